Background: an optimization exercise with open tools, aiming at small area, a short achievable clock period and few clock cycles. Do not read the settings as production practice.
At most, simulation tests tie the RTL to the original design; equivalence was not proved.
The runs stand in the order in which they began. Some may have run side by side, so a run need not build on the results above it, and the first need not be the original design.
The series may have gaps, and a smaller design here may also do less where the tests do not look.
Only the layout flow was run in runs 3 to 8, 13, 14, 16, 17, 25, 29 and 32; the RTL was not checked for function there.
Power and IR drop assume default switching activity.

===== flow/design.v =====
module encode#(
	parameter DATAWIDTH_STATE		= 16,
	parameter DATAWIDTH_XMAX		= 18,
	parameter DATAWIDTH_RCPFREQ		= 32,
	parameter DATAWIDTH_BIAS		= 10,
	parameter DATAWIDTH_CMPLFREQ	= 9,
	parameter DATAWIDTH_RCPSHIFT	= 6,
	parameter RANS_BYTE_L_SHIFT		= 8,
	parameter DATANUM				= 130560
)(
	input wire								clk,
	input wire								rst,
	input wire								start,
	output reg								onebyte_end,
	output reg								finish,
	input wire	[	 DATAWIDTH_XMAX-1:0]	x_max,
	input wire								x_max_valid,
	input wire	[ DATAWIDTH_RCPFREQ-1:0]	rcp_freq,
	input wire								rcp_freq_valid,
	input wire	[	 DATAWIDTH_BIAS-1:0]	bias,
	input wire								bias_valid,
	input wire	[DATAWIDTH_CMPLFREQ-1:0]	cmpl_freq,
	input wire								cmpl_freq_valid,
	input wire	[DATAWIDTH_RCPSHIFT-1:0]	rcp_shift,
	input wire								rcp_shift_valid,
	input wire								tvalid,
	input wire	[			   	    7:0]	tdata,
	input wire								tlast,
	output reg	[			   	    7:0]	byte_enc,
	output reg								out_valid
);
	function [9:0] r4step;
		input [7:0] R;
		input [1:0] d;
		input [7:0] f;
		input [9:0] f3;
		reg   [9:0]  W;
		reg   [10:0] d1, d2, d3;
		begin
			W  = {R, d};
			d1 = {1'b0, W} - {3'b0, f};
			d2 = {1'b0, W} - {2'b0, f, 1'b0};
			d3 = {1'b0, W} - {1'b0, f3};
			if (!d3[10])      r4step = {2'd3, d3[7:0]};
			else if (!d2[10]) r4step = {2'd2, d2[7:0]};
			else if (!d1[10]) r4step = {2'd1, d1[7:0]};
			else              r4step = {2'd0, W[7:0]};
		end
	endfunction
	reg rst_r;
	always @(posedge clk) rst_r <= rst;
	reg			ld_v;
	reg	[7:0]	ld_f;
	always @(posedge clk) begin
		ld_v <= x_max_valid;
		ld_f <= x_max[15:8];
	end
	reg	[7:0]	ld_cnt;		 
	reg	[8:0]	ld_acc;		 
	always @(posedge clk) begin
		if (rst_r) begin
			ld_cnt <= 8'd0;
			ld_acc <= 9'd0;
		end else if (ld_v) begin
			ld_cnt <= ld_cnt + 8'd1;
			ld_acc <= ld_acc + {1'b0, ld_f};
		end
	end
	reg	[3*255-1:0]	lsr;	 
	always @(posedge clk)
		if (ld_v) lsr <= {lsr[3*254-1:0], ld_acc[2:0]};
	reg	[7:0]	thr [1:32];
	genvar gk;
	generate for (gk = 1; gk <= 32; gk = gk + 1) begin : g_thr
		always @(posedge clk)
			if (ld_v && ld_acc[8:3] < gk) thr[gk] <= ld_cnt;
	end endgenerate
	reg	[7:0]	idx;
	always @(posedge clk)
		idx <= tvalid ? tdata : idx + 8'd1;
	wire [2:0] lrow [0:255];
	genvar gp;
	generate for (gp = 0; gp < 255; gp = gp + 1) begin : g_row
		assign lrow[gp] = lsr[3*gp +: 3];
	end endgenerate
	assign lrow[255] = 3'd0;
	wire [2:0] rd_lo = lrow[~idx];
	wire [32:1] t;
	generate for (gk = 1; gk <= 32; gk = gk + 1) begin : g_cmp
		assign t[gk] = idx > thr[gk];
	end endgenerate
	wire [4:0] rd_hi;
	assign rd_hi[4] = t[16] ^ t[32];
	assign rd_hi[3] = t[8] ^ t[16] ^ t[24] ^ t[32];
	assign rd_hi[2] = t[4] ^ t[8] ^ t[12] ^ t[16] ^ t[20] ^ t[24] ^ t[28] ^ t[32];
	assign rd_hi[1] = ^{t[2], t[4], t[6], t[8], t[10], t[12], t[14], t[16],
	                    t[18], t[20], t[22], t[24], t[26], t[28], t[30], t[32]};
	assign rd_hi[0] = ^t;
	wire [7:0] rd_cdf = {rd_hi, rd_lo};
	reg			v1, v2, v3, v4, v5, fin1;
	reg			l1, l2, l3, l4, l5;
	always @(posedge clk) begin
		if (rst_r) begin
			v1 <= 1'b0; v2 <= 1'b0; v3 <= 1'b0; v4 <= 1'b0; v5 <= 1'b0; fin1 <= 1'b0;
		end else begin
			v1 <= tvalid; v2 <= v1; v3 <= v2; v4 <= v3; v5 <= v4;
			fin1 <= v5 & l5;
		end
		l1 <= tlast; l2 <= l1; l3 <= l2; l4 <= l3; l5 <= l4;
	end
	reg	[7:0]	c0, c1;
	always @(posedge clk) begin
		if (v1) c0 <= rd_cdf;
		c1 <= rd_cdf;
	end
	reg	[7:0]	pf, pc;
	reg	[9:0]	pf3;
	wire [7:0] f_new = c1 - c0;
	always @(posedge clk)
		if (v3) begin
			pf  <= f_new;
			pf3 <= {2'b0, f_new} + {1'b0, f_new, 1'b0};
			pc  <= c0;
		end
	reg	[15:0]	x;
	wire [7:0] hi = x[15:8];
	wire [7:0] lo = x[7:0];
	wire [9:0] a1 = r4step(8'd0,    hi[7:6], pf, pf3);
	wire [9:0] a2 = r4step(a1[7:0], hi[5:4], pf, pf3);
	wire [9:0] b1 = r4step(hi,      lo[7:6], pf, pf3);
	wire [9:0] b2 = r4step(b1[7:0], lo[5:4], pf, pf3);
	wire need = hi >= pf;
	reg			s_need;
	reg	[7:0]	s_ra, s_rb;
	reg	[3:0]	s_qa, s_qb, s_ha, s_lb;
	always @(posedge clk)
		if (v4) begin
			s_need <= need;
			s_ra <= a2[7:0]; s_qa <= {a1[9:8], a2[9:8]}; s_ha <= hi[3:0];
			s_rb <= b2[7:0]; s_qb <= {b1[9:8], b2[9:8]}; s_lb <= lo[3:0];
		end
	wire [9:0] a3 = r4step(s_ra,    s_ha[3:2], pf, pf3);
	wire [9:0] a4 = r4step(a3[7:0], s_ha[1:0], pf, pf3);
	wire [9:0] b3 = r4step(s_rb,    s_lb[3:2], pf, pf3);
	wire [9:0] b4 = r4step(b3[7:0], s_lb[1:0], pf, pf3);
	wire [7:0] q_new = s_need ? {s_qa, a3[9:8], a4[9:8]} : {s_qb, b3[9:8], b4[9:8]};
	wire [7:0] r_new = s_need ? a4[7:0] : b4[7:0];
	wire [15:0] x_new = {q_new, r_new + pc};
	always @(posedge clk)
		if (start)   x <= 16'd256;
		else if (v5) x <= x_new;
	always @(posedge clk) begin
		onebyte_end <= tvalid;
		if (rst_r) begin
			out_valid <= 1'b0;
			finish    <= 1'b0;
		end else begin
			out_valid <= (v4 & need) | (v5 & l5) | fin1;
			finish    <= fin1;
		end
		if (v4)
			byte_enc <= lo;
		else if (fin1)
			byte_enc <= x[15:8];
		else
			byte_enc <= x_new[7:0];
	end
endmodule

===== flow/run.sh =====
#!/bin/bash
# synth_recipe.tcl (not shown) runs the flow's synth.tcl, then flattens the netlist and writes it again
# the make line also repeats each setting of config.mk as NAME=value (left out here)
make -C /OpenROAD-flow-scripts/flow DESIGN_CONFIG=/design/flow/config.mk WORK_HOME=/design/flow/orfs CLKGATE_MAP_FILE= SYNTH_SCRIPT=/design/flow/synth_recipe.tcl finish

===== flow/config.mk =====
export PLATFORM = sky130hd
export DESIGN_NAME = encode
export DESIGN_NICKNAME = encode
export VERILOG_FILES = /design/flow/design.v
export SDC_FILE = /design/flow/constraint.sdc
export NUM_CORES = 8
export LEC_CHECK = 0
export CAP_MARGIN = 20
export CORE_MARGIN = 2
export CORE_UTILIZATION = 45
export SLEW_MARGIN = 20
export SYNTH_MEMORY_MAX_BITS = 16384

===== flow/constraint.sdc =====
create_clock -name core_clock -period 10.0 [get_ports {clk}]
set_input_delay 2.0000 -clock core_clock [delete_from_list [all_inputs] [get_ports {clk}]]
set_output_delay 2.0000 -clock core_clock [all_outputs]
set_load 0.01 [all_outputs]

==> results of run 1 <==
==> critical path, delay by kind of cell (launching register included) <==
family                     cells  cell delay (ns)
AOI/OAI and AO/OA             15             3.32
xor gates and xnor gates       1             0.21
adders and majority gates      3             1.09
buffers and inverters          1             0.65
DFF                            1             0.35
muxes                          2             0.80
and+or+nand+nor                7             1.88
==> routing by layer <==
layer / global-route usage [%] / vias up / share of wire, %
li1: - / 18290 / -
met2: 40.27 / 2516 / 42
met3: 8.969 / 596 / 13
met4: 10.82 / 2 / 4.7
met5: 0 / - / 0.0070
met1: 38.00 / 20140 / 40
==> logic make-up after synthesis <==
| kind of cell | count (synthesis) |
|---|---|
| AOI/OAI and AO/OA | 1302 |
| xor gates and xnor gates | 149 |
| adders and majority gates | 508 |
| buffers and inverters | 526 |
| DFF | 1168 |
| muxes | 75 |
| and+or+nand+nor | 967 |
==> cell usage after synthesis (13+ instances only) <==
library cell,n
o22ai_1,112
ha_1,481
nor3_1,64
a222oi_1,22
buf_1,16
dfxtp_1,81
edfxtp_1,1087
nand4_1,62
clkbuf_1,159
a32oi_1,75
nor2_1,278
nand2b_1,29
o211ai_1,20
or3_1,21
a211oi_1,26
nand3_1,135
a211o_1,15
and3_1,13
nor4_1,40
mux2_2,14
xor2_1,44
o21a_1,30
xnor2_1,103
a22o_1,25
fa_1,27
o21ai_0,197
o21bai_1,52
nor2b_1,88
mux2i_1,61
a221oi_1,30
a21oi_1,249
and2_1,23
a21o_1,87
a31oi_1,31
inv_1,343
a22oi_1,211
nand2_1,163
==> sequential cells by signal, summed over array words and instances, names as in the netlist, 4 cells and up <==
register and cells:
lsr 765, thr 256, x 16, pf3 10
ld_acc 9, byte_enc 8, c0 8, c1 8
idx 8, ld_cnt 8, ld_f 8, pc 8
s_ra 8, s_rb 8, pf 7, s_ha 4
s_lb 4, s_qa 4, s_qb 4
==> power by group <==
part | switching, W | leakage, nW | internal, W
clock | 0.00197 | 1.83 | 0.00240
sequential | 0.000273 | 11.3 | 0.00593
combinational | 0.00295 | 11.3 | 0.00199
==> layout make-up <==
| cell class | instances | area share [%] |
|---|---|---|
| well taps | 1742 | 3.344 |
| diodes | 1 | 0.003840 |
| clock inverters | 64 | 0.9465 |
| multi-input cells | 3001 | 34.38 |
| inverters | 343 | 1.976 |
| clock buffers | 162 | 4.894 |
| flip-flops and latches | 1168 | 52.64 |
| repair buffers | 146 | 1.824 |
==> worst paths after layout <==
path                            startpoint  depth (start not counted)  slack (ns)     endpoint
worst max register to register       pf[4]                         29        1.61  byte_enc[7]
worst min-delay path                    l3                          0        0.34           l4
worst min register to register          l3                          0        0.34           l4
worst max-delay path                 pf[4]                         29        1.61  byte_enc[7]
==> metrics by stage <==
stage / power (W) / util, % / setup slack (ns) / hold slack [ns] / area (µm²)
3_3_place_gp: 0.01108 / 47.44 / 1.807 / 0.3166 / 61350
5_1_grt: 0.01633 / 50.39 / 1.153 / 0.3360 / 65170
4_1_cts: 0.01554 / 50.38 / 1.708 / 0.3364 / 65150
3_5_place_dp: 0.01119 / 47.44 / 1.707 / 0.3216 / 61350
6_report: 0.01553 / 50.39 / 1.612 / 0.3364 / 65170
2_1_floorplan: 0.009724 / - / 2.445 / 0.3096 / 58570
==> results.txt, run 1 <==
- Largest net degree at the start of global routing: 172
- Fillers: 11130
- Die width: 364.8 µm
- Fin crit period: 8.388 ns
- Fmax: 119.2 MHz
- Final setup TNS: 0 ns
- Max rail drop VDD: 0.1868 mV
- Status: timing/DRC/antenna clean
- Antenna violations before repair: 3
- Largest family of logic cells by synthesized area: compound AO/OA/AOI/OAI gates
- Worst skew pair latency: 0.81 ns
- Initial Util: 45.29%
- Post-Syn Instances: 4695
- Tightest Hold Check Type: reg -> reg
- CP max-delay cell: inv_1
- Post-Synth Simple-Gate Area: 8.144%
- Final net count: 5380
- Resize count post-CTS: 0
- CTS Hold Buffers Added: 0
- CP endpoint kind: flop
- Asr flop ratio synth: 0%
- DRT iter0 DRCs: 6066
- Area leader, netlist: edfxtp_1
- Antenna Nets Post-Route: 0
- Worst slew pin tran: 1.268 ns
- Synth cell types: 80
- Final Hold Viols: 0
- Final Wtd Congestion: 0.9608
- Top cell type's share of synthesized area: 55.74%
- TritonCTS buffer count: 119
- Area contributors post-synth: edfxtp_1, ha_1, dfxtp_1, a22oi_1, inv_1
- Mapped cell area: 58560 µm²
- Commonest non-fill, non-tap cells in the layout: edfxtp_1, ha_1, inv_1
- Max-slew violations: 0
- Vias: 41550
- CP Max Fanout: 11
- Finished Layout Cells: 6627
- CP peak stage delay: 0.65 ns
- Layout area overhead: 11.28%
- Compound-Gate Fraction of Synth Area: 15.15%
- Seq/Total Area, Yosys: 58.51%
- DIE HEIGHT: 364.8 µm
- Drt total wl: 186200 µm
- Storage cell area: 34300 µm²
- Num Clock Sinks: 1168
- Gr usage total: 27.58%
- CTS tree: done
- CP Class: reg -> reg
- Post-Syn Nets: 5296
- First-pass GRT wire length: 266900 µm
- Clock Path Buffers: 3
- I/O pins: 104
- H-tree level count: 3
- Critical Path AT: 9.02 ns
- Crit path launch type: flop
- Vias in the first global route: 39370
- Cell mode on critical path: a21oi_1
- Leakage: 24.51 nW
- Max-Slew Margin vs Limit: 15.16%
- Number of synthesized register bits: 1168
- Unrepaired setup endpoints after global routing: false
- Drt via density: 6.269
- Reg clk slew, reported paths: 0.06 ns
- Yosys warns: 2
- Port buffer count: 32
- Worst Path Required: 10.63 ns
- Post-CTS setup buffer count: 0
- Max Clock Skew: 0.1033 ns
- CORE AREA: 129300 µm²
- Dpl cells: 6400
- GRT overflow: 0
- Adder-Cell Fraction of Synth Area: 11.20%
- Final Setup Violations: 0
- Final worst path period share: 83.88%
- DRC viols: 0
- Max Cap Violations: 0
- Xor-xnor portion of the synthesized cell area: 2.275%
- TritonRoute pass-1 iters: 8
- Mux contribution to synthesized area: 1.312%
- EDFF count, synth: 1087
- Layout cells sized above 1: 7.391%
- Area of the multi-input gates: 22400 µm²
- Synthesized area per cell: 12.47 µm²
- Commonest non-fill, non-tap cell in the layout: edfxtp_1
- Site Rows: 132
- HPWL Detailed: 120000 µm
- P per Cell Area: 238.3 nW/µm²
- Wire length per cell: 28.10 µm
- Synth Flop Type: edfxtp_1
- DIE AREA: 133000 µm²
- CTS root buffer: clkbuf_16
Testbench counts, summed over its fixed seeds: cycles 36,336.
==> run 2: changes to the inputs <==
--- a/flow/config.mk
+++ b/flow/config.mk
@@ -7,2 +7,3 @@
 export LEC_CHECK = 0
+export ABC_CLOCK_PERIOD_IN_PS = 3000
 export CAP_MARGIN = 20
@@ -10,2 +11,3 @@
 export CORE_UTILIZATION = 45
+export SETUP_SLACK_MARGIN = 5
 export SLEW_MARGIN = 20
==> run 2 against run 1 <==
  * Still clean on timing, DRC and antenna
  * Non-clock buffer count rose by 184
  * Final cell count rose by 2.7%
  * Count of clock-buffer cells in the layout fell by 22
  * Clock power rose by 3%
  * Clock skew fell by 0.026 ns
  * Worst setup slack improved by 2.1 ns
  * Critical endpoint unchanged
  * Highest routed layer unchanged
==> results.txt, run 2 <==
- Max-Slew Margin vs Limit: 18.91% (+3.7 points)
- Tightest Hold Check Type: reg -> reg
- Yosys warns: 2 (unchanged)
- Commonest non-fill, non-tap cell in the layout: edfxtp_1
- DRT iter0 DRCs: 6147 (+1.3%)
- GRT met1 Usage: 38.66% (+0.66 points)
- Status: timing/DRC/antenna clean
- Synthesized area per cell: 12.47 µm² (unchanged)
- Post-Syn Nets: 5296 (unchanged)
- Vias in the first global route: 40580 (+3.1%)
- CP peak stage delay: 0.43 ns (-0.22 ns)
- HPWL Detailed: 119300 µm (-0.58%)
- CP Max Fanout: 9 (-2)
- CTS Hold Buffers Added: 0 (unchanged)
- Finished Layout Cells: 6809 (+2.7%)
- Max-slew violations: 0 (unchanged)
- Worst slew pin tran: 1.213 ns (-0.05449 ns)
- Layout area overhead: 16.58%
- Worst Hold Path EP: l5
- Global routing usage on met2: 42.02% (+1.8 points)
- Post-Syn Instances: 4695 (unchanged)
- Registers with the most flip-flops: lsr: 765 flops, thr: 256 flops, x: 16 flops
- Number of flip-flops in the largest register: 765 (unchanged)
- Reg clk slew, reported paths: 0.07 ns (about the same)
- I/O pins: 104 (unchanged)
- Final worst path period share: 63.30% (-21 points)
- Pwr Total: 0.01670 W (+7.5%)
- Max Cap Violations: 0 (unchanged)
- Synth cell types: 80 (unchanged)
- Worst Path Required: 10.62 ns (about the same)
- Port buffer count: 32 (unchanged)
- Area of the multi-input gates: 23650 µm² (+5.6%)
- CP Class: reg -> reg
- Storage cell area: 34300 µm² (about the same)
- Area contributors post-synth: edfxtp_1, ha_1, dfxtp_1, a22oi_1, inv_1
- CP endpoint kind: flop
- Final setup TNS: 0 ns (unchanged)
- Reg2reg setup slack: 3.67 ns (+2.06 ns)
- Final net count: 5560 (+3.3%)
- Site Rows: 132 (unchanged)
- Crit path launch type: flop
- Max rail drop VDD: 0.1859 mV (-0.50%)
- Final Hold Viols: 0 (unchanged)
- Antenna Nets Post-Route: 0 (unchanged)
- Final Setup Violations: 0 (unchanged)
- Leakage: 25.66 nW (+4.7%)
- Drt total wl: 190700 µm (+2.4%)
- EDFF count, synth: 1087 (unchanged)
- Largest net degree at the start of global routing: 193 (+12%)
- Worst skew pair latency: 0.78 ns (-0.03 ns)
- Most common cell in the netlist: edfxtp_1
- CP max-delay cell: or4b_1
- DIE AREA: 133000 µm² (unchanged)
- Drt via density: 6.276 (+0.11%)
- First-pass GRT wire length: 273600 µm (+2.5%)
- DIE HEIGHT: 364.8 µm (unchanged)
- Cell mode on critical path: buf_4
- Top post-synthesis cells by count: edfxtp_1, ha_1, inv_1
- Die width: 364.8 µm (unchanged)
- Unrepaired setup endpoints after global routing: true
- Layout cells sized above 1: 14.86% (+7.5 points)
- RR Endpoint: byte_enc[7]
- Antenna violations before repair: 6 (+3)
- Commonest non-fill, non-tap cells in the layout: edfxtp_1, ha_1, inv_1
- Max Clock Skew: 0.07695 ns (-0.02640 ns)
- Mapped cell area: 58560 µm² (unchanged)
- Synth Flop Type: edfxtp_1
- Num Clock Sinks: 1168 (unchanged)
- TritonCTS buffer count: 115 (-3.4%)
- Worst r2r src: pf[5]
- Fmax: 158.0 MHz (+33%)
- P per Cell Area: 244.6 nW/µm² (+2.6%)
- Vias: 42730 (+2.9%)
- Fin crit period: 6.330 ns (-2.058 ns)
- Top cell type's share of synthesized area: 55.74% (unchanged)
- Largest Register: lsr
- Most used routing layer: met2
- GRT overflow: 0 (unchanged)
- Asr flop ratio synth: 0% (unchanged)
- Area leader, netlist: edfxtp_1
- H-tree level count: 3 (unchanged)
- Seq/Total Area, Yosys: 58.51% (unchanged)
- Clock Path Buffers: 3 (unchanged)
- CTS root buffer: clkbuf_16
- CTS tree: done
- Number of synthesized register bits: 1168 (unchanged)
- Dpl cells: 6395 (-0.078%)
- Initial Util: 45.29% (unchanged)
- Wire length per cell: 28.00 µm (-0.35%)
- Critical Path AT: 6.95 ns (-2.07 ns)
- DRC viols: 0 (unchanged)
- Fillers: 10860 (-2.3%)
- Worst Hold Path Cells: 0 (unchanged)
- Final Wtd Congestion: 0.9688 (+0.83%)
- CORE AREA: 129300 µm² (unchanged)
- Met3 usage: 8.099% (-0.87 points)
- Hold_sp: l4
- Gr usage total: 28.17% (+0.59 points)
- R2R cell count: 28 (-3.4%)
- Hold slack: 0.3267 ns (-0.009780 ns)
- TritonRoute pass-1 iters: 10 (+2)
## run 2: cell count changes in the layout (fill, tap and decap cells not counted), sizes merged
cell / previous run / this run
clkbuf: 162 / 140
bufbuf: 0 / 1
inv: 345 / 333
diode: 1 / 5
clkinv: 52 / 54
buf: 114 / 297
bufinv: 6 / 14
clkinvlp: 4 / 22
## run 2: layout make-up
type	count	area share, %
inverters	343	1.970
well taps	1742	3.192
multi-input cells	3001	34.64
diodes	5	0.01833
clock buffers	140	4.457
repair buffers	330	4.173
clock inverters	80	1.307
flip-flops and latches	1168	50.24
## run 2: routing by layer
layer	wire length (µm)	share of wire, %
met1	76960	40
met2	82230	43
met3	22910	12
met4	8521	4.5
met5	63	0.033
## run 2: worst max path at each step
| stage | cells after the start | slack [ns] | startpoint | end |
|---|---|---|---|---|
| after global routing | 29 | 3.42 | pf[5] | byte_enc[7] |
| after floorplan | 32 | 2.95 | pf[1] | byte_enc[7] |
| after detailed placement | 28 | 1.98 | pf[1] | byte_enc[7] |
| after CTS | 30 | 3.71 | pf[1] | byte_enc[7] |
| final | 28 | 3.67 | pf[5] | byte_enc[7] |
| after global placement | 26 | 2.14 | pf[7] | byte_enc[7] |
## run 2: worst max-delay path: cells and delay by family, from the launching register on
kind                     cells  cell delay, ns
buffers and inverters        5            0.91
XOR/XNOR                     1            0.14
flip-flops                   1            0.41
AND/OR/NAND/NOR              8            1.48
adder cells (fa/ha/maj)      3            0.96
AO/OA/AOI/OAI               11            2.35
## run 2: metrics by stage
step	utilization, %	setup WS (ns)	area, µm²
2_1_floorplan	-	2.951	58840
3_3_place_gp	47.60	2.143	61550
3_5_place_dp	47.60	1.984	61560
4_1_cts	52.22	3.712	67530
5_1_grt	52.78	3.423	68260
6_report	52.79	3.670	68270
## run 2: repair_timing
item,in CTS,in global routing
gates resized for setup,189,73
setup buffers,135,51
gates cloned,1,0
setup endpoints to repair,39,39
pin swaps,67,47
## run 2: kinds of logic after synthesis
logic type      after synthesis  synth area share (%)
mux                          75                 1.312
flops                      1168                 58.51
xor+xnor                    149                 2.275
simple gates                967                 8.144
buf+inv                     526                 3.410
compound gates             1302                 15.15
fa+ha+maj                   508                 11.20
## run 2: power breakdown
part	leakage (nW)	internal (W)	total [W]	switching, W
Sequential	11.3	0.00593	0.00620	0.000263
Clock	1.89	0.00254	0.00453	0.00199
Combinational	12.4	0.00265	0.00597	0.00332
Total	25.7	0.0111	0.0167	0.00557
==> run 3: changes to the inputs <==
--- a/flow/design.v
+++ b/flow/design.v
@@ -31,18 +31,36 @@
 );
-	function [9:0] r4step;
-		input [7:0] R;
-		input [1:0] d;
-		input [7:0] f;
-		input [9:0] f3;
-		reg   [9:0]  W;
-		reg   [10:0] d1, d2, d3;
+	function gt8;
+		input [7:0] a;
+		input [7:0] b;
+		integer i;
+		reg g;
 		begin
-			W  = {R, d};
-			d1 = {1'b0, W} - {3'b0, f};
-			d2 = {1'b0, W} - {2'b0, f, 1'b0};
-			d3 = {1'b0, W} - {1'b0, f3};
-			if (!d3[10])      r4step = {2'd3, d3[7:0]};
-			else if (!d2[10]) r4step = {2'd2, d2[7:0]};
-			else if (!d1[10]) r4step = {2'd1, d1[7:0]};
-			else              r4step = {2'd0, W[7:0]};
+			g = 1'b0;
+			for (i = 0; i < 8; i = i + 1)
+				g = (a[i] & ~b[i]) | (a[i] & g) | (~b[i] & g);
+			gt8 = g;
+		end
+	endfunction
+	function ge12;
+		input [11:0] a;
+		input [11:0] b;
+		reg [11:0] g, p;
+		reg [5:0] g1, p1;
+		reg [2:0] g2, p2;
+		reg g3, p3;
+		integer i;
+		begin
+			g = a & ~b;		 
+			p = a | ~b;		 
+			for (i = 0; i < 6; i = i + 1) begin
+				g1[i] = g[2*i+1] | (p[2*i+1] & g[2*i]);
+				p1[i] = g[2*i+1] | (p[2*i+1] & p[2*i]);
+			end
+			for (i = 0; i < 3; i = i + 1) begin
+				g2[i] = g1[2*i+1] | (p1[2*i+1] & g1[2*i]);
+				p2[i] = g1[2*i+1] | (p1[2*i+1] & p1[2*i]);
+			end
+			g3 = g2[1] | (p2[1] & g2[0]);
+			p3 = g2[1] | (p2[1] & p2[0]);
+			ge12 = g2[2] | (p2[2] & p3);
 		end
@@ -89,3 +107,3 @@
 	generate for (gk = 1; gk <= 32; gk = gk + 1) begin : g_cmp
-		assign t[gk] = idx > thr[gk];
+		assign t[gk] = gt8(idx, thr[gk]);
 	end endgenerate
@@ -99,12 +117,13 @@
 	wire [7:0] rd_cdf = {rd_hi, rd_lo};
-	reg			v1, v2, v3, v4, v5, fin1;
-	reg			l1, l2, l3, l4, l5;
+	reg			v1, v2, v3, v4, v5, v6, fin1;
+	reg			l1, l2, l3, l4, l5, l6;
 	always @(posedge clk) begin
 		if (rst_r) begin
-			v1 <= 1'b0; v2 <= 1'b0; v3 <= 1'b0; v4 <= 1'b0; v5 <= 1'b0; fin1 <= 1'b0;
+			v1 <= 1'b0; v2 <= 1'b0; v3 <= 1'b0; v4 <= 1'b0; v5 <= 1'b0; v6 <= 1'b0;
+			fin1 <= 1'b0;
 		end else begin
-			v1 <= tvalid; v2 <= v1; v3 <= v2; v4 <= v3; v5 <= v4;
-			fin1 <= v5 & l5;
-		end
-		l1 <= tlast; l2 <= l1; l3 <= l2; l4 <= l3; l5 <= l4;
+			v1 <= tvalid; v2 <= v1; v3 <= v2; v4 <= v3; v5 <= v4; v6 <= v5;
+			fin1 <= v6 & l6;
+		end
+		l1 <= tlast; l2 <= l1; l3 <= l2; l4 <= l3; l5 <= l4; l6 <= l5;
 	end
@@ -115,38 +134,95 @@
 	end
-	reg	[7:0]	pf, pc;
-	reg	[9:0]	pf3;
-	wire [7:0] f_new = c1 - c0;
+	reg	[7:0]	fa, ca;
 	always @(posedge clk)
 		if (v3) begin
-			pf  <= f_new;
-			pf3 <= {2'b0, f_new} + {1'b0, f_new, 1'b0};
-			pc  <= c0;
-		end
+			fa <= c1 - c0;
+			ca <= c0;
+		end
+	reg	[7:0]	pc;
+	reg	[7:0]	m1;
+	reg	[9:0]	m3;
+	reg	[10:0]	m5, m7;
+	reg	[11:0]	m9, m11, m13, m15;
+	always @(posedge clk)
+		if (v4) begin
+			pc  <= ca;
+			m1  <= fa;
+			m3  <= {2'b0, fa} + {1'b0, fa, 1'b0};
+			m5  <= {3'b0, fa} + {1'b0, fa, 2'b0};
+			m7  <= {fa, 3'b0} - {3'b0, fa};
+			m9  <= {1'b0, fa, 3'b0} + {4'b0, fa};
+			m11 <= {1'b0, fa, 3'b0} + {3'b0, fa, 1'b0} + {4'b0, fa};
+			m13 <= {fa, 4'b0} - {3'b0, fa, 1'b0} - {4'b0, fa};
+			m15 <= {fa, 4'b0} - {4'b0, fa};
+		end
+	wire [11:0] mul [0:15];
+	assign mul[0]  = 12'd0;
+	assign mul[1]  = {4'b0, m1};
+	assign mul[2]  = {3'b0, m1, 1'b0};
+	assign mul[3]  = {2'b0, m3};
+	assign mul[4]  = {2'b0, m1, 2'b0};
+	assign mul[5]  = {1'b0, m5};
+	assign mul[6]  = {1'b0, m3, 1'b0};
+	assign mul[7]  = {1'b0, m7};
+	assign mul[8]  = {1'b0, m1, 3'b0};
+	assign mul[9]  = m9;
+	assign mul[10] = {m5, 1'b0};
+	assign mul[11] = m11;
+	assign mul[12] = {m3, 2'b0};
+	assign mul[13] = m13;
+	assign mul[14] = {m7, 1'b0};
+	assign mul[15] = m15;
 	reg	[15:0]	x;
+	reg			need;		 
 	wire [7:0] hi = x[15:8];
 	wire [7:0] lo = x[7:0];
-	wire [9:0] a1 = r4step(8'd0,    hi[7:6], pf, pf3);
-	wire [9:0] a2 = r4step(a1[7:0], hi[5:4], pf, pf3);
-	wire [9:0] b1 = r4step(hi,      lo[7:6], pf, pf3);
-	wire [9:0] b2 = r4step(b1[7:0], lo[5:4], pf, pf3);
-	wire need = hi >= pf;
-	reg			s_need;
-	reg	[7:0]	s_ra, s_rb;
-	reg	[3:0]	s_qa, s_qb, s_ha, s_lb;
-	always @(posedge clk)
-		if (v4) begin
-			s_need <= need;
-			s_ra <= a2[7:0]; s_qa <= {a1[9:8], a2[9:8]}; s_ha <= hi[3:0];
-			s_rb <= b2[7:0]; s_qb <= {b1[9:8], b2[9:8]}; s_lb <= lo[3:0];
-		end
-	wire [9:0] a3 = r4step(s_ra,    s_ha[3:2], pf, pf3);
-	wire [9:0] a4 = r4step(a3[7:0], s_ha[1:0], pf, pf3);
-	wire [9:0] b3 = r4step(s_rb,    s_lb[3:2], pf, pf3);
-	wire [9:0] b4 = r4step(b3[7:0], s_lb[1:0], pf, pf3);
-	wire [7:0] q_new = s_need ? {s_qa, a3[9:8], a4[9:8]} : {s_qb, b3[9:8], b4[9:8]};
-	wire [7:0] r_new = s_need ? a4[7:0] : b4[7:0];
-	wire [15:0] x_new = {q_new, r_new + pc};
-	always @(posedge clk)
+	wire [7:0] r0 = need ? 8'd0 : hi;	 
+	wire [7:0] dv = need ? hi : lo;
+	reg	[7:0]	r1;			 
+	reg	[3:0]	qh;			 
+	wire [7:0]	u_r = v6 ? r1 : r0;
+	wire [3:0]	u_d = v6 ? dv[3:0] : dv[7:4];
+	wire [11:0]	u_w = {u_r, u_d};
+	wire [7:0]	u_v = u_w[7:0] + (v6 ? pc : 8'd0);	 
+	wire [15:0]	u_t;		 
+	wire [15:0]	u_e;		 
+	wire [7:0]	u_c [0:15];
+	assign u_t[0] = 1'b1;
+	genvar gm;
+	generate for (gm = 1; gm < 16; gm = gm + 1) begin : g_div
+		assign u_t[gm] = ge12(u_w, mul[gm]);
+	end endgenerate
+	generate for (gm = 0; gm < 16; gm = gm + 1) begin : g_cand
+		assign u_c[gm] = u_v - mul[gm][7:0];
+		if (gm < 15) begin : g_e
+			assign u_e[gm] = u_t[gm] & ~u_t[gm+1];
+		end else begin : g_e
+			assign u_e[gm] = u_t[gm];
+		end
+	end endgenerate
+	reg [7:0] u_rem;
+	reg [3:0] u_q;
+	integer mi;
+	always @(*) begin
+		u_rem = 8'd0;
+		u_q = 4'd0;
+		for (mi = 0; mi < 16; mi = mi + 1)
+			if (u_e[mi]) begin
+				u_rem = u_rem | u_c[mi];
+				u_q = u_q | mi[3:0];
+			end
+	end
+	wire [15:0] x_new = {qh, u_q, u_rem};
+	wire [3:0] fah = fa[7:4];
+	wire need_fast = (qh > fah) | ((qh == fah) & u_t[fa[3:0]]);
+	wire need_slow = hi >= fa;
+	always @(posedge clk) begin
+		if (v5) begin
+			r1 <= u_rem;
+			qh <= u_q;
+		end
+		if (v4) need <= v6 ? need_fast : need_slow;
 		if (start)   x <= 16'd256;
-		else if (v5) x <= x_new;
+		else if (v6) x <= x_new;
+	end
 	always @(posedge clk) begin
@@ -157,9 +233,9 @@
 		end else begin
-			out_valid <= (v4 & need) | (v5 & l5) | fin1;
+			out_valid <= (v5 & need) | (v6 & l6) | fin1;
 			finish    <= fin1;
 		end
-		if (v4)
+		if (v5)
 			byte_enc <= lo;
 		else if (fin1)
-			byte_enc <= x[15:8];
+			byte_enc <= hi;
 		else
==> flow/flow/run.sh (new file) <==
#!/bin/bash
# Standard layout flow, run through standard.sh.
set -e
bash standard.sh > standard.log 2>&1
==> flow/standard.sh (new file) <==
#!/bin/bash
# synth_recipe.tcl (not shown) runs the flow's synth.tcl, then flattens the netlist and writes it again
# the make line also repeats each setting of config.mk as NAME=value (left out here)
make -C /OpenROAD-flow-scripts/flow DESIGN_CONFIG=/design/flow/config.mk WORK_HOME=/design/flow/orfs CLKGATE_MAP_FILE= SYNTH_SCRIPT=/design/flow/synth_recipe.tcl "${@:-finish}"
--- a/flow/config.mk
+++ b/flow/config.mk
@@ -7,3 +7,2 @@
 export LEC_CHECK = 0
-export ABC_CLOCK_PERIOD_IN_PS = 3000
 export CAP_MARGIN = 20
removed: flow/run.sh
==> run 3 against run 2 <==
  * Combinational power is 65% lower
  * Final area is 4.4% lower
  * Sequential power is 3% higher
  * Global-route usage is 0.60 points higher
  * Sequential share of layout area is 4.8 points higher
  * Clock power is 11% higher
  * Register-to-register slack better by 1.4 ns
  * Via count is 3.2% lower
  * Maximum frequency is 27% higher
  * Worst hold slack worse by 0.0012 ns
==> results.txt, run 3 <==
- Vias in the first global route: 39160 (-3.5%)
- CP endpoint kind: flop
- Unrepaired setup endpoints after global routing: false
- Final Wtd Congestion: 0.9830 (+1.5%)
- DIE HEIGHT: 361.0 µm (-1.0%)
- Final setup TNS: 0 ns (unchanged)
- Int Pwr: 0.009740 W (-12%)
- Leakage: 22.81 nW (-11%)
- Vias: 41360 (-3.2%)
- Reg clk slew, reported paths: 0.06 ns (about the same)
- Tightest Hold Check Type: reg -> reg
- First-pass GRT wire length: 273100 µm (-0.17%)
- Clock Path Buffers: 3 (unchanged)
- Worst skew pair latency: 0.77 ns (about the same)
- GRT overflow: 0 (unchanged)
- Final worst path period share: 49.77% (-14 points)
- Area contributors post-synth: edfxtp_1, ha_1, a22oi_1, dfxtp_1, xnor2_1
- Critical Path AT: 5.58 ns (-1.37 ns)
- R2R cell count: 20 (-29%)
- Final Setup Violations: 0 (unchanged)
- TritonCTS buffer count: 135 (+17%)
- Worst slew pin tran: 1.243 ns (+0.02979 ns)
- Seq/Total Area, Yosys: 62.55% (+4.0 points)
- Hold slack: 0.3255 ns (-0.001165 ns)
- Commonest non-fill, non-tap cells in the layout: edfxtp_1, a22oi_1, nor2_1
- Max-Slew Margin vs Limit: 16.92% (-2.0 points)
- Mapped cell area: 57340 µm² (-2.1%)
- CP Max Fanout: 6 (-3)
- Synth cell types: 93 (+16%)
- Most common cell in the netlist: edfxtp_1
- H-tree level count: 4 (+1)
- Wire length per cell: 30.51 µm (+8.9%)
- Num Clock Sinks: 1222 (+4.6%)
- Layout cells sized above 1: 11.50% (-3.4 points)
- Pwr Total: 0.01347 W (-19%)
- Final net count: 4832 (-13%)
- Final Hold Viols: 0 (unchanged)
- DRC viols: 0 (unchanged)
- Layout area overhead: 13.80%
- Max Clock Skew: 0.03111 ns (-0.04584 ns)
- Top cell type's share of synthesized area: 59.65% (+3.9 points)
- Max Cap Violations: 0 (unchanged)
- Top post-synthesis cells by count: edfxtp_1, a22oi_1, nor2_1
- Final Core Density: 51.76% (-1.0 points)
- Hold_sp: l2
- DIE AREA: 130300 µm² (-2.1%)
- Number of flip-flops in the largest register: 765 (unchanged)
- Net Sw Frac: 27.71% (-5.7 points)
- Asr flop ratio synth: 0% (unchanged)
- Initial Util: 45.49% (+0.20 points)
- EDFF count, synth: 1139 (+4.8%)
- HPWL Detailed: 124200 µm (+4.1%)
- Port buffer count: 32 (unchanged)
- Fmax: 200.9 MHz (+27%)
- Largest net degree at the start of global routing: 86 (-55%)
- I/O pins: 104 (unchanged)
- Registers with the most flip-flops: lsr: 765 flops, thr: 256 flops, x: 16 flops
- Area leader, netlist: edfxtp_1
- Worst r2r src: need
- Largest Register: lsr
- Site Rows: 130 (-1.5%)
- Yosys warns: 2 (unchanged)
- Max-slew violations: 0 (unchanged)
- Antenna violations before repair: 8 (+2)
- Gr usage total: 28.77% (+0.60 points)
- Flop pwr share: 47.2% (+10 points)
- Antenna Nets Post-Route: 0 (unchanged)
- Status: timing/DRC/antenna clean
- Reg2reg setup slack: 5.02 ns (+1.35 ns)
- Placed Area: 60070 µm² (-2.4%)
- Die width: 361.0 µm (-1.0%)
- Post-Syn Nets: 4748 (-10%)
- TritonRoute pass-1 iters: 11 (+1)
- Worst Path Required: 10.60 ns (-0.02 ns)
- Final Instance Area: 65250 µm² (-4.4%)
- CORE AREA: 126100 µm² (-2.5%)
- Worst Hold Path Cells: 0 (unchanged)
- NetSw: 0.003734 W (-33%)
- Drt via density: 6.550 (+4.4%)
- CTS root buffer: clkbuf_16
- P per Cell Area: 206.5 nW/µm² (-16%)
- DRT iter0 DRCs: 6717 (+9.3%)
- Post-Syn Instances: 4467 (-4.9%)
- CP Class: reg -> reg
- CTS tree: done
- Gate power share: 15.7% (-20 points)
- Clock power frac: 37.2% (+10 points)
- RR Endpoint: byte_enc[6]
- Drt total wl: 192700 µm (+1.0%)
- Number of synthesized register bits: 1222 (+4.6%)
- Commonest non-fill, non-tap cell in the layout: edfxtp_1
- Fin crit period: 4.977 ns (-1.353 ns)
- Max rail drop VDD: 0.1974 mV (+6.2%)
- Synth Flop Type: edfxtp_1
- CTS Hold Buffers Added: 0 (unchanged)
- Synthesized area per cell: 12.84 µm² (+2.9%)
- Crit path launch type: flop
- Worst Hold Path EP: l3
run 3: changes by cell type after synthesis, sizes merged, moves of 49 or more:
cell / previous run / this run
ha: 481 / 164
inv: 343 / 212
maj3: 0 / 103
edfxtp: 1087 / 1139
nand2b: 29 / 79
nor2: 278 / 229
run 3: layer usage:
| layer | track usage, % | up-vias | share of wire (%) |
|---|---|---|---|
| met5 | 0 | - | 0.023 |
| met4 | 10.80 | 8 | 4.2 |
| met3 | 8.437 | 569 | 13 |
| met2 | 42.61 | 2875 | 43 |
| met1 | 40.04 | 20280 | 40 |
| li1 | - | 17630 | - |
run 3: repair_timing:
item                                    CTS  global route
pin swaps                                 3            20
cloned                                    0             4
resized for setup                        29            72
hold endpoints to repair                  0             0
endpoints found under the setup margin   29            22
setup buffers                             7            23
run 3: critical path: stages (launching register included):
cell	delay, ns
edfxtp_1	0.50
buf_4	0.19
buf_4	0.12
mux2_2	0.30
mux2i_4	0.23
inv_2	0.12
ha_4	0.33
a21oi_2	0.06
nor2_1	0.11
nor2_2	0.06
o31ai_1	0.26
a21oi_1	0.14
xnor2_2	0.28
clkbuf_4	0.29
ha_1	0.28
xnor2_1	0.16
a221o_1	0.34
nor4b_2	0.28
nand4_1	0.32
mux2i_1	0.26
o21ai_2	0.16
run 3: cell type report:
| class | count | area, µm² |
|---|---|---|
| Inverter | 215 | 823.3 |
| Clock inverter | 80 | 852.1 |
| Tap cell | 1650 | 2064 |
| Timing Repair Buffer | 189 | 1634 |
| Fill cell | 10650 | 60810 |
| Sequential cell | 1222 | 35890 |
| Antenna cell | 3 | 7.507 |
| Multi-Input combinational cell | 2788 | 20420 |
| Clock buffer | 168 | 3563 |
run 3: how the worst max path moves through the flow:
stage	start	endpoint	slack [ns]	depth (start not counted)
final	need	byte_enc[6]	5.02	20
after global routing	need	r1[7]	4.96	21
after CTS	need	byte_enc[6]	4.91	19
after detailed placement	need	byte_enc[6]	4.01	18
after global placement	need	byte_enc[6]	4.05	18
after floorplan	ld_v	thr[2][0]	2.96	8
run 3: cell families (layout without fill, tap and decap cells):
kind of cell,Yosys count,count (layout),share of synthesized area (%)
DFF,1222,1222,62.55
AOI/OAI and AO/OA,1267,1267,15.36
other,0,3,0
and+or+nand+nor,977,977,8.519
adders and majority gates,291,291,6.219
xor gates and xnor gates,210,210,3.509
buffers and inverters,458,652,3.044
muxes,42,43,0.8008
run 3: power groups by stage:
stage               Combinational, W  Sequential [W]  Clock (W)
CTS                          0.00207         0.00635    0.00506
detailed placement           0.00204         0.00645          0
global route                 0.00227         0.00639    0.00525
finish                       0.00211         0.00636    0.00501
global placement             0.00201         0.00644          0
floorplan                    0.00138         0.00641          0
run 3: metrics by stage:
step | instances | setup WS [ns]
floorplan | 4467 | 2.955
CTS | 6284 | 4.910
finish | 6315 | 5.023
global placement | 6029 | 4.050
global route | 6312 | 4.958
detailed placement | 6029 | 4.013
==> run 4: changes to the inputs <==
--- a/flow/design.v
+++ b/flow/design.v
@@ -34,9 +34,18 @@
 		input [7:0] b;
+		reg [7:0] g, p;
+		reg [3:0] g1, p1;
+		reg [1:0] g2, p2;
 		integer i;
-		reg g;
 		begin
-			g = 1'b0;
-			for (i = 0; i < 8; i = i + 1)
-				g = (a[i] & ~b[i]) | (a[i] & g) | (~b[i] & g);
-			gt8 = g;
+			g = a & ~b;		 
+			p = a | ~b;		 
+			for (i = 0; i < 4; i = i + 1) begin
+				g1[i] = g[2*i+1] | (p[2*i+1] & g[2*i]);
+				p1[i] = g[2*i+1] | (p[2*i+1] & p[2*i]);
+			end
+			for (i = 0; i < 2; i = i + 1) begin
+				g2[i] = g1[2*i+1] | (p1[2*i+1] & g1[2*i]);
+				p2[i] = g1[2*i+1] | (p1[2*i+1] & p1[2*i]);
+			end
+			gt8 = g2[1] | (p2[1] & g2[0]);
 		end
@@ -49,3 +58,3 @@
 		reg [2:0] g2, p2;
-		reg g3, p3;
+		reg p3;
 		integer i;
@@ -62,5 +71,10 @@
 			end
-			g3 = g2[1] | (p2[1] & g2[0]);
 			p3 = g2[1] | (p2[1] & p2[0]);
 			ge12 = g2[2] | (p2[2] & p3);
+		end
+	endfunction
+	function [15:0] dec4;
+		input [3:0] a;
+		begin
+			dec4 = 16'd1 << a;
 		end
@@ -96,11 +110,32 @@
 	reg	[7:0]	idx;
-	always @(posedge clk)
-		idx <= tvalid ? tdata : idx + 8'd1;
-	wire [2:0] lrow [0:255];
+	reg	[15:0]	oh_hi, oh_lo;
+	always @(posedge clk) begin
+		if (tvalid) begin
+			idx   <= tdata;
+			oh_hi <= dec4(tdata[7:4]);
+			oh_lo <= dec4(tdata[3:0]);
+		end else begin
+			idx   <= idx + 8'd1;
+			oh_lo <= {oh_lo[14:0], oh_lo[15]};
+			if (oh_lo[15]) oh_hi <= {oh_hi[14:0], oh_hi[15]};
+		end
+	end
+	wire [2:0] lent [0:255];
 	genvar gp;
 	generate for (gp = 0; gp < 255; gp = gp + 1) begin : g_row
-		assign lrow[gp] = lsr[3*gp +: 3];
-	end endgenerate
-	assign lrow[255] = 3'd0;
-	wire [2:0] rd_lo = lrow[~idx];
+		assign lent[gp] = lsr[3*gp +: 3];
+	end endgenerate
+	assign lent[255] = 3'd0;
+	reg [2:0] rd_lo;
+	reg [2:0] grp;
+	integer ia, ib;
+	always @(*) begin
+		rd_lo = 3'd0;
+		for (ia = 0; ia < 16; ia = ia + 1) begin
+			grp = 3'd0;
+			for (ib = 0; ib < 16; ib = ib + 1)
+				grp = grp | ({3{oh_lo[ib]}} & lent[16*(15-ia) + (15-ib)]);
+			rd_lo = rd_lo | ({3{oh_hi[ia]}} & grp);
+		end
+	end
 	wire [32:1] t;
@@ -109,9 +144,9 @@
 	end endgenerate
-	wire [4:0] rd_hi;
-	assign rd_hi[4] = t[16] ^ t[32];
-	assign rd_hi[3] = t[8] ^ t[16] ^ t[24] ^ t[32];
-	assign rd_hi[2] = t[4] ^ t[8] ^ t[12] ^ t[16] ^ t[20] ^ t[24] ^ t[28] ^ t[32];
-	assign rd_hi[1] = ^{t[2], t[4], t[6], t[8], t[10], t[12], t[14], t[16],
-	                    t[18], t[20], t[22], t[24], t[26], t[28], t[30], t[32]};
-	assign rd_hi[0] = ^t;
+	reg [4:0] rd_hi;
+	integer ik;
+	always @(*) begin
+		rd_hi = 5'd0;
+		for (ik = 1; ik < 32; ik = ik + 1)
+			if (t[ik] & ~t[ik+1]) rd_hi = rd_hi | ik[4:0];
+	end
 	wire [7:0] rd_cdf = {rd_hi, rd_lo};
@@ -176,12 +211,16 @@
 	reg			need;		 
+	reg			sel_n, sel_x;	 
 	wire [7:0] hi = x[15:8];
 	wire [7:0] lo = x[7:0];
-	wire [7:0] r0 = need ? 8'd0 : hi;	 
-	wire [7:0] dv = need ? hi : lo;
 	reg	[7:0]	r1;			 
 	reg	[3:0]	qh;			 
-	wire [7:0]	u_r = v6 ? r1 : r0;
-	wire [3:0]	u_d = v6 ? dv[3:0] : dv[7:4];
-	wire [11:0]	u_w = {u_r, u_d};
-	wire [7:0]	u_v = u_w[7:0] + (v6 ? pc : 8'd0);	 
+	reg	[3:0]	d2;			 
+	reg	[7:0]	e2;			 
+	wire [11:0]	u_w = ({12{sel_n}} & {8'd0, hi[7:4]})
+	                | ({12{sel_x}} & {hi, lo[7:4]})
+	                | ({12{v6}}    & {r1, d2});
+	wire [7:0]	v2h = r1[3:0] + e2[7:4];
+	wire [7:0]	u_v = ({8{sel_n}} & {4'd0, hi[7:4]})
+	                | ({8{sel_x}} & {hi[3:0], lo[7:4]})
+	                | ({8{v6}}    & {v2h[3:0], e2[3:0]});
 	wire [15:0]	u_t;		 
@@ -218,3 +257,8 @@
 	wire need_slow = hi >= fa;
-	always @(posedge clk) begin
+	wire need_nx = v6 ? need_fast : need_slow;
+	wire [3:0] d2_nx = need ? hi[3:0] : lo[3:0];
+	always @(posedge clk) begin
+		if (v4) need <= need_nx;
+		sel_n <= v4 & need_nx;
+		sel_x <= v4 & ~need_nx;
 		if (v5) begin
@@ -222,4 +266,5 @@
 			qh <= u_q;
-		end
-		if (v4) need <= v6 ? need_fast : need_slow;
+			d2 <= d2_nx;
+			e2 <= {4'd0, d2_nx} + pc;
+		end
 		if (start)   x <= 16'd256;
@@ -241,3 +286,3 @@
 		else
-			byte_enc <= x_new[7:0];
+			byte_enc <= u_rem;
 	end
==> flow/flow/run.sh (replaced) <==
#!/bin/bash
# Standard synthesis, then the standard ORFS layout steps with repair_timing
# aiming at a larger setup slack (a tighter internal target than the clock).
set -euo pipefail
MARGIN=${MARGIN:-6.5}
bash standard.sh synth > synth.log 2>&1
sed "s/SETUP_SLACK_MARGIN=[0-9.]*/SETUP_SLACK_MARGIN=$MARGIN/" standard.sh > layout.sh
grep -q "SETUP_SLACK_MARGIN=$MARGIN" layout.sh
bash layout.sh > layout.log 2>&1
==> run 4 against run 3 <==
  * Still clean
  * First-iteration DRC count fell by 34%
  * Power fell by 3.4%
  * Core utilization rose by 1.4 points
  * Count of clock-buffer cells in the layout rose by 12
  * Global-route usage fell by 5.5 points
  * Final cell count fell by 5.4%
  * Die area fell by 2.2%
  * Final area rose by 0.75%
  * Sequential cell count rose by 46
  * Clock skew fell by 0.0075 ns
==> results.txt, run 4 <==
- Status: timing/DRC/antenna clean
- Max rail drop VDD: 0.1853 mV (-6.1%)
- Final Setup Violations: 0 (unchanged)
- CTS root buffer: clkbuf_16
- Wire length per cell: 25.37 µm (-17%)
- Die width: 356.9 µm (-1.1%)
- TritonRoute pass-1 iters: 7 (-4)
- Commonest non-fill, non-tap cells in the layout: edfxtp_1, inv_1, a22oi_1
- Mux contribution to synthesized area: 0.4353% (-0.37 points)
- Final setup TNS: 0 ns (unchanged)
- Final Hold Viols: 0 (unchanged)
- Num Clock Sinks: 1268 (+3.8%)
- Worst slew pin tran: 1.028 ns (-0.2155 ns)
- DRT iter0 DRCs: 4427 (-34%)
- H-tree level count: 4 (unchanged)
- DRC viols: 0 (unchanged)
- CORE AREA: 123600 µm² (-1.9%)
- Drt total wl: 151600 µm (-21%)
- Xor-xnor portion of the synthesized cell area: 2.688% (-0.82 points)
- Tightest Hold Check Type: reg -> reg
- Vias in the first global route: 35300 (-9.9%)
- Worst skew pair latency: 0.76 ns (about the same)
- Area contributors post-synth: edfxtp_1, dfxtp_1, ha_1, a22oi_1, a221oi_1
- Layout area overhead: 17.29%
- CP Max Fanout: 9 (+3)
- Fmax: 269.3 MHz (+34%)
- Commonest non-fill, non-tap cell in the layout: edfxtp_1
- Leakage: 23.59 nW (+3.4%)
- Clock Path Buffers: 3 (unchanged)
- Final worst path period share: 37.13% (-13 points)
- Most common cell in the netlist: edfxtp_1
- HPWL Detailed: 89710 µm (-28%)
- Largest family of logic cells by synthesized area: compound AO/OA/AOI/OAI gates
- Port buffer count: 32 (unchanged)
- Post-Synth Simple-Gate Area: 6.045% (-2.5 points)
- Critical Path AT: 4.23 ns (-1.35 ns)
- Max Clock Skew: 0.02364 ns (-0.007475 ns)
- Final net count: 4503 (-6.8%)
- Final Instance Area: 65740 µm² (+0.75%)
- Antenna Nets Post-Route: 0 (unchanged)
- CP Class: reg -> reg
- Area leader, netlist: edfxtp_1
- Placed Area: 58520 µm² (-2.6%)
- Fillers: 10220 (-4.1%)
- EDFF count, synth: 1167 (+2.5%)
- CTS tree: done
- P per Cell Area: 197.9 nW/µm² (-4.1%)
- Adder-Cell Fraction of Synth Area: 6.694% (+0.48 points)
- Post-Syn Nets: 4329 (-8.8%)
- Seq/Total Area, Yosys: 66.12% (+3.6 points)
- Fin crit period: 3.713 ns (-1.263 ns)
- Compound-Gate Fraction of Synth Area: 15.11% (-0.25 points)
- Vias: 36620 (-11%)
- DP Worst Slack: 4.902 ns (+0.8886 ns)
- Reg clk slew, reported paths: 0.06 ns (about the same)
- Worst setup margin: 6.287 ns (+1.263 ns)
- CP endpoint kind: flop
- Post-Syn Instances: 4050 (-9.3%)
- DIE HEIGHT: 356.9 µm (-1.1%)
- Number of synthesized register bits: 1268 (+3.8%)
- I/O pins: 104 (unchanged)
- Max-Slew Margin vs Limit: 31.49% (+15 points)
- Yosys warns: 2 (unchanged)
- Largest Register: lsr
- GRT overflow: 0 (unchanged)
- Synth Flop Type: edfxtp_1
- First-pass GRT wire length: 224000 µm (-18%)
- Number of flip-flops in the largest register: 765 (unchanged)
- Initial Util: 45.34% (-0.15 points)
- Max Cap Violations: 0 (unchanged)
- Asr flop ratio synth: 0% (unchanged)
- TritonCTS buffer count: 137 (+1.5%)
- Top post-synthesis cells by count: edfxtp_1, inv_1, a22oi_1
- Final Wtd Congestion: 0.9128 (-7.1%)
- Worst Path Required: 10.51 ns (-0.09 ns)
- Unrepaired setup endpoints after global routing: true
- Crit path launch type: flop
- Antenna violations before repair: 2 (-6)
- Gr usage total: 23.25% (-5.5 points)
- Top cell type's share of synthesized area: 62.52% (+2.9 points)
- Synthesized area per cell: 13.84 µm² (+7.8%)
- Drt via density: 6.130 (-6.4%)
- DIE AREA: 127400 µm² (-2.2%)
- Registers with the most flip-flops: lsr: 765 flops, thr: 256 flops
- Layout cells sized above 1: 16.92% (+5.4 points)
- Mapped cell area: 56050 µm² (-2.2%)
- Largest net degree at the start of global routing: 205 (+140%)
- Max-slew violations: 0 (unchanged)
- Site Rows: 129 (-0.77%)
- Synth cell types: 83 (-11%)
- Ant. Diodes: 0 (-3)
==> run 4: changes by cell type after synthesis, sizes merged, moves of 65 or more <==
cell,before,now
nor2,229,151
o22ai,121,45
clkbuf,198,133
a22o,32,130
a221oi,32,141
nand3,159,88
==> run 4: cells by family after synthesis <==
family                     count (synthesis)
and+or+nand+nor                          667
muxes                                     23
xor gates and xnor gates                 172
buffers and inverters                    424
adders and majority gates                309
AOI/OAI and AO/OA                       1187
DFF                                     1268
==> run 4: area by class of cell <==
| class | instances | area [µm²] | share of cell area, % |
|---|---|---|---|
| multi-input combinational | 2358 | 18720 | 28.47 |
| timing repair buffer | 243 | 2382 | 3.624 |
| clock buffer | 180 | 3756 | 5.713 |
| inverter | 216 | 874.6 | 1.330 |
| clock inverter | 72 | 849.6 | 1.292 |
| sequential | 1268 | 37120 | 56.46 |
| tap | 1637 | 2048 | 3.115 |
==> run 4: what timing repair did <==
item / in CTS / in global routing
buffers inserted: 74 / 36
gates resized for setup: 283 / 122
pin swaps: 94 / 87
gates cloned: 7 / 4
endpoints found under the setup margin: 215 / 131
hold buffers: 0 / 0
==> run 4: per-stage QoR <==
stage	hold WS [ns]	std cells	total power (W)	util [%]
after floorplan	0.3096	4050	0.007285	-
after global placement	0.3113	5600	0.007646	47.33
after detailed placement	0.3121	5600	0.007672	47.33
after CTS	0.3252	5933	0.01303	52.44
after global routing	0.3384	5974	0.01346	53.17
final	0.3243	5974	0.01301	53.17
==> run 4: critical path: stages (launching register included) <==
cell and delay, ns:
dfxtp_4 0.37, buf_12 0.14, a222oi_1 0.29, buf_4 0.21, buf_4 0.12, buf_12 0.10
buf_4 0.11, a21oi_1 0.07, o2111a_1 0.23, o21ai_0 0.19, nand4_1 0.26, nand2_2 0.17
o22ai_1 0.12, a221o_1 0.32, a2111oi_4 0.39, o2111a_2 0.33, inv_1 0.05
==> run 4: report_power, final <==
part | internal (W) | switching, W
clock network | 0.00312 | 0.00210
logic | 0.000552 | 0.000807
registers | 0.00622 | 0.000214
total | 0.00989 | 0.00313
==> run 4: worst paths after layout <==
check | start | end | cells after the start | slack, ns
hold / removal | l4 | l5 | 0 | 0.32
hold reg to reg | l4 | l5 | 0 | 0.32
setup / recovery | v6 | r1[5] | 16 | 6.29
setup reg to reg | v6 | r1[5] | 16 | 6.29
==> run 4: routing by layer <==
metal | up-vias | part of all wire, % | GRT usage [%] | wire, µm
met1 | 18450 | 44 | 33.87 | 66470
met5 | - | 0.0073 | 0 | 11
li1 | 16270 | - | - | -
met4 | 2 | 2.5 | 6.387 | 3757
met2 | 1620 | 46 | 36.16 | 69420
met3 | 282 | 7.9 | 3.847 | 11920
==> run 5: changes to the inputs <==
--- a/flow/design.v
+++ b/flow/design.v
@@ -144,2 +144,8 @@
 	end endgenerate
+	reg	[32:1]	t_r;
+	reg	[2:0]	lo_r;
+	always @(posedge clk) begin
+		t_r  <= t;
+		lo_r <= rd_lo;
+	end
 	reg [4:0] rd_hi;
@@ -149,16 +155,16 @@
 		for (ik = 1; ik < 32; ik = ik + 1)
-			if (t[ik] & ~t[ik+1]) rd_hi = rd_hi | ik[4:0];
-	end
-	wire [7:0] rd_cdf = {rd_hi, rd_lo};
-	reg			v1, v2, v3, v4, v5, v6, fin1;
-	reg			l1, l2, l3, l4, l5, l6;
+			if (t_r[ik] & ~t_r[ik+1]) rd_hi = rd_hi | ik[4:0];
+	end
+	wire [7:0] rd_cdf = {rd_hi, lo_r};
+	reg			v1, v2, v3, v4, v5, v6, v7, fin1;
+	reg			l1, l2, l3, l4, l5, l6, l7;
 	always @(posedge clk) begin
 		if (rst_r) begin
-			v1 <= 1'b0; v2 <= 1'b0; v3 <= 1'b0; v4 <= 1'b0; v5 <= 1'b0; v6 <= 1'b0;
+			v1 <= 1'b0; v2 <= 1'b0; v3 <= 1'b0; v4 <= 1'b0; v5 <= 1'b0; v6 <= 1'b0; v7 <= 1'b0;
 			fin1 <= 1'b0;
 		end else begin
-			v1 <= tvalid; v2 <= v1; v3 <= v2; v4 <= v3; v5 <= v4; v6 <= v5;
-			fin1 <= v6 & l6;
-		end
-		l1 <= tlast; l2 <= l1; l3 <= l2; l4 <= l3; l5 <= l4; l6 <= l5;
+			v1 <= tvalid; v2 <= v1; v3 <= v2; v4 <= v3; v5 <= v4; v6 <= v5; v7 <= v6;
+			fin1 <= v7 & l7;
+		end
+		l1 <= tlast; l2 <= l1; l3 <= l2; l4 <= l3; l5 <= l4; l6 <= l5; l7 <= l6;
 	end
@@ -166,3 +172,3 @@
 	always @(posedge clk) begin
-		if (v1) c0 <= rd_cdf;
+		c0 <= c1;
 		c1 <= rd_cdf;
@@ -170,7 +176,6 @@
 	reg	[7:0]	fa, ca;
-	always @(posedge clk)
-		if (v3) begin
-			fa <= c1 - c0;
-			ca <= c0;
-		end
+	always @(posedge clk) begin
+		fa <= c1 - c0;
+		ca <= c0;
+	end
 	reg	[7:0]	pc;
@@ -181,3 +186,3 @@
 	always @(posedge clk)
-		if (v4) begin
+		if (v5) begin
 			pc  <= ca;
@@ -210,17 +215,9 @@
 	reg	[15:0]	x;
-	reg			need;		 
-	reg			sel_n, sel_x;	 
+	reg	[11:0]	w;
+	reg	[3:0]	qh;			 
+	reg	[7:0]	e2;			 
 	wire [7:0] hi = x[15:8];
 	wire [7:0] lo = x[7:0];
-	reg	[7:0]	r1;			 
-	reg	[3:0]	qh;			 
-	reg	[3:0]	d2;			 
-	reg	[7:0]	e2;			 
-	wire [11:0]	u_w = ({12{sel_n}} & {8'd0, hi[7:4]})
-	                | ({12{sel_x}} & {hi, lo[7:4]})
-	                | ({12{v6}}    & {r1, d2});
-	wire [7:0]	v2h = r1[3:0] + e2[7:4];
-	wire [7:0]	u_v = ({8{sel_n}} & {4'd0, hi[7:4]})
-	                | ({8{sel_x}} & {hi[3:0], lo[7:4]})
-	                | ({8{v6}}    & {v2h[3:0], e2[3:0]});
+	wire [3:0]	v2h = w[7:4] + e2[7:4];
+	wire [7:0]	u_v = v7 ? {v2h, e2[3:0]} : w[7:0];
 	wire [15:0]	u_t;		 
@@ -231,3 +228,3 @@
 	generate for (gm = 1; gm < 16; gm = gm + 1) begin : g_div
-		assign u_t[gm] = ge12(u_w, mul[gm]);
+		assign u_t[gm] = ge12(w, mul[gm]);
 	end endgenerate
@@ -253,20 +250,40 @@
 	end
+	wire [15:0]	s_t;
+	wire [15:0]	s_e;
+	assign s_t[0] = 1'b1;
+	generate for (gm = 1; gm < 16; gm = gm + 1) begin : g_sdiv
+		assign s_t[gm] = ge12({8'd0, w[11:8]}, mul[gm]);
+	end endgenerate
+	generate for (gm = 0; gm < 16; gm = gm + 1) begin : g_se
+		if (gm < 15) begin : g_e
+			assign s_e[gm] = s_t[gm] & ~s_t[gm+1];
+		end else begin : g_e
+			assign s_e[gm] = s_t[gm];
+		end
+	end endgenerate
+	reg [3:0] s_m;
+	reg [3:0] s_q;
+	always @(*) begin
+		s_m = 4'd0;
+		s_q = 4'd0;
+		for (mi = 0; mi < 16; mi = mi + 1)
+			if (s_e[mi]) begin
+				s_m = s_m | mul[mi][3:0];
+				s_q = s_q | mi[3:0];
+			end
+	end
+	wire [3:0] s_rem = w[11:8] - s_m;
+	wire need = w[11:4] >= m1;			 
+	wire [7:0] rem1 = need ? {4'd0, s_rem} : u_rem;
+	wire [3:0] dig1 = need ? s_q : u_q;
+	wire [3:0] d2   = need ? hi[3:0] : lo[3:0];
 	wire [15:0] x_new = {qh, u_q, u_rem};
-	wire [3:0] fah = fa[7:4];
-	wire need_fast = (qh > fah) | ((qh == fah) & u_t[fa[3:0]]);
-	wire need_slow = hi >= fa;
-	wire need_nx = v6 ? need_fast : need_slow;
-	wire [3:0] d2_nx = need ? hi[3:0] : lo[3:0];
-	always @(posedge clk) begin
-		if (v4) need <= need_nx;
-		sel_n <= v4 & need_nx;
-		sel_x <= v4 & ~need_nx;
-		if (v5) begin
-			r1 <= u_rem;
-			qh <= u_q;
-			d2 <= d2_nx;
-			e2 <= {4'd0, d2_nx} + pc;
-		end
+	always @(posedge clk) begin
+		qh <= dig1;
+		e2 <= {4'd0, d2} + pc;
+		if (v6)      w <= {rem1, d2};
+		else if (v7) w <= x_new[15:4];
+		else         w <= x[15:4];
 		if (start)   x <= 16'd256;
-		else if (v6) x <= x_new;
+		else if (v7) x <= x_new;
 	end
@@ -278,6 +295,6 @@
 		end else begin
-			out_valid <= (v5 & need) | (v6 & l6) | fin1;
+			out_valid <= (v6 & need) | (v7 & l7) | fin1;
 			finish    <= fin1;
 		end
-		if (v5)
+		if (v6)
 			byte_enc <= lo;
==> run 5 against run 4 <==
  * Non-clock buffer count is 5 higher
  * Sequential share of layout area fell by 1.7 points
  * Global-route usage increased by 0.35 points
  * Critical path depth down 4
  * Core utilization shrank 0.52 points
==> results.txt, run 5 <==
- Registers with the most flip-flops: lsr: 765 flops, thr: 256 flops, t_r: 32 flops
- First-pass GRT wire length: 236600 µm (+5.6%)
- CP Class: reg -> reg
- Worst skew pair latency: 0.76 ns (about the same)
- Fillers: 10970 (+7.3%)
- Die width: 365.2 µm (+2.3%)
- Layout cells sized above 1: 19.83% (+2.9 points)
- Fmax: 264.6 MHz (-1.7%)
- Final net count: 4849 (+7.7%)
- Synth Flop Type: edfxtp_1
- HPWL Detailed: 94780 µm (+5.7%)
- Mapped cell area: 58710 µm² (+4.7%)
- Max Clock Skew: 0.03209 ns (+0.008454 ns)
- DIE AREA: 133400 µm² (+4.7%)
- DIE HEIGHT: 365.2 µm (+2.3%)
- Max-Slew Margin vs Limit: 30.25% (-1.2 points)
- Post-Syn Instances: 4381 (+8.2%)
- Antenna Nets Post-Route: 0 (unchanged)
- Final worst path period share: 37.79% (+0.66 points)
- Worst slew pin tran: 1.046 ns (+0.01861 ns)
- Worst r2r src: w[9]
- Area leader, netlist: edfxtp_1
- Drt via density: 5.972 (-2.6%)
- Status: timing/DRC/antenna clean
- I/O pins: 104 (unchanged)
- Port buffer count: 32 (unchanged)
- Critical Path AT: 4.37 ns (+0.14 ns)
- Final Setup Violations: 0 (unchanged)
- P per Cell Area: 204.0 nW/µm² (+3.1%)
- Wire length per cell: 24.69 µm (-2.7%)
- Seq/Total Area, Yosys: 63.46% (-2.7 points)
- CTS tree: done
- Tightest Hold Check Type: reg -> reg
- CORE AREA: 129500 µm² (+4.7%)
- TritonCTS buffer count: 138 (+0.73%)
- Top cell type's share of synthesized area: 57.18% (-5.3 points)
- Dpl cells: 6027 (+7.6%)
- Crit path launch type: flop
- Number of synthesized register bits: 1302 (+2.7%)
- Largest net degree at the start of global routing: 166 (-19%)
- Gr usage total: 23.60% (+0.35 points)
- CP endpoint kind: flop
- Final Wtd Congestion: 0.9703 (+6.3%)
- Final setup TNS: 0 ns (unchanged)
- Site Rows: 132 (+2.3%)
- Max rail drop VDD: 0.1618 mV (-13%)
- Ant. Diodes: 0 (unchanged)
- H-tree level count: 4 (unchanged)
- DRT iter0 DRCs: 4183 (-5.5%)
- Post-Syn Nets: 4660 (+7.6%)
- Pwr Total: 0.01391 W (+6.9%)
- Commonest non-fill, non-tap cells in the layout: edfxtp_1, inv_1, maj3_2
- Clock Path Buffers: 3 (unchanged)
- Vias: 38300 (+4.6%)
- Antenna violations before repair: 1 (-1)
- Top post-synthesis cells by count: edfxtp_1, inv_1, maj3_2
- Most common cell in the netlist: edfxtp_1
- Worst Path Required: 10.59 ns (+0.08 ns)
- Max-slew violations: 0 (unchanged)
- Hold_sp: l6
- Synth cell types: 88 (+6.0%)
- Reg clk slew, reported paths: 0.06 ns (about the same)
- Drt total wl: 158300 µm (+4.4%)
- Max Cap Violations: 0 (unchanged)
- Finished Layout Cells: 6412 (+7.3%)
- CTS root buffer: clkbuf_16
- CTS Hold Buffers Added: 0 (unchanged)
- GRT overflow: 0 (unchanged)
- Layout area overhead: 16.12%
- Final Hold Viols: 0 (unchanged)
- Fin crit period: 3.779 ns (+0.06604 ns)
- Largest Register: lsr
- Worst Setup SP: w[9]
- Asr flop ratio synth: 0% (unchanged)
- Commonest non-fill, non-tap cell in the layout: edfxtp_1
- Initial Util: 45.34% (about the same)
- Unrepaired setup endpoints after global routing: true
- Number of flip-flops in the largest register: 765 (unchanged)
- EDFF count, synth: 1118 (-4.2%)
- DRC viols: 0 (unchanged)
- Vias in the first global route: 37340 (+5.8%)
- Num Clock Sinks: 1302 (+2.7%)
- Leakage: 24.64 nW (+4.5%)
- Area contributors post-synth: edfxtp_1, dfxtp_1, maj3_2, ha_1, inv_1
- Synthesized area per cell: 13.40 µm² (-3.2%)
- Yosys warns: 2 (unchanged)
- CP Max Fanout: 23 (+14)
- TritonRoute pass-1 iters: 7 (unchanged)
==> run 5: repair_timing <==
action,4_1_cts,5_1_grt
setup buffers,115,24
pin swaps,56,30
cloned,6,0
endpoints found under the setup margin,254,168
gates resized for setup,241,97
==> run 5: stage by stage <==
| stage | utilization (%) | setup WS (ns) | hold slack, ns | instance area, µm² |
|---|---|---|---|---|
| 6_report | 52.65 | 6.221 | 0.3049 | 68180 |
| 5_1_grt | 52.65 | 6.092 | 0.3131 | 68180 |
| 4_1_cts | 52.17 | 6.294 | 0.3101 | 67550 |
| 3_5_place_dp | 47.22 | 4.609 | 0.3128 | 61140 |
| 3_3_place_gp | 47.22 | 4.594 | 0.3138 | 61140 |
| 2_1_floorplan | - | 2.972 | 0.3096 | 58920 |
==> run 5: final timing paths <==
check        endpoint  slack [ns]  depth (start not counted)
max              x[5]        6.22                         12
min                l7        0.30                          0
max reg2reg      x[5]        6.22                         12
min reg2reg        l7        0.30                          0
==> run 5: layer usage <==
metal  global-route usage, %  vias up  wire (µm)
met3                   4.225      365      13030
met1                   33.45    19070      67990
li1                        -    17120          -
met5                       0        -         13
met2                   36.78     1744      72100
met4                   7.819        2       5144
==> run 5: power by group <==
group / internal, W / total [W] / switching (W) / leakage (nW)
clock network: 0.00287 / 0.00495 / 0.00208 / 2.10
logic: 0.000961 / 0.00221 / 0.00125 / 10.0
registers: 0.00647 / 0.00674 / 0.000276 / 12.5
==> run 5: logic make-up after synthesis <==
family / share of synthesized area, %
AO/OA/AOI/OAI: 13.13
XOR/XNOR: 2.088
adder cells (fa/ha/maj): 9.198
buffers and inverters: 4.117
flip-flops: 63.46
multiplexers: 0.3836
AND/OR/NAND/NOR: 7.631
==> run 5: worst max-delay path, stage by stage, from the launching register on <==
cell and delay (ns):
dfxtp_1 0.30, buf_4 0.36, clkinvlp_4 0.26, buf_4 0.25
a222oi_1 0.40, o211ai_1 0.21, o22ai_4 0.36, nor2_2 0.17
a22o_1 0.28, a221o_1 0.32, a2111oi_4 0.35, buf_4 0.23
a311oi_1 0.10
==> run 5: final cells by class <==
cell class	instances	area (µm²)	share of cell area, %
clock buffers	193	3815	5.596
clock inverters	47	488.0	0.7157
inverters	423	1654	2.426
multi-input cells	2455	20440	29.98
flip-flops and latches	1302	37310	54.73
well taps	1742	2180	3.197
repair buffers	248	2273	3.335
repair inverters	2	15.01	0.02202
==> run 6: changes to the inputs <==
--- a/flow/config.mk
+++ b/flow/config.mk
@@ -9,3 +9,4 @@
 export CORE_MARGIN = 2
-export CORE_UTILIZATION = 45
+export CORE_UTILIZATION = 60
+export CTS_BUF_LIST = sky130_fd_sc_hd__clkbuf_8
 export SETUP_SLACK_MARGIN = 5
==> run 6 against run 5 <==
  * Routed wire length fell by 0.31%
  * Die area down 25%
  * Highest routed layer is now met4
  * Global-route usage rose by 7.6 points
  * Via count increased by 1.4%
  * Sequential share of layout area grew 0.82 points
  * Final cell count decreased by 5.2%
  * Clock power fell by 15%
  * Worst hold slack better by 0.020 ns
  * Final area decreased by 1.4%
  * Sequential power about the same
  * Critical path depth is 6 higher
  * Power is 5.0% lower
==> results.txt, run 6 <==
- Top post-synthesis cells by count: edfxtp_1, inv_1, maj3_2
- Status: timing/DRC/antenna clean
- Clock power frac: 32.0% (-3.6 points)
- Pwr Total: 0.01321 W (-5.0%)
- Worst Path Required: 10.70 ns (+0.11 ns)
- Max rail drop VDD: 0.1561 mV (-3.5%)
- Final worst path period share: 38.40% (+0.60 points)
- Max Cap Violations: 0 (unchanged)
- Max-Slew Margin vs Limit: 25.85% (-4.4 points)
- Antenna Nets Post-Route: 0 (unchanged)
- DIE AREA: 100400 µm² (-25%)
- Site Rows: 114 (-14%)
- Wire length per cell: 25.95 µm (+5.1%)
- DIE HEIGHT: 316.8 µm (-13%)
- CTS tree: done
- Asr flop ratio synth: 0% (unchanged)
- Hold slack: 0.3254 ns (+0.02048 ns)
- Leakage: 24.88 nW (+0.97%)
- CP Max Fanout: 10 (-57%)
- Final Hold Viols: 0 (unchanged)
- DRC viols: 0 (unchanged)
- Area leader, netlist: edfxtp_1
- Number of synthesized register bits: 1302 (unchanged)
- Commonest non-fill, non-tap cells in the layout: edfxtp_1, inv_1, maj3_2
- Worst Setup SP: m11[2]
- Post-Syn Instances: 4381 (unchanged)
- Registers with the most flip-flops: lsr: 765 flops, thr: 256 flops, t_r: 32 flops
- Final setup TNS: 0 ns (unchanged)
- R2R cell count: 18 (+6)
- CORE AREA: 96850 µm² (-25%)
- Worst Hold Path Cells: 0 (unchanged)
- Synth cell types: 88 (unchanged)
- Worst skew pair latency: 0.87 ns (+0.11 ns)
- Vias in the first global route: 37450 (+0.30%)
- Num Clock Sinks: 1302 (unchanged)
- CP endpoint kind: flop
- Largest Register: lsr
- P per Cell Area: 196.6 nW/µm² (-3.6%)
- Area contributors post-synth: edfxtp_1, dfxtp_1, maj3_2, ha_1, inv_1
- DRT iter0 DRCs: 4763 (+14%)
- Reg clk slew, reported paths: 0.06 ns (about the same)
- Worst Hold Path EP: c1[2]
- Max Clock Skew: 0.04411 ns (+0.01202 ns)
- Drt total wl: 157800 µm (-0.31%)
- EDFF count, synth: 1118 (unchanged)
- Commonest non-fill, non-tap cell in the layout: edfxtp_1
- Critical Path AT: 4.54 ns (+0.17 ns)
- Drt via density: 6.388 (+7.0%)
- Final net count: 4912 (+1.3%)
- Mapped cell area: 58710 µm² (unchanged)
- RR Endpoint: qh[1]
- TritonCTS buffer count: 201 (+46%)
- Tightest Hold Check Type: reg -> reg
- CTS root buffer: clkbuf_8
- Vias: 38850 (+1.4%)
- Layout area overhead: 14.44%
- I/O pins: 104 (unchanged)
- Final Wtd Congestion: 1.000 (+3.1%)
- Crit path launch type: flop
- Post-Syn Nets: 4660 (unchanged)
- HPWL Detailed: 94220 µm (-0.60%)
- Number of flip-flops in the largest register: 765 (unchanged)
- CTS Hold Buffers Added: 0 (unchanged)
- Antenna violations before repair: 2 (+1)
- Layout cells sized above 1: 20.53% (+0.70 points)
- Worst r2r src: m11[2]
- GRT overflow: 0 (unchanged)
- Hold_sp: lo_r[2]
- Gate power share: 16.9% (+1.0 points)
- Worst slew pin tran: 1.112 ns (+0.06596 ns)
- Max-slew violations: 0 (unchanged)
- Reg2reg setup slack: 6.16 ns (-0.06 ns)
- Final Setup Violations: 0 (unchanged)
- Unrepaired setup endpoints after global routing: true
- Initial Util: 60.62% (+15 points)
- Int Pwr: 0.009607 W (-6.7%)
- Fmax: 260.4 MHz (-1.6%)
- Fillers: 6836 (-38%)
- Largest net degree at the start of global routing: 200 (+20%)
- CP Class: reg -> reg
- Synth Flop Type: edfxtp_1
- Most common cell in the netlist: edfxtp_1
- Net Sw Frac: 27.27% (+1.3 points)
- Flop pwr share: 51.1% (+2.6 points)
- TritonRoute pass-1 iters: 8 (+1)
- Die width: 316.8 µm (-13%)
- Yosys warns: 2 (unchanged)
- Synthesized area per cell: 13.40 µm² (unchanged)
- H-tree level count: 4 (unchanged)
- First-pass GRT wire length: 232600 µm (-1.7%)
- Clock Path Buffers: 3 (unchanged)
- NetSw: 0.003603 W (-0.19%)
- Fin crit period: 3.840 ns (+0.06030 ns)
- Port buffer count: 32 (unchanged)
- Gr usage total: 31.15% (+7.6 points)
- Seq/Total Area, Yosys: 63.46% (unchanged)
- Top cell type's share of synthesized area: 57.18% (unchanged)
==> run 6: cell counts after synthesis <==
No cell type changed its count.
==> run 6: metrics by stage <==
| step | setup slack, ns | cell area, µm² | utilization, % | instances |
|---|---|---|---|---|
| 2_1_floorplan | 2.972 | 58920 | - | 4381 |
| 3_3_place_gp | 5.029 | 60600 | 62.57 | 5564 |
| 3_5_place_dp | 5.039 | 60600 | 62.57 | 5564 |
| 4_1_cts | 6.252 | 66050 | 68.20 | 6032 |
| 5_1_grt | 6.105 | 67190 | 69.38 | 6081 |
| 6_report | 6.160 | 67190 | 69.38 | 6081 |
==> run 6: timing repair <==
| item | CTS | global route |
|---|---|---|
| resized for setup | 191 | 139 |
| pin swaps | 39 | 47 |
| endpoints found under the setup margin | 57 | 40 |
| buffers inserted | 89 | 41 |
| gates cloned | 6 | 5 |
==> run 6: final cells by class <==
cell class                 instances  area [µm²]  area share [%]
antenna                            2       5.005        0.007449
inverter                         423        1643           2.445
tap                             1276        1597           2.376
clock inverter                   154       835.8           1.244
timing repair buffer             248        2431           3.618
sequential                      1302       37320           55.54
clock buffer                     219        3014           4.486
timing repair inverter             2       12.51         0.01862
multi-input combinational       2455       20330           30.26
==> run 6: power by group through the flow <==
stage	Sequential, W	Combinational (W)	Clock [W]
after floorplan	0.00681	0.00163	0
after CTS	0.00675	0.00221	0.00432
after global placement	0.00685	0.00212	0
after detailed placement	0.00686	0.00218	0
after global routing	0.00679	0.00249	0.00456
final	0.00675	0.00224	0.00423
==> run 6: routing by layer <==
metal,share of wire [%],wire (µm),GRT usage (%),up-vias
li1,-,-,-,17280
met4,2.9,4643,10.01,0
met2,45,71090,47.40,2005
met5,0,0,0,-
met3,10,15840,5.987,342
met1,42,66220,45.54,19220
==> run 6: logic make-up (layout without fill, tap and decap cells) <==
kind of cell / Yosys count / count (layout) / share of synthesized area (%)
fa+ha+maj: 446 / 446 / 9.198
simple gates: 796 / 796 / 7.631
compound gates: 1051 / 1051 / 13.13
flops: 1302 / 1302 / 63.46
other cells: 0 / 2 / 0
buf+inv: 624 / 1046 / 4.117
mux: 22 / 22 / 0.3836
xor+xnor: 140 / 140 / 2.088
==> run 6: worst max path at each step <==
stage / end / slack [ns] / cells after the start
5_1_grt: w[7] / 6.10 / 17
3_3_place_gp: w[2] / 5.03 / 13
2_1_floorplan: thr[2][0] / 2.97 / 7
4_1_cts: w[7] / 6.25 / 15
6_report: qh[1] / 6.16 / 18
3_5_place_dp: byte_enc[7] / 5.04 / 13
==> run 6: worst max-delay path: stages (launching register included) <==
cell      delay (ns)
edfxtp_1        0.50
clkinv_2        0.35
maj3_2          0.43
maj3_2          0.34
nand2_2         0.10
nor2_2          0.04
nand3b_1        0.23
buf_4           0.17
buf_4           0.12
buf_4           0.13
buf_4           0.13
buf_4           0.12
buf_4           0.12
buf_4           0.12
buf_4           0.12
buf_4           0.12
buf_4           0.13
nor3_2          0.35
nor2_1          0.06
==> run 7: changes to the inputs <==
==> flow/design.v: back to that of run 4 <==
--- a/flow/flow/run.sh
+++ b/flow/flow/run.sh
@@ -4,3 +4,3 @@
 set -euo pipefail
-MARGIN=${MARGIN:-6.5}
+MARGIN=${MARGIN:-6.0}
 bash standard.sh synth > synth.log 2>&1
--- a/flow/config.mk
+++ b/flow/config.mk
@@ -9,4 +9,3 @@
 export CORE_MARGIN = 2
-export CORE_UTILIZATION = 60
-export CTS_BUF_LIST = sky130_fd_sc_hd__clkbuf_8
+export CORE_UTILIZATION = 45
 export SETUP_SLACK_MARGIN = 5
==> run 7 against run 6 <==
  * Final cell count fell by 3.3%
  * Worst hold slack got worse by 0.0011 ns
  * Global-route usage fell by 8.3 points
  * Sequential power fell by 4.9%
  * Non-clock buffer count fell by 96
  * Highest routed layer is now met5
  * Synthesized cell count fell by 7.6%
  * Clock skew fell by 0.021 ns
==> results.txt, run 7 <==
- Antenna Nets Post-Route: 0 (unchanged)
- Reg2reg setup slack: 6.10 ns (-0.06 ns)
- TritonCTS buffer count: 137 (-32%)
- Unrepaired setup endpoints after global routing: true
- Layout cells sized above 1: 10.83% (-9.7 points)
- Worst setup endpoint: r1[2]
- Max Clock Skew: 0.02349 ns (-0.02062 ns)
- Largest net degree at the start of global routing: 205 (+2.5%)
- DRC viols: 0 (unchanged)
- RR Endpoint: r1[2]
- Int Pwr: 0.009780 W (+1.8%)
- Final setup TNS: 0 ns (unchanged)
- Synth cell types: 83 (-5.7%)
- Die width: 356.9 µm (+13%)
- CP Class: reg -> reg
- Post-Syn Nets: 4329 (-7.1%)
- Leakage: 22.75 nW (-8.6%)
- Layout area overhead: 13.92%
- Final Wtd Congestion: 0.9128 (-8.7%)
- GRT overflow: 0 (unchanged)
- Max rail drop VDD: 0.1842 mV (+18%)
- Most common cell in the netlist: edfxtp_1
- Port buffer count: 32 (unchanged)
- Worst slew pin tran: 1.029 ns (-0.08276 ns)
- CP endpoint kind: flop
- Top cell type's share of synthesized area: 62.52% (+5.3 points)
- HPWL Detailed: 89710 µm (-4.8%)
- Reg clk slew, reported paths: 0.06 ns (about the same)
- Seq/Total Area, Yosys: 66.12% (+2.7 points)
- Area leader, netlist: edfxtp_1
- Max-slew violations: 0 (unchanged)
- Gate power share: 9.2% (-7.7 points)
- Crit path depth: 13 (-5)
- Vias in the first global route: 34810 (-7.0%)
- Synth Flop Type: edfxtp_1
- Registers with the most flip-flops: lsr: 765 flops, thr: 256 flops
- Worst skew pair latency: 0.76 ns (-0.11 ns)
- Net Sw Frac: 23.69% (-3.6 points)
- Gr usage total: 22.85% (-8.3 points)
- NetSw: 0.003036 W (-16%)
- DIE AREA: 127400 µm² (+27%)
- Site Rows: 129 (+13%)
- Worst Setup SP: sel_x
- Number of flip-flops in the largest register: 765 (unchanged)
- CP Max Fanout: 42 (+32)
- Final net count: 4412 (-10%)
- Mapped cell area: 56050 µm² (-4.5%)
- Worst r2r src: sel_x
- CTS root buffer: clkbuf_16
- I/O pins: 104 (unchanged)
- Status: timing/DRC/antenna clean
- Vias: 35830 (-7.8%)
- Worst setup margin: 6.104 ns (-0.05611 ns)
- Commonest non-fill, non-tap cell in the layout: edfxtp_1
- CP bufs+invs: 3 (-8)
- Clock Path Buffers: 3 (unchanged)
- Final Setup Violations: 0 (unchanged)
- CP max-delay cell: nor4_4
- Worst Path Required: 10.49 ns (-0.21 ns)
- DP Worst Slack: 4.902 ns (-0.1368 ns)
- Fin crit period: 3.896 ns (+0.05611 ns)
- Antenna violations before repair: 3 (+1)
- TritonRoute pass-1 iters: 6 (-2)
- EDFF count, synth: 1167 (+4.4%)
- Met2 WL: 66670 µm (-6.2%)
- Drt via density: 6.090 (-4.7%)
- Clock power frac: 40.7% (+8.7 points)
- CP peak stage delay: 0.53 ns (+0.03 ns)
- Number of synthesized register bits: 1268 (-2.6%)
- Critical Path AT: 4.38 ns (-0.16 ns)
- Max-Slew Margin vs Limit: 31.37% (+5.5 points)
- Commonest non-fill, non-tap cells in the layout: edfxtp_1, inv_1, a22oi_1
- Pwr Total: 0.01282 W (-3.0%)
- H-tree level count: 4 (unchanged)
- Ant. Diodes: 0 (-2)
- CP Cell Sequence: buf_4, a22oi_2, buf_6, a222oi_1, a22o_1, a221oi_1, o21ai_2, nor2b_2, or2_2, nand3b_1, nand3_1, nor4_4, inv_1
- Largest Register: lsr
- Tightest Hold Check Type: reg -> reg
- Area contributors post-synth: edfxtp_1, dfxtp_1, ha_1, a22oi_1, a221oi_1
- Final worst path period share: 38.96% (+0.56 points)
- Max Cap Violations: 0 (unchanged)
- Met3 wire length: 10520 µm (-34%)
- Metal-1 WL: 66040 µm (-0.28%)
- First-pass GRT wire length: 220400 µm (-5.2%)
- Crit path launch type: flop
- Num Clock Sinks: 1268 (-2.6%)
- Asr flop ratio synth: 0% (unchanged)
- Final Hold Viols: 0 (unchanged)
- Crit path max-delay family: simple AND/OR/NAND/NOR gates
- Synthesized area per cell: 13.84 µm² (+3.3%)
- DR top layer: met5
- DIE HEIGHT: 356.9 µm (+13%)
- Fillers: 10410 (+52%)
- Flop pwr share: 50.1% (-1.0 points)
- P per Cell Area: 200.7 nW/µm² (+2.1%)
- DRT iter0 DRCs: 4316 (-9.4%)
- Drt total wl: 147000 µm (-6.8%)
- Post-Syn Instances: 4050 (-7.6%)
- Fmax: 256.7 MHz (-1.4%)
- Yosys warns: 2 (unchanged)
- R2R cell count: 13 (-5)
- Wire length per cell: 24.99 µm (-3.7%)
- CORE AREA: 123600 µm² (+28%)
- Top post-synthesis cells by count: edfxtp_1, inv_1, a22oi_1
- Initial Util: 45.34% (-15 points)
- CTS tree: done
- Final Core Density: 51.65% (-18 points)
## run 7: cell count changes after synthesis, sizes merged, moves of 49 or more
cell,delta
edfxtp,+49
a22oi,+62
nor2b,-73
maj3,-137
dfxtp,-83
inv,-204
a21oi,+52
## run 7: area by class of cell
class / instances / area, µm² / area share (%)
multi-input cells: 2358 / 17860 / 27.97
repair buffers: 152 / 1386 / 2.171
flip-flops and latches: 1268 / 37110 / 58.12
clock buffers: 180 / 3756 / 5.882
inverters: 216 / 843.3 / 1.321
well taps: 1637 / 2048 / 3.208
clock inverters: 72 / 849.6 / 1.330
## run 7: metrics by stage
step	hold slack [ns]	cells	instance area, µm²
floorplan	0.3096	4050	56270
global placement	0.3113	5600	58520
detailed placement	0.3121	5600	58520
CTS	0.3252	5870	63540
global route	0.3384	5883	63850
finish	0.3243	5883	63850
## run 7: per-layer routing
layer | vias to the layer above | global-route usage [%]
li1 | 16080 | -
met1 | 18010 | 33.39
met2 | 1465 | 35.28
met3 | 263 | 3.939
met4 | 4 | 6.303
met5 | - | 0
## run 7: worst reg2reg max path, cell delays in order (launching register included)
cell and delay [ns]:
dfxtp_4 0.41, buf_4 0.21, a22oi_2 0.21, buf_6 0.34, a222oi_1 0.25, a22o_1 0.25, a221oi_1 0.33, o21ai_2 0.21
nor2b_2 0.27, or2_2 0.31, nand3b_1 0.09, nand3_1 0.14, nor4_4 0.54, inv_1 0.08
## run 7: cells by family (layout without fill, tap and decap cells)
kind of cell,Yosys count,count (layout),synth area share [%]
muxes,23,23,0.4353
and+or+nand+nor,667,667,6.045
DFF,1268,1268,66.13
AOI/OAI and AO/OA,1187,1187,15.11
adders and majority gates,309,309,6.694
xor gates and xnor gates,172,172,2.687
buffers and inverters,424,620,2.900
## run 7: worst min path at each step
stage | startpoint | endpoint | slack (ns) | depth (start not counted)
after CTS | l4 | l5 | 0.33 | 0
final | l4 | l5 | 0.32 | 0
after global routing | l1 | l2 | 0.34 | 0
after detailed placement | l2 | l3 | 0.31 | 0
after global placement | l5 | l6 | 0.31 | 0
after floorplan | l1 | l2 | 0.31 | 0
## run 7: power groups by stage
stage | registers (W) | logic, W | clock network [W]
after global placement | 0.00652 | 0.00113 | 0
final | 0.00642 | 0.00118 | 0.00522
after detailed placement | 0.00653 | 0.00114 | 0
after global routing | 0.00646 | 0.00129 | 0.00552
after floorplan | 0.00651 | 0.000779 | 0
after CTS | 0.00642 | 0.00117 | 0.00533
## run 7: timing repair
action | 4_1_cts | 5_1_grt
setup endpoints to repair | 40 | 189
pin swaps | 8 | 15
cloned | 1 | 1
setup buffers | 17 | 11
gates resized for setup | 62 | 49
hold buffers | 0 | 0
==> run 8: changes to the inputs <==
--- a/flow/flow/run.sh
+++ b/flow/flow/run.sh
@@ -4,3 +4,3 @@
 set -euo pipefail
-MARGIN=${MARGIN:-6.0}
+MARGIN=${MARGIN:-7.5}
 bash standard.sh synth > synth.log 2>&1
==> run 8 against run 7 <==
  * Critical path type unchanged
  * Largest power group unchanged
  * Worst setup slack better by 0.12 ns
  * Largest cell class unchanged
  * Final cell count up 5.5%
  * First-iteration DRC count rose by 15%
  * Area after synthesis unchanged
  * Power grew 2.7%
  * Core utilization up 4.9 points
==> results.txt, run 8 <==
- Layout cells sized above 1: 25.43% (+15 points)
- TritonRoute pass-1 iters: 9 (+3)
- Gr usage total: 24.78% (+1.9 points)
- Tightest Hold Check Type: reg -> reg
- Mapped cell area: 56050 µm² (unchanged)
- Top cell type's share of synthesized area: 62.52% (unchanged)
- Flop pwr share: 48.8% (-1.3 points)
- Synth Flop Type: edfxtp_1
- Asr flop ratio synth: 0% (unchanged)
- Fin crit period: 3.771 ns (-0.1244 ns)
- Max-Slew Margin vs Limit: 31.29% (-0.077 points)
- Worst Setup SP: v6
- Worst r2r src: v6
- Critical Path AT: 4.28 ns (-0.10 ns)
- Max Clock Skew: 0.03142 ns (+0.007934 ns)
- Final Setup Violations: 0 (unchanged)
- Site Rows: 129 (unchanged)
- Layout area overhead: 24.67%
- Clock power frac: 39.8% (-0.9 points)
- GRT overflow: 0 (unchanged)
- Seq/Total Area, Yosys: 66.12% (unchanged)
- CP Max Fanout: 5 (-88%)
- TritonCTS buffer count: 137 (unchanged)
- P per Cell Area: 188.4 nW/µm² (-6.1%)
- Yosys warns: 2 (unchanged)
- Pwr Total: 0.01317 W (+2.7%)
- Drt total wl: 163500 µm (+11%)
- HPWL Detailed: 89710 µm (unchanged)
- Net Sw Frac: 24.24% (+0.55 points)
- CTS tree: done
- DRT iter0 DRCs: 4958 (+15%)
- CP peak stage delay: 0.38 ns (-0.15 ns)
- Hold_sp: l4
- Post-Syn Instances: 4050 (unchanged)
- Number of flip-flops in the largest register: 765 (unchanged)
- DIE HEIGHT: 356.9 µm (unchanged)
- Initial Util: 45.34% (unchanged)
- Die width: 356.9 µm (unchanged)
- Worst slew pin tran: 1.031 ns (+0.001151 ns)
- Commonest non-fill, non-tap cells in the layout: edfxtp_1, buf_4, inv_1
- Gate power share: 11.4% (+2.2 points)
- Max-slew violations: 0 (unchanged)
- Vias in the first global route: 37080 (+6.5%)
- Post-Syn Nets: 4329 (unchanged)
- Registers with the most flip-flops: lsr: 765 flops, thr: 256 flops
- CORE AREA: 123600 µm² (unchanged)
- Reg clk slew, reported paths: 0.06 ns (about the same)
- Drt via density: 6.200 (+1.8%)
- Wire length per cell: 26.34 µm (+5.4%)
- CP endpoint kind: flop
- Worst Path Required: 10.51 ns (+0.02 ns)
- I/O pins: 104 (unchanged)
- Leakage: 25.36 nW (+11%)
- Largest net degree at the start of global routing: 205 (unchanged)
- Int Pwr: 0.009976 W (+2.0%)
- Unrepaired setup endpoints after global routing: true
- Status: timing/DRC/antenna clean
- Most common cell in the netlist: edfxtp_1
- Reg2reg setup slack: 6.23 ns (+0.12 ns)
- Final net count: 4732 (+7.3%)
- Antenna violations before repair: 7 (+4)
- EDFF count, synth: 1167 (unchanged)
- Synth cell types: 83 (unchanged)
- CP Cell Sequence: buf_12, a222oi_1, buf_4, buf_6, buf_12, buf_8, a21oi_4, o2111a_1, o21ai_2, nand4_1, nand2_2, buf_6, buf_12, a21oi_2, a2111oi_2, nand2_1, nor4_4, buf_6, inv_1
- DP Worst Slack: 4.902 ns (unchanged)
- CTS root buffer: clkbuf_16
- Area contributors post-synth: edfxtp_1, dfxtp_1, ha_1, a22oi_1, a221oi_1
- First-pass GRT wire length: 237100 µm (+7.6%)
- Final Hold Viols: 0 (unchanged)
- Largest Register: lsr
- Worst skew pair latency: 0.77 ns (about the same)
- Top post-synthesis cells by count: edfxtp_1, inv_1, a22oi_1
- Antenna Nets Post-Route: 0 (unchanged)
- H-tree level count: 4 (unchanged)
- Final worst path period share: 37.71% (-1.2 points)
- CP max-delay cell: dfxtp_4
- Fmax: 265.1 MHz (+3.3%)
- Final Wtd Congestion: 0.9128 (unchanged)
- Final setup TNS: 0 ns (unchanged)
- Hold slack: 0.3243 ns (+0.000001000 ns)
- Clock Path Buffers: 3 (unchanged)
- Vias: 38470 (+7.4%)
- CP Class: reg -> reg
- Port buffer count: 32 (unchanged)
- Max rail drop VDD: 0.1796 mV (-2.5%)
- Max Cap Violations: 0 (unchanged)
- Area leader, netlist: edfxtp_1
- Commonest non-fill, non-tap cell in the layout: edfxtp_1
- Crit path launch type: flop
- DIE AREA: 127400 µm² (unchanged)
- Num Clock Sinks: 1268 (unchanged)
- Final Core Density: 56.52% (+4.9 points)
- Number of synthesized register bits: 1268 (unchanged)
- Synthesized area per cell: 13.84 µm² (unchanged)
- NetSw: 0.003192 W (+5.1%)
- DRC viols: 0 (unchanged)
- Worst setup margin: 6.229 ns (+0.1244 ns)
[run 8: final timing paths]
kind	end	cells after the start
setup / recovery	r1[2]	19
hold / removal	l5	0
setup reg to reg	r1[2]	19
hold reg to reg	l5	0
[run 8: layout make-up]
type / instances / area, µm²
Tap cell: 1637 / 2048
Clock buffer: 180 / 3756
Inverter: 216 / 897.1
Timing Repair Buffer: 472 / 5311
Sequential cell: 1268 / 37150
Antenna cell: 2 / 5.005
Clock inverter: 72 / 849.6
Multi-Input combinational cell: 2358 / 19860
Fill cell: 9703 / 53760
[run 8: metal layers]
metal,vias up,global-route usage [%],wire (µm)
met3,474,5.423,15040
met4,2,7.824,5664
met5,-,0,11
met1,19290,35.30,68970
met2,1955,37.96,73780
li1,16750,-,-
[run 8: timing repair]
item                                    CTS  global route
cloned                                   25             4
hold buffers                              0             0
gates resized for setup                 685           230
pin swaps                               218           148
endpoints found under the setup margin  583           122
buffers inserted                        230            91
[run 8: cells by family (layout without fill, tap and decap cells)]
| group | count (synthesis) | after routing | synth area share, % |
|---|---|---|---|
| DFF | 1268 | 1268 | 66.13 |
| AOI/OAI and AO/OA | 1187 | 1187 | 15.11 |
| and+or+nand+nor | 667 | 667 | 6.045 |
| buffers and inverters | 424 | 940 | 2.900 |
| adders and majority gates | 309 | 309 | 6.694 |
| xor gates and xnor gates | 172 | 172 | 2.687 |
| muxes | 23 | 23 | 0.4353 |
| other | 0 | 2 | 0 |
[run 8: critical path: cells and delay by family (launching register included)]
kind	cells	cell delay, ns
buffers and inverters	9	1.13
DFF	1	0.38
and+or+nand+nor	4	0.81
AOI/OAI and AO/OA	6	1.19
[run 8: power groups by stage]
| stage | sequential (W) | combinational [W] | clock, W |
|---|---|---|---|
| after global routing | 0.00646 | 0.00162 | 0.00553 |
| after detailed placement | 0.00653 | 0.00114 | 0 |
| after floorplan | 0.00651 | 0.000779 | 0 |
| after global placement | 0.00652 | 0.00113 | 0 |
| final | 0.00643 | 0.00151 | 0.00523 |
| after CTS | 0.00642 | 0.00142 | 0.00533 |
[run 8: metrics by stage]
stage / instances / instance area (µm²)
global route: 6204 / 69880
CTS: 6107 / 68010
detailed placement: 5600 / 58520
finish: 6205 / 69880
floorplan: 4050 / 56270
global placement: 5600 / 58520
==> run 9: changes to the inputs <==
--- a/flow/design.v
+++ b/flow/design.v
@@ -166,12 +166,9 @@
 	always @(posedge clk) begin
-		if (v1) c0 <= rd_cdf;
+		c0 <= c1;
 		c1 <= rd_cdf;
 	end
-	reg	[7:0]	fa, ca;
+	reg	[7:0]	fa;
 	always @(posedge clk)
-		if (v3) begin
-			fa <= c1 - c0;
-			ca <= c0;
-		end
-	reg	[7:0]	pc;
+		if (v3) fa <= c1 - c0;
+	reg	[7:0]	ca, pc;
 	reg	[7:0]	m1;
@@ -180,14 +177,14 @@
 	reg	[11:0]	m9, m11, m13, m15;
-	always @(posedge clk)
-		if (v4) begin
-			pc  <= ca;
-			m1  <= fa;
-			m3  <= {2'b0, fa} + {1'b0, fa, 1'b0};
-			m5  <= {3'b0, fa} + {1'b0, fa, 2'b0};
-			m7  <= {fa, 3'b0} - {3'b0, fa};
-			m9  <= {1'b0, fa, 3'b0} + {4'b0, fa};
-			m11 <= {1'b0, fa, 3'b0} + {3'b0, fa, 1'b0} + {4'b0, fa};
-			m13 <= {fa, 4'b0} - {3'b0, fa, 1'b0} - {4'b0, fa};
-			m15 <= {fa, 4'b0} - {4'b0, fa};
-		end
+	always @(posedge clk) begin
+		ca  <= c0;
+		pc  <= ca;
+		m1  <= fa;
+		m3  <= {2'b0, fa} + {1'b0, fa, 1'b0};
+		m5  <= {3'b0, fa} + {1'b0, fa, 2'b0};
+		m7  <= {fa, 3'b0} - {3'b0, fa};
+		m9  <= {1'b0, fa, 3'b0} + {4'b0, fa};
+		m11 <= {1'b0, fa, 3'b0} + {3'b0, fa, 1'b0} + {4'b0, fa};
+		m13 <= {fa, 4'b0} - {3'b0, fa, 1'b0} - {4'b0, fa};
+		m15 <= {fa, 4'b0} - {4'b0, fa};
+	end
 	wire [11:0] mul [0:15];
@@ -260,11 +257,9 @@
 	always @(posedge clk) begin
-		if (v4) need <= need_nx;
+		need <= need_nx;
 		sel_n <= v4 & need_nx;
 		sel_x <= v4 & ~need_nx;
-		if (v5) begin
-			r1 <= u_rem;
-			qh <= u_q;
-			d2 <= d2_nx;
-			e2 <= {4'd0, d2_nx} + pc;
-		end
+		r1 <= u_rem;
+		qh <= u_q;
+		d2 <= d2_nx;
+		e2 <= {4'd0, d2_nx} + pc;
 		if (start)   x <= 16'd256;
--- a/flow/flow/run.sh
+++ b/flow/flow/run.sh
@@ -4,3 +4,3 @@
 set -euo pipefail
-MARGIN=${MARGIN:-7.5}
+MARGIN=${MARGIN:-6.5}
 bash standard.sh synth > synth.log 2>&1
==> run 9 against run 8 <==
  * Register-to-register slack gained 0.09 ns
  * Combinational power up 7%
  * Sequential share of layout area grew 3.3 points
  * Routed wire length is 9.3% lower
  * Sequential power rose by 2%
  * Clock skew is essentially flat
  * Critical path depth shrank 4
  * Critical endpoint is now byte_enc[2]
==> results.txt, run 9 <==
- TritonCTS buffer count: 137 (unchanged)
- Wire length per cell: 24.76 µm (-6.0%)
- TritonRoute pass-1 iters: 8 (-1)
- CORE AREA: 122000 µm² (-1.3%)
- DIE AREA: 126000 µm² (-1.1%)
- Die width: 354.9 µm (-0.57%)
- CTS root buffer: clkbuf_16
- Largest net degree at the start of global routing: 179 (-13%)
- Worst Hold Path Cells: 0 (unchanged)
- Commonest non-fill, non-tap cell in the layout: edfxtp_1
- Clock Path Buffers: 3 (unchanged)
- Largest Register: lsr
- Global routing usage on met2: 35.28% (-2.7 points)
- Final Wtd Congestion: 0.9300 (+1.9%)
- Final worst path period share: 36.77% (-0.94 points)
- Yosys warns: 2 (unchanged)
- Synthesized area per cell: 13.40 µm² (-3.2%)
- Max Clock Skew: 0.03146 ns (+0.00003710 ns)
- Status: timing/DRC/antenna clean
- Most common cell in the netlist: edfxtp_1
- H-tree level count: 4 (unchanged)
- DIE HEIGHT: 354.9 µm (-0.57%)
- Num Clock Sinks: 1268 (unchanged)
- EDFF count, synth: 1045 (-10%)
- Post-Syn Instances: 4136 (+2.1%)
- CTS Hold Buffers Added: 0 (unchanged)
- Antenna violations before repair: 5 (-2)
- Met3 usage: 3.862% (-1.6 points)
- Synth Flop Type: edfxtp_1
- Max Cap Violations: 0 (unchanged)
- Area leader, netlist: edfxtp_1
- Registers with the most flip-flops: lsr: 765 flops, thr: 256 flops
- Port buffer count: 32 (unchanged)
- Final Instance Area: 63580 µm² (-9.0%)
- CP Cell Sequence: buf_12, a222oi_1, buf_4, buf_12, buf_4, a22oi_1, o211ai_1, nand4_1, and2_1, and2_2, a221o_1, a211o_1, a2111oi_4, buf_4, a221oi_1
- Mapped cell area: 55410 µm² (-1.1%)
- Layout cells sized above 1: 12.84% (-13 points)
- Top post-synthesis cells by count: edfxtp_1, inv_1, dfxtp_1
- Initial Util: 45.41% (+0.070 points)
- Top cell type's share of synthesized area: 56.63% (-5.9 points)
- Cell mode on critical path: buf_4
- Crit path launch type: flop
- Hold slack: 0.3249 ns (+0.0006510 ns)
- DRC viols: 0 (unchanged)
- Worst slew pin tran: 1.044 ns (+0.01298 ns)
- Fin crit period: 3.677 ns (-0.09413 ns)
- Fillers: 10300 (+6.1%)
- P per Cell Area: 204.2 nW/µm² (+8.4%)
- Commonest non-fill, non-tap cells in the layout: edfxtp_1, inv_1, a22oi_1, dfxtp_1, nor2_1
- Worst skew pair latency: 0.76 ns (about the same)
- DRT iter0 DRCs: 4307 (-13%)
- I/O pins: 104 (unchanged)
- Max rail drop VDD: 0.1353 mV (-25%)
- Drt total wl: 148300 µm (-9.3%)
- Final setup TNS: 0 ns (unchanged)
- Unrepaired setup endpoints after global routing: true
- Critical Path AT: 4.27 ns (about the same)
- Drt via density: 6.089 (-1.8%)
- GRT met1 Usage: 33.79% (-1.5 points)
- Vias: 36470 (-5.2%)
- R2R cell count: 15 (-4)
- Seq/Total Area, Yosys: 64.68% (-1.4 points)
- GRT overflow: 0 (unchanged)
- Fmax: 271.9 MHz (+2.6%)
- Final Hold Viols: 0 (unchanged)
- Final net count: 4534 (-4.2%)
- Placed Area: 57690 µm² (-1.4%)
- Area contributors post-synth: edfxtp_1, dfxtp_1, ha_1, a22oi_1, a221oi_1
- Antenna Nets Post-Route: 0 (unchanged)
- Asr flop ratio synth: 0% (unchanged)
- Max-Slew Margin vs Limit: 30.43% (-0.87 points)
- Max-slew violations: 0 (unchanged)
- CP Max Fanout: 13 (+8)
- Final Setup Violations: 0 (unchanged)
- CP peak stage delay: 0.40 ns (+0.02 ns)
- Post-Syn Nets: 4415 (+2.0%)
- Number of flip-flops in the largest register: 765 (unchanged)
- Gr usage total: 23.08% (-1.7 points)
- CP endpoint kind: flop
- Tightest Hold Check Type: reg -> reg
- Synth cell types: 94 (+13%)
- Leakage: 22.94 nW (-9.6%)
- Reg clk slew, reported paths: 0.06 ns (about the same)
- CTS tree: done
- CP max-delay cell: a222oi_1
- Most used routing layer: met2
- Vias in the first global route: 35070 (-5.4%)
- Number of synthesized register bits: 1268 (unchanged)
- Worst Path Required: 10.59 ns (+0.08 ns)
- Layout area overhead: 14.74%
- Site Rows: 128 (-0.78%)
- First-pass GRT wire length: 221000 µm (-6.8%)
- HPWL Detailed: 90100 µm (+0.44%)
- CP Class: reg -> reg
run 9: cell types whose count changed after synthesis, sizes merged, moves of 16 or more:
cell    before   now
dfxtp      101   223
edfxtp    1167  1045
inv        214   230
maj3       123   107
nor2       151   168
o21ai      185   158
run 9: kinds of logic (layout without fill, tap and decap cells):
kind of cell | after synthesis | after routing | share of synthesized area, %
flops | 1268 | 1268 | 64.68
compound gates | 1199 | 1199 | 15.61
simple gates | 742 | 743 | 6.927
buf+inv | 440 | 665 | 3.161
fa+ha+maj | 293 | 293 | 6.473
xor+xnor | 170 | 170 | 2.687
mux | 24 | 24 | 0.4606
other cells | 0 | 3 | 0
run 9: area by class of cell:
type                            count  area, µm²  share of cell area, %
Antenna cell                        3      7.507                0.01181
Clock buffer                      182       3755                  5.905
Clock inverter                     64      526.8                 0.8284
Inverter                          232      923.4                  1.452
Multi-Input combinational cell   2429      18760                  29.51
Sequential cell                  1268      35890                  56.44
Tap cell                         1625       2033                  3.198
Timing Repair Buffer              187       1685                  2.651
run 9: stage by stage:
stage	utilization, %	instances	power (W)	worst slack, ns
finish	52.10	5990	0.01299	6.323
global route	52.10	5987	0.01348	6.284
CTS	51.63	5959	0.01305	6.399
detailed placement	47.27	5662	0.008168	5.296
floorplan	-	4136	0.007653	2.950
global placement	47.27	5662	0.008132	5.350
run 9: power by group:
part / total (W) / internal [W] / switching, W
sequential: 0.00653 / 0.00621 / 0.000321
combinational: 0.00161 / 0.000636 / 0.000978
clock: 0.00484 / 0.00274 / 0.00210
total: 0.0130 / 0.00959 / 0.00340
run 9: final timing paths:
check,start,end,slack (ns)
worst max-delay path,sel_x,byte_enc[2],6.32
worst min-delay path,l3,l4,0.32
worst max register to register,sel_x,byte_enc[2],6.32
worst min register to register,l3,l4,0.32
run 9: layer usage:
metal,share of wire (%),vias up
li1,-,16380
met1,44,18230
met2,45,1620
met3,8.6,246
met4,2.5,2
met5,0.0088,-
run 9: worst max-delay path: cells and delay by family, from the launching register on:
family / cells / cell delay, ns
buffers and inverters: 5 / 0.82
AND/OR/NAND/NOR: 3 / 0.76
AO/OA/AOI/OAI: 7 / 1.58
flip-flops: 1 / 0.34
run 9: timing repair:
item / in CTS / in global routing
gates cloned: 4 / 0
buffers inserted: 47 / 28
resized for setup: 148 / 77
endpoints found under the setup margin: 268 / 270
pin swaps: 30 / 36
Testbench counts for the RTL of run 9, summed over its fixed seeds: cycles 36,384.
==> run 10: changes to the inputs <==
--- a/flow/config.mk
+++ b/flow/config.mk
@@ -10,2 +10,4 @@
 export CORE_UTILIZATION = 45
+export CTS_CLUSTER_DIAMETER = 50
+export CTS_CLUSTER_SIZE = 40
 export SETUP_SLACK_MARGIN = 5
==> run 10 against run 9 <==
  * Still clean
  * Sequential cell count unchanged
  * Register-to-register slack improved by 0.06 ns
  * Die area is the same
  * Synthesized cell count stayed put
  * Routed wire length is 0.60% lower
  * Clock skew shrank 0.0026 ns
  * Sequential share of layout area barely moved
  * Critical endpoint is now byte_enc[5]
==> results.txt, run 10 <==
- CP Class: reg -> reg
- Final Instance Area: 63640 µm² (about the same)
- Reg clk slew, reported paths: 0.07 ns (about the same)
- Final Core Density: 52.15% (about the same)
- DRT iter0 DRCs: 4327 (+0.46%)
- Crit path launch type: flop
- Met3 usage: 3.544% (-0.32 points)
- Status: timing/DRC/antenna clean
- Area of the multi-input gates: 18830 µm² (+0.37%)
- Area leader, netlist: edfxtp_1
- DIE HEIGHT: 354.9 µm (unchanged)
- Yosys warns: 2 (unchanged)
- Top cell type's share of synthesized area: 56.63% (unchanged)
- Area contributors post-synth: edfxtp_1, dfxtp_1, ha_1, a22oi_1, a221oi_1
- Mapped cell area: 55410 µm² (unchanged)
- Max rail drop VDD: 0.1615 mV (+19%)
- Worst slew pin tran: 1.057 ns (+0.01310 ns)
- CP Max Fanout: 7 (-6)
- Max-Slew Margin vs Limit: 29.56% (-0.87 points)
- Largest net degree at the start of global routing: 179 (unchanged)
- Synth cell types: 94 (unchanged)
- Fmax: 276.4 MHz (+1.6%)
- Fin crit period: 3.618 ns (-0.05899 ns)
- Seq/Total Area, Yosys: 64.68% (unchanged)
- Top post-synthesis cells by count: edfxtp_1, inv_1, dfxtp_1
- Synthesized area per cell: 13.40 µm² (unchanged)
- Layout cells sized above 1: 13.83% (+0.99 points)
- DIE AREA: 126000 µm² (unchanged)
- Largest Register: lsr
- TritonRoute pass-1 iters: 6 (-2)
- CP Cell Sequence: buf_12, a222oi_1, buf_4, buf_6, nand2_4, a2111oi_4, a2111oi_4, a221oi_4, nand2b_4, buf_6, o32ai_1, nor4_1, and3_2, a31oi_1
- Leakage: 22.96 nW (about the same)
- Die width: 354.9 µm (unchanged)
- Max-slew violations: 0 (unchanged)
- Commonest non-fill, non-tap cell in the layout: edfxtp_1
- CTS tree: done
- Critical Path AT: 4.18 ns (-0.09 ns)
- DRC viols: 0 (unchanged)
- H-tree level count: 3 (-1)
- Antenna Nets Post-Route: 0 (unchanged)
- CTS root buffer: clkbuf_16
- Max Clock Skew: 0.02883 ns (-0.002630 ns)
- Number of flip-flops in the largest register: 765 (unchanged)
- Number of synthesized register bits: 1268 (unchanged)
- Tightest Hold Check Type: reg -> reg
- Dpl cells: 5662 (unchanged)
- Initial Util: 45.41% (unchanged)
- Num Clock Sinks: 1268 (unchanged)
- CTS Hold Buffers Added: 0 (unchanged)
- Vias in the first global route: 34770 (-0.85%)
- GRT overflow: 0 (unchanged)
- Site Rows: 128 (unchanged)
- EDFF count, synth: 1045 (unchanged)
- Clock Path Buffers: 3 (unchanged)
- I/O pins: 104 (unchanged)
- Pwr Total: 0.01284 W (-1.1%)
- CP max-delay cell: a221oi_4
- Wire length per cell: 24.68 µm (-0.35%)
- Worst Path Required: 10.56 ns (-0.03 ns)
- HPWL Detailed: 90100 µm (unchanged)
- Final Hold Viols: 0 (unchanged)
- Storage cell area: 35890 µm² (about the same)
- Final Setup Violations: 0 (unchanged)
- CP endpoint kind: flop
- Commonest non-fill, non-tap cells in the layout: edfxtp_1, inv_1, a22oi_1
- Asr flop ratio synth: 0% (unchanged)
- Fillers: 10280 (-0.17%)
- Global routing usage on met2: 35.19% (-0.086 points)
- Layout area overhead: 14.84% (about the same)
- Post-Syn Instances: 4136 (unchanged)
- TritonCTS buffer count: 118 (-14%)
- Drt via density: 6.078 (-0.17%)
- Worst skew pair latency: 0.73 ns (-0.03 ns)
- Placed Area: 57690 µm² (unchanged)
- Vias: 36320 (-0.42%)
- GRT met1 Usage: 33.60% (-0.18 points)
- Final net count: 4525 (-0.20%)
- Max Cap Violations: 0 (unchanged)
- Most common cell in the netlist: edfxtp_1
- Antenna violations before repair: 5 (unchanged)
- Post-Syn Nets: 4415 (unchanged)
- CP peak stage delay: 0.49 ns (+0.09 ns)
- P per Cell Area: 201.8 nW/µm² (-1.2%)
- Final setup TNS: 0 ns (unchanged)
- Port buffer count: 32 (unchanged)
- Final Wtd Congestion: 0.9300 (unchanged)
- Final worst path period share: 36.18% (-0.59 points)
- First-pass GRT wire length: 219500 µm (-0.71%)
- Drt total wl: 147400 µm (-0.60%)
- CORE AREA: 122000 µm² (unchanged)
- Finished Layout Cells: 5975 (-0.25%)
- Unrepaired setup endpoints after global routing: true
- Synth Flop Type: edfxtp_1
- Registers with the most flip-flops: lsr: 765 flops, thr: 256 flops
- Most used routing layer: met2
- Gr usage total: 22.81% (-0.27 points)
-- run 10: changes by cell type in the layout (fill, tap and decap cells not counted), moves of 7 or more --
cell	previous run	this run
clkinv_4	1	11
clkbuf_1	32	5
clkbuf_16	140	120
clkinv_2	21	10
clkbuf_8	9	2
clkinv_1	20	3
inv_6	5	27
inv_8	1	15
-- run 10: where the power goes --
group / internal (W) / switching [W]
clock: 0.00247 / 0.00224
combinational: 0.000639 / 0.000978
sequential: 0.00620 / 0.000321
-- run 10: final timing paths --
check,start,to,slack (ns),cells after the start
min reg2reg,l1,l2,0.33,0
max reg2reg,sel_x,byte_enc[5],6.38,14
max,sel_x,byte_enc[5],6.38,14
min,l1,l2,0.33,0
-- run 10: metal layers --
layer  up-vias  part of all wire [%]  wire [µm]
met5         -                0.0061          9
met4         2                   2.2       3246
met3       238                   8.2      12160
met2      1473                    45      66630
met1     18230                    44      65390
li1      16370                     -          -
-- run 10: timing repair --
item / in CTS / in global routing
buffers inserted: 36 / 47
endpoints found under the setup margin: 275 / 220
gates cloned: 3 / 3
resized for setup: 152 / 107
pin swaps: 27 / 49
-- run 10: area by class of cell --
class	instances	share of cell area (%)
Clock inverter	95	1.703
Clock buffer	126	4.752
Sequential cell	1268	56.40
Inverter	232	1.447
Multi-Input combinational cell	2428	29.59
Timing Repair Buffer	198	2.896
Antenna cell	3	0.01180
Tap cell	1625	3.195
-- run 10: logic make-up (layout without fill, tap and decap cells) --
group	Yosys count	in the layout	synth area share [%]
adders and majority gates	293	293	6.473
buffers and inverters	440	651	3.161
AOI/OAI and AO/OA	1199	1199	15.61
and+or+nand+nor	742	742	6.927
muxes	24	24	0.4606
xor gates and xnor gates	170	170	2.687
other	0	3	0
DFF	1268	1268	64.68
-- run 10: stage by stage --
step                hold WS, ns  setup WS [ns]
finish                   0.3258          6.382
detailed placement       0.3128          5.296
CTS                      0.3274          6.391
global route             0.3272          6.325
floorplan                0.3096          2.950
global placement         0.3118          5.350
-- run 10: critical path, delay by kind of cell, from the launching register on --
family | cells | cell delay, ns
buf+inv | 4 | 0.59
compound gates | 6 | 1.56
flops | 1 | 0.36
simple gates | 4 | 0.94
==> run 11: changes to the inputs <==
--- a/flow/config.mk
+++ b/flow/config.mk
@@ -10,4 +10,4 @@
 export CORE_UTILIZATION = 45
-export CTS_CLUSTER_DIAMETER = 50
-export CTS_CLUSTER_SIZE = 40
+export CTS_CLUSTER_DIAMETER = 100
+export CTS_CLUSTER_SIZE = 30
 export SETUP_SLACK_MARGIN = 5
==> run 11 against run 10 <==
  * Global-route usage fell by 0.27 points
  * Via count fell by 1.7%
  * Sequential cell count did not move
  * Final cell count fell by 2.3%
  * Synthesized cell count did not move
  * Sequential share of layout area rose by 2.5 points
  * Routed wire length fell by 0.85%
  * Sequential power barely moved
  * Maximum frequency rose by 0.15%
  * Area after synthesis did not move
  * Critical path depth rose by 1
  * Register-to-register slack barely moved
==> results.txt, run 11 <==
- Status: timing/DRC/antenna clean
- Area leader, netlist: edfxtp_1
- GRT overflow: 0 (unchanged)
- CTS tree: done
- Crit path launch type: flop
- Asr flop ratio synth: 0% (unchanged)
- Placed Area: 57690 µm² (unchanged)
- Most used routing layer: met2
- Final net count: 4457 (-1.5%)
- CORE AREA: 122000 µm² (unchanged)
- Final worst path period share: 36.13% (-0.053 points)
- Worst Path Required: 10.53 ns (-0.03 ns)
- HPWL Detailed: 90100 µm (unchanged)
- Gr usage total: 22.54% (-0.27 points)
- Global routing usage on met2: 35.25% (+0.059 points)
- Layout area overhead: 10.00%
- Worst setup margin: 6.387 ns (+0.005300 ns)
- CTS root buffer: clkbuf_16
- Fillers: 10510 (+2.2%)
- Die width: 354.9 µm (unchanged)
- Max Cap Violations: 0 (unchanged)
- Clock Path Buffers: 3 (unchanged)
- Leakage: 21.65 nW (-5.7%)
- Tightest Hold Check Type: reg -> reg
- Registers with the most flip-flops: lsr: 765 flops, thr: 256 flops
- Largest net degree at the start of global routing: 179 (unchanged)
- Fin crit period: 3.613 ns (-0.005300 ns)
- Number of flip-flops in the largest register: 765 (unchanged)
- Hold_sp: l2
- DIE HEIGHT: 354.9 µm (unchanged)
- Synthesized area per cell: 13.40 µm² (unchanged)
- Commonest non-fill, non-tap cell in the layout: edfxtp_1
- H-tree level count: 2 (-1)
- I/O pins: 104 (unchanged)
- Critical Path AT: 4.14 ns (-0.04 ns)
- Mapped cell area: 55410 µm² (unchanged)
- Drt via density: 6.117 (+0.64%)
- Initial Util: 45.41% (unchanged)
- Final Wtd Congestion: 0.9300 (unchanged)
- Site Rows: 128 (unchanged)
- Top post-synthesis cells by count: edfxtp_1, inv_1, dfxtp_1
- GRT met1 Usage: 33.52% (-0.082 points)
- Unrepaired setup endpoints after global routing: true
- P per Cell Area: 177.0 nW/µm² (-12%)
- Met3 usage: 3.354% (-0.19 points)
- CP endpoint kind: flop
- Worst skew pair latency: 0.69 ns (-0.04 ns)
- Antenna Nets Post-Route: 0 (unchanged)
- Post-Syn Nets: 4415 (unchanged)
- Top cell type's share of synthesized area: 56.63% (unchanged)
- Layout cells sized above 1: 10.55% (-3.3 points)
- Most common cell in the netlist: edfxtp_1
- Final Instance Area: 60960 µm² (-4.2%)
- Final Core Density: 49.95% (-2.2 points)
- Area contributors post-synth: edfxtp_1, dfxtp_1, ha_1, a22oi_1, a221oi_1
- CP Class: reg -> reg
- Max rail drop VDD: 0.1337 mV (-17%)
- DRT iter0 DRCs: 4370 (+0.99%)
- First-pass GRT wire length: 216600 µm (-1.3%)
- Max-Slew Margin vs Limit: 30.06% (+0.50 points)
- Reg clk slew, reported paths: 0.11 ns (+0.04 ns)
- Yosys warns: 2 (unchanged)
- Port buffer count: 32 (unchanged)
- DIE AREA: 126000 µm² (unchanged)
- Worst r2r src: sel_x
- Worst slew pin tran: 1.049 ns (-0.007513 ns)
- Num Clock Sinks: 1268 (unchanged)
- EDFF count, synth: 1045 (unchanged)
- Final Hold Viols: 0 (unchanged)
- Worst Setup SP: sel_x
- Drt total wl: 146200 µm (-0.85%)
- DRC viols: 0 (unchanged)
- Vias: 35720 (-1.7%)
- Final Setup Violations: 0 (unchanged)
- Antenna violations before repair: 4 (-1)
- Seq/Total Area, Yosys: 64.68% (unchanged)
- Largest Register: lsr
- Number of synthesized register bits: 1268 (unchanged)
- Vias in the first global route: 33980 (-2.3%)
- Final setup TNS: 0 ns (unchanged)
- Max Clock Skew: 0.02185 ns (-0.006977 ns)
- Commonest non-fill, non-tap cells in the layout: edfxtp_1, inv_1, dfxtp_1
- Fmax: 276.8 MHz (+0.15%)
- Synth cell types: 94 (unchanged)
- Max-slew violations: 0 (unchanged)
- TritonCTS buffer count: 50 (-58%)
- Wire length per cell: 25.04 µm (+1.5%)
- Post-Syn Instances: 4136 (unchanged)
- CTS Hold Buffers Added: 0 (unchanged)
- Synth Flop Type: edfxtp_1
- DP Worst Slack: 5.296 ns (unchanged)
- TritonRoute pass-1 iters: 8 (+2)
- CP Max Fanout: 26 (+19)
## run 11: changes by cell type in the layout (fill, tap and decap cells not counted), sizes merged, moves of 2 or more
| cell | delta |
|---|---|
| clkbuf | -53 |
| clkinvlp | -5 |
| bufbuf | -2 |
| clkinv | -33 |
| bufinv | -4 |
| inv | -43 |
## run 11: critical path: stages, from the launching register on
cell and delay, ns:
dfxtp_2 0.35, buf_12 0.16, a222oi_1 0.32, buf_4 0.20, clkdlybuf4s15_2 0.30, a31oi_1 0.18
a2111oi_2 0.27, nor4_1 0.11, or3_4 0.42, nand3_4 0.15, buf_4 0.15, o22ai_1 0.06
a211o_1 0.27, nor4_4 0.25, buf_4 0.20, a211oi_1 0.08
## run 11: routing by layer
metal	part of all wire (%)	wire [µm]
met4	2.1	3064
met1	44	63990
met3	8.8	12830
met5	0	0
met2	45	66300
## run 11: area by class of cell
class,count,area [µm²],share of cell area [%]
clock inverters,10,155.1,0.2545
well taps,1625,2033,3.335
repair buffers,196,1763,2.892
multi-input cells,2430,18820,30.87
diodes,4,10.01,0.01642
inverters,232,920.9,1.511
flip-flops and latches,1268,35890,58.88
clock buffers,74,1366,2.241
## run 11: timing repair
item                                   4_1_cts  5_1_grt
setup endpoints to repair                  274      228
endpoints found under the hold margin        0        0
pin swaps                                   44       44
gates resized for setup                    162       70
cloned                                       4        2
setup buffers                               45       38
## run 11: cells by family (layout without fill, tap and decap cells)
| family | after synthesis | after routing | share of synthesized area [%] |
|---|---|---|---|
| other | 0 | 4 | 0 |
| AOI/OAI and AO/OA | 1199 | 1199 | 15.61 |
| muxes | 24 | 24 | 0.4606 |
| buffers and inverters | 440 | 512 | 3.161 |
| and+or+nand+nor | 742 | 744 | 6.927 |
| DFF | 1268 | 1268 | 64.68 |
| adders and majority gates | 293 | 293 | 6.473 |
| xor gates and xnor gates | 170 | 170 | 2.687 |
## run 11: final timing paths
path                             end  depth (start not counted)  slack (ns)
worst max-delay path            x[7]                         15        6.39
worst min-delay path              l3                          0        0.34
worst max register to register  x[7]                         15        6.39
worst min register to register    l3                          0        0.34
## run 11: through the flow
stage	cells	total power (W)	hold WS, ns
6_report	5839	0.01079	0.3383
3_5_place_dp	5662	0.008168	0.3128
5_1_grt	5835	0.01122	0.3397
3_3_place_gp	5662	0.008132	0.3118
2_1_floorplan	4136	0.007653	0.3096
4_1_cts	5795	0.01081	0.3401
## run 11: where the power goes
| group | internal, W | total (W) | switching, W |
|---|---|---|---|
| sequential | 0.00620 | 0.00652 | 0.000319 |
| clock | 0.00104 | 0.00265 | 0.00162 |
| combinational | 0.000638 | 0.00162 | 0.000978 |
==> run 12: changes to the inputs <==
--- a/flow/config.mk
+++ b/flow/config.mk
@@ -9,3 +9,3 @@
 export CORE_MARGIN = 2
-export CORE_UTILIZATION = 45
+export CORE_UTILIZATION = 58
 export CTS_CLUSTER_DIAMETER = 100
==> run 12 against run 11 <==
  * Final area fell by 0.47%
  * Non-clock buffer count rose by 14
  * Clock power is 3% lower
  * Register-to-register slack worse by 0.03 ns
  * Still clean on timing, DRC and antenna
  * Routed wire length is 4.0% higher
  * Power fell by 0.38%
  * First-iteration DRC count rose by 7.2%
  * Global-route usage rose by 7.6 points
==> results.txt, run 12 <==
- Commonest non-fill, non-tap cell in the layout: edfxtp_1
- GRT met1 Usage: 43.87% (+10 points)
- Worst setup margin: 6.357 ns (-0.03026 ns)
- Die width: 313.1 µm (-12%)
- Number of flip-flops in the largest register: 765 (unchanged)
- Post-Syn Instances: 4136 (unchanged)
- Global routing usage on met2: 47.12% (+12 points)
- Final setup TNS: 0 ns (unchanged)
- DRC viols: 0 (unchanged)
- Synthesized area per cell: 13.40 µm² (unchanged)
- Top post-synthesis cells by count: edfxtp_1, inv_1, dfxtp_1
- Largest net degree at the start of global routing: 188 (+5.0%)
- Drt total wl: 152000 µm (+4.0%)
- Reg clk slew, reported paths: 0.11 ns (about the same)
- GRT overflow: 0 (unchanged)
- CP max-delay cell: dfxtp_2
- CP Cell Sequence: bufbuf_16, a22oi_1, nand2_1, buf_6, ha_1, nor2b_1, o21a_1, o21ai_2, mux2i_1, nand2_1, xnor2_2, o22ai_2, a211o_1, nor4_4, buf_6, a221oi_4
- Area contributors post-synth: edfxtp_1, dfxtp_1, ha_1, a22oi_1, a221oi_1
- CP Max Fanout: 18 (-31%)
- CORE AREA: 94870 µm² (-22%)
- Gate power share: 15.3% (+0.3 points)
- Initial Util: 58.41% (+13 points)
- Num Clock Sinks: 1268 (unchanged)
- NetSw: 0.002930 W (+0.52%)
- Final net count: 4470 (+0.29%)
- Met3 usage: 5.657% (+2.3 points)
- Max-slew violations: 0 (unchanged)
- Mapped cell area: 55410 µm² (unchanged)
- Registers with the most flip-flops: lsr: 765 flops, thr: 256 flops
- Vias in the first global route: 36040 (+6.0%)
- Fin crit period: 3.643 ns (+0.03026 ns)
- Final Instance Area: 60670 µm² (-0.47%)
- Antenna violations before repair: 7 (+3)
- CP endpoint kind: flop
- CP peak stage delay: 0.35 ns (-0.07 ns)
- Crit path launch type: flop
- DIE HEIGHT: 313.1 µm (-12%)
- Layout cells sized above 1: 10.78% (+0.24 points)
- TritonCTS buffer count: 49 (-2.0%)
- Layout area overhead: 9.485%
- Critical Path AT: 4.19 ns (+0.05 ns)
- First-pass GRT wire length: 224500 µm (+3.7%)
- Max Cap Violations: 0 (unchanged)
- Max rail drop VDD: 0.1621 mV (+21%)
- Asr flop ratio synth: 0% (unchanged)
- Final worst path period share: 36.43% (+0.30 points)
- Worst slew pin tran: 1.113 ns (+0.06409 ns)
- Commonest non-fill, non-tap cells in the layout: edfxtp_1, inv_1, a22oi_1, dfxtp_1, nor2_1
- Clock power frac: 23.9% (-0.7 points)
- Max Clock Skew: 0.03809 ns (+0.01624 ns)
- Reg2reg setup slack: 6.36 ns (-0.03 ns)
- DP Worst Slack: 5.322 ns (+0.02641 ns)
- Gr usage total: 30.15% (+7.6 points)
- P per Cell Area: 177.1 nW/µm² (about the same)
- Status: timing/DRC/antenna clean
- HPWL Detailed: 93440 µm (+3.7%)
- Antenna Nets Post-Route: 0 (unchanged)
- Fmax: 274.5 MHz (-0.83%)
- Flop pwr share: 60.8% (+0.4 points)
- Placed Area: 57270 µm² (-0.72%)
- Net Sw Frac: 27.26% (+0.24 points)
- TritonRoute pass-1 iters: 7 (-1)
- Yosys warns: 2 (unchanged)
- Synth cell types: 94 (unchanged)
- Area leader, netlist: edfxtp_1
- Most common cell in the netlist: edfxtp_1
- Most used routing layer: met2
- EDFF count, synth: 1045 (unchanged)
- Fillers: 7135 (-32%)
- Synth Flop Type: edfxtp_1
- Vias: 36890 (+3.3%)
- DRT iter0 DRCs: 4686 (+7.2%)
- Tightest Hold Check Type: reg -> reg
- Max-Slew Margin vs Limit: 25.78% (-4.3 points)
- Wire length per cell: 27.66 µm (+10%)
- Top cell type's share of synthesized area: 56.63% (unchanged)
- CTS tree: done
- Clock Path Buffers: 3 (unchanged)
- Unrepaired setup endpoints after global routing: true
- CTS root buffer: clkbuf_16
- Port buffer count: 32 (unchanged)
- Seq/Total Area, Yosys: 64.68% (unchanged)
- CTS Hold Buffers Added: 0 (unchanged)
- Final Hold Viols: 0 (unchanged)
- Number of synthesized register bits: 1268 (unchanged)
- Int Pwr: 0.007817 W (-0.71%)
- I/O pins: 104 (unchanged)
- H-tree level count: 2 (unchanged)
- Final Wtd Congestion: 0.9417 (+1.3%)
- DIE AREA: 98030 µm² (-22%)
- Largest Register: lsr
- CP bufs+invs: 3 (-2)
- Crit path max-delay family: compound AO/OA/AOI/OAI gates
- Post-Syn Nets: 4415 (unchanged)
- Drt via density: 6.711 (+9.7%)
- Site Rows: 113 (-12%)
- Final Setup Violations: 0 (unchanged)
- Worst skew pair latency: 0.70 ns (about the same)
- Leakage: 21.76 nW (+0.50%)
- Worst Path Required: 10.54 ns (about the same)
- CP Class: reg -> reg
## run 12: cell types whose count changed in the layout (fill, tap and decap cells not counted), moves of 4 or more
cell      change
clkbuf_1     +12
a221oi_1      -4
a221oi_2      +4
buf_4         +8
a21oi_2       -4
a21oi_1       +4
## run 12: path summary, 6_finish.rpt
| check | endpoint | startpoint | cells past startpoint |
|---|---|---|---|
| setup / recovery | byte_enc[7] | sel_x | 16 |
| hold / removal | l2 | l1 | 0 |
| setup reg to reg | byte_enc[7] | sel_x | 16 |
| hold reg to reg | l2 | l1 | 0 |
## run 12: stage by stage
step           power [W]  instances  utilization (%)  hold slack (ns)
2_1_floorplan   0.007653       4136                -           0.3096
3_3_place_gp    0.008117       5305            60.37           0.3135
3_5_place_dp    0.008191       5305            60.37           0.3138
4_1_cts          0.01074       5450            63.15           0.3307
5_1_grt          0.01116       5496            63.95           0.3422
6_report         0.01075       5497            63.95           0.3318
## run 12: layout make-up
cell class	instances	area (µm²)	area share, %
diodes	3	7.507	0.01237
well taps	1265	1583	2.609
inverters	232	912.1	1.503
multi-input cells	2429	18830	31.03
clock inverters	6	118.9	0.1959
flip-flops and latches	1268	35890	59.16
clock buffers	83	1354	2.231
repair inverters	1	5.005	0.008249
repair buffers	210	1974	3.254
## run 12: kinds of logic after synthesis
kind of cell	count (synthesis)	share of synthesized area, %
compound gates	1199	15.61
xor+xnor	170	2.687
fa+ha+maj	293	6.473
buf+inv	440	3.161
flops	1268	64.68
mux	24	0.4606
simple gates	742	6.927
## run 12: layer usage
layer / up-vias / wire, µm / part of all wire [%]
met5: - / 43 / 0.028
met4: 8 / 3675 / 2.4
met3: 268 / 14130 / 9.3
met2: 1865 / 70110 / 46
met1: 18580 / 64070 / 42
li1: 16170 / - / -
## run 12: timing repair
action	in CTS	in global routing
resized for setup	169	75
buffers inserted	50	39
pin swaps	47	46
setup endpoints to repair	145	136
cloned	6	5
## run 12: power by group through the flow
| stage | Combinational, W | Clock, W | Sequential, W |
|---|---|---|---|
| 5_1_grt | 0.00179 | 0.00279 | 0.00658 |
| 6_report | 0.00164 | 0.00257 | 0.00654 |
| 3_3_place_gp | 0.00150 | 0 | 0.00662 |
| 4_1_cts | 0.00159 | 0.00263 | 0.00653 |
| 2_1_floorplan | 0.00111 | 0 | 0.00655 |
| 3_5_place_dp | 0.00155 | 0 | 0.00664 |
==> run 13: changes to the inputs <==
--- a/flow/design.v
+++ b/flow/design.v
@@ -75,2 +75,15 @@
 	endfunction
+	function cmp7;
+		input [6:0] a;
+		input [6:0] b;
+		input ge;
+		integer i;
+		reg r;
+		begin
+			r = ge;
+			for (i = 0; i < 7; i = i + 1)
+				r = (a[i] & ~b[i]) | ((a[i] | ~b[i]) & r);
+			cmp7 = r;
+		end
+	endfunction
 	function [15:0] dec4;
@@ -100,10 +113,15 @@
 	end
-	reg	[3*255-1:0]	lsr;	 
+	reg	[2*255-1:0]	lsr;	 
 	always @(posedge clk)
-		if (ld_v) lsr <= {lsr[3*254-1:0], ld_acc[2:0]};
-	reg	[7:0]	thr [1:32];
+		if (ld_v) lsr <= {lsr[2*254-1:0], ld_acc[1:0]};
+	reg	[4:0]	thb [1:64];
 	genvar gk;
-	generate for (gk = 1; gk <= 32; gk = gk + 1) begin : g_thr
+	generate for (gk = 1; gk <= 64; gk = gk + 1) begin : g_thb
+		always @(posedge clk)
+			if (ld_v && !cmp7(ld_acc[8:2], gk, 1'b1)) thb[gk] <= ld_cnt[4:0];
+	end endgenerate
+	reg	[6:0]	thw [1:7];
+	generate for (gk = 1; gk <= 7; gk = gk + 1) begin : g_thw
 		always @(posedge clk)
-			if (ld_v && ld_acc[8:3] < gk) thr[gk] <= ld_cnt;
+			if (ld_v && ld_cnt == 32*gk) thw[gk] <= ld_acc[8:2];
 	end endgenerate
@@ -122,43 +140,60 @@
 	end
-	wire [2:0] lent [0:255];
+	wire [1:0] lent [0:255];
 	genvar gp;
 	generate for (gp = 0; gp < 255; gp = gp + 1) begin : g_row
-		assign lent[gp] = lsr[3*gp +: 3];
+		assign lent[gp] = lsr[2*gp +: 2];
 	end endgenerate
-	assign lent[255] = 3'd0;
-	reg [2:0] rd_lo;
-	reg [2:0] grp;
+	assign lent[255] = 2'd0;
+	reg [1:0] rd_lo;
+	reg [1:0] grp;
 	integer ia, ib;
 	always @(*) begin
-		rd_lo = 3'd0;
+		rd_lo = 2'd0;
 		for (ia = 0; ia < 16; ia = ia + 1) begin
-			grp = 3'd0;
+			grp = 2'd0;
 			for (ib = 0; ib < 16; ib = ib + 1)
-				grp = grp | ({3{oh_lo[ib]}} & lent[16*(15-ia) + (15-ib)]);
-			rd_lo = rd_lo | ({3{oh_hi[ia]}} & grp);
+				grp = grp | ({2{oh_lo[ib]}} & lent[16*(15-ia) + (15-ib)]);
+			rd_lo = rd_lo | ({2{oh_hi[ia]}} & grp);
 		end
 	end
-	wire [32:1] t;
-	generate for (gk = 1; gk <= 32; gk = gk + 1) begin : g_cmp
-		assign t[gk] = gt8(idx, thr[gk]);
+	reg [6:0] thw_a, thw_b;
+	reg [4:0] s_lo;
+	reg [1:0] lo_r;
+	always @(posedge clk) begin
+		case (idx[7:5])
+			3'd0: begin thw_a <= 7'd0;   thw_b <= thw[1]; end
+			3'd1: begin thw_a <= thw[1]; thw_b <= thw[2]; end
+			3'd2: begin thw_a <= thw[2]; thw_b <= thw[3]; end
+			3'd3: begin thw_a <= thw[3]; thw_b <= thw[4]; end
+			3'd4: begin thw_a <= thw[4]; thw_b <= thw[5]; end
+			3'd5: begin thw_a <= thw[5]; thw_b <= thw[6]; end
+			3'd6: begin thw_a <= thw[6]; thw_b <= thw[7]; end
+			default: begin thw_a <= thw[7]; thw_b <= 7'd64; end
+		endcase
+		s_lo <= idx[4:0];
+		lo_r <= rd_lo;
+	end
+	wire [64:1] t;
+	generate for (gk = 1; gk <= 64; gk = gk + 1) begin : g_cmp
+		assign t[gk] = cmp7(thw_a, gk, 1'b1) | (cmp7(thw_b, gk, 1'b1) & cmp7({2'b0, s_lo}, {2'b0, thb[gk]}, 1'b0));
 	end endgenerate
-	reg [4:0] rd_hi;
+	reg [5:0] rd_hi;
 	integer ik;
 	always @(*) begin
-		rd_hi = 5'd0;
-		for (ik = 1; ik < 32; ik = ik + 1)
-			if (t[ik] & ~t[ik+1]) rd_hi = rd_hi | ik[4:0];
-	end
-	wire [7:0] rd_cdf = {rd_hi, rd_lo};
-	reg			v1, v2, v3, v4, v5, v6, fin1;
-	reg			l1, l2, l3, l4, l5, l6;
+		rd_hi = 6'd0;
+		for (ik = 1; ik < 64; ik = ik + 1)
+			if (t[ik] & ~t[ik+1]) rd_hi = rd_hi | ik[5:0];
+	end
+	wire [7:0] rd_cdf = {rd_hi, lo_r};
+	reg			v1, v2, v3, v4, v5, v6, v7, fin1;
+	reg			l1, l2, l3, l4, l5, l6, l7;
 	always @(posedge clk) begin
 		if (rst_r) begin
-			v1 <= 1'b0; v2 <= 1'b0; v3 <= 1'b0; v4 <= 1'b0; v5 <= 1'b0; v6 <= 1'b0;
+			v1 <= 1'b0; v2 <= 1'b0; v3 <= 1'b0; v4 <= 1'b0; v5 <= 1'b0; v6 <= 1'b0; v7 <= 1'b0;
 			fin1 <= 1'b0;
 		end else begin
-			v1 <= tvalid; v2 <= v1; v3 <= v2; v4 <= v3; v5 <= v4; v6 <= v5;
-			fin1 <= v6 & l6;
+			v1 <= tvalid; v2 <= v1; v3 <= v2; v4 <= v3; v5 <= v4; v6 <= v5; v7 <= v6;
+			fin1 <= v7 & l7;
 		end
-		l1 <= tlast; l2 <= l1; l3 <= l2; l4 <= l3; l5 <= l4; l6 <= l5;
+		l1 <= tlast; l2 <= l1; l3 <= l2; l4 <= l3; l5 <= l4; l6 <= l5; l7 <= l6;
 	end
@@ -171,3 +206,3 @@
 	always @(posedge clk)
-		if (v3) fa <= c1 - c0;
+		if (v4) fa <= c1 - c0;
 	reg	[7:0]	ca, pc;
@@ -217,3 +252,3 @@
 	                | ({12{sel_x}} & {hi, lo[7:4]})
-	                | ({12{v6}}    & {r1, d2});
+	                | ({12{v7}}    & {r1, d2});
 	wire [7:0]	v2h = r1[3:0] + e2[7:4];
@@ -221,3 +256,3 @@
 	                | ({8{sel_x}} & {hi[3:0], lo[7:4]})
-	                | ({8{v6}}    & {v2h[3:0], e2[3:0]});
+	                | ({8{v7}}    & {v2h[3:0], e2[3:0]});
 	wire [15:0]	u_t;		 
@@ -254,3 +289,3 @@
 	wire need_slow = hi >= fa;
-	wire need_nx = v6 ? need_fast : need_slow;
+	wire need_nx = v7 ? need_fast : need_slow;
 	wire [3:0] d2_nx = need ? hi[3:0] : lo[3:0];
@@ -258,4 +293,4 @@
 		need <= need_nx;
-		sel_n <= v4 & need_nx;
-		sel_x <= v4 & ~need_nx;
+		sel_n <= v5 & need_nx;
+		sel_x <= v5 & ~need_nx;
 		r1 <= u_rem;
@@ -265,3 +300,3 @@
 		if (start)   x <= 16'd256;
-		else if (v6) x <= x_new;
+		else if (v7) x <= x_new;
 	end
@@ -273,6 +308,6 @@
 		end else begin
-			out_valid <= (v5 & need) | (v6 & l6) | fin1;
+			out_valid <= (v6 & need) | (v7 & l7) | fin1;
 			finish    <= fin1;
 		end
-		if (v5)
+		if (v6)
 			byte_enc <= lo;
--- a/flow/config.mk
+++ b/flow/config.mk
@@ -9,3 +9,3 @@
 export CORE_MARGIN = 2
-export CORE_UTILIZATION = 58
+export CORE_UTILIZATION = 45
 export CTS_CLUSTER_DIAMETER = 100
==> run 13 against run 12 <==
  * Final area down 1.1%
  * Sequential cell count down 120
  * Global-route usage down 6.3 points
  * Power down 4.3%
  * Clock skew down 0.0098 ns
  * Count of clock-buffer cells in the layout down 17
  * Critical endpoint is now byte_enc[6]
  * Largest cell class unchanged
  * Highest routed layer is now met4
==> results.txt, run 13 <==
- P per Cell Area: 171.4 nW/µm² (-3.2%)
- Synth Flop Type: edfxtp_1
- Layout area overhead: 13.60%
- Wire length per cell: 25.50 µm (-7.8%)
- Clock Path Buffers: 3 (unchanged)
- Crit path launch type: flop
- First-pass GRT wire length: 219800 µm (-2.1%)
- Port buffer count: 32 (unchanged)
- Area leader, netlist: edfxtp_1
- Status: timing/DRC/antenna clean
- Gr usage total: 23.90% (-6.3 points)
- TritonRoute pass-1 iters: 6 (-1)
- Final Instance Area: 60020 µm² (-1.1%)
- Worst Hold Path EP: l7
- TritonCTS buffer count: 47 (-4.1%)
- Max-Slew Margin vs Limit: 27.96% (+2.2 points)
- Post-Syn Nets: 4473 (+1.3%)
- Storage cell area: 32080 µm² (-11%)
- Worst Hold Path Cells: 0 (unchanged)
- Fmax: 261.1 MHz (-4.9%)
- Mapped cell area: 52830 µm² (-4.7%)
- Hold_sp: l6
- Final Setup Violations: 0 (unchanged)
- Final Wtd Congestion: 0.9774 (+3.8%)
- Max Cap Violations: 0 (unchanged)
- Worst slew pin tran: 1.081 ns (-0.03259 ns)
- Largest Register: lsr
- Site Rows: 125 (+11%)
- Antenna Nets Post-Route: 0 (unchanged)
- Worst r2r src: sel_x
- Unrepaired setup endpoints after global routing: true
- Placed Area: 55020 µm² (-3.9%)
- CP max-delay cell: fa_2
- Num Clock Sinks: 1148 (-9.5%)
- Initial Util: 45.40% (-13 points)
- Drt via density: 6.124 (-8.7%)
- Asr flop ratio synth: 0% (unchanged)
- Number of flip-flops in the largest register: 510 (-33%)
- Fillers: 10040 (+41%)
- DRC viols: 0 (unchanged)
- Post-Syn Instances: 4193 (+1.4%)
- Antenna violations before repair: 0 (-7)
- H-tree level count: 2 (unchanged)
- Max rail drop VDD: 0.1493 mV (-7.9%)
- Die width: 346.6 µm (+11%)
- Vias: 35950 (-2.5%)
- Number of synthesized register bits: 1148 (-9.5%)
- Seq/Total Area, Yosys: 60.61% (-4.1 points)
- Layout cells sized above 1: 16.64% (+5.9 points)
- Reg clk slew, reported paths: 0.10 ns (about the same)
- CTS Hold Buffers Added: 0 (unchanged)
- Reg2reg setup slack: 6.17 ns (-0.19 ns)
- Leakage: 21.73 nW (-0.12%)
- DRT iter0 DRCs: 3646 (-22%)
- Tightest Hold Check Type: reg -> reg
- RR Endpoint: byte_enc[6]
- CP endpoint kind: flop
- Worst skew pair latency: 0.70 ns (about the same)
- Finished Layout Cells: 5870 (+6.8%)
- Largest net degree at the start of global routing: 184 (-2.1%)
- Commonest non-fill, non-tap cell in the layout: edfxtp_1
- CP peak stage delay: 0.43 ns (+0.08 ns)
- Critical Path AT: 4.40 ns (+0.21 ns)
- Final Hold Viols: 0 (unchanged)
- Final setup TNS: 0 ns (unchanged)
- Registers with the most flip-flops: lsr: 510 flops, thb: 320 flops, thw: 49 flops
- GRT overflow: 0 (unchanged)
- Synth cell types: 94 (unchanged)
- Max Clock Skew: 0.02832 ns (-0.009768 ns)
- Final net count: 4598 (+2.9%)
- HPWL Detailed: 90230 µm (-3.4%)
- CTS root buffer: clkbuf_16
- CP Cell Sequence: a22oi_2, a21boi_4, ha_4, clkinvlp_4, fa_2, a21o_1, buf_6, a21oi_4, o21bai_1, a21oi_1, xor2_1, nor3_1, a2111o_1, nor4_4, buf_4, nand2b_1, a22o_1
- Most common cell in the netlist: edfxtp_1
- CORE AREA: 116400 µm² (+23%)
- Synthesized area per cell: 12.60 µm² (-6.0%)
- Ant. Diodes: 0 (-3)
- CP Max Fanout: 6 (-12)
- Top post-synthesis cells by count: edfxtp_1, dfxtp_1, nor2_1
- I/O pins: 104 (unchanged)
- Area contributors post-synth: edfxtp_1, dfxtp_1, ha_1, maj3_1, a21oi_1
- Dpl cells: 5599 (+5.5%)
- Commonest non-fill, non-tap cells in the layout: edfxtp_1, dfxtp_1, buf_4
- EDFF count, synth: 903 (-14%)
- Max-slew violations: 0 (unchanged)
- Vias in the first global route: 34520 (-4.2%)
- Fin crit period: 3.829 ns (+0.1860 ns)
- Area of the multi-input gates: 20740 µm² (+10%)
- DIE AREA: 120200 µm² (+23%)
- CTS tree: done
- Final worst path period share: 38.29% (+1.9 points)
- Drt total wl: 149700 µm (-1.5%)
- R2R cell count: 17 (+1)
- DIE HEIGHT: 346.6 µm (+11%)
- Final Core Density: 51.58% (-12 points)
- Top cell type's share of synthesized area: 51.32% (-5.3 points)
- CP Class: reg -> reg
- Worst Path Required: 10.57 ns (+0.03 ns)
- Yosys warns: 3 (+1)
[run 13: per-stage QoR]
| stage | hold WS (ns) | power [W] | setup WS (ns) |
|---|---|---|---|
| after CTS | 0.3394 | 0.01025 | 6.317 |
| after global routing | 0.3452 | 0.01068 | 6.063 |
| final | 0.3344 | 0.01029 | 6.171 |
| after floorplan | 0.3096 | 0.007098 | 4.491 |
| after detailed placement | 0.3132 | 0.007672 | 4.672 |
| after global placement | 0.3102 | 0.007648 | 4.761 |
[run 13: how the worst max path moves through the flow]
stage | start | end | slack [ns] | cells past startpoint
after global routing | sel_x | byte_enc[6] | 6.06 | 17
after global placement | sel_x | byte_enc[6] | 4.76 | 15
after detailed placement | sel_x | byte_enc[6] | 4.67 | 15
after floorplan | ld_v | thb[35][0] | 4.49 | 6
after CTS | v7 | byte_enc[7] | 6.32 | 16
final | sel_x | byte_enc[6] | 6.17 | 17
[run 13: layout make-up]
type                            instances  share of cell area, %
Clock buffer                           66                  2.114
Tap cell                             1524                  3.177
Multi-Input combinational cell       2616                  34.57
Clock inverter                         11                 0.3190
Timing Repair Buffer                  304                  5.018
Inverter                              199                  1.326
Sequential cell                      1148                  53.45
Timing Repair inverter                  2                0.02710
[run 13: kinds of logic (layout without fill, tap and decap cells)]
logic type                 after synthesis  count (layout)  synth area share [%]
xor gates and xnor gates               168             168                 2.837
and+or+nand+nor                        845             845                 8.239
buffers and inverters                  429             582                 3.192
DFF                                   1148            1148                 60.61
adders and majority gates              387             387                 8.592
muxes                                   55              55                 1.198
AOI/OAI and AO/OA                     1161            1161                 15.33
[run 13: worst max-delay path, delay by kind of cell (launching register included)]
kind / cells / cell delay, ns
compound gates: 8 / 1.62
buf+inv: 3 / 0.48
flops: 1 / 0.39
simple gates: 3 / 0.44
xor+xnor: 1 / 0.16
fa+ha+maj: 2 / 0.62
[run 13: per-layer routing]
| layer | vias to the layer above | track usage, % | share of wire [%] |
|---|---|---|---|
| met1 | 17960 | 33.02 | 43 |
| li1 | 16240 | - | - |
| met5 | - | 0 | 0 |
| met2 | 1494 | 39.65 | 48 |
| met4 | 0 | 6.699 | 2.8 |
| met3 | 250 | 3.086 | 6.9 |
[run 13: where the power goes]
group          internal [W]  switching (W)
combinational      0.000779        0.00117
clock              0.000935        0.00150
sequential          0.00565       0.000245
total               0.00737        0.00292
[run 13: what timing repair did]
item,in CTS,in global routing
gates resized for setup,241,199
pin swaps,80,133
endpoints found under the setup margin,129,122
setup buffers,96,81
cloned,11,6
==> run 14: changes to the inputs <==
--- a/flow/design.v
+++ b/flow/design.v
@@ -75,15 +75,2 @@
 	endfunction
-	function cmp7;
-		input [6:0] a;
-		input [6:0] b;
-		input ge;
-		integer i;
-		reg r;
-		begin
-			r = ge;
-			for (i = 0; i < 7; i = i + 1)
-				r = (a[i] & ~b[i]) | ((a[i] | ~b[i]) & r);
-			cmp7 = r;
-		end
-	endfunction
 	function [15:0] dec4;
@@ -113,15 +100,10 @@
 	end
-	reg	[2*255-1:0]	lsr;	 
+	reg	[3*255-1:0]	lsr;	 
 	always @(posedge clk)
-		if (ld_v) lsr <= {lsr[2*254-1:0], ld_acc[1:0]};
-	reg	[4:0]	thb [1:64];
+		if (ld_v) lsr <= {lsr[3*254-1:0], ld_acc[2:0]};
+	reg	[7:0]	thr [1:32];
 	genvar gk;
-	generate for (gk = 1; gk <= 64; gk = gk + 1) begin : g_thb
-		always @(posedge clk)
-			if (ld_v && !cmp7(ld_acc[8:2], gk, 1'b1)) thb[gk] <= ld_cnt[4:0];
-	end endgenerate
-	reg	[6:0]	thw [1:7];
-	generate for (gk = 1; gk <= 7; gk = gk + 1) begin : g_thw
+	generate for (gk = 1; gk <= 32; gk = gk + 1) begin : g_thr
 		always @(posedge clk)
-			if (ld_v && ld_cnt == 32*gk) thw[gk] <= ld_acc[8:2];
+			if (ld_v && ld_acc[8:3] < gk) thr[gk] <= ld_cnt;
 	end endgenerate
@@ -140,60 +122,45 @@
 	end
-	wire [1:0] lent [0:255];
+	wire [2:0] lent [0:255];
 	genvar gp;
 	generate for (gp = 0; gp < 255; gp = gp + 1) begin : g_row
-		assign lent[gp] = lsr[2*gp +: 2];
+		assign lent[gp] = lsr[3*gp +: 3];
 	end endgenerate
-	assign lent[255] = 2'd0;
-	reg [1:0] rd_lo;
-	reg [1:0] grp;
+	assign lent[255] = 3'd0;
+	reg [2:0] rd_lo;
+	reg [2:0] grp;
 	integer ia, ib;
 	always @(*) begin
-		rd_lo = 2'd0;
+		rd_lo = 3'd0;
 		for (ia = 0; ia < 16; ia = ia + 1) begin
-			grp = 2'd0;
+			grp = 3'd0;
 			for (ib = 0; ib < 16; ib = ib + 1)
-				grp = grp | ({2{oh_lo[ib]}} & lent[16*(15-ia) + (15-ib)]);
-			rd_lo = rd_lo | ({2{oh_hi[ia]}} & grp);
+				grp = grp | ({3{oh_lo[ib]}} & lent[16*(15-ia) + (15-ib)]);
+			rd_lo = rd_lo | ({3{oh_hi[ia]}} & grp);
 		end
 	end
-	reg [6:0] thw_a, thw_b;
-	reg [4:0] s_lo;
-	reg [1:0] lo_r;
-	always @(posedge clk) begin
-		case (idx[7:5])
-			3'd0: begin thw_a <= 7'd0;   thw_b <= thw[1]; end
-			3'd1: begin thw_a <= thw[1]; thw_b <= thw[2]; end
-			3'd2: begin thw_a <= thw[2]; thw_b <= thw[3]; end
-			3'd3: begin thw_a <= thw[3]; thw_b <= thw[4]; end
-			3'd4: begin thw_a <= thw[4]; thw_b <= thw[5]; end
-			3'd5: begin thw_a <= thw[5]; thw_b <= thw[6]; end
-			3'd6: begin thw_a <= thw[6]; thw_b <= thw[7]; end
-			default: begin thw_a <= thw[7]; thw_b <= 7'd64; end
-		endcase
-		s_lo <= idx[4:0];
-		lo_r <= rd_lo;
-	end
-	wire [64:1] t;
-	generate for (gk = 1; gk <= 64; gk = gk + 1) begin : g_cmp
-		assign t[gk] = cmp7(thw_a, gk, 1'b1) | (cmp7(thw_b, gk, 1'b1) & cmp7({2'b0, s_lo}, {2'b0, thb[gk]}, 1'b0));
+	wire [32:1] t;
+	generate for (gk = 1; gk <= 32; gk = gk + 1) begin : g_cmp
+		assign t[gk] = gt8(idx, thr[gk]);
 	end endgenerate
-	reg [5:0] rd_hi;
+	reg [4:0] rd_hi;
 	integer ik;
 	always @(*) begin
-		rd_hi = 6'd0;
-		for (ik = 1; ik < 64; ik = ik + 1)
-			if (t[ik] & ~t[ik+1]) rd_hi = rd_hi | ik[5:0];
-	end
-	wire [7:0] rd_cdf = {rd_hi, lo_r};
-	reg			v1, v2, v3, v4, v5, v6, v7, fin1;
-	reg			l1, l2, l3, l4, l5, l6, l7;
+		rd_hi = 5'd0;
+		for (ik = 1; ik < 32; ik = ik + 1)
+			if (t[ik] & ~t[ik+1]) rd_hi = rd_hi | ik[4:0];
+	end
+	wire [7:0] rd_cdf = {rd_hi, rd_lo};
+	reg			v1, v2, v3, v4, v5, v6, fin1, fin2;
+	reg			l1, l2, l3, l4, l5, l6;
 	always @(posedge clk) begin
 		if (rst_r) begin
-			v1 <= 1'b0; v2 <= 1'b0; v3 <= 1'b0; v4 <= 1'b0; v5 <= 1'b0; v6 <= 1'b0; v7 <= 1'b0;
+			v1 <= 1'b0; v2 <= 1'b0; v3 <= 1'b0; v4 <= 1'b0; v5 <= 1'b0; v6 <= 1'b0;
 			fin1 <= 1'b0;
+			fin2 <= 1'b0;
 		end else begin
-			v1 <= tvalid; v2 <= v1; v3 <= v2; v4 <= v3; v5 <= v4; v6 <= v5; v7 <= v6;
-			fin1 <= v7 & l7;
+			v1 <= tvalid; v2 <= v1; v3 <= v2; v4 <= v3; v5 <= v4; v6 <= v5;
+			fin1 <= v6 & l6;
+			fin2 <= fin1;
 		end
-		l1 <= tlast; l2 <= l1; l3 <= l2; l4 <= l3; l5 <= l4; l6 <= l5; l7 <= l6;
+		l1 <= tlast; l2 <= l1; l3 <= l2; l4 <= l3; l5 <= l4; l6 <= l5;
 	end
@@ -206,3 +173,3 @@
 	always @(posedge clk)
-		if (v4) fa <= c1 - c0;
+		if (v3) fa <= c1 - c0;
 	reg	[7:0]	ca, pc;
@@ -252,3 +219,3 @@
 	                | ({12{sel_x}} & {hi, lo[7:4]})
-	                | ({12{v7}}    & {r1, d2});
+	                | ({12{v6}}    & {r1, d2});
 	wire [7:0]	v2h = r1[3:0] + e2[7:4];
@@ -256,3 +223,3 @@
 	                | ({8{sel_x}} & {hi[3:0], lo[7:4]})
-	                | ({8{v7}}    & {v2h[3:0], e2[3:0]});
+	                | ({8{v6}}    & {v2h[3:0], e2[3:0]});
 	wire [15:0]	u_t;		 
@@ -289,3 +256,3 @@
 	wire need_slow = hi >= fa;
-	wire need_nx = v7 ? need_fast : need_slow;
+	wire need_nx = v6 ? need_fast : need_slow;
 	wire [3:0] d2_nx = need ? hi[3:0] : lo[3:0];
@@ -293,4 +260,4 @@
 		need <= need_nx;
-		sel_n <= v5 & need_nx;
-		sel_x <= v5 & ~need_nx;
+		sel_n <= v4 & need_nx;
+		sel_x <= v4 & ~need_nx;
 		r1 <= u_rem;
@@ -300,3 +267,3 @@
 		if (start)   x <= 16'd256;
-		else if (v7) x <= x_new;
+		else if (v6) x <= x_new;
 	end
@@ -308,11 +275,6 @@
 		end else begin
-			out_valid <= (v6 & need) | (v7 & l7) | fin1;
-			finish    <= fin1;
+			out_valid <= (v5 & need) | fin1 | fin2;
+			finish    <= fin2;
 		end
-		if (v6)
-			byte_enc <= lo;
-		else if (fin1)
-			byte_enc <= hi;
-		else
-			byte_enc <= u_rem;
+		byte_enc <= (v5 | fin1) ? lo : hi;
 	end
==> run 14 against run 13 <==
  * Still clean on timing, DRC and antenna
  * Count of clock-buffer cells in the layout rose by 9
  * Via count fell by 1.2%
  * Area after synthesis rose by 4.7%
  * Non-clock buffer count fell by 85
  * Core utilization fell by 1.3 points
  * Register-to-register slack improved by 0.19 ns
  * Final area rose by 2.2%
  * Combinational power fell by 16%
  * Final cell count fell by 0.94%
==> results.txt, run 14 <==
- Status: timing/DRC/antenna clean
- Synth Flop Type: edfxtp_1
- Largest Register: lsr
- CP endpoint kind: flop
- CP Class: reg -> reg
- Worst Path Required: 10.59 ns (+0.02 ns)
- Mapped cell area: 55330 µm² (+4.7%)
- Top cell type's share of synthesized area: 56.72% (+5.4 points)
- Yosys warns: 2 (-1)
- Antenna violations before repair: 6 (+6)
- DIE AREA: 125800 µm² (+4.7%)
- Largest net degree at the start of global routing: 183 (-0.54%)
- Seq/Total Area, Yosys: 64.79% (+4.2 points)
- Top post-synthesis cells by count: edfxtp_1, dfxtp_1, inv_1
- Synth cell types: 93 (-1.1%)
- Die width: 354.6 µm (+2.3%)
- Final Wtd Congestion: 0.8906 (-8.9%)
- CTS tree: done
- CTS root buffer: clkbuf_16
- Pwr Total: 0.01086 W (+5.5%)
- Port buffer count: 32 (unchanged)
- P per Cell Area: 177.0 nW/µm² (+3.3%)
- Worst setup margin: 6.364 ns (+0.1936 ns)
- Area leader, netlist: edfxtp_1
- Worst skew pair latency: 0.72 ns (+0.02 ns)
- DRC viols: 0 (unchanged)
- Final net count: 4434 (-3.6%)
- Most common cell in the netlist: edfxtp_1
- GRT overflow: 0 (unchanged)
- Vias in the first global route: 33860 (-1.9%)
- Hold slack: 0.3361 ns (+0.001713 ns)
- Asr flop ratio synth: 0% (unchanged)
- Placed Area: 57620 µm² (+4.7%)
- Layout area overhead: 10.84%
- DP Worst Slack: 4.865 ns (+0.1931 ns)
- CORE AREA: 121900 µm² (+4.7%)
- Antenna Nets Post-Route: 0 (unchanged)
- Wire length per cell: 25.19 µm (-1.2%)
- H-tree level count: 2 (unchanged)
- Final Hold Viols: 0 (unchanged)
- TritonRoute pass-1 iters: 6 (unchanged)
- DRT iter0 DRCs: 4385 (+20%)
- CP Max Fanout: 7 (+1)
- Crit path launch type: flop
- Drt via density: 6.106 (-0.30%)
- DIE HEIGHT: 354.6 µm (+2.3%)
- HPWL Detailed: 87550 µm (-3.0%)
- Max Cap Violations: 0 (unchanged)
- Number of synthesized register bits: 1268 (+10%)
- Site Rows: 128 (+2.4%)
- Registers with the most flip-flops: lsr: 765 flops, thr: 256 flops
- Fmax: 275.0 MHz (+5.3%)
- Unrepaired setup endpoints after global routing: true
- Max rail drop VDD: 0.1379 mV (-7.6%)
- First-pass GRT wire length: 216300 µm (-1.6%)
- Max Clock Skew: 0.03823 ns (+0.009905 ns)
- Layout cells sized above 1: 11.72% (-4.9 points)
- Final Setup Violations: 0 (unchanged)
- Clock Path Buffers: 3 (unchanged)
- Max-Slew Margin vs Limit: 27.56% (-0.40 points)
- Final worst path period share: 36.36% (-1.9 points)
- Post-Syn Instances: 4095 (-2.3%)
- TritonCTS buffer count: 52 (+11%)
- Number of flip-flops in the largest register: 765 (+50%)
- Drt total wl: 146500 µm (-2.2%)
- Synthesized area per cell: 13.51 µm² (+7.2%)
- I/O pins: 104 (unchanged)
- Leakage: 21.92 nW (+0.87%)
- Reg clk slew, reported paths: 0.12 ns (+0.02 ns)
- EDFF count, synth: 1045 (+16%)
- Worst slew pin tran: 1.087 ns (+0.006026 ns)
- Num Clock Sinks: 1268 (+10%)
- Initial Util: 45.40% (about the same)
- Tightest Hold Check Type: reg -> reg
- Fin crit period: 3.636 ns (-0.1936 ns)
- Final setup TNS: 0 ns (unchanged)
- Gr usage total: 22.49% (-1.4 points)
- Area contributors post-synth: edfxtp_1, dfxtp_1, ha_1, a221oi_1, a22o_1
- Commonest non-fill, non-tap cell in the layout: edfxtp_1
- Post-Syn Nets: 4374 (-2.2%)
- Final Instance Area: 61320 µm² (+2.2%)
- Critical Path AT: 4.22 ns (-0.18 ns)
- Vias: 35510 (-1.2%)
- Fillers: 10370 (+3.3%)
- Max-slew violations: 0 (unchanged)
- Commonest non-fill, non-tap cells in the layout: edfxtp_1, inv_1, dfxtp_1
run 14: layout make-up:
cell class,count,area [µm²],area share [%]
antenna,1,2.502,0.004081
multi-input combinational,2386,18700,30.50
clock inverter,13,192.7,0.3142
inverter,228,908.4,1.481
tap,1625,2033,3.316
sequential,1268,35890,58.52
timing repair buffer,219,2167,3.534
clock buffer,75,1430,2.332
run 14: timing repair:
action                                  in CTS  in global routing
buffers inserted                            59                 40
gates resized for setup                    166                103
hold buffers                                 0                  0
pin swaps                                   45                 70
cloned                                       7                  4
endpoints found under the setup margin     106                 31
run 14: through the flow:
stage               std cells  utilization [%]
floorplan                4095                -
global placement         5616            47.28
detailed placement       5616            47.28
CTS                      5770            49.64
global route             5814            50.31
finish                   5815            50.32
run 14: final timing paths:
kind              startpoint    end  slack, ns  cells after the start
setup / recovery       sel_x   x[5]       6.36                     15
hold / removal         ca[0]  pc[0]       0.34                      0
setup reg to reg       sel_x   x[5]       6.36                     15
hold reg to reg        ca[0]  pc[0]       0.34                      0
run 14: layer usage:
layer / global-route usage [%] / part of all wire [%]
met3: 3.018 / 7.5
met5: 0 / 0.027
met1: 33.26 / 45
met2: 35.37 / 46
met4: 5.051 / 2.1
run 14: kinds of logic (layout without fill, tap and decap cells):
kind of cell	after synthesis	count (layout)	share of synthesized area [%]
flip-flops	1268	1268	64.79
AO/OA/AOI/OAI	1163	1163	15.61
AND/OR/NAND/NOR	727	727	6.646
buffers and inverters	441	535	3.132
adder cells (fa/ha/maj)	293	293	6.483
XOR/XNOR	168	168	2.659
multiplexers	35	35	0.6829
other	0	1	0
run 14: power breakdown:
group | switching, W | leakage (nW) | total [W] | internal, W
Combinational | 0.000977 | 8.99 | 0.00163 | 0.000648
Clock | 0.00168 | 0.776 | 0.00272 | 0.00105
Sequential | 0.000310 | 12.2 | 0.00651 | 0.00620
Total | 0.00297 | 21.9 | 0.0109 | 0.00789
run 14: critical path: stages, from the launching register on:
cell,delay [ns]
dfxtp_4,0.39
buf_8,0.14
a222oi_1,0.33
buf_4,0.21
clkinvlp_4,0.18
buf_6,0.17
ha_4,0.22
o21ai_2,0.06
nand2b_1,0.19
a31oi_2,0.22
nand2b_1,0.09
xor2_1,0.14
a31oi_1,0.19
o221ai_1,0.17
or3_4,0.44
o41a_1,0.37
==> run 15: changes to the inputs <==
--- a/flow/design.v
+++ b/flow/design.v
@@ -75,2 +75,15 @@
 	endfunction
+	function cmp7;
+		input [6:0] a;
+		input [6:0] b;
+		input ge;
+		integer i;
+		reg r;
+		begin
+			r = ge;
+			for (i = 0; i < 7; i = i + 1)
+				r = (a[i] & ~b[i]) | ((a[i] | ~b[i]) & r);
+			cmp7 = r;
+		end
+	endfunction
 	function [15:0] dec4;
@@ -100,59 +113,73 @@
 	end
-	reg	[3*255-1:0]	lsr;	 
+	reg	[2*255-1:0]	lsr;	 
 	always @(posedge clk)
-		if (ld_v) lsr <= {lsr[3*254-1:0], ld_acc[2:0]};
-	reg	[7:0]	thr [1:32];
+		if (ld_v) lsr <= {lsr[2*254-1:0], ld_acc[1:0]};
+	reg	[4:0]	thb [1:64];
 	genvar gk;
-	generate for (gk = 1; gk <= 32; gk = gk + 1) begin : g_thr
+	generate for (gk = 1; gk <= 64; gk = gk + 1) begin : g_thb
 		always @(posedge clk)
-			if (ld_v && ld_acc[8:3] < gk) thr[gk] <= ld_cnt;
+			if (ld_v && !cmp7(ld_acc[8:2], gk, 1'b1)) thb[gk] <= ld_cnt[4:0];
+	end endgenerate
+	reg	[6:0]	thw [1:7];
+	generate for (gk = 1; gk <= 7; gk = gk + 1) begin : g_thw
+		always @(posedge clk)
+			if (ld_v && ld_cnt == 32*gk) thw[gk] <= ld_acc[8:2];
 	end endgenerate
 	reg	[7:0]	idx;
-	reg	[15:0]	oh_hi, oh_lo;
-	always @(posedge clk) begin
-		if (tvalid) begin
-			idx   <= tdata;
-			oh_hi <= dec4(tdata[7:4]);
-			oh_lo <= dec4(tdata[3:0]);
-		end else begin
-			idx   <= idx + 8'd1;
-			oh_lo <= {oh_lo[14:0], oh_lo[15]};
-			if (oh_lo[15]) oh_hi <= {oh_hi[14:0], oh_hi[15]};
-		end
-	end
-	wire [2:0] lent [0:255];
+	always @(posedge clk)
+		idx <= tvalid ? tdata : idx + 8'd1;
+	wire [15:0] oh_hi = dec4(idx[7:4]);
+	wire [15:0] oh_lo = dec4(idx[3:0]);
+	wire [1:0] lent [0:255];
 	genvar gp;
 	generate for (gp = 0; gp < 255; gp = gp + 1) begin : g_row
-		assign lent[gp] = lsr[3*gp +: 3];
-	end endgenerate
-	assign lent[255] = 3'd0;
-	reg [2:0] rd_lo;
-	reg [2:0] grp;
+		assign lent[gp] = lsr[2*gp +: 2];
+	end endgenerate
+	assign lent[255] = 2'd0;
+	reg [1:0] rd_lo;
+	reg [1:0] grp;
 	integer ia, ib;
 	always @(*) begin
-		rd_lo = 3'd0;
+		rd_lo = 2'd0;
 		for (ia = 0; ia < 16; ia = ia + 1) begin
-			grp = 3'd0;
+			grp = 2'd0;
 			for (ib = 0; ib < 16; ib = ib + 1)
-				grp = grp | ({3{oh_lo[ib]}} & lent[16*(15-ia) + (15-ib)]);
-			rd_lo = rd_lo | ({3{oh_hi[ia]}} & grp);
-		end
-	end
-	wire [32:1] t;
-	generate for (gk = 1; gk <= 32; gk = gk + 1) begin : g_cmp
-		assign t[gk] = gt8(idx, thr[gk]);
-	end endgenerate
-	reg [4:0] rd_hi;
+				grp = grp | ({2{oh_lo[ib]}} & lent[16*(15-ia) + (15-ib)]);
+			rd_lo = rd_lo | ({2{oh_hi[ia]}} & grp);
+		end
+	end
+	reg [6:0] thw_a, thw_b;
+	reg [4:0] s_lo;
+	reg [1:0] lo_r;
+	always @(posedge clk) begin
+		case (idx[7:5])
+			3'd0: begin thw_a <= 7'd0;   thw_b <= thw[1]; end
+			3'd1: begin thw_a <= thw[1]; thw_b <= thw[2]; end
+			3'd2: begin thw_a <= thw[2]; thw_b <= thw[3]; end
+			3'd3: begin thw_a <= thw[3]; thw_b <= thw[4]; end
+			3'd4: begin thw_a <= thw[4]; thw_b <= thw[5]; end
+			3'd5: begin thw_a <= thw[5]; thw_b <= thw[6]; end
+			3'd6: begin thw_a <= thw[6]; thw_b <= thw[7]; end
+			default: begin thw_a <= thw[7]; thw_b <= 7'd64; end
+		endcase
+		s_lo <= idx[4:0];
+		lo_r <= rd_lo;
+	end
+	wire [64:1] t;
+	generate for (gk = 1; gk <= 64; gk = gk + 1) begin : g_cmp
+		assign t[gk] = cmp7(thw_a, gk, 1'b1) | (cmp7(thw_b, gk, 1'b1) & cmp7({2'b0, s_lo}, {2'b0, thb[gk]}, 1'b0));
+	end endgenerate
+	reg [5:0] rd_hi;
 	integer ik;
 	always @(*) begin
-		rd_hi = 5'd0;
-		for (ik = 1; ik < 32; ik = ik + 1)
-			if (t[ik] & ~t[ik+1]) rd_hi = rd_hi | ik[4:0];
-	end
-	wire [7:0] rd_cdf = {rd_hi, rd_lo};
-	reg			v1, v2, v3, v4, v5, v6, fin1, fin2;
-	reg			l1, l2, l3, l4, l5, l6;
+		rd_hi = 6'd0;
+		for (ik = 1; ik < 64; ik = ik + 1)
+			if (t[ik] & ~t[ik+1]) rd_hi = rd_hi | ik[5:0];
+	end
+	wire [7:0] rd_cdf = {rd_hi, lo_r};
+	reg			v1, v2, v3, v4, v5, v6, v7, fin1, fin2;
+	reg			l1, l2, l3, l4, l5, l6, l7;
 	always @(posedge clk) begin
 		if (rst_r) begin
-			v1 <= 1'b0; v2 <= 1'b0; v3 <= 1'b0; v4 <= 1'b0; v5 <= 1'b0; v6 <= 1'b0;
+			v1 <= 1'b0; v2 <= 1'b0; v3 <= 1'b0; v4 <= 1'b0; v5 <= 1'b0; v6 <= 1'b0; v7 <= 1'b0;
 			fin1 <= 1'b0;
@@ -160,7 +187,7 @@
 		end else begin
-			v1 <= tvalid; v2 <= v1; v3 <= v2; v4 <= v3; v5 <= v4; v6 <= v5;
-			fin1 <= v6 & l6;
+			v1 <= tvalid; v2 <= v1; v3 <= v2; v4 <= v3; v5 <= v4; v6 <= v5; v7 <= v6;
+			fin1 <= v7 & l7;
 			fin2 <= fin1;
 		end
-		l1 <= tlast; l2 <= l1; l3 <= l2; l4 <= l3; l5 <= l4; l6 <= l5;
+		l1 <= tlast; l2 <= l1; l3 <= l2; l4 <= l3; l5 <= l4; l6 <= l5; l7 <= l6;
 	end
@@ -173,3 +200,3 @@
 	always @(posedge clk)
-		if (v3) fa <= c1 - c0;
+		if (v4) fa <= c1 - c0;
 	reg	[7:0]	ca, pc;
@@ -219,3 +246,3 @@
 	                | ({12{sel_x}} & {hi, lo[7:4]})
-	                | ({12{v6}}    & {r1, d2});
+	                | ({12{v7}}    & {r1, d2});
 	wire [7:0]	v2h = r1[3:0] + e2[7:4];
@@ -223,3 +250,3 @@
 	                | ({8{sel_x}} & {hi[3:0], lo[7:4]})
-	                | ({8{v6}}    & {v2h[3:0], e2[3:0]});
+	                | ({8{v7}}    & {v2h[3:0], e2[3:0]});
 	wire [15:0]	u_t;		 
@@ -256,3 +283,3 @@
 	wire need_slow = hi >= fa;
-	wire need_nx = v6 ? need_fast : need_slow;
+	wire need_nx = v7 ? need_fast : need_slow;
 	wire [3:0] d2_nx = need ? hi[3:0] : lo[3:0];
@@ -260,4 +287,4 @@
 		need <= need_nx;
-		sel_n <= v4 & need_nx;
-		sel_x <= v4 & ~need_nx;
+		sel_n <= v5 & need_nx;
+		sel_x <= v5 & ~need_nx;
 		r1 <= u_rem;
@@ -267,3 +294,3 @@
 		if (start)   x <= 16'd256;
-		else if (v6) x <= x_new;
+		else if (v7) x <= x_new;
 	end
@@ -275,6 +302,6 @@
 		end else begin
-			out_valid <= (v5 & need) | fin1 | fin2;
+			out_valid <= (v6 & need) | fin1 | fin2;
 			finish    <= fin2;
 		end
-		byte_enc <= (v5 | fin1) ? lo : hi;
+		byte_enc <= (v6 | fin1) ? lo : hi;
 	end
==> run 15 against run 14 <==
  * Power down 1.3%
  * Critical path depth fell by 2
  * Clock power shrank 7%
  * Core utilization decreased by 0.12 points
  * Final area decreased by 5.3%
  * Global-route usage increased by 2.0 points
  * Combinational power grew 44%
  * Critical path type unchanged
  * Non-clock buffer count did not move
==> results.txt, run 15 <==
- Status: timing/DRC/antenna clean
- Largest Register: lsr
- Layout cells sized above 1: 14.31% (+2.6 points)
- Wire length per cell: 25.90 µm (+2.8%)
- Reg clk slew, reported paths: 0.11 ns (about the same)
- Max Clock Skew: 0.05652 ns (+0.01830 ns)
- Final setup TNS: 0 ns (unchanged)
- Drt via density: 6.104 (about the same)
- Leakage: 21.06 nW (-3.9%)
- Post-Syn Instances: 4165 (+1.7%)
- CTS tree: done
- Area contributors post-synth: edfxtp_1, dfxtp_1, ha_1, maj3_1, a22oi_1
- Number of synthesized register bits: 1118 (-12%)
- Vias in the first global route: 33890 (+0.10%)
- EDFF count, synth: 887 (-15%)
- Area of the multi-input gates: 20380 µm² (+9.0%)
- CP Class: reg -> reg
- GRT met1 Usage: 34.52% (+1.3 points)
- Top cell type's share of synthesized area: 50.92% (-5.8 points)
- TritonCTS buffer count: 49 (-5.8%)
- Dpl cells: 5571 (-0.80%)
- Site Rows: 125 (-2.3%)
- Vias: 35270 (-0.66%)
- Synthesized area per cell: 12.56 µm² (-7.0%)
- Top post-synthesis cells by count: edfxtp_1, dfxtp_1, nor2_1
- Unrepaired setup endpoints after global routing: true
- Clock Path Buffers: 3 (unchanged)
- Asr flop ratio synth: 0% (unchanged)
- H-tree level count: 2 (unchanged)
- TritonRoute pass-1 iters: 7 (+1)
- Registers with the most flip-flops: lsr: 510 flops, thb: 320 flops, thw: 49 flops
- Fmax: 273.4 MHz (-0.60%)
- Largest net degree at the start of global routing: 196 (+7.1%)
- HPWL Detailed: 92560 µm (+5.7%)
- GRT overflow: 0 (unchanged)
- Die width: 345.0 µm (-2.7%)
- Port buffer count: 32 (unchanged)
- Final worst path period share: 36.58% (+0.22 points)
- Final net count: 4499 (+1.5%)
- Max Cap Violations: 0 (unchanged)
- Number of flip-flops in the largest register: 510 (-33%)
- Mapped cell area: 52310 µm² (-5.5%)
- I/O pins: 104 (unchanged)
- Post-Syn Nets: 4450 (+1.7%)
- Drt total wl: 149700 µm (+2.2%)
- CP Max Fanout: 8 (+1)
- Tightest Hold Check Type: reg -> reg
- Crit path launch type: flop
- Synth Flop Type: edfxtp_1
- Met3 usage: 3.056% (+0.038 points)
- Antenna Nets Post-Route: 0 (unchanged)
- Fin crit period: 3.658 ns (+0.02201 ns)
- Worst skew pair latency: 0.71 ns (about the same)
- DRT iter0 DRCs: 3928 (-10%)
- Fillers: 10040 (-3.1%)
- Initial Util: 45.20% (-0.20 points)
- CP endpoint kind: flop
- CORE AREA: 115700 µm² (-5.0%)
- Synth cell types: 101 (+8.6%)
- Finished Layout Cells: 5779 (-0.62%)
- Seq/Total Area, Yosys: 59.76% (-5.0 points)
- Max-Slew Margin vs Limit: 19.46% (-8.1 points)
- Storage cell area: 31310 µm² (-13%)
- R2R cell count: 13 (-2)
- Yosys warns: 3 (+1)
- Most used routing layer: met2
- Commonest non-fill, non-tap cells in the layout: edfxtp_1, nor2_1, dfxtp_1
- Final Hold Viols: 0 (unchanged)
- Max rail drop VDD: 0.1521 mV (+10%)
- Layout area overhead: 11.06%
- Final Wtd Congestion: 0.9738 (+9.3%)
- Worst Path Required: 10.59 ns (about the same)
- Final Setup Violations: 0 (unchanged)
- Worst Hold Path Cells: 0 (unchanged)
- Commonest non-fill, non-tap cell in the layout: edfxtp_1
- First-pass GRT wire length: 218600 µm (+1.1%)
- DIE AREA: 119000 µm² (-5.4%)
- Max-slew violations: 0 (unchanged)
- Ant. Diodes: 0 (-1)
- Most common cell in the netlist: edfxtp_1
- Critical Path AT: 4.24 ns (+0.02 ns)
- CTS Hold Buffers Added: 0 (unchanged)
- CTS root buffer: clkbuf_16
- Worst slew pin tran: 1.208 ns (+0.1214 ns)
- Antenna violations before repair: 1 (-5)
- Gr usage total: 24.51% (+2.0 points)
- DRC viols: 0 (unchanged)
- Global routing usage on met2: 39.38% (+4.0 points)
- P per Cell Area: 184.4 nW/µm² (+4.1%)
- Num Clock Sinks: 1118 (-12%)
- DIE HEIGHT: 345.0 µm (-2.7%)
- Area leader, netlist: edfxtp_1
-- run 15: changes by cell type after synthesis, moves of 37 or more --
cell | previous run | this run
o21ai_0 | 134 | 185
a22oi_1 | 103 | 167
nand2_1 | 123 | 192
inv_1 | 223 | 172
nand2b_1 | 70 | 107
maj3_1 | 106 | 187
a221oi_1 | 182 | 75
nor2_1 | 183 | 229
a21oi_1 | 167 | 228
mux2_2 | 12 | 82
a22o_1 | 174 | 47
edfxtp_1 | 1045 | 887
-- run 15: through the flow --
| step | setup WS, ns | total power (W) | util, % | hold WS, ns | instance area, µm² |
|---|---|---|---|---|---|
| finish | 6.342 | 0.01071 | 50.20 | 0.3305 | 58100 |
| CTS | 6.397 | 0.01068 | 49.43 | 0.3336 | 57210 |
| detailed placement | 5.414 | 0.008052 | 47.08 | 0.3121 | 54490 |
| global placement | 5.438 | 0.008032 | 47.08 | 0.3103 | 54490 |
| global route | 6.275 | 0.01114 | 50.20 | 0.3449 | 58100 |
| floorplan | 4.491 | 0.007315 | - | 0.3096 | 52620 |
-- run 15: cell families after synthesis --
group,Yosys count,share of synthesized area (%)
simple gates,846,8.072
flops,1118,59.76
xor+xnor,169,2.830
compound gates,1109,14.62
fa+ha+maj,401,9.003
mux,122,2.626
buf+inv,400,3.088
-- run 15: critical path, cell delays in order, from the launching register on --
cell and delay [ns]:
dfxtp_4 0.40, buf_12 0.14, a222oi_1 0.41, bufbuf_16 0.36, buf_12 0.14, nor2_1 0.06
nor4_2 0.27, nand3_1 0.13, and3_2 0.26, o21a_1 0.30, nand2_1 0.16, o221ai_1 0.13
or4_1 0.52, o31a_1 0.28
-- run 15: final timing paths --
check                           from   end  slack, ns
worst max register to register    v7  x[2]       6.34
worst min register to register    l3    l4       0.33
worst max-delay path              v7  x[2]       6.34
worst min-delay path              l3    l4       0.33
-- run 15: timing repair --
item                                    CTS  global route
pin swaps                                41            61
cloned                                   10             2
resized for setup                       136           122
setup buffers                            51            53
endpoints found under the setup margin   47            33
-- run 15: area by class of cell --
class	instances	area share, %
inverter	176	1.219
sequential	1118	53.88
timing repair inverter	1	0.01507
timing repair buffer	219	3.773
tap	1524	3.282
clock buffer	74	2.272
multi-input combinational	2649	35.08
clock inverter	18	0.4802
-- run 15: metal layers --
layer  routed length [µm]  share of wire, %
met4                 4950               3.3
met2                69600                46
met3                 9884               6.6
met1                65240                44
met5                    0                 0
-- run 15: power by group --
part | switching, W | internal, W
clock network | 0.00156 | 0.000988
logic | 0.00143 | 0.000908
registers | 0.000281 | 0.00554
Testbench counts for the RTL of run 15, summed over its fixed seeds: cycles 36,480.
==> run 16: changes to the inputs <==
--- a/flow/design.v
+++ b/flow/design.v
@@ -235,7 +235,8 @@
 	assign mul[15] = m15;
-	reg	[15:0]	x;
+	reg	[15:0]	xr;			 
+	reg			fresh;		 
 	reg			need;		 
 	reg			sel_n, sel_x;	 
-	wire [7:0] hi = x[15:8];
-	wire [7:0] lo = x[7:0];
+	wire [7:0] hi = fresh ? 8'd1 : xr[15:8];
+	wire [7:0] lo = fresh ? 8'd0 : xr[7:0];
 	reg	[7:0]	r1;			 
@@ -293,4 +294,5 @@
 		e2 <= {4'd0, d2_nx} + pc;
-		if (start)   x <= 16'd256;
-		else if (v7) x <= x_new;
+		if (start)   fresh <= 1'b1;
+		else if (v7) fresh <= 1'b0;
+		if (v7) xr <= x_new;
 	end
==> run 16 against run 15 <==
  * Largest cell class unchanged
  * Maximum frequency shrank 5.7%
  * Critical path depth grew 3
  * Sequential cell count is the same
  * Routed wire length grew 0.13%
  * Clock skew shrank 0.013 ns
  * Register-to-register slack lost 0.22 ns
  * Highest routed layer is now met5
==> results.txt, run 16 <==
- Status: timing/DRC/antenna clean
- Number of flip-flops in the largest register: 510 (unchanged)
- Top post-synthesis cells by count: edfxtp_1, a21oi_1, dfxtp_1
- HPWL Detailed: 94420 µm (+2.0%)
- P per Cell Area: 178.1 nW/µm² (-3.4%)
- CORE AREA: 116200 µm² (+0.41%)
- CTS root buffer: clkbuf_16
- Clock Path Buffers: 3 (unchanged)
- Final Wtd Congestion: 0.9597 (-1.4%)
- Tightest Hold Check Type: reg -> reg
- Final setup TNS: 0 ns (unchanged)
- Synth Flop Type: edfxtp_1
- Area contributors post-synth: edfxtp_1, dfxtp_1, ha_1, maj3_1, a22oi_1
- Initial Util: 45.33% (+0.13 points)
- Registers with the most flip-flops: lsr: 510 flops, thb: 320 flops, thw: 49 flops
- Synth cell types: 103 (+2.0%)
- Max rail drop VDD: 0.1875 mV (+23%)
- EDFF count, synth: 903 (+1.8%)
- DIE HEIGHT: 346.1 µm (+0.35%)
- Yosys warns: 3 (unchanged)
- Largest net degree at the start of global routing: 88 (-55%)
- Drt total wl: 149900 µm (+0.13%)
- First-pass GRT wire length: 220400 µm (+0.83%)
- Largest Register: lsr
- H-tree level count: 2 (unchanged)
- TritonRoute pass-1 iters: 5 (-2)
- Max-slew violations: 0 (unchanged)
- Max Clock Skew: 0.04336 ns (-0.01316 ns)
- Port buffer count: 32 (unchanged)
- GRT overflow: 0 (unchanged)
- Worst slew pin tran: 1.163 ns (-0.04532 ns)
- Placed Area: 54760 µm² (+0.50%)
- Most common cell in the netlist: edfxtp_1
- Critical Path AT: 4.30 ns (+0.06 ns)
- Final net count: 4490 (-0.20%)
- Number of synthesized register bits: 1118 (unchanged)
- Worst Hold Path Cells: 0 (unchanged)
- Top cell type's share of synthesized area: 51.47% (+0.56 points)
- Asr flop ratio synth: 0% (unchanged)
- Unrepaired setup endpoints after global routing: true
- Antenna violations before repair: 1 (unchanged)
- Fillers: 9940 (-1.0%)
- Final Hold Viols: 0 (unchanged)
- Commonest non-fill, non-tap cell in the layout: edfxtp_1
- R2R cell count: 16 (+3)
- Antenna Nets Post-Route: 0 (unchanged)
- Drt via density: 6.114 (+0.17%)
- Post-Syn Instances: 4133 (-0.77%)
- Worst Path Required: 10.42 ns (-0.17 ns)
- Layout area overhead: 12.27%
- Layout cells sized above 1: 18.29% (+4.0 points)
- Fmax: 257.8 MHz (-5.7%)
- Reg clk slew, reported paths: 0.11 ns (about the same)
- Worst setup margin: 6.121 ns (-0.2208 ns)
- Post-Syn Nets: 4418 (-0.72%)
- DRT iter0 DRCs: 3740 (-4.8%)
- Num Clock Sinks: 1118 (unchanged)
- Commonest non-fill, non-tap cells in the layout: edfxtp_1, a21oi_1, dfxtp_1
- I/O pins: 104 (unchanged)
- DRC viols: 0 (unchanged)
- Gr usage total: 24.17% (-0.34 points)
- Final worst path period share: 38.79% (+2.2 points)
- Synthesized area per cell: 12.75 µm² (+1.5%)
- TritonCTS buffer count: 46 (-6.1%)
- DIE AREA: 119800 µm² (+0.69%)
- Max-Slew Margin vs Limit: 22.38% (+2.9 points)
- CTS Hold Buffers Added: 0 (unchanged)
- Vias: 35260 (-0.040%)
- CTS tree: done
- CP endpoint kind: flop
- DP Worst Slack: 5.042 ns (-0.3712 ns)
- CP Class: reg -> reg
- Worst skew pair latency: 0.69 ns (-0.02 ns)
- Wire length per cell: 25.99 µm (+0.34%)
- Site Rows: 125 (unchanged)
- Vias in the first global route: 33900 (+0.0059%)
- Fin crit period: 3.879 ns (+0.2208 ns)
- Final Setup Violations: 0 (unchanged)
- Mapped cell area: 52680 µm² (+0.70%)
- Die width: 346.1 µm (+0.35%)
- Final Instance Area: 59140 µm² (+1.8%)
- Crit path launch type: flop
- Leakage: 21.38 nW (+1.5%)
- CP Max Fanout: 8 (unchanged)
- Area leader, netlist: edfxtp_1
- Seq/Total Area, Yosys: 59.65% (-0.11 points)
- Pwr Total: 0.01053 W (-1.7%)
- Max Cap Violations: 0 (unchanged)
==> run 16: final cells by class <==
type / instances / area, µm² / area share (%)
Timing Repair inverter: 1 / 8.758 / 0.01481
Tap cell: 1524 / 1907 / 3.224
Timing Repair Buffer: 245 / 2421 / 4.094
Antenna cell: 1 / 2.502 / 0.004231
Multi-Input combinational cell: 2619 / 21160 / 35.79
Clock inverter: 11 / 211.5 / 0.3575
Sequential cell: 1118 / 31470 / 53.22
Inverter: 174 / 688.2 / 1.164
Clock buffer: 74 / 1266 / 2.141
==> run 16: layer usage <==
layer  share of wire [%]  global-route usage [%]  wire length, µm
met3                 6.8                   2.696            10200
met5               0.013                       0               20
met1                  44                   34.64            65540
met4                 3.1                   7.210             4680
met2                  46                   38.73            69420
==> run 16: worst paths after layout <==
path                             start  slack (ns)    end
worst max-delay path            xr[15]        6.12  xr[7]
worst min-delay path             ca[6]        0.33  pc[6]
worst max register to register  xr[15]        6.12  xr[7]
worst min register to register   ca[6]        0.33  pc[6]
==> run 16: worst max-delay path, stage by stage (launching register included) <==
cell	delay (ns)
edfxtp_1	0.49
a22oi_2	0.22
nor2_1	0.07
a21oi_2	0.20
clkinvlp_4	0.13
buf_6	0.15
ha_1	0.32
a21o_1	0.22
a21oi_2	0.18
o21bai_1	0.11
a21oi_2	0.17
xnor2_1	0.15
xnor2_1	0.15
nor3b_1	0.10
a2111oi_4	0.29
o2111ai_2	0.19
or4_4	0.48
==> run 16: cell families (layout without fill, tap and decap cells) <==
group	Yosys count	count (layout)	share of synthesized area, %
buf+inv	399	505	3.116
simple gates	813	816	7.919
flops	1118	1118	59.65
fa+ha+maj	435	435	9.762
compound gates	1103	1103	14.66
xor+xnor	164	164	2.727
other cells	0	1	0
mux	101	101	2.166
==> run 16: what timing repair did <==
item,in CTS,in global routing
gates resized for setup,228,144
cloned,10,3
pin swaps,49,77
buffers inserted,74,58
setup endpoints to repair,46,35
==> run 16: report_power, final <==
group	internal [W]	switching (W)
clock	0.000947	0.00149
combinational	0.000905	0.00137
sequential	0.00554	0.000283
==> run 16: per-stage QoR <==
step / hold slack, ns / std cells / utilization (%)
floorplan: 0.3096 / 4133 / -
global placement: 0.3123 / 5535 / 47.13
detailed placement: 0.3132 / 5535 / 47.13
CTS: 0.3377 / 5704 / 49.87
global route: 0.3448 / 5766 / 50.89
finish: 0.3349 / 5767 / 50.89
==> run 17: changes to the inputs <==
--- a/flow/design.v
+++ b/flow/design.v
@@ -235,19 +235,13 @@
 	assign mul[15] = m15;
-	reg	[15:0]	xr;			 
-	reg			fresh;		 
+	reg	[15:0]	x;
 	reg			need;		 
-	reg			sel_n, sel_x;	 
-	wire [7:0] hi = fresh ? 8'd1 : xr[15:8];
-	wire [7:0] lo = fresh ? 8'd0 : xr[7:0];
-	reg	[7:0]	r1;			 
+	wire [7:0] hi = x[15:8];
+	wire [7:0] lo = x[7:0];
+	reg	[7:0]	ur;
+	reg	[3:0]	ud;
 	reg	[3:0]	qh;			 
-	reg	[3:0]	d2;			 
 	reg	[7:0]	e2;			 
-	wire [11:0]	u_w = ({12{sel_n}} & {8'd0, hi[7:4]})
-	                | ({12{sel_x}} & {hi, lo[7:4]})
-	                | ({12{v7}}    & {r1, d2});
-	wire [7:0]	v2h = r1[3:0] + e2[7:4];
-	wire [7:0]	u_v = ({8{sel_n}} & {4'd0, hi[7:4]})
-	                | ({8{sel_x}} & {hi[3:0], lo[7:4]})
-	                | ({8{v7}}    & {v2h[3:0], e2[3:0]});
+	wire [11:0]	u_w = {ur, ud};
+	wire [3:0]	v2h = ur[3:0] + e2[7:4];
+	wire [7:0]	u_v = v7 ? {v2h, e2[3:0]} : {ur[3:0], ud};
 	wire [15:0]	u_t;		 
@@ -285,2 +279,3 @@
 	wire need_nx = v7 ? need_fast : need_slow;
+	wire [15:0] x_src = v7 ? x_new : x;
 	wire [3:0] d2_nx = need ? hi[3:0] : lo[3:0];
@@ -288,11 +283,13 @@
 		need <= need_nx;
-		sel_n <= v5 & need_nx;
-		sel_x <= v5 & ~need_nx;
-		r1 <= u_rem;
+		if (v6) begin
+			ur <= u_rem;
+			ud <= d2_nx;
+		end else begin
+			ur <= need_nx ? 8'd0 : x_src[15:8];
+			ud <= need_nx ? x_src[15:12] : x_src[7:4];
+		end
 		qh <= u_q;
-		d2 <= d2_nx;
 		e2 <= {4'd0, d2_nx} + pc;
-		if (start)   fresh <= 1'b1;
-		else if (v7) fresh <= 1'b0;
-		if (v7) xr <= x_new;
+		if (start)   x <= 16'd256;
+		else if (v7) x <= x_new;
 	end
==> run 17 against run 16 <==
  * Still clean
  * Maximum frequency up 2.2%
  * First-iteration DRC count up 5.8%
  * Sequential cell count shrank 3
  * Critical endpoint is now ud[3]
  * Largest cell class unchanged
==> results.txt, run 17 <==
- Port buffer count: 32 (unchanged)
- Final Hold Viols: 0 (unchanged)
- Antenna Nets Post-Route: 0 (unchanged)
- Yosys warns: 3 (unchanged)
- Hold_sp: l6
- DRT iter0 DRCs: 3957 (+5.8%)
- Final Wtd Congestion: 1.025 (+6.8%)
- Worst Path Required: 10.55 ns (+0.13 ns)
- R2R cell count: 19 (+3)
- Finished Layout Cells: 5860 (+1.6%)
- Asr flop ratio synth: 0% (unchanged)
- Fmax: 263.6 MHz (+2.2%)
- Worst slew pin tran: 1.169 ns (+0.006210 ns)
- Post-Syn Nets: 4498 (+1.8%)
- Number of flip-flops in the largest register: 510 (unchanged)
- Initial Util: 45.35% (about the same)
- Crit path launch type: flop
- Fin crit period: 3.794 ns (-0.08464 ns)
- Area contributors post-synth: edfxtp_1, dfxtp_1, ha_1, maj3_1, a22oi_1
- Clock Path Buffers: 3 (unchanged)
- Leakage: 21.25 nW (-0.62%)
- Synth cell types: 91 (-12%)
- Synth Flop Type: edfxtp_1
- Crit path max-delay family: compound AO/OA/AOI/OAI gates
- TritonCTS buffer count: 47 (+2.2%)
- Critical Path AT: 4.34 ns (+0.04 ns)
- Commonest non-fill, non-tap cells in the layout: edfxtp_1, nor2_1, dfxtp_1
- Worst setup margin: 6.206 ns (+0.08464 ns)
- Mapped cell area: 52630 µm² (about the same)
- Dpl cells: 5641 (+1.9%)
- First-pass GRT wire length: 220000 µm (-0.18%)
- Registers with the most flip-flops: lsr: 510 flops, thb: 320 flops, thw: 49 flops
- Seq/Total Area, Yosys: 59.28% (-0.36 points)
- DIE AREA: 119700 µm² (about the same)
- Crit path depth: 19 (+3)
- Final Setup Violations: 0 (unchanged)
- Site Rows: 125 (unchanged)
- Gr usage total: 23.94% (-0.23 points)
- Max-Slew Margin vs Limit: 21.47% (-0.91 points)
- DP Worst Slack: 5.144 ns (+0.1018 ns)
- Max rail drop VDD: 0.2245 mV (+20%)
- P per Cell Area: 179.3 nW/µm² (+0.69%)
- Largest Register: lsr
- Vias in the first global route: 34570 (+2.0%)
- Number of synthesized register bits: 1115 (-0.27%)
- CP bufs+invs: 4 (+2)
- Antenna violations before repair: 3 (+2)
- CTS Hold Buffers Added: 0 (unchanged)
- Largest net degree at the start of global routing: 88 (unchanged)
- Drt via density: 6.103 (-0.18%)
- Most common cell in the netlist: edfxtp_1
- RR Endpoint: ud[3]
- Num Clock Sinks: 1115 (-0.27%)
- CTS tree: done
- CP max-delay cell: fa_1
- EDFF count, synth: 887 (-1.8%)
- Synthesized area per cell: 12.50 µm² (-2.0%)
- Reg2reg setup slack: 6.21 ns (+0.08 ns)
- Layout cells sized above 1: 15.94% (-2.4 points)
- Worst skew pair latency: 0.69 ns (about the same)
- CP peak stage delay: 0.44 ns (-0.05 ns)
- Final net count: 4583 (+2.1%)
- CTS root buffer: clkbuf_16
- Wire length per cell: 25.32 µm (-2.6%)
- Die width: 346.0 µm (about the same)
- Reg clk slew, reported paths: 0.11 ns (about the same)
- Worst Hold Path EP: l7
- CP endpoint kind: flop
- Worst Hold Path Cells: 0 (unchanged)
- Hold slack: 0.3368 ns (+0.001894 ns)
- H-tree level count: 2 (unchanged)
- Final setup TNS: 0 ns (unchanged)
- DIE HEIGHT: 346.0 µm (about the same)
- Final worst path period share: 37.94% (-0.85 points)
- Pwr Total: 0.01057 W (+0.40%)
- Max-slew violations: 0 (unchanged)
- Tightest Hold Check Type: reg -> reg
- CP Cell Sequence: ha_4, fa_1, nand2_1, o21ai_2, buf_6, buf_4, buf_4, ha_4, a21o_1, a21oi_4, xnor2_2, xnor2_1, a2111o_1, o2111ai_4, nor4bb_4, nand4_1, buf_6, mux2i_1, a221oi_2
- DRC viols: 0 (unchanged)
- GRT overflow: 0 (unchanged)
- Max Cap Violations: 0 (unchanged)
- HPWL Detailed: 94190 µm (-0.24%)
- Vias: 35760 (+1.4%)
- Post-Syn Instances: 4212 (+1.9%)
- Top cell type's share of synthesized area: 50.61% (-0.87 points)
- CORE AREA: 116000 µm² (-0.13%)
- Unrepaired setup endpoints after global routing: true
- Status: timing/DRC/antenna clean
- I/O pins: 104 (unchanged)
- Top post-synthesis cells by count: edfxtp_1, dfxtp_1, nor2_1
- Area leader, netlist: edfxtp_1
- Worst r2r src: ur[0]
- CP Max Fanout: 5 (-3)
- Ant. Diodes: 0 (-1)
- Drt total wl: 148400 µm (-0.99%)
- TritonRoute pass-1 iters: 6 (+1)
- CP Class: reg -> reg
- Layout area overhead: 12.05%
- Max Clock Skew: 0.05601 ns (+0.01264 ns)
- Commonest non-fill, non-tap cell in the layout: edfxtp_1
-- run 17: cell types whose count changed in the layout (fill, tap and decap cells not counted), moves of 26 or more --
cell	delta
maj3_1	+26
maj3_2	-46
nand2_1	+52
nand2b_1	+37
nor2b_1	+38
nor3_1	+32
-- run 17: cell families after synthesis --
logic type      synth area share [%]
flops                          59.28
compound gates                 14.06
simple gates                   9.450
fa+ha+maj                      9.322
buf+inv                        2.988
xor+xnor                       2.297
mux                            2.601
-- run 17: through the flow --
stage	util [%]	instance area (µm²)
after floorplan	-	53160
after global placement	47.52	55140
after detailed placement	47.52	55140
after CTS	49.85	57850
after global routing	50.82	58970
final	50.82	58970
-- run 17: worst max-delay path by stage --
stage | startpoint | to | slack, ns
floorplan | ld_v | thb[3][0] | 4.51
finish | ur[0] | ud[3] | 6.21
global placement | ur[0] | ud[3] | 5.19
global route | ur[0] | ud[3] | 6.10
CTS | ur[0] | ud[3] | 6.20
detailed placement | ur[0] | ud[3] | 5.14
-- run 17: cell type report --
cell class                      count  area (µm²)
Sequential cell                  1115       31270
Tap cell                         1524        1907
Clock buffer                       73        1295
Fill cell                       10070       57080
Multi-Input combinational cell   2695       21100
Timing Repair Buffer              249        2421
Clock inverter                     15       201.4
Inverter                          189       782.0
-- run 17: metal layers --
metal	wire length (µm)	up-vias	track usage (%)
met5	13	-	0
met2	67840	1438	38.21
met1	64730	17850	33.97
li1	-	16210	-
met3	10900	264	3.363
met4	4894	2	7.183
-- run 17: power breakdown --
group	internal, W	switching [W]	total, W
combinational	0.000929	0.00144	0.00237
sequential	0.00552	0.000244	0.00577
clock	0.000948	0.00149	0.00244
total	0.00740	0.00318	0.0106
-- run 17: timing repair --
action                     4_1_cts  5_1_grt
gates resized for setup        164      125
setup buffers                   66       58
setup endpoints to repair      127      112
pin swaps                       26       59
hold endpoints to repair         0        0
cloned                           3        4
==> run 18: changes to the inputs <==
--- a/flow/design.v
+++ b/flow/design.v
@@ -237,11 +237,16 @@
 	reg			need;		 
+	reg			sel_n, sel_x;	 
 	wire [7:0] hi = x[15:8];
 	wire [7:0] lo = x[7:0];
-	reg	[7:0]	ur;
-	reg	[3:0]	ud;
+	reg	[7:0]	r1;			 
 	reg	[3:0]	qh;			 
+	reg	[3:0]	d2;			 
 	reg	[7:0]	e2;			 
-	wire [11:0]	u_w = {ur, ud};
-	wire [3:0]	v2h = ur[3:0] + e2[7:4];
-	wire [7:0]	u_v = v7 ? {v2h, e2[3:0]} : {ur[3:0], ud};
+	wire [11:0]	u_w = ({12{sel_n}} & {8'd0, hi[7:4]})
+	                | ({12{sel_x}} & {hi, lo[7:4]})
+	                | ({12{v7}}    & {r1, d2});
+	wire [7:0]	v2h = r1[3:0] + e2[7:4];
+	wire [7:0]	u_v = ({8{sel_n}} & {4'd0, hi[7:4]})
+	                | ({8{sel_x}} & {hi[3:0], lo[7:4]})
+	                | ({8{v7}}    & {v2h[3:0], e2[3:0]});
 	wire [15:0]	u_t;		 
@@ -279,3 +284,2 @@
 	wire need_nx = v7 ? need_fast : need_slow;
-	wire [15:0] x_src = v7 ? x_new : x;
 	wire [3:0] d2_nx = need ? hi[3:0] : lo[3:0];
@@ -283,10 +287,7 @@
 		need <= need_nx;
-		if (v6) begin
-			ur <= u_rem;
-			ud <= d2_nx;
-		end else begin
-			ur <= need_nx ? 8'd0 : x_src[15:8];
-			ud <= need_nx ? x_src[15:12] : x_src[7:4];
-		end
+		sel_n <= v5 & need_nx;
+		sel_x <= v5 & ~need_nx;
+		r1 <= u_rem;
 		qh <= u_q;
+		d2 <= d2_nx;
 		e2 <= {4'd0, d2_nx} + pc;
--- a/flow/flow/run.sh
+++ b/flow/flow/run.sh
@@ -4,3 +4,3 @@
 set -euo pipefail
-MARGIN=${MARGIN:-6.5}
+MARGIN=${MARGIN:-6.0}
 bash standard.sh synth > synth.log 2>&1
==> run 18 against run 17 <==
  * Routed wire length fell by 2.3%
  * Die area is 0.60% lower
  * Sequential share of layout area grew 2.3 points
  * Count of clock-buffer cells in the layout increased by 1
  * Via count shrank 2.9%
  * Maximum frequency fell by 4.3%
  * Critical path type unchanged
  * Critical endpoint is now x[2]
  * Largest power group unchanged
==> results.txt, run 18 <==
- Pwr Total: 0.01053 W (-0.44%)
- DRT iter0 DRCs: 4065 (+2.7%)
- Worst slew pin tran: 1.107 ns (-0.06233 ns)
- Antenna violations before repair: 2 (-1)
- Finished Layout Cells: 5693 (-2.8%)
- Yosys warns: 3 (unchanged)
- DP Worst Slack: 5.414 ns (+0.2694 ns)
- CORE AREA: 115700 µm² (-0.27%)
- Top post-synthesis cells by count: edfxtp_1, dfxtp_1, nor2_1
- Commonest non-fill, non-tap cell in the layout: edfxtp_1
- Drt total wl: 145000 µm (-2.3%)
- CP Class: reg -> reg
- Seq/Total Area, Yosys: 59.76% (+0.47 points)
- TritonCTS buffer count: 49 (+4.3%)
- Post-Syn Instances: 4165 (-1.1%)
- Number of synthesized register bits: 1118 (+0.27%)
- Max-slew violations: 0 (unchanged)
- CP Max Fanout: 9 (+4)
- Critical Path AT: 4.55 ns (+0.21 ns)
- EDFF count, synth: 887 (unchanged)
- Initial Util: 45.20% (-0.15 points)
- Leakage: 20.33 nW (-4.3%)
- CTS Hold Buffers Added: 0 (unchanged)
- Clock power frac: 24.1% (+1.1 points)
- TritonRoute pass-1 iters: 9 (+3)
- DIE AREA: 119000 µm² (-0.60%)
- Crit path launch type: flop
- Net Sw Frac: 30.27% (+0.25 points)
- Max Cap Violations: 0 (unchanged)
- Die width: 345.0 µm (-0.30%)
- Worst Path Required: 10.58 ns (+0.03 ns)
- Final setup TNS: 0 ns (unchanged)
- Area contributors post-synth: edfxtp_1, dfxtp_1, ha_1, maj3_1, a22oi_1
- Fillers: 10170 (+1.0%)
- Worst skew pair latency: 0.70 ns (about the same)
- Synth cell types: 101 (+11%)
- Mapped cell area: 52310 µm² (-0.60%)
- Clock Path Buffers: 3 (unchanged)
- Drt via density: 6.097 (about the same)
- Port buffer count: 32 (unchanged)
- Max rail drop VDD: 0.1519 mV (-32%)
- H-tree level count: 2 (unchanged)
- Max-Slew Margin vs Limit: 25.95% (+4.5 points)
- Layout cells sized above 1: 10.06% (-5.9 points)
- DIE HEIGHT: 345.0 µm (-0.30%)
- Vias: 34710 (-2.9%)
- Flop pwr share: 55.3% (+0.8 points)
- Status: timing/DRC/antenna clean
- Site Rows: 125 (unchanged)
- NetSw: 0.003187 W (+0.38%)
- Largest Register: lsr
- P per Cell Area: 186.2 nW/µm² (+3.8%)
- First-pass GRT wire length: 214100 µm (-2.7%)
- Final Wtd Congestion: 0.9738 (-5.0%)
- Top cell type's share of synthesized area: 50.92% (+0.31 points)
- CTS root buffer: clkbuf_16
- Reg clk slew, reported paths: 0.11 ns (about the same)
- I/O pins: 104 (unchanged)
- Worst setup margin: 6.034 ns (-0.1721 ns)
- Asr flop ratio synth: 0% (unchanged)
- CP endpoint kind: flop
- Tightest Hold Check Type: reg -> reg
- HPWL Detailed: 92560 µm (-1.7%)
- Fmax: 252.1 MHz (-4.3%)
- DRC viols: 0 (unchanged)
- Vias in the first global route: 33280 (-3.7%)
- Commonest non-fill, non-tap cells in the layout: edfxtp_1, nor2_1, a21oi_1
- Number of flip-flops in the largest register: 510 (unchanged)
- Layout area overhead: 8.096%
- Final Hold Viols: 0 (unchanged)
- Num Clock Sinks: 1118 (+0.27%)
- Final worst path period share: 39.66% (+1.7 points)
- Gate power share: 20.5% (-1.9 points)
- Wire length per cell: 25.47 µm (+0.58%)
- Area leader, netlist: edfxtp_1
- Gr usage total: 23.93% (about the same)
- CTS tree: done
- Unrepaired setup endpoints after global routing: true
- Synthesized area per cell: 12.56 µm² (+0.52%)
- Post-Syn Nets: 4450 (-1.1%)
- Fin crit period: 3.966 ns (+0.1721 ns)
- Dpl cells: 5571 (-1.2%)
- Most common cell in the netlist: edfxtp_1
- Final Core Density: 48.86% (-2.0 points)
- Synth Flop Type: edfxtp_1
- Antenna Nets Post-Route: 0 (unchanged)
- Final net count: 4411 (-3.8%)
- Int Pwr: 0.007341 W (-0.79%)
- Registers with the most flip-flops: lsr: 510 flops, thb: 320 flops, thw: 49 flops
- Max Clock Skew: 0.05230 ns (-0.003708 ns)
- Final Setup Violations: 0 (unchanged)
- Largest net degree at the start of global routing: 196 (+120%)
- GRT overflow: 0 (unchanged)
- Reg2reg setup slack: 6.03 ns (-0.17 ns)
run 18: cell types whose count changed in the layout (fill, tap and decap cells not counted), moves of 17 or more:
| cell | delta |
|---|---|
| nor3_1 | -26 |
| buf_6 | -17 |
| maj3_2 | -40 |
| maj3_1 | +26 |
| a21oi_1 | +40 |
| o21a_1 | -18 |
| o22ai_1 | +22 |
| xnor2_1 | +33 |
| nand2b_1 | -24 |
| o21ai_0 | +45 |
| buf_4 | -76 |
| nor2b_1 | -47 |
run 18: through the flow:
step | instance area (µm²) | hold slack (ns)
final | 56550 | 0.3311
after global routing | 56540 | 0.3449
after CTS | 56240 | 0.3336
after detailed placement | 54490 | 0.3121
after global placement | 54490 | 0.3103
after floorplan | 52620 | 0.3096
run 18: kinds of logic (layout without fill, tap and decap cells):
family                   Yosys count  in the layout  share of synthesized area, %
AO/OA/AOI/OAI                   1109           1111                         14.62
XOR/XNOR                         169            169                         2.830
adder cells (fa/ha/maj)          401            401                         9.003
buffers and inverters            400            400                         3.088
flip-flops                      1118           1118                         59.76
multiplexers                     122            122                         2.626
other                              0              2                             0
AND/OR/NAND/NOR                  846            846                         8.072
run 18: cell type report:
cell class	instances	area, µm²	share of cell area, %
flip-flops and latches	1118	31290	55.34
multi-input cells	2649	19910	35.20
well taps	1524	1907	3.372
clock buffers	74	1320	2.334
repair buffers	132	1167	2.064
inverters	176	671.9	1.188
clock inverters	18	279.0	0.4934
diodes	2	5.005	0.008851
run 18: what timing repair did:
item / CTS / global route
gates cloned: 2 / 0
setup endpoints to repair: 30 / 24
resized for setup: 23 / 37
buffers inserted: 4 / 22
pin swaps: 3 / 7
run 18: worst paths after layout:
kind         startpoint  endpoint  depth (start not counted)
max               x[15]      x[2]                         10
max reg2reg       x[15]      x[2]                         10
min                  l3        l4                          0
min reg2reg          l3        l4                          0
run 18: worst max-delay path, stage by stage (launching register included):
cell and delay (ns):
dfxtp_1 0.42, o21ai_0 0.76, nand2_1 0.31, nor4_1 0.33, nand3_1 0.17, a31oi_4 0.41
nor2b_2 0.18, a21oi_1 0.28, o221ai_1 0.18, or4_1 0.52, o31a_1 0.28
run 18: routing by layer:
layer / global-route usage, % / wire length (µm)
met1: 33.80 / 63440
met4: 7.873 / 4534
met5: 0 / 13
met2: 38.33 / 67160
met3: 3.062 / 9857
run 18: power by group through the flow:
stage,sequential (W),clock (W),combinational (W)
after floorplan,0.00584,0,0.00148
after global placement,0.00592,0,0.00211
after detailed placement,0.00594,0,0.00212
after CTS,0.00582,0.00261,0.00215
after global routing,0.00587,0.00275,0.00234
final,0.00583,0.00254,0.00216
Testbench counts for the RTL of run 18, summed over its fixed seeds: cycles 36,480.
==> run 19: changes to the inputs <==
--- a/flow/flow/run.sh
+++ b/flow/flow/run.sh
@@ -4,3 +4,3 @@
 set -euo pipefail
-MARGIN=${MARGIN:-6.0}
+MARGIN=${MARGIN:-7.0}
 bash standard.sh synth > synth.log 2>&1
==> run 19 against run 18 <==
  * Still clean on timing, DRC and antenna
  * Routed wire length increased by 8.0%
  * Power increased by 4.0%
  * Die area unchanged
  * Worst setup slack improved by 0.35 ns
  * Non-clock buffer count increased by 244
  * Sequential share of layout area decreased by 3.9 points
  * Sequential power about the same
  * Maximum frequency increased by 9.6%
  * Global-route usage increased by 1.4 points
  * Critical path type unchanged
==> results.txt, run 19 <==
- Worst skew pair latency: 0.71 ns (about the same)
- Final Wtd Congestion: 0.9738 (unchanged)
- Area leader, netlist: edfxtp_1
- CTS root buffer: clkbuf_16
- TritonCTS buffer count: 49 (unchanged)
- Final Core Density: 52.64% (+3.8 points)
- Synth cell types: 101 (unchanged)
- Max-slew violations: 0 (unchanged)
- Unrepaired setup endpoints after global routing: true
- DRT iter0 DRCs: 4358 (+7.2%)
- Hold_sp: l3
- H-tree level count: 2 (unchanged)
- Max-Slew Margin vs Limit: 22.96% (-3.0 points)
- Clock power frac: 23.3% (-0.8 points)
- Commonest non-fill, non-tap cells in the layout: edfxtp_1, buf_4, nor2_1
- Yosys warns: 3 (unchanged)
- Max rail drop VDD: 0.1598 mV (+5.2%)
- Status: timing/DRC/antenna clean
- DIE AREA: 119000 µm² (unchanged)
- HPWL Detailed: 92560 µm (unchanged)
- Post-Syn Nets: 4450 (unchanged)
- Worst slew pin tran: 1.156 ns (+0.04898 ns)
- Post-Syn Instances: 4165 (unchanged)
- Layout cells sized above 1: 21.96% (+12 points)
- TritonRoute pass-1 iters: 9 (unchanged)
- Top post-synthesis cells by count: edfxtp_1, dfxtp_1, nor2_1
- P per Cell Area: 179.6 nW/µm² (-3.5%)
- Synth Flop Type: edfxtp_1
- Final setup TNS: 0 ns (unchanged)
- Wire length per cell: 26.37 µm (+3.5%)
- CORE AREA: 115700 µm² (unchanged)
- CP Class: reg -> reg
- Max Cap Violations: 0 (unchanged)
- CP Max Fanout: 7 (-2)
- Worst r2r src: sel_x
- Most common cell in the netlist: edfxtp_1
- Mapped cell area: 52310 µm² (unchanged)
- Layout area overhead: 16.47%
- Crit path launch type: flop
- GRT overflow: 0 (unchanged)
- NetSw: 0.003375 W (+5.9%)
- Num Clock Sinks: 1118 (unchanged)
- First-pass GRT wire length: 225000 µm (+5.1%)
- Pwr Total: 0.01095 W (+4.0%)
- Registers with the most flip-flops: lsr: 510 flops, thb: 320 flops, thw: 49 flops
- Seq/Total Area, Yosys: 59.76% (unchanged)
- Number of flip-flops in the largest register: 510 (unchanged)
- Gr usage total: 25.31% (+1.4 points)
- I/O pins: 104 (unchanged)
- Port buffer count: 32 (unchanged)
- Ant. Diodes: 0 (-2)
- Area contributors post-synth: edfxtp_1, dfxtp_1, ha_1, maj3_1, a22oi_1
- Leakage: 22.27 nW (+9.5%)
- Max Clock Skew: 0.05270 ns (+0.0004039 ns)
- Fmax: 276.5 MHz (+9.6%)
- Antenna Nets Post-Route: 0 (unchanged)
- Critical Path AT: 4.22 ns (-0.33 ns)
- Die width: 345.0 µm (unchanged)
- Final worst path period share: 36.17% (-3.5 points)
- Vias: 36650 (+5.6%)
- Drt total wl: 156500 µm (+8.0%)
- Asr flop ratio synth: 0% (unchanged)
- EDFF count, synth: 887 (unchanged)
- Clock Path Buffers: 3 (unchanged)
- Largest Register: lsr
- Final net count: 4656 (+5.6%)
- Number of synthesized register bits: 1118 (unchanged)
- DRC viols: 0 (unchanged)
- DIE HEIGHT: 345.0 µm (unchanged)
- Top cell type's share of synthesized area: 50.92% (unchanged)
- CTS tree: done
- Int Pwr: 0.007571 W (+3.1%)
- Flop pwr share: 53.3% (-2.0 points)
- Vias in the first global route: 34670 (+4.2%)
- Worst Path Required: 10.60 ns (+0.02 ns)
- Worst Setup SP: sel_x
- Site Rows: 125 (unchanged)
- CP endpoint kind: flop
- CTS Hold Buffers Added: 0 (unchanged)
- Commonest non-fill, non-tap cell in the layout: edfxtp_1
- Initial Util: 45.20% (unchanged)
- Fin crit period: 3.617 ns (-0.3489 ns)
- Synthesized area per cell: 12.56 µm² (unchanged)
- Reg clk slew, reported paths: 0.11 ns (about the same)
- Net Sw Frac: 30.83% (+0.56 points)
- Tightest Hold Check Type: reg -> reg
- Drt via density: 6.174 (+1.2%)
- Gate power share: 23.4% (+2.9 points)
- Final Setup Violations: 0 (unchanged)
- Final Hold Viols: 0 (unchanged)
- Largest net degree at the start of global routing: 196 (unchanged)
- Antenna violations before repair: 1 (-1)
-- run 19: what timing repair did --
item,in CTS,in global routing
endpoints found under the setup margin,56,53
pin swaps,111,158
cloned,16,6
gates resized for setup,372,273
buffers inserted,151,100
-- run 19: metal layers --
metal  GRT usage, %  wire length, µm  up-vias
li1               -                -    16240
met1          35.76            66050    18360
met2          40.16            72060     1707
met3          3.397            12480      341
met4          8.874             5942        0
met5              0                0        -
-- run 19: layout make-up --
| type | count | area (µm²) |
|---|---|---|
| Clock inverter | 18 | 279.0 |
| Tap cell | 1524 | 1907 |
| Multi-Input combinational cell | 2649 | 21420 |
| Clock buffer | 74 | 1320 |
| Inverter | 176 | 721.9 |
| Fill cell | 9745 | 54810 |
| Timing Repair inverter | 1 | 8.758 |
| Timing Repair Buffer | 376 | 3943 |
| Sequential cell | 1118 | 31330 |
-- run 19: stage by stage --
step                      instances  hold slack, ns  cell area, µm²  setup WS [ns]
after floorplan                4165          0.3096           52620          4.491
after global placement         5571          0.3103           54490          5.438
after detailed placement       5571          0.3121           54490          5.414
after CTS                      5830          0.3336           58870          6.489
after global routing           5936          0.3449           60930          6.299
final                          5936          0.3306           60930          6.383
-- run 19: kinds of logic after synthesis --
kind of cell | after synthesis | share of synthesized area [%]
flops | 1118 | 59.76
compound gates | 1109 | 14.62
simple gates | 846 | 8.072
fa+ha+maj | 401 | 9.003
buf+inv | 400 | 3.088
xor+xnor | 169 | 2.830
mux | 122 | 2.626
-- run 19: worst max-delay path: stages (launching register included) --
cell and delay, ns:
dfxtp_4 0.39, buf_6 0.13, a222oi_1 0.41, buf_4 0.28, a31o_4 0.20, a22o_1 0.16
o211ai_1 0.11, a211oi_2 0.34, and3b_2 0.32, buf_4 0.16, a2bb2oi_2 0.10, nand4_1 0.10
or4_4 0.60, o21a_1 0.20
-- run 19: final timing paths --
kind,endpoint,slack [ns],depth (start not counted)
min reg2reg,l4,0.33,0
max,x[4],6.38,13
min,l4,0.33,0
max reg2reg,x[4],6.38,13
-- run 19: power by group through the flow --
stage,combinational (W),sequential (W),clock (W)
CTS,0.00239,0.00582,0.00261
global route,0.00274,0.00588,0.00275
global placement,0.00211,0.00592,0
floorplan,0.00148,0.00584,0
finish,0.00256,0.00583,0.00255
detailed placement,0.00212,0.00594,0
==> run 20: changes to the inputs <==
--- a/flow/flow/run.sh
+++ b/flow/flow/run.sh
@@ -4,3 +4,3 @@
 set -euo pipefail
-MARGIN=${MARGIN:-7.0}
+MARGIN=${MARGIN:-6.5}
 bash standard.sh synth > synth.log 2>&1
--- a/flow/config.mk
+++ b/flow/config.mk
@@ -15 +15,2 @@
 export SYNTH_MEMORY_MAX_BITS = 16384
+export TNS_END_PERCENT = 50
==> run 20 against run 19 <==
  * Sequential power is essentially flat
  * Maximum frequency shrank 1.1%
  * Routed wire length shrank 4.7%
  * Count of clock-buffer cells in the layout is the same
  * Largest power group unchanged
  * Worst setup slack lost 0.041 ns
  * Final area shrank 4.9%
  * Sequential share of layout area grew 2.6 points
  * Largest cell class unchanged
  * Synthesized cell count is the same
  * Clock power is essentially flat
  * Clock skew grew 0.0028 ns
==> results.txt, run 20 <==
- Worst skew pair latency: 0.70 ns (about the same)
- Largest net degree at the start of global routing: 196 (unchanged)
- Net Sw Frac: 30.50% (-0.33 points)
- Tightest Hold Check Type: reg -> reg
- GRT overflow: 0 (unchanged)
- Final worst path period share: 36.58% (+0.41 points)
- NetSw: 0.003258 W (-3.5%)
- Mapped cell area: 52310 µm² (unchanged)
- Number of flip-flops in the largest register: 510 (unchanged)
- DIE HEIGHT: 345.0 µm (unchanged)
- Synth Flop Type: edfxtp_1
- CTS tree: done
- RR Endpoint: x[4]
- R2R cell count: 13 (unchanged)
- Max-slew violations: 0 (unchanged)
- Registers with the most flip-flops: lsr: 510 flops, thb: 320 flops, thw: 49 flops
- Drt total wl: 149200 µm (-4.7%)
- Max Cap Violations: 0 (unchanged)
- CTS root buffer: clkbuf_16
- Fmax: 273.4 MHz (-1.1%)
- H-tree level count: 2 (unchanged)
- CP Max Fanout: 31 (+24)
- Area leader, netlist: edfxtp_1
- Critical Path AT: 4.25 ns (+0.03 ns)
- Synth cell types: 101 (unchanged)
- Clock Path Buffers: 3 (unchanged)
- Leakage: 20.95 nW (-5.9%)
- Most common cell in the netlist: edfxtp_1
- Layout cells sized above 1: 13.79% (-8.2 points)
- Post-Syn Nets: 4450 (unchanged)
- Hold_sp: l3
- DRC viols: 0 (unchanged)
- Vias in the first global route: 33890 (-2.3%)
- Worst slew pin tran: 1.170 ns (+0.01398 ns)
- Reg2reg setup slack: 6.34 ns (-0.04 ns)
- Asr flop ratio synth: 0% (unchanged)
- P per Cell Area: 184.4 nW/µm² (+2.6%)
- CP Class: reg -> reg
- Largest Register: lsr
- Number of synthesized register bits: 1118 (unchanged)
- Final net count: 4492 (-3.5%)
- Commonest non-fill, non-tap cells in the layout: edfxtp_1, nor2_1, dfxtp_1
- Antenna violations before repair: 1 (unchanged)
- Clock power frac: 23.8% (+0.5 points)
- TritonRoute pass-1 iters: 8 (-1)
- Site Rows: 125 (unchanged)
- Fin crit period: 3.658 ns (+0.04070 ns)
- Crit path launch type: flop
- CP endpoint kind: flop
- Hold slack: 0.3305 ns (-0.00009500 ns)
- Ant. Diodes: 0 (unchanged)
- Final setup TNS: 0 ns (unchanged)
- Post-Syn Instances: 4165 (unchanged)
- Top post-synthesis cells by count: edfxtp_1, dfxtp_1, nor2_1
- EDFF count, synth: 887 (unchanged)
- Die width: 345.0 µm (unchanged)
- Top cell type's share of synthesized area: 50.92% (unchanged)
- Max-Slew Margin vs Limit: 21.74% (-1.2 points)
- Seq/Total Area, Yosys: 59.76% (unchanged)
- Reg clk slew, reported paths: 0.10 ns (about the same)
- Commonest non-fill, non-tap cell in the layout: edfxtp_1
- Worst Hold Path Cells: 0 (unchanged)
- DIE AREA: 119000 µm² (unchanged)
- TritonCTS buffer count: 49 (unchanged)
- Max Clock Skew: 0.05551 ns (+0.002809 ns)
- Yosys warns: 3 (unchanged)
- Worst Path Required: 10.59 ns (about the same)
- Final Wtd Congestion: 0.9738 (unchanged)
- Initial Util: 45.20% (unchanged)
- Int Pwr: 0.007425 W (-1.9%)
- Antenna Nets Post-Route: 0 (unchanged)
- Area contributors post-synth: edfxtp_1, dfxtp_1, ha_1, maj3_1, a22oi_1
- HPWL Detailed: 92560 µm (unchanged)
- Synthesized area per cell: 12.56 µm² (unchanged)
- CTS Hold Buffers Added: 0 (unchanged)
- Worst r2r src: v7
- CORE AREA: 115700 µm² (unchanged)
- Num Clock Sinks: 1118 (unchanged)
- Gr usage total: 24.50% (-0.81 points)
- DRT iter0 DRCs: 4043 (-7.2%)
- Status: timing/DRC/antenna clean
- Final Hold Viols: 0 (unchanged)
- Drt via density: 6.102 (-1.2%)
- Vias: 35220 (-3.9%)
- Wire length per cell: 25.85 µm (-2.0%)
- First-pass GRT wire length: 218600 µm (-2.9%)
- Layout area overhead: 10.77%
- Worst Hold Path EP: l4
- Gate power share: 21.6% (-1.8 points)
- I/O pins: 104 (unchanged)
- Max rail drop VDD: 0.1519 mV (-4.9%)
- Final Setup Violations: 0 (unchanged)
- Port buffer count: 32 (unchanged)
- Flop pwr share: 54.5% (+1.2 points)
- Unrepaired setup endpoints after global routing: true
[run 20: cell counts after synthesis]
No cell type changed its count.
[run 20: power by group through the flow]
| stage | registers (W) | clock network [W] | logic (W) |
|---|---|---|---|
| 2_1_floorplan | 0.00584 | 0 | 0.00148 |
| 3_3_place_gp | 0.00592 | 0 | 0.00211 |
| 3_5_place_dp | 0.00594 | 0 | 0.00212 |
| 4_1_cts | 0.00582 | 0.00261 | 0.00225 |
| 5_1_grt | 0.00587 | 0.00275 | 0.00249 |
| 6_report | 0.00582 | 0.00255 | 0.00231 |
[run 20: worst max path at each step]
stage	end	slack [ns]	start
global route	x[4]	6.28	v7
finish	x[4]	6.34	v7
global placement	c1[7]	5.44	s_lo[0]
detailed placement	x[7]	5.41	sel_x
CTS	x[4]	6.40	sel_x
floorplan	thb[42][0]	4.49	ld_v
[run 20: worst max-delay path, stage by stage, from the launching register on]
cell      delay, ns
dfxtp_4        0.40
buf_12         0.14
buf_4          0.13
a22oi_2        0.14
buf_4          0.36
nor2_1         0.11
a211oi_1       0.24
a41oi_1        0.20
o41ai_4        0.47
o21bai_4       0.28
o22a_1         0.20
nand4_1        0.08
or4_4          0.61
o21a_1         0.19
[run 20: per-layer routing]
metal	up-vias	GRT usage (%)	wire length (µm)
li1	15910	-	-
met4	0	8.144	5023
met3	281	3.056	10160
met5	-	0	0
met2	1415	39.38	69130
met1	17620	34.50	64890
[run 20: area by class of cell]
type / instances / area [µm²]
Fill cell: 10040 / 57790
Sequential cell: 1118 / 31300
Multi-Input combinational cell: 2649 / 20290
Timing Repair Buffer: 212 / 2132
Tap cell: 1524 / 1907
Clock buffer: 74 / 1320
Inverter: 176 / 708.2
Clock inverter: 18 / 279.0
Timing Repair inverter: 1 / 8.758
[run 20: metrics by stage]
step	cell area [µm²]	utilization (%)	setup WS, ns	total power (W)	std cells
after detailed placement	54490	47.08	5.414	0.008052	5571
after global placement	54490	47.08	5.438	0.008032	5571
after floorplan	52620	-	4.491	0.007315	4165
after CTS	57190	49.42	6.397	0.01068	5722
final	57940	50.07	6.342	0.01068	5772
after global routing	57940	50.07	6.277	0.01111	5772
[run 20: logic make-up (layout without fill, tap and decap cells)]
| family | Yosys count | after routing | synth area share (%) |
|---|---|---|---|
| flops | 1118 | 1118 | 59.76 |
| compound gates | 1109 | 1111 | 14.62 |
| simple gates | 846 | 846 | 8.072 |
| fa+ha+maj | 401 | 401 | 9.003 |
| buf+inv | 400 | 481 | 3.088 |
| xor+xnor | 169 | 169 | 2.830 |
| mux | 122 | 122 | 2.626 |
[run 20: what timing repair did]
item                                    4_1_cts  5_1_grt
pin swaps                                    41       48
endpoints found under the setup margin       47       43
setup buffers                                49       48
gates resized for setup                     123       99
gates cloned                                 10        2
==> run 21: changes to the inputs <==
--- a/flow/config.mk
+++ b/flow/config.mk
@@ -15,2 +15,2 @@
 export SYNTH_MEMORY_MAX_BITS = 16384
-export TNS_END_PERCENT = 50
+export TNS_END_PERCENT = 5
==> run 21 against run 20 <==
  * Synthesized cell count is the same
  * Sequential power hardly changed
  * Worst setup slack better by 0.025 ns
  * Final area shrank 0.17%
  * Maximum frequency rose by 0.69%
  * First-iteration DRC count up 2.1%
  * Critical path type unchanged
==> results.txt, run 21 <==
- Fin crit period: 3.633 ns (-0.02522 ns)
- H-tree level count: 2 (unchanged)
- I/O pins: 104 (unchanged)
- Registers with the most flip-flops: lsr: 510 flops, thb: 320 flops, thw: 49 flops
- TritonCTS buffer count: 49 (unchanged)
- Tightest Hold Check Type: reg -> reg
- Final Core Density: 49.98% (-0.087 points)
- Compound-Gate Fraction of Synth Area: 14.62% (unchanged)
- CTS tree: done
- Pwr Total: 0.01063 W (-0.50%)
- Antenna violations before repair: 2 (+1)
- Storage cell area: 31300 µm² (about the same)
- Vias in the first global route: 33470 (-1.2%)
- Seq/Total Area, Yosys: 59.76% (unchanged)
- Initial Util: 45.20% (unchanged)
- Drt via density: 6.130 (+0.46%)
- Layout cells sized above 1: 13.27% (-0.52 points)
- Adder-Cell Fraction of Synth Area: 9.003% (unchanged)
- Area contributors post-synth: edfxtp_1, dfxtp_1, ha_1, maj3_1, a22oi_1
- Int Pwr: 0.007424 W (about the same)
- CP endpoint kind: flop
- Most common cell in the netlist: edfxtp_1
- Unrepaired setup endpoints after global routing: true
- DRT iter0 DRCs: 4126 (+2.1%)
- Layout area overhead: 10.57%
- Final net count: 4479 (-0.29%)
- Vias: 35300 (+0.21%)
- CP Class: reg -> reg
- Max rail drop VDD: 0.1750 mV (+15%)
- Top cell type's share of synthesized area: 50.92% (unchanged)
- Post-Synth Simple-Gate Area: 8.072% (unchanged)
- Leakage: 20.94 nW (about the same)
- Num Clock Sinks: 1118 (unchanged)
- HPWL Detailed: 91740 µm (-0.88%)
- TritonRoute pass-1 iters: 6 (-2)
- Largest family of logic cells by synthesized area: compound AO/OA/AOI/OAI gates
- DIE HEIGHT: 345.0 µm (unchanged)
- Final Setup Violations: 0 (unchanged)
- Top post-synthesis cells by count: edfxtp_1, dfxtp_1, nor2_1
- Worst skew pair latency: 0.70 ns (about the same)
- EDFF count, synth: 887 (unchanged)
- Net Sw Frac: 30.16% (-0.34 points)
- Mapped cell area: 52310 µm² (unchanged)
- First-pass GRT wire length: 216600 µm (-0.87%)
- Final Wtd Congestion: 0.9783 (+0.46%)
- Max-slew violations: 0 (unchanged)
- CORE AREA: 115700 µm² (unchanged)
- Drt total wl: 148700 µm (-0.35%)
- DIE AREA: 119000 µm² (unchanged)
- Crit path launch type: flop
- Final Hold Viols: 0 (unchanged)
- Largest Register: lsr
- Fmax: 275.3 MHz (+0.69%)
- Synth Flop Type: edfxtp_1
- Max Clock Skew: 0.05230 ns (-0.003209 ns)
- Yosys warns: 3 (unchanged)
- Gr usage total: 24.15% (-0.35 points)
- Clock Path Buffers: 3 (unchanged)
- GRT overflow: 0 (unchanged)
- Site Rows: 125 (unchanged)
- Synthesized area per cell: 12.56 µm² (unchanged)
- Clock power frac: 23.8% (about the same)
- Mux contribution to synthesized area: 2.626% (unchanged)
- NetSw: 0.003206 W (-1.6%)
- Commonest non-fill, non-tap cells in the layout: edfxtp_1, nor2_1, dfxtp_1
- Antenna Nets Post-Route: 0 (unchanged)
- Max-Slew Margin vs Limit: 21.52% (-0.22 points)
- Reg clk slew, reported paths: 0.11 ns (about the same)
- Die width: 345.0 µm (unchanged)
- Gate power share: 21.3% (-0.3 points)
- Area leader, netlist: edfxtp_1
- Wire length per cell: 25.82 µm (-0.11%)
- Largest net degree at the start of global routing: 191 (-2.6%)
- Final setup TNS: 0 ns (unchanged)
- Fillers: 10130 (+0.84%)
- Post-Syn Nets: 4450 (unchanged)
- Final worst path period share: 36.33% (-0.25 points)
- P per Cell Area: 183.8 nW/µm² (-0.33%)
- Number of synthesized register bits: 1118 (unchanged)
- Post-Syn Instances: 4165 (unchanged)
- Worst Path Required: 10.58 ns (about the same)
- Synth cell types: 101 (unchanged)
- Area of the multi-input gates: 20260 µm² (-0.12%)
- Flop pwr share: 54.9% (+0.4 points)
- Asr flop ratio synth: 0% (unchanged)
- Ant. Diodes: 0 (unchanged)
- Critical Path AT: 4.22 ns (-0.03 ns)
- Port buffer count: 32 (unchanged)
- Worst slew pin tran: 1.175 ns (+0.005228 ns)
- Max Cap Violations: 0 (unchanged)
- CTS root buffer: clkbuf_16
- Status: timing/DRC/antenna clean
- DRC viols: 0 (unchanged)
- Hold slack: 0.3312 ns (+0.0007000 ns)
- Number of flip-flops in the largest register: 510 (unchanged)
- Xor-xnor portion of the synthesized cell area: 2.830% (unchanged)
- CP Max Fanout: 8 (-74%)
- Commonest non-fill, non-tap cell in the layout: edfxtp_1
-- run 21: what timing repair did --
action                                  4_1_cts  5_1_grt
endpoints found under the setup margin      111      107
gates cloned                                  6        8
pin swaps                                    21       77
buffers inserted                             33       46
hold buffers                                  0        0
gates resized for setup                     108      126
-- run 21: path summary, 6_finish.rpt --
kind	end	cells after the start	startpoint	slack, ns
setup / recovery	x[7]	12	sel_x	6.37
setup reg to reg	x[7]	12	sel_x	6.37
hold / removal	l3	0	l2	0.33
hold reg to reg	l3	0	l2	0.33
-- run 21: per-stage QoR --
stage	cell area, µm²	setup WS, ns	std cells
5_1_grt	57840	6.291	5758
2_1_floorplan	52470	4.490	4165
4_1_cts	56840	6.389	5704
3_5_place_dp	54380	5.189	5574
6_report	57840	6.367	5758
3_3_place_gp	54380	5.194	5574
-- run 21: routing by layer --
layer  routed length, µm  GRT usage [%]  up-vias
met5                   0              0        -
met4                4520          6.737        0
met3               10980          3.386      248
met2               68570          38.55     1489
met1               64600          34.51    17670
li1                    -              -    15890
-- run 21: power by group through the flow --
stage	registers, W	logic, W	clock network [W]
after floorplan	0.00584	0.00146	0
after global placement	0.00592	0.00208	0
after detailed placement	0.00594	0.00208	0
after CTS	0.00583	0.00215	0.00260
after global routing	0.00587	0.00245	0.00275
final	0.00583	0.00226	0.00253
-- run 21: logic make-up after synthesis --
family | after synthesis
mux | 122
xor+xnor | 169
flops | 1118
fa+ha+maj | 401
buf+inv | 400
compound gates | 1109
simple gates | 846
-- run 21: cell type report --
type | count | share of cell area, %
Clock inverter | 13 | 0.4413
Sequential cell | 1118 | 54.12
Timing Repair Buffer | 200 | 3.604
Inverter | 176 | 1.166
Multi-Input combinational cell | 2649 | 35.03
Clock buffer | 78 | 2.345
Tap cell | 1524 | 3.297
-- run 21: worst max-delay path, stage by stage (launching register included) --
cell and delay [ns]:
dfxtp_4 0.40, buf_6 0.15, a22oi_2 0.48, buf_12 0.20, o22ai_1 0.11, a211oi_2 0.24
a41oi_2 0.17, o41ai_4 0.45, o21bai_4 0.28, inv_1 0.11, a21boi_2 0.25, nand4b_1 0.24
o41a_1 0.42
==> run 22: changes to the inputs <==
--- a/flow/config.mk
+++ b/flow/config.mk
@@ -7,3 +7,3 @@
 export LEC_CHECK = 0
-export CAP_MARGIN = 20
+export CAP_MARGIN = 5
 export CORE_MARGIN = 2
@@ -13,4 +13,4 @@
 export SETUP_SLACK_MARGIN = 5
-export SLEW_MARGIN = 20
+export SLEW_MARGIN = 5
 export SYNTH_MEMORY_MAX_BITS = 16384
-export TNS_END_PERCENT = 5
+export TNS_END_PERCENT = 20
==> run 22 against run 21 <==
  * Still clean on timing, DRC and antenna
  * Routed wire length up 1.1%
  * Via count is 0.78% lower
  * Sequential cell count unchanged
  * Die area did not move
  * Largest power group unchanged
  * Largest cell class unchanged
==> results.txt, run 22 <==
- Max Clock Skew: 0.05314 ns (+0.0008353 ns)
- Max-slew violations: 0 (unchanged)
- HPWL Detailed: 95280 µm (+3.9%)
- Max rail drop VDD: 0.2032 mV (+16%)
- Clock power frac: 23.8% (about the same)
- Net Sw Frac: 30.52% (+0.36 points)
- Drt total wl: 150300 µm (+1.1%)
- Final worst path period share: 36.30% (about the same)
- Synthesized area per cell: 12.56 µm² (unchanged)
- Drt via density: 6.083 (-0.77%)
- TritonRoute pass-1 iters: 6 (unchanged)
- Critical Path AT: 4.23 ns (about the same)
- Largest net degree at the start of global routing: 86 (-55%)
- Ant. Diodes: 0 (unchanged)
- Leakage: 20.90 nW (-0.17%)
- Status: timing/DRC/antenna clean
- Largest Register: lsr
- Gr usage total: 24.52% (+0.37 points)
- Final Core Density: 50.02% (about the same)
- Asr flop ratio synth: 0% (unchanged)
- Final Hold Viols: 0 (unchanged)
- Die width: 345.0 µm (unchanged)
- CTS root buffer: clkbuf_16
- Post-Syn Nets: 4450 (unchanged)
- Seq/Total Area, Yosys: 59.76% (unchanged)
- P per Cell Area: 184.3 nW/µm² (+0.30%)
- Crit path launch type: flop
- Vias in the first global route: 33870 (+1.2%)
- Worst skew pair latency: 0.71 ns (about the same)
- DRC viols: 0 (unchanged)
- Commonest non-fill, non-tap cells in the layout: edfxtp_1, nor2_1, dfxtp_1
- CORE AREA: 115700 µm² (unchanged)
- Num Clock Sinks: 1118 (unchanged)
- CP Class: reg -> reg
- First-pass GRT wire length: 218900 µm (+1.0%)
- Layout cells sized above 1: 13.61% (+0.33 points)
- Worst slew pin tran: 1.323 ns (+0.1483 ns)
- CP endpoint kind: flop
- Worst Setup SP: v7
- GRT overflow: 0 (unchanged)
- Synth cell types: 101 (unchanged)
- DIE HEIGHT: 345.0 µm (unchanged)
- Wire length per cell: 26.10 µm (+1.1%)
- Port buffer count: 32 (unchanged)
- Fmax: 275.5 MHz (about the same)
- CP max-delay cell: o41a_1
- Most common cell in the netlist: edfxtp_1
- Top post-synthesis cells by count: edfxtp_1, dfxtp_1, nor2_1
- Storage cell area: 31310 µm² (about the same)
- Area contributors post-synth: edfxtp_1, dfxtp_1, ha_1, maj3_1, a22oi_1
- Area of the multi-input gates: 20310 µm² (+0.25%)
- Worst Path Required: 10.60 ns (+0.02 ns)
- Vias: 35020 (-0.78%)
- Final net count: 4478 (-0.022%)
- DRT iter0 DRCs: 3753 (-9.0%)
- Fillers: 10090 (-0.36%)
- Final Setup Violations: 0 (unchanged)
- Registers with the most flip-flops: lsr: 510 flops, thb: 320 flops, thw: 49 flops
- Int Pwr: 0.007415 W (-0.12%)
- Reg clk slew, reported paths: 0.11 ns (about the same)
- Clock Path Buffers: 3 (unchanged)
- Antenna violations before repair: 0 (-2)
- Final Wtd Congestion: 0.9634 (-1.5%)
- Final setup TNS: 0 ns (unchanged)
- CTS Hold Buffers Added: 0 (unchanged)
- Hold_sp: c1[0]
- Area leader, netlist: edfxtp_1
- Synth Flop Type: edfxtp_1
- Number of synthesized register bits: 1118 (unchanged)
- Tightest Hold Check Type: reg -> reg
- Commonest non-fill, non-tap cell in the layout: edfxtp_1
- DIE AREA: 119000 µm² (unchanged)
- Max-Slew Margin vs Limit: 11.47% (-10 points)
- Yosys warns: 3 (unchanged)
- Number of flip-flops in the largest register: 510 (unchanged)
- CTS tree: done
- Flop pwr share: 54.6% (-0.3 points)
- Site Rows: 125 (unchanged)
- Mapped cell area: 52310 µm² (unchanged)
- NetSw: 0.003256 W (+1.6%)
- EDFF count, synth: 887 (unchanged)
- CP Max Fanout: 5 (-3)
- Gate power share: 21.6% (+0.3 points)
- Fin crit period: 3.630 ns (-0.002860 ns)
- Layout area overhead: 10.67% (about the same)
- Worst r2r src: v7
- CP peak stage delay: 0.47 ns (about the same)
- H-tree level count: 2 (unchanged)
- Top cell type's share of synthesized area: 50.92% (unchanged)
- I/O pins: 104 (unchanged)
- Post-Syn Instances: 4165 (unchanged)
- TritonCTS buffer count: 48 (-2.0%)
- Unrepaired setup endpoints after global routing: true
- Antenna Nets Post-Route: 0 (unchanged)
- Max Cap Violations: 0 (unchanged)
- CP Cell Sequence: buf_6, a222oi_1, buf_4, buf_6, ha_4, inv_4, fa_2, a21oi_2, nor2_1, nor2_2, o21bai_1, a21oi_1, xnor2_1, xnor2_1, a21boi_2, nand4b_1, o41a_1
- Initial Util: 45.20% (unchanged)
[run 22: cell counts after synthesis]
Identical to the previous run, type by type.
[run 22: repair_timing]
item / CTS / global route
gates resized for setup: 107 / 134
pin swaps: 34 / 51
cloned: 4 / 6
buffers inserted: 46 / 36
endpoints found under the setup margin: 75 / 166
[run 22: final cells by class]
type                       count  area share (%)
multi-input combinational   2648           35.09
clock buffer                  72           2.230
tap                         1524           3.294
sequential                  1118           54.08
timing repair buffer         201           3.581
clock inverter                18          0.5403
inverter                     176           1.186
[run 22: critical path: cells and delay by family, from the launching register on]
family	cells	cell delay [ns]
AO/OA/AOI/OAI	6	1.39
XOR/XNOR	2	0.29
adder cells (fa/ha/maj)	2	0.55
buffers and inverters	4	0.48
flip-flops	1	0.39
AND/OR/NAND/NOR	3	0.43
[run 22: layer usage]
| metal | wire length (µm) | share of wire, % | track usage, % |
|---|---|---|---|
| met5 | 0 | 0 | 0 |
| met4 | 5265 | 3.5 | 7.864 |
| met3 | 9684 | 6.4 | 3.073 |
| met2 | 69060 | 46 | 39.22 |
| met1 | 66250 | 44 | 34.81 |
[run 22: stage by stage]
stage          instance area [µm²]  std cells  power [W]  hold slack (ns)  setup slack (ns)
2_1_floorplan                52590       4165   0.007310           0.3096             4.491
3_3_place_gp                 54480       5575   0.008040           0.3103             5.382
3_5_place_dp                 54480       5575   0.008063           0.3121             5.356
4_1_cts                      56930       5715    0.01061           0.3111             6.305
5_1_grt                      57900       5757    0.01110           0.3270             6.271
6_report                     57900       5757    0.01067           0.3214             6.370
[run 22: power groups by stage]
stage	logic, W	registers [W]	clock network (W)
2_1_floorplan	0.00147	0.00584	0
3_3_place_gp	0.00212	0.00592	0
3_5_place_dp	0.00212	0.00594	0
4_1_cts	0.00218	0.00583	0.00261
5_1_grt	0.00248	0.00588	0.00275
6_report	0.00230	0.00583	0.00254
[run 22: cells by family after synthesis]
family,synth area share [%]
flops,59.76
compound gates,14.62
fa+ha+maj,9.003
xor+xnor,2.830
mux,2.626
buf+inv,3.088
simple gates,8.072
[run 22: final timing paths]
path	end	slack, ns	cells past startpoint
max	x[7]	6.37	17
max reg2reg	x[7]	6.37	17
min	c0[0]	0.32	0
min reg2reg	c0[0]	0.32	0
==> run 23: changes to the inputs <==
--- a/flow/config.mk
+++ b/flow/config.mk
@@ -7,3 +7,3 @@
 export LEC_CHECK = 0
-export CAP_MARGIN = 5
+export CAP_MARGIN = 20
 export CORE_MARGIN = 2
@@ -13,3 +13,3 @@
 export SETUP_SLACK_MARGIN = 5
-export SLEW_MARGIN = 5
+export SLEW_MARGIN = 20
 export SYNTH_MEMORY_MAX_BITS = 16384
==> run 23 against run 22 <==
  * Highest routed layer unchanged
  * Clock power barely moved
  * Synthesized cell count is the same
  * Critical path type unchanged
  * Largest cell class unchanged
  * Register-to-register slack barely moved
  * Critical endpoint unchanged
  * Still clean on timing, DRC and antenna
  * Sequential cell count unchanged
==> results.txt, run 23 <==
- Status: timing/DRC/antenna clean
- Gr usage total: 24.52% (unchanged)
- CP Class: reg -> reg
- HPWL Detailed: 95280 µm (unchanged)
- Vias: 35020 (-0.0086%)
- I/O pins: 104 (unchanged)
- Reg clk slew, reported paths: 0.11 ns (about the same)
- Port buffer count: 32 (unchanged)
- Fin crit period: 3.630 ns (+0.0005800 ns)
- Final setup TNS: 0 ns (unchanged)
- Synthesized area per cell: 12.56 µm² (unchanged)
- H-tree level count: 2 (unchanged)
- Worst setup margin: 6.370 ns (-0.0005800 ns)
- Vias in the first global route: 33870 (unchanged)
- Unrepaired setup endpoints after global routing: true
- Initial Util: 45.20% (unchanged)
- CTS root buffer: clkbuf_16
- Drt via density: 6.082 (about the same)
- Layout area overhead: 10.68% (about the same)
- R2R cell count: 17 (unchanged)
- TritonCTS buffer count: 48 (unchanged)
- Hold_sp: c1[0]
- Yosys warns: 3 (unchanged)
- Post-Syn Nets: 4450 (unchanged)
- Post-Syn Instances: 4165 (unchanged)
- Reg2reg setup slack: 6.37 ns (about the same)
- Final Setup Violations: 0 (unchanged)
- Mapped cell area: 52310 µm² (unchanged)
- Site Rows: 125 (unchanged)
- Largest net degree at the start of global routing: 86 (unchanged)
- Asr flop ratio synth: 0% (unchanged)
- Num Clock Sinks: 1118 (unchanged)
- Final net count: 4478 (unchanged)
- Finished Layout Cells: 5757 (unchanged)
- TritonRoute pass-1 iters: 6 (unchanged)
- Crit path launch type: flop
- DP Worst Slack: 5.356 ns (unchanged)
- P per Cell Area: 184.3 nW/µm² (about the same)
- Commonest non-fill, non-tap cell in the layout: edfxtp_1
- Final Core Density: 50.03% (about the same)
- Final worst path period share: 36.30% (about the same)
- CP Max Fanout: 5 (unchanged)
- Area leader, netlist: edfxtp_1
- Worst slew pin tran: 1.076 ns (-0.2476 ns)
- Final Instance Area: 57900 µm² (about the same)
- Max-Slew Margin vs Limit: 28.03% (+17 points)
- Leakage: 20.90 nW (about the same)
- Worst Path Required: 10.59 ns (about the same)
- Clock Path Buffers: 3 (unchanged)
- CP endpoint kind: flop
- Max Cap Violations: 0 (unchanged)
- Layout cells sized above 1: 13.63% (+0.024 points)
- Registers with the most flip-flops: lsr: 510 flops, thb: 320 flops, thw: 49 flops
- Most used routing layer: met2
- Met3 usage: 3.073% (unchanged)
- Antenna Nets Post-Route: 0 (unchanged)
- Top post-synthesis cells by count: edfxtp_1, dfxtp_1, nor2_1
- Worst Hold Path Cells: 0 (unchanged)
- Critical Path AT: 4.22 ns (about the same)
- Placed Area: 54480 µm² (unchanged)
- DIE HEIGHT: 345.0 µm (unchanged)
- Max rail drop VDD: 0.2032 mV (about the same)
- Most common cell in the netlist: edfxtp_1
- Final Hold Viols: 0 (unchanged)
- CTS Hold Buffers Added: 0 (unchanged)
- Synth cell types: 101 (unchanged)
- DRC viols: 0 (unchanged)
- Commonest non-fill, non-tap cells in the layout: edfxtp_1, nor2_1, dfxtp_1
- Fmax: 275.5 MHz (about the same)
- Wire length per cell: 26.13 µm (+0.11%)
- Worst Setup SP: v7
- Worst r2r src: v7
- Die width: 345.0 µm (unchanged)
- Max-slew violations: 0 (unchanged)
- GRT overflow: 0 (unchanged)
- GRT met1 Usage: 34.81% (unchanged)
- Global routing usage on met2: 39.22% (unchanged)
- CORE AREA: 115700 µm² (unchanged)
- RR Endpoint: x[7]
- Final Wtd Congestion: 0.9634 (unchanged)
- Tightest Hold Check Type: reg -> reg
- Ant. Diodes: 0 (unchanged)
- Worst Hold Path EP: c0[0]
- First-pass GRT wire length: 218900 µm (unchanged)
- EDFF count, synth: 887 (unchanged)
- Area contributors post-synth: edfxtp_1, dfxtp_1, ha_1, maj3_1, a22oi_1
- Top cell type's share of synthesized area: 50.92% (unchanged)
- Synth Flop Type: edfxtp_1
- Largest Register: lsr
- Number of synthesized register bits: 1118 (unchanged)
- Dpl cells: 5575 (unchanged)
- Drt total wl: 150400 µm (+0.11%)
- Worst skew pair latency: 0.71 ns (about the same)
- Number of flip-flops in the largest register: 510 (unchanged)
- Antenna violations before repair: 0 (unchanged)
- Seq/Total Area, Yosys: 59.76% (unchanged)
- DIE AREA: 119000 µm² (unchanged)
- DRT iter0 DRCs: 3778 (+0.67%)
- Max Clock Skew: 0.05019 ns (-0.002947 ns)
- CTS tree: done
-- run 23: metal layers --
layer,part of all wire [%],up-vias
met1,44,17650
met3,6.5,238
li1,-,15850
met5,0,-
met2,46,1275
met4,3.4,0
-- run 23: metrics by stage --
stage,hold WS [ns],total power (W)
2_1_floorplan,0.3096,0.007310
3_3_place_gp,0.3103,0.008040
3_5_place_dp,0.3121,0.008063
4_1_cts,0.3111,0.01061
5_1_grt,0.3270,0.01110
6_report,0.3204,0.01067
-- run 23: worst max path at each step --
stage | slack (ns) | cells after the start | to
floorplan | 4.49 | 6 | thb[42][0]
global placement | 5.38 | 15 | x[6]
detailed placement | 5.36 | 14 | x[7]
CTS | 6.30 | 12 | c1[6]
global route | 6.27 | 17 | x[7]
finish | 6.37 | 17 | x[7]
-- run 23: area by class of cell --
type | instances | area (µm²)
Timing Repair Buffer | 201 | 2073
Tap cell | 1524 | 1907
Clock inverter | 18 | 312.8
Fill cell | 10090 | 57840
Inverter | 176 | 686.9
Multi-Input combinational cell | 2648 | 20320
Sequential cell | 1118 | 31310
Clock buffer | 72 | 1291
-- run 23: repair_timing --
item,4_1_cts,5_1_grt
pin swaps,34,51
resized for setup,107,134
endpoints found under the hold margin,0,0
buffers inserted,46,36
gates cloned,4,6
setup endpoints to repair,75,166
-- run 23: worst max-delay path: stages, from the launching register on --
cell and delay [ns]:
dfxtp_4 0.39, buf_6 0.13, a222oi_1 0.21, buf_4 0.19
buf_6 0.11, ha_4 0.13, inv_4 0.05, fa_2 0.42
a21oi_2 0.18, nor2_1 0.07, nor2_2 0.11, o21bai_1 0.09
a21oi_1 0.16, xnor2_1 0.16, xnor2_1 0.13, a21boi_2 0.28
nand4b_1 0.25, o41a_1 0.47
-- run 23: logic make-up after synthesis --
kind of cell / count (synthesis) / share of synthesized area (%)
AO/OA/AOI/OAI: 1109 / 14.62
XOR/XNOR: 169 / 2.830
adder cells (fa/ha/maj): 401 / 9.003
buffers and inverters: 400 / 3.088
flip-flops: 1118 / 59.76
multiplexers: 122 / 2.626
AND/OR/NAND/NOR: 846 / 8.072
-- run 23: report_power, final --
group          switching (W)  internal (W)  leakage (nW)  total (W)
clock                0.00155      0.000994         0.758    0.00254
sequential          0.000285       0.00554          10.7    0.00583
combinational        0.00142      0.000877          9.42    0.00230
total                0.00326       0.00741          20.9     0.0107
==> run 24: changes to the inputs <==
--- a/flow/config.mk
+++ b/flow/config.mk
@@ -12,2 +12,3 @@
 export CTS_CLUSTER_SIZE = 30
+export PLACE_DENSITY = 0.8
 export SETUP_SLACK_MARGIN = 5
==> run 24 against run 23 <==
  * Via count is 4.1% higher
  * Clock skew shrank 0.015 ns
  * Count of clock-buffer cells in the layout shrank 5
  * Still clean on timing, DRC and antenna
  * Clock power shrank 6%
  * Final cell count rose by 0.61%
  * Core utilization grew 0.67 points
  * Largest cell class unchanged
  * Power decreased by 1.4%
  * Sequential power rose by 0.9%
  * Routed wire length fell by 4.6%
==> results.txt, run 24 <==
- CTS root buffer: clkbuf_16
- Post-Syn Nets: 4450 (unchanged)
- R2R cell count: 13 (-4)
- Worst Hold Path EP: pc[7]
- Final setup TNS: 0 ns (unchanged)
- Worst Hold Path Cells: 0 (unchanged)
- Pwr Total: 0.01052 W (-1.4%)
- Seq/Total Area, Yosys: 59.76% (unchanged)
- GRT overflow: 0 (unchanged)
- First-pass GRT wire length: 209000 µm (-4.5%)
- Max-slew violations: 0 (unchanged)
- Fmax: 259.4 MHz (-5.8%)
- Worst skew pair latency: 0.70 ns (about the same)
- Dpl cells: 5565 (-0.18%)
- Top cell type's share of synthesized area: 50.92% (unchanged)
- DIE HEIGHT: 345.0 µm (unchanged)
- CTS Hold Buffers Added: 0 (unchanged)
- Antenna violations before repair: 3 (+3)
- Fillers: 9542 (-5.4%)
- Num Clock Sinks: 1118 (unchanged)
- Commonest non-fill, non-tap cell in the layout: edfxtp_1
- Area contributors post-synth: edfxtp_1, dfxtp_1, ha_1, maj3_1, a22oi_1
- Reg2reg setup slack: 6.14 ns (-0.22 ns)
- CP endpoint kind: flop
- H-tree level count: 2 (unchanged)
- I/O pins: 104 (unchanged)
- Tightest Hold Check Type: reg -> reg
- Commonest non-fill, non-tap cells in the layout: edfxtp_1, nor2_1, dfxtp_1
- P per Cell Area: 179.3 nW/µm² (-2.7%)
- EDFF count, synth: 887 (unchanged)
- Synth cell types: 101 (unchanged)
- Final Setup Violations: 0 (unchanged)
- Site Rows: 125 (unchanged)
- Synthesized area per cell: 12.56 µm² (unchanged)
- Unrepaired setup endpoints after global routing: true
- Initial Util: 45.20% (unchanged)
- RR Endpoint: x[7]
- Antenna Nets Post-Route: 0 (unchanged)
- TritonRoute pass-1 iters: 7 (+1)
- Leakage: 21.26 nW (+1.7%)
- Synth Flop Type: edfxtp_1
- Number of synthesized register bits: 1118 (unchanged)
- Top post-synthesis cells by count: edfxtp_1, dfxtp_1, nor2_1
- Fin crit period: 3.855 ns (+0.2249 ns)
- Gr usage total: 22.89% (-1.6 points)
- Max Cap Violations: 0 (unchanged)
- CP Class: reg -> reg
- Worst Path Required: 10.58 ns (about the same)
- Worst slew pin tran: 1.206 ns (+0.1301 ns)
- Number of flip-flops in the largest register: 510 (unchanged)
- Layout cells sized above 1: 15.44% (+1.8 points)
- Port buffer count: 32 (unchanged)
- Crit path launch type: flop
- Vias: 36460 (+4.1%)
- Final Wtd Congestion: 1.002 (+4.0%)
- Final net count: 4523 (+1.0%)
- DIE AREA: 119000 µm² (unchanged)
- Reg clk slew, reported paths: 0.11 ns (about the same)
- Mapped cell area: 52310 µm² (unchanged)
- Hold_sp: ca[7]
- TritonCTS buffer count: 46 (-4.2%)
- Yosys warns: 3 (unchanged)
- Critical Path AT: 4.43 ns (+0.21 ns)
- Area of the multi-input gates: 20600 µm² (+1.4%)
- Drt via density: 6.295 (+3.5%)
- Largest Register: lsr
- Drt total wl: 143600 µm (-4.6%)
- Ant. Diodes: 0 (unchanged)
- DRT iter0 DRCs: 4866 (+29%)
- Storage cell area: 31300 µm² (about the same)
- Max Clock Skew: 0.03486 ns (-0.01533 ns)
- Registers with the most flip-flops: lsr: 510 flops, thb: 320 flops, thw: 49 flops
- Final worst path period share: 38.55% (+2.2 points)
- Asr flop ratio synth: 0% (unchanged)
- CORE AREA: 115700 µm² (unchanged)
- Final Hold Viols: 0 (unchanged)
- Clock Path Buffers: 3 (unchanged)
- Max-Slew Margin vs Limit: 19.51% (-8.5 points)
- Status: timing/DRC/antenna clean
- CTS tree: done
- Finished Layout Cells: 5792 (+0.61%)
- DRC viols: 0 (unchanged)
- Area leader, netlist: edfxtp_1
- Post-Syn Instances: 4165 (unchanged)
- Final Core Density: 50.69% (+0.67 points)
- Largest net degree at the start of global routing: 196 (+130%)
- Most common cell in the netlist: edfxtp_1
- Worst r2r src: v7
- Die width: 345.0 µm (unchanged)
- HPWL Detailed: 86030 µm (-9.7%)
- CP Max Fanout: 8 (+3)
- Wire length per cell: 24.79 µm (-5.1%)
- Vias in the first global route: 34920 (+3.1%)
- Layout area overhead: 12.15%
- Max rail drop VDD: 0.1893 mV (-6.8%)
run 24: cell counts after synthesis:
Identical to the previous run, type by type.
run 24: cells by family after synthesis:
kind of cell | count (synthesis) | synth area share (%)
AOI/OAI and AO/OA | 1109 | 14.62
DFF | 1118 | 59.76
adders and majority gates | 401 | 9.003
muxes | 122 | 2.626
xor gates and xnor gates | 169 | 2.830
and+or+nand+nor | 846 | 8.072
buffers and inverters | 400 | 3.088
run 24: routing by layer:
| layer | routed length [µm] | track usage (%) |
|---|---|---|
| met1 | 55890 | 30.95 |
| met2 | 65740 | 36.35 |
| met3 | 15300 | 4.573 |
| met4 | 6578 | 8.992 |
| met5 | 52 | 0 |
run 24: timing repair:
item,4_1_cts,5_1_grt
pin swaps,60,108
setup endpoints to repair,255,239
buffers inserted,53,74
gates cloned,14,8
endpoints found under the hold margin,0,0
resized for setup,159,172
run 24: worst max-delay path by stage:
| stage | slack [ns] | to | from |
|---|---|---|---|
| 3_3_place_gp | 5.62 | x[7] | v7 |
| 6_report | 6.14 | x[7] | v7 |
| 2_1_floorplan | 4.49 | thb[42][0] | ld_v |
| 3_5_place_dp | 5.62 | x[7] | v7 |
| 5_1_grt | 6.08 | x[7] | sel_x |
| 4_1_cts | 6.29 | lo_r[1] | idx[3] |
run 24: where the power goes:
group	switching (W)	leakage, nW	total [W]	internal, W
registers	0.000332	10.7	0.00588	0.00555
logic	0.00136	9.85	0.00226	0.000902
clock network	0.00145	0.683	0.00238	0.000931
run 24: stage by stage:
step	hold WS, ns	area, µm²	setup WS (ns)
after floorplan	0.3096	52590	4.491
after global placement	0.3126	54420	5.619
after detailed placement	0.3138	54420	5.619
after CTS	0.3259	57350	6.292
after global routing	0.3160	58670	6.080
final	0.3134	58670	6.145
run 24: critical path, stage by stage (launching register included):
cell and delay, ns:
dfxtp_4 0.38, buf_12 0.14, a222oi_1 0.46, bufbuf_16 0.37, buf_6 0.12, o22ai_1 0.09, nor3_2 0.23, a211oi_2 0.08
o41ai_4 0.48, o21bai_4 0.27, inv_1 0.14, a21boi_1 0.22, nand4b_1 0.28, o41a_1 0.45
run 24: final cells by class:
cell class | instances | area share, %
Clock buffer | 67 | 2.096
Clock inverter | 11 | 0.3711
Inverter | 176 | 1.190
Multi-Input combinational cell | 2649 | 35.11
Sequential cell | 1118 | 53.36
Tap cell | 1524 | 3.250
Timing Repair Buffer | 247 | 4.626
==> run 25: changes to the inputs <==
--- a/flow/design.v
+++ b/flow/design.v
@@ -88,2 +88,19 @@
 	endfunction
+	function [63:0] therm64;
+		input [6:0] w;
+		reg [8:0] eqh, gth;
+		reg [7:0] gel;
+		integer i, j;
+		begin
+			for (i = 0; i < 9; i = i + 1) begin
+				eqh[i] = (w[6:3] == i);
+				gth[i] = (w[6:3] > i);
+			end
+			for (j = 0; j < 8; j = j + 1)
+				gel[j] = (w[2:0] >= j);
+			for (i = 0; i < 8; i = i + 1)
+				for (j = 0; j < 8; j = j + 1)
+					therm64[8*i+j] = (j == 7) ? gth[i] : (gth[i] | (eqh[i] & gel[j+1]));
+		end
+	endfunction
 	function [15:0] dec4;
@@ -117,2 +134,3 @@
 	reg	[4:0]	thb [1:64];
+	wire [63:0] ld_ge = therm64(ld_acc[8:2]);	 
 	genvar gk;
@@ -120,3 +138,3 @@
 		always @(posedge clk)
-			if (ld_v && !cmp7(ld_acc[8:2], gk, 1'b1)) thb[gk] <= ld_cnt[4:0];
+			if (ld_v && !ld_ge[gk-1]) thb[gk] <= ld_cnt[4:0];
 	end endgenerate
@@ -167,5 +185,7 @@
 	end
+	wire [63:0] ta = therm64(thw_a);
+	wire [63:0] tb = therm64(thw_b);
 	wire [64:1] t;
 	generate for (gk = 1; gk <= 64; gk = gk + 1) begin : g_cmp
-		assign t[gk] = cmp7(thw_a, gk, 1'b1) | (cmp7(thw_b, gk, 1'b1) & cmp7({2'b0, s_lo}, {2'b0, thb[gk]}, 1'b0));
+		assign t[gk] = ta[gk-1] | (tb[gk-1] & cmp7({2'b0, s_lo}, {2'b0, thb[gk]}, 1'b0));
 	end endgenerate
@@ -247,2 +267,3 @@
 	                | ({12{v7}}    & {r1, d2});
+	wire [11:0]	u_w2 = v7 ? {r1, d2} : sel_n ? {8'd0, hi[7:4]} : {hi, lo[7:4]};
 	wire [7:0]	v2h = r1[3:0] + e2[7:4];
@@ -257,3 +278,3 @@
 	generate for (gm = 1; gm < 16; gm = gm + 1) begin : g_div
-		assign u_t[gm] = ge12(u_w, mul[gm]);
+		assign u_t[gm] = ge12((gm < 8) ? u_w : u_w2, mul[gm]);
 	end endgenerate
--- a/flow/config.mk
+++ b/flow/config.mk
@@ -12,3 +12,2 @@
 export CTS_CLUSTER_SIZE = 30
-export PLACE_DENSITY = 0.8
 export SETUP_SLACK_MARGIN = 5
==> run 25 against run 24 <==
  * Area after synthesis rose by 1.1%
  * Via count rose by 0.21%
  * Still clean on timing, DRC and antenna
  * Clock power rose by 5%
  * Non-clock buffer count rose by 56
  * Final cell count rose by 2.1%
  * Sequential share of layout area fell by 1.2 points
  * Highest routed layer is now met4
  * Power rose by 0.56%
  * Sequential power fell by 2%
  * Critical path depth did not move
  * Maximum frequency fell by 0.98%
  * Critical endpoint is now x[6]
  * Worst hold slack improved by 0.021 ns
==> results.txt, run 25 <==
- RR Endpoint: x[6]
- Port buffer count: 32 (unchanged)
- Registers with the most flip-flops: lsr: 510 flops, thb: 320 flops, thw: 49 flops
- Gr usage total: 25.16% (+2.3 points)
- Worst skew pair latency: 0.72 ns (+0.02 ns)
- EDFF count, synth: 887 (unchanged)
- Max rail drop VDD: 0.1570 mV (-17%)
- Layout area overhead: 13.44%
- DRT iter0 DRCs: 4309 (-11%)
- Synthesized area per cell: 12.48 µm² (-0.66%)
- CP endpoint kind: flop
- DRC viols: 0 (unchanged)
- NetSw: 0.003190 W (+1.7%)
- Worst Path Required: 10.59 ns (about the same)
- Tightest Hold Check Type: reg -> reg
- Antenna Nets Post-Route: 0 (unchanged)
- Top post-synthesis cells by count: edfxtp_1, a21oi_1, dfxtp_1
- Reg2reg setup slack: 6.11 ns (-0.04 ns)
- Asr flop ratio synth: 0% (unchanged)
- Post-Syn Instances: 4239 (+1.8%)
- CTS Hold Buffers Added: 0 (unchanged)
- H-tree level count: 2 (unchanged)
- GRT overflow: 0 (unchanged)
- CP max-delay cell: or4_4
- Synth cell types: 98 (-3.0%)
- Final Hold Viols: 0 (unchanged)
- TritonRoute pass-1 iters: 8 (+1)
- Clock power frac: 23.5% (+0.9 points)
- P per Cell Area: 176.3 nW/µm² (-1.7%)
- DIE AREA: 120300 µm² (+1.1%)
- Drt via density: 6.177 (-1.9%)
- Ant. Diodes: 0 (unchanged)
- Fin crit period: 3.893 ns (+0.03816 ns)
- Max Clock Skew: 0.03373 ns (-0.001130 ns)
- Max-slew violations: 0 (unchanged)
- Worst Setup SP: sel_n
- Layout cells sized above 1: 18.04% (+2.6 points)
- Antenna violations before repair: 0 (-3)
- Area contributors post-synth: edfxtp_1, dfxtp_1, ha_1, maj3_1, a21oi_1
- Area leader, netlist: edfxtp_1
- Clock Path Buffers: 3 (unchanged)
- Num Clock Sinks: 1118 (unchanged)
- Storage cell area: 31320 µm² (about the same)
- Seq/Total Area, Yosys: 59.10% (-0.66 points)
- Yosys warns: 3 (unchanged)
- Site Rows: 125 (unchanged)
- TritonCTS buffer count: 47 (+2.2%)
- Max-Slew Margin vs Limit: 22.13% (+2.6 points)
- Largest Register: lsr
- Status: timing/DRC/antenna clean
- Wire length per cell: 26.41 µm (+6.5%)
- Synth Flop Type: edfxtp_1
- Int Pwr: 0.007386 W (about the same)
- Most common cell in the netlist: edfxtp_1
- Vias in the first global route: 35380 (+1.3%)
- CTS root buffer: clkbuf_16
- Crit path launch type: flop
- R2R cell count: 13 (unchanged)
- Initial Util: 45.45% (+0.26 points)
- Fmax: 256.9 MHz (-0.98%)
- CP peak stage delay: 0.54 ns (+0.06 ns)
- Final Setup Violations: 0 (unchanged)
- CP Cell Sequence: buf_4, buf_16, or3b_4, buf_4, a32oi_1, o221ai_1, a311oi_1, a21oi_2, nand2_1, o221ai_1, or4_4, or4_4, o21a_1
- Mapped cell area: 52890 µm² (+1.1%)
- CORE AREA: 116400 µm² (+0.54%)
- Worst setup endpoint: x[6]
- CTS tree: done
- Reg clk slew, reported paths: 0.11 ns (about the same)
- Fillers: 10050 (+5.3%)
- Area of the multi-input gates: 21430 µm² (+4.1%)
- First-pass GRT wire length: 229500 µm (+9.8%)
- Largest net degree at the start of global routing: 91 (-54%)
- Unrepaired setup endpoints after global routing: true
- Number of synthesized register bits: 1118 (unchanged)
- HPWL Detailed: 97630 µm (+13%)
- Worst slew pin tran: 1.162 ns (-0.04394 ns)
- Final worst path period share: 38.93% (+0.38 points)
- Max Cap Violations: 0 (unchanged)
- Leakage: 21.70 nW (+2.0%)
- CP Max Fanout: 6 (-2)
- Vias: 36540 (+0.21%)
- I/O pins: 104 (unchanged)
- Commonest non-fill, non-tap cell in the layout: edfxtp_1
- Worst r2r src: sel_n
- Final setup TNS: 0 ns (unchanged)
- Die width: 346.8 µm (+0.55%)
- Number of flip-flops in the largest register: 510 (unchanged)
- Post-Syn Nets: 4524 (+1.7%)
- Critical Path AT: 4.49 ns (+0.06 ns)
- Commonest non-fill, non-tap cells in the layout: edfxtp_1, a21oi_1, buf_4
- Net Sw Frac: 30.17% (+0.33 points)
- Final Wtd Congestion: 0.9846 (-1.7%)
- Worst setup margin: 6.107 ns (-0.03816 ns)
- Gate power share: 21.7% (+0.2 points)
- DIE HEIGHT: 346.8 µm (+0.55%)
- CP Class: reg -> reg
- Drt total wl: 156200 µm (+8.8%)
- Flop pwr share: 54.8% (-1.1 points)
- Final net count: 4637 (+2.5%)
- Top cell type's share of synthesized area: 50.36% (-0.56 points)
- DP Worst Slack: 4.452 ns (-1.167 ns)
==> run 25: cell families after synthesis <==
kind of cell             count (synthesis)  synth area share [%]
AO/OA/AOI/OAI                         1165                 15.29
XOR/XNOR                               168                 2.782
adder cells (fa/ha/maj)                404                 8.921
buffers and inverters                  415                 3.066
flip-flops                            1118                 59.10
multiplexers                           122                 2.600
AND/OR/NAND/NOR                        847                 8.237
==> run 25: critical path, delay by kind of cell (launching register included) <==
kind                   cells  cell delay [ns]
AND/OR/NAND/NOR            4             1.61
AO/OA/AOI/OAI              6             1.34
buffers and inverters      3             0.45
flip-flops                 1             0.39
==> run 25: metrics by stage <==
stage          hold slack [ns]  power, W  area, µm²  utilization [%]  instances
2_1_floorplan           0.3096  0.007175      53140                -       4239
3_3_place_gp            0.3124  0.007852      54990            47.26       5631
3_5_place_dp            0.3143  0.007871      54990            47.26       5631
4_1_cts                 0.3378   0.01056      58950            50.66       5846
5_1_grt                 0.3449   0.01100      60000            51.56       5915
6_report                0.3340   0.01058      60000            51.56       5915
==> run 25: final cells by class <==
class                           instances  share of cell area [%]
Clock inverter                         15                  0.4755
Tap cell                             1524                   3.178
Timing Repair Buffer                  303                   5.111
Multi-Input combinational cell       2706                   35.72
Clock buffer                           73                   2.123
Inverter                              176                   1.195
Sequential cell                      1118                   52.19
==> run 25: what timing repair did <==
action | CTS | global route
setup buffers | 115 | 68
cloned | 12 | 1
pin swaps | 123 | 77
setup endpoints to repair | 275 | 109
gates resized for setup | 318 | 121
==> run 25: worst min path at each step <==
stage / start / end / slack (ns) / cells past startpoint
final: l2 / l3 / 0.33 / 0
after global routing: l6 / l7 / 0.34 / 0
after CTS: l2 / l3 / 0.34 / 0
after detailed placement: l2 / l3 / 0.31 / 0
after global placement: ca[6] / pc[6] / 0.31 / 0
after floorplan: lo_r[0] / c1[0] / 0.31 / 0
==> run 25: power by group through the flow <==
| stage | logic, W | registers (W) | clock network [W] |
|---|---|---|---|
| detailed placement | 0.00198 | 0.00590 | 0 |
| global placement | 0.00197 | 0.00589 | 0 |
| finish | 0.00229 | 0.00579 | 0.00249 |
| global route | 0.00247 | 0.00584 | 0.00270 |
| CTS | 0.00222 | 0.00579 | 0.00256 |
| floorplan | 0.00141 | 0.00577 | 0 |
==> run 25: routing by layer <==
layer	wire, µm	vias up	global-route usage (%)
met1	67880	18160	35.98
met2	70230	1618	38.73
met5	0	-	0
met3	11700	338	3.638
li1	-	16420	-
met4	6392	0	9.698
==> run 26: changes to the inputs <==
--- a/flow/design.v
+++ b/flow/design.v
@@ -267,3 +267,2 @@
 	                | ({12{v7}}    & {r1, d2});
-	wire [11:0]	u_w2 = v7 ? {r1, d2} : sel_n ? {8'd0, hi[7:4]} : {hi, lo[7:4]};
 	wire [7:0]	v2h = r1[3:0] + e2[7:4];
@@ -278,3 +277,3 @@
 	generate for (gm = 1; gm < 16; gm = gm + 1) begin : g_div
-		assign u_t[gm] = ge12((gm < 8) ? u_w : u_w2, mul[gm]);
+		assign u_t[gm] = ge12(u_w, mul[gm]);
 	end endgenerate
==> run 26 against run 25 <==
  * Sequential cell count unchanged
  * Global-route usage decreased by 0.84 points
  * Clock power decreased by 2%
  * Critical path type is now reg -> out
  * Die area decreased by 1.5%
  * First-iteration DRC count decreased by 16%
  * Critical endpoint is now finish
==> results.txt, run 26 <==
- Status: timing/DRC/antenna clean
- TritonRoute pass-1 iters: 8 (unchanged)
- Initial Util: 45.44% (about the same)
- Leakage: 20.74 nW (-4.4%)
- CP Class: reg -> out
- CORE AREA: 114700 µm² (-1.5%)
- P per Cell Area: 179.5 nW/µm² (+1.8%)
- CP peak stage delay: 0.54 ns (about the same)
- Final net count: 4435 (-4.4%)
- Site Rows: 124 (-0.80%)
- Top cell type's share of synthesized area: 51.12% (+0.76 points)
- Clock Path Buffers: 3 (unchanged)
- Final Wtd Congestion: 0.9648 (-2.0%)
- Max-Slew Margin vs Limit: 21.50% (-0.63 points)
- Vias: 34860 (-4.6%)
- Antenna Nets Post-Route: 0 (unchanged)
- DRC viols: 0 (unchanged)
- Die width: 344.3 µm (-0.74%)
- Critical Path AT: 1.58 ns (-2.91 ns)
- Synth cell types: 92 (-6.1%)
- H-tree level count: 2 (unchanged)
- Synthesized area per cell: 12.63 µm² (+1.2%)
- I/O pins: 104 (unchanged)
- Layout area overhead: 10.71%
- DIE AREA: 118500 µm² (-1.5%)
- Fin crit period: 3.577 ns (-0.3158 ns)
- Area leader, netlist: edfxtp_1
- Most common cell in the netlist: edfxtp_1
- Commonest non-fill, non-tap cell in the layout: edfxtp_1
- Fmax: 279.5 MHz (+8.8%)
- Mapped cell area: 52100 µm² (-1.5%)
- Number of flip-flops in the largest register: 510 (unchanged)
- Gr usage total: 24.31% (-0.84 points)
- Max-slew violations: 0 (unchanged)
- HPWL Detailed: 90210 µm (-7.6%)
- Post-Syn Instances: 4125 (-2.7%)
- Crit path max-delay family: buffers and inverters
- CP max-delay cell: clkdlybuf4s50_1
- Asr flop ratio synth: 0% (unchanged)
- Wire length per cell: 25.95 µm (-1.7%)
- CP endpoint kind: output port
- CP bufs+invs: 1 (-2)
- Registers with the most flip-flops: lsr: 510 flops, thb: 320 flops, thw: 49 flops
- Final setup TNS: 0 ns (unchanged)
- Drt total wl: 147900 µm (-5.3%)
- Drt via density: 6.118 (-0.95%)
- Largest net degree at the start of global routing: 202 (+120%)
- Placed Area: 54320 µm² (-1.2%)
- Port buffer count: 32 (unchanged)
- Top post-synthesis cells by count: edfxtp_1, a21oi_1, dfxtp_1
- Crit path launch type: flop
- Number of synthesized register bits: 1118 (unchanged)
- Num Clock Sinks: 1118 (unchanged)
- Reg2reg setup slack: 6.44 ns (+0.33 ns)
- Max Clock Skew: 0.07383 ns (+0.04010 ns)
- Unrepaired setup endpoints after global routing: true
- Final Setup Violations: 0 (unchanged)
- Tightest Hold Check Type: reg -> reg
- TritonCTS buffer count: 47 (unchanged)
- CTS root buffer: clkbuf_16
- Area contributors post-synth: edfxtp_1, dfxtp_1, ha_1, maj3_1, a21oi_1
- Commonest non-fill, non-tap cells in the layout: edfxtp_1, a21oi_1, dfxtp_1
- GRT overflow: 0 (unchanged)
- Vias in the first global route: 33220 (-6.1%)
- Max Cap Violations: 0 (unchanged)
- First-pass GRT wire length: 216600 µm (-5.6%)
- Reg clk slew, reported paths: 0.12 ns (about the same)
- EDFF count, synth: 887 (unchanged)
- DRT iter0 DRCs: 3630 (-16%)
- CTS tree: done
- Antenna violations before repair: 2 (+2)
- Yosys warns: 3 (unchanged)
- Worst Path Required: 8.00 ns (-2.59 ns)
- Seq/Total Area, Yosys: 60.00% (+0.89 points)
- Dpl cells: 5524 (-1.9%)
- CP Cell Sequence: clkdlybuf4s50_1
- DIE HEIGHT: 344.3 µm (-0.74%)
- Synth Flop Type: edfxtp_1
- Final worst path period share: 35.78% (-3.2 points)
- Post-Syn Nets: 4410 (-2.5%)
- Layout cells sized above 1: 14.53% (-3.5 points)
- Final Instance Area: 57680 µm² (-3.9%)
- Finished Layout Cells: 5698 (-3.7%)
- Worst slew pin tran: 1.178 ns (+0.01578 ns)
- Worst skew pair latency: 0.72 ns (about the same)
- Max rail drop VDD: 0.2007 mV (+28%)
- CP Max Fanout: 1 (-5)
- Final Hold Viols: 0 (unchanged)
- Largest Register: lsr
[run 26: cell types whose count changed in the layout (fill, tap and decap cells not counted), sizes merged, moves of 10 or more]
cell    change
nand2b     -26
a21boi     -11
a21oi      -16
buf        -98
o21ai      +10
a22oi      +25
a221oi     -14
and2       -10
or2b       +17
[run 26: area by class of cell]
cell class	instances	area, µm²
Multi-Input combinational cell	2606	20130
Sequential cell	1118	31310
Timing Repair inverter	1	8.758
Timing Repair Buffer	204	2142
Clock inverter	15	247.7
Inverter	172	681.9
Fill cell	9898	56970
Tap cell	1512	1892
Antenna cell	1	2.502
Clock buffer	69	1269
[run 26: final timing paths]
check / depth (start not counted) / endpoint / start
worst max-delay path: 1 / finish / finish
worst min-delay path: 0 / pc[0] / ca[0]
worst max register to register: 8 / c1[3] / thw_b[5]
worst min register to register: 0 / pc[0] / ca[0]
[run 26: through the flow]
stage / hold WS, ns / worst slack [ns] / utilization [%] / total power [W]
after floorplan: 0.3096 / 4.451 / - / 0.007104
after detailed placement: 0.3121 / 5.284 / 47.37 / 0.007750
after global routing: 0.3392 / 6.342 / 50.31 / 0.01076
after global placement: 0.3134 / 5.287 / 47.37 / 0.007731
after CTS: 0.3311 / 6.314 / 49.51 / 0.01026
final: 0.3256 / 6.423 / 50.31 / 0.01035
[run 26: routing by layer]
layer / vias up / share of wire [%] / track usage [%]
met4: 0 / 3.3 / 7.835
li1: 15780 / - / -
met5: - / 0 / 0
met3: 268 / 6.6 / 2.949
met2: 1413 / 46 / 38.55
met1: 17410 / 44 / 34.87
[run 26: repair_timing]
item	4_1_cts	5_1_grt
resized for setup	124	148
endpoints found under the setup margin	48	43
endpoints found under the hold margin	0	0
gates cloned	5	5
setup buffers	42	37
pin swaps	41	84
hold buffers	0	0
[run 26: cell families after synthesis]
family	synth area share [%]
compound gates	14.77
xor+xnor	2.891
fa+ha+maj	9.108
buf+inv	3.014
flops	60.00
mux	2.639
simple gates	7.584
[run 26: report_power, final]
part / switching [W] / total [W] / internal, W
Combinational: 0.00129 / 0.00217 / 0.000880
Sequential: 0.000275 / 0.00575 / 0.00548
Clock: 0.00149 / 0.00243 / 0.000940
Testbench counts for the RTL of run 26, summed over its fixed seeds: cycles 36,480.
==> run 27: changes to the inputs <==
--- a/flow/flow/run.sh
+++ b/flow/flow/run.sh
@@ -4,3 +4,3 @@
 set -euo pipefail
-MARGIN=${MARGIN:-6.5}
+MARGIN=${MARGIN:-6.3}
 bash standard.sh synth > synth.log 2>&1
==> run 27 against run 26 <==
  * Still clean on timing, DRC and antenna
  * Global-route usage is 0.38 points lower
  * Core utilization is 1.0 points lower
  * Non-clock buffer count is 56 lower
  * Worst hold slack improved by 0.0035 ns
  * Register-to-register slack got worse by 0.19 ns
  * Sequential cell count did not move
  * Power down 2.0%
  * Synthesized cell count unchanged
  * Combinational power decreased by 9.7%
  * Maximum frequency shrank 4.7%
  * Count of clock-buffer cells in the layout is the same
  * Critical path type unchanged
  * Largest cell class unchanged
==> results.txt, run 27 <==
- CP peak stage delay: 0.59 ns (+0.05 ns)
- Max Cap Violations: 0 (unchanged)
- Post-Syn Instances: 4125 (unchanged)
- Mapped cell area: 52100 µm² (unchanged)
- Port buffer count: 32 (unchanged)
- Mux contribution to synthesized area: 2.639% (unchanged)
- CTS Hold Buffers Added: 0 (unchanged)
- Largest net degree at the start of global routing: 202 (unchanged)
- I/O pins: 104 (unchanged)
- Unrepaired setup endpoints after global routing: true
- Worst slew pin tran: 1.182 ns (+0.004704 ns)
- Layout area overhead: 8.453%
- DRT iter0 DRCs: 3703 (+2.0%)
- Status: timing/DRC/antenna clean
- Final net count: 4378 (-1.3%)
- GRT overflow: 0 (unchanged)
- Wire length per cell: 25.57 µm (-1.5%)
- Vias in the first global route: 32870 (-1.1%)
- Clock Path Buffers: 3 (unchanged)
- Crit path max-delay family: buffers and inverters
- DRC viols: 0 (unchanged)
- Synth Flop Type: edfxtp_1
- Registers with the most flip-flops: lsr: 510 flops, thb: 320 flops, thw: 49 flops
- Area leader, netlist: edfxtp_1
- Dpl cells: 5524 (unchanged)
- Yosys warns: 3 (unchanged)
- Commonest non-fill, non-tap cells in the layout: edfxtp_1, a21oi_1, dfxtp_1
- DIE AREA: 118500 µm² (unchanged)
- Max rail drop VDD: 0.1967 mV (-2.0%)
- Max-Slew Margin vs Limit: 21.19% (-0.31 points)
- Fmax: 266.3 MHz (-4.7%)
- Synth cell types: 92 (unchanged)
- Finished Layout Cells: 5643 (-0.97%)
- Antenna violations before repair: 4 (+2)
- Num Clock Sinks: 1118 (unchanged)
- Largest family of logic cells by synthesized area: compound AO/OA/AOI/OAI gates
- CP bufs+invs: 1 (unchanged)
- Hold slack: 0.3292 ns (+0.003537 ns)
- Seq/Total Area, Yosys: 60.00% (unchanged)
- Gr usage total: 23.93% (-0.38 points)
- Area contributors post-synth: edfxtp_1, dfxtp_1, ha_1, maj3_1, a21oi_1
- Compound-Gate Fraction of Synth Area: 14.77% (unchanged)
- Reg clk slew, reported paths: 0.11 ns (about the same)
- R2R cell count: 9 (+1)
- Post-Syn Nets: 4410 (unchanged)
- DIE HEIGHT: 344.3 µm (unchanged)
- CP max-delay cell: clkdlybuf4s50_1
- EDFF count, synth: 887 (unchanged)
- Max Clock Skew: 0.07334 ns (-0.0004870 ns)
- TritonRoute pass-1 iters: 8 (unchanged)
- Drt via density: 6.080 (-0.62%)
- Adder-Cell Fraction of Synth Area: 9.108% (unchanged)
- Top cell type's share of synthesized area: 51.12% (unchanged)
- Worst Hold Path Cells: 0 (unchanged)
- H-tree level count: 2 (unchanged)
- Max-slew violations: 0 (unchanged)
- Final Setup Violations: 0 (unchanged)
- CP Max Fanout: 1 (unchanged)
- Final setup TNS: 0 ns (unchanged)
- P per Cell Area: 179.6 nW/µm² (about the same)
- Final Hold Viols: 0 (unchanged)
- First-pass GRT wire length: 213600 µm (-1.4%)
- Number of synthesized register bits: 1118 (unchanged)
- Top post-synthesis cells by count: edfxtp_1, a21oi_1, dfxtp_1
- Fin crit period: 3.756 ns (+0.1781 ns)
- Worst skew pair latency: 0.72 ns (about the same)
- CP Class: reg -> out
- Asr flop ratio synth: 0% (unchanged)
- CTS tree: done
- Final Wtd Congestion: 0.9648 (unchanged)
- CORE AREA: 114700 µm² (unchanged)
- Vias: 34310 (-1.6%)
- Most common cell in the netlist: edfxtp_1
- Worst Path Required: 8.00 ns (about the same)
- Final worst path period share: 37.56% (+1.8 points)
- CTS root buffer: clkbuf_16
- Commonest non-fill, non-tap cell in the layout: edfxtp_1
- Number of flip-flops in the largest register: 510 (unchanged)
- CP Cell Sequence: clkdlybuf4s50_1
- Layout cells sized above 1: 10.59% (-3.9 points)
- Critical Path AT: 1.76 ns (+0.18 ns)
- Largest Register: lsr
- Xor-xnor portion of the synthesized cell area: 2.891% (unchanged)
- HPWL Detailed: 90210 µm (unchanged)
- Leakage: 20.17 nW (-2.7%)
- Post-Synth Simple-Gate Area: 7.584% (unchanged)
- Drt total wl: 144300 µm (-2.4%)
- Tightest Hold Check Type: reg -> reg
- Synthesized area per cell: 12.63 µm² (unchanged)
- TritonCTS buffer count: 47 (unchanged)
- Site Rows: 124 (unchanged)
- Initial Util: 45.44% (unchanged)
- Antenna Nets Post-Route: 0 (unchanged)
- Crit path depth: 1 (unchanged)
- Die width: 344.3 µm (unchanged)
- CP endpoint kind: output port
- Crit path launch type: flop
## run 27: layout make-up
| class | count | area, µm² |
|---|---|---|
| multi-input cells | 2606 | 19720 |
| inverters | 172 | 673.1 |
| clock inverters | 15 | 247.7 |
| flip-flops and latches | 1118 | 31290 |
| repair buffers | 148 | 1403 |
| fillers | 10010 | 58150 |
| diodes | 3 | 7.507 |
| well taps | 1512 | 1892 |
| clock buffers | 69 | 1269 |
## run 27: where the power goes
part	total, W	switching [W]	internal (W)
combinational	0.00196	0.00121	0.000755
sequential	0.00575	0.000275	0.00548
clock	0.00243	0.00149	0.000940
## run 27: metal layers
layer  GRT usage, %  up-vias  share of wire, %
met5              0        -                 0
met2          37.95     1317                46
li1               -    15670                 -
met4          7.681        0               3.3
met1          34.51    17090                45
met3          2.634      235               6.3
## run 27: stage by stage
stage	worst slack (ns)	instance area (µm²)	total power (W)	utilization [%]
6_report	6.244	56510	0.01015	49.29
5_1_grt	6.209	56500	0.01056	49.28
4_1_cts	6.153	56130	0.01019	48.95
3_5_place_dp	5.284	54320	0.007750	47.37
3_3_place_gp	5.287	54310	0.007731	47.37
2_1_floorplan	4.451	52320	0.007104	-
## run 27: path summary, 6_finish.rpt
| check | slack, ns | start | endpoint |
|---|---|---|---|
| min reg2reg | 0.33 | ca[0] | pc[0] |
| min | 0.33 | ca[0] | pc[0] |
| max reg2reg | 6.25 | sel_x | x[0] |
| max | 6.24 | out_valid | out_valid |
## run 27: kinds of logic after synthesis
family | count (synthesis)
flip-flops | 1118
multiplexers | 121
AND/OR/NAND/NOR | 787
adder cells (fa/ha/maj) | 405
AO/OA/AOI/OAI | 1121
XOR/XNOR | 172
buffers and inverters | 401
## run 27: timing repair
| item | CTS | global route |
|---|---|---|
| resized for setup | 51 | 50 |
| gates cloned | 1 | 1 |
| buffers inserted | 5 | 25 |
| endpoints found under the setup margin | 36 | 29 |
| pin swaps | 3 | 11 |
## run 27: worst register-to-register path, cell delays in order, from the launching register on
cell and delay [ns]:
dfxtp_4 0.44, buf_4 0.21, a22o_1 0.41, nor2_2 0.48, a21oi_1 0.14, o21ai_1 0.62
nor2b_2 0.28, or3_1 0.50, o31ai_1 0.38, a311oi_1 0.15
==> run 28: changes to the inputs <==
--- a/flow/flow/run.sh
+++ b/flow/flow/run.sh
@@ -4,3 +4,3 @@
 set -euo pipefail
-MARGIN=${MARGIN:-6.3}
+MARGIN=${MARGIN:-6.7}
 bash standard.sh synth > synth.log 2>&1
==> run 28 against run 27 <==
  * Still clean on timing, DRC and antenna
  * Via count increased by 2.2%
  * Combinational power increased by 12%
  * Count of clock-buffer cells in the layout unchanged
  * Power increased by 2.3%
  * Maximum frequency increased by 5.0%
  * Sequential share of layout area decreased by 1.8 points
  * First-iteration DRC count increased by 3.9%
  * Non-clock buffer count increased by 100
  * Core utilization increased by 1.7 points
==> results.txt, run 28 <==
- P per Cell Area: 177.4 nW/µm² (-1.2%)
- Fin crit period: 3.577 ns (-0.1787 ns)
- Reg clk slew, reported paths: 0.12 ns (about the same)
- Antenna Nets Post-Route: 0 (unchanged)
- Antenna violations before repair: 2 (-2)
- DRT iter0 DRCs: 3846 (+3.9%)
- Initial Util: 45.44% (unchanged)
- Max Cap Violations: 0 (unchanged)
- First-pass GRT wire length: 218500 µm (+2.3%)
- Top cell type's share of synthesized area: 51.12% (unchanged)
- Worst skew pair latency: 0.72 ns (about the same)
- Cell mode on critical path: maj3_1
- Site Rows: 124 (unchanged)
- Crit path launch type: flop
- Vias in the first global route: 33500 (+1.9%)
- Worst Path Required: 10.50 ns (+2.50 ns)
- CTS root buffer: clkbuf_16
- Layout cells sized above 1: 16.67% (+6.1 points)
- CORE AREA: 114700 µm² (unchanged)
- I/O pins: 104 (unchanged)
- Placed Area: 54320 µm² (unchanged)
- Post-Synth Simple-Gate Area: 7.584% (unchanged)
- Post-Syn Nets: 4410 (unchanged)
- Final worst path period share: 35.77% (-1.8 points)
- H-tree level count: 2 (unchanged)
- CTS tree: done
- Synthesized area per cell: 12.63 µm² (unchanged)
- Synth cell types: 92 (unchanged)
- Post-Syn Instances: 4125 (unchanged)
- Pwr Total: 0.01038 W (+2.3%)
- Largest family of logic cells by synthesized area: compound AO/OA/AOI/OAI gates
- Max-Slew Margin vs Limit: 23.38% (+2.2 points)
- Max Clock Skew: 0.06879 ns (-0.004557 ns)
- Area leader, netlist: edfxtp_1
- Final setup TNS: 0 ns (unchanged)
- DIE AREA: 118500 µm² (unchanged)
- Die width: 344.3 µm (unchanged)
- Drt total wl: 149500 µm (+3.6%)
- Number of synthesized register bits: 1118 (unchanged)
- TritonCTS buffer count: 47 (unchanged)
- DP Worst Slack: 5.284 ns (unchanged)
- Largest net degree at the start of global routing: 202 (unchanged)
- CP max-delay cell: maj3_1
- Leakage: 21.01 nW (+4.2%)
- GRT overflow: 0 (unchanged)
- Asr flop ratio synth: 0% (unchanged)
- Final Hold Viols: 0 (unchanged)
- Mux contribution to synthesized area: 2.639% (unchanged)
- CP bufs+invs: 3 (+2)
- CP endpoint kind: flop
- Layout area overhead: 12.27%
- CP Max Fanout: 6 (+5)
- Seq/Total Area, Yosys: 60.00% (unchanged)
- Max rail drop VDD: 0.1987 mV (+1.0%)
- Top post-synthesis cells by count: edfxtp_1, a21oi_1, dfxtp_1
- Final Setup Violations: 0 (unchanged)
- Yosys warns: 3 (unchanged)
- Area contributors post-synth: edfxtp_1, dfxtp_1, ha_1, maj3_1, a21oi_1
- Worst slew pin tran: 1.149 ns (-0.03292 ns)
- Final Wtd Congestion: 0.9648 (unchanged)
- Xor-xnor portion of the synthesized cell area: 2.891% (unchanged)
- Drt via density: 6.108 (+0.45%)
- Commonest non-fill, non-tap cells in the layout: edfxtp_1, a21oi_1, dfxtp_1
- Mapped cell area: 52100 µm² (unchanged)
- Compound-Gate Fraction of Synth Area: 14.77% (unchanged)
- TritonRoute pass-1 iters: 6 (-2)
- HPWL Detailed: 90210 µm (unchanged)
- Final Instance Area: 58490 µm² (+3.5%)
- Wire length per cell: 26.04 µm (+1.8%)
- Final Core Density: 51.02% (+1.7 points)
- Final net count: 4479 (+2.3%)
- Adder-Cell Fraction of Synth Area: 9.108% (unchanged)
- Largest Register: lsr
- EDFF count, synth: 887 (unchanged)
- Crit path max-delay family: adder cells
- Critical Path AT: 4.08 ns (+2.32 ns)
- DRC viols: 0 (unchanged)
- Tightest Hold Check Type: reg -> reg
- CP Cell Sequence: inv_16, buf_16, buf_12, maj3_1, maj3_1, maj3_1, maj3_1, o21ai_2, or3b_2, o211ai_1, nor4_2, nand4b_1
- Port buffer count: 32 (unchanged)
- Max-slew violations: 0 (unchanged)
- Worst setup margin: 6.423 ns (+0.1787 ns)
- Status: timing/DRC/antenna clean
- Gr usage total: 24.54% (+0.61 points)
- Most common cell in the netlist: edfxtp_1
- Registers with the most flip-flops: lsr: 510 flops, thb: 320 flops, thw: 49 flops
- Unrepaired setup endpoints after global routing: true
- Synth Flop Type: edfxtp_1
- CP Class: reg -> reg
- Number of flip-flops in the largest register: 510 (unchanged)
- Vias: 35080 (+2.2%)
- Num Clock Sinks: 1118 (unchanged)
- Commonest non-fill, non-tap cell in the layout: edfxtp_1
- Clock Path Buffers: 3 (unchanged)
- CP peak stage delay: 0.44 ns (-0.15 ns)
- DIE HEIGHT: 344.3 µm (unchanged)
- Fmax: 279.6 MHz (+5.0%)
==> run 28: cell counts after synthesis <==
No cell type changed its count.
==> run 28: path summary, 6_finish.rpt <==
path | from | endpoint | slack (ns) | cells past startpoint
min | ca[0] | pc[0] | 0.33 | 0
min reg2reg | ca[0] | pc[0] | 0.33 | 0
max reg2reg | s_lo[1] | c1[3] | 6.42 | 12
max | s_lo[1] | c1[3] | 6.42 | 12
==> run 28: timing repair <==
action | 4_1_cts | 5_1_grt
endpoints found under the setup margin | 66 | 71
pin swaps | 59 | 78
gates resized for setup | 193 | 176
gates cloned | 9 | 7
hold buffers | 0 | 0
setup buffers | 70 | 47
==> run 28: cell families after synthesis <==
| kind of cell | count (synthesis) |
|---|---|
| mux | 121 |
| flops | 1118 |
| simple gates | 787 |
| buf+inv | 401 |
| fa+ha+maj | 405 |
| compound gates | 1121 |
| xor+xnor | 172 |
==> run 28: layout make-up <==
type                    instances  area [µm²]
inverters                     172       701.9
fillers                      9840       56160
flip-flops and latches       1118       31320
repair inverters                1       8.758
clock inverters                15       247.7
multi-input cells            2606       20460
repair buffers                248        2585
diodes                          2       5.005
well taps                    1512        1892
clock buffers                  69        1269
==> run 28: through the flow <==
stage	instances	hold WS (ns)
after floorplan	4125	0.3096
after global placement	5523	0.3134
after detailed placement	5524	0.3121
after CTS	5687	0.3311
after global routing	5742	0.3392
final	5743	0.3271
==> run 28: routing by layer <==
metal	track usage, %	share of wire, %
met1	34.95	44
met2	38.97	46
met3	2.960	6.8
met4	8.388	3.8
met5	0	0
==> run 28: report_power, final <==
group | switching (W) | total [W] | internal [W]
clock | 0.00149 | 0.00243 | 0.000940
sequential | 0.000277 | 0.00576 | 0.00548
combinational | 0.00130 | 0.00219 | 0.000889
==> run 28: worst register-to-register path, cell delays in order, from the launching register on <==
cell	delay, ns
dfxtp_4	0.43
inv_16	0.06
buf_16	0.16
buf_12	0.13
maj3_1	0.34
maj3_1	0.36
maj3_1	0.37
maj3_1	0.44
o21ai_2	0.21
or3b_2	0.17
o211ai_1	0.17
nor4_2	0.29
nand4b_1	0.25
==> run 29: changes to the inputs <==
--- a/flow/design.v
+++ b/flow/design.v
@@ -105,2 +105,14 @@
 	endfunction
+	function cmp8;
+		input [7:0] a;
+		input [7:0] b;
+		integer i;
+		reg r;
+		begin
+			r = 1'b1;
+			for (i = 0; i < 8; i = i + 1)
+				r = (a[i] & ~b[i]) | ((a[i] | ~b[i]) & r);
+			cmp8 = r;
+		end
+	endfunction
 	function [15:0] dec4;
@@ -219,5 +231,11 @@
 	reg	[7:0]	fa;
+	reg	[9:0]	fa3;		 
+	reg	[7:0]	pc;			 
+	wire [7:0] f_rd = c1 - c0;
 	always @(posedge clk)
-		if (v4) fa <= c1 - c0;
-	reg	[7:0]	ca, pc;
+		if (v4) begin
+			fa  <= f_rd;
+			fa3 <= {2'b0, f_rd} + {1'b0, f_rd, 1'b0};
+			pc  <= c0;
+		end
 	reg	[7:0]	m1;
@@ -227,6 +245,4 @@
 	always @(posedge clk) begin
-		ca  <= c0;
-		pc  <= ca;
 		m1  <= fa;
-		m3  <= {2'b0, fa} + {1'b0, fa, 1'b0};
+		m3  <= fa3;
 		m5  <= {3'b0, fa} + {1'b0, fa, 2'b0};
@@ -234,4 +250,4 @@
 		m9  <= {1'b0, fa, 3'b0} + {4'b0, fa};
-		m11 <= {1'b0, fa, 3'b0} + {3'b0, fa, 1'b0} + {4'b0, fa};
-		m13 <= {fa, 4'b0} - {3'b0, fa, 1'b0} - {4'b0, fa};
+		m11 <= {1'b0, fa, 3'b0} + {2'b0, fa3};
+		m13 <= {fa, 4'b0} - {2'b0, fa3};
 		m15 <= {fa, 4'b0} - {4'b0, fa};
@@ -302,3 +318,3 @@
 	wire need_fast = (qh > fah) | ((qh == fah) & u_t[fa[3:0]]);
-	wire need_slow = hi >= fa;
+	wire need_slow = cmp8(hi, fa);
 	wire need_nx = v7 ? need_fast : need_slow;
--- a/flow/flow/run.sh
+++ b/flow/flow/run.sh
@@ -4,3 +4,3 @@
 set -euo pipefail
-MARGIN=${MARGIN:-6.7}
+MARGIN=${MARGIN:-6.5}
 bash standard.sh synth > synth.log 2>&1
==> run 29 against run 28 <==
  * Maximum frequency fell by 5.0%
  * Register-to-register slack got worse by 0.19 ns
  * Final cell count fell by 1.2%
  * Worst setup slack got worse by 0.19 ns
  * Clock skew fell by 0.035 ns
  * Power rose by 1.0%
  * Highest routed layer unchanged
  * Routed wire length fell by 4.6%
  * Largest power group unchanged
==> results.txt, run 29 <==
- Asr flop ratio synth: 0% (unchanged)
- Storage cell area: 31520 µm² (+0.63%)
- Final Wtd Congestion: 0.9492 (-1.6%)
- Flop pwr share: 55.2% (-0.3 points)
- Seq/Total Area, Yosys: 60.42% (+0.43 points)
- Unrepaired setup endpoints after global routing: true
- DRC viols: 0 (unchanged)
- Worst setup margin: 6.233 ns (-0.1899 ns)
- Status: timing/DRC/antenna clean
- CORE AREA: 114500 µm² (-0.14%)
- R2R cell count: 8 (-4)
- Finished Layout Cells: 5675 (-1.2%)
- Max Clock Skew: 0.03360 ns (-0.03519 ns)
- Crit path depth: 8 (-4)
- H-tree level count: 2 (unchanged)
- Max rail drop VDD: 0.1703 mV (-14%)
- Worst Path Required: 10.55 ns (+0.05 ns)
- CP endpoint kind: flop
- Critical Path AT: 4.32 ns (+0.24 ns)
- Pwr Total: 0.01048 W (+1.0%)
- Die width: 344.2 µm (about the same)
- Crit path launch type: flop
- Layout cells sized above 1: 14.54% (-2.1 points)
- Fin crit period: 3.767 ns (+0.1899 ns)
- Area leader, netlist: edfxtp_1
- RR Endpoint: c1[2]
- Synth cell types: 92 (unchanged)
- Top post-synthesis cells by count: edfxtp_1, a21oi_1, dfxtp_1
- Number of synthesized register bits: 1120 (+0.18%)
- GRT overflow: 0 (unchanged)
- Worst r2r src: thw_b[2]
- Final worst path period share: 37.67% (+1.9 points)
- CP Class: reg -> reg
- Max-slew violations: 0 (unchanged)
- Layout area overhead: 10.91%
- CTS tree: done
- Mapped cell area: 52080 µm² (about the same)
- CTS Hold Buffers Added: 0 (unchanged)
- Clock power frac: 22.8% (-0.7 points)
- Synth Flop Type: edfxtp_1
- TritonRoute pass-1 iters: 8 (+2)
- Gr usage total: 23.77% (-0.77 points)
- Top cell type's share of synthesized area: 52.12% (+1.0 points)
- Final setup TNS: 0 ns (unchanged)
- Yosys warns: 3 (unchanged)
- Clock Path Buffers: 3 (unchanged)
- Worst skew pair latency: 0.68 ns (-0.04 ns)
- Fmax: 265.5 MHz (-5.0%)
- Area contributors post-synth: edfxtp_1, dfxtp_1, ha_1, maj3_1, a21oi_1
- CP Max Fanout: 18 (+12)
- CP peak stage delay: 0.75 ns (+0.31 ns)
- Hold slack: 0.3374 ns (+0.01027 ns)
- Antenna Nets Post-Route: 0 (unchanged)
- Reg2reg setup slack: 6.23 ns (-0.19 ns)
- First-pass GRT wire length: 213700 µm (-2.2%)
- Net Sw Frac: 29.59% (about the same)
- Area of the multi-input gates: 19910 µm² (-2.7%)
- Registers with the most flip-flops: lsr: 510 flops, thb: 320 flops, thw: 49 flops
- DP Worst Slack: 5.382 ns (+0.09832 ns)
- Largest net degree at the start of global routing: 188 (-6.9%)
- Max Cap Violations: 0 (unchanged)
- NetSw: 0.003102 W (+1.1%)
- Port buffer count: 32 (unchanged)
- Crit path max-delay family: simple AND/OR/NAND/NOR gates
- DIE AREA: 118500 µm² (about the same)
- HPWL Detailed: 88400 µm (-2.0%)
- Final Hold Viols: 0 (unchanged)
- Dpl cells: 5495 (-0.52%)
- Worst setup endpoint: c1[2]
- Site Rows: 124 (unchanged)
- Synthesized area per cell: 12.69 µm² (+0.47%)
- Fillers: 9938 (+1.0%)
- Final net count: 4394 (-1.9%)
- TritonCTS buffer count: 46 (-2.1%)
- CP bufs+invs: 0 (-3)
- DIE HEIGHT: 344.2 µm (about the same)
- Drt via density: 6.053 (-0.90%)
- Most common cell in the netlist: edfxtp_1
- Antenna violations before repair: 1 (-1)
- Wire length per cell: 25.13 µm (-3.5%)
- EDFF count, synth: 904 (+1.9%)
- Final Setup Violations: 0 (unchanged)
- Post-Syn Instances: 4104 (-0.51%)
- Int Pwr: 0.007380 W (+0.98%)
- Commonest non-fill, non-tap cells in the layout: edfxtp_1, a21oi_1, dfxtp_1
- Num Clock Sinks: 1120 (+0.18%)
- CTS root buffer: clkbuf_16
- Post-Syn Nets: 4368 (-0.95%)
- CP max-delay cell: a221oi_1
- Tightest Hold Check Type: reg -> reg
- Cell mode on critical path: a221oi_1
- Max-Slew Margin vs Limit: 25.12% (+1.7 points)
- Worst slew pin tran: 1.123 ns (-0.02610 ns)
- Largest Register: lsr
- Reg clk slew, reported paths: 0.11 ns (about the same)
- P per Cell Area: 181.5 nW/µm² (+2.3%)
- Commonest non-fill, non-tap cell in the layout: edfxtp_1
- I/O pins: 104 (unchanged)
- Initial Util: 45.49% (about the same)
- Vias: 34350 (-2.1%)
- DRT iter0 DRCs: 3329 (-13%)
- Vias in the first global route: 33770 (+0.82%)
- Number of flip-flops in the largest register: 510 (unchanged)
- Worst Setup SP: thw_b[2]
- Leakage: 20.93 nW (-0.41%)
- Gate power share: 21.9% (+0.8 points)
- CP Cell Sequence: or3_1, o21ai_0, a221oi_1, a221oi_1, o221ai_1, and4b_1, nand4_1, or4_4
- Drt total wl: 142600 µm (-4.6%)
[run 29: cell types whose count changed in the layout (fill, tap and decap cells not counted), sizes merged, moves of 15 or more]
cell and delta:
edfxtp +17, buf -37, o21ai -20, nand2b +16, a21oi +19, maj3 -15, dfxtp -15
[run 29: worst min-delay path by stage]
stage | from | endpoint | slack, ns | cells past startpoint
after floorplan | lo_r[0] | c1[0] | 0.31 | 0
after global placement | l1 | l2 | 0.31 | 0
after detailed placement | l6 | l7 | 0.31 | 0
after CTS | l6 | l7 | 0.34 | 0
after global routing | l2 | l3 | 0.35 | 0
final | lo_r[0] | c1[0] | 0.34 | 0
[run 29: what timing repair did]
| action | in CTS | in global routing |
|---|---|---|
| endpoints found under the hold margin | 0 | 0 |
| resized for setup | 223 | 24 |
| setup buffers | 82 | 5 |
| endpoints found under the setup margin | 137 | 168 |
| gates cloned | 12 | 0 |
| pin swaps | 91 | 21 |
[run 29: stage by stage]
| step | utilization [%] | instance area, µm² |
|---|---|---|
| CTS | 50.33 | 57620 |
| floorplan | - | 52400 |
| global placement | 47.45 | 54330 |
| global route | 50.45 | 57760 |
| finish | 50.45 | 57770 |
| detailed placement | 47.45 | 54330 |
[run 29: area by class of cell]
class / instances / area share [%]
clock inverter: 11 / 0.3379
clock buffer: 69 / 2.142
tap: 1512 / 3.275
inverter: 175 / 1.226
sequential: 1120 / 54.56
multi-input combinational: 2574 / 34.47
timing repair inverter: 1 / 0.01516
timing repair buffer: 212 / 3.970
antenna: 1 / 0.004332
[run 29: kinds of logic after synthesis]
kind of cell    synth area share [%]
flops                          60.42
mux                            2.582
compound gates                 15.23
simple gates                   7.481
buf+inv                        3.109
xor+xnor                       2.926
fa+ha+maj                      8.254
[run 29: power by group through the flow]
| stage | Combinational (W) | Clock, W | Sequential, W |
|---|---|---|---|
| 5_1_grt | 0.00251 | 0.00260 | 0.00583 |
| 4_1_cts | 0.00230 | 0.00246 | 0.00579 |
| 3_3_place_gp | 0.00213 | 0 | 0.00588 |
| 3_5_place_dp | 0.00215 | 0 | 0.00589 |
| 6_report | 0.00230 | 0.00239 | 0.00579 |
| 2_1_floorplan | 0.00155 | 0 | 0.00582 |
[run 29: layer usage]
metal / global-route usage, % / up-vias / part of all wire, %
li1: - / 15730 / -
met1: 33.74 / 17260 / 44
met2: 39.10 / 1184 / 47
met3: 2.778 / 182 / 6.1
met4: 5.670 / 0 / 2.4
met5: 0 / - / 0
==> run 30: changes to the inputs <==
--- a/flow/design.v
+++ b/flow/design.v
@@ -105,14 +105,2 @@
 	endfunction
-	function cmp8;
-		input [7:0] a;
-		input [7:0] b;
-		integer i;
-		reg r;
-		begin
-			r = 1'b1;
-			for (i = 0; i < 8; i = i + 1)
-				r = (a[i] & ~b[i]) | ((a[i] | ~b[i]) & r);
-			cmp8 = r;
-		end
-	endfunction
 	function [15:0] dec4;
@@ -231,11 +219,5 @@
 	reg	[7:0]	fa;
-	reg	[9:0]	fa3;		 
-	reg	[7:0]	pc;			 
-	wire [7:0] f_rd = c1 - c0;
 	always @(posedge clk)
-		if (v4) begin
-			fa  <= f_rd;
-			fa3 <= {2'b0, f_rd} + {1'b0, f_rd, 1'b0};
-			pc  <= c0;
-		end
+		if (v4) fa <= c1 - c0;
+	reg	[7:0]	ca, pc;
 	reg	[7:0]	m1;
@@ -245,4 +227,6 @@
 	always @(posedge clk) begin
+		ca  <= c0;
+		pc  <= ca;
 		m1  <= fa;
-		m3  <= fa3;
+		m3  <= {2'b0, fa} + {1'b0, fa, 1'b0};
 		m5  <= {3'b0, fa} + {1'b0, fa, 2'b0};
@@ -250,4 +234,4 @@
 		m9  <= {1'b0, fa, 3'b0} + {4'b0, fa};
-		m11 <= {1'b0, fa, 3'b0} + {2'b0, fa3};
-		m13 <= {fa, 4'b0} - {2'b0, fa3};
+		m11 <= {1'b0, fa, 3'b0} + {3'b0, fa, 1'b0} + {4'b0, fa};
+		m13 <= {fa, 4'b0} - {3'b0, fa, 1'b0} - {4'b0, fa};
 		m15 <= {fa, 4'b0} - {4'b0, fa};
@@ -318,3 +302,3 @@
 	wire need_fast = (qh > fah) | ((qh == fah) & u_t[fa[3:0]]);
-	wire need_slow = cmp8(hi, fa);
+	wire need_slow = hi >= fa;
 	wire need_nx = v7 ? need_fast : need_slow;
--- a/flow/config.mk
+++ b/flow/config.mk
@@ -9,3 +9,3 @@
 export CORE_MARGIN = 2
-export CORE_UTILIZATION = 45
+export CORE_UTILIZATION = 40
 export CTS_CLUSTER_DIAMETER = 100
==> run 30 against run 29 <==
  * Die area increased by 12%
  * Sequential power decreased by 0.7%
  * Clock skew increased by 0.028 ns
  * Global-route usage decreased by 2.6 points
  * Worst setup slack improved by 0.16 ns
  * Final cell count increased by 4.7%
  * Worst hold slack got worse by 0.019 ns
  * Combinational power decreased by 8%
  * Register-to-register slack improved by 0.16 ns
  * Final area increased by 0.77%
  * First-iteration DRC count increased by 24%
  * Critical path type unchanged
==> results.txt, run 30 <==
- Cell mode on critical path: buf_4
- Final net count: 4444 (+1.1%)
- DIE AREA: 133200 µm² (+12%)
- TritonRoute pass-1 iters: 9 (+1)
- Antenna violations before repair: 1 (unchanged)
- Final setup TNS: 0 ns (unchanged)
- Initial Util: 40.29% (-5.2 points)
- Post-Syn Nets: 4410 (+0.96%)
- Fmax: 277.3 MHz (+4.5%)
- CP endpoint kind: flop
- EDFF count, synth: 887 (-1.9%)
- Final Core Density: 45.01% (-5.4 points)
- Die width: 364.9 µm (+6.0%)
- Worst Hold Path EP: c0[0]
- Max Cap Violations: 0 (unchanged)
- DRT iter0 DRCs: 4143 (+24%)
- Number of synthesized register bits: 1118 (-0.18%)
- Placed Area: 54570 µm² (+0.45%)
- Worst Path Required: 10.54 ns (about the same)
- Pwr Total: 0.01044 W (-0.41%)
- Crit path launch type: flop
- GRT overflow: 0 (unchanged)
- Hold_sp: c1[0]
- Site Rows: 132 (+6.5%)
- Top post-synthesis cells by count: edfxtp_1, a21oi_1, dfxtp_1
- First-pass GRT wire length: 214900 µm (+0.52%)
- Dpl cells: 5750 (+4.6%)
- Worst slew pin tran: 1.087 ns (-0.03609 ns)
- Largest Register: lsr
- Max-slew violations: 0 (unchanged)
- Synth cell types: 92 (unchanged)
- CORE AREA: 129300 µm² (+13%)
- Layout area overhead: 11.72%
- Max-Slew Margin vs Limit: 27.26% (+2.1 points)
- Most common cell in the netlist: edfxtp_1
- CTS root buffer: clkbuf_16
- Ant. Diodes: 0 (-1)
- CP max-delay cell: dfxtp_4
- CTS tree: done
- Port buffer count: 32 (unchanged)
- Clock Path Buffers: 3 (unchanged)
- Mapped cell area: 52100 µm² (about the same)
- Post-Syn Instances: 4125 (+0.51%)
- Finished Layout Cells: 5942 (+4.7%)
- Num Clock Sinks: 1118 (-0.18%)
- Reg clk slew, reported paths: 0.12 ns (about the same)
- TritonCTS buffer count: 49 (+6.5%)
- Final Hold Viols: 0 (unchanged)
- Top cell type's share of synthesized area: 51.12% (-1.0 points)
- CP Max Fanout: 8 (-10)
- DRC viols: 0 (unchanged)
- Crit path max-delay family: compound AO/OA/AOI/OAI gates
- Vias in the first global route: 33680 (-0.27%)
- Registers with the most flip-flops: lsr: 510 flops, thb: 320 flops, thw: 49 flops
- Layout cells sized above 1: 14.95% (+0.42 points)
- P per Cell Area: 179.3 nW/µm² (-1.2%)
- Worst Hold Path Cells: 0 (unchanged)
- Drt via density: 5.885 (-2.8%)
- Final Wtd Congestion: 0.9555 (+0.66%)
- CP peak stage delay: 0.39 ns (-0.36 ns)
- Critical Path AT: 4.15 ns (-0.17 ns)
- Reg2reg setup slack: 6.39 ns (+0.16 ns)
- Final Instance Area: 58210 µm² (+0.77%)
- I/O pins: 104 (unchanged)
- Tightest Hold Check Type: reg -> reg
- Wire length per cell: 24.38 µm (-3.0%)
- H-tree level count: 2 (unchanged)
- Number of flip-flops in the largest register: 510 (unchanged)
- CP Cell Sequence: clkbuf_4, a222oi_1, buf_4, clkdlybuf4s15_2, buf_4, o221ai_1, a21o_1, a221o_1, nand2_2, nor2_1, a211oi_1, and4_1, a311oi_1
- Worst skew pair latency: 0.72 ns (+0.04 ns)
- DIE HEIGHT: 364.9 µm (+6.0%)
- Max Clock Skew: 0.06166 ns (+0.02806 ns)
- Yosys warns: 3 (unchanged)
- Synth Flop Type: edfxtp_1
- Commonest non-fill, non-tap cells in the layout: edfxtp_1, a21oi_1, dfxtp_1
- CP Class: reg -> reg
- Antenna Nets Post-Route: 0 (unchanged)
- Drt total wl: 144800 µm (+1.5%)
- Area leader, netlist: edfxtp_1
- Gr usage total: 21.21% (-2.6 points)
- RR Endpoint: x[4]
- Commonest non-fill, non-tap cell in the layout: edfxtp_1
- Max rail drop VDD: 0.1502 mV (-12%)
- Final Setup Violations: 0 (unchanged)
- Leakage: 20.74 nW (-0.91%)
- Final worst path period share: 36.06% (-1.6 points)
- Synthesized area per cell: 12.63 µm² (-0.47%)
- CP bufs+invs: 4 (+4)
- Worst r2r src: sel_x
- Area contributors post-synth: edfxtp_1, dfxtp_1, ha_1, maj3_1, a21oi_1
- R2R cell count: 13 (+5)
- Unrepaired setup endpoints after global routing: true
- Asr flop ratio synth: 0% (unchanged)
- Seq/Total Area, Yosys: 60.00% (-0.43 points)
- HPWL Detailed: 90790 µm (+2.7%)
- Vias: 34970 (+1.8%)
- Status: timing/DRC/antenna clean
- Fin crit period: 3.606 ns (-0.1606 ns)
- Largest net degree at the start of global routing: 173 (-8.0%)
==> run 30: changes by cell type after synthesis, sizes merged, moves of 11 or more <==
cell	previous run	this run
dfxtp	216	231
o21ai	148	168
a21oi	274	255
a22oi	182	169
nand2b	98	82
nand2	162	176
maj3	198	213
edfxtp	904	887
ha	153	167
xor2	55	44
==> run 30: timing repair <==
| action | 4_1_cts | 5_1_grt |
|---|---|---|
| resized for setup | 121 | 149 |
| hold buffers | 0 | 0 |
| cloned | 3 | 5 |
| setup buffers | 40 | 52 |
| pin swaps | 33 | 73 |
| setup endpoints to repair | 46 | 59 |
==> run 30: report_power, final <==
group          internal [W]  total, W  switching (W)  leakage (nW)
Clock               0.00104   0.00258        0.00154         0.791
Combinational      0.000846   0.00211        0.00126          9.29
Sequential          0.00548   0.00575       0.000270          10.7
==> run 30: worst max-delay path by stage <==
stage | startpoint | endpoint | slack [ns] | depth (start not counted)
floorplan | ld_v | thb[4][0] | 4.45 | 9
CTS | s_lo[0] | c1[7] | 6.39 | 11
detailed placement | s_lo[0] | c1[6] | 5.40 | 12
finish | sel_x | x[4] | 6.39 | 13
global placement | s_lo[0] | c1[6] | 5.40 | 12
global route | s_lo[0] | c1[7] | 6.33 | 12
==> run 30: cell type report <==
cell class	instances	area, µm²
clock buffers	78	1409
clock inverters	14	256.5
fillers	11710	71110
inverters	172	685.7
multi-input cells	2606	20330
flip-flops and latches	1118	31310
well taps	1742	2180
repair buffers	212	2042
==> run 30: logic make-up (layout without fill, tap and decap cells) <==
kind of cell               after synthesis  count (layout)  synth area share (%)
AOI/OAI and AO/OA                     1121            1121                 14.77
xor gates and xnor gates               172             172                 2.891
adders and majority gates              405             405                 9.108
buffers and inverters                  401             476                 3.014
DFF                                   1118            1118                 60.00
muxes                                  121             121                 2.639
and+or+nand+nor                        787             787                 7.584
==> run 30: stage by stage <==
stage	hold WS [ns]	setup slack, ns
after global routing	0.3415	6.331
after CTS	0.3317	6.389
after global placement	0.3111	5.405
after floorplan	0.3096	4.451
after detailed placement	0.3121	5.402
final	0.3188	6.394
==> run 30: layer usage <==
| layer | up-vias | wire, µm | track usage, % |
|---|---|---|---|
| li1 | 15800 | - | - |
| met1 | 17460 | 62480 | 29.50 |
| met2 | 1441 | 67510 | 34.50 |
| met3 | 270 | 10040 | 2.519 |
| met4 | 0 | 4805 | 6.952 |
| met5 | - | 0 | 0 |
Testbench counts for the RTL of run 30, summed over its fixed seeds: cycles 36,480.
==> run 31: changes to the inputs <==
--- a/flow/config.mk
+++ b/flow/config.mk
@@ -9,3 +9,3 @@
 export CORE_MARGIN = 2
-export CORE_UTILIZATION = 40
+export CORE_UTILIZATION = 50
 export CTS_CLUSTER_DIAMETER = 100
==> run 31 against run 30 <==
  * Still clean
  * Count of clock-buffer cells in the layout down 3
  * Final cell count down 6.7%
  * Area after synthesis unchanged
  * Global-route usage up 5.0 points
  * Core utilization up 10 points
  * Routed wire length down 0.89%
  * First-iteration DRC count down 13%
  * Worst hold slack better by 0.018 ns
  * Sequential share of layout area up 1.1 points
  * Critical endpoint is now c1[7]
  * Largest cell class unchanged
  * Largest power group unchanged
  * Highest routed layer unchanged
==> results.txt, run 31 <==
- Drt total wl: 143600 µm (-0.89%)
- Port buffer count: 32 (unchanged)
- Registers with the most flip-flops: lsr: 510 flops, thb: 320 flops, thw: 49 flops
- Worst Hold Path EP: l7
- Vias: 34560 (-1.2%)
- Hold slack: 0.3371 ns (+0.01834 ns)
- Largest Register: lsr
- Final Instance Area: 56990 µm² (-2.1%)
- Ant. Diodes: 0 (unchanged)
- Synthesized area per cell: 12.63 µm² (unchanged)
- RR Endpoint: c1[7]
- Layout area overhead: 9.377%
- Site Rows: 118 (-11%)
- CTS root buffer: clkbuf_16
- DIE AREA: 106800 µm² (-20%)
- Vias in the first global route: 33430 (-0.74%)
- Worst slew pin tran: 1.120 ns (+0.03288 ns)
- Wire length per cell: 25.89 µm (+6.2%)
- CP endpoint kind: flop
- CP peak stage delay: 0.86 ns (+0.47 ns)
- Layout cells sized above 1: 12.66% (-2.3 points)
- Seq/Total Area, Yosys: 60.00% (unchanged)
- DRC viols: 0 (unchanged)
- Num Clock Sinks: 1118 (unchanged)
- P per Cell Area: 176.9 nW/µm² (-1.3%)
- Worst Path Required: 10.56 ns (+0.02 ns)
- DIE HEIGHT: 326.8 µm (-10%)
- Asr flop ratio synth: 0% (unchanged)
- Number of synthesized register bits: 1118 (unchanged)
- Final setup TNS: 0 ns (unchanged)
- TritonRoute pass-1 iters: 5 (-4)
- Die width: 326.8 µm (-10%)
- Area leader, netlist: edfxtp_1
- Largest net degree at the start of global routing: 169 (-2.3%)
- Unrepaired setup endpoints after global routing: true
- Fillers: 8718 (-26%)
- Placed Area: 54170 µm² (-0.72%)
- Synth Flop Type: edfxtp_1
- Antenna violations before repair: 1 (unchanged)
- Crit path launch type: flop
- Dpl cells: 5396 (-6.2%)
- Worst r2r src: thw_b[1]
- Pwr Total: 0.01008 W (-3.4%)
- Max rail drop VDD: 0.1693 mV (+13%)
- EDFF count, synth: 887 (unchanged)
- Worst skew pair latency: 0.68 ns (-0.04 ns)
- I/O pins: 104 (unchanged)
- Area of the multi-input gates: 20130 µm² (-0.99%)
- CP Class: reg -> reg
- Crit path max-delay family: simple AND/OR/NAND/NOR gates
- TritonCTS buffer count: 44 (-10%)
- DRT iter0 DRCs: 3616 (-13%)
- Antenna Nets Post-Route: 0 (unchanged)
- Synth cell types: 92 (unchanged)
- CP bufs+invs: 0 (-4)
- Drt via density: 6.234 (+5.9%)
- Post-Syn Nets: 4410 (unchanged)
- Max-slew violations: 0 (unchanged)
- Max Clock Skew: 0.03280 ns (-0.02887 ns)
- CP Cell Sequence: o21ai_0, nor2_1, o22ai_1, a31oi_1, o21ai_0, o211ai_1, mux2i_1, and4bb_2, nand4_1, or4_4
- First-pass GRT wire length: 211700 µm (-1.5%)
- Commonest non-fill, non-tap cell in the layout: edfxtp_1
- Initial Util: 50.34% (+10 points)
- Leakage: 20.43 nW (-1.5%)
- Tightest Hold Check Type: reg -> reg
- CP max-delay cell: dfxtp_1
- Storage cell area: 31300 µm² (about the same)
- Post-Syn Instances: 4125 (unchanged)
- Final worst path period share: 37.30% (+1.2 points)
- Reg2reg setup slack: 6.27 ns (-0.12 ns)
- Max-Slew Margin vs Limit: 25.23% (-2.0 points)
- Top post-synthesis cells by count: edfxtp_1, a21oi_1, dfxtp_1
- Cell mode on critical path: o21ai_0
- Number of flip-flops in the largest register: 510 (unchanged)
- Worst Hold Path Cells: 0 (unchanged)
- H-tree level count: 2 (unchanged)
- Final Hold Viols: 0 (unchanged)
- R2R cell count: 10 (-3)
- Mapped cell area: 52100 µm² (unchanged)
- Area contributors post-synth: edfxtp_1, dfxtp_1, ha_1, maj3_1, a21oi_1
- Fin crit period: 3.730 ns (+0.1239 ns)
- Reg clk slew, reported paths: 0.11 ns (about the same)
- GRT overflow: 0 (unchanged)
- Hold_sp: l6
- CTS tree: done
- Final net count: 4414 (-0.68%)
- Final Setup Violations: 0 (unchanged)
- CORE AREA: 103500 µm² (-20%)
- Status: timing/DRC/antenna clean
- CP Max Fanout: 14 (+6)
- Critical Path AT: 4.29 ns (+0.14 ns)
- HPWL Detailed: 90880 µm (about the same)
- Top cell type's share of synthesized area: 51.12% (unchanged)
- Clock Path Buffers: 3 (unchanged)
- Max Cap Violations: 0 (unchanged)
- Final Wtd Congestion: 0.9865 (+3.2%)
- Most common cell in the netlist: edfxtp_1
- CTS Hold Buffers Added: 0 (unchanged)
- Gr usage total: 26.18% (+5.0 points)
- Finished Layout Cells: 5544 (-6.7%)
- Commonest non-fill, non-tap cells in the layout: edfxtp_1, a21oi_1, dfxtp_1
- Fmax: 268.1 MHz (-3.3%)
- Yosys warns: 3 (unchanged)
==> run 31: cell counts after synthesis <==
No cell type changed its count.
==> run 31: worst register-to-register path: cells and delay by family (launching register included) <==
family | cells | cell delay (ns)
muxes | 1 | 0.28
DFF | 1 | 0.86
AOI/OAI and AO/OA | 5 | 1.20
and+or+nand+nor | 4 | 1.27
==> run 31: stage by stage <==
stage / setup slack (ns) / util, %
2_1_floorplan: 4.451 / -
3_3_place_gp: 5.377 / 52.34
3_5_place_dp: 5.363 / 52.34
4_1_cts: 6.299 / 54.44
5_1_grt: 6.248 / 55.06
6_report: 6.270 / 55.06
==> run 31: final cells by class <==
| type | instances | area share, % |
|---|---|---|
| multi-input combinational | 2606 | 35.31 |
| sequential | 1118 | 54.93 |
| timing repair buffer | 187 | 3.197 |
| clock buffer | 75 | 2.174 |
| tap | 1380 | 3.030 |
| clock inverter | 6 | 0.1888 |
| inverter | 172 | 1.168 |
==> run 31: kinds of logic (layout without fill, tap and decap cells) <==
kind of cell,after synthesis,after routing,synth area share [%]
xor+xnor,172,172,2.891
simple gates,787,787,7.584
mux,121,121,2.639
fa+ha+maj,405,405,9.108
buf+inv,401,440,3.014
flops,1118,1118,60.00
compound gates,1121,1121,14.77
==> run 31: worst max-delay path by stage <==
stage / slack (ns) / to / depth (start not counted) / start
floorplan: 4.45 / thb[4][0] / 9 / ld_v
global placement: 5.38 / x[0] / 11 / v7
detailed placement: 5.36 / x[0] / 11 / v7
CTS: 6.30 / byte_enc[1] / 1 / byte_enc[1]
global route: 6.25 / c1[3] / 15 / s_lo[0]
finish: 6.27 / c1[7] / 10 / thw_b[1]
==> run 31: report_power, final <==
part           internal [W]  switching [W]  leakage (nW)
clock              0.000882        0.00143         0.636
sequential          0.00548       0.000244          10.6
combinational      0.000794        0.00126          9.14
==> run 31: what timing repair did <==
| item | in CTS | in global routing |
|---|---|---|
| buffers inserted | 31 | 25 |
| gates cloned | 3 | 6 |
| resized for setup | 124 | 77 |
| pin swaps | 32 | 19 |
| endpoints found under the setup margin | 48 | 48 |
==> run 31: layer usage <==
metal | vias to the layer above | track usage [%] | share of wire [%]
li1 | 15740 | - | -
met1 | 17270 | 36.80 | 43
met2 | 1312 | 42.26 | 47
met3 | 247 | 3.376 | 6.6
met4 | 0 | 8.586 | 3.6
met5 | - | 0 | 0
==> run 32: changes to the inputs <==
--- a/flow/design.v
+++ b/flow/design.v
@@ -256,17 +256,9 @@
 	reg	[15:0]	x;
-	reg			need;		 
-	reg			sel_n, sel_x;	 
-	wire [7:0] hi = x[15:8];
-	wire [7:0] lo = x[7:0];
-	reg	[7:0]	r1;			 
+	reg	[11:0]	w;
 	reg	[3:0]	qh;			 
-	reg	[3:0]	d2;			 
 	reg	[7:0]	e2;			 
-	wire [11:0]	u_w = ({12{sel_n}} & {8'd0, hi[7:4]})
-	                | ({12{sel_x}} & {hi, lo[7:4]})
-	                | ({12{v7}}    & {r1, d2});
-	wire [7:0]	v2h = r1[3:0] + e2[7:4];
-	wire [7:0]	u_v = ({8{sel_n}} & {4'd0, hi[7:4]})
-	                | ({8{sel_x}} & {hi[3:0], lo[7:4]})
-	                | ({8{v7}}    & {v2h[3:0], e2[3:0]});
+	wire [7:0] hi = x[15:8];
+	wire [7:0] lo = x[7:0];
+	wire [3:0]	v2h = w[7:4] + e2[7:4];
+	wire [7:0]	u_v = v7 ? {v2h, e2[3:0]} : w[7:0];
 	wire [15:0]	u_t;		 
@@ -277,3 +269,3 @@
 	generate for (gm = 1; gm < 16; gm = gm + 1) begin : g_div
-		assign u_t[gm] = ge12(u_w, mul[gm]);
+		assign u_t[gm] = ge12(w, mul[gm]);
 	end endgenerate
@@ -299,16 +291,40 @@
 	end
+	wire [15:0]	s_t;
+	wire [15:0]	s_e;
+	assign s_t[0] = 1'b1;
+	generate for (gm = 1; gm < 16; gm = gm + 1) begin : g_sdiv
+		assign s_t[gm] = ge12({8'd0, w[11:8]}, mul[gm]);
+	end endgenerate
+	generate for (gm = 0; gm < 16; gm = gm + 1) begin : g_se
+		if (gm < 15) begin : g_e
+			assign s_e[gm] = s_t[gm] & ~s_t[gm+1];
+		end else begin : g_e
+			assign s_e[gm] = s_t[gm];
+		end
+	end endgenerate
+	reg [3:0] s_m;
+	reg [3:0] s_q;
+	always @(*) begin
+		s_m = 4'd0;
+		s_q = 4'd0;
+		for (mi = 0; mi < 16; mi = mi + 1)
+			if (s_e[mi]) begin
+				s_m = s_m | mul[mi][3:0];
+				s_q = s_q | mi[3:0];
+			end
+	end
+	wire [3:0] s_rem = w[11:8] - s_m;
+	wire need = w[11:4] >= m1;			 
+	wire [7:0] rem1 = need ? {4'd0, s_rem} : u_rem;
+	wire [3:0] dig1 = need ? s_q : u_q;
+	wire [3:0] d2   = need ? hi[3:0] : lo[3:0];
 	wire [15:0] x_new = {qh, u_q, u_rem};
-	wire [3:0] fah = fa[7:4];
-	wire need_fast = (qh > fah) | ((qh == fah) & u_t[fa[3:0]]);
-	wire need_slow = hi >= fa;
-	wire need_nx = v7 ? need_fast : need_slow;
-	wire [3:0] d2_nx = need ? hi[3:0] : lo[3:0];
 	always @(posedge clk) begin
-		need <= need_nx;
-		sel_n <= v5 & need_nx;
-		sel_x <= v5 & ~need_nx;
-		r1 <= u_rem;
-		qh <= u_q;
-		d2 <= d2_nx;
-		e2 <= {4'd0, d2_nx} + pc;
+		if (v6) begin
+			qh <= dig1;
+			e2 <= {4'd0, d2} + pc;
+		end
+		if (v6)      w <= {rem1, d2};
+		else if (v7) w <= x_new[15:4];
+		else         w <= x[15:4];
 		if (start)   x <= 16'd256;
--- a/flow/config.mk
+++ b/flow/config.mk
@@ -9,3 +9,3 @@
 export CORE_MARGIN = 2
-export CORE_UTILIZATION = 50
+export CORE_UTILIZATION = 45
 export CTS_CLUSTER_DIAMETER = 100
==> run 32 against run 31 <==
  * Sequential share of layout area down 2.3 points
  * Sequential power about the same
  * Worst hold slack lost 0.00074 ns
  * Core utilization decreased by 5.2 points
  * Global-route usage decreased by 1.7 points
  * Area after synthesis rose by 3.7%
  * Sequential cell count is 3 lower
  * Count of clock-buffer cells in the layout down 1
  * Clock skew grew 0.017 ns
  * Via count up 8.9%
  * Worst setup slack lost 0.38 ns
  * Maximum frequency shrank 9.2%
  * Critical path type unchanged
  * Critical endpoint is now lo_r[1]
==> results.txt, run 32 <==
- CP Cell Sequence: buf_8, and3b_2, buf_4, a22oi_1, nand2_1, a221oi_1, nand4_1, o21ai_0, o21ai_0, a21oi_1, o21ai_0
- CP max-delay cell: dfxtp_4
- Synth Flop Type: edfxtp_1
- Placed Area: 56350 µm² (+4.0%)
- P per Cell Area: 174.6 nW/µm² (-1.3%)
- CP Class: reg -> reg
- Seq/Total Area, Yosys: 57.99% (-2.0 points)
- Final Setup Violations: 0 (unchanged)
- Max Cap Violations: 0 (unchanged)
- GRT overflow: 0 (unchanged)
- Final Hold Viols: 0 (unchanged)
- Worst Path Required: 10.54 ns (-0.02 ns)
- Net Sw Frac: 30.20% (+1.2 points)
- Finished Layout Cells: 6086 (+9.8%)
- Num Clock Sinks: 1115 (-0.27%)
- Drt total wl: 155500 µm (+8.3%)
- Antenna violations before repair: 1 (unchanged)
- First-pass GRT wire length: 228500 µm (+7.9%)
- Clock Path Buffers: 3 (unchanged)
- Synth cell types: 95 (+3.3%)
- Vias in the first global route: 36010 (+7.7%)
- Clock power frac: 23.0% (about the same)
- Die width: 350.4 µm (+7.2%)
- Vias: 37630 (+8.9%)
- Final net count: 4722 (+7.0%)
- Crit path max-delay family: compound AO/OA/AOI/OAI gates
- DRC viols: 0 (unchanged)
- Gr usage total: 24.52% (-1.7 points)
- Top post-synthesis cells by count: edfxtp_1, a21oi_1, dfxtp_1
- CP bufs+invs: 2 (+2)
- Fin crit period: 4.110 ns (+0.3798 ns)
- Critical Path AT: 4.65 ns (+0.36 ns)
- Final Wtd Congestion: 0.9630 (-2.4%)
- DRT iter0 DRCs: 4220 (+17%)
- DIE HEIGHT: 350.4 µm (+7.2%)
- CORE AREA: 119500 µm² (+15%)
- Port buffer count: 32 (unchanged)
- CP peak stage delay: 0.72 ns (-0.14 ns)
- Cell mode on critical path: o21ai_0
- Ant. Diodes: 0 (unchanged)
- Synthesized area per cell: 12.22 µm² (-3.2%)
- Most common cell in the netlist: edfxtp_1
- Unrepaired setup endpoints after global routing: true
- Post-Syn Nets: 4705 (+6.7%)
- Worst r2r src: idx[3]
- Layout area overhead: 10.29%
- Max rail drop VDD: 0.1465 mV (-13%)
- Post-Syn Instances: 4419 (+7.1%)
- Largest Register: lsr
- Final setup TNS: 0 ns (unchanged)
- I/O pins: 104 (unchanged)
- R2R cell count: 11 (+1)
- Wire length per cell: 25.55 µm (-1.3%)
- CP endpoint kind: flop
- Reg clk slew, reported paths: 0.11 ns (about the same)
- CTS root buffer: clkbuf_16
- Max-Slew Margin vs Limit: 30.15% (+4.9 points)
- TritonRoute pass-1 iters: 7 (+2)
- Gate power share: 21.8% (+1.5 points)
- EDFF count, synth: 899 (+1.4%)
- Final worst path period share: 41.10% (+3.8 points)
- Initial Util: 45.20% (-5.1 points)
- Dpl cells: 5911 (+9.5%)
- Status: timing/DRC/antenna clean
- Commonest non-fill, non-tap cells in the layout: edfxtp_1, a21oi_1, nand2_1
- TritonCTS buffer count: 46 (+4.5%)
- NetSw: 0.003141 W (+7.3%)
- Max Clock Skew: 0.05029 ns (+0.01750 ns)
- Crit path launch type: flop
- Max-slew violations: 0 (unchanged)
- CP Max Fanout: 50 (+36)
- Number of synthesized register bits: 1115 (-0.27%)
- DIE AREA: 122800 µm² (+15%)
- H-tree level count: 2 (unchanged)
- Yosys warns: 3 (unchanged)
- Reg2reg setup slack: 5.89 ns (-0.38 ns)
- Commonest non-fill, non-tap cell in the layout: edfxtp_1
- Number of flip-flops in the largest register: 510 (unchanged)
- Top cell type's share of synthesized area: 49.99% (-1.1 points)
- Fmax: 243.3 MHz (-9.2%)
- Site Rows: 127 (+7.6%)
- Worst setup endpoint: lo_r[1]
- CTS tree: done
- Largest net degree at the start of global routing: 82 (-51%)
- Registers with the most flip-flops: lsr: 510 flops, thb: 320 flops, thw: 49 flops
- Tightest Hold Check Type: reg -> reg
- CTS Hold Buffers Added: 0 (unchanged)
- Layout cells sized above 1: 13.23% (+0.58 points)
- Crit path depth: 11 (+1)
- Int Pwr: 0.007260 W (+1.5%)
- Leakage: 21.04 nW (+3.0%)
- Area contributors post-synth: edfxtp_1, dfxtp_1, ha_1, maj3_1, a22oi_1
- Worst skew pair latency: 0.69 ns (about the same)
- Antenna Nets Post-Route: 0 (unchanged)
- Final Instance Area: 59570 µm² (+4.5%)
- Flop pwr share: 55.1% (-1.6 points)
- HPWL Detailed: 100300 µm (+10%)
- Worst Setup SP: idx[3]
- Asr flop ratio synth: 0% (unchanged)
- Drt via density: 6.183 (-0.82%)
- RR Endpoint: lo_r[1]
- Area leader, netlist: edfxtp_1
- Worst slew pin tran: 1.043 ns (-0.07677 ns)
- Mapped cell area: 54010 µm² (+3.7%)
[run 32: changes by cell type after synthesis, sizes merged, moves of 15 or more]
| cell | previous run | this run |
|---|---|---|
| clkbuf | 161 | 176 |
| dfxtp | 231 | 216 |
| inv | 172 | 203 |
| maj3 | 213 | 185 |
| nand2 | 176 | 201 |
| nand2b | 82 | 138 |
| nor2b | 47 | 116 |
| o221ai | 14 | 31 |
| or2b | 17 | 0 |
| xnor2 | 128 | 92 |
[run 32: worst min-delay path by stage]
| stage | start | to | slack [ns] | cells after the start |
|---|---|---|---|---|
| after floorplan | lo_r[0] | c1[0] | 0.31 | 0 |
| after global placement | ca[7] | pc[7] | 0.31 | 0 |
| after detailed placement | ca[0] | pc[0] | 0.31 | 0 |
| after CTS | ca[0] | pc[0] | 0.34 | 0 |
| after global routing | l2 | l3 | 0.34 | 0 |
| final | ca[6] | pc[6] | 0.34 | 0 |
[run 32: power groups by stage]
stage	Sequential, W	Clock, W	Combinational, W
5_1_grt	0.00578	0.00260	0.00245
3_3_place_gp	0.00583	0	0.00213
4_1_cts	0.00573	0.00246	0.00218
3_5_place_dp	0.00584	0	0.00214
6_report	0.00574	0.00239	0.00227
2_1_floorplan	0.00573	0	0.00151
[run 32: final cells by class]
class	count	area (µm²)
Clock buffer	74	1299
Clock inverter	12	181.4
Fill cell	10590	59930
Inverter	210	858.3
Multi-Input combinational cell	2849	21790
Sequential cell	1115	31380
Tap cell	1612	2017
Timing Repair Buffer	213	2041
Timing Repair inverter	1	5.005
[run 32: cell families after synthesis]
family                     synth area share (%)
adders and majority gates                 8.354
buffers and inverters                     3.281
muxes                                     2.419
DFF                                       57.99
AOI/OAI and AO/OA                         15.93
and+or+nand+nor                           9.726
xor gates and xnor gates                  2.303
[run 32: repair_timing]
action                     in CTS  in global routing
setup endpoints to repair      54                 66
resized for setup              83                136
setup buffers                  32                 51
pin swaps                      21                 52
gates cloned                    3                  3
[run 32: routing by layer]
metal | wire length (µm) | track usage, %
met1 | 66870 | 34.21
met2 | 71680 | 39.74
met3 | 11590 | 3.080
met4 | 5352 | 8.076
met5 | 0 | 0
[run 32: through the flow]
| stage | worst slack (ns) | hold slack (ns) | util [%] | total power (W) |
|---|---|---|---|---|
| after floorplan | 4.308 | 0.3096 | - | 0.007248 |
| after global placement | 5.149 | 0.3121 | 47.15 | 0.007957 |
| after global routing | 5.862 | 0.3424 | 49.85 | 0.01083 |
| final | 5.890 | 0.3364 | 49.85 | 0.01040 |
| after detailed placement | 5.166 | 0.3121 | 47.15 | 0.007982 |
| after CTS | 6.000 | 0.3394 | 48.95 | 0.01038 |
==> run 33: changes to the inputs <==
--- a/flow/design.v
+++ b/flow/design.v
@@ -256,9 +256,17 @@
 	reg	[15:0]	x;
-	reg	[11:0]	w;
-	reg	[3:0]	qh;			 
-	reg	[7:0]	e2;			 
+	reg			need;		 
+	reg			sel_n, sel_x;	 
 	wire [7:0] hi = x[15:8];
 	wire [7:0] lo = x[7:0];
-	wire [3:0]	v2h = w[7:4] + e2[7:4];
-	wire [7:0]	u_v = v7 ? {v2h, e2[3:0]} : w[7:0];
+	reg	[7:0]	r1;			 
+	reg	[3:0]	qh;			 
+	reg	[3:0]	d2;			 
+	reg	[7:0]	e2;			 
+	wire [11:0]	u_w = ({12{sel_n}} & {8'd0, hi[7:4]})
+	                | ({12{sel_x}} & {hi, lo[7:4]})
+	                | ({12{v7}}    & {r1, d2});
+	wire [7:0]	v2h = r1[3:0] + e2[7:4];
+	wire [7:0]	u_v = ({8{sel_n}} & {4'd0, hi[7:4]})
+	                | ({8{sel_x}} & {hi[3:0], lo[7:4]})
+	                | ({8{v7}}    & {v2h[3:0], e2[3:0]});
 	wire [15:0]	u_t;		 
@@ -269,3 +277,3 @@
 	generate for (gm = 1; gm < 16; gm = gm + 1) begin : g_div
-		assign u_t[gm] = ge12(w, mul[gm]);
+		assign u_t[gm] = ge12(u_w, mul[gm]);
 	end endgenerate
@@ -291,40 +299,16 @@
 	end
-	wire [15:0]	s_t;
-	wire [15:0]	s_e;
-	assign s_t[0] = 1'b1;
-	generate for (gm = 1; gm < 16; gm = gm + 1) begin : g_sdiv
-		assign s_t[gm] = ge12({8'd0, w[11:8]}, mul[gm]);
-	end endgenerate
-	generate for (gm = 0; gm < 16; gm = gm + 1) begin : g_se
-		if (gm < 15) begin : g_e
-			assign s_e[gm] = s_t[gm] & ~s_t[gm+1];
-		end else begin : g_e
-			assign s_e[gm] = s_t[gm];
-		end
-	end endgenerate
-	reg [3:0] s_m;
-	reg [3:0] s_q;
-	always @(*) begin
-		s_m = 4'd0;
-		s_q = 4'd0;
-		for (mi = 0; mi < 16; mi = mi + 1)
-			if (s_e[mi]) begin
-				s_m = s_m | mul[mi][3:0];
-				s_q = s_q | mi[3:0];
-			end
-	end
-	wire [3:0] s_rem = w[11:8] - s_m;
-	wire need = w[11:4] >= m1;			 
-	wire [7:0] rem1 = need ? {4'd0, s_rem} : u_rem;
-	wire [3:0] dig1 = need ? s_q : u_q;
-	wire [3:0] d2   = need ? hi[3:0] : lo[3:0];
 	wire [15:0] x_new = {qh, u_q, u_rem};
+	wire [3:0] fah = fa[7:4];
+	wire need_fast = (qh > fah) | ((qh == fah) & u_t[fa[3:0]]);
+	wire need_slow = hi >= fa;
+	wire need_nx = v7 ? need_fast : need_slow;
+	wire [3:0] d2_nx = need ? hi[3:0] : lo[3:0];
 	always @(posedge clk) begin
-		if (v6) begin
-			qh <= dig1;
-			e2 <= {4'd0, d2} + pc;
-		end
-		if (v6)      w <= {rem1, d2};
-		else if (v7) w <= x_new[15:4];
-		else         w <= x[15:4];
+		need <= need_nx;
+		sel_n <= v5 & need_nx;
+		sel_x <= v5 & ~need_nx;
+		r1 <= u_rem;
+		qh <= u_q;
+		d2 <= d2_nx;
+		e2 <= {4'd0, d2_nx} + pc;
 		if (start)   x <= 16'd256;
--- a/flow/config.mk
+++ b/flow/config.mk
@@ -12,2 +12,3 @@
 export CTS_CLUSTER_SIZE = 30
+export GPL_ROUTABILITY_DRIVEN = 0
 export SETUP_SLACK_MARGIN = 5
==> run 33 against run 32 <==
  * Clock skew up 0.0057 ns
  * Global-route usage down 0.79 points
  * Count of clock-buffer cells in the layout unchanged
  * Sequential cell count up 3
  * Worst hold slack worse by 0.015 ns
  * Worst setup slack better by 0.44 ns
  * Highest routed layer unchanged
  * Combinational power down 8%
  * Largest cell class unchanged
  * Still clean
  * Largest power group unchanged
==> results.txt, run 33 <==
- CP peak stage delay: 0.54 ns (-0.18 ns)
- Synth cell types: 92 (-3.2%)
- Status: timing/DRC/antenna clean
- Post-Syn Nets: 4410 (-6.3%)
- Worst slew pin tran: 1.254 ns (+0.2107 ns)
- CTS root buffer: clkbuf_16
- Worst setup margin: 6.333 ns (+0.4434 ns)
- Antenna Nets Post-Route: 0 (unchanged)
- CP Max Fanout: 7 (-86%)
- CP bufs+invs: 4 (+2)
- TritonCTS buffer count: 47 (+2.2%)
- Area of the multi-input gates: 20240 µm² (-7.1%)
- HPWL Detailed: 87160 µm (-13%)
- Seq/Total Area, Yosys: 60.00% (+2.0 points)
- Layout area overhead: 10.99%
- Final setup TNS: 0 ns (unchanged)
- Leakage: 20.77 nW (-1.3%)
- Mapped cell area: 52100 µm² (-3.5%)
- Fin crit period: 3.667 ns (-0.4434 ns)
- Site Rows: 124 (-2.4%)
- Clock Path Buffers: 3 (unchanged)
- I/O pins: 104 (unchanged)
- DRT iter0 DRCs: 4004 (-5.1%)
- Commonest non-fill, non-tap cell in the layout: edfxtp_1
- Area contributors post-synth: edfxtp_1, dfxtp_1, ha_1, maj3_1, a21oi_1
- Final Core Density: 50.44% (+0.59 points)
- Max-Slew Margin vs Limit: 15.52% (-15 points)
- Most common cell in the netlist: edfxtp_1
- Gr usage total: 23.73% (-0.79 points)
- Layout cells sized above 1: 14.73% (+1.5 points)
- Drt via density: 6.146 (-0.60%)
- Final worst path period share: 36.67% (-4.4 points)
- CP Class: reg -> reg
- DIE AREA: 118500 µm² (-3.5%)
- H-tree level count: 2 (unchanged)
- Largest net degree at the start of global routing: 183 (+120%)
- EDFF count, synth: 887 (-1.3%)
- Ant. Diodes: 0 (unchanged)
- Registers with the most flip-flops: lsr: 510 flops, thb: 320 flops, thw: 49 flops
- CTS Hold Buffers Added: 0 (unchanged)
- CP max-delay cell: or4bb_4
- Largest Register: lsr
- Hold slack: 0.3217 ns (-0.01472 ns)
- Placed Area: 54260 µm² (-3.7%)
- Final Instance Area: 57830 µm² (-2.9%)
- Tightest Hold Check Type: reg -> reg
- Vias: 35120 (-6.7%)
- Number of synthesized register bits: 1118 (+0.27%)
- Critical Path AT: 4.16 ns (-0.49 ns)
- Max-slew violations: 0 (unchanged)
- P per Cell Area: 178.3 nW/µm² (+2.1%)
- Final net count: 4449 (-5.8%)
- Fmax: 272.7 MHz (+12%)
- Vias in the first global route: 33280 (-7.6%)
- Number of flip-flops in the largest register: 510 (unchanged)
- Area leader, netlist: edfxtp_1
- CTS tree: done
- Asr flop ratio synth: 0% (unchanged)
- DRC viols: 0 (unchanged)
- Worst skew pair latency: 0.70 ns (about the same)
- Die width: 344.3 µm (-1.8%)
- Yosys warns: 3 (unchanged)
- Fillers: 9924 (-6.2%)
- Drt total wl: 145600 µm (-6.3%)
- Commonest non-fill, non-tap cells in the layout: edfxtp_1, a21oi_1, dfxtp_1
- Final Setup Violations: 0 (unchanged)
- DP Worst Slack: 5.304 ns (+0.1385 ns)
- CORE AREA: 114700 µm² (-4.1%)
- Top post-synthesis cells by count: edfxtp_1, a21oi_1, dfxtp_1
- Initial Util: 45.44% (+0.25 points)
- Max rail drop VDD: 0.1724 mV (+18%)
- Post-Syn Instances: 4125 (-6.7%)
- Wire length per cell: 25.49 µm (-0.24%)
- Synthesized area per cell: 12.63 µm² (+3.4%)
- Cell mode on critical path: maj3_2
- Crit path max-delay family: adder cells
- Antenna violations before repair: 2 (+1)
- Max Cap Violations: 0 (unchanged)
- Worst Path Required: 10.49 ns (-0.05 ns)
- TritonRoute pass-1 iters: 6 (-1)
- Port buffer count: 32 (unchanged)
- Top cell type's share of synthesized area: 51.12% (+1.1 points)
- Unrepaired setup endpoints after global routing: true
- Final Hold Viols: 0 (unchanged)
- CP Cell Sequence: inv_6, buf_12, buf_16, maj3_2, maj3_2, maj3_2, maj3_2, o311a_1, nor2b_4, buf_4, or4bb_4, nor2_4, nand4_1
- DIE HEIGHT: 344.3 µm (-1.8%)
- CP endpoint kind: flop
- Num Clock Sinks: 1118 (+0.27%)
- GRT overflow: 0 (unchanged)
- First-pass GRT wire length: 213000 µm (-6.8%)
- Reg clk slew, reported paths: 0.11 ns (about the same)
- Storage cell area: 31310 µm² (-0.21%)
- Max Clock Skew: 0.05595 ns (+0.005653 ns)
- Crit path launch type: flop
- Synth Flop Type: edfxtp_1
run 33: worst paths after layout:
path                              start    end  slack, ns  cells after the start
worst max-delay path            s_lo[1]  c1[2]       6.33                     13
worst min-delay path              ca[7]  pc[7]       0.32                      0
worst min register to register    ca[7]  pc[7]       0.32                      0
worst max register to register  s_lo[1]  c1[2]       6.33                     13
run 33: routing by layer:
metal	vias to the layer above	wire [µm]	GRT usage, %
li1	15810	-	-
met1	17360	63730	34.39
met2	1618	65760	37.07
met3	329	10890	3.053
met4	0	5251	7.672
met5	-	0	0
run 33: final cells by class:
cell class	instances	area share, %
tap	1512	3.271
sequential	1118	54.14
clock buffer	74	2.261
timing repair buffer	219	3.797
inverter	172	1.177
clock inverter	13	0.3548
multi-input combinational	2606	35.00
run 33: cell families after synthesis:
group | synth area share [%]
AOI/OAI and AO/OA | 14.77
DFF | 60.00
and+or+nand+nor | 7.584
adders and majority gates | 9.108
buffers and inverters | 3.014
xor gates and xnor gates | 2.891
muxes | 2.639
run 33: where the power goes:
group	switching [W]	total, W	internal [W]
clock network	0.00151	0.00247	0.000960
logic	0.00124	0.00208	0.000838
registers	0.000279	0.00576	0.00548
run 33: worst reg2reg max path, cell delays in order, from the launching register on:
cell and delay, ns:
dfxtp_4 0.42, inv_6 0.05, buf_12 0.14, buf_16 0.15
maj3_2 0.29, maj3_2 0.30, maj3_2 0.30, maj3_2 0.31
o311a_1 0.32, nor2b_4 0.14, buf_4 0.12, or4bb_4 0.54
nor2_4 0.10, nand4_1 0.26
run 33: repair_timing:
action | CTS | global route
pin swaps | 39 | 63
endpoints found under the setup margin | 110 | 106
gates resized for setup | 111 | 145
setup buffers | 43 | 54
gates cloned | 5 | 7
run 33: through the flow:
stage / cells / power (W)
finish: 5714 / 0.01031
detailed placement: 5518 / 0.007723
global route: 5714 / 0.01072
CTS: 5653 / 0.01028
floorplan: 4125 / 0.007104
global placement: 5518 / 0.007699
Testbench counts for the RTL of run 33, summed over its fixed seeds: cycles 36,480.
==> run 34: changes to the inputs <==
--- a/flow/config.mk
+++ b/flow/config.mk
@@ -10,5 +10,4 @@
 export CORE_UTILIZATION = 45
-export CTS_CLUSTER_DIAMETER = 100
-export CTS_CLUSTER_SIZE = 30
-export GPL_ROUTABILITY_DRIVEN = 0
+export CTS_CLUSTER_DIAMETER = 80
+export CTS_CLUSTER_SIZE = 24
 export SETUP_SLACK_MARGIN = 5
==> run 34 against run 33 <==
  * Synthesized cell count stayed put
  * Power is 3.1% higher
  * Clock skew up 0.027 ns
  * Worst hold slack worse by 0.055 ns
  * Sequential power is essentially flat
  * Global-route usage is 0.73 points higher
  * Final cell count increased by 0.25%
  * Critical endpoint is now c1[7]
==> results.txt, run 34 <==
- Antenna violations before repair: 3 (+1)
- Vias in the first global route: 33490 (+0.65%)
- Hold slack: 0.2665 ns (-0.05517 ns)
- Compound-Gate Fraction of Synth Area: 14.77% (unchanged)
- Synth Flop Type: edfxtp_1
- Commonest non-fill, non-tap cells in the layout: edfxtp_1, a21oi_1, dfxtp_1
- Max Cap Violations: 0 (unchanged)
- Final Setup Violations: 0 (unchanged)
- Final Instance Area: 58130 µm² (+0.52%)
- Largest net degree at the start of global routing: 202 (+10%)
- DRT iter0 DRCs: 3647 (-8.9%)
- P per Cell Area: 182.9 nW/µm² (+2.6%)
- First-pass GRT wire length: 218000 µm (+2.3%)
- CTS Hold Buffers Added: 0 (unchanged)
- Flop pwr share: 54.1% (-1.7 points)
- Clock Path Buffers: 3 (unchanged)
- Crit path max-delay family: simple AND/OR/NAND/NOR gates
- Commonest non-fill, non-tap cell in the layout: edfxtp_1
- Vias: 34960 (-0.44%)
- Site Rows: 124 (unchanged)
- Post-Synth Simple-Gate Area: 7.584% (unchanged)
- Worst Path Required: 10.59 ns (+0.10 ns)
- NetSw: 0.003119 W (+2.8%)
- Placed Area: 54320 µm² (about the same)
- Reg clk slew, reported paths: 0.09 ns (-0.02 ns)
- Port buffer count: 32 (unchanged)
- Largest family of logic cells by synthesized area: compound AO/OA/AOI/OAI gates
- Status: timing/DRC/antenna clean
- Yosys warns: 3 (unchanged)
- Max rail drop VDD: 0.1339 mV (-22%)
- TritonRoute pass-1 iters: 6 (unchanged)
- Unrepaired setup endpoints after global routing: true
- Mapped cell area: 52100 µm² (unchanged)
- Synthesized area per cell: 12.63 µm² (unchanged)
- Worst slew pin tran: 1.162 ns (-0.09236 ns)
- Pwr Total: 0.01064 W (+3.1%)
- Final worst path period share: 36.61% (-0.051 points)
- Synth cell types: 92 (unchanged)
- Layout cells sized above 1: 14.66% (-0.073 points)
- Net Sw Frac: 29.33% (-0.11 points)
- CP Cell Sequence: inv_1, nor4b_1, buf_4, a221oi_1, a221o_1, buf_4, and2_4, or4_4, or4_4
- Wire length per cell: 25.92 µm (+1.7%)
- EDFF count, synth: 887 (unchanged)
- Final Wtd Congestion: 0.9648
- Max Clock Skew: 0.08338 ns (+0.02744 ns)
- Drt total wl: 148500 µm (+1.9%)
- CP Class: reg -> reg
- Initial Util: 45.44% (unchanged)
- Clock power frac: 26.0% (+2.0 points)
- Worst Hold Path EP: pc[7]
- Final net count: 4449 (unchanged)
- Post-Syn Nets: 4410 (unchanged)
- Worst r2r src: thw_b[5]
- Crit path launch type: flop
- Layout area overhead: 11.57%
- Ant. Diodes: 0 (unchanged)
- Area contributors post-synth: edfxtp_1, dfxtp_1, ha_1, maj3_1, a21oi_1
- HPWL Detailed: 90210 µm (+3.5%)
- Tightest Hold Check Type: reg -> reg
- DIE AREA: 118500 µm² (unchanged)
- Hold_sp: ca[7]
- Worst Hold Path Cells: 0 (unchanged)
- Die width: 344.3 µm (unchanged)
- Gate power share: 19.9% (-0.3 points)
- Most common cell in the netlist: edfxtp_1
- Worst skew pair latency: 0.74 ns (+0.04 ns)
- DIE HEIGHT: 344.3 µm (unchanged)
- Largest Register: lsr
- CP endpoint kind: flop
- Max-Slew Margin vs Limit: 22.56% (+7.0 points)
- CTS root buffer: clkbuf_16
- Antenna Nets Post-Route: 0 (unchanged)
- Asr flop ratio synth: 0% (unchanged)
- TritonCTS buffer count: 60 (+28%)
- H-tree level count: 2 (unchanged)
- CTS tree: done
- Adder-Cell Fraction of Synth Area: 9.108% (unchanged)
- Final setup TNS: 0 ns (unchanged)
- DRC viols: 0 (unchanged)
- Number of synthesized register bits: 1118 (unchanged)
- Int Pwr: 0.007516 W (+3.3%)
- Xor-xnor portion of the synthesized cell area: 2.891% (unchanged)
- Num Clock Sinks: 1118 (unchanged)
- GRT overflow: 0 (unchanged)
- Number of flip-flops in the largest register: 510 (unchanged)
- I/O pins: 104 (unchanged)
- Critical Path AT: 4.25 ns (+0.09 ns)
- Registers with the most flip-flops: lsr: 510 flops, thb: 320 flops, thw: 49 flops
- Drt via density: 6.104 (-0.69%)
- Fmax: 273.1 MHz (+0.14%)
- CP max-delay cell: dfxtp_1
- Reg2reg setup slack: 6.34 ns (about the same)
- CORE AREA: 114700 µm² (unchanged)
- Final Hold Viols: 0 (unchanged)
- Max-slew violations: 0 (unchanged)
- Gr usage total: 24.46% (+0.73 points)
- CP Max Fanout: 9 (+2)
- RR Endpoint: c1[7]
- Mux contribution to synthesized area: 2.639% (unchanged)
- Area leader, netlist: edfxtp_1
- Seq/Total Area, Yosys: 60.00% (unchanged)
- Fin crit period: 3.661 ns (-0.005090 ns)
- CP peak stage delay: 0.72 ns (+0.18 ns)
- Leakage: 20.95 nW (+0.88%)
- Final Core Density: 50.70% (+0.26 points)
- Top post-synthesis cells by count: edfxtp_1, a21oi_1, dfxtp_1
- Top cell type's share of synthesized area: 51.12% (unchanged)
- Post-Syn Instances: 4125 (unchanged)
- R2R cell count: 9 (-4)
- CP bufs+invs: 3 (-1)
==> run 34: through the flow <==
step                worst slack (ns)  cells
global route                   6.279   5728
global placement               5.287   5523
CTS                            6.277   5695
floorplan                      4.451   4125
detailed placement             5.284   5524
finish                         6.339   5728
==> run 34: repair_timing <==
action                     CTS  global route
setup endpoints to repair   48            54
setup buffers               51            27
pin swaps                   54            58
cloned                       6             6
resized for setup          157           113
==> run 34: logic make-up (layout without fill, tap and decap cells) <==
kind of cell	Yosys count	count (layout)
simple gates	787	787
compound gates	1121	1121
mux	121	121
fa+ha+maj	405	405
xor+xnor	172	172
flops	1118	1118
buf+inv	401	492
==> run 34: metal layers <==
metal / track usage (%) / up-vias / routed length (µm)
met5: 0 / - / 0
li1: - / 15830 / -
met1: 34.96 / 17370 / 64650
met4: 7.745 / 0 / 5284
met3: 3.384 / 300 / 10580
met2: 38.68 / 1465 / 67960
==> run 34: worst max-delay path by stage <==
stage	from	to	slack [ns]	depth (start not counted)
after detailed placement	s_lo[0]	c1[7]	5.28	11
after CTS	s_lo[0]	c1[7]	6.28	12
after global placement	s_lo[0]	c1[7]	5.29	11
after floorplan	ld_v	thb[4][0]	4.45	9
after global routing	s_lo[0]	c1[3]	6.28	11
final	thw_b[5]	c1[7]	6.34	9
==> run 34: final cells by class <==
type                       count  area (µm²)
clock buffer                  94        1650
clock inverter                20       281.5
fill                        9877       56520
inverter                     172       681.9
multi-input combinational   2606       20120
sequential                  1118       31310
tap                         1512        1892
timing repair buffer         205        2190
timing repair inverter         1       8.758
==> run 34: worst reg2reg max path, stage by stage (launching register included) <==
cell and delay, ns:
dfxtp_1 0.72, inv_1 0.33, nor4b_1 0.40, buf_4 0.22, a221oi_1 0.08, a221o_1 0.41
buf_4 0.14, and2_4 0.13, or4_4 0.51, or4_4 0.57
==> run 34: power groups by stage <==
stage               registers, W  clock network (W)  logic [W]
floorplan                0.00575                  0    0.00135
global placement         0.00585                  0    0.00188
detailed placement       0.00586                  0    0.00189
CTS                      0.00576            0.00284    0.00203
global route             0.00580            0.00298    0.00229
finish                   0.00576            0.00276    0.00212

==> separate check: timing with driven ports <==
How much do the figures lean on ideal ports? The routed layouts below were timed once more, with nothing changed but the port constraints. Step 1, drivers: a clkbuf_16 drives clk and a buf_2 each remaining input, both assumed. Step 2 also shifts input and output timing later by t, the mid clock arrival at the registers, as if the neighbouring blocks saw the same clock. Slacks: ideal ports / drivers / drivers and shift; pairs: ideal ports / drivers.
run	t, ns	setup WS [ns]	worst register clock-pin slew, ns	pins driven straight from the clock port
run 1	0.833	1.612 / 1.612 / 1.612	0.07 / 0.07	1
run 2	0.812	3.670 / 3.670 / 3.670	0.07 / 0.07	1
run 3	0.827	5.023 / 5.023 / 5.023	0.07 / 0.07	1
run 4	0.822	6.287 / 6.287 / 6.102	0.07 / 0.07	1
run 5	0.810	6.221 / 6.221 / 6.221	0.08 / 0.08	1
run 6	0.914	6.160 / 6.160 / 6.160	0.07 / 0.07	1
run 7	0.821	6.104 / 6.104 / 6.104	0.06 / 0.06	1
run 8	0.831	6.229 / 6.229 / 6.229	0.06 / 0.06	1
run 9	0.808	6.323 / 6.323 / 6.323	0.07 / 0.07	1
run 10	0.784	6.382 / 6.382 / 6.382	0.08 / 0.08	1
run 11	0.745	6.387 / 6.387 / 6.387	0.12 / 0.12	1
run 12	0.750	6.357 / 6.357 / 6.357	0.12 / 0.12	1
run 13	0.752	6.171 / 6.171 / 6.171	0.12 / 0.12	1
run 14	0.770	6.364 / 6.364 / 6.364	0.12 / 0.12	1
run 15	0.758	6.342 / 6.342 / 6.305	0.12 / 0.12	1
run 16	0.752	6.121 / 6.121 / 6.121	0.12 / 0.12	1
run 17	0.737	6.206 / 6.206 / 6.206	0.12 / 0.12	1
run 18	0.750	6.034 / 6.034 / 6.034	0.12 / 0.12	1
run 19	0.765	6.383 / 6.383 / 6.311	0.12 / 0.12	1
run 20	0.756	6.342 / 6.342 / 6.293	0.12 / 0.12	1
run 21	0.748	6.367 / 6.367 / 6.307	0.12 / 0.12	1
run 22	0.763	6.370 / 6.348 / 6.370	0.12 / 0.12	1
run 23	0.761	6.370 / 6.349 / 6.370	0.12 / 0.12	1
run 24	0.747	6.145 / 6.145 / 6.145	0.12 / 0.12	1
run 25	0.759	6.107 / 6.107 / 6.107	0.12 / 0.12	1
run 26	0.756	6.422 / 6.349 / 6.438	0.12 / 0.12	1
run 27	0.754	6.244 / 6.171 / 6.255	0.12 / 0.12	1
run 28	0.754	6.423 / 6.393 / 6.423	0.12 / 0.12	1
run 29	0.741	6.233 / 6.233 / 6.233	0.12 / 0.12	1
run 30	0.750	6.394 / 6.393 / 6.354	0.12 / 0.12	1
run 31	0.740	6.270 / 6.270 / 6.270	0.12 / 0.12	1
run 32	0.739	5.890 / 5.890 / 5.890	0.12 / 0.12	1
run 33	0.752	6.333 / 6.272 / 6.333	0.12 / 0.12	1
run 34	0.770	6.339 / 6.339 / 6.339	0.10 / 0.10	1
After both steps every run listed still meets setup and hold. For run 4, which loses most, drivers alone change the setup slack by 0.000 ns; drivers and shift together by -0.185 ns.
